What follows belongs to an exercise in optimizing a design on an open flow for small area and a short achievable clock period; a production flow would make more cautious choices. RTL that was checked went through simulation tests only; none was proved equivalent to the original. Runs are listed by start time; runs that overlapped did not see each other's results, and the first one shown may already differ from the original design. Some runs may be left out. An edit can pass the tests and still lose a function that they never use. Function not checked in runs 1 to 6, 9 to 19 and 33 to 37: the RTL went through the layout flow alone. Power figures rest on the tool's default switching activity, not on a simulated workload.

==> flow/config.mk <==
export PLATFORM = sky130hd
export DESIGN_NAME = bist
export DESIGN_NICKNAME = bist
export VERILOG_FILES = /design/flow/design.v
export SDC_FILE = /design/flow/constraint.sdc
export NUM_CORES = 4
export LEC_CHECK = 0
export CAP_MARGIN = 20
export CORE_MARGIN = 2
export CORE_UTILIZATION = 40
export SETUP_SLACK_MARGIN = 1.5
export SLEW_MARGIN = 20
==> flow/constraint.sdc <==
create_clock -name core_clock -period 4.5 [get_ports {clk}]
set_input_delay 0.9000 -clock core_clock [delete_from_list [all_inputs] [get_ports {clk}]]
set_output_delay 0.9000 -clock core_clock [all_outputs]
set_load 0.01 [all_outputs]
==> flow/design.v <==
module controller (
    input  logic clk,
    input  logic rst,
    input  logic start,
    input  logic cout,
    output logic NbarT,
    output logic ld
);
  typedef enum logic { 
    S_RESET, 
    S_TEST 
  } state_t;
  state_t state, next_state;
  always_comb begin
    next_state = state;
    NbarT      = 1'b0;
    ld         = 1'b0;
    case (state)
      S_RESET: begin
        ld = 1'b1;                  
        if (start)
          next_state = S_TEST;
      end
      S_TEST: begin
        NbarT = 1'b1;               
        if (cout)
          next_state = S_RESET;
      end
    endcase
  end
  always_ff @(posedge clk) begin
    if (rst)
      state <= S_RESET;
    else
      state <= next_state;
  end
endmodule
module counter #(
    parameter int length = 10  
) (
    input  logic [length-1:0] d_in,   
    input  logic              clk,    
    input  logic              ld,     
    input  logic              u_d,    
    input  logic              cen,    
    output logic [length-1:0] q,      
    output logic              cout    
);
    always_ff @(posedge clk) begin
        if (cen) begin
            if (ld) begin
                q <= d_in;
                cout <= 0;
            end else if (u_d) begin   
                if (q == {length{1'b1}}) begin
                    q <= '0;         
                    cout <= 1;       
                end else begin
                    q <= q + 1;
                    cout <= 0;
                end
            end else begin   
                if (q == 0) begin
                    q <= {length{1'b1}};   
                    cout <= 1;            
                end else begin
                    q <= q - 1;
                    cout <= 0;
                end
            end
        end
    end
endmodule
module decoder (
    input  logic [2:0] q,      
    output logic [7:0] data_t  
);
    always_comb begin
        case (q)
            3'b000: data_t = 8'b1010_1010;   
            3'b001: data_t = 8'b0101_0101;   
            3'b010: data_t = 8'b1111_0000;   
            3'b011: data_t = 8'b0000_1111;   
            3'b100: data_t = 8'b0000_0000;   
            3'b101: data_t = 8'b1111_1111;   
            3'b110: data_t = 8'b0011_0011;   
            default: data_t = 8'b1100_1100;  
        endcase
    end
endmodule
module multiplexer #(
    parameter int WIDTH = 6 
) (
    input  logic [WIDTH-1:0] normal_in,  
    input  logic [WIDTH-1:0] bist_in,    
    input  logic             NbarT,      
    output logic [WIDTH-1:0] out         
);
    assign out = (NbarT) ? bist_in : normal_in;
endmodule
module sram (
    input  logic [5:0]  ramaddr,  
    input  logic [7:0]  ramin,    
    input  logic        rwbar,    
    input  logic        clk,      
    input  logic        cs,       
    output logic [7:0]  ramout    
);
    logic [7:0] ram [63:0];
    logic [5:0] addr_reg;
    always_ff @(posedge clk) begin
        addr_reg <= ramaddr;
        if (cs) begin
            if (!rwbar) begin
                ram[ramaddr] <= ramin;
            end
        end
    end
    assign ramout = (cs && rwbar) ? ram[addr_reg] : 8'd0;
endmodule
module comparator (
    input  logic [7:0] data_t,   
    input  logic [7:0] ramout,   
    output logic       gt,       
    output logic       eq,       
    output logic       lt        
);
    assign gt = (data_t > ramout);
    assign eq = (data_t == ramout);
    assign lt = (data_t < ramout);
endmodule
module bist #(
  parameter int size   = 6,  
  parameter int length = 8   
) (
  input  logic             start,    
  input  logic             rst,      
  input  logic             clk,      
  input  logic             csin,    
  input  logic             rwbarin,  
  input  logic             opr,      
  input  logic [size-1:0]  address,  
  input  logic [length-1:0] datain,  
  output logic [length-1:0] dataout, 
  output logic             fail      
);
  logic [9:0]               q;           
  logic                     cout;        
  logic [length-1:0]        data_t;      
  logic [size-1:0]          address_sel; 
  logic [length-1:0]        din_sel;     
  logic                     NbarT, ld;   
  logic                     rwbar;       
  logic                     cs;          
  logic [length-1:0]        ramout;      
  logic                     eq, gt, lt;  
  controller u_ctrl (
    .clk   (clk),
    .rst   (rst),
    .start (start),
    .cout  (cout),
    .NbarT (NbarT),
    .ld    (ld)
  );
  counter #(.length(10)) u_ctr (
    .d_in  (10'b0),   
    .clk   (clk),
    .ld    (ld),
    .u_d   (1'b1),    
    .cen   (1'b1),    
    .q     (q),
    .cout  (cout)
  );
  decoder u_dec (
    .q      (q[9:7]),
    .data_t (data_t)
  );
  multiplexer #(.WIDTH(size)) u_muxA (
    .normal_in(address),
    .bist_in  (q[size-1:0]),
    .NbarT    (NbarT),
    .out      (address_sel)
  );
  multiplexer #(.WIDTH(length)) u_muxD (
    .normal_in(datain),
    .bist_in  (data_t),
    .NbarT    (NbarT),
    .out      (din_sel)
  );
  sram u_sram (
    .ramaddr(address_sel),
    .ramin  (din_sel),
    .rwbar  (rwbar),
    .clk    (clk),
    .cs     (cs),
    .ramout (ramout)
  );
  comparator u_cmp (
    .data_t(data_t),
    .ramout(ramout),
    .gt    (gt),
    .eq    (eq),
    .lt    (lt)
  );
  assign rwbar = NbarT ? q[6]      : rwbarin;
  assign cs    = NbarT ? 1'b1      : csin;
  assign dataout = ramout;
  logic read_cycle;
  assign read_cycle = (NbarT && rwbarin) || (NbarT && q[6]);
  always_ff @(posedge clk) begin
    if (rst) begin
      fail <= 1'b0;
    end else begin
      if (opr && read_cycle && ~eq) begin
        fail <= 1'b1;
      end
    end
  end
endmodule
==> flow/run.sh <==
#!/bin/bash
# synth_recipe.tcl (not shown) runs the flow's synth.tcl, then flattens the netlist and writes it again
# the make line also repeats each setting of config.mk as NAME=value (left out here)
make -C /OpenROAD-flow-scripts/flow DESIGN_CONFIG=/design/flow/config.mk WORK_HOME=/design/flow/orfs CLKGATE_MAP_FILE= SYNTH_SCRIPT=/design/flow/synth_recipe.tcl finish
==> results of run 1 <==
[area by class of cell]
| cell class | instances | area [um^2] |
|---|---|---|
| Fill cell | 4249 | 27040 |
| Sequential cell | 531 | 15770 |
| Multi-Input combinational cell | 484 | 5527 |
| Timing Repair Buffer | 152 | 1524 |
| Clock buffer | 68 | 1443 |
| Tap cell | 688 | 860.8 |
| Clock inverter | 24 | 212.7 |
| Inverter | 19 | 71.32 |
[flip-flops by register name (all words and copies together) (netlist names), named ones only]
name and count:
u_ctr.q 10, u_ctrl.state 1, fail 1, u_ctr.cout 1, u_sram.ram 512
[kinds of logic after synthesis]
| logic type | share of synthesized area [%] |
|---|---|
| compound gates | 2.871 |
| fa+ha+maj | 0.1181 |
| buf+inv | 1.890 |
| simple gates | 4.223 |
| mux | 15.69 |
| flops | 74.38 |
| xor+xnor | 0.8270 |
[timing repair]
item,in CTS,in global routing
pin swaps,17,15
gates resized for setup,109,46
cloned,6,0
setup buffers,27,6
hold buffers,0,0
setup endpoints to repair,117,125
[metal layers]
metal  vias up  track usage (%)  part of all wire, %
li1       4721                -                    -
met1      5873            27.54                   43
met2       389            30.40                   48
met3        89            2.833                  6.2
met4         0            5.676                  2.8
met5         -                0                    0
[stage by stage]
stage	instance area, um^2	setup WS, ps	power, mW	hold WS [ps]
global placement	22770	431.3	6.483	469.5
global route	25410	641.9	11.13	530.1
floorplan	21200	1057	6.163	437.9
CTS	25170	708.6	10.85	489.4
finish	25410	719.1	10.81	488.7
detailed placement	22810	385.6	6.502	475.4
[power groups by stage]
stage	combinational [mW]	sequential, mW	clock (mW)
after floorplan	0.547	5.62	0
after global placement	0.845	5.64	0
after detailed placement	0.862	5.64	0
after CTS	1.01	5.52	4.31
after global routing	1.09	5.53	4.51
final	1.04	5.53	4.25
[cell usage in the layout, fill, tap and decap left out, types with 12 or more instances in the layout]
| master | n |
|---|---|
| nor2_1 | 88 |
| edfxtp_1 | 512 |
| buf_4 | 98 |
| clkdlybuf4s50_1 | 20 |
| dfxtp_1 | 14 |
| nand2_1 | 30 |
| mux4_2 | 127 |
| nand3_1 | 13 |
| clkbuf_16 | 53 |
| inv_1 | 17 |
| xnor2_1 | 15 |
| nor2_2 | 12 |
| mux2i_1 | 29 |
[path summary, 6_finish.rpt]
path | start | to | slack, ps | depth (start not counted)
max | register | dataout[5] | 720 | 7
max reg2reg | register | fail | 1250 | 13
min | u_ctr.q[0] | u_ctr.q[0] | 490 | 1
min reg2reg | u_ctr.q[0] | u_ctr.q[0] | 490 | 1
==> flow_summary.toml, run 1 <==
[outcome]
outcome = "no timing/DRC/antenna violations"

[yosys]
synth_area_leaders = "edfxtp_1 (73%), mux4_2 (14%), mux2i_1 (2.1%), nor2_1 (1.8%), dfxtp_1 (1.8%)"
synth_seq_area_share_pct = 74.38
synthesis.area_um2 = 21180
yosys_warnings = 5
ys_ff_latch = 531
ys.flop_type = "edfxtp_1"
netlist_instances = 1084
synth_area_leader_cell = "edfxtp_1"
synth.distinct_cells = 55
netlist.area_leader.share_pct = 72.59
synth_edf_count = 512
synthArstFlopShare_pct = 0
ys_top_cells_by_count = "edfxtp_1 (512), mux4_2 (127), nor2_1 (104)"
avgSynthCellArea_um2 = 19.54
synth_most_common_cell = "edfxtp_1"

[critical_path]
endpoint_kind = "primary output"
cp.required_ps = 3600
crit_fanout = 8
crit_chain = "buf_12 > buf_16 > mux4_2 > mux4_2 > a22oi_2 > nand2_2 > buf_6"
critical_path_arrival_ps = 2880
critPathKind = "register to primary output"
critPathSlowestCell = "mux4_2"
cp_slowest_stage_delay_ps = 570
crit_family = "multiplexers"
cpMostUsedCell = "mux4_2"
worstSetupStartpointType = "register"
critical_path_buf_inv_count = 3

[global_route]
overflow = 0
grt_max_degree = 65
grt_pass1_wl_mm = 75.47
antenna_found_initial = 0
grt_usage_pct = 19.14
grt_pass1_vias = 11020

[clock_network]
clock_latency_ps = 570
clk_pin_slew_ps = 60
clock_path_buffers = 3
cts_root_buffer = "clkbuf_16"
tritoncts = "done"
cts.sinks = 531
cts_inserted_buffers = 52
htree_levels = 2

[power]
vdd_drop_max_uv = 261.6
swShare_pct = 22.21
p_leak_nw = 8.119
power.share.combinational_pct = 9.6
powerDensity_nw_per_um2 = 425.5
p_int_mw = 8.411
power.switching_mw = 2.401
p_seq_share_pct = 51.1
pwr-share-clk_pct = 39.3

[drt]
ant_nets = 0
vias_per_cell = 5.632
wire_per_inst_um = 26.20
num_vias = 11070
dr.first_iter.drc_count = 1181
totalWireLength_mm = 51.50
drt_first_pass_iters = 5
drc_errors = 0

[floorplan]
ios = 29
fp.dieH_um = 234.1
die_area_um2 = 54810
start_util_pct = 40.39
core_area_um2 = 52450
die_w_um = 234.1
rows = 84

[placed_design]
place_congestion = 0.8777
io_buffers = 28
dp_cells = 1835
dp_hpwl_mm = 32.01

[job]
maxCapViolCount = 0

[hold_path]
hold_class = "register to register"

[sta]
fmax_ghz = 0.2645
worst_pin_slew_ps = 774.3
rsz0062_at_grt = "true"
period_minus_slack_ps = 3781
finalClockSkew_ps = 9.443
tns_ps = 0
slew_headroom_pct = 46.90
setup_viol_count_final = 0
final_max_slew_viol_count = 0
hold_viol_final = 0
post-route-period-util_pct = 84.02

[finish]
fin_util_pct = 48.44
nets = 1262
area_delta_synth_final_pct = 19.95
instances_no_fill = 1966
n_antenna_cell = 0
layout-drive-gt1-share_pct = 33.18
==> run 2, diff against run 1 <==
==> flow/design.v (replaced) <==
module bist #(
  parameter int size   = 6,
  parameter int length = 8
) (
  input  logic              start,
  input  logic              rst,
  input  logic              clk,
  input  logic              csin,
  input  logic              rwbarin,
  input  logic              opr,
  input  logic [size-1:0]   address,
  input  logic [length-1:0] datain,
  output logic [length-1:0] dataout,
  output logic              fail
);
  localparam int HB = 2;                
  localparam int NG = 1 << HB;          
  localparam int LB = size - HB;        
  logic             NbarT;              
  logic [9:0]       q;
  logic             cout;
  logic [7:0]       ram [0:63];
  logic [7:0] data_t;
  always_comb begin
    case (q[9:7])
      3'd0: data_t = 8'hAA;
      3'd1: data_t = 8'h55;
      3'd2: data_t = 8'hF0;
      3'd3: data_t = 8'h0F;
      3'd4: data_t = 8'h00;
      3'd5: data_t = 8'hFF;
      3'd6: data_t = 8'h33;
      default: data_t = 8'hCC;
    endcase
  end
  logic [5:0] a;
  logic [7:0] d;
  logic       we;
  assign a  = NbarT ? q[5:0] : address;
  assign d  = NbarT ? data_t : datain;
  assign we = NbarT ? ~q[6] : (csin & ~rwbarin);
  always_ff @(posedge clk)
    if (we) ram[a] <= d;
  logic [7:0]    grp [0:NG-1];
  logic [HB-1:0] a_hi;
  always_ff @(posedge clk) begin
    a_hi <= a[5:LB];
    for (int k = 0; k < NG; k++)
      grp[k] <= we ? d : ram[{k[HB-1:0], a[LB-1:0]}];
  end
  logic [7:0] word;
  logic       rd_en;
  assign word    = grp[a_hi];
  assign rd_en   = NbarT ? q[6] : (csin & rwbarin);
  assign dataout = rd_en ? word : 8'd0;
  always_ff @(posedge clk) begin
    if (rst) NbarT <= 1'b0;
    else if (!NbarT) NbarT <= start;
    else if (cout) NbarT <= 1'b0;
  end
  always_ff @(posedge clk) begin
    if (!NbarT) begin
      q    <= '0;
      cout <= 1'b0;
    end else begin
      q    <= q + 10'd1;
      cout <= (q == 10'h3FF);
    end
  end
  always_ff @(posedge clk) begin
    if (rst) fail <= 1'b0;
    else if (opr && NbarT && (rwbarin || q[6]) && (dataout != data_t)) fail <= 1'b1;
  end
endmodule
--- a/flow/config.mk
+++ b/flow/config.mk
@@ -9,4 +9,4 @@
 export CORE_MARGIN = 2
 export CORE_UTILIZATION = 40
-export SETUP_SLACK_MARGIN = 1.5
+export SETUP_SLACK_MARGIN = 2.2
 export SLEW_MARGIN = 20
==> run 2 against run 1 <==
Compared with the run above:
- largest power group unchanged
- hold slack better by 19 ps
- worst setup slack better by 760 ps
- global-route usage up 7.7 points
- register-to-register slack better by 230 ps
- power up 17%
==> flow_summary.toml, run 2 <==
[yosys]
ys_ff_latch = 559
synth.distinct_cells = 73
synthesis.area_um2 = 22280
ys_top_cells_by_count = "edfxtp_1 (512), nand2_1 (128), nor2_1 (106)"
synth_area_leader_cell = "edfxtp_1"
synthArstFlopShare_pct = 0
avgSynthCellArea_um2 = 15.42
ys.flop_type = "edfxtp_1"
synth_most_common_cell = "edfxtp_1"
netlist.area_leader.share_pct = 69.02
netlist_instances = 1445
synth_seq_area_share_pct = 73.24
synth_edf_count = 512
yosys_warnings = 2
synth_area_leaders = "edfxtp_1 (69%), dfxtp_1 (4.2%), mux2_2 (3.7%), a221oi_1 (2.9%), nand2_1 (2.2%)"

[sta]
worst_pin_slew_ps = 920.1
post-route-period-util_pct = 67.20
tns_ps = 0
rsz0062_at_grt = "true"
final_max_slew_viol_count = 0
slew_headroom_pct = 38.66
finalClockSkew_ps = 27.12
period_minus_slack_ps = 3024
setup_viol_count_final = 0
fmax_ghz = 0.3307
hold_viol_final = 0

[finish]
top_register = "ram"
layout_common_cells = "edfxtp_1 (512), buf_4 (179), buf_12 (109), nand2_1 (107), buf_6 (68)"
n_antenna_cell = 0
layout_commonest_cell = "edfxtp_1"
reg_top3 = "ram (512), grp (32), q (10)"
nets = 1848
area_delta_synth_final_pct = 43.38
layout-drive-gt1-share_pct = 46.42
largest_reg_flops = 512

[critical_path]
crit_family = "compound AO/OA/AOI/OAI gates"
cp.required_ps = 4990
critPathSlowestCell = "a2111oi_1"
crit_fanout = 12
cp_slowest_stage_delay_ps = 590
endpoint_kind = "register"
worstSetupStartpointType = "register"
crit_chain = "buf_6 > buf_12 > buf_4 > buf_12 > and3b_2 > buf_4 > o21a_2 > buf_8 > a22oi_1 > o21ai_0 > a2111oi_1 > o31ai_1"
critical_path_buf_inv_count = 6
critical_path_arrival_ps = 3510
r2r_setup_slack_ps = 1480
critPathKind = "register to register"

[drt]
num_vias = 16660
drc_errors = 0
ant_nets = 0
dr.first_iter.drc_count = 2453
vias_per_cell = 6.360
drt_first_pass_iters = 6
totalWireLength_mm = 86.15
wire_per_inst_um = 32.88

[power]
power_mw = 12.65
p_leak_nw = 10.79
vdd_drop_max_uv = 320.0
powerDensity_nw_per_um2 = 396.0

[clock_network]
cts.sinks = 559
clock_path_buffers = 3
cts_root_buffer = "clkbuf_16"
clock_latency_ps = 640
cts_inserted_buffers = 57
htree_levels = 2
postCtsHoldBufs = 0
clk_pin_slew_ps = 70
tritoncts = "done"

[job]
maxCapViolCount = 0

[global_route]
grt_usage_pct = 26.83
grt_pass1_vias = 15240
antenna_found_initial = 1
grt_pass1_wl_mm = 109.4
grt_max_degree = 64
overflow = 0

[floorplan]
core_area_um2 = 55090
start_util_pct = 40.43
ios = 29
die_area_um2 = 57600
fp.dieH_um = 240.0
rows = 86
die_w_um = 240.0

[placed_design]
io_buffers = 28
place_congestion = 0.8902
dp_hpwl_mm = 43.44

[outcome]
outcome = "no timing/DRC/antenna violations"

[hold_path]
hold_class = "register to register"
[run 2: final timing paths]
| path | end | depth (start not counted) | startpoint |
|---|---|---|---|
| worst max-delay path | grp[3][2] | 12 | NbarT |
| worst min-delay path | NbarT | 3 | cout |
| worst max register to register | grp[3][2] | 12 | NbarT |
| worst min register to register | NbarT | 3 | cout |
[run 2: cell type report]
type                       count  area (um^2)
timing repair buffer         401         4928
multi-input combinational    794         7799
inverter                      10        41.29
tap                          748        935.9
fill                        3939        23150
sequential                   559        16330
clock buffer                  72         1545
clock inverter                36        356.6
[run 2: kinds of logic after synthesis]
logic type / Yosys count / share of synthesized area [%]
and+or+nand+nor: 326 / 6.504
adders and majority gates: 5 / 0.2808
xor gates and xnor gates: 11 / 0.4325
DFF: 559 / 73.24
buffers and inverters: 101 / 2.393
AOI/OAI and AO/OA: 329 / 10.80
muxes: 114 / 6.352
[run 2: power breakdown]
| group | switching [mW] | total [mW] | internal, mW |
|---|---|---|---|
| combinational | 1.15 | 1.97 | 0.818 |
| clock | 2.06 | 4.84 | 2.78 |
| sequential | 0.0573 | 5.83 | 5.78 |
[run 2: per-layer routing]
layer	vias to the layer above	share of wire, %	track usage, %
met5	-	0.010	0
met4	2	7.1	13.59
met3	370	13	6.372
met2	1364	44	41.19
met1	8392	36	35.73
li1	6534	-	-
[run 2: tightest hold or removal path: stages, from the launching register on]
cell and delay [ps]:
dfxtp_1 300, inv_1 50, mux2i_1 60, nor2_1 70
[run 2: metrics by stage]
step	hold slack, ps	cell area, um^2	cells	setup WS [ps]	util, %
floorplan	466.2	23040	1445	1921	-
global placement	481.6	24370	2211	60.81	44.23
detailed placement	488.9	24370	2211	309.7	44.23
CTS	501.0	29360	2480	1638	53.30
global route	564.4	31940	2620	1534	57.97
finish	508.1	31940	2620	1476	57.97
[run 2: timing repair]
action                                  in CTS  in global routing
gates cloned                                 8                  9
buffers inserted                           153                131
pin swaps                                  102                140
endpoints found under the setup margin    1039                732
gates resized for setup                    301                262
==> run 3, diff against run 2 <==
--- a/flow/design.v
+++ b/flow/design.v
@@ -14,7 +14,4 @@
   output logic              fail
 );
-  localparam int HB = 2;                
-  localparam int NG = 1 << HB;          
-  localparam int LB = size - HB;        
   logic             NbarT;              
   logic [9:0]       q;
@@ -42,16 +39,10 @@
   always_ff @(posedge clk)
     if (we) ram[a] <= d;
-  logic [7:0]    grp [0:NG-1];
-  logic [HB-1:0] a_hi;
-  always_ff @(posedge clk) begin
-    a_hi <= a[5:LB];
-    for (int k = 0; k < NG; k++)
-      grp[k] <= we ? d : ram[{k[HB-1:0], a[LB-1:0]}];
-  end
-  logic [7:0] word;
-  logic       rd_en;
-  assign word    = grp[a_hi];
+  logic [7:0] rdata;
+  always_ff @(posedge clk)
+    rdata <= we ? d : ram[a];
+  logic rd_en;
   assign rd_en   = NbarT ? q[6] : (csin & rwbarin);
-  assign dataout = rd_en ? word : 8'd0;
+  assign dataout = rd_en ? rdata : 8'd0;
   always_ff @(posedge clk) begin
     if (rst) NbarT <= 1'b0;
--- a/flow/config.mk
+++ b/flow/config.mk
@@ -9,4 +9,4 @@
 export CORE_MARGIN = 2
 export CORE_UTILIZATION = 40
-export SETUP_SLACK_MARGIN = 2.2
+export SETUP_SLACK_MARGIN = 2.3
 export SLEW_MARGIN = 20
==> run 3 against run 2 <==
Compared with the run above:
- global-route usage is 6.6 points lower
- non-clock buffer count shrank 163
- final cell count is 23% lower
- hold slack worse by 43 ps
- synthesized cell count fell by 28%
- clock power fell by 17%
- core utilization shrank 4.1 points
- die area fell by 5.7%
- via count decreased by 31%
- critical endpoint is now dataout[0]
==> flow_summary.toml, run 3 <==
[finish]
layout_commonest_cell = "edfxtp_1"
multi_input_area_um2 = 6371
layout_common_cells = "edfxtp_1 (512), mux4_2 (128), buf_4 (96), buf_12 (85), nor2_4 (75)"
top_register = "ram"
fin_area_um2 = 27820
nets = 1321
instances_no_fill = 2017
fillCellCount = 3891
reg_top3 = "ram (512), q (10)"
area_delta_synth_final_pct = 32.51
layout-drive-gt1-share_pct = 46.07
register_area_um2 = 15780
largest_reg_flops = 512
n_antenna_cell = 0

[sta]
rsz0062_at_grt = "true"
finalClockSkew_ps = 19.40
post-route-period-util_pct = 83.39
fmax_ghz = 0.2665
period_minus_slack_ps = 3752
setup_viol_count_final = 0
worst_pin_slew_ps = 712.8
final_max_slew_viol_count = 0
tns_ps = 0
setup_ws_ps = 747.5
hold_viol_final = 0
slew_headroom_pct = 52.38

[floorplan]
rows = 83
fp.dieH_um = 233.1
die_area_um2 = 54340
start_util_pct = 40.68
die_w_um = 233.1
core_area_um2 = 51610
ios = 29

[clock_network]
tritoncts = "done"
clk_pin_slew_ps = 60
clock_path_buffers = 3
cts_inserted_buffers = 53
cts_root_buffer = "clkbuf_16"
htree_levels = 2
cts.sinks = 531
clock_latency_ps = 610
postCtsHoldBufs = 0

[yosys]
synth_area_leader_cell = "edfxtp_1"
ys_top_cells_by_count = "edfxtp_1 (512), mux4_2 (128), nor2_1 (91)"
synth.distinct_cells = 53
avgSynthCellArea_um2 = 20.09
netlist_instances = 1045
yosys_warnings = 1
ys.flop_type = "edfxtp_1"
synthArstFlopShare_pct = 0
synthesis.area_um2 = 21000
ys_ff_latch = 531
synth_edf_count = 512
synth_most_common_cell = "edfxtp_1"
synth_area_leaders = "edfxtp_1 (73%), mux4_2 (14%), dfxtp_1 (1.8%), nor2_1 (1.6%), mux2i_1 (1.4%)"
synth_seq_area_share_pct = 75.04
netlist.area_leader.share_pct = 73.23

[global_route]
grt_pass1_wl_mm = 78.14
overflow = 0
grt_pass1_vias = 11430
grt_max_degree = 65
grt_usage_pct = 20.24
antenna_found_initial = 0

[critical_path]
critPathSlowestCell = "mux4_2"
r2r_setup_slack_ps = 1520
cp.required_ps = 3600
endpoint_kind = "primary output"
critical_path_arrival_ps = 2850
worstSetupStartpointType = "register"
critical_path_buf_inv_count = 4
crit_fanout = 5
cp_slowest_stage_delay_ps = 500
crit_chain = "buf_12 > buf_16 > buf_4 > mux4_2 > o22a_1 > o221a_2 > a22o_1 > buf_2"
critPathKind = "register to primary output"
crit_family = "compound AO/OA/AOI/OAI gates"
reg2reg_depth = 12
timing.rr.end = "fail"

[placed_design]
dp_slack_ps = 530.4
io_buffers = 28
post_dp_cell_area_um2 = 23080
place_congestion = 0.8397
dp_hpwl_mm = 30.82
dp_cells = 1745

[drt]
wire_per_inst_um = 26.89
drc_errors = 0
totalWireLength_mm = 54.24
drt_first_pass_iters = 6
num_vias = 11420
vias_per_cell = 5.659
ant_nets = 0
dr.first_iter.drc_count = 997

[power]
vdd_drop_max_uv = 274.4
power_mw = 10.78
p_leak_nw = 8.819
powerDensity_nw_per_um2 = 387.3

[hold_path]
hold_path.startpoint = "fail"
hold_depth = 2
holdPathEnd = "fail"
hold_class = "register to register"

[outcome]
outcome = "no timing/DRC/antenna violations"

[job]
maxCapViolCount = 0
==> run 3: worst max-delay path by stage <==
| stage | depth (start not counted) | to | start | slack, ps |
|---|---|---|---|---|
| after global routing | 8 | dataout[0] | register | 690 |
| after detailed placement | 7 | dataout[5] | rwbarin | 530 |
| after CTS | 8 | dataout[3] | register | 710 |
| after floorplan | 7 | dataout[1] | register | 1780 |
| after global placement | 7 | dataout[2] | register | 530 |
| final | 8 | dataout[0] | register | 750 |
==> run 3: timing repair <==
| action | in CTS | in global routing |
|---|---|---|
| cloned | 9 | 1 |
| gates resized for setup | 141 | 65 |
| endpoints found under the setup margin | 888 | 882 |
| buffers inserted | 139 | 27 |
| pin swaps | 81 | 66 |
| endpoints found under the hold margin | 0 | 0 |
==> run 3: cell families (layout without fill, tap and decap cells) <==
kind of cell | after synthesis | in the layout | share of synthesized area [%]
xor gates and xnor gates | 15 | 15 | 0.6258
buffers and inverters | 58 | 346 | 1.508
DFF | 531 | 531 | 75.04
adders and majority gates | 5 | 5 | 0.2980
and+or+nand+nor | 181 | 181 | 3.999
AOI/OAI and AO/OA | 94 | 97 | 3.200
muxes | 161 | 162 | 15.33
==> run 3: worst min-delay path, cell delays in order, from the launching register on <==
cell	delay, ps
dfxtp_1	320
nand2b_1	50
o31ai_1	50
==> run 3: area by class of cell <==
type	count	area share, %
sequential	531	56.72
multi-input combinational	460	22.90
timing repair buffer	238	11.57
clock buffer	65	4.929
tap	680	3.058
clock inverter	31	0.6431
inverter	12	0.1799
==> run 3: layer usage <==
layer	routed length (um)	track usage (%)	vias up	share of wire (%)
met5	0	0	-	0
met4	1525	6.190	0	2.8
met3	3906	5.042	89	7.2
met2	26670	32.84	412	49
met1	22140	27.04	6080	41
li1	-	-	4834	-
==> run 3: stage by stage <==
stage | utilization (%) | hold slack, ps
2_1_floorplan | - | 464.7
3_3_place_gp | 44.71 | 446.8
3_5_place_dp | 44.71 | 455.7
4_1_cts | 52.57 | 467.7
5_1_grt | 53.90 | 495.9
6_report | 53.90 | 464.7
==> run 3: where the power goes <==
part           total, mW  internal [mW]  switching (mW)
Clock               4.02           2.21            1.81
Combinational       1.23          0.571           0.661
Sequential          5.52           5.49          0.0305
Total               10.8           8.27            2.50
==> run 4, diff against run 3 <==
--- a/flow/design.v
+++ b/flow/design.v
@@ -17,5 +17,5 @@
   logic [9:0]       q;
   logic             cout;
-  logic [7:0]       ram [0:63];
+  logic [63:0][7:0] ram;               
   logic [7:0] data_t;
   always_comb begin
@@ -38,8 +38,23 @@
   assign we = NbarT ? ~q[6] : (csin & ~rwbarin);
   always_ff @(posedge clk)
-    if (we) ram[a] <= d;
+    for (int w = 0; w < 64; w++)
+      if (we && a == w[5:0]) ram[w] <= d;
+  logic [7:0] l1 [0:31];
+  logic [7:0] l2 [0:15];
+  logic [7:0] l3 [0:7];
+  logic [7:0] l4 [0:3];
+  logic [7:0] l5 [0:1];
+  logic [7:0] rd;
+  always_comb begin
+    for (int i = 0; i < 32; i++) l1[i] = a[0] ? ram[2*i+1] : ram[2*i];
+    for (int i = 0; i < 16; i++) l2[i] = a[1] ? l1[2*i+1]  : l1[2*i];
+    for (int i = 0; i < 8;  i++) l3[i] = a[2] ? l2[2*i+1]  : l2[2*i];
+    for (int i = 0; i < 4;  i++) l4[i] = a[3] ? l3[2*i+1]  : l3[2*i];
+    for (int i = 0; i < 2;  i++) l5[i] = a[4] ? l4[2*i+1]  : l4[2*i];
+    rd = a[5] ? l5[1] : l5[0];
+  end
   logic [7:0] rdata;
   always_ff @(posedge clk)
-    rdata <= we ? d : ram[a];
+    rdata <= we ? d : rd;
   logic rd_en;
   assign rd_en   = NbarT ? q[6] : (csin & rwbarin);
==> run 4 against run 3 <==
Compared with the run above:
- clock skew rose by 2.6 ps
- flip-flop and latch count rose by 2
- wire length up 75%
- global-route usage increased by 7.9 points
- cell area rose by 22%
- clock power is 11% higher
- sequential power up 0.7%
- sequential share of layout area down 10 points
- highest routed layer is now met5
- hold slack gained 60 ps
- combinational power rose by 59%
- non-clock buffer count rose by 153
- critical path type is now register to register
- maximum frequency rose by 26%
==> flow_summary.toml, run 4 <==
[yosys]
synth_most_common_cell = "edfxtp_1"
ys_ff_latch = 533
ys_top_cells_by_count = "edfxtp_1 (512), nand2_1 (223), a22oi_1 (129)"
avgSynthCellArea_um2 = 12.33
netlist.area_leader.share_pct = 63.09
synth.distinct_cells = 58
synthArstFlopShare_pct = 0
synth_area_leaders = "edfxtp_1 (63%), a22oi_1 (4.0%), nand2_1 (3.4%), o41ai_1 (2.9%), a32o_1 (2.8%)"
synthesis.area_um2 = 24370
yosys_warnings = 6
netlist_instances = 1976
synth_area_leader_cell = "edfxtp_1"
ys.flop_type = "edfxtp_1"
synth_seq_area_share_pct = 64.82
synth_edf_count = 512

[power]
powerDensity_nw_per_um2 = 351.6
power.share.combinational_pct = 16.4
p_seq_share_pct = 46.4
power.switching_mw = 3.178
pwr-share-clk_pct = 37.2
swShare_pct = 26.54
p_leak_nw = 11.32
p_int_mw = 8.795
vdd_drop_max_uv = 281.2

[critical_path]
r2r_setup_slack_ps = 1520
critPathSlowestCell = "o41ai_1"
crit_fanout = 8
cpMostUsedCell = "buf_12"
critPathKind = "register to register"
cp.required_ps = 4980
critical_path_arrival_ps = 3460
crit_family = "buffers and inverters"
critical_path_buf_inv_count = 8
cp_slowest_stage_delay_ps = 410
crit_chain = "buf_6 > buf_12 > buf_12 > buf_12 > nor2_4 > buf_6 > clkbuf_16 > clkbuf_4 > buf_4 > a32o_1 > o41ai_1 > nand4_1 > a22oi_2 > a41oi_2"
endpoint_kind = "register"
worstSetupStartpointType = "register"

[floorplan]
fp.dieH_um = 250.8
rows = 90
core_area_um2 = 60250
ios = 29
die_area_um2 = 62910
die_w_um = 250.8
start_util_pct = 40.45

[sta]
hold_viol_final = 0
slew_headroom_pct = 50.65
final_max_slew_viol_count = 0
setup_viol_count_final = 0
rsz0062_at_grt = "true"
fmax_ghz = 0.3357
setup_ws_ps = 1521
worst_pin_slew_ps = 740.3
period_minus_slack_ps = 2979
tns_ps = 0
finalClockSkew_ps = 22.02
post-route-period-util_pct = 66.21

[placed_design]
dp_cells = 2734
place_congestion = 0.8672
io_buffers = 28
dp_slack_ps = 314.8
dp_hpwl_mm = 46.39

[drt]
wire_per_inst_um = 30.91
ant_nets = 0
drt_first_pass_iters = 7
totalWireLength_mm = 94.94
drc_errors = 0
dr.first_iter.drc_count = 3416
num_vias = 20320
vias_per_cell = 6.617

[global_route]
antenna_found_initial = 1
grt_usage_pct = 28.14
overflow = 0
grt_pass1_vias = 19160
grt_max_degree = 66
grt_pass1_wl_mm = 130.3

[finish]
top_register = "ram"
layout-drive-gt1-share_pct = 33.64
reg_top3 = "ram (512), q (10), rdata (8)"
layout_commonest_cell = "edfxtp_1"
nets = 2266
area_delta_synth_final_pct = 39.76
largest_reg_flops = 512
register_area_um2 = 15810
instances_no_fill = 3071
n_antenna_cell = 0
multi_input_area_um2 = 9819
fin_util_pct = 56.53
layout_common_cells = "edfxtp_1 (512), nand2_1 (200), buf_4 (132), a22oi_1 (91), buf_6 (80)"
fillCellCount = 4470

[clock_network]
clk_pin_slew_ps = 70
clock_path_buffers = 3
tritoncts = "done"
cts_inserted_buffers = 53
htree_levels = 2
cts.sinks = 533
cts_root_buffer = "clkbuf_16"
clock_latency_ps = 640

[job]
maxCapViolCount = 0

[outcome]
outcome = "no timing/DRC/antenna violations"

[hold_path]
hold_class = "register to register"
==> run 4: cell types whose count changed in the layout (fill, tap and decap cells not counted), sizes merged, moves of 61 or more <==
cell / change
a32o: +66
mux4: -128
nand2b: +62
inv: +64
a21oi: +63
o41ai: +79
buf: +139
a22oi: +129
nand4: +75
o21ai: +61
o32ai: +65
nand2: +194
==> run 4: kinds of logic after synthesis <==
family | share of synthesized area [%]
mux | 0.2619
xor+xnor | 0.4313
fa+ha+maj | 0.05134
buf+inv | 4.801
simple gates | 11.25
flops | 64.82
compound gates | 18.39
==> run 4: worst min-delay path, cell delays in order (launching register included) <==
cell	delay [ps]
dfxtp_1	290
inv_1	50
mux2i_1	70
nor2_1	80
==> run 4: repair_timing <==
item / CTS / global route
hold buffers: 0 / 0
pin swaps: 118 / 103
resized for setup: 474 / 182
endpoints found under the setup margin: 991 / 782
cloned: 34 / 6
setup buffers: 154 / 44
==> run 4: final timing paths <==
check | startpoint | end | cells past startpoint
setup / recovery | NbarT | rdata[1] | 14
hold / removal | cout | NbarT | 3
setup reg to reg | NbarT | rdata[1] | 14
hold reg to reg | cout | NbarT | 3
==> run 4: final cells by class <==
type / instances / share of cell area (%)
clock buffers: 67 / 4.199
repair buffers: 391 / 15.89
flip-flops and latches: 533 / 46.43
inverters: 75 / 0.8891
clock inverters: 32 / 0.8303
well taps: 782 / 2.873
multi-input cells: 1189 / 28.83
repair inverters: 2 / 0.05878
==> run 4: per-layer routing <==
metal  vias up  track usage (%)  wire (um)
met3       387            5.684      12480
met5         -                0         13
met2      1630            44.07      42190
li1       8321                -          -
met1      9980            37.87      34530
met4         2            12.81       5724
==> run 4: per-stage QoR <==
| step | area, um^2 | hold WS, ps | power, mW |
|---|---|---|---|
| after global routing | 34060 | 603.6 | 12.20 |
| after floorplan | 24800 | 466.2 | 6.307 |
| final | 34060 | 524.9 | 11.97 |
| after detailed placement | 26240 | 515.1 | 6.754 |
| after CTS | 32680 | 532.9 | 11.71 |
| after global placement | 26240 | 495.4 | 6.738 |
==> run 4: power groups by stage <==
stage	combinational (mW)	clock, mW	sequential (mW)
6_report	1.96	4.45	5.56
5_1_grt	1.99	4.65	5.56
4_1_cts	1.70	4.46	5.55
3_5_place_dp	1.07	0	5.68
3_3_place_gp	1.06	0	5.68
2_1_floorplan	0.668	0	5.64
==> run 5, diff against run 4 <==
--- a/flow/design.v
+++ b/flow/design.v
@@ -15,7 +15,9 @@
 );
   logic             NbarT;              
+  logic             nrm_a;              
+  logic             nrm_d;              
   logic [9:0]       q;
   logic             cout;
-  logic [63:0][7:0] ram;               
+  logic [63:0][7:0] ram;                
   logic [7:0] data_t;
   always_comb begin
@@ -34,23 +36,23 @@
   logic [7:0] d;
   logic       we;
-  assign a  = NbarT ? q[5:0] : address;
-  assign d  = NbarT ? data_t : datain;
+  assign a  = nrm_a ? address : q[5:0];
+  assign d  = nrm_d ? datain  : data_t;
   assign we = NbarT ? ~q[6] : (csin & ~rwbarin);
+  logic [7:0]  lo, hi;
+  logic [63:0] sel;
+  always_comb begin
+    for (int j = 0; j < 8; j++) begin
+      lo[j] = (a[2:0] == j[2:0]);
+      hi[j] = (a[5:3] == j[2:0]);
+    end
+    for (int w = 0; w < 64; w++) sel[w] = hi[w/8] & lo[w%8];
+  end
   always_ff @(posedge clk)
     for (int w = 0; w < 64; w++)
-      if (we && a == w[5:0]) ram[w] <= d;
-  logic [7:0] l1 [0:31];
-  logic [7:0] l2 [0:15];
-  logic [7:0] l3 [0:7];
-  logic [7:0] l4 [0:3];
-  logic [7:0] l5 [0:1];
+      if (we && sel[w]) ram[w] <= d;
   logic [7:0] rd;
   always_comb begin
-    for (int i = 0; i < 32; i++) l1[i] = a[0] ? ram[2*i+1] : ram[2*i];
-    for (int i = 0; i < 16; i++) l2[i] = a[1] ? l1[2*i+1]  : l1[2*i];
-    for (int i = 0; i < 8;  i++) l3[i] = a[2] ? l2[2*i+1]  : l2[2*i];
-    for (int i = 0; i < 4;  i++) l4[i] = a[3] ? l3[2*i+1]  : l3[2*i];
-    for (int i = 0; i < 2;  i++) l5[i] = a[4] ? l4[2*i+1]  : l4[2*i];
-    rd = a[5] ? l5[1] : l5[0];
+    rd = '0;
+    for (int w = 0; w < 64; w++) rd = rd | (ram[w] & {8{sel[w]}});
   end
   logic [7:0] rdata;
@@ -60,8 +62,15 @@
   assign rd_en   = NbarT ? q[6] : (csin & rwbarin);
   assign dataout = rd_en ? rdata : 8'd0;
+  logic mode_next;
+  always_comb begin
+    if (rst) mode_next = 1'b0;
+    else if (!NbarT) mode_next = start;
+    else if (cout) mode_next = 1'b0;
+    else mode_next = 1'b1;
+  end
   always_ff @(posedge clk) begin
-    if (rst) NbarT <= 1'b0;
-    else if (!NbarT) NbarT <= start;
-    else if (cout) NbarT <= 1'b0;
+    NbarT <= mode_next;
+    nrm_a <= ~mode_next;
+    nrm_d <= ~mode_next;
   end
   always_ff @(posedge clk) begin
--- a/flow/config.mk
+++ b/flow/config.mk
@@ -9,4 +9,4 @@
 export CORE_MARGIN = 2
 export CORE_UTILIZATION = 40
-export SETUP_SLACK_MARGIN = 2.3
+export SETUP_SLACK_MARGIN = 2.0
 export SLEW_MARGIN = 20
==> run 5 against run 4 <==
Compared with the run above:
- still clean on timing, DRC and antenna
- first-iteration DRC count is 13% lower
- register-to-register slack got worse by 70 ps
- sequential share of layout area increased by 11 points
- core utilization down 3.1 points
- cell area shrank 19%
- hold slack worse by 39 ps
==> flow_summary.toml, run 5 <==
[clock_network]
cts_root_buffer = "clkbuf_16"
htree_levels = 2
tritoncts = "done"
clock_path_buffers = 3
cts.sinks = 534
clock_latency_ps = 650
postCtsHoldBufs = 0
cts_inserted_buffers = 53
clk_pin_slew_ps = 60

[yosys]
synthArstFlopShare_pct = 0
synth-compound-area-share_pct = 12.30
synth_area_leaders = "edfxtp_1 (73%), a22oi_1 (3.2%), a22o_1 (2.1%), dfxtp_1 (2.1%), a221oi_1 (1.9%)"
synth_simple_gate_area_share_pct = 8.996
synth_edf_count = 512
ys_ff_latch = 534
yosys_warnings = 1
synth-xor-area-share_pct = 0.5422
synthesis.area_um2 = 21000
avgSynthCellArea_um2 = 15.89
synth_area_leader_cell = "edfxtp_1"
synth_top_family_by_area = "compound AO/OA/AOI/OAI gates"
synthMuxAreaShare_pct = 0.6196
netlist.area_leader.share_pct = 73.21
synth_most_common_cell = "edfxtp_1"
netlist_instances = 1322
synth_seq_area_share_pct = 75.31
ys_top_cells_by_count = "edfxtp_1 (512), a22oi_1 (89), nand2_1 (75)"
synth_fa_ha_area_share_pct = 0.2979
synth.distinct_cells = 62
ys.flop_type = "edfxtp_1"

[sta]
holdWs_ps = 485.8
tns_ps = 0
hold_viol_final = 0
period_minus_slack_ps = 3053
final_max_slew_viol_count = 0
worst_pin_slew_ps = 923.8
fmax_ghz = 0.3276
setup_viol_count_final = 0
slew_headroom_pct = 38.41
rsz0062_at_grt = "true"
post-route-period-util_pct = 67.84
finalClockSkew_ps = 23.83

[drt]
num_vias = 15920
drt_first_pass_iters = 6
ant_nets = 0
dr.first_iter.drc_count = 2963
wire_per_inst_um = 39.91
vias_per_cell = 6.822
totalWireLength_mm = 93.15
drc_errors = 0

[placed_design]
place_congestion = 1.033
dp_hpwl_mm = 62.02
io_buffers = 28

[floorplan]
fp.dieH_um = 233.1
rows = 83
die_area_um2 = 54350
ios = 29
die_w_um = 233.1
core_area_um2 = 51610
start_util_pct = 40.69

[power]
powerDensity_nw_per_um2 = 393.6
power_mw = 10.86
p_leak_nw = 9.321
vdd_drop_max_uv = 273.4

[outcome]
outcome = "no timing/DRC/antenna violations"

[global_route]
grt_max_degree = 66
grt_pass1_wl_mm = 124.0
antenna_found_initial = 3
overflow = 0
grt_usage_pct = 34.19
grt_pass1_vias = 14790

[critical_path]
crit_fanout = 8
cp.required_ps = 5010
worstSetupStartpointType = "register"
endpoint_kind = "register"
critical_path_arrival_ps = 3560
critPathKind = "register to register"

[finish]
layout_commonest_cell = "edfxtp_1"
area_delta_synth_final_pct = 31.40
largest_reg_flops = 512
nets = 1635
top_register = "ram"
layout_common_cells = "edfxtp_1 (512), buf_4 (218), a22oi_1 (70), clkbuf_16 (57), nand2_1 (53)"
layout-drive-gt1-share_pct = 37.27
fillCellCount = 4126
reg_top3 = "ram (512), q (10), rdata (8)"

[hold_path]
hold_class = "register to register"

[job]
maxCapViolCount = 0
run 5: cell types whose count changed after synthesis, sizes merged, moves of 40 or more:
cell,previous run,this run
o22ai,67,7
a221oi,0,45
a32o,67,25
a22oi,129,89
o32ai,65,0
a21oi,80,15
nor2b,67,1
inv,74,7
buf,113,19
a22o,1,51
o41ai,80,1
nand2b,69,3
o21ai,73,10
nand2,223,80
run 5: layout make-up:
cell class	instances	area, um^2	share of cell area, %
Antenna cell	1	2.502	0.009068
Clock buffer	75	1451	5.260
Clock inverter	23	232.7	0.8433
Inverter	7	26.28	0.09522
Multi-Input combinational cell	696	6148	22.28
Sequential cell	534	15830	57.37
Tap cell	680	850.8	3.083
Timing Repair Buffer	318	3053	11.06
run 5: where the power goes:
part	switching (mW)	leakage [nW]	internal [mW]	total (mW)
Clock	1.89	0.814	2.52	4.41
Combinational	0.591	3.71	0.304	0.895
Sequential	0.0365	4.80	5.51	5.55
Total	2.52	9.32	8.34	10.9
run 5: kinds of logic after synthesis:
logic type                 after synthesis
AOI/OAI and AO/OA                      316
adders and majority gates                5
muxes                                   12
DFF                                    534
xor gates and xnor gates                13
buffers and inverters                   93
and+or+nand+nor                        349
run 5: through the flow:
| step | setup WS [ps] | instances | area (um^2) | util (%) |
|---|---|---|---|---|
| 6_report | 1447 | 2334 | 27600 | 53.47 |
| 5_1_grt | 1529 | 2333 | 27590 | 53.46 |
| 4_1_cts | 1573 | 2298 | 26890 | 52.10 |
| 3_5_place_dp | -116.4 | 2093 | 23270 | 45.09 |
| 3_3_place_gp | -121.4 | 2093 | 23270 | 45.08 |
| 2_1_floorplan | 1629 | 1322 | 21400 | - |
run 5: worst max-delay path, stage by stage (launching register included):
cell and delay [ps]:
dfxtp_4 430, buf_6 150, nand3b_1 250, a22oi_2 230
buf_4 210, a32oi_4 380, nand4b_1 350, or4_1 570
o32a_1 360
run 5: final timing paths:
path	start	endpoint	slack, ps	cells past startpoint
max	nrm_a	rdata[4]	1450	8
min	cout	nrm_a	490	2
max reg2reg	nrm_a	rdata[4]	1450	8
min reg2reg	cout	nrm_a	490	2
run 5: metal layers:
layer	wire length (um)	track usage (%)	vias up	part of all wire, %
met5	63	0	-	0.068
met4	7645	22.23	8	8.2
met3	13060	11.43	360	14
met2	39010	48.98	1513	42
met1	33370	44.34	7983	36
li1	-	-	6058	-
run 5: what timing repair did:
action / 4_1_cts / 5_1_grt
setup buffers: 105 / 33
setup endpoints to repair: 610 / 456
gates resized for setup: 268 / 78
cloned: 2 / 2
pin swaps: 74 / 39
==> run 6, diff against run 5 <==
--- a/flow/config.mk
+++ b/flow/config.mk
@@ -9,4 +9,4 @@
 export CORE_MARGIN = 2
 export CORE_UTILIZATION = 40
-export SETUP_SLACK_MARGIN = 2.0
+export SETUP_SLACK_MARGIN = 2.3
 export SLEW_MARGIN = 20
==> run 6 against run 5 <==
Compared with the run above:
- still clean
- global-route usage fell by 0.50 points
- cell area rose by 5.5%
- die area did not move
- worst setup slack improved by 72 ps
- via count rose by 3.9%
- combinational power rose by about 10%
- flip-flop and latch count did not move
- power rose by 2.2%
- critical path type unchanged
- largest power group unchanged
==> flow_summary.toml, run 6 <==
[critical_path]
endpoint_kind = "register"
critical_path_arrival_ps = 3490
worstSetupStartpointType = "register"
critPathKind = "register to register"
crit_fanout = 13
cp.required_ps = 5010

[clock_network]
cts_root_buffer = "clkbuf_16"
cts_inserted_buffers = 54
cts.sinks = 534
clock_path_buffers = 3
htree_levels = 2
postCtsHoldBufs = 0
clk_pin_slew_ps = 60
clock_latency_ps = 630
tritoncts = "done"

[floorplan]
start_util_pct = 40.69
ios = 29
core_area_um2 = 51610
die_w_um = 233.1
fp.dieH_um = 233.1
die_area_um2 = 54350
rows = 83

[sta]
final_max_slew_viol_count = 0
slew_headroom_pct = 48.54
rsz0062_at_grt = "true"
period_minus_slack_ps = 2981
worst_pin_slew_ps = 771.9
post-route-period-util_pct = 66.24
holdWs_ps = 501.1
setup_viol_count_final = 0
tns_ps = 0
fmax_ghz = 0.3355
finalClockSkew_ps = 20.16
setup_ws_ps = 1519
hold_viol_final = 0

[yosys]
synth-compound-area-share_pct = 12.30
netlist_instances = 1322
synthMuxAreaShare_pct = 0.6196
netlist.area_leader.share_pct = 73.21
synth.distinct_cells = 62
synth_simple_gate_area_share_pct = 8.996
synth_fa_ha_area_share_pct = 0.2979
synthesis.area_um2 = 21000
ys_top_cells_by_count = "edfxtp_1 (512), a22oi_1 (89), nand2_1 (75)"
synth_area_leader_cell = "edfxtp_1"
synth-xor-area-share_pct = 0.5422
synthArstFlopShare_pct = 0
synth_most_common_cell = "edfxtp_1"
synth_top_family_by_area = "compound AO/OA/AOI/OAI gates"
ys.flop_type = "edfxtp_1"
synth_edf_count = 512
ys_ff_latch = 534
yosys_warnings = 1
avgSynthCellArea_um2 = 15.89
synth_area_leaders = "edfxtp_1 (73%), a22oi_1 (3.2%), a22o_1 (2.1%), dfxtp_1 (2.1%), a221oi_1 (1.9%)"
synth_seq_area_share_pct = 75.31

[drt]
ant_nets = 0
drt_first_pass_iters = 10
num_vias = 16540
totalWireLength_mm = 93.18
vias_per_cell = 6.980
wire_per_inst_um = 39.32
drc_errors = 0
dr.first_iter.drc_count = 3294

[placed_design]
dp_hpwl_mm = 57.70
dp_slack_ps = 259.3
io_buffers = 28
post_dp_cell_area_um2 = 23320
place_congestion = 1.063

[finish]
register_area_um2 = 15840
reg_top3 = "ram (512), q (10), rdata (8)"
nets = 1666
area_delta_synth_final_pct = 38.59
layout_commonest_cell = "edfxtp_1"
layout_common_cells = "edfxtp_1 (512), buf_4 (182), a22oi_1 (72), buf_12 (69), buf_6 (58)"
multi_input_area_um2 = 6730
largest_reg_flops = 512
top_register = "ram"
layout-drive-gt1-share_pct = 41.97
fin_area_um2 = 29110
fillCellCount = 3797

[power]
vdd_drop_max_uv = 348.7
power_mw = 11.10
p_leak_nw = 9.808
powerDensity_nw_per_um2 = 381.3

[global_route]
grt_usage_pct = 33.69
grt_max_degree = 66
overflow = 0
grt_pass1_vias = 15120
antenna_found_initial = 6
grt_pass1_wl_mm = 123.9

[hold_path]
hold_class = "register to register"

[job]
maxCapViolCount = 0

[outcome]
outcome = "no timing/DRC/antenna violations"
[run 6: cell counts after synthesis]
No cell type changed its count.
[run 6: cell families (layout without fill, tap and decap cells)]
family | count (synthesis) | count (layout)
AOI/OAI and AO/OA | 316 | 316
xor gates and xnor gates | 13 | 13
adders and majority gates | 5 | 5
buffers and inverters | 93 | 454
DFF | 534 | 534
muxes | 12 | 13
other | 0 | 3
and+or+nand+nor | 349 | 352
[run 6: final timing paths]
path / start / endpoint / slack (ps) / cells after the start
worst min-delay path: cout / nrm_a / 500 / 2
worst min register to register: cout / nrm_a / 500 / 2
worst max-delay path: nrm_a / rdata[4] / 1520 / 10
worst max register to register: nrm_a / rdata[4] / 1520 / 10
[run 6: layout make-up]
cell class	count	share of cell area, %
Sequential cell	534	54.41
Multi-Input combinational cell	699	23.12
Timing Repair Buffer	345	13.32
Clock buffer	80	5.288
Tap cell	680	2.923
Clock inverter	22	0.8254
Inverter	7	0.09028
Antenna cell	3	0.02579
[run 6: what timing repair did]
action | 4_1_cts | 5_1_grt
pin swaps | 101 | 80
setup buffers | 162 | 60
resized for setup | 276 | 152
gates cloned | 6 | 2
setup endpoints to repair | 864 | 754
[run 6: metal layers]
layer,global-route usage [%],up-vias,share of wire (%)
li1,-,6143,-
met1,42.42,8197,34
met2,47.90,1745,41
met3,13.24,449,16
met4,22.55,8,9.0
met5,0,-,0.14
[run 6: metrics by stage]
step                util (%)  std cells
global placement       45.18       2035
CTS                    54.04       2305
detailed placement     45.19       2035
finish                 56.39       2370
floorplan                  -       1322
global route           56.38       2368
[run 6: power by group]
part,internal [mW],total [mW],switching [mW]
combinational,0.352,0.988,0.636
clock,2.61,4.55,1.95
sequential,5.51,5.56,0.0445
[run 6: critical path: stages, from the launching register on]
cell and delay (ps):
dfxtp_4 400, buf_16 150, nand3b_1 270, buf_4 190
a22oi_2 100, buf_6 210, a32o_2 350, a221oi_2 240
buf_4 190, nand4_1 340, o32a_1 410
==> run 7, diff against run 6 <==
==> flow/design.v (replaced) <==
module bist #(
  parameter int size   = 6,
  parameter int length = 8
) (
  input  logic              start,
  input  logic              rst,
  input  logic              clk,
  input  logic              csin,
  input  logic              rwbarin,
  input  logic              opr,
  input  logic [size-1:0]   address,
  input  logic [length-1:0] datain,
  output logic [length-1:0] dataout,
  output logic              fail
);
  logic             NbarT;              
  logic             nrm;                
  logic [9:0]       q;
  logic             cout;
  logic [7:0]       tlo, thi;           
  logic [63:0][7:0] ram;                
  logic [7:0] data_t;
  always_comb begin
    case (q[9:7])
      3'd0: data_t = 8'hAA;
      3'd1: data_t = 8'h55;
      3'd2: data_t = 8'hF0;
      3'd3: data_t = 8'h0F;
      3'd4: data_t = 8'h00;
      3'd5: data_t = 8'hFF;
      3'd6: data_t = 8'h33;
      default: data_t = 8'hCC;
    endcase
  end
  logic [7:0] d;
  logic       we;
  assign d  = nrm ? datain : data_t;
  assign we = NbarT ? ~q[6] : (csin & ~rwbarin);
  logic [7:0]  lo, hi;
  logic [63:0] sel;
  always_comb begin
    for (int j = 0; j < 8; j++) begin
      lo[j] = (nrm && address[2:0] == j[2:0]) || tlo[j];
      hi[j] = (nrm && address[5:3] == j[2:0]) || thi[j];
    end
    for (int w = 0; w < 64; w++) sel[w] = hi[w/8] & lo[w%8];
  end
  always_ff @(posedge clk)
    for (int w = 0; w < 64; w++)
      if (we && sel[w]) ram[w] <= d;
  logic [7:0] grp [0:7];
  logic [7:0] rd, rnext;
  always_comb begin
    for (int i = 0; i < 8; i++) begin
      grp[i] = '0;
      for (int j = 0; j < 8; j++) grp[i] = grp[i] | (ram[8*i+j] & {8{lo[j]}});
    end
    rd = '0;
    for (int i = 0; i < 8; i++) rd = rd | (grp[i] & {8{hi[i]}});
    rnext = we ? d : rd;
  end
  logic       mode_next;
  logic [9:0] q_next;
  always_comb begin
    if (rst) mode_next = 1'b0;
    else if (!NbarT) mode_next = start;
    else if (cout) mode_next = 1'b0;
    else mode_next = 1'b1;
    q_next = NbarT ? q + 10'd1 : 10'd0;
  end
  always_ff @(posedge clk) begin
    NbarT <= mode_next;
    nrm   <= ~mode_next;
    q     <= q_next;
    cout  <= NbarT && (q == 10'h3FF);
    for (int j = 0; j < 8; j++) begin
      tlo[j] <= mode_next && (q_next[2:0] == j[2:0]);
      thi[j] <= mode_next && (q_next[5:3] == j[2:0]);
    end
  end
  logic [7:0] rd_n;                     
  logic [7:0] rd_t;                     
  always_ff @(posedge clk) begin
    rd_n <= rnext & {8{~mode_next}};
    rd_t <= rnext & {8{mode_next & q_next[6]}};
  end
  assign dataout = ({8{csin & rwbarin}} & rd_n) | rd_t;
  always_ff @(posedge clk) begin
    if (rst) fail <= 1'b0;
    else if (opr && NbarT && (rwbarin || q[6]) && (rd_t != data_t)) fail <= 1'b1;
  end
endmodule
--- a/flow/config.mk
+++ b/flow/config.mk
@@ -9,4 +9,4 @@
 export CORE_MARGIN = 2
 export CORE_UTILIZATION = 40
-export SETUP_SLACK_MARGIN = 2.3
+export SETUP_SLACK_MARGIN = 2.2
 export SLEW_MARGIN = 20
==> run 7 against run 6 <==
Compared with the run above:
- via count decreased by 14%
- cell area decreased by 7.3%
- count of clock-buffer cells in the layout decreased by 9
- critical path depth decreased by 1
- wire length decreased by 26%
- sequential share of layout area increased by 6.0 points
- clock skew increased by 4.6 ps
- clock power increased by 4.6%
- power increased by 2.8%
- still clean on timing, DRC and antenna
- critical path type is now primary input to register
- core utilization decreased by 5.0 points
==> flow_summary.toml, run 7 <==
[finish]
reg_top3 = "ram (512), q (10)"
layout_common_cells = "edfxtp_1 (512), o21ai_0 (147), a22oi_1 (101), buf_4 (94), nand2_1 (67)"
top_register = "ram"
layout-drive-gt1-share_pct = 29.00
nets = 1575
largest_reg_flops = 512
instances_no_fill = 2288
fin_area_um2 = 26980
n_antenna_cell = 0
layout_commonest_cell = "edfxtp_1"
area_delta_synth_final_pct = 26.85
fillCellCount = 4212

[power]
p_leak_nw = 8.241
p_seq_share_pct = 50.5
power.switching_mw = 2.598
vdd_drop_max_uv = 309.1
p_int_mw = 8.812
power.share.combinational_pct = 7.7
swShare_pct = 22.77
power_mw = 11.41
powerDensity_nw_per_um2 = 422.9
pwr-share-clk_pct = 41.7

[floorplan]
rows = 84
core_area_um2 = 52550
start_util_pct = 40.48
die_w_um = 234.6
ios = 29
die_area_um2 = 55040
fp.dieH_um = 234.6

[yosys]
avgSynthCellArea_um2 = 15.16
ys.flop_type = "edfxtp_1"
netlist_instances = 1403
synth-xor-area-share_pct = 0.4529
synth_area_leaders = "edfxtp_1 (72%), a22oi_1 (5.1%), dfxtp_1 (4.3%), o21ai_0 (3.6%), and4_1 (1.8%)"
synth_top_family_by_area = "compound AO/OA/AOI/OAI gates"
synth_most_common_cell = "edfxtp_1"
synth.distinct_cells = 57
synth_area_leader_cell = "edfxtp_1"
synthesis.area_um2 = 21270
synthArstFlopShare_pct = 0
synth_fa_ha_area_share_pct = 0.1176
netlist.area_leader.share_pct = 72.28
synthMuxAreaShare_pct = 0.2000
yosys_warnings = 2
synth-compound-area-share_pct = 12.71
ys_ff_latch = 558
synth_simple_gate_area_share_pct = 7.976
synth_edf_count = 512
ys_top_cells_by_count = "edfxtp_1 (512), o21ai_0 (155), a22oi_1 (145)"
synth_seq_area_share_pct = 76.61

[clock_network]
cts_root_buffer = "clkbuf_16"
cts_inserted_buffers = 57
tritoncts = "done"
cts.sinks = 558
clock_latency_ps = 620
clk_pin_slew_ps = 60
clock_path_buffers = 3
htree_levels = 2

[sta]
fmax_ghz = 0.3738
finalClockSkew_ps = 24.77
tns_ps = 0
setup_viol_count_final = 0
slew_headroom_pct = 28.75
post-route-period-util_pct = 59.45
worst_pin_slew_ps = 1069
hold_viol_final = 0
period_minus_slack_ps = 2675
final_max_slew_viol_count = 0
rsz0062_at_grt = "true"

[drt]
dr.first_iter.drc_count = 1623
wire_per_inst_um = 30.09
ant_nets = 0
totalWireLength_mm = 68.85
drt_first_pass_iters = 5
vias_per_cell = 6.233
drc_errors = 0
num_vias = 14260

[critical_path]
worstSetupStartpointType = "primary input"
critical_path_arrival_ps = 3150
cp_slowest_stage_delay_ps = 530
critPathSlowestCell = "nor4_1"
crit_fanout = 6
cp.required_ps = 4970
critPathKind = "primary input to register"
crit_chain = "clkdlybuf4s15_1 > nor2b_4 > buf_4 > a31oi_4 > buf_12 > a31oi_1 > nor4_1 > and3_4 > nor3_1"
endpoint_kind = "register"

[placed_design]
post_dp_cell_area_um2 = 23300
place_congestion = 0.8380
dp_cells = 2095
dp_hpwl_mm = 38.15
io_buffers = 28

[global_route]
grt_max_degree = 66
grt_usage_pct = 24.46
overflow = 0
antenna_found_initial = 2
gr-usage-met1_pct = 33.71
grt_pass1_wl_mm = 97.77
use_met3_pct = 5.146
grt-busiest-layer = "met2"
grt_pass1_vias = 13490
met2_usage_pct = 38.01

[job]
maxCapViolCount = 0

[hold_path]
hold_class = "register to register"

[outcome]
outcome = "no timing/DRC/antenna violations"
## run 7: changes by cell type after synthesis, sizes merged, moves of 14 or more
cell,previous run,this run
and2,33,3
a32o,25,0
dfxtp,22,46
a32oi,21,0
a41oi,0,14
and4,3,44
a22oi,89,146
nor2,60,89
a22o,51,11
a221oi,45,4
nand4,51,6
o21ai,10,155
a31oi,4,52
and3,37,4
## run 7: cells by family (layout without fill, tap and decap cells)
family	Yosys count	count (layout)
AOI/OAI and AO/OA	417	421
xor gates and xnor gates	11	11
adders and majority gates	2	2
buffers and inverters	96	284
DFF	558	558
muxes	4	4
and+or+nand+nor	315	320
## run 7: final cells by class
cell class / count / area (um^2) / share of cell area, %
Clock buffer: 71 / 1509 / 5.592
Clock inverter: 35 / 365.4 / 1.354
Inverter: 8 / 35.03 / 0.1298
Multi-Input combinational cell: 758 / 6038 / 22.38
Sequential cell: 558 / 16310 / 60.45
Tap cell: 688 / 860.8 / 3.190
Timing Repair Buffer: 170 / 1863 / 6.904
## run 7: timing repair
action,4_1_cts,5_1_grt
gates cloned,15,0
setup endpoints to repair,955,370
hold buffers,0,0
endpoints found under the hold margin,0,0
buffers inserted,46,26
resized for setup,203,48
pin swaps,58,26
## run 7: critical path, delay by kind of cell
family | cells | cell delay, ps
compound gates | 2 | 390
simple gates | 4 | 1030
buf+inv | 3 | 820
## run 7: final timing paths
check                           startpoint  endpoint  slack (ps)  cells after the start
worst min-delay path                  fail      fail         480                      1
worst max register to register         nrm   rd_t[3]        1840                     10
worst max-delay path            address[3]   rd_t[3]        1820                      9
worst min register to register        fail      fail         480                      1
## run 7: power groups by stage
stage               logic, mW  clock network (mW)  registers [mW]
finish                  0.882                4.76            5.77
global route            0.912                4.98            5.76
CTS                     0.825                4.80            5.76
detailed placement      0.676                   0            5.87
global placement        0.669                   0            5.87
floorplan               0.386                   0            5.86
## run 7: metrics by stage
step | hold slack [ps] | utilization [%] | setup WS [ps]
6_report | 481.4 | 51.35 | 1825
5_1_grt | 523.6 | 51.35 | 1813
4_1_cts | 486.7 | 50.25 | 1910
3_5_place_dp | 476.6 | 44.33 | 492.4
3_3_place_gp | 473.6 | 44.33 | 527.4
2_1_floorplan | 486.6 | - | 1736
## run 7: metal layers
metal,vias to the layer above,wire length (um)
met3,172,7121
li1,5954,-
met1,7252,27150
met4,4,2962
met2,880,31590
met5,-,28
==> run 8, diff against run 7 <==
--- a/flow/config.mk
+++ b/flow/config.mk
@@ -9,4 +9,4 @@
 export CORE_MARGIN = 2
 export CORE_UTILIZATION = 40
-export SETUP_SLACK_MARGIN = 2.2
+export SETUP_SLACK_MARGIN = 1.8
 export SLEW_MARGIN = 20
==> run 8 against run 7 <==
Compared with the run above:
- first-iteration DRC count up 4.9%
- synthesized cell count is the same
- combinational power shrank 18%
- global-route usage down 1.3 points
- hold slack got worse by 4.0 ps
- register-to-register slack hardly changed
- count of clock-buffer cells in the layout is 2 higher
- non-clock buffer count down 46
- area after synthesis unchanged
==> flow_summary.toml, run 8 <==
[placed_design]
io_buffers = 28
dp_hpwl_mm = 38.54
place_congestion = 0.8806

[drt]
ant_nets = 0
num_vias = 13670
drt_first_pass_iters = 6
wire_per_inst_um = 28.90
vias_per_cell = 6.118
drc_errors = 0
dr.first_iter.drc_count = 1702
totalWireLength_mm = 64.55

[critical_path]
reg2reg_depth = 5
timing.rr.end = "ram[252]"
path_depth = 8
r2r_setup_slack_ps = 1830
critPathKind = "primary input to register"
endpoint_kind = "register"
cp.required_ps = 4960
crit_chain = "clkdlybuf4s50_1 > nor2_1 > a21oi_4 > buf_4 > a31oi_1 > nor4_2 > and3_4 > nor3_1"
critical_path_buf_inv_count = 2
worstSetupStartpointType = "primary input"
critPathSlowestCell = "clkdlybuf4s50_1"
r2r-start = "NbarT"
crit_fanout = 7
critical_path_arrival_ps = 3150
crit_family = "simple AND/OR/NAND/NOR gates"
cp_slowest_stage_delay_ps = 600

[yosys]
synthArstFlopShare_pct = 0
synth_seq_area_share_pct = 76.61
synth.distinct_cells = 57
yosys_warnings = 2
netlist_instances = 1403
synth_edf_count = 512
ys.flop_type = "edfxtp_1"
synthesis.area_um2 = 21270
synth_most_common_cell = "edfxtp_1"
netlist.area_leader.share_pct = 72.28
synth_area_leader_cell = "edfxtp_1"
ys_ff_latch = 558
synth_area_leaders = "edfxtp_1 (72%), a22oi_1 (5.1%), dfxtp_1 (4.3%), o21ai_0 (3.6%), and4_1 (1.8%)"
ys_top_cells_by_count = "edfxtp_1 (512), o21ai_0 (155), a22oi_1 (145)"
avgSynthCellArea_um2 = 15.16

[global_route]
grt_pass1_wl_mm = 93.40
antenna_found_initial = 2
grt_max_degree = 66
overflow = 0
grt_usage_pct = 23.12
grt_pass1_vias = 13230

[sta]
finalClockSkew_ps = 21.87
setup_viol_count_final = 0
hold_viol_final = 0
final_max_slew_viol_count = 0
tns_ps = 0
slew_headroom_pct = 37.35
worst_pin_slew_ps = 936.2
fmax_ghz = 0.3716
rsz0062_at_grt = "true"
post-route-period-util_pct = 59.79
period_minus_slack_ps = 2691

[hold_path]
hold_depth = 1
holdPathEnd = "fail"
hold_path.startpoint = "fail"
hold_class = "register to register"

[floorplan]
ios = 29
die_area_um2 = 55040
rows = 84
die_w_um = 234.6
start_util_pct = 40.48
core_area_um2 = 52550
fp.dieH_um = 234.6

[finish]
nets = 1521
largest_reg_flops = 512
layout_common_cells = "edfxtp_1 (512), o21ai_0 (150), a22oi_1 (134), nand2_1 (76), buf_4 (72)"
layout-drive-gt1-share_pct = 19.43
layout_commonest_cell = "edfxtp_1"
area_delta_synth_final_pct = 18.35
top_register = "ram"
fillCellCount = 4485
reg_top3 = "ram (512), q (10)"

[power]
vdd_drop_max_uv = 254.4
power_mw = 10.83
powerDensity_nw_per_um2 = 430.4
p_leak_nw = 7.657

[clock_network]
cts.sinks = 558
tritoncts = "done"
cts_root_buffer = "clkbuf_16"
postCtsHoldBufs = 0
clock_path_buffers = 3
clk_pin_slew_ps = 60
clock_latency_ps = 620
htree_levels = 2
cts_inserted_buffers = 55

[outcome]
outcome = "no timing/DRC/antenna violations"

[job]
maxCapViolCount = 0
## run 8: timing repair
action,in CTS,in global routing
resized for setup,116,38
pin swaps,12,7
setup buffers,10,14
cloned,3,0
setup endpoints to repair,586,198
## run 8: metrics by stage
step	setup slack (ps)	hold WS (ps)	std cells	area [um^2]	util, %
after CTS	1708	481.0	2218	24890	47.37
after detailed placement	305.7	467.7	2103	22840	43.47
after global routing	1778	511.1	2232	25170	47.90
after global placement	302.7	467.9	2103	22840	43.47
after floorplan	1626	486.6	1403	21390	-
final	1809	477.4	2234	25170	47.90
## run 8: cell families (layout without fill, tap and decap cells)
| group | count (synthesis) | after routing | share of synthesized area (%) |
|---|---|---|---|
| adders and majority gates | 2 | 2 | 0.1176 |
| other | 0 | 2 | 0 |
| buffers and inverters | 96 | 234 | 1.941 |
| muxes | 4 | 4 | 0.2000 |
| AOI/OAI and AO/OA | 417 | 418 | 12.71 |
| xor gates and xnor gates | 11 | 11 | 0.4529 |
| DFF | 558 | 558 | 76.61 |
| and+or+nand+nor | 315 | 317 | 7.976 |
## run 8: final cells by class
| class | count | area, um^2 | area share, % |
|---|---|---|---|
| flip-flops and latches | 558 | 16300 | 64.76 |
| diodes | 2 | 5.005 | 0.01988 |
| clock inverters | 29 | 225.2 | 0.8946 |
| multi-input cells | 752 | 5161 | 20.50 |
| clock buffers | 73 | 1454 | 5.775 |
| repair buffers | 124 | 1134 | 4.503 |
| well taps | 688 | 860.8 | 3.419 |
| inverters | 8 | 31.28 | 0.1243 |
## run 8: how the worst max path moves through the flow
| stage | end | startpoint |
|---|---|---|
| floorplan | ram[0] | address[0] |
| global placement | rd_n[0] | address[1] |
| detailed placement | rd_n[0] | address[1] |
| CTS | ram[271] | nrm |
| global route | fail | q[7] |
| finish | rd_n[5] | address[4] |
## run 8: layer usage
layer  routed length (um)  global-route usage [%]
met5                   13                       0
met3                 6661                   4.864
met1                26020                   32.37
met2                29700                   35.74
met4                 2158                   8.362
## run 8: power breakdown
part           total, mW  switching, mW  internal, mW
Sequential          5.76         0.0188          5.74
Clock               4.36           1.92          2.44
Combinational      0.720          0.505         0.215
Total               10.8           2.44          8.39
==> run 9, diff against run 8 <==
--- a/flow/design.v
+++ b/flow/design.v
@@ -20,4 +20,6 @@
   logic [7:0]       tlo, thi;           
   logic [63:0][7:0] ram;                
+  logic [7:0]       rd_n;               
+  logic [7:0]       rd_t;               
   logic [7:0] data_t;
   always_comb begin
@@ -37,27 +39,4 @@
   assign d  = nrm ? datain : data_t;
   assign we = NbarT ? ~q[6] : (csin & ~rwbarin);
-  logic [7:0]  lo, hi;
-  logic [63:0] sel;
-  always_comb begin
-    for (int j = 0; j < 8; j++) begin
-      lo[j] = (nrm && address[2:0] == j[2:0]) || tlo[j];
-      hi[j] = (nrm && address[5:3] == j[2:0]) || thi[j];
-    end
-    for (int w = 0; w < 64; w++) sel[w] = hi[w/8] & lo[w%8];
-  end
-  always_ff @(posedge clk)
-    for (int w = 0; w < 64; w++)
-      if (we && sel[w]) ram[w] <= d;
-  logic [7:0] grp [0:7];
-  logic [7:0] rd, rnext;
-  always_comb begin
-    for (int i = 0; i < 8; i++) begin
-      grp[i] = '0;
-      for (int j = 0; j < 8; j++) grp[i] = grp[i] | (ram[8*i+j] & {8{lo[j]}});
-    end
-    rd = '0;
-    for (int i = 0; i < 8; i++) rd = rd | (grp[i] & {8{hi[i]}});
-    rnext = we ? d : rd;
-  end
   logic       mode_next;
   logic [9:0] q_next;
@@ -68,4 +47,47 @@
     else mode_next = 1'b1;
     q_next = NbarT ? q + 10'd1 : 10'd0;
+  end
+  logic [7:0] lo, hi;
+  predec u_lo (.en(nrm), .a(address[2:0]), .t(tlo), .y(lo));
+  predec u_hi (.en(nrm), .a(address[5:3]), .t(thi), .y(hi));
+  logic [7:0]  hiw;
+  logic [63:0] de;
+  always_comb begin
+    hiw = hi & {8{we}};
+    for (int w = 0; w < 64; w++) de[w] = hiw[w/8] & lo[w%8];
+  end
+  always_ff @(posedge clk)
+    for (int w = 0; w < 64; w++)
+      if (de[w]) ram[w] <= d;
+  logic [7:0] grp [0:7];
+  for (genvar i = 0; i < 8; i++) begin : g_grp
+    for (genvar b = 0; b < 8; b++) begin : g_bit
+      ao8 u_ao (.s(lo),
+                .m({ram[8*i+7][b], ram[8*i+6][b], ram[8*i+5][b], ram[8*i+4][b],
+                    ram[8*i+3][b], ram[8*i+2][b], ram[8*i+1][b], ram[8*i][b]}),
+                .y(grp[i][b]));
+    end
+  end
+  logic       to_n, to_t;               
+  logic [7:0] hin, hit;
+  logic       byn, byt;
+  always_comb begin
+    to_n = ~mode_next;
+    to_t = mode_next & q_next[6];
+    hin  = hi & {8{~we & to_n}};
+    hit  = hi & {8{~we & to_t}};
+    byn  = we & to_n;
+    byt  = we & to_t;
+  end
+  logic [7:0] rn_next, rt_next;
+  for (genvar b = 0; b < 8; b++) begin : g_rd
+    ao9 u_n (.s({byn, hin}),
+             .m({d[b], grp[7][b], grp[6][b], grp[5][b], grp[4][b],
+                 grp[3][b], grp[2][b], grp[1][b], grp[0][b]}),
+             .y(rn_next[b]));
+    ao9 u_t (.s({byt, hit}),
+             .m({d[b], grp[7][b], grp[6][b], grp[5][b], grp[4][b],
+                 grp[3][b], grp[2][b], grp[1][b], grp[0][b]}),
+             .y(rt_next[b]));
   end
   always_ff @(posedge clk) begin
@@ -78,12 +100,10 @@
       thi[j] <= mode_next && (q_next[5:3] == j[2:0]);
     end
+    rd_n <= rn_next;
+    rd_t <= rt_next;
   end
-  logic [7:0] rd_n;                     
-  logic [7:0] rd_t;                     
-  always_ff @(posedge clk) begin
-    rd_n <= rnext & {8{~mode_next}};
-    rd_t <= rnext & {8{mode_next & q_next[6]}};
+  for (genvar b = 0; b < 8; b++) begin : g_out
+    outgate u_o (.a(csin), .b(rwbarin), .c(rd_n[b]), .d(rd_t[b]), .y(dataout[b]));
   end
-  assign dataout = ({8{csin & rwbarin}} & rd_n) | rd_t;
   always_ff @(posedge clk) begin
     if (rst) fail <= 1'b0;
@@ -91,2 +111,34 @@
   end
 endmodule
+module predec (
+  input  logic       en,
+  input  logic [2:0] a,
+  input  logic [7:0] t,
+  output logic [7:0] y
+);
+  always_comb
+    for (int j = 0; j < 8; j++) y[j] = (en && a == j[2:0]) || t[j];
+endmodule
+module ao8 (
+  input  logic [7:0] s,
+  input  logic [7:0] m,
+  output logic       y
+);
+  assign y = |(s & m);
+endmodule
+module ao9 (
+  input  logic [8:0] s,
+  input  logic [8:0] m,
+  output logic       y
+);
+  assign y = |(s & m);
+endmodule
+module outgate (
+  input  logic a,
+  input  logic b,
+  input  logic c,
+  input  logic d,
+  output logic y
+);
+  assign y = (a & b & c) | d;
+endmodule
--- a/flow/config.mk
+++ b/flow/config.mk
@@ -9,4 +9,6 @@
 export CORE_MARGIN = 2
 export CORE_UTILIZATION = 40
-export SETUP_SLACK_MARGIN = 1.8
+export SETUP_SLACK_MARGIN = 2.2
 export SLEW_MARGIN = 20
+export SYNTH_HIERARCHICAL = 1
+export SYNTH_MINIMUM_KEEP_SIZE = 0
==> run 9 against run 8 <==
Compared with the run above:
- maximum frequency rose by 1.5%
- wire length increased by 6.2%
- area after synthesis fell by 1.3%
- flip-flop and latch count unchanged
- cell area rose by 5.4%
- hold slack better by 110 ps
- combinational power grew 44%
- via count is 3.5% higher
- sequential share of layout area down 3.3 points
- synthesized cell count fell by 13%
- still clean on timing, DRC and antenna
- non-clock buffer count is 30 higher
- core utilization up 3.5 points
==> flow_summary.toml, run 9 <==
[outcome]
outcome = "no timing/DRC/antenna violations"

[floorplan]
core_area_um2 = 51610
die_w_um = 233.1
rows = 83
die_area_um2 = 54350
start_util_pct = 40.69
ios = 29
fp.dieH_um = 233.1

[sta]
worst_pin_slew_ps = 1039
setup_viol_count_final = 0
final_max_slew_viol_count = 0
period_minus_slack_ps = 2652
tns_ps = 0
setup_ws_ps = 1848
rsz0062_at_grt = "true"
fmax_ghz = 0.3770
hold_viol_final = 0
post-route-period-util_pct = 58.94
finalClockSkew_ps = 12.38
slew_headroom_pct = 30.48

[global_route]
use_met3_pct = 7.178
met2_usage_pct = 36.56
antenna_found_initial = 1
grt_usage_pct = 24.95
grt_max_degree = 67
overflow = 0
grt_pass1_vias = 13350
grt-busiest-layer = "met2"
gr-usage-met1_pct = 35.10
grt_pass1_wl_mm = 96.39

[finish]
layout_common_cells = "edfxtp_1 (512), a22oi_1 (193), a22oi_2 (79), buf_4 (79), nand4_1 (64)"
nets = 1468
area_delta_synth_final_pct = 26.32
reg_top3 = "ram (512), q (10)"
largest_reg_flops = 512
n_antenna_cell = 0
layout-drive-gt1-share_pct = 31.65
layout_commonest_cell = "edfxtp_1"
top_register = "ram"

[power]
p_leak_nw = 8.676
pwr-share-clk_pct = 40.4
p_int_mw = 8.827
powerDensity_nw_per_um2 = 430.5
vdd_drop_max_uv = 273.5
power.share.combinational_pct = 9.1
swShare_pct = 22.71
power.switching_mw = 2.594
p_seq_share_pct = 50.5

[yosys]
synth_edf_count = 512
ys.flop_type = "edfxtp_1"
yosys_warnings = 9
ys_ff_latch = 558
ys_top_cells_by_count = "edfxtp_1 (512), a22oi_1 (272), and3_1 (67)"
synth.distinct_cells = 53
netlist_instances = 1220
synth_most_common_cell = "edfxtp_1"
synthArstFlopShare_pct = 0
avgSynthCellArea_um2 = 17.21
synth_seq_area_share_pct = 77.60
netlist.area_leader.share_pct = 73.21
synthesis.area_um2 = 21000
synth_area_leader_cell = "edfxtp_1"
synth_area_leaders = "edfxtp_1 (73%), a22oi_1 (9.7%), dfxtp_1 (4.4%), and3_1 (2.0%), nand4_1 (1.9%)"

[critical_path]
crit_family = "compound AO/OA/AOI/OAI gates"
endpoint_kind = "register"
critPathSlowestCell = "a222oi_1"
crit_fanout = 7
cp.required_ps = 4940
cp_slowest_stage_delay_ps = 860
critical_path_buf_inv_count = 2
critical_path_arrival_ps = 3100
crit_chain = "nor2b_4 > buf_6 > buf_8 > a31o_4 > a22oi_2 > nand4_1 > a222oi_1 > nand3_1"
worstSetupStartpointType = "register"
critPathKind = "register to register"

[placed_design]
dp_hpwl_mm = 33.49
dp_slack_ps = 676.3
place_congestion = 0.8562
io_buffers = 28

[clock_network]
clock_path_buffers = 3
tritoncts = "done"
cts_inserted_buffers = 56
clock_latency_ps = 600
postCtsHoldBufs = 0
cts.sinks = 558
clk_pin_slew_ps = 60
htree_levels = 2
cts_root_buffer = "clkbuf_16"

[drt]
totalWireLength_mm = 68.54
num_vias = 14150
drc_errors = 0
wire_per_inst_um = 31.61
ant_nets = 0
vias_per_cell = 6.525
dr.first_iter.drc_count = 2294
drt_first_pass_iters = 10

[hold_path]
hold_class = "register to register"

[job]
maxCapViolCount = 0
==> run 9: cell count changes after synthesis, sizes merged, moves of 21 or more <==
cell    before  now
buf         32    5
a31oi       52    2
nand4        6   64
a22oi      146  272
nor3        25    4
o21ai      155   18
nor2        89   28
clkbuf      56    8
nand2       77   17
and4        44    1
and3         4   67
==> run 9: path summary, 6_finish.rpt <==
path         startpoint      end  slack (ps)  cells past startpoint
max                 nrm  rd_t[6]        1850                      8
min                q[0]   tlo[2]         590                      2
max reg2reg         nrm  rd_t[6]        1850                      8
min reg2reg        q[0]   tlo[2]         590                      2
==> run 9: per-module statistics from Yosys, one instance, submodules excluded <==
module / cells inside / flops+latches
ao8: 5 / 0
ao9: 5 / 0
predec: 12 / 0
outgate: 1 / 0
bist: 788 / 558
==> run 9: worst reg2reg max path, cell delays in order (launching register included) <==
cell and delay, ps:
dfxtp_4 360, nor2b_4 180, buf_6 150, buf_8 140, a31o_4 270, a22oi_2 190
nand4_1 190, a222oi_1 860, nand3_1 160
==> run 9: per-stage QoR <==
| stage | util, % | instance area, um^2 | power [mW] | hold WS, ps | cells |
|---|---|---|---|---|---|
| global route | 51.40 | 26530 | 11.68 | 614.7 | 2168 |
| CTS | 50.20 | 25910 | 11.38 | 576.2 | 2136 |
| global placement | 43.50 | 22450 | 6.550 | 506.6 | 1942 |
| finish | 51.40 | 26530 | 11.42 | 587.8 | 2168 |
| floorplan | - | 21050 | 6.219 | 476.7 | 1220 |
| detailed placement | 43.50 | 22450 | 6.566 | 509.7 | 1942 |
==> run 9: cell type report <==
class                   instances  area [um^2]
flip-flops and latches        558        16310
clock buffers                  71         1499
repair buffers                154         1709
multi-input cells             664         5786
clock inverters                29        316.6
fillers                      4044        25090
well taps                     680        850.8
inverters                      12        53.80
==> run 9: power groups by stage <==
stage | Sequential (mW) | Clock (mW) | Combinational [mW]
3_3_place_gp | 5.87 | 0 | 0.683
2_1_floorplan | 5.87 | 0 | 0.348
6_report | 5.77 | 4.62 | 1.04
4_1_cts | 5.77 | 4.67 | 0.942
5_1_grt | 5.77 | 4.86 | 1.06
3_5_place_dp | 5.87 | 0 | 0.698
==> run 9: cell families after synthesis <==
family	Yosys count	synth area share [%]
XOR/XNOR	16	0.6673
adder cells (fa/ha/maj)	2	0.1191
AO/OA/AOI/OAI	383	14.57
AND/OR/NAND/NOR	233	6.375
multiplexers	3	0.1490
flip-flops	558	77.60
buffers and inverters	25	0.5242
==> run 9: timing repair <==
item	CTS	global route
pin swaps	83	73
setup endpoints to repair	932	471
buffers inserted	63	30
hold endpoints to repair	0	0
cloned	31	2
resized for setup	249	99
==> run 9: metal layers <==
| metal | vias up | wire, um |
|---|---|---|
| li1 | 5812 | - |
| met1 | 7177 | 27500 |
| met2 | 952 | 29700 |
| met3 | 204 | 8505 |
| met4 | 2 | 2819 |
| met5 | - | 13 |
==> run 10, diff against run 9 <==
--- a/flow/config.mk
+++ b/flow/config.mk
@@ -9,5 +9,5 @@
 export CORE_MARGIN = 2
 export CORE_UTILIZATION = 40
-export SETUP_SLACK_MARGIN = 2.2
+export SETUP_SLACK_MARGIN = 2.0
 export SLEW_MARGIN = 20
 export SYNTH_HIERARCHICAL = 1
==> run 10 against run 9 <==
Compared with the run above:
- count of clock-buffer cells in the layout increased by 4
- core utilization shrank 3.1 points
- synthesized cell count unchanged
- wire length fell by 9.6%
- worst setup slack improved by 150 ps
- critical path depth grew 1
- die area is the same
- area after synthesis is the same
- maximum frequency increased by 5.9%
- sequential share of layout area is 3.9 points higher
- sequential power barely moved
- flip-flop and latch count unchanged
- critical path type is now primary input to register
- critical endpoint is now rd_t[7]
==> flow_summary.toml, run 10 <==
[sta]
finalClockSkew_ps = 23.03
tns_ps = 0
rsz0062_at_grt = "true"
final_max_slew_viol_count = 0
period_minus_slack_ps = 2505
worst_pin_slew_ps = 868.6
setup_ws_ps = 1995
post-route-period-util_pct = 55.66
hold_viol_final = 0
slew_headroom_pct = 42.08
fmax_ghz = 0.3992
setup_viol_count_final = 0

[placed_design]
dp_hpwl_mm = 33.54
place_congestion = 0.8443
io_buffers = 28
dp_slack_ps = 655.3
dp_cells = 1945

[critical_path]
crit_fanout = 8
critPathKind = "primary input to register"
critical_path_arrival_ps = 3040
cp.required_ps = 5030
worstSetupStartpointType = "primary input"
endpoint_kind = "register"

[floorplan]
start_util_pct = 40.69
die_area_um2 = 54350
rows = 83
die_w_um = 233.1
core_area_um2 = 51610
ios = 29
fp.dieH_um = 233.1

[power]
p_leak_nw = 8.078
power_mw = 10.99
powerDensity_nw_per_um2 = 440.9
vdd_drop_max_uv = 348.0

[finish]
instances_no_fill = 2092
largest_reg_flops = 512
layout_commonest_cell = "edfxtp_1"
area_delta_synth_final_pct = 18.73
multi_input_area_um2 = 5144
reg_top3 = "ram (512), q (10)"
fin_util_pct = 48.31
nets = 1392
layout-drive-gt1-share_pct = 17.22
layout_common_cells = "edfxtp_1 (512), a22oi_1 (258), and3_1 (66), nand4_1 (64), clkbuf_16 (57)"
top_register = "ram"
register_area_um2 = 16310
fillCellCount = 4284

[yosys]
ys.flop_type = "edfxtp_1"
synth_area_leaders = "edfxtp_1 (73%), a22oi_1 (9.7%), dfxtp_1 (4.4%), and3_1 (2.0%), nand4_1 (1.9%)"
ys_ff_latch = 558
netlist_instances = 1220
ys_top_cells_by_count = "edfxtp_1 (512), a22oi_1 (272), and3_1 (67)"
yosys_warnings = 9
netlist.area_leader.share_pct = 73.21
synth_most_common_cell = "edfxtp_1"
synthArstFlopShare_pct = 0
synth.distinct_cells = 53
avgSynthCellArea_um2 = 17.21
synth_seq_area_share_pct = 77.60
synth_edf_count = 512
synth_area_leader_cell = "edfxtp_1"
synthesis.area_um2 = 21000

[drt]
wl_met2_mm = 27.20
dr.first_iter.drc_count = 2496
highest_layer = "met4"
drc_errors = 0
ant_nets = 0
drt-met1-wl_mm = 26.28
vias_per_cell = 6.427
wl_met3_mm = 6.793
totalWireLength_mm = 61.96
wire_per_inst_um = 29.62
num_vias = 13450
drt_first_pass_iters = 7

[clock_network]
htree_levels = 2
cts_root_buffer = "clkbuf_16"
clock_latency_ps = 610
clock_path_buffers = 3
tritoncts = "done"
cts_inserted_buffers = 55
clk_pin_slew_ps = 60
cts.sinks = 558

[global_route]
grt_pass1_wl_mm = 88.37
antenna_found_initial = 2
grt_max_degree = 67
grt_usage_pct = 22.63
overflow = 0
grt_pass1_vias = 12490

[outcome]
outcome = "no timing/DRC/antenna violations"

[hold_path]
hold_class = "register to register"

[job]
maxCapViolCount = 0
==> run 10: changes by cell type in the layout (fill, tap and decap cells not counted), sizes merged, moves of 2 or more <==
cell	delta
a41o	+2
a21o	-2
dlygate4sd2	+7
buf	-71
clkdlybuf4s50	+3
clkinv	-3
a31o	-10
bufinv	-4
==> run 10: worst max-delay path: stages <==
cell,delay (ps)
clkdlybuf4s50_1,500
nor2_2,60
a211oi_4,340
buf_4,200
and4_4,310
and2_1,320
a22o_1,230
a221oi_2,70
nand3_1,110
==> run 10: modules after synthesis, one instance, submodules excluded <==
module   cells  copies in the design
ao9          5                    16
ao8          5                    64
bist       788                     1
outgate      1                     8
predec      12                     2
==> run 10: final cells by class <==
cell class | instances | share of cell area (%)
antenna | 1 | 0.01004
clock buffer | 75 | 6.072
clock inverter | 23 | 0.7578
inverter | 12 | 0.2158
multi-input combinational | 655 | 20.63
sequential | 558 | 65.40
tap | 680 | 3.412
timing repair buffer | 88 | 3.498
==> run 10: power by group <==
part | internal, mW | switching, mW | total (mW)
Clock | 2.51 | 1.88 | 4.39
Sequential | 5.74 | 0.0220 | 5.76
Combinational | 0.237 | 0.604 | 0.841
Total | 8.49 | 2.50 | 11.0
==> run 10: per-stage QoR <==
stage               cell area (um^2)  hold WS, ps
floorplan                      21040        476.7
global placement               22420        517.3
detailed placement             22420        527.4
CTS                            24590        558.2
global route                   24930        592.0
finish                         24930        562.9
==> run 10: cell families (layout without fill, tap and decap cells) <==
| kind of cell | after synthesis | count (layout) | share of synthesized area [%] |
|---|---|---|---|
| flops | 558 | 558 | 77.60 |
| compound gates | 383 | 401 | 14.57 |
| simple gates | 233 | 233 | 6.375 |
| buf+inv | 25 | 198 | 0.5242 |
| xor+xnor | 16 | 16 | 0.6673 |
| mux | 3 | 3 | 0.1490 |
| fa+ha+maj | 2 | 2 | 0.1191 |
| other cells | 0 | 1 | 0 |
==> run 10: path summary, 6_finish.rpt <==
kind,from,cells past startpoint,slack [ps],endpoint
worst max-delay path,start,9,2000,rd_t[7]
worst min-delay path,q[0],2,560,tlo[2]
worst max register to register,NbarT,6,2030,ram[16]
worst min register to register,q[0],2,560,tlo[2]
==> run 10: routing by layer <==
metal | up-vias | GRT usage (%)
met5 | - | 0
met4 | 0 | 6.210
met3 | 109 | 4.968
met2 | 827 | 33.33
met1 | 6891 | 33.79
li1 | 5619 | -
==> run 10: what timing repair did <==
action / CTS / global route
endpoints found under the setup margin: 787 / 369
gates resized for setup: 80 / 34
hold buffers: 0 / 0
pin swaps: 22 / 24
cloned: 16 / 2
setup buffers: 13 / 17
==> run 11, diff against run 10 <==
--- a/flow/design.v
+++ b/flow/design.v
@@ -132,5 +132,19 @@
   output logic       y
 );
-  assign y = |(s & m);
+  logic [3:0] x;
+  aoi22  u_x0 (.a(s[0]), .b(m[0]), .c(s[1]), .d(m[1]), .y(x[0]));
+  aoi22  u_x1 (.a(s[2]), .b(m[2]), .c(s[3]), .d(m[3]), .y(x[1]));
+  aoi22  u_x2 (.a(s[4]), .b(m[4]), .c(s[5]), .d(m[5]), .y(x[2]));
+  aoi222 u_x3 (.a(s[6]), .b(m[6]), .c(s[7]), .d(m[7]), .e(s[8]), .f(m[8]), .y(x[3]));
+  nand4  u_y  (.a(x[0]), .b(x[1]), .c(x[2]), .d(x[3]), .y(y));
+endmodule
+module aoi22 (input logic a, b, c, d, output logic y);
+  assign y = ~((a & b) | (c & d));
+endmodule
+module aoi222 (input logic a, b, c, d, e, f, output logic y);
+  assign y = ~((a & b) | (c & d) | (e & f));
+endmodule
+module nand4 (input logic a, b, c, d, output logic y);
+  assign y = ~(a & b & c & d);
 endmodule
 module outgate (
==> run 11 against run 10 <==
Compared with the run above:
- critical endpoint is now ram[300]
- highest routed layer unchanged
- final cell count is 0.19% higher
- flip-flop and latch count stayed put
- power is 1.4% higher
- maximum frequency is 0.96% lower
==> flow_summary.toml, run 11 <==
[outcome]
outcome = "no timing/DRC/antenna violations"

[finish]
layout_common_cells = "edfxtp_1 (512), a22oi_1 (252), nand4_1 (80), clkbuf_16 (57), and3_1 (56)"
layout_commonest_cell = "edfxtp_1"
top_register = "ram"
n_antenna_cell = 0
largest_reg_flops = 512
nets = 1385
fin_area_um2 = 25070
reg_top3 = "ram (512), q (10)"
fin_util_pct = 47.90
layout-drive-gt1-share_pct = 19.03
instances_no_fill = 2096
area_delta_synth_final_pct = 18.71

[clock_network]
htree_levels = 2
clock_path_buffers = 3
clock_latency_ps = 620
cts.sinks = 558
cts_inserted_buffers = 56
cts_root_buffer = "clkbuf_16"
clk_pin_slew_ps = 60
tritoncts = "done"

[drt]
ant_nets = 0
totalWireLength_mm = 63.49
num_vias = 13210
dr.first_iter.drc_count = 2103
drt_first_pass_iters = 7
vias_per_cell = 6.300
wire_per_inst_um = 30.29
drc_errors = 0

[power]
p_int_mw = 8.596
swShare_pct = 22.89
power.share.combinational_pct = 7.5
powerDensity_nw_per_um2 = 444.6
p_leak_nw = 8.012
power.switching_mw = 2.552
p_seq_share_pct = 51.7
pwr-share-clk_pct = 40.8
vdd_drop_max_uv = 291.9
power_mw = 11.15

[sta]
period_minus_slack_ps = 2529
post-route-period-util_pct = 56.20
finalClockSkew_ps = 21.96
setup_ws_ps = 1971
fmax_ghz = 0.3954
rsz0062_at_grt = "true"
holdWs_ps = 565.8
final_max_slew_viol_count = 0
worst_pin_slew_ps = 1035
slew_headroom_pct = 31.01
hold_viol_final = 0
setup_viol_count_final = 0
tns_ps = 0

[global_route]
grt_usage_pct = 22.48
antenna_found_initial = 4
overflow = 0
grt_pass1_wl_mm = 87.88
grt_max_degree = 67
use_met3_pct = 5.533
gr-usage-met1_pct = 31.82
grt_pass1_vias = 12480
grt-busiest-layer = "met2"
met2_usage_pct = 34.66

[placed_design]
dp_hpwl_mm = 33.89
io_buffers = 28
post_dp_cell_area_um2 = 22570
dp_slack_ps = 647.8
dp_cells = 1951
place_congestion = 0.8655

[yosys]
synth_most_common_cell = "edfxtp_1"
yosys_warnings = 9
netlist.area_leader.share_pct = 72.80
ys_ff_latch = 558
ys_top_cells_by_count = "edfxtp_1 (512), a22oi_1 (256), nand4_1 (80)"
netlist_instances = 1220
synth.distinct_cells = 52
synthArstFlopShare_pct = 0
synth_area_leader_cell = "edfxtp_1"
ys.flop_type = "edfxtp_1"
synth_seq_area_share_pct = 77.16
avgSynthCellArea_um2 = 17.31
synthesis.area_um2 = 21120
synth_area_leaders = "edfxtp_1 (73%), a22oi_1 (9.1%), dfxtp_1 (4.4%), a22oi_2 (2.8%), nand4_1 (2.4%)"
synth_edf_count = 512

[critical_path]
cp.required_ps = 4740
worstSetupStartpointType = "primary input"
endpoint_kind = "register"
critical_path_arrival_ps = 2770
crit_fanout = 10
critPathKind = "primary input to register"

[floorplan]
fp.dieH_um = 233.8
die_w_um = 233.8
start_util_pct = 40.35
rows = 84
core_area_um2 = 52340
die_area_um2 = 54660
ios = 29

[hold_path]
hold_class = "register to register"

[job]
maxCapViolCount = 0
==> run 11: cell types whose count changed in the layout (fill, tap and decap cells not counted), moves of 5 or more <==
cell             before  now
a31o_4               12   18
dlygate4sd2_1         9    2
a22oi_2              14   52
and3_2                1   11
a22o_1               16    0
and3_1               66   56
a22oi_1             258  252
clkdlybuf4s15_1       1    6
a221oi_2             14    0
nand3_1              24    8
nand4_1              64   80
==> run 11: final timing paths <==
path,from,end,slack (ps),cells past startpoint
setup / recovery,address[4],ram[300],1970,4
setup reg to reg,nrm,rd_t[6],2000,7
hold / removal,q[0],tlo[2],570,2
hold reg to reg,q[0],tlo[2],570,2
==> run 11: cell families after synthesis <==
| family | count (synthesis) | synth area share [%] |
|---|---|---|
| muxes | 3 | 0.1481 |
| AOI/OAI and AO/OA | 383 | 14.96 |
| buffers and inverters | 25 | 0.5213 |
| xor gates and xnor gates | 16 | 0.6635 |
| adders and majority gates | 2 | 0.1185 |
| and+or+nand+nor | 233 | 6.434 |
| DFF | 558 | 77.16 |
==> run 11: timing repair <==
item / in CTS / in global routing
setup buffers: 12 / 12
hold buffers: 0 / 0
resized for setup: 77 / 40
pin swaps: 14 / 11
cloned: 12 / 5
setup endpoints to repair: 840 / 247
==> run 11: layer usage <==
metal | part of all wire [%] | vias to the layer above
li1 | - | 5612
met1 | 41 | 6708
met2 | 45 | 771
met3 | 11 | 114
met4 | 3.1 | 0
met5 | 0 | -
==> run 11: per-module statistics from Yosys (local to each module, per instance), a selection <==
module  area, um^2  flip-flops and latches  cells  copies in the design
aoi22        12.51                       0      1                    48
nand4        6.256                       0      1                    16
predec       102.6                       0     12                     2
ao8          36.28                       0      5                    64
aoi222       10.01                       0      1                    16
bist         17660                     558    788                     1
==> run 11: layout make-up <==
type | instances | area [um^2]
Multi-Input combinational cell | 654 | 5245
Clock inverter | 27 | 229.0
Fill cell | 4435 | 27270
Sequential cell | 558 | 16310
Timing Repair Buffer | 81 | 822.0
Clock buffer | 76 | 1548
Inverter | 12 | 55.05
Tap cell | 688 | 860.8
==> run 11: power by group through the flow <==
stage / Clock, mW / Sequential, mW / Combinational (mW)
5_1_grt: 4.82 / 5.77 / 0.870
3_3_place_gp: 0 / 5.87 / 0.700
2_1_floorplan: 0 / 5.87 / 0.366
6_report: 4.55 / 5.77 / 0.831
4_1_cts: 4.61 / 5.76 / 0.781
3_5_place_dp: 0 / 5.87 / 0.712
==> run 11: critical path, stage by stage <==
cell,delay (ps)
clkdlybuf4s50_1,610
nor2_1,240
a31o_1,450
and3_1,560
==> run 12, diff against run 11 <==
--- a/flow/config.mk
+++ b/flow/config.mk
@@ -9,5 +9,5 @@
 export CORE_MARGIN = 2
 export CORE_UTILIZATION = 40
-export SETUP_SLACK_MARGIN = 2.0
+export SETUP_SLACK_MARGIN = 1.7
 export SLEW_MARGIN = 20
 export SYNTH_HIERARCHICAL = 1
==> run 12 against run 11 <==
Compared with the run above:
- hold slack lost 67 ps
- clock skew grew 3.2 ps
- synthesized cell count is the same
- die area is the same
- power shrank 2.0%
- sequential share of layout area grew 1.3 points
- sequential power is essentially flat
- worst setup slack lost 250 ps
- count of clock-buffer cells in the layout shrank 5
- flip-flop and latch count is the same
- maximum frequency shrank 8.9%
- via count shrank 3.5%
==> flow_summary.toml, run 12 <==
[drt]
drt_first_pass_iters = 6
num_vias = 12750
dr.first_iter.drc_count = 1806
wire_per_inst_um = 28.49
ant_nets = 0
totalWireLength_mm = 58.85
vias_per_cell = 6.169
drc_errors = 0

[floorplan]
start_util_pct = 40.35
die_w_um = 233.8
die_area_um2 = 54660
ios = 29
fp.dieH_um = 233.8
rows = 84
core_area_um2 = 52340

[sta]
period_minus_slack_ps = 2776
final_max_slew_viol_count = 0
tns_ps = 0
setup_viol_count_final = 0
post-route-period-util_pct = 61.70
rsz0062_at_grt = "true"
finalClockSkew_ps = 25.17
slew_headroom_pct = 42.01
hold_viol_final = 0
fmax_ghz = 0.3602
worst_pin_slew_ps = 866.6

[clock_network]
cts_inserted_buffers = 56
clock_latency_ps = 610
cts.sinks = 558
clock_path_buffers = 3
cts_root_buffer = "clkbuf_16"
postCtsHoldBufs = 0
clk_pin_slew_ps = 60
htree_levels = 2
tritoncts = "done"

[finish]
reg_top3 = "ram (512), q (10)"
layout-drive-gt1-share_pct = 15.89
fin_util_pct = 46.92
n_antenna_cell = 0
layout_common_cells = "edfxtp_1 (512), a22oi_1 (254), nand4_1 (80), and3_1 (67), clkbuf_16 (58)"
nets = 1354
layout_commonest_cell = "edfxtp_1"
area_delta_synth_final_pct = 16.27
top_register = "ram"
largest_reg_flops = 512

[global_route]
grt_usage_pct = 21.62
grt_max_degree = 73
overflow = 0
grt_pass1_vias = 12500
antenna_found_initial = 0
grt_pass1_wl_mm = 85.57

[power]
power.switching_mw = 2.504
pwr-share-clk_pct = 40.0
power.share.combinational_pct = 7.1
swShare_pct = 22.92
p_int_mw = 8.421
p_leak_nw = 7.745
p_seq_share_pct = 52.8
powerDensity_nw_per_um2 = 444.9
vdd_drop_max_uv = 245.2

[yosys]
synth_area_leader_cell = "edfxtp_1"
ys_ff_latch = 558
netlist_instances = 1220
netlist.area_leader.share_pct = 72.80
avgSynthCellArea_um2 = 17.31
synth_edf_count = 512
synthArstFlopShare_pct = 0
ys_top_cells_by_count = "edfxtp_1 (512), a22oi_1 (256), nand4_1 (80)"
synthesis.area_um2 = 21120
yosys_warnings = 9
ys.flop_type = "edfxtp_1"
synth_most_common_cell = "edfxtp_1"
synth_seq_area_share_pct = 77.16
synth.distinct_cells = 52
synth_area_leaders = "edfxtp_1 (73%), a22oi_1 (9.1%), dfxtp_1 (4.4%), a22oi_2 (2.8%), nand4_1 (2.4%)"

[critical_path]
worstSetupStartpointType = "primary input"
cp.required_ps = 3600
reg2reg_depth = 7
critical_path_arrival_ps = 1880
cp-endpoint = "dataout[7]"
r2r_setup_slack_ps = 1750
r2r-start = "nrm"
critPathKind = "primary input to primary output"
startpoint = "csin"
timing.rr.end = "rd_t[0]"
endpoint_kind = "primary output"
crit_fanout = 9

[hold_path]
hold_class = "register to register"

[placed_design]
place_congestion = 0.8810
io_buffers = 28
dp_hpwl_mm = 35.16

[job]
maxCapViolCount = 0

[outcome]
outcome = "no timing/DRC/antenna violations"
-- run 12: cell counts after synthesis --
No cell type changed its count.
-- run 12: repair_timing --
action	CTS	global route
buffers inserted	4	1
cloned	4	1
resized for setup	40	13
endpoints found under the setup margin	357	11
pin swaps	6	8
-- run 12: how the worst min path moves through the flow --
stage,start,endpoint,slack [ps],depth (start not counted)
finish,cout,NbarT,500,1
global route,cout,NbarT,510,1
CTS,cout,NbarT,550,1
detailed placement,cout,NbarT,540,1
global placement,cout,NbarT,550,1
floorplan,cout,NbarT,480,1
-- run 12: final cells by class --
type	count	area, um^2
clock buffer	71	1500
fill	4491	27780
inverter	12	46.29
multi-input combinational	642	4960
clock inverter	33	216.5
timing repair buffer	62	669.4
tap	688	860.8
sequential	558	16300
-- run 12: modules after synthesis (local to each module, per instance), a selection --
module   copies in the design  flip-flops and latches
ao8                        64                       0
aoi22                      48                       0
aoi222                     16                       0
bist                        1                     558
nand4                      16                       0
outgate                     8                       0
predec                      2                       0
-- run 12: worst max-delay path, stage by stage --
cell and delay (ps):
buf_4 190, a31o_4 230, clkdlybuf4s50_1 550
-- run 12: cells by family after synthesis --
group / count (synthesis) / share of synthesized area (%)
AOI/OAI and AO/OA: 383 / 14.96
adders and majority gates: 2 / 0.1185
DFF: 558 / 77.16
and+or+nand+nor: 233 / 6.434
muxes: 3 / 0.1481
buffers and inverters: 25 / 0.5213
xor gates and xnor gates: 16 / 0.6635
-- run 12: power groups by stage --
| stage | registers (mW) | clock network, mW | logic, mW |
|---|---|---|---|
| after global routing | 5.77 | 4.65 | 0.819 |
| after CTS | 5.77 | 4.45 | 0.772 |
| after global placement | 5.88 | 0 | 0.715 |
| final | 5.77 | 4.37 | 0.779 |
| after floorplan | 5.87 | 0 | 0.365 |
| after detailed placement | 5.87 | 0 | 0.740 |
-- run 12: metrics by stage --
stage / hold slack [ps] / std cells / setup WS, ps / total power [mW] / cell area (um^2)
floorplan: 476.7 / 1220 / 1573 / 6.235 / 21140
global placement: 545.9 / 1949 / 640.0 / 6.591 / 22570
detailed placement: 537.2 / 1952 / 630.3 / 6.614 / 22660
CTS: 545.3 / 2064 / 1674 / 10.99 / 24520
global route: 509.0 / 2066 / 1695 / 11.24 / 24560
finish: 499.3 / 2066 / 1724 / 10.93 / 24560
-- run 12: routing by layer --
layer  track usage, %  up-vias  share of wire (%)
met5                0        -                  0
met3            4.645       93                8.5
met2            33.52      590                 46
met4            5.775        0                2.5
li1                 -     5500                  -
met1            30.99     6563                 43
==> run 13, diff against run 12 <==
--- a/flow/design.v
+++ b/flow/design.v
@@ -19,4 +19,7 @@
   logic             cout;
   logic [7:0]       tlo, thi;           
+  logic             wt;                 
+  logic             endt;               
+  logic             kt;                 
   logic [63:0][7:0] ram;                
   logic [7:0]       rd_n;               
@@ -38,7 +41,7 @@
   logic       we;
   assign d  = nrm ? datain : data_t;
-  assign we = NbarT ? ~q[6] : (csin & ~rwbarin);
-  logic       mode_next;
-  logic [9:0] q_next;
+  assign we = wt | (nrm & csin & ~rwbarin);
+  logic       mode_next, cout_next;
+  logic [9:0] q_next, q_next1;
   always_comb begin
     if (rst) mode_next = 1'b0;
@@ -46,14 +49,25 @@
     else if (cout) mode_next = 1'b0;
     else mode_next = 1'b1;
-    q_next = NbarT ? q + 10'd1 : 10'd0;
+    q_next    = NbarT ? q + 10'd1 : 10'd0;
+    q_next1   = q_next + 10'd1;
+    cout_next = NbarT && (q == 10'h3FF);
   end
-  logic [7:0] lo, hi;
-  predec u_lo (.en(nrm), .a(address[2:0]), .t(tlo), .y(lo));
-  predec u_hi (.en(nrm), .a(address[5:3]), .t(thi), .y(hi));
-  logic [7:0]  hiw;
+  logic to_n, to_t;
+  assign to_n = rst | endt | (nrm & ~start);
+  assign to_t = ~rst & kt;
+  logic gn, gt, byn, byt;
+  assign gn  = ~we & to_n;
+  assign gt  = ~we & to_t;
+  assign byn = we & to_n;
+  assign byt = we & to_t;
+  logic [7:0] lo_r, lo_w, hin, hit, hiw;
+  predec u_lo_r (.g(1'b1), .en(nrm), .a(address[2:0]), .t(tlo), .y(lo_r));
+  predec u_lo_w (.g(1'b1), .en(nrm), .a(address[2:0]), .t(tlo), .y(lo_w));
+  predec u_hin  (.g(gn),   .en(nrm), .a(address[5:3]), .t(thi), .y(hin));
+  predec u_hit  (.g(gt),   .en(nrm), .a(address[5:3]), .t(thi), .y(hit));
+  predec u_hiw  (.g(we),   .en(nrm), .a(address[5:3]), .t(thi), .y(hiw));
   logic [63:0] de;
-  always_comb begin
-    hiw = hi & {8{we}};
-    for (int w = 0; w < 64; w++) de[w] = hiw[w/8] & lo[w%8];
+  for (genvar w = 0; w < 64; w++) begin : g_de
+    and2 u_de (.a(hiw[w/8]), .b(lo_w[w%8]), .y(de[w]));
   end
   always_ff @(posedge clk)
@@ -63,20 +77,9 @@
   for (genvar i = 0; i < 8; i++) begin : g_grp
     for (genvar b = 0; b < 8; b++) begin : g_bit
-      ao8 u_ao (.s(lo),
+      ao8 u_ao (.s(lo_r),
                 .m({ram[8*i+7][b], ram[8*i+6][b], ram[8*i+5][b], ram[8*i+4][b],
                     ram[8*i+3][b], ram[8*i+2][b], ram[8*i+1][b], ram[8*i][b]}),
                 .y(grp[i][b]));
     end
-  end
-  logic       to_n, to_t;               
-  logic [7:0] hin, hit;
-  logic       byn, byt;
-  always_comb begin
-    to_n = ~mode_next;
-    to_t = mode_next & q_next[6];
-    hin  = hi & {8{~we & to_n}};
-    hit  = hi & {8{~we & to_t}};
-    byn  = we & to_n;
-    byt  = we & to_t;
   end
   logic [7:0] rn_next, rt_next;
@@ -95,5 +98,8 @@
     nrm   <= ~mode_next;
     q     <= q_next;
-    cout  <= NbarT && (q == 10'h3FF);
+    cout  <= cout_next;
+    wt    <= mode_next & ~q_next[6];
+    endt  <= mode_next & cout_next;
+    kt    <= mode_next & ~cout_next & q_next1[6];
     for (int j = 0; j < 8; j++) begin
       tlo[j] <= mode_next && (q_next[2:0] == j[2:0]);
@@ -112,4 +118,5 @@
 endmodule
 module predec (
+  input  logic       g,
   input  logic       en,
   input  logic [2:0] a,
@@ -118,5 +125,5 @@
 );
   always_comb
-    for (int j = 0; j < 8; j++) y[j] = (en && a == j[2:0]) || t[j];
+    for (int j = 0; j < 8; j++) y[j] = g && ((en && a == j[2:0]) || t[j]);
 endmodule
 module ao8 (
@@ -148,4 +155,7 @@
   assign y = ~(a & b & c & d);
 endmodule
+module and2 (input logic a, b, output logic y);
+  assign y = a & b;
+endmodule
 module outgate (
   input  logic a,
--- a/flow/config.mk
+++ b/flow/config.mk
@@ -9,5 +9,5 @@
 export CORE_MARGIN = 2
 export CORE_UTILIZATION = 40
-export SETUP_SLACK_MARGIN = 1.7
+export SETUP_SLACK_MARGIN = 2.0
 export SLEW_MARGIN = 20
 export SYNTH_HIERARCHICAL = 1
==> run 13 against run 12 <==
Compared with the run above:
- still clean on timing, DRC and antenna
- cell area rose by 4.4%
- clock power rose by 6.4%
- register-to-register slack improved by 270 ps
- global-route usage grew 1.8 points
- combinational power fell by 12%
- area after synthesis increased by 2.8%
- count of clock-buffer cells in the layout is 7 lower
- power is 1.7% higher
- hold slack gained 25 ps
==> flow_summary.toml, run 13 <==
[critical_path]
timing.rr.end = "ram[424]"
endpoint_kind = "primary output"
cp_slowest_stage_delay_ps = 260
worstSetupStartpointType = "primary input"
critical_path_arrival_ps = 1610
reg2reg_depth = 4
critPathKind = "primary input to primary output"
crit_chain = "buf_2 > buf_6 > a31o_4 > clkbuf_2"
critPathSlowestCell = "a31o_4"
r2r-start = "nrm"
startpoint = "rwbarin"
cp.required_ps = 3600
r2r_setup_slack_ps = 2020
crit_fanout = 5

[yosys]
synth_most_common_cell = "edfxtp_1"
synthesis.area_um2 = 21720
synth_seq_area_share_pct = 75.30
ys_ff_latch = 561
synth.distinct_cells = 53
synth_edf_count = 512
synth_area_leader_cell = "edfxtp_1"
synthArstFlopShare_pct = 0
netlist.area_leader.share_pct = 70.78
ys_top_cells_by_count = "edfxtp_1 (512), a22oi_1 (256), nand4_1 (82)"
ys.flop_type = "edfxtp_1"
synth_area_leaders = "edfxtp_1 (71%), a22oi_1 (8.8%), dfxtp_1 (4.5%), a22oi_2 (2.8%), nand4_1 (2.4%)"
netlist_instances = 1283
yosys_warnings = 9
avgSynthCellArea_um2 = 16.93

[global_route]
grt_pass1_vias = 13080
overflow = 0
grt_pass1_wl_mm = 94.30
grt_usage_pct = 23.45
antenna_found_initial = 5
grt_max_degree = 65

[sta]
rsz0062_at_grt = "true"
finalClockSkew_ps = 25.89
slew_headroom_pct = 30.08
setup_ws_ps = 1987
hold_viol_final = 0
fmax_ghz = 0.3979
tns_ps = 0
holdWs_ps = 524.3
worst_pin_slew_ps = 1049
setup_viol_count_final = 0
post-route-period-util_pct = 55.85
final_max_slew_viol_count = 0
period_minus_slack_ps = 2513

[clock_network]
clock_latency_ps = 620
htree_levels = 2
clk_pin_slew_ps = 60
cts_root_buffer = "clkbuf_16"
clock_path_buffers = 3
postCtsHoldBufs = 0
tritoncts = "done"
cts_inserted_buffers = 56
cts.sinks = 561

[drt]
totalWireLength_mm = 68.03
wire_per_inst_um = 31.50
vias_per_cell = 6.340
num_vias = 13690
drc_errors = 0
ant_nets = 0
drt_first_pass_iters = 8
dr.first_iter.drc_count = 1824

[finish]
fin_area_um2 = 25630
fin_util_pct = 47.73
layout-drive-gt1-share_pct = 22.83
layout_common_cells = "edfxtp_1 (512), a22oi_1 (244), nand4_1 (82), a22oi_2 (60), clkbuf_16 (60)"
area_delta_synth_final_pct = 18.01
fillCellCount = 4477
top_register = "ram"
layout_commonest_cell = "edfxtp_1"
instances_no_fill = 2160
largest_reg_flops = 512
nets = 1437
reg_top3 = "ram (512), q (10)"

[placed_design]
place_congestion = 0.8759
io_buffers = 28
dp_cells = 2027
dp_slack_ps = 613.5
dp_hpwl_mm = 38.24
post_dp_cell_area_um2 = 23250

[power]
vdd_drop_max_uv = 293.8
power_mw = 11.11
powerDensity_nw_per_um2 = 433.5
p_leak_nw = 7.921

[floorplan]
rows = 85
start_util_pct = 40.44
core_area_um2 = 53710
ios = 29
die_area_um2 = 56180
fp.dieH_um = 237.0
die_w_um = 237.0

[job]
maxCapViolCount = 0

[hold_path]
holdPathEnd = "tlo[6]"
hold_class = "register to register"
hold_path.startpoint = "q[0]"
hold_depth = 2

[outcome]
outcome = "no timing/DRC/antenna violations"
[run 13: kinds of logic after synthesis]
kind of cell / synth area share, %
other: 0.01726
adders and majority gates: 0.1613
muxes: 0.4435
AOI/OAI and AO/OA: 15.09
and+or+nand+nor: 8.151
xor gates and xnor gates: 0.4033
buffers and inverters: 0.4320
DFF: 75.30
[run 13: worst max path at each step]
stage                       endpoint  slack (ps)
after floorplan             ram[103]        1250
after global placement       rd_n[2]         670
after detailed placement     rd_n[2]         610
after CTS                 dataout[0]        1850
after global routing         rd_t[0]        1960
final                     dataout[0]        1990
[run 13: critical path: cells and delay by family]
| kind | cells | cell delay (ps) |
|---|---|---|
| buffers and inverters | 3 | 450 |
| AO/OA/AOI/OAI | 1 | 260 |
[run 13: area by class of cell]
| type | instances | area (um^2) | area share (%) |
|---|---|---|---|
| Inverter | 11 | 41.29 | 0.1611 |
| Clock buffer | 64 | 1474 | 5.750 |
| Multi-Input combinational cell | 711 | 5813 | 22.68 |
| Clock inverter | 42 | 364.1 | 1.420 |
| Tap cell | 696 | 870.8 | 3.397 |
| Sequential cell | 561 | 16370 | 63.86 |
| Timing Repair Buffer | 74 | 698.2 | 2.724 |
| Antenna cell | 1 | 2.502 | 0.009763 |
[run 13: per-layer routing]
metal  track usage (%)  vias up  wire [um]
met5                 0        -         40
met4             9.494        6       3132
met3             5.188      143       7102
met2             36.56      769      30880
met1             31.99     7005      26880
li1                  -     5771          -
[run 13: power breakdown]
group          leakage, nW  internal (mW)  switching, mW  total, mW
clock                0.894           2.69           1.96       4.65
combinational         2.01          0.187          0.496      0.683
sequential            5.02           5.75         0.0227       5.78
total                 7.92           8.63           2.48       11.1
[run 13: repair_timing]
item | in CTS | in global routing
resized for setup | 129 | 37
endpoints found under the hold margin | 0 | 0
setup buffers | 8 | 3
gates cloned | 11 | 4
pin swaps | 13 | 8
setup endpoints to repair | 687 | 399
[run 13: per-module statistics from Yosys (local to each module, per instance), a selection]
module	cells inside	copies in the design	cell area (um^2)
outgate	1	8	8.758
nand4	1	16	6.256
aoi22	1	48	12.51
and2	1	64	6.256
predec	17	5	150.1
bist	726	1	17320
ao8	5	64	36.28
aoi222	1	16	10.01
==> run 14, diff against run 13 <==
==> flow/flow/run.sh (new file) <==
#!/bin/bash
# Layout flow: the standard flow (standard.sh), with two changes after
# the standard synthesis:
#  - the port buffers are plain buffers (buf_4) instead of the delay cells
#    buffer_ports picks by default;
#  - the delay cells are not used by repair, so no path gets a delay cell
#    as a buffer.
# Each step's output goes to a log of its own in this folder (ORFS also
# keeps its per-step logs under orfs/logs).
set -euo pipefail

bash standard.sh synth > synth.log 2>&1

export BUFFER_PORTS_ARGS="-buffer_cell sky130_fd_sc_hd__buf_4"
export DONT_USE_CELLS="sky130_fd_sc_hd__dlygate4sd1_1 sky130_fd_sc_hd__dlygate4sd2_1 sky130_fd_sc_hd__dlygate4sd3_1 sky130_fd_sc_hd__clkdlybuf4s15_1 sky130_fd_sc_hd__clkdlybuf4s15_2 sky130_fd_sc_hd__clkdlybuf4s18_1 sky130_fd_sc_hd__clkdlybuf4s18_2 sky130_fd_sc_hd__clkdlybuf4s25_1 sky130_fd_sc_hd__clkdlybuf4s25_2 sky130_fd_sc_hd__clkdlybuf4s50_1 sky130_fd_sc_hd__clkdlybuf4s50_2 sky130_fd_sc_hd__dlymetal6s2s_1 sky130_fd_sc_hd__dlymetal6s4s_1 sky130_fd_sc_hd__dlymetal6s6s_1"

bash standard.sh floorplan > floorplan.log 2>&1
bash standard.sh place > place.log 2>&1
bash standard.sh cts > cts.log 2>&1
bash standard.sh route > route.log 2>&1
bash standard.sh finish > finish.log 2>&1
==> flow/standard.sh (new file) <==
#!/bin/bash
# synth_recipe.tcl (not shown) runs the flow's synth.tcl, then flattens the netlist and writes it again
# the make line also repeats each setting of config.mk as NAME=value (left out here)
make -C /OpenROAD-flow-scripts/flow DESIGN_CONFIG=/design/flow/config.mk WORK_HOME=/design/flow/orfs CLKGATE_MAP_FILE= SYNTH_SCRIPT=/design/flow/synth_recipe.tcl "${@:-finish}"
removed: flow/run.sh
==> run 14 against run 13 <==
Compared with the run above:
- still clean on timing, DRC and antenna
- non-clock buffer count is 6 higher
- count of clock-buffer cells in the layout is 5 higher
- first-iteration DRC count is 18% higher
- critical endpoint is now rd_n[1]
- largest power group unchanged
==> flow_summary.toml, run 14 <==
[outcome]
outcome = "no timing/DRC/antenna violations"

[placed_design]
io_buffers = 28
place_congestion = 0.8929
post_dp_cell_area_um2 = 23080
dp_hpwl_mm = 36.56

[finish]
largest_reg_flops = 512
layout_commonest_cell = "edfxtp_1"
register_area_um2 = 16370
multi_input_area_um2 = 5727
layout-drive-gt1-share_pct = 20.01
area_delta_synth_final_pct = 17.91
layout_common_cells = "edfxtp_1 (512), a22oi_1 (255), nand4_1 (82), buf_4 (66), and2_1 (65)"
fillCellCount = 4441
reg_top3 = "ram (512), q (10)"
nets = 1449
top_register = "ram"
fin_area_um2 = 25610

[yosys]
synth_seq_area_share_pct = 75.30
synth.distinct_cells = 53
synthArstFlopShare_pct = 0
synth_area_leaders = "edfxtp_1 (71%), a22oi_1 (8.8%), dfxtp_1 (4.5%), a22oi_2 (2.8%), nand4_1 (2.4%)"
synth_most_common_cell = "edfxtp_1"
netlist_instances = 1283
ys_ff_latch = 561
synthesis.area_um2 = 21720
ys_top_cells_by_count = "edfxtp_1 (512), a22oi_1 (256), nand4_1 (82)"
ys.flop_type = "edfxtp_1"
yosys_warnings = 9
avgSynthCellArea_um2 = 16.93
synth_edf_count = 512
netlist.area_leader.share_pct = 70.78
synth_area_leader_cell = "edfxtp_1"

[floorplan]
die_w_um = 237.0
fp.dieH_um = 237.0
core_area_um2 = 53710
die_area_um2 = 56180
rows = 85
start_util_pct = 40.44
ios = 29

[sta]
slew_headroom_pct = 35.60
rsz0062_at_grt = "false"
hold_viol_final = 0
fmax_ghz = 0.3956
final_max_slew_viol_count = 0
post-route-period-util_pct = 56.17
worst_pin_slew_ps = 947.3
tns_ps = 0
setup_viol_count_final = 0
period_minus_slack_ps = 2528
finalClockSkew_ps = 33.99

[global_route]
antenna_found_initial = 3
grt_max_degree = 43
grt_usage_pct = 23.60
grt_pass1_wl_mm = 95.28
grt_pass1_vias = 13120
overflow = 0

[critical_path]
reg2reg_depth = 6
critPathKind = "primary input to register"
timing.rr.end = "rd_n[1]"
critical_path_arrival_ps = 2980
cp.required_ps = 4950
endpoint_kind = "register"
r2r_setup_slack_ps = 2000
worstSetupStartpointType = "primary input"
r2r-start = "nrm"
crit_fanout = 16

[drt]
totalWireLength_mm = 67.59
drt_first_pass_iters = 9
num_vias = 13870
ant_nets = 0
drc_errors = 0
dr.first_iter.drc_count = 2148
vias_per_cell = 6.386
wire_per_inst_um = 31.13

[clock_network]
htree_levels = 2
cts.sinks = 561
clk_pin_slew_ps = 60
cts_inserted_buffers = 56
clock_path_buffers = 3
tritoncts = "done"
cts_root_buffer = "clkbuf_16"
postCtsHoldBufs = 0
clock_latency_ps = 630

[power]
p_seq_share_pct = 51.8
power_mw = 11.16
powerDensity_nw_per_um2 = 435.7
p_int_mw = 8.674
p_leak_nw = 7.943
power.share.combinational_pct = 6.1
power.switching_mw = 2.484
swShare_pct = 22.26
vdd_drop_max_uv = 332.9
pwr-share-clk_pct = 42.1

[hold_path]
hold_path.startpoint = "q[0]"
hold_depth = 2
hold_class = "register to register"
holdPathEnd = "tlo[2]"

[job]
maxCapViolCount = 0
-- run 14: changes by cell type in the layout (fill, tap and decap cells not counted), moves of 11 or more --
cell,previous run,this run
clkdlybuf4s50_1,13,0
and2_1,30,65
a22oi_1,244,255
buf_4,35,66
and2_2,40,5
o21a_1,19,30
a22oi_2,60,49
-- run 14: how the worst max path moves through the flow --
| stage | from | endpoint | slack, ps |
|---|---|---|---|
| floorplan | q[9] | ram[103] | 1250 |
| global placement | address[0] | rd_n[1] | 1010 |
| detailed placement | address[0] | rd_n[1] | 1050 |
| CTS | rd_t[0] | dataout[0] | 2010 |
| global route | address[0] | rd_n[1] | 2000 |
| finish | address[0] | rd_n[1] | 1970 |
-- run 14: cell families after synthesis --
logic type | synth area share, %
other cells | 0.01726
fa+ha+maj | 0.1613
flops | 75.30
buf+inv | 0.4320
compound gates | 15.09
mux | 0.4435
xor+xnor | 0.4033
simple gates | 8.151
-- run 14: layout make-up --
cell class | count | area share (%)
Clock inverter | 36 | 1.466
Clock buffer | 69 | 5.745
Inverter | 11 | 0.1612
Timing Repair Buffer | 80 | 2.956
Multi-Input combinational cell | 717 | 22.36
Antenna cell | 1 | 0.009771
Sequential cell | 561 | 63.90
Tap cell | 696 | 3.400
-- run 14: modules after synthesis (local to each module, per instance), excerpt --
module   flops+latches  cells  cell area [um^2]  times used
aoi222               0      1             10.01          16
nand4                0      1             6.256          16
outgate              0      1             8.758           8
aoi22                0      1             12.51          48
ao8                  0      5             36.28          64
bist               561    726             17320           1
predec               0     17             150.1           5
and2                 0      1             6.256          64
-- run 14: what timing repair did --
| item | in CTS | in global routing |
|---|---|---|
| cloned | 17 | 3 |
| endpoints found under the setup margin | 803 | 63 |
| pin swaps | 8 | 12 |
| buffers inserted | 6 | 21 |
| resized for setup | 30 | 24 |
-- run 14: per-layer routing --
layer	vias up	routed length [um]	track usage (%)
met5	-	31	0
met1	7086	27590	33.17
li1	5819	-	-
met3	151	7158	5.852
met4	4	2556	8.650
met2	805	30260	35.62
-- run 14: power by group through the flow --
| stage | clock [mW] | sequential, mW | combinational [mW] |
|---|---|---|---|
| floorplan | 0 | 5.89 | 0.293 |
| global placement | 0 | 5.88 | 0.581 |
| detailed placement | 0 | 5.88 | 0.592 |
| CTS | 4.78 | 5.77 | 0.641 |
| global route | 4.98 | 5.77 | 0.709 |
| finish | 4.70 | 5.77 | 0.683 |
-- run 14: stage by stage --
step	setup WS, ps	cells	utilization, %	hold slack [ps]
global placement	1015	2018	42.98	510.8
floorplan	1247	1284	-	466.3
global route	1997	2170	47.68	559.7
CTS	2006	2146	47.11	525.8
detailed placement	1050	2018	42.98	516.7
finish	1972	2171	47.69	520.4
-- run 14: critical path, stage by stage --
cell and delay, ps:
buf_6 150, and4bb_2 330, o21a_4 320, a22oi_1 220, nand4_1 300, a222oi_1 570
nand4_1 170
==> run 15, diff against run 14 <==
--- a/flow/design.v
+++ b/flow/design.v
@@ -24,5 +24,5 @@
   logic [63:0][7:0] ram;                
   logic [7:0]       rd_n;               
-  logic [7:0]       rd_t;               
+  logic [7:0]       rd_t_n;             
   logic [7:0] data_t;
   always_comb begin
@@ -83,14 +83,18 @@
     end
   end
-  logic [7:0] rn_next, rt_next;
+  logic [7:0] rn_next, rt_next, bn, bt;
+  always_comb begin
+    bn = d & {8{byn}};
+    bt = d & {8{byt}};
+  end
   for (genvar b = 0; b < 8; b++) begin : g_rd
-    ao9 u_n (.s({byn, hin}),
-             .m({d[b], grp[7][b], grp[6][b], grp[5][b], grp[4][b],
-                 grp[3][b], grp[2][b], grp[1][b], grp[0][b]}),
-             .y(rn_next[b]));
-    ao9 u_t (.s({byt, hit}),
-             .m({d[b], grp[7][b], grp[6][b], grp[5][b], grp[4][b],
-                 grp[3][b], grp[2][b], grp[1][b], grp[0][b]}),
-             .y(rt_next[b]));
+    ao8b u_n (.s(hin),
+              .m({grp[7][b], grp[6][b], grp[5][b], grp[4][b],
+                  grp[3][b], grp[2][b], grp[1][b], grp[0][b]}),
+              .b(bn[b]), .y(rn_next[b]));
+    ao8b u_t (.s(hit),
+              .m({grp[7][b], grp[6][b], grp[5][b], grp[4][b],
+                  grp[3][b], grp[2][b], grp[1][b], grp[0][b]}),
+              .b(bt[b]), .y(rt_next[b]));
   end
   always_ff @(posedge clk) begin
@@ -107,12 +111,14 @@
     end
     rd_n <= rn_next;
-    rd_t <= rt_next;
+    rd_t_n <= ~rt_next;
   end
+  logic [7:0] on;
   for (genvar b = 0; b < 8; b++) begin : g_out
-    outgate u_o (.a(csin), .b(rwbarin), .c(rd_n[b]), .d(rd_t[b]), .y(dataout[b]));
+    nand3 u_a (.a(csin), .b(rwbarin), .c(rd_n[b]), .y(on[b]));
+    nand2 u_o (.a(on[b]), .b(rd_t_n[b]), .y(dataout[b]));
   end
   always_ff @(posedge clk) begin
     if (rst) fail <= 1'b0;
-    else if (opr && NbarT && (rwbarin || q[6]) && (rd_t != data_t)) fail <= 1'b1;
+    else if (opr && NbarT && (rwbarin || q[6]) && (~rd_t_n != data_t)) fail <= 1'b1;
   end
 endmodule
@@ -134,7 +140,8 @@
   assign y = |(s & m);
 endmodule
-module ao9 (
-  input  logic [8:0] s,
-  input  logic [8:0] m,
+module ao8b (
+  input  logic [7:0] s,
+  input  logic [7:0] m,
+  input  logic       b,
   output logic       y
 );
@@ -143,5 +150,5 @@
   aoi22  u_x1 (.a(s[2]), .b(m[2]), .c(s[3]), .d(m[3]), .y(x[1]));
   aoi22  u_x2 (.a(s[4]), .b(m[4]), .c(s[5]), .d(m[5]), .y(x[2]));
-  aoi222 u_x3 (.a(s[6]), .b(m[6]), .c(s[7]), .d(m[7]), .e(s[8]), .f(m[8]), .y(x[3]));
+  aoi221 u_x3 (.a(s[6]), .b(m[6]), .c(s[7]), .d(m[7]), .e(b), .y(x[3]));
   nand4  u_y  (.a(x[0]), .b(x[1]), .c(x[2]), .d(x[3]), .y(y));
 endmodule
@@ -149,6 +156,6 @@
   assign y = ~((a & b) | (c & d));
 endmodule
-module aoi222 (input logic a, b, c, d, e, f, output logic y);
-  assign y = ~((a & b) | (c & d) | (e & f));
+module aoi221 (input logic a, b, c, d, e, output logic y);
+  assign y = ~((a & b) | (c & d) | e);
 endmodule
 module nand4 (input logic a, b, c, d, output logic y);
@@ -158,11 +165,8 @@
   assign y = a & b;
 endmodule
-module outgate (
-  input  logic a,
-  input  logic b,
-  input  logic c,
-  input  logic d,
-  output logic y
-);
-  assign y = (a & b & c) | d;
+module nand3 (input logic a, b, c, output logic y);
+  assign y = ~(a & b & c);
 endmodule
+module nand2 (input logic a, b, output logic y);
+  assign y = ~(a & b);
+endmodule
--- a/flow/config.mk
+++ b/flow/config.mk
@@ -9,5 +9,5 @@
 export CORE_MARGIN = 2
 export CORE_UTILIZATION = 40
-export SETUP_SLACK_MARGIN = 2.0
+export SETUP_SLACK_MARGIN = 2.2
 export SLEW_MARGIN = 20
 export SYNTH_HIERARCHICAL = 1
==> run 15 against run 14 <==
Compared with the run above:
- combinational power increased by 4.5%
- global-route usage increased by 1.7 points
- core utilization increased by 0.32 points
- first-iteration DRC count decreased by 4.0%
- clock power decreased by 5.3%
- clock skew decreased by 12 ps
- maximum frequency increased by 7.2%
- power decreased by 2.0%
- via count increased by 3.6%
- critical path type unchanged
- critical endpoint unchanged
- largest cell class unchanged
==> flow_summary.toml, run 15 <==
[outcome]
outcome = "no timing/DRC/antenna violations"

[floorplan]
die_w_um = 237.7
core_area_um2 = 53920
start_util_pct = 40.52
fp.dieH_um = 237.7
rows = 85
die_area_um2 = 56500
ios = 29

[clock_network]
clock_latency_ps = 630
cts_inserted_buffers = 56
cts_root_buffer = "clkbuf_16"
clock_path_buffers = 3
cts.sinks = 561
tritoncts = "done"
htree_levels = 2
clk_pin_slew_ps = 60

[global_route]
grt_pass1_wl_mm = 100.9
grt_usage_pct = 25.30
grt_max_degree = 65
overflow = 0
grt_pass1_vias = 13500
antenna_found_initial = 6

[yosys]
synthesis.area_um2 = 21850
synth_most_common_cell = "edfxtp_1"
ys_ff_latch = 561
synth.distinct_cells = 53
synthArstFlopShare_pct = 0
synth_area_leader_cell = "edfxtp_1"
ys.flop_type = "edfxtp_1"
ys_top_cells_by_count = "edfxtp_1 (512), a22oi_1 (256), nand4_1 (85)"
avgSynthCellArea_um2 = 16.74
synth_area_leaders = "edfxtp_1 (70%), a22oi_1 (8.8%), dfxtp_1 (4.5%), a22oi_2 (2.7%), nand4_1 (2.4%)"
netlist.area_leader.share_pct = 70.38
synth_edf_count = 512
yosys_warnings = 9
netlist_instances = 1305
synth_seq_area_share_pct = 74.87

[finish]
layout_commonest_cell = "edfxtp_1"
top_register = "ram"
layout-drive-gt1-share_pct = 24.47
area_delta_synth_final_pct = 18.48
layout_common_cells = "edfxtp_1 (512), a22oi_1 (235), nand4_1 (85), a22oi_2 (69), buf_4 (59)"
reg_top3 = "ram (512), q (10)"
nets = 1478
largest_reg_flops = 512
fin_area_um2 = 25880

[drt]
totalWireLength_mm = 72.54
drc_errors = 0
drt_first_pass_iters = 5
vias_per_cell = 6.535
ant_nets = 0
num_vias = 14370
wire_per_inst_um = 33.00
dr.first_iter.drc_count = 2063

[sta]
setup_viol_count_final = 0
rsz0062_at_grt = "true"
fmax_ghz = 0.4242
period_minus_slack_ps = 2357
holdWs_ps = 515.4
hold_viol_final = 0
slew_headroom_pct = 38.93
final_max_slew_viol_count = 0
worst_pin_slew_ps = 914.7
post-route-period-util_pct = 52.39
tns_ps = 0
finalClockSkew_ps = 22.36

[critical_path]
endpoint_kind = "register"
cpMostUsedCell = "nand4_1"
critPathSlowestCell = "o21a_4"
cp.required_ps = 4950
cp_slowest_stage_delay_ps = 350
critical_path_buf_inv_count = 1
critical_path_arrival_ps = 2810
critPathKind = "primary input to register"
crit_chain = "buf_6 > and4b_4 > o21a_4 > a22oi_1 > nand4_1 > a22oi_2 > nand4_1"
crit_family = "compound AO/OA/AOI/OAI gates"
crit_fanout = 16
worstSetupStartpointType = "primary input"

[job]
maxCapViolCount = 0

[power]
powerDensity_nw_per_um2 = 422.4
p_leak_nw = 8.019
vdd_drop_max_uv = 274.6
power_mw = 10.93

[placed_design]
dp_hpwl_mm = 36.82
place_congestion = 0.8910
post_dp_cell_area_um2 = 23070
io_buffers = 28

[hold_path]
hold_class = "primary input to register"
run 15: kinds of logic (layout without fill, tap and decap cells):
kind of cell / Yosys count / in the layout / share of synthesized area (%)
xor+xnor: 17 / 17 / 0.6815
flops: 561 / 561 / 74.87
simple gates: 295 / 295 / 8.471
buf+inv: 36 / 202 / 0.6643
compound gates: 387 / 411 / 14.91
fa+ha+maj: 2 / 2 / 0.1145
mux: 6 / 6 / 0.2749
other cells: 1 / 8 / 0.01717
run 15: worst paths after layout:
path / start / endpoint / slack (ps) / cells past startpoint
max: address[1] / rd_n[1] / 2140 / 7
min: rst / fail / 520 / 2
max reg2reg: nrm / rd_n[1] / 2150 / 8
min reg2reg: cout / nrm / 530 / 1
run 15: routing by layer:
layer,routed length [um],track usage (%),vias to the layer above
met5,13,0,-
met4,3154,10.94,2
met3,8267,5.214,155
li1,-,-,5873
met1,29070,35.91,7393
met2,32030,37.80,942
run 15: stage by stage:
step	setup slack (ps)	std cells	utilization, %
floorplan	2097	1306	-
global placement	1226	2032	42.79
detailed placement	1264	2032	42.79
CTS	2174	2183	47.60
global route	2151	2193	47.98
finish	2143	2198	48.00
run 15: power breakdown:
part           total [mW]  internal, mW  switching, mW  leakage, nW
clock network        4.45          2.53           1.92        0.827
logic               0.714         0.199          0.515         2.18
registers            5.77          5.75         0.0235         5.01
total                10.9          8.48           2.46         8.02
run 15: area by class of cell:
type / instances / area [um^2]
timing repair buffer: 79 / 742.0
fill: 4462 / 28040
tap: 696 / 870.8
clock buffer: 73 / 1486
multi-input combinational: 733 / 6058
antenna: 6 / 15.01
clock inverter: 25 / 219.0
sequential: 561 / 16370
inverter: 25 / 120.1
run 15: Yosys stat by module (local to each module, per instance), excerpt:
module | flip-flops and latches | cell area (um^2) | cells inside
bist | 561 | 17360 | 740
predec | 0 | 150.1 | 17
ao8 | 0 | 36.28 | 5
aoi221 | 0 | 15.01 | 1
aoi22 | 0 | 12.51 | 1
and2 | 0 | 6.256 | 1
nand4 | 0 | 6.256 | 1
nand3 | 0 | 5.005 | 1
nand2 | 0 | 3.754 | 1
run 15: timing repair:
| item | 4_1_cts | 5_1_grt |
|---|---|---|
| hold buffers | 0 | 0 |
| cloned | 22 | 2 |
| resized for setup | 87 | 38 |
| pin swaps | 32 | 19 |
| setup buffers | 31 | 7 |
| setup endpoints to repair | 1047 | 445 |
==> run 16, diff against run 15 <==
==> flow/run.sh (new file) <==
#!/bin/bash
# synth_recipe.tcl (not shown) runs the flow's synth.tcl, then flattens the netlist and writes it again
# the make line also repeats each setting of config.mk as NAME=value (left out here)
make -C /OpenROAD-flow-scripts/flow DESIGN_CONFIG=/design/flow/config.mk WORK_HOME=/design/flow/orfs CLKGATE_MAP_FILE= SYNTH_SCRIPT=/design/flow/synth_recipe.tcl finish
removed: flow/flow/run.sh
removed: flow/standard.sh
==> run 16 against run 15 <==
Compared with the run above:
- still clean
- flip-flop and latch count did not move
- wire length is 2.9% higher
- die area unchanged
- cell area is 4.3% higher
- first-iteration DRC count increased by 11%
- area after synthesis stayed put
- clock skew grew 11 ps
- worst setup slack worse by 13 ps
- maximum frequency shrank 0.54%
- combinational power up 11%
- sequential power about the same
- critical path type unchanged
- largest cell class unchanged
==> flow_summary.toml, run 16 <==
[outcome]
outcome = "no timing/DRC/antenna violations"

[yosys]
netlist_instances = 1305
synth_seq_area_share_pct = 74.87
synth_most_common_cell = "edfxtp_1"
netlist.area_leader.share_pct = 70.38
yosys_warnings = 9
synth_area_leader_cell = "edfxtp_1"
synth_area_leaders = "edfxtp_1 (70%), a22oi_1 (8.8%), dfxtp_1 (4.5%), a22oi_2 (2.7%), nand4_1 (2.4%)"
ys.flop_type = "edfxtp_1"
ys_ff_latch = 561
synth_edf_count = 512
ys_top_cells_by_count = "edfxtp_1 (512), a22oi_1 (256), nand4_1 (85)"
synthesis.area_um2 = 21850
avgSynthCellArea_um2 = 16.74
synthArstFlopShare_pct = 0
synth.distinct_cells = 53

[global_route]
antenna_found_initial = 9
grt_usage_pct = 26.10
overflow = 0
grt_max_degree = 38
grt_pass1_wl_mm = 104.3
grt_pass1_vias = 14050

[clock_network]
htree_levels = 2
tritoncts = "done"
postCtsHoldBufs = 0
cts.sinks = 561
clk_pin_slew_ps = 60
clock_latency_ps = 640
cts_root_buffer = "clkbuf_16"
cts_inserted_buffers = 56
clock_path_buffers = 3

[critical_path]
r2r_setup_slack_ps = 2150
crit_fanout = 8
cp.required_ps = 5060
critPathKind = "primary input to register"
worstSetupStartpointType = "primary input"
critical_path_arrival_ps = 2930
endpoint_kind = "register"

[sta]
finalClockSkew_ps = 32.90
fmax_ghz = 0.4219
setup_viol_count_final = 0
hold_viol_final = 0
post-route-period-util_pct = 52.67
period_minus_slack_ps = 2370
worst_pin_slew_ps = 837.5
slew_headroom_pct = 44.05
tns_ps = 0
final_max_slew_viol_count = 0
rsz0062_at_grt = "true"

[floorplan]
die_area_um2 = 56500
core_area_um2 = 53920
fp.dieH_um = 237.7
start_util_pct = 40.52
die_w_um = 237.7
rows = 85
ios = 29

[placed_design]
dp_hpwl_mm = 39.19
place_congestion = 0.9321
io_buffers = 28
dp_cells = 2045

[finish]
area_delta_synth_final_pct = 23.55
nets = 1528
n_antenna_cell = 0
layout_commonest_cell = "edfxtp_1"
largest_reg_flops = 512
top_register = "ram"
layout-drive-gt1-share_pct = 30.69
layout_common_cells = "edfxtp_1 (512), a22oi_1 (211), a22oi_2 (93), nand4_1 (85), buf_4 (62)"
instances_no_fill = 2250
reg_top3 = "ram (512), q (10)"

[drt]
drt_first_pass_iters = 5
dr.first_iter.drc_count = 2294
num_vias = 14680
totalWireLength_mm = 74.64
drc_errors = 0
vias_per_cell = 6.526
ant_nets = 0
wire_per_inst_um = 33.17

[power]
p_leak_nw = 8.470
powerDensity_nw_per_um2 = 421.0
vdd_drop_max_uv = 265.6

[job]
maxCapViolCount = 0

[hold_path]
hold_class = "register to register"
run 16: cell counts after synthesis:
No cell type changed its count.
run 16: layout make-up:
| class | instances | area (um^2) |
|---|---|---|
| repair buffers | 122 | 1275 |
| clock inverters | 36 | 402.9 |
| flip-flops and latches | 561 | 16380 |
| well taps | 696 | 870.8 |
| inverters | 25 | 107.6 |
| multi-input cells | 740 | 6476 |
| clock buffers | 70 | 1475 |
| fillers | 4337 | 26930 |
run 16: per-layer routing:
layer	vias to the layer above	global-route usage, %	share of wire, %
li1	5988	-	-
met1	7419	35.09	39
met2	1056	39.74	45
met3	211	7.328	12
met4	10	11.23	4.7
met5	-	0	0.074
run 16: metrics by stage:
stage / power (mW) / area (um^2) / hold slack [ps] / setup WS [ps] / utilization, %
3_3_place_gp: 6.452 / 23280 / 525.8 / 679.2 / 43.17
5_1_grt: 11.62 / 26990 / 557.5 / 2099 / 50.05
3_5_place_dp: 6.463 / 23280 / 527.2 / 662.5 / 43.17
4_1_cts: 11.34 / 26480 / 541.7 / 2068 / 49.11
2_1_floorplan: 6.168 / 21940 / 476.7 / 2097 / -
6_report: 11.36 / 26990 / 553.8 / 2130 / 50.05
run 16: cells by family after synthesis:
kind of cell,Yosys count,share of synthesized area [%]
xor+xnor,17,0.6815
mux,6,0.2749
other cells,1,0.01717
flops,561,74.87
compound gates,387,14.91
simple gates,295,8.471
fa+ha+maj,2,0.1145
buf+inv,36,0.6643
run 16: where the power goes:
part	internal (mW)	total, mW	switching (mW)
combinational	0.257	0.794	0.537
clock	2.79	4.80	2.01
sequential	5.74	5.77	0.0236
total	8.79	11.4	2.57
run 16: per-module statistics from Yosys (local to each module, per instance), a selection:
module	area [um^2]	flops+latches	copies in the design	cells inside
nand2	3.754	0	8	1
nand4	6.256	0	16	1
predec	150.1	0	5	17
nand3	5.005	0	8	1
ao8	36.28	0	64	5
aoi221	15.01	0	16	1
run 16: critical path: stages:
cell and delay, ps:
buf_4 130, buf_2 160, and4bb_4 300, o21a_4 310, a22oi_2 220, nand4_1 130, buf_6 160, a221oi_4 370
nand4_1 130, inv_1 100
run 16: path summary, 6_finish.rpt:
check,start,endpoint,cells after the start
setup / recovery,address[2],rd_t_n[1],10
hold / removal,cout,nrm,1
setup reg to reg,nrm,rd_t_n[6],10
hold reg to reg,cout,nrm,1
run 16: timing repair:
item,in CTS,in global routing
endpoints found under the setup margin,960,444
pin swaps,60,52
endpoints found under the hold margin,0,0
gates cloned,34,2
gates resized for setup,194,107
setup buffers,50,13
==> run 17, diff against run 16 <==
--- a/flow/design.v
+++ b/flow/design.v
@@ -67,11 +67,16 @@
   predec u_hit  (.g(gt),   .en(nrm), .a(address[5:3]), .t(thi), .y(hit));
   predec u_hiw  (.g(we),   .en(nrm), .a(address[5:3]), .t(thi), .y(hiw));
-  logic [63:0] de;
+  logic [63:0] de, den;
   for (genvar w = 0; w < 64; w++) begin : g_de
-    and2 u_de (.a(hiw[w/8]), .b(lo_w[w%8]), .y(de[w]));
+    and2  u_de  (.a(hiw[w/8]), .b(lo_w[w%8]), .y(de[w]));
+    nand2 u_den (.a(hiw[w/8]), .b(lo_w[w%8]), .y(den[w]));
   end
-  always_ff @(posedge clk)
-    for (int w = 0; w < 64; w++)
-      if (de[w]) ram[w] <= d;
+  logic [63:0][7:0] ram_d;
+  for (genvar w = 0; w < 64; w++) begin : g_hold
+    for (genvar b = 0; b < 8; b++) begin : g_bit
+      hold u_h (.s(de[w]), .sn(den[w]), .d(d[b]), .q(ram[w][b]), .y(ram_d[w][b]));
+    end
+  end
+  always_ff @(posedge clk) ram <= ram_d;
   logic [7:0] grp [0:7];
   for (genvar i = 0; i < 8; i++) begin : g_grp
@@ -168,4 +173,7 @@
   assign y = ~(a & b & c);
 endmodule
+module hold (input logic s, sn, d, q, output logic y);
+  assign y = (s & d) | (sn & q);
+endmodule
 module nand2 (input logic a, b, output logic y);
   assign y = ~(a & b);
==> run 17 against run 16 <==
Compared with the run above:
- still clean
- die area is 2.0% lower
- hold slack lost 84 ps
- wire length up 15%
- highest routed layer is now met4
==> flow_summary.toml, run 17 <==
[outcome]
outcome = "no timing/DRC/antenna violations"

[global_route]
antenna_found_initial = 3
grt_pass1_wl_mm = 121.7
gr-usage-met1_pct = 41.47
use_met3_pct = 5.546
met2_usage_pct = 42.08
grt_usage_pct = 29.13
grt_pass1_vias = 17590
grt_max_degree = 53
overflow = 0
grt-busiest-layer = "met2"

[critical_path]
cp.required_ps = 3600
endpoint_kind = "primary output"
critical_path_arrival_ps = 1490
critPathKind = "primary input to primary output"
reg2reg_depth = 7
crit_fanout = 6
timing.rr.end = "ram[279]"
r2r-start = "q[7]"
r2r_setup_slack_ps = 2210
worstSetupStartpointType = "primary input"

[clock_network]
clk_pin_slew_ps = 60
htree_levels = 2
clock_latency_ps = 650
clock_path_buffers = 3
cts_inserted_buffers = 58
tritoncts = "done"
cts_root_buffer = "clkbuf_16"
cts.sinks = 561

[yosys]
synth_most_common_cell = "dfxtp_1"
ys_ff_latch = 561
synthesis.area_um2 = 21400
synth.distinct_cells = 50
synth_seq_area_share_pct = 52.49
synth_area_leader_cell = "dfxtp_1"
synth_edf_count = 0
netlist.area_leader.share_pct = 52.49
ys.flop_type = "dfxtp_1"
avgSynthCellArea_um2 = 11.40
ys_top_cells_by_count = "dfxtp_1 (561), a22o_1 (512), a22oi_1 (256)"
synthArstFlopShare_pct = 0
netlist_instances = 1877
yosys_warnings = 9
synth_area_leaders = "dfxtp_1 (52%), a22o_1 (21%), a22oi_1 (9.0%), a22oi_2 (2.8%), nand4_1 (2.4%)"

[sta]
post-route-period-util_pct = 53.14
worst_pin_slew_ps = 683.2
period_minus_slack_ps = 2391
finalClockSkew_ps = 41.94
slew_headroom_pct = 54.39
fmax_ghz = 0.4182
tns_ps = 0
hold_viol_final = 0
setup_viol_count_final = 0
final_max_slew_viol_count = 0
rsz0062_at_grt = "true"

[power]
swShare_pct = 25.31
power.share.combinational_pct = 8.8
powerDensity_nw_per_um2 = 443.2
power_mw = 11.43
p_seq_share_pct = 48.9
power.switching_mw = 2.892
pwr-share-clk_pct = 42.3
p_leak_nw = 9.470
vdd_drop_max_uv = 314.8
p_int_mw = 8.536

[drt]
num_vias = 19060
totalWireLength_mm = 86.09
drc_errors = 0
vias_per_cell = 6.893
drt_first_pass_iters = 6
ant_nets = 0
dr.first_iter.drc_count = 2532
wire_per_inst_um = 31.14

[hold_path]
hold_depth = 1
hold_class = "register to register"
hold_path.startpoint = "ram[20]"
holdPathEnd = "ram[20]"

[finish]
top_register = "ram"
fillCellCount = 4710
layout-drive-gt1-share_pct = 17.37
register_area_um2 = 11250
area_delta_synth_final_pct = 20.51
layout_common_cells = "dfxtp_1 (551), a22o_1 (512), a22oi_1 (240), nand4_1 (81), nand2_1 (80)"
multi_input_area_um2 = 10760
reg_top3 = "ram (512), q (10)"
nets = 2054
layout_commonest_cell = "dfxtp_1"
fin_area_um2 = 25780
largest_reg_flops = 512

[floorplan]
start_util_pct = 40.55
die_w_um = 235.3
core_area_um2 = 52760
fp.dieH_um = 235.3
ios = 29
die_area_um2 = 55360
rows = 84

[placed_design]
io_buffers = 28
place_congestion = 0.9106
dp_hpwl_mm = 46.70
post_dp_cell_area_um2 = 22830

[job]
maxCapViolCount = 0
[run 17: critical path, stage by stage]
cell and delay [ps]:
buf_12 110, buf_8 130, nand3_4 80, nand2_4 100, buf_6 150
[run 17: cell type report]
cell class                      count  share of cell area (%)
Tap cell                          688                   3.339
Clock buffer                       86                   6.585
Multi-Input combinational cell   1301                   41.74
Timing Repair Buffer               82                   3.372
Sequential cell                   561                   43.62
Inverter                           28                  0.6114
Antenna cell                        4                 0.03882
Clock inverter                     15                  0.6891
[run 17: worst max path at each step]
stage | startpoint | to | slack, ps | cells after the start
after floorplan | address[2] | rd_t_n[0] | 2100 | 7
after CTS | csin | dataout[0] | 2050 | 5
after global routing | csin | dataout[2] | 2110 | 5
after global placement | address[2] | rd_n[7] | 630 | 7
after detailed placement | address[2] | rd_n[7] | 530 | 7
final | csin | dataout[1] | 2110 | 5
[run 17: kinds of logic (layout without fill, tap and decap cells)]
logic type                 Yosys count  count (layout)  synth area share (%)
and+or+nand+nor                    356             356                 9.701
other                                1               6               0.01753
DFF                                561             561                 52.49
adders and majority gates            2               2                0.1169
buffers and inverters               40             211                0.7192
xor gates and xnor gates            15              15                0.6140
AOI/OAI and AO/OA                  897             921                 36.05
muxes                                5               5                0.2924
[run 17: repair_timing]
action                     4_1_cts  5_1_grt
hold endpoints to repair         0        0
pin swaps                       21       22
setup endpoints to repair      537      479
setup buffers                   16       12
gates resized for setup        153       56
hold buffers                     0        0
cloned                          18        6
[run 17: Yosys stat by module (local to each module, per instance), excerpt]
module | cells inside | cell area (um^2) | flip-flops and latches | copies in the design
ao8 | 5 | 36.28 | 0 | 64
predec | 17 | 150.1 | 0 | 5
nand4 | 1 | 6.256 | 0 | 16
aoi221 | 1 | 15.01 | 0 | 16
nand2 | 1 | 3.754 | 0 | 72
and2 | 1 | 6.256 | 0 | 64
aoi22 | 1 | 12.51 | 0 | 48
bist | 736 | 12190 | 561 | 1
hold | 1 | 8.758 | 0 | 512
nand3 | 1 | 5.005 | 0 | 8
[run 17: through the flow]
step | utilization, % | worst slack (ps) | instances | hold WS, ps
3_3_place_gp | 43.28 | 633.4 | 2608 | 452.2
4_1_cts | 48.07 | 2054 | 2743 | 472.5
2_1_floorplan | - | 2104 | 1878 | 439.8
5_1_grt | 48.87 | 2114 | 2764 | 479.5
3_5_place_dp | 43.28 | 534.4 | 2608 | 452.8
6_report | 48.87 | 2109 | 2765 | 469.6
[run 17: power by group through the flow]
| stage | registers [mW] | clock network [mW] | logic, mW |
|---|---|---|---|
| after detailed placement | 5.68 | 0 | 0.843 |
| after CTS | 5.57 | 4.86 | 0.933 |
| after floorplan | 5.61 | 0 | 0.550 |
| after global placement | 5.67 | 0 | 0.822 |
| final | 5.59 | 4.84 | 1.00 |
| after global routing | 5.62 | 5.06 | 1.04 |
[run 17: per-layer routing]
layer  up-vias  routed length, um
li1       8125                  -
met1      9473              36610
met2      1226              35990
met3       234               9058
met4         0               4434
met5         -                  0
==> run 18, diff against run 17 <==
==> flow/flow/run.sh (new file) <==
#!/bin/bash
# Layout flow: the standard flow (standard.sh), with two changes after
# the standard synthesis:
#  - the port buffers are plain buffers (buf_4) instead of the delay cells
#    buffer_ports picks by default;
#  - the delay cells are not used by repair, so no path gets a delay cell
#    as a buffer.
# Each step's output goes to a log of its own in this folder (ORFS also
# keeps its per-step logs under orfs/logs).
set -euo pipefail

bash standard.sh synth > synth.log 2>&1

export BUFFER_PORTS_ARGS="-buffer_cell sky130_fd_sc_hd__buf_4"
export DONT_USE_CELLS="sky130_fd_sc_hd__dlygate4sd1_1 sky130_fd_sc_hd__dlygate4sd2_1 sky130_fd_sc_hd__dlygate4sd3_1 sky130_fd_sc_hd__clkdlybuf4s15_1 sky130_fd_sc_hd__clkdlybuf4s15_2 sky130_fd_sc_hd__clkdlybuf4s18_1 sky130_fd_sc_hd__clkdlybuf4s18_2 sky130_fd_sc_hd__clkdlybuf4s25_1 sky130_fd_sc_hd__clkdlybuf4s25_2 sky130_fd_sc_hd__clkdlybuf4s50_1 sky130_fd_sc_hd__clkdlybuf4s50_2 sky130_fd_sc_hd__dlymetal6s2s_1 sky130_fd_sc_hd__dlymetal6s4s_1 sky130_fd_sc_hd__dlymetal6s6s_1"

bash standard.sh floorplan > floorplan.log 2>&1
bash standard.sh place > place.log 2>&1
bash standard.sh cts > cts.log 2>&1
bash standard.sh route > route.log 2>&1
bash standard.sh finish > finish.log 2>&1
==> flow/standard.sh (new file) <==
#!/bin/bash
# synth_recipe.tcl (not shown) runs the flow's synth.tcl, then flattens the netlist and writes it again
# the make line also repeats each setting of config.mk as NAME=value (left out here)
make -C /OpenROAD-flow-scripts/flow DESIGN_CONFIG=/design/flow/config.mk WORK_HOME=/design/flow/orfs CLKGATE_MAP_FILE= SYNTH_SCRIPT=/design/flow/synth_recipe.tcl "${@:-finish}"
removed: flow/run.sh
==> run 18 against run 17 <==
Compared with the run above:
- critical path depth grew 2
- die area stayed put
- count of clock-buffer cells in the layout shrank 1
- cell area rose by 0.74%
- maximum frequency is 1.4% lower
- sequential share of layout area decreased by 0.34 points
- power rose by 0.21%
- combinational power is essentially flat
- sequential power hardly changed
- clock skew is 19 ps lower
- worst setup slack got worse by 34 ps
- register-to-register slack lost 140 ps
- largest cell class unchanged
- highest routed layer unchanged
==> flow_summary.toml, run 18 <==
[floorplan]
ios = 29
rows = 84
die_area_um2 = 55360
fp.dieH_um = 235.3
start_util_pct = 40.55
die_w_um = 235.3
core_area_um2 = 52760

[drt]
dr.first_iter.drc_count = 2314
wire_per_inst_um = 31.00
ant_nets = 0
vias_per_cell = 6.898
drc_errors = 0
totalWireLength_mm = 86.61
drt_first_pass_iters = 6
num_vias = 19270

[critical_path]
cp.required_ps = 4980
endpoint_kind = "register"
critical_path_arrival_ps = 2900
crit_fanout = 16
critPathKind = "register to register"
worstSetupStartpointType = "register"

[power]
power_mw = 11.45
powerDensity_nw_per_um2 = 440.8
vdd_drop_max_uv = 304.3
p_leak_nw = 9.625

[placed_design]
place_congestion = 0.9057
io_buffers = 28
dp_hpwl_mm = 45.16

[sta]
final_max_slew_viol_count = 0
setup_viol_count_final = 0
finalClockSkew_ps = 23.09
post-route-period-util_pct = 53.90
worst_pin_slew_ps = 1092
hold_viol_final = 0
rsz0062_at_grt = "true"
slew_headroom_pct = 26.57
period_minus_slack_ps = 2425
tns_ps = 0
fmax_ghz = 0.4123

[yosys]
synth_area_leaders = "dfxtp_1 (52%), a22o_1 (21%), a22oi_1 (9.0%), a22oi_2 (2.8%), nand4_1 (2.4%)"
netlist.area_leader.share_pct = 52.49
avgSynthCellArea_um2 = 11.40
synth_edf_count = 0
ys.flop_type = "dfxtp_1"
synthArstFlopShare_pct = 0
netlist_instances = 1877
synthesis.area_um2 = 21400
synth_most_common_cell = "dfxtp_1"
synth_seq_area_share_pct = 52.49
synth.distinct_cells = 50
ys_ff_latch = 561
synth_area_leader_cell = "dfxtp_1"
yosys_warnings = 9
ys_top_cells_by_count = "dfxtp_1 (561), a22o_1 (512), a22oi_1 (256)"

[clock_network]
postCtsHoldBufs = 0
cts_root_buffer = "clkbuf_16"
clock_path_buffers = 3
cts.sinks = 561
clock_latency_ps = 630
clk_pin_slew_ps = 70
cts_inserted_buffers = 57
tritoncts = "done"
htree_levels = 2

[global_route]
grt_pass1_wl_mm = 122.8
grt_max_degree = 63
overflow = 0
grt_usage_pct = 29.29
grt_pass1_vias = 17870
antenna_found_initial = 3

[finish]
layout_commonest_cell = "dfxtp_1"
layout_common_cells = "dfxtp_1 (554), a22o_1 (512), a22oi_1 (229), nand4_1 (81), nand2_1 (76)"
top_register = "ram"
reg_top3 = "ram (512), q (10)"
layout-drive-gt1-share_pct = 19.81
largest_reg_flops = 512
area_delta_synth_final_pct = 21.40
nets = 2079
fillCellCount = 4673

[hold_path]
hold_class = "register to register"

[outcome]
outcome = "no timing/DRC/antenna violations"

[job]
maxCapViolCount = 0
## run 18: report_power, final
part           total (mW)  leakage, nW  switching [mW]  internal [mW]
Clock                4.86        0.954            2.04           2.82
Sequential           5.58         4.56           0.229           5.35
Combinational        1.01         4.11           0.600          0.413
Total                11.5         9.63            2.87           8.58
## run 18: cell type report
| cell class | instances | area (um^2) | area share (%) |
|---|---|---|---|
| Antenna cell | 1 | 2.502 | 0.009633 |
| Multi-Input combinational cell | 1308 | 10870 | 41.83 |
| Sequential cell | 561 | 11240 | 43.29 |
| Clock inverter | 22 | 200.2 | 0.7707 |
| Inverter | 28 | 126.4 | 0.4865 |
| Tap cell | 688 | 860.8 | 3.314 |
| Clock buffer | 85 | 1724 | 6.637 |
| Timing Repair Buffer | 101 | 950.9 | 3.661 |
## run 18: timing repair
item	CTS	global route
pin swaps	32	21
resized for setup	75	59
setup buffers	34	21
cloned	24	7
setup endpoints to repair	464	367
## run 18: metrics by stage
step / cell area (um^2) / std cells / hold WS [ps] / util (%) / worst slack, ps
floorplan: 21520 / 1878 / 439.8 / - / 2104
global placement: 22670 / 2599 / 452.1 / 42.97 / 1178
detailed placement: 22690 / 2600 / 452.8 / 43.01 / 1174
CTS: 25450 / 2765 / 472.7 / 48.24 / 2001
global route: 25980 / 2794 / 481.2 / 49.23 / 2130
finish: 25980 / 2794 / 469.9 / 49.23 / 2075
## run 18: path summary, 6_finish.rpt
kind,end,slack [ps],cells after the start,from
worst max-delay path,rd_n[2],2070,7,nrm
worst min-delay path,ram[143],470,1,ram[143]
worst max register to register,rd_n[2],2070,7,nrm
worst min register to register,ram[143],470,1,ram[143]
## run 18: critical path: stages, from the launching register on
cell     delay [ps]
dfxtp_4         420
nor4b_4         150
buf_4           180
o21a_4          350
a22oi_1         370
nand4_1         370
a22oi_2         310
nand4_1         130
## run 18: logic make-up (layout without fill, tap and decap cells)
| family | after synthesis | count (layout) | synth area share (%) |
|---|---|---|---|
| other | 1 | 3 | 0.01753 |
| AND/OR/NAND/NOR | 356 | 356 | 9.701 |
| XOR/XNOR | 15 | 15 | 0.6140 |
| buffers and inverters | 40 | 236 | 0.7192 |
| flip-flops | 561 | 561 | 52.49 |
| multiplexers | 5 | 5 | 0.2924 |
| AO/OA/AOI/OAI | 897 | 928 | 36.05 |
| adder cells (fa/ha/maj) | 2 | 2 | 0.1169 |
## run 18: metal layers
metal | GRT usage (%) | up-vias | routed length [um]
li1 | - | 8197 | -
met1 | 40.69 | 9629 | 36480
met2 | 42.68 | 1180 | 36210
met3 | 6.719 | 267 | 9315
met4 | 14.46 | 0 | 4601
met5 | 0 | - | 0
## run 18: Yosys stat by module (local to each module, per instance), a selection
module  area [um^2]  copies in the design
nand3         5.005                     8
ao8           36.28                    64
and2          6.256                    64
bist          12190                     1
hold          8.758                   512
predec        150.1                     5
aoi22         12.51                    48
nand2         3.754                    72
nand4         6.256                    16
aoi221        15.01                    16
==> run 19, diff against run 18 <==
==> flow/run.sh (new file) <==
#!/bin/bash
# synth_recipe.tcl (not shown) runs the flow's synth.tcl, then flattens the netlist and writes it again
# the make line also repeats each setting of config.mk as NAME=value (left out here)
make -C /OpenROAD-flow-scripts/flow DESIGN_CONFIG=/design/flow/config.mk WORK_HOME=/design/flow/orfs CLKGATE_MAP_FILE= SYNTH_SCRIPT=/design/flow/synth_recipe.tcl finish
--- a/flow/config.mk
+++ b/flow/config.mk
@@ -9,4 +9,5 @@
 export CORE_MARGIN = 2
 export CORE_UTILIZATION = 40
+export CTS_BUF_LIST = sky130_fd_sc_hd__clkbuf_8
 export SETUP_SLACK_MARGIN = 2.2
 export SLEW_MARGIN = 20
removed: flow/flow/run.sh
removed: flow/standard.sh
==> run 19 against run 18 <==
Compared with the run above:
- non-clock buffer count fell by 18
- die area did not move
- worst setup slack improved by 28 ps
- highest routed layer unchanged
==> flow_summary.toml, run 19 <==
[power]
p_leak_nw = 9.640
vdd_drop_max_uv = 205.2
pwr-share-clk_pct = 40.4
p_seq_share_pct = 50.5
power.switching_mw = 2.893
power_mw = 11.07
swShare_pct = 26.14
p_int_mw = 8.174
power.share.combinational_pct = 9.0
powerDensity_nw_per_um2 = 429.7

[sta]
tns_ps = 0
hold_viol_final = 0
final_max_slew_viol_count = 0
post-route-period-util_pct = 53.28
fmax_ghz = 0.4171
worst_pin_slew_ps = 698.2
rsz0062_at_grt = "true"
finalClockSkew_ps = 49.78
setup_viol_count_final = 0
holdWs_ps = 471.0
slew_headroom_pct = 53.46
setup_ws_ps = 2102
period_minus_slack_ps = 2398

[global_route]
grt_usage_pct = 29.12
grt_pass1_vias = 17760
overflow = 0
grt_max_degree = 53
grt_pass1_wl_mm = 121.7
antenna_found_initial = 4

[finish]
largest_reg_flops = 512
reg_top3 = "ram (512), q (10)"
fin_area_um2 = 25750
layout-drive-gt1-share_pct = 20.13
nets = 2092
top_register = "ram"
area_delta_synth_final_pct = 20.37
instances_no_fill = 2828
layout_commonest_cell = "dfxtp_1"
fin_util_pct = 48.81
layout_common_cells = "dfxtp_1 (544), a22o_1 (512), a22oi_1 (238), clkbuf_8 (122), nand4_1 (81)"

[floorplan]
start_util_pct = 40.55
ios = 29
rows = 84
core_area_um2 = 52760
die_w_um = 235.3
die_area_um2 = 55360
fp.dieH_um = 235.3

[placed_design]
dp_hpwl_mm = 46.70
place_congestion = 0.9106
io_buffers = 28
dp_slack_ps = 534.4
dp_cells = 2608
post_dp_cell_area_um2 = 22830

[yosys]
ys_top_cells_by_count = "dfxtp_1 (561), a22o_1 (512), a22oi_1 (256)"
avgSynthCellArea_um2 = 11.40
yosys_warnings = 9
ys_ff_latch = 561
synth_area_leaders = "dfxtp_1 (52%), a22o_1 (21%), a22oi_1 (9.0%), a22oi_2 (2.8%), nand4_1 (2.4%)"
netlist.area_leader.share_pct = 52.49
ys.flop_type = "dfxtp_1"
synth_most_common_cell = "dfxtp_1"
synth_edf_count = 0
synth_area_leader_cell = "dfxtp_1"
synthArstFlopShare_pct = 0
synthesis.area_um2 = 21400
netlist_instances = 1877
synth.distinct_cells = 50
synth_seq_area_share_pct = 52.49

[clock_network]
tritoncts = "done"
clock_latency_ps = 700
clk_pin_slew_ps = 50
clock_path_buffers = 3
cts_root_buffer = "clkbuf_8"
cts.sinks = 561
cts_inserted_buffers = 95
htree_levels = 3

[critical_path]
crit_family = "buffers and inverters"
cp.required_ps = 3600
r2r_setup_slack_ps = 2170
worstSetupStartpointType = "primary input"
r2r-start = "nrm"
endpoint_kind = "primary output"
cp_slowest_stage_delay_ps = 150
critPathSlowestCell = "buf_6"
reg2reg_depth = 7
critPathKind = "primary input to primary output"
crit_fanout = 6
critical_path_arrival_ps = 1500
critical_path_buf_inv_count = 3
crit_chain = "buf_12 > buf_8 > nand3_4 > nand2_4 > buf_6"
timing.rr.end = "rd_n[0]"

[outcome]
outcome = "no timing/DRC/antenna violations"

[drt]
drc_errors = 0
wire_per_inst_um = 30.43
highest_layer = "met4"
wl_met2_mm = 36.10
drt_first_pass_iters = 8
ant_nets = 0
totalWireLength_mm = 86.06
wl_met3_mm = 9.673
drt-met1-wl_mm = 36.06
dr.first_iter.drc_count = 2428
vias_per_cell = 6.807
num_vias = 19250

[job]
maxCapViolCount = 0

[hold_path]
holdPathEnd = "ram[93]"
hold_path.startpoint = "ram[93]"
hold_depth = 1
hold_class = "register to register"
## run 19: cell types whose count changed in the layout (fill, tap and decap cells not counted), moves of 10 or more
cell	delta
buf_4	-30
clkbuf_1	-11
clkbuf_16	-59
clkbuf_8	+107
clkdlybuf4s50_1	+10
dfxtp_1	-10
inv_1	+32
## run 19: modules after synthesis, one instance, submodules excluded, excerpt
module  flip-flops and latches  cells inside
bist                       561           736
predec                       0            17
ao8                          0             5
aoi221                       0             1
aoi22                        0             1
hold                         0             1
and2                         0             1
nand4                        0             1
nand3                        0             1
nand2                        0             1
## run 19: power by group through the flow
stage               Combinational [mW]  Sequential (mW)  Clock (mW)
finish                           0.997             5.59        4.48
global route                      1.03             5.62        4.75
CTS                              0.927             5.58        4.52
detailed placement               0.843             5.68           0
floorplan                        0.550             5.61           0
global placement                 0.822             5.67           0
## run 19: metal layers
metal,global-route usage [%],vias up
met3,6.543,233
met4,14.07,0
met2,42.18,1243
met5,0,-
met1,40.85,9556
li1,-,8218
## run 19: cells by family after synthesis
logic type / after synthesis / share of synthesized area, %
AND/OR/NAND/NOR: 356 / 9.701
multiplexers: 5 / 0.2924
buffers and inverters: 40 / 0.7192
XOR/XNOR: 15 / 0.6140
other: 1 / 0.01753
adder cells (fa/ha/maj): 2 / 0.1169
flip-flops: 561 / 52.49
AO/OA/AOI/OAI: 897 / 36.05
## run 19: cell type report
| type | instances | area [um^2] |
|---|---|---|
| fill | 4756 | 27010 |
| sequential | 561 | 11260 |
| multi-input combinational | 1301 | 10820 |
| clock buffer | 122 | 1679 |
| tap | 688 | 860.8 |
| timing repair buffer | 83 | 798.3 |
| clock inverter | 41 | 173.9 |
| inverter | 28 | 155.1 |
| antenna | 4 | 10.01 |
## run 19: worst max-delay path by stage
stage               startpoint  depth (start not counted)          to  slack, ps
global route              csin                          5  dataout[1]       2110
floorplan           address[2]                          7   rd_t_n[0]       2100
finish                    csin                          5  dataout[3]       2100
detailed placement  address[2]                          7     rd_n[7]        530
global placement    address[2]                          7     rd_n[7]        630
CTS                       csin                          5  dataout[3]       2050
## run 19: timing repair
action / CTS / global route
hold buffers: 0 / 0
setup endpoints to repair: 537 / 399
pin swaps: 18 / 21
resized for setup: 162 / 65
buffers inserted: 13 / 16
cloned: 18 / 6
==> run 20, diff against run 19 <==
--- a/flow/design.v
+++ b/flow/design.v
@@ -18,5 +18,5 @@
   logic [9:0]       q;
   logic             cout;
-  logic [7:0]       tlo, thi;           
+  logic [7:0]       tlo_n, thi_n;       
   logic             wt;                 
   logic             endt;               
@@ -25,4 +25,5 @@
   logic [7:0]       rd_n;               
   logic [7:0]       rd_t_n;             
+  logic [7:0]       rd_t;               
   logic [7:0] data_t;
   always_comb begin
@@ -61,14 +62,33 @@
   assign byn = we & to_n;
   assign byt = we & to_t;
-  logic [7:0] lo_r, lo_w, hin, hit, hiw;
-  predec u_lo_r (.g(1'b1), .en(nrm), .a(address[2:0]), .t(tlo), .y(lo_r));
-  predec u_lo_w (.g(1'b1), .en(nrm), .a(address[2:0]), .t(tlo), .y(lo_w));
-  predec u_hin  (.g(gn),   .en(nrm), .a(address[5:3]), .t(thi), .y(hin));
-  predec u_hit  (.g(gt),   .en(nrm), .a(address[5:3]), .t(thi), .y(hit));
-  predec u_hiw  (.g(we),   .en(nrm), .a(address[5:3]), .t(thi), .y(hiw));
+  logic [5:0] l1, l0;                   
+  for (genvar k = 0; k < 6; k++) begin : g_lit
+    and2  u_l1 (.a(address[k]), .b(nrm), .y(l1[k]));
+    nor2b u_l0 (.a(address[k]), .bn(nrm), .y(l0[k]));
+  end
+  logic [7:0] mlo_n, mhi_n;             
+  for (genvar j = 0; j < 8; j++) begin : g_match
+    nand3 u_ml (.a(j[0] ? l1[0] : l0[0]), .b(j[1] ? l1[1] : l0[1]), .c(j[2] ? l1[2] : l0[2]), .y(mlo_n[j]));
+    nand3 u_mh (.a(j[0] ? l1[3] : l0[3]), .b(j[1] ? l1[4] : l0[4]), .c(j[2] ? l1[5] : l0[5]), .y(mhi_n[j]));
+  end
+  logic [15:0] lo_r, lo_w;              
+  logic       gn_n, gt_n, we_n;
+  assign gn_n = ~gn;
+  assign gt_n = ~gt;
+  assign we_n = ~we;
+  logic [7:0] hin, hit, hiw;
+  for (genvar j = 0; j < 8; j++) begin : g_sel
+    nand2 u_r0 (.a(mlo_n[j]), .b(tlo_n[j]), .y(lo_r[j]));
+    nand2 u_r1 (.a(mlo_n[j]), .b(tlo_n[j]), .y(lo_r[8+j]));
+    nand2 u_w0 (.a(mlo_n[j]), .b(tlo_n[j]), .y(lo_w[j]));
+    nand2 u_w1 (.a(mlo_n[j]), .b(tlo_n[j]), .y(lo_w[8+j]));
+    aoi21 u_hn (.a(mhi_n[j]), .b(thi_n[j]), .c(gn_n), .y(hin[j]));
+    aoi21 u_ht (.a(mhi_n[j]), .b(thi_n[j]), .c(gt_n), .y(hit[j]));
+    aoi21 u_hw (.a(mhi_n[j]), .b(thi_n[j]), .c(we_n), .y(hiw[j]));
+  end
   logic [63:0] de, den;
   for (genvar w = 0; w < 64; w++) begin : g_de
-    and2  u_de  (.a(hiw[w/8]), .b(lo_w[w%8]), .y(de[w]));
-    nand2 u_den (.a(hiw[w/8]), .b(lo_w[w%8]), .y(den[w]));
+    and2  u_de  (.a(hiw[w/8]), .b(lo_w[(w/32)*8 + w%8]), .y(de[w]));
+    nand2 u_den (.a(hiw[w/8]), .b(lo_w[(w/32)*8 + w%8]), .y(den[w]));
   end
   logic [63:0][7:0] ram_d;
@@ -82,5 +102,5 @@
   for (genvar i = 0; i < 8; i++) begin : g_grp
     for (genvar b = 0; b < 8; b++) begin : g_bit
-      ao8 u_ao (.s(lo_r),
+      ao8 u_ao (.s(lo_r[(i/4)*8 +: 8]),
                 .m({ram[8*i+7][b], ram[8*i+6][b], ram[8*i+5][b], ram[8*i+4][b],
                     ram[8*i+3][b], ram[8*i+2][b], ram[8*i+1][b], ram[8*i][b]}),
@@ -112,9 +132,10 @@
     kt    <= mode_next & ~cout_next & q_next1[6];
     for (int j = 0; j < 8; j++) begin
-      tlo[j] <= mode_next && (q_next[2:0] == j[2:0]);
-      thi[j] <= mode_next && (q_next[5:3] == j[2:0]);
+      tlo_n[j] <= !(mode_next && (q_next[2:0] == j[2:0]));
+      thi_n[j] <= !(mode_next && (q_next[5:3] == j[2:0]));
     end
     rd_n <= rn_next;
     rd_t_n <= ~rt_next;
+    rd_t   <= rt_next;
   end
   logic [7:0] on;
@@ -125,16 +146,12 @@
   always_ff @(posedge clk) begin
     if (rst) fail <= 1'b0;
-    else if (opr && NbarT && (rwbarin || q[6]) && (~rd_t_n != data_t)) fail <= 1'b1;
+    else if (opr && NbarT && (rwbarin || q[6]) && (rd_t != data_t)) fail <= 1'b1;
   end
 endmodule
-module predec (
-  input  logic       g,
-  input  logic       en,
-  input  logic [2:0] a,
-  input  logic [7:0] t,
-  output logic [7:0] y
-);
-  always_comb
-    for (int j = 0; j < 8; j++) y[j] = g && ((en && a == j[2:0]) || t[j]);
+module nor2b (input logic a, bn, output logic y);
+  assign y = ~a & bn;
+endmodule
+module aoi21 (input logic a, b, c, output logic y);
+  assign y = ~((a & b) | c);
 endmodule
 module ao8 (
==> flow/flow/run.sh (new file) <==
#!/bin/bash
# Layout flow: the standard flow (standard.sh), with two changes after
# the standard synthesis:
#  - the port buffers are plain buffers (buf_4) instead of the delay cells
#    buffer_ports picks by default;
#  - the delay cells are not used by repair, so no path gets a delay cell
#    as a buffer.
# Each step's output goes to a log of its own in this folder (ORFS also
# keeps its per-step logs under orfs/logs).
set -euo pipefail

bash standard.sh synth > synth.log 2>&1

export BUFFER_PORTS_ARGS="-buffer_cell sky130_fd_sc_hd__buf_4"
export DONT_USE_CELLS="sky130_fd_sc_hd__dlygate4sd1_1 sky130_fd_sc_hd__dlygate4sd2_1 sky130_fd_sc_hd__dlygate4sd3_1 sky130_fd_sc_hd__clkdlybuf4s15_1 sky130_fd_sc_hd__clkdlybuf4s15_2 sky130_fd_sc_hd__clkdlybuf4s18_1 sky130_fd_sc_hd__clkdlybuf4s18_2 sky130_fd_sc_hd__clkdlybuf4s25_1 sky130_fd_sc_hd__clkdlybuf4s25_2 sky130_fd_sc_hd__clkdlybuf4s50_1 sky130_fd_sc_hd__clkdlybuf4s50_2 sky130_fd_sc_hd__dlymetal6s2s_1 sky130_fd_sc_hd__dlymetal6s4s_1 sky130_fd_sc_hd__dlymetal6s6s_1"

bash standard.sh floorplan > floorplan.log 2>&1
bash standard.sh place > place.log 2>&1
bash standard.sh cts > cts.log 2>&1
bash standard.sh route > route.log 2>&1
bash standard.sh finish > finish.log 2>&1
==> flow/standard.sh (new file) <==
#!/bin/bash
# synth_recipe.tcl (not shown) runs the flow's synth.tcl, then flattens the netlist and writes it again
# the make line also repeats each setting of config.mk as NAME=value (left out here)
make -C /OpenROAD-flow-scripts/flow DESIGN_CONFIG=/design/flow/config.mk WORK_HOME=/design/flow/orfs CLKGATE_MAP_FILE= SYNTH_SCRIPT=/design/flow/synth_recipe.tcl "${@:-finish}"
--- a/flow/config.mk
+++ b/flow/config.mk
@@ -9,5 +9,4 @@
 export CORE_MARGIN = 2
 export CORE_UTILIZATION = 40
-export CTS_BUF_LIST = sky130_fd_sc_hd__clkbuf_8
 export SETUP_SLACK_MARGIN = 2.2
 export SLEW_MARGIN = 20
removed: flow/run.sh
==> run 20 against run 19 <==
Compared with the run above:
- critical path depth increased by 3
- clock skew shrank 27 ps
- via count down 4.2%
- largest power group unchanged
==> flow_summary.toml, run 20 <==
[yosys]
synth_seq_area_share_pct = 53.06
ys_top_cells_by_count = "dfxtp_1 (569), a22o_1 (512), a22oi_1 (256)"
synth_most_common_cell = "dfxtp_1"
yosys_warnings = 8
ys.flop_type = "dfxtp_1"
synth_edf_count = 0
synthesis.area_um2 = 21470
avgSynthCellArea_um2 = 11.28
synth_area_leader_cell = "dfxtp_1"
synth.distinct_cells = 56
netlist_instances = 1903
ys_ff_latch = 569
synthArstFlopShare_pct = 0
netlist.area_leader.share_pct = 53.06
synth_area_leaders = "dfxtp_1 (53%), a22o_1 (21%), a22oi_1 (9.0%), a22oi_2 (2.8%), nand4_1 (2.3%)"

[clock_network]
clock_path_buffers = 3
clk_pin_slew_ps = 60
clock_latency_ps = 620
htree_levels = 2
cts_root_buffer = "clkbuf_16"
tritoncts = "done"
postCtsHoldBufs = 0
cts_inserted_buffers = 58
cts.sinks = 569

[global_route]
antenna_found_initial = 0
use_met3_pct = 4.597
grt-busiest-layer = "met2"
grt_usage_pct = 26.03
grt_pass1_vias = 17480
overflow = 0
grt_max_degree = 59
met2_usage_pct = 39.00
grt_pass1_wl_mm = 112.2
gr-usage-met1_pct = 37.74

[finish]
layout_commonest_cell = "dfxtp_1"
fin_area_um2 = 26270
largest_reg_flops = 512
area_delta_synth_final_pct = 22.36
top_register = "ram"
nets = 2094
layout-drive-gt1-share_pct = 20.54
layout_common_cells = "dfxtp_1 (559), a22o_1 (512), a22oi_1 (201), a22oi_2 (103), buf_4 (96)"
reg_top3 = "ram (512), q (10)"
instances_no_fill = 2802

[sta]
post-route-period-util_pct = 51.03
setup_viol_count_final = 0
hold_viol_final = 0
tns_ps = 0
period_minus_slack_ps = 2297
slew_headroom_pct = 37.04
rsz0062_at_grt = "true"
holdWs_ps = 469.9
finalClockSkew_ps = 22.60
final_max_slew_viol_count = 0
worst_pin_slew_ps = 943.0
fmax_ghz = 0.4354

[floorplan]
ios = 29
start_util_pct = 40.69
rows = 84
die_w_um = 235.7
fp.dieH_um = 235.7
die_area_um2 = 55540
core_area_um2 = 52760

[drt]
drt_first_pass_iters = 6
totalWireLength_mm = 78.35
ant_nets = 0
drc_errors = 0
wire_per_inst_um = 27.96
vias_per_cell = 6.583
num_vias = 18450
dr.first_iter.drc_count = 2068

[critical_path]
endpoint_kind = "register"
cp.required_ps = 4960
crit_fanout = 32
r2r-start = "nrm"
critPathKind = "register to register"
worstSetupStartpointType = "register"
r2r_setup_slack_ps = 2200
critical_path_arrival_ps = 2760
timing.rr.end = "rd_n[0]"
reg2reg_depth = 8

[hold_path]
hold_class = "register to register"
hold_depth = 1
holdPathEnd = "ram[69]"
hold_path.startpoint = "ram[69]"

[placed_design]
place_congestion = 0.9645
dp_hpwl_mm = 48.51
io_buffers = 28
post_dp_cell_area_um2 = 22840
dp_cells = 2619

[job]
maxCapViolCount = 0

[outcome]
outcome = "no timing/DRC/antenna violations"

[power]
p_leak_nw = 9.654
powerDensity_nw_per_um2 = 431.4
power_mw = 11.33
vdd_drop_max_uv = 286.1
## run 20: changes by cell type after synthesis, moves of 5 or more
| cell | before | now |
|---|---|---|
| and4b_1 | 5 | 0 |
| a21oi_2 | 0 | 25 |
| nor4b_1 | 5 | 0 |
| and2_1 | 67 | 73 |
| nand2_1 | 87 | 123 |
| o21a_1 | 36 | 1 |
| nand3_1 | 13 | 37 |
| and4bb_2 | 15 | 0 |
| and4b_2 | 10 | 0 |
| nor2b_4 | 0 | 6 |
| nor3_1 | 8 | 3 |
| dfxtp_1 | 561 | 569 |
## run 20: power breakdown
group          switching (mW)  internal (mW)
combinational           0.596          0.375
sequential              0.204           5.36
clock                    2.01           2.79
total                    2.81           8.52
## run 20: per-stage QoR
stage                     utilization (%)  worst slack [ps]
after floorplan                         -              1795
after global placement              43.29              1272
after CTS                           48.53              2158
after detailed placement            43.29              1243
after global routing                49.78              2158
final                               49.79              2203
## run 20: worst max-delay path by stage
stage | start | endpoint | slack [ps] | cells past startpoint
floorplan | csin | rd_t_n[0] | 1790 | 6
global placement | address[0] | rd_n[1] | 1270 | 8
detailed placement | rwbarin | rd_t_n[7] | 1240 | 8
CTS | nrm | rd_n[1] | 2160 | 8
global route | nrm | rd_t_n[5] | 2160 | 10
finish | nrm | rd_n[0] | 2200 | 8
## run 20: per-layer routing
layer | up-vias | wire length, um
met5 | - | 0
met4 | 0 | 2811
met3 | 181 | 6727
met2 | 944 | 33740
met1 | 9184 | 35070
li1 | 8137 | -
## run 20: cell type report
class	count	area, um^2
Antenna cell	1	2.502
Clock buffer	89	1689
Clock inverter	12	168.9
Fill cell	4713	26490
Inverter	29	141.4
Multi-Input combinational cell	1303	11020
Sequential cell	569	11410
Tap cell	688	860.8
Timing Repair Buffer	110	973.4
Timing Repair inverter	1	7.507
## run 20: what timing repair did
action,4_1_cts,5_1_grt
endpoints found under the setup margin,544,418
gates cloned,2,9
gates resized for setup,98,64
buffers inserted,45,25
pin swaps,48,35
## run 20: critical path: stages (launching register included)
cell	delay (ps)
dfxtp_4	410
and2_4	200
nand3_4	180
nand2_8	200
a22oi_2	350
nand4_1	110
buf_4	170
a22oi_2	270
nand4_1	200
## run 20: cells by family (layout without fill, tap and decap cells)
family,after synthesis,after routing,synth area share (%)
AND/OR/NAND/NOR,383,393,9.331
multiplexers,7,7,0.4429
adder cells (fa/ha/maj),2,2,0.1165
AO/OA/AOI/OAI,888,888,35.76
flip-flops,569,569,53.06
XOR/XNOR,13,13,0.5304
other,0,1,0
buffers and inverters,41,241,0.7577
## run 20: modules after synthesis, one instance, submodules excluded, excerpt
module  cells  cell area [um^2]  flip-flops and latches  copies in the design
bist      763             12480                     569                     1
aoi21       1             8.758                       0                    24
nand3       1             5.005                       0                    24
aoi22       1             12.51                       0                    48
hold        1             8.758                       0                   512
and2        1             6.256                       0                    70
nand2       1             3.754                       0                   104
ao8         5             36.28                       0                    64
nor2b       1             13.76                       0                     6
aoi221      1             15.01                       0                    16
==> run 21, diff against run 20 <==
--- a/flow/config.mk
+++ b/flow/config.mk
@@ -9,5 +9,5 @@
 export CORE_MARGIN = 2
 export CORE_UTILIZATION = 40
-export SETUP_SLACK_MARGIN = 2.2
+export SETUP_SLACK_MARGIN = 2.35
 export SLEW_MARGIN = 20
 export SYNTH_HIERARCHICAL = 1
==> run 21 against run 20 <==
Compared with the run above:
- still clean
- global-route usage increased by 2.0 points
- clock power increased by 4%
- cell area increased by 5.9%
- final cell count increased by 2.2%
- flip-flop and latch count unchanged
- die area unchanged
- area after synthesis unchanged
- highest routed layer unchanged
==> flow_summary.toml, run 21 <==
[power]
power.switching_mw = 2.937
powerDensity_nw_per_um2 = 420.0
power.share.combinational_pct = 9.6
p_leak_nw = 10.20
p_int_mw = 8.742
p_seq_share_pct = 47.7
vdd_drop_max_uv = 328.3
pwr-share-clk_pct = 42.7
swShare_pct = 25.15

[placed_design]
place_congestion = 0.9384
dp_slack_ps = 1285
dp_cells = 2618
dp_hpwl_mm = 47.07
io_buffers = 28

[floorplan]
start_util_pct = 40.69
core_area_um2 = 52760
rows = 84
ios = 29
die_w_um = 235.7
die_area_um2 = 55540
fp.dieH_um = 235.7

[sta]
worst_pin_slew_ps = 756.5
period_minus_slack_ps = 2386
post-route-period-util_pct = 53.02
finalClockSkew_ps = 19.12
rsz0062_at_grt = "true"
slew_headroom_pct = 49.57
fmax_ghz = 0.4191
hold_viol_final = 0
setup_ws_ps = 2114
setup_viol_count_final = 0
final_max_slew_viol_count = 0
tns_ps = 0

[global_route]
grt_pass1_vias = 18140
grt_max_degree = 65
overflow = 0
grt_pass1_wl_mm = 119.1
grt_usage_pct = 28.01
antenna_found_initial = 0

[clock_network]
clock_latency_ps = 630
clk_pin_slew_ps = 60
clock_path_buffers = 3
tritoncts = "done"
postCtsHoldBufs = 0
htree_levels = 2
cts.sinks = 569
cts_inserted_buffers = 58
cts_root_buffer = "clkbuf_16"

[yosys]
synthesis.area_um2 = 21470
ys.flop_type = "dfxtp_1"
netlist.area_leader.share_pct = 53.06
yosys_warnings = 8
synth_most_common_cell = "dfxtp_1"
netlist_instances = 1903
synth.distinct_cells = 56
synth_area_leaders = "dfxtp_1 (53%), a22o_1 (21%), a22oi_1 (9.0%), a22oi_2 (2.8%), nand4_1 (2.3%)"
synth_seq_area_share_pct = 53.06
synth_edf_count = 0
synthArstFlopShare_pct = 0
ys_ff_latch = 569
synth_area_leader_cell = "dfxtp_1"
avgSynthCellArea_um2 = 11.28
ys_top_cells_by_count = "dfxtp_1 (569), a22o_1 (512), a22oi_1 (256)"

[finish]
area_delta_synth_final_pct = 29.54
reg_top3 = "ram (512), q (10)"
nets = 2151
layout_commonest_cell = "dfxtp_1"
instances_no_fill = 2864
largest_reg_flops = 512
multi_input_area_um2 = 11700
register_area_um2 = 11430
fillCellCount = 4559
layout_common_cells = "dfxtp_1 (551), a22o_1 (512), a22oi_1 (183), a22oi_2 (121), buf_4 (97)"
top_register = "ram"
layout-drive-gt1-share_pct = 26.57

[critical_path]
r2r_setup_slack_ps = 2140
worstSetupStartpointType = "primary input"
cp_slowest_stage_delay_ps = 390
crit_fanout = 7
critPathKind = "primary input to register"
crit_family = "simple AND/OR/NAND/NOR gates"
crit_chain = "buf_6 > and2_4 > nand3_4 > buf_12 > nand2_8 > a22oi_2 > nand4_1 > buf_4 > a221oi_4 > nand4_1"
critical_path_arrival_ps = 2820
cp.required_ps = 4940
endpoint_kind = "register"
cpMostUsedCell = "nand4_1"
critPathSlowestCell = "a221oi_4"
critical_path_buf_inv_count = 3

[drt]
totalWireLength_mm = 84.85
drc_errors = 0
dr.first_iter.drc_count = 2349
num_vias = 19450
wire_per_inst_um = 29.63
drt_first_pass_iters = 6
ant_nets = 0
vias_per_cell = 6.790

[outcome]
outcome = "no timing/DRC/antenna violations"

[job]
maxCapViolCount = 0

[hold_path]
hold_class = "register to register"
run 21: power by group through the flow:
| stage | clock network (mW) | logic [mW] | registers, mW |
|---|---|---|---|
| final | 4.99 | 1.12 | 5.57 |
| after global routing | 5.23 | 1.15 | 5.60 |
| after detailed placement | 0 | 0.841 | 5.65 |
| after global placement | 0 | 0.823 | 5.64 |
| after CTS | 5.02 | 1.01 | 5.55 |
| after floorplan | 0 | 0.542 | 5.58 |
run 21: cells by family after synthesis:
group | after synthesis | share of synthesized area [%]
adders and majority gates | 2 | 0.1165
DFF | 569 | 53.06
muxes | 7 | 0.4429
and+or+nand+nor | 383 | 9.331
buffers and inverters | 41 | 0.7577
xor gates and xnor gates | 13 | 0.5304
AOI/OAI and AO/OA | 888 | 35.76
run 21: per-stage QoR:
stage	utilization, %	cell area (um^2)	hold slack [ps]	power [mW]
after floorplan	-	21860	439.8	6.126
after global placement	43.53	22970	452.0	6.467
after detailed placement	43.53	22970	452.8	6.486
after CTS	50.97	26890	472.7	11.59
after global routing	52.70	27810	481.0	11.98
final	52.71	27810	467.8	11.68
run 21: final timing paths:
kind	from	endpoint	cells past startpoint
max	address[1]	rd_n[2]	10
min	ram[122]	ram[122]	1
max reg2reg	nrm	rd_n[2]	9
min reg2reg	ram[122]	ram[122]	1
run 21: modules after synthesis, one instance, submodules excluded, a selection:
module  flops+latches  cell area, um^2
aoi221              0            15.01
hold                0            8.758
nand4               0            6.256
aoi21               0            8.758
nand2               0            3.754
nor2b               0            13.76
and2                0            6.256
bist              569            12480
nand3               0            5.005
ao8                 0            36.28
aoi22               0            12.51
run 21: cell type report:
cell class,instances,share of cell area [%]
Multi-Input combinational cell,1316,42.06
Sequential cell,569,41.11
Clock buffer,92,6.447
Timing Repair Buffer,151,6.024
Tap cell,688,3.095
Clock inverter,14,0.6209
Inverter,29,0.5174
Timing Repair inverter,4,0.1080
Antenna cell,1,0.008998
run 21: layer usage:
metal / GRT usage (%) / vias up / wire (um)
li1: - / 8274 / -
met1: 40.19 / 9609 / 35630
met2: 39.39 / 1276 / 34790
met3: 6.895 / 287 / 10100
met4: 12.64 / 0 / 4327
met5: 0 / - / 0
run 21: what timing repair did:
action,4_1_cts,5_1_grt
gates cloned,19,10
gates resized for setup,185,103
buffers inserted,80,30
endpoints found under the setup margin,544,459
pin swaps,85,43
==> run 22, diff against run 21 <==
--- a/flow/config.mk
+++ b/flow/config.mk
@@ -9,5 +9,7 @@
 export CORE_MARGIN = 2
 export CORE_UTILIZATION = 40
-export SETUP_SLACK_MARGIN = 2.35
+export CTS_CLUSTER_DIAMETER = 100
+export CTS_CLUSTER_SIZE = 30
+export SETUP_SLACK_MARGIN = 2.2
 export SLEW_MARGIN = 20
 export SYNTH_HIERARCHICAL = 1
==> run 22 against run 21 <==
Compared with the run above:
- count of clock-buffer cells in the layout down 68
- cell area decreased by 10%
- clock skew down 2.2 ps
- non-clock buffer count shrank 45
- global-route usage decreased by 1.8 points
- area after synthesis is the same
- via count is 7.4% lower
- die area did not move
- sequential share of layout area is 4.6 points higher
- first-iteration DRC count shrank 16%
- critical path type unchanged
- critical endpoint unchanged
- largest power group unchanged
==> flow_summary.toml, run 22 <==
[critical_path]
cp.required_ps = 4960
timing.rr.end = "rd_n[2]"
path_depth = 10
reg2reg_depth = 9
worstSetupStartpointType = "primary input"
r2r_setup_slack_ps = 2210
critPathKind = "primary input to register"
crit_fanout = 8
crit_chain = "buf_4 > and2_4 > nand3_4 > buf_12 > nand2_4 > a22oi_2 > nand4_1 > buf_4 > a221oi_2 > nand4_1"
r2r-start = "nrm"
endpoint_kind = "register"
critPathSlowestCell = "a22oi_2"
startpoint = "address[0]"
crit_family = "simple AND/OR/NAND/NOR gates"
cp_slowest_stage_delay_ps = 330
cp-endpoint = "rd_n[2]"
critical_path_buf_inv_count = 3
critical_path_arrival_ps = 2780

[finish]
n_antenna_cell = 0
area_delta_synth_final_pct = 16.21
top_register = "ram"
layout_commonest_cell = "dfxtp_1"
nets = 2051
layout_common_cells = "dfxtp_1 (562), a22o_1 (512), a22oi_1 (218), nand2_1 (95)"
layout-drive-gt1-share_pct = 17.18
fillCellCount = 4804
largest_reg_flops = 512
fin_util_pct = 47.29
reg_top3 = "ram (512), q (10)"

[yosys]
yosys_warnings = 8
avgSynthCellArea_um2 = 11.28
synthesis.area_um2 = 21470
ys_ff_latch = 569
ys_top_cells_by_count = "dfxtp_1 (569), a22o_1 (512), a22oi_1 (256)"
synth_area_leader_cell = "dfxtp_1"
ys.flop_type = "dfxtp_1"
synth_seq_area_share_pct = 53.06
synth.distinct_cells = 56
netlist_instances = 1903
synth_most_common_cell = "dfxtp_1"
synth_area_leaders = "dfxtp_1 (53%), a22o_1 (21%), a22oi_1 (9.0%), a22oi_2 (2.8%), nand4_1 (2.3%)"
netlist.area_leader.share_pct = 53.06
synthArstFlopShare_pct = 0
synth_edf_count = 0

[floorplan]
rows = 84
ios = 29
start_util_pct = 40.69
die_w_um = 235.7
die_area_um2 = 55540
core_area_um2 = 52760
fp.dieH_um = 235.7

[clock_network]
clock_path_buffers = 3
cts.sinks = 569
clock_latency_ps = 600
postCtsHoldBufs = 0
cts_root_buffer = "clkbuf_16"
clk_pin_slew_ps = 110
htree_levels = 1
tritoncts = "done"
cts_inserted_buffers = 23

[power]
vdd_drop_max_uv = 253.9
powerDensity_nw_per_um2 = 363.7
p_leak_nw = 9.044

[sta]
period_minus_slack_ps = 2317
fmax_ghz = 0.4317
final_max_slew_viol_count = 0
hold_viol_final = 0
rsz0062_at_grt = "true"
finalClockSkew_ps = 16.96
setup_viol_count_final = 0
slew_headroom_pct = 62.28
worst_pin_slew_ps = 565.9
post-route-period-util_pct = 51.48
tns_ps = 0

[drt]
drt_first_pass_iters = 5
vias_per_cell = 6.620
num_vias = 18000
dr.first_iter.drc_count = 1974
ant_nets = 0
drc_errors = 0
totalWireLength_mm = 75.48
wire_per_inst_um = 27.76

[global_route]
overflow = 0
antenna_found_initial = 0
grt_pass1_wl_mm = 112.9
grt_usage_pct = 26.25
grt_pass1_vias = 17110
grt_max_degree = 59

[outcome]
outcome = "no timing/DRC/antenna violations"

[placed_design]
dp_hpwl_mm = 48.51
io_buffers = 28
place_congestion = 0.9645

[hold_path]
hold_path.startpoint = "ram[380]"
hold_class = "register to register"

[job]
maxCapViolCount = 0
## run 22: changes by cell type in the layout (fill, tap and decap cells not counted), moves of 16 or more
cell / before / now
clkbuf_16: 61 / 23
a22oi_1: 183 / 218
a22oi_2: 121 / 86
nand2_1: 75 / 95
buf_12: 33 / 15
and2_1: 53 / 70
and2_2: 17 / 0
clkbuf_1: 16 / 0
## run 22: report_power, final
group,total [mW],internal (mW),leakage [nW],switching (mW)
Combinational,0.966,0.378,4.12,0.587
Sequential,5.55,5.35,4.62,0.200
Clock,2.56,0.965,0.310,1.59
## run 22: layout make-up
class                   count  area, um^2  area share [%]
clock buffers              24       589.3           2.362
repair inverters            1       7.507         0.03009
clock inverters             3       38.79          0.1555
well taps                 688       860.8           3.450
multi-input cells        1299       10870           43.57
flip-flops and latches    569       11410           45.72
repair buffers            106        1010           4.047
inverters                  29       165.2          0.6620
## run 22: modules after synthesis (local to each module, per instance), excerpt
module / cells / flip-flops and latches
and2: 1 / 0
ao8: 5 / 0
aoi21: 1 / 0
aoi22: 1 / 0
aoi221: 1 / 0
bist: 763 / 569
nand3: 1 / 0
nor2b: 1 / 0
## run 22: worst reg2reg max path, cell delays in order, from the launching register on
cell,delay [ps]
dfxtp_4,410
and2_4,190
nand3_4,120
buf_12,160
nand2_4,180
a22oi_2,340
nand4_1,120
buf_4,180
a221oi_2,280
nand4_1,180
## run 22: layer usage
layer | global-route usage [%] | share of wire [%] | wire, um
met1 | 38.53 | 46 | 34530
met3 | 4.491 | 8.0 | 6011
met4 | 8.203 | 3.3 | 2488
met5 | 0 | 0 | 0
met2 | 39.09 | 43 | 32450
## run 22: what timing repair did
item	CTS	global route
setup endpoints to repair	544	467
resized for setup	94	52
buffers inserted	49	17
cloned	6	1
pin swaps	48	28
## run 22: worst min-delay path by stage
stage	cells past startpoint	slack, ps	to
2_1_floorplan	1	440	ram[0]
3_3_place_gp	1	450	ram[173]
3_5_place_dp	1	450	ram[379]
4_1_cts	1	480	ram[221]
5_1_grt	1	490	ram[317]
6_report	1	480	ram[380]
## run 22: stage by stage
stage / area (um^2) / worst slack, ps / hold WS [ps] / total power [mW] / instances
5_1_grt: 24950 / 2147 / 493.7 / 9.378 / 2719
2_1_floorplan: 21730 / 1795 / 439.8 / 6.114 / 1903
3_3_place_gp: 22840 / 1272 / 452.0 / 6.450 / 2619
3_5_place_dp: 22840 / 1243 / 453.7 / 6.466 / 2619
4_1_cts: 24500 / 2202 / 483.8 / 9.056 / 2701
6_report: 24950 / 2183 / 480.1 / 9.074 / 2719
## run 22: cells by family after synthesis
logic type	count (synthesis)	share of synthesized area (%)
flops	569	53.06
buf+inv	41	0.7577
mux	7	0.4429
compound gates	888	35.76
fa+ha+maj	2	0.1165
simple gates	383	9.331
xor+xnor	13	0.5304
==> run 23, diff against run 22 <==
--- a/flow/design.v
+++ b/flow/design.v
@@ -62,13 +62,14 @@
   assign byn = we & to_n;
   assign byt = we & to_t;
-  logic [5:0] l1, l0;                   
+  logic [5:0] an;                       
   for (genvar k = 0; k < 6; k++) begin : g_lit
-    and2  u_l1 (.a(address[k]), .b(nrm), .y(l1[k]));
-    nor2b u_l0 (.a(address[k]), .bn(nrm), .y(l0[k]));
+    inv u_an (.a(address[k]), .y(an[k]));
   end
   logic [7:0] mlo_n, mhi_n;             
   for (genvar j = 0; j < 8; j++) begin : g_match
-    nand3 u_ml (.a(j[0] ? l1[0] : l0[0]), .b(j[1] ? l1[1] : l0[1]), .c(j[2] ? l1[2] : l0[2]), .y(mlo_n[j]));
-    nand3 u_mh (.a(j[0] ? l1[3] : l0[3]), .b(j[1] ? l1[4] : l0[4]), .c(j[2] ? l1[5] : l0[5]), .y(mhi_n[j]));
+    nand4 u_ml (.a(nrm), .b(j[0] ? address[0] : an[0]), .c(j[1] ? address[1] : an[1]),
+                .d(j[2] ? address[2] : an[2]), .y(mlo_n[j]));
+    nand4 u_mh (.a(nrm), .b(j[0] ? address[3] : an[3]), .c(j[1] ? address[4] : an[4]),
+                .d(j[2] ? address[5] : an[5]), .y(mhi_n[j]));
   end
   logic [15:0] lo_r, lo_w;              
@@ -149,6 +150,6 @@
   end
 endmodule
-module nor2b (input logic a, bn, output logic y);
-  assign y = ~a & bn;
+module inv (input logic a, output logic y);
+  assign y = ~a;
 endmodule
 module aoi21 (input logic a, b, c, output logic y);
==> run 23 against run 22 <==
Compared with the run above:
- combinational power increased by 46%
- critical path type unchanged
- sequential share of layout area increased by 1.2 points
- global-route usage decreased by 0.69 points
- cell area decreased by 2.6%
- highest routed layer is now met5
- largest power group unchanged
- still clean
- critical path depth decreased by 1
==> flow_summary.toml, run 23 <==
[yosys]
netlist_instances = 1897
ys_top_cells_by_count = "dfxtp_1 (569), a22o_1 (512), a22oi_1 (256)"
synth_area_leaders = "dfxtp_1 (53%), a22o_1 (21%), a22oi_1 (9.0%), a22oi_2 (2.8%), nand4_1 (2.8%)"
synth.distinct_cells = 55
synthArstFlopShare_pct = 0
netlist.area_leader.share_pct = 53.25
synth_seq_area_share_pct = 53.25
synth_most_common_cell = "dfxtp_1"
synthesis.area_um2 = 21390
ys.flop_type = "dfxtp_1"
ys_ff_latch = 569
avgSynthCellArea_um2 = 11.28
synth_area_leader_cell = "dfxtp_1"
synth_edf_count = 0
yosys_warnings = 8

[hold_path]
hold_class = "register to register"

[global_route]
grt_usage_pct = 25.56
grt_pass1_wl_mm = 110.3
grt_max_degree = 44
antenna_found_initial = 1
grt_pass1_vias = 16950
overflow = 0

[sta]
final_max_slew_viol_count = 0
tns_ps = 0
finalClockSkew_ps = 21.90
period_minus_slack_ps = 2323
rsz0062_at_grt = "true"
worst_pin_slew_ps = 589.2
setup_viol_count_final = 0
post-route-period-util_pct = 51.63
slew_headroom_pct = 60.63
setup_ws_ps = 2177
hold_viol_final = 0
fmax_ghz = 0.4304

[clock_network]
cts.sinks = 569
htree_levels = 1
clk_pin_slew_ps = 120
clock_path_buffers = 3
tritoncts = "done"
cts_root_buffer = "clkbuf_16"
clock_latency_ps = 610
cts_inserted_buffers = 23

[floorplan]
rows = 84
ios = 29
fp.dieH_um = 235.3
die_w_um = 235.3
core_area_um2 = 52760
start_util_pct = 40.54
die_area_um2 = 55340

[critical_path]
crit_chain = "buf_4 > inv_1 > nand4_1 > buf_6 > nand2_8 > a22oi_1 > nand4_1 > a221oi_2 > nand4_1"
cpMostUsedCell = "nand4_1"
cp_slowest_stage_delay_ps = 410
worstSetupStartpointType = "primary input"
endpoint_kind = "register"
critical_path_arrival_ps = 2790
critPathKind = "primary input to register"
cp.required_ps = 4960
crit_fanout = 32
critPathSlowestCell = "a221oi_2"

[finish]
top_register = "ram"
layout-drive-gt1-share_pct = 14.59
area_delta_synth_final_pct = 13.62
nets = 2014
layout_common_cells = "dfxtp_1 (564), a22o_1 (512), a22oi_1 (231), nand4_1 (96), nand2_1 (92)"
register_area_um2 = 11410
layout_commonest_cell = "dfxtp_1"
multi_input_area_um2 = 10500
n_antenna_cell = 0
largest_reg_flops = 512
reg_top3 = "ram (512), q (10)"
fin_util_pct = 46.07
fillCellCount = 4823

[drt]
dr.first_iter.drc_count = 2308
wire_per_inst_um = 27.74
drc_errors = 0
drt_first_pass_iters = 6
vias_per_cell = 6.705
num_vias = 17990
ant_nets = 0
totalWireLength_mm = 74.43

[placed_design]
io_buffers = 28
dp_slack_ps = 1198
dp_hpwl_mm = 49.55
place_congestion = 0.9187

[job]
maxCapViolCount = 0

[power]
power_mw = 10.02
powerDensity_nw_per_um2 = 412.3
vdd_drop_max_uv = 284.1
p_leak_nw = 8.958

[outcome]
outcome = "no timing/DRC/antenna violations"
==> run 23: cell types whose count changed after synthesis <==
cell / delta
and2_1: -6
inv_1: +6
nand3_1: -16
nand4_1: +16
nor2b_4: -6
==> run 23: stage by stage <==
stage / cells / hold WS (ps) / area (um^2)
after CTS: 2669 / 484.4 / 23980
after floorplan: 1897 / 439.8 / 21540
after global routing: 2683 / 491.8 / 24300
after global placement: 2617 / 452.1 / 22680
after detailed placement: 2617 / 453.1 / 22690
final: 2683 / 483.3 / 24300
==> run 23: final timing paths <==
path / startpoint / end / slack [ps] / cells past startpoint
hold reg to reg: ram[203] / ram[203] / 480 / 1
setup reg to reg: q[9] / ram[21] / 2240 / 8
hold / removal: ram[203] / ram[203] / 480 / 1
setup / recovery: address[2] / rd_t[0] / 2180 / 9
==> run 23: routing by layer <==
layer	vias up	global-route usage (%)	wire (um)
met1	9014	36.54	32530
met2	901	40.04	33010
met5	-	0	11
li1	7929	-	-
met3	143	3.940	6572
met4	2	7.045	2296
==> run 23: final cells by class <==
class / count / area share (%)
flip-flops and latches: 569 / 46.93
multi-input cells: 1282 / 43.20
well taps: 688 / 3.542
repair buffers: 80 / 3.058
clock buffers: 23 / 2.368
inverters: 35 / 0.6641
clock inverters: 5 / 0.2059
repair inverters: 1 / 0.03089
==> run 23: worst max-delay path, delay by kind of cell <==
kind,cells,cell delay [ps]
AOI/OAI and AO/OA,2,720
buffers and inverters,3,400
and+or+nand+nor,4,730
==> run 23: power by group <==
part / switching, mW / internal (mW)
clock network: 1.61 / 0.949
registers: 0.393 / 5.66
logic: 0.802 / 0.608
==> run 23: timing repair <==
item                                    4_1_cts  5_1_grt
hold buffers                                  0        0
setup buffers                                23       13
endpoints found under the setup margin      545      503
pin swaps                                    22       26
gates cloned                                  1        1
gates resized for setup                      91       34
hold endpoints to repair                      0        0
==> run 23: kinds of logic after synthesis <==
family,after synthesis,share of synthesized area [%]
and+or+nand+nor,371,8.897
DFF,569,53.25
AOI/OAI and AO/OA,888,35.89
adders and majority gates,2,0.1170
buffers and inverters,47,0.8657
xor gates and xnor gates,13,0.5323
muxes,7,0.4445
==> run 23: per-module statistics from Yosys (local to each module, per instance), excerpt <==
module | cell area [um^2] | flip-flops and latches | times used | cells inside
nand4 | 6.256 | 0 | 32 | 1
nand3 | 5.005 | 0 | 8 | 1
hold | 8.758 | 0 | 512 | 1
aoi22 | 12.51 | 0 | 48 | 1
ao8 | 36.28 | 0 | 64 | 5
and2 | 6.256 | 0 | 64 | 1
bist | 12480 | 569 | 1 | 763
nand2 | 3.754 | 0 | 104 | 1
aoi221 | 15.01 | 0 | 16 | 1
aoi21 | 8.758 | 0 | 24 | 1
==> run 24, diff against run 23 <==
--- a/flow/config.mk
+++ b/flow/config.mk
@@ -9,6 +9,6 @@
 export CORE_MARGIN = 2
 export CORE_UTILIZATION = 40
-export CTS_CLUSTER_DIAMETER = 100
-export CTS_CLUSTER_SIZE = 30
+export CTS_CLUSTER_DIAMETER = 80
+export CTS_CLUSTER_SIZE = 24
 export SETUP_SLACK_MARGIN = 2.2
 export SLEW_MARGIN = 20
==> run 24 against run 23 <==
Compared with the run above:
- flip-flop and latch count unchanged
- via count up 0.23%
- sequential power about the same
- synthesized cell count unchanged
- maximum frequency up 0.99%
- critical path type is now primary input to primary output
- largest power group unchanged
==> flow_summary.toml, run 24 <==
[clock_network]
htree_levels = 1
clock_latency_ps = 620
cts_root_buffer = "clkbuf_16"
postCtsHoldBufs = 0
cts_inserted_buffers = 30
clock_path_buffers = 3
tritoncts = "done"
clk_pin_slew_ps = 90
cts.sinks = 569

[yosys]
synthArstFlopShare_pct = 0
netlist.area_leader.share_pct = 53.25
synth_most_common_cell = "dfxtp_1"
synthesis.area_um2 = 21390
synth.distinct_cells = 55
netlist_instances = 1897
ys_top_cells_by_count = "dfxtp_1 (569), a22o_1 (512), a22oi_1 (256)"
synth_area_leader_cell = "dfxtp_1"
ys_ff_latch = 569
synth_area_leaders = "dfxtp_1 (53%), a22o_1 (21%), a22oi_1 (9.0%), a22oi_2 (2.8%), nand4_1 (2.8%)"
synth_edf_count = 0
yosys_warnings = 8
synth_seq_area_share_pct = 53.25
ys.flop_type = "dfxtp_1"
avgSynthCellArea_um2 = 11.28

[finish]
layout-drive-gt1-share_pct = 15.48
area_delta_synth_final_pct = 15.32
top_register = "ram"
nets = 2027
layout_common_cells = "dfxtp_1 (565), a22o_1 (512), a22oi_1 (228), nand4_1 (96), nand2_1 (93)"
largest_reg_flops = 512
reg_top3 = "ram (512), q (10)"
n_antenna_cell = 0
fin_util_pct = 46.75
layout_commonest_cell = "dfxtp_1"

[sta]
slew_headroom_pct = 55.33
post-route-period-util_pct = 51.12
rsz0062_at_grt = "true"
finalClockSkew_ps = 18.28
period_minus_slack_ps = 2300
final_max_slew_viol_count = 0
setup_viol_count_final = 0
fmax_ghz = 0.4347
worst_pin_slew_ps = 668.4
hold_viol_final = 0
tns_ps = 0

[critical_path]
cp.required_ps = 3600
crit_fanout = 9
endpoint_kind = "primary output"
critPathKind = "primary input to primary output"
critical_path_arrival_ps = 1400
worstSetupStartpointType = "primary input"

[floorplan]
core_area_um2 = 52760
rows = 84
die_area_um2 = 55340
ios = 29
fp.dieH_um = 235.3
start_util_pct = 40.54
die_w_um = 235.3

[power]
p_seq_share_pct = 57.3
pwr-share-clk_pct = 29.3
p_int_mw = 7.642
powerDensity_nw_per_um2 = 428.1
power.share.combinational_pct = 13.4
swShare_pct = 27.64
p_leak_nw = 9.139
vdd_drop_max_uv = 320.9
power.switching_mw = 2.919

[drt]
vias_per_cell = 6.668
dr.first_iter.drc_count = 2122
drt_first_pass_iters = 6
num_vias = 18030
wire_per_inst_um = 27.40
drc_errors = 0
ant_nets = 0
totalWireLength_mm = 74.09

[placed_design]
dp_hpwl_mm = 49.55
place_congestion = 0.9187
io_buffers = 28

[global_route]
grt_pass1_vias = 17000
antenna_found_initial = 1
grt_pass1_wl_mm = 110.5
grt_usage_pct = 25.63
grt_max_degree = 44
overflow = 0

[job]
maxCapViolCount = 0

[outcome]
outcome = "no timing/DRC/antenna violations"

[hold_path]
hold_class = "register to register"
run 24: cell counts after synthesis:
No cell type changed its count.
run 24: power groups by stage:
| stage | Combinational [mW] | Clock [mW] | Sequential (mW) |
|---|---|---|---|
| floorplan | 0.876 | 0 | 6.01 |
| global route | 1.49 | 3.33 | 6.12 |
| CTS | 1.35 | 3.14 | 6.03 |
| detailed placement | 1.29 | 0 | 6.13 |
| finish | 1.41 | 3.10 | 6.05 |
| global placement | 1.25 | 0 | 6.14 |
run 24: what timing repair did:
action	in CTS	in global routing
pin swaps	21	27
endpoints found under the setup margin	545	519
resized for setup	87	37
hold endpoints to repair	0	0
gates cloned	1	0
setup buffers	25	18
run 24: layout make-up:
cell class / count / area (um^2)
well taps: 688 / 860.8
clock buffers: 34 / 807.0
multi-input cells: 1281 / 10500
repair buffers: 87 / 817.0
repair inverters: 1 / 7.507
inverters: 35 / 161.4
clock inverters: 9 / 112.6
fillers: 4797 / 28090
flip-flops and latches: 569 / 11410
run 24: per-stage QoR:
stage / hold slack (ps) / worst slack, ps / area, um^2 / instances / total power, mW
2_1_floorplan: 439.8 / 1795 / 21540 / 1897 / 6.884
3_3_place_gp: 452.1 / 1056 / 22680 / 2617 / 7.389
3_5_place_dp: 453.1 / 1198 / 22690 / 2617 / 7.417
4_1_cts: 479.6 / 2205 / 24270 / 2686 / 10.53
5_1_grt: 487.6 / 2159 / 24670 / 2704 / 10.95
6_report: 479.7 / 2200 / 24670 / 2704 / 10.56
run 24: final timing paths:
check             slack, ps  startpoint    endpoint  cells past startpoint
setup / recovery       2200        csin  dataout[4]                      4
hold / removal          480    ram[477]    ram[477]                      1
setup reg to reg       2240         nrm     rd_t[2]                      7
hold reg to reg         480    ram[477]    ram[477]                      1
run 24: cell families (layout without fill, tap and decap cells):
kind of cell,count (synthesis),in the layout,share of synthesized area (%)
simple gates,371,371,8.897
flops,569,569,53.25
mux,7,7,0.4445
xor+xnor,13,13,0.5323
buf+inv,47,166,0.8657
fa+ha+maj,2,2,0.1170
compound gates,888,888,35.89
run 24: per-module statistics from Yosys (local to each module, per instance), a selection:
module  flip-flops and latches  cell area (um^2)
bist                       569             12480
ao8                          0             36.28
aoi221                       0             15.01
aoi21                        0             8.758
hold                         0             8.758
nand4                        0             6.256
and2                         0             6.256
nand3                        0             5.005
inv                          0             3.754
run 24: routing by layer:
layer / global-route usage [%] / share of wire, %
met1: 36.97 / 44
met2: 39.33 / 44
met3: 3.705 / 8.1
met4: 8.435 / 3.4
met5: 0 / 0.015
run 24: worst max-delay path, stage by stage:
cell and delay, ps:
buf_12 120, nand3_2 90, nand2_2 120, buf_4 150
==> run 25, diff against run 24 <==
--- a/flow/design.v
+++ b/flow/design.v
@@ -24,6 +24,6 @@
   logic [63:0][7:0] ram;                
   logic [7:0]       rd_n;               
-  logic [7:0]       rd_t_n;             
   logic [7:0]       rd_t;               
+  logic             s63;                
   logic [7:0] data_t;
   always_comb begin
@@ -109,8 +109,7 @@
     end
   end
-  logic [7:0] rn_next, rt_next, bn, bt;
+  logic [7:0] rn_next, rt_next, bn;
   always_comb begin
     bn = d & {8{byn}};
-    bt = d & {8{byt}};
   end
   for (genvar b = 0; b < 8; b++) begin : g_rd
@@ -119,8 +118,8 @@
                   grp[3][b], grp[2][b], grp[1][b], grp[0][b]}),
               .b(bn[b]), .y(rn_next[b]));
-    ao8b u_t (.s(hit),
+    ao8  u_t (.s(hit),
               .m({grp[7][b], grp[6][b], grp[5][b], grp[4][b],
                   grp[3][b], grp[2][b], grp[1][b], grp[0][b]}),
-              .b(bt[b]), .y(rt_next[b]));
+              .y(rt_next[b]));
   end
   always_ff @(posedge clk) begin
@@ -137,15 +136,19 @@
     end
     rd_n <= rn_next;
-    rd_t_n <= ~rt_next;
     rd_t   <= rt_next;
-  end
-  logic [7:0] on;
+    s63    <= byt;
+  end
+  logic [7:0] on, rd_t_n, w63_n;
   for (genvar b = 0; b < 8; b++) begin : g_out
+    inv   u_i (.a(rd_t[b]), .y(rd_t_n[b]));
+    nand2 u_w (.a(s63), .b(ram[63][b]), .y(w63_n[b]));
     nand3 u_a (.a(csin), .b(rwbarin), .c(rd_n[b]), .y(on[b]));
-    nand2 u_o (.a(on[b]), .b(rd_t_n[b]), .y(dataout[b]));
-  end
+    nand3 u_o (.a(on[b]), .b(rd_t_n[b]), .c(w63_n[b]), .y(dataout[b]));
+  end
+  logic [7:0] test_out;                 
+  assign test_out = rd_t | (ram[63] & {8{s63}});
   always_ff @(posedge clk) begin
     if (rst) fail <= 1'b0;
-    else if (opr && NbarT && (rwbarin || q[6]) && (rd_t != data_t)) fail <= 1'b1;
+    else if (opr && NbarT && (rwbarin || q[6]) && (test_out != data_t)) fail <= 1'b1;
   end
 endmodule
==> run 25 against run 24 <==
Compared with the run above:
- synthesized cell count shrank 1.3%
- count of clock-buffer cells in the layout grew 3
- highest routed layer unchanged
- power grew 2.4%
- cell area is 0.86% lower
- clock skew is 0.81 ps higher
- maximum frequency is 1.2% lower
- critical path type is now register to register
- still clean
==> flow_summary.toml, run 25 <==
[yosys]
synth_edf_count = 0
synth_fa_ha_area_share_pct = 0.1191
synth.distinct_cells = 47
ys_top_cells_by_count = "dfxtp_1 (562), a22o_1 (512), a22oi_1 (288)"
synthArstFlopShare_pct = 0
synthesis.area_um2 = 21010
ys_ff_latch = 562
netlist_instances = 1873
ys.flop_type = "dfxtp_1"
synthMuxAreaShare_pct = 0.1548
synth-xor-area-share_pct = 0.7086
synth_seq_area_share_pct = 53.54
synth_area_leader_cell = "dfxtp_1"
synth_most_common_cell = "dfxtp_1"
yosys_warnings = 8
synth_simple_gate_area_share_pct = 9.224
synth-compound-area-share_pct = 35.53
netlist.area_leader.share_pct = 53.54
synth_area_leaders = "dfxtp_1 (54%), a22o_1 (21%), a22oi_1 (10%), nand4_1 (2.9%), nand2_1 (2.3%)"
avgSynthCellArea_um2 = 11.22
synth_top_family_by_area = "compound AO/OA/AOI/OAI gates"

[sta]
slew_headroom_pct = 42.92
fmax_ghz = 0.4293
period_minus_slack_ps = 2329
post-route-period-util_pct = 51.76
finalClockSkew_ps = 19.09
rsz0062_at_grt = "true"
hold_viol_final = 0
final_max_slew_viol_count = 0
setup_viol_count_final = 0
worst_pin_slew_ps = 856.1
tns_ps = 0

[floorplan]
fp.dieH_um = 233.2
die_w_um = 233.2
rows = 83
ios = 29
die_area_um2 = 54380
start_util_pct = 40.71
core_area_um2 = 51610

[global_route]
grt_usage_pct = 26.93
grt_pass1_vias = 16810
overflow = 0
grt_pass1_wl_mm = 111.6
grt_max_degree = 66
antenna_found_initial = 1

[critical_path]
worstSetupStartpointType = "register"
cp.required_ps = 5000
crit_fanout = 32
endpoint_kind = "register"
critPathKind = "register to register"
critical_path_arrival_ps = 2830

[clock_network]
cts_inserted_buffers = 31
postCtsHoldBufs = 0
cts.sinks = 562
tritoncts = "done"
htree_levels = 1
clock_latency_ps = 630
cts_root_buffer = "clkbuf_16"
clk_pin_slew_ps = 90
clock_path_buffers = 3

[finish]
nets = 2013
layout_commonest_cell = "dfxtp_1"
largest_reg_flops = 512
layout_common_cells = "dfxtp_1 (553), a22o_1 (512), a22oi_1 (279), nand2_1 (103), nand4_1 (98)"
layout-drive-gt1-share_pct = 13.59
top_register = "ram"
reg_top3 = "ram (512), q (10)"
fin_util_pct = 47.38
area_delta_synth_final_pct = 16.39

[drt]
num_vias = 18050
dr.first_iter.drc_count = 2146
ant_nets = 0
totalWireLength_mm = 75.70
drt_first_pass_iters = 6
drc_errors = 0
vias_per_cell = 6.709
wire_per_inst_um = 28.13

[placed_design]
dp_hpwl_mm = 48.85
io_buffers = 28
place_congestion = 0.8931

[hold_path]
hold_class = "register to register"

[power]
vdd_drop_max_uv = 301.0
power_mw = 10.81
powerDensity_nw_per_um2 = 442.1
p_leak_nw = 9.229

[job]
maxCapViolCount = 0

[outcome]
outcome = "no timing/DRC/antenna violations"
-- run 25: changes by cell type in the layout (fill, tap and decap cells not counted), moves of 6 or more --
cell      before  now
a22oi_1      228  279
a22oi_2       76   33
nor2_1        39   20
dfxtp_1      565  553
nand2_1       93  103
nand3_2        5   15
a221oi_2      16    8
dfxtp_2        0    8
nand2_2       15    8
nor2b_1        3    9
-- run 25: layer usage --
metal / part of all wire [%] / GRT usage [%] / vias to the layer above / routed length [um]
met5: 0.017 / 0 / - / 13
met4: 3.7 / 9.295 / 2 / 2817
met3: 10 / 5.151 / 145 / 7577
met2: 42 / 38.92 / 987 / 31560
met1: 45 / 39.75 / 8994 / 33730
li1: - / - / 7925 / -
-- run 25: final cells by class --
cell class                 count  area (um^2)
antenna                        2        5.005
clock buffer                  37        808.3
clock inverter                14        236.5
fill                        4707        27160
inverter                      24        90.09
multi-input combinational   1281        10320
sequential                   562        11260
tap                          680        850.8
timing repair buffer          91        875.8
-- run 25: modules after synthesis, one instance, submodules excluded, a selection --
module  cell area (um^2)  cells inside  times used
nand2              3.754             1         104
aoi21              8.758             1          24
bist               12210           723           1
and2               6.256             1          64
ao8                36.28             5          72
aoi221             15.01             1           8
nand4              6.256             1          24
aoi22              12.51             1          24
-- run 25: critical path, cell delays in order, from the launching register on --
cell,delay [ps]
dfxtp_1,330
buf_12,180
nand4_1,120
buf_4,180
nand2_8,170
a22oi_1,390
nand4_1,320
a221oi_2,350
nand4_1,120
-- run 25: path summary, 6_finish.rpt --
path,startpoint,to,slack [ps],cells past startpoint
setup / recovery,nrm,rd_n[4],2170,8
setup reg to reg,nrm,rd_n[4],2170,8
hold reg to reg,ram[122],ram[122],480,1
hold / removal,ram[122],ram[122],480,1
-- run 25: power breakdown --
group	switching (mW)	internal, mW	leakage, nW	total [mW]
combinational	0.812	0.639	4.13	1.45
sequential	0.421	5.61	4.60	6.03
clock	1.77	1.56	0.501	3.33
total	3.00	7.81	9.23	10.8
-- run 25: cell families (layout without fill, tap and decap cells) --
group,Yosys count,count (layout)
AO/OA/AOI/OAI,884,885
flip-flops,562,562
AND/OR/NAND/NOR,372,374
buffers and inverters,33,166
XOR/XNOR,17,17
multiplexers,3,3
adder cells (fa/ha/maj),2,2
other,0,2
-- run 25: stage by stage --
step	worst slack, ps	cell area, um^2	hold WS, ps	cells
finish	2171	24460	478.7	2691
floorplan	2183	21180	439.8	1873
global placement	1297	22340	452.1	2590
CTS	2093	24120	468.7	2678
detailed placement	1297	22370	452.8	2591
global route	2149	24450	491.1	2689
-- run 25: what timing repair did --
action                                  4_1_cts  5_1_grt
endpoints found under the setup margin      536      417
gates cloned                                  2        1
endpoints found under the hold margin         0        0
resized for setup                            77       39
setup buffers                                34       10
pin swaps                                    29       24
==> run 26, diff against run 25 <==
--- a/flow/design.v
+++ b/flow/design.v
@@ -16,4 +16,5 @@
   logic             NbarT;              
   logic             nrm;                
+  logic             nrm_l, nrm_h;       
   logic [9:0]       q;
   logic             cout;
@@ -26,17 +27,17 @@
   logic [7:0]       rd_t;               
   logic             s63;                
+  function automatic logic [7:0] pattern(input logic [2:0] p);
+    case (p)
+      3'd0: pattern = 8'hAA;
+      3'd1: pattern = 8'h55;
+      3'd2: pattern = 8'hF0;
+      3'd3: pattern = 8'h0F;
+      3'd4: pattern = 8'h00;
+      3'd5: pattern = 8'hFF;
+      3'd6: pattern = 8'h33;
+      default: pattern = 8'hCC;
+    endcase
+  endfunction
   logic [7:0] data_t;
-  always_comb begin
-    case (q[9:7])
-      3'd0: data_t = 8'hAA;
-      3'd1: data_t = 8'h55;
-      3'd2: data_t = 8'hF0;
-      3'd3: data_t = 8'h0F;
-      3'd4: data_t = 8'h00;
-      3'd5: data_t = 8'hFF;
-      3'd6: data_t = 8'h33;
-      default: data_t = 8'hCC;
-    endcase
-  end
   logic [7:0] d;
   logic       we;
@@ -66,9 +67,12 @@
     inv u_an (.a(address[k]), .y(an[k]));
   end
+  logic nrm_l_d, nrm_h_d;
+  inv u_nl (.a(mode_next), .y(nrm_l_d));
+  inv u_nh (.a(mode_next), .y(nrm_h_d));
   logic [7:0] mlo_n, mhi_n;             
   for (genvar j = 0; j < 8; j++) begin : g_match
-    nand4 u_ml (.a(nrm), .b(j[0] ? address[0] : an[0]), .c(j[1] ? address[1] : an[1]),
+    nand4 u_ml (.a(nrm_l), .b(j[0] ? address[0] : an[0]), .c(j[1] ? address[1] : an[1]),
                 .d(j[2] ? address[2] : an[2]), .y(mlo_n[j]));
-    nand4 u_mh (.a(nrm), .b(j[0] ? address[3] : an[3]), .c(j[1] ? address[4] : an[4]),
+    nand4 u_mh (.a(nrm_h), .b(j[0] ? address[3] : an[3]), .c(j[1] ? address[4] : an[4]),
                 .d(j[2] ? address[5] : an[5]), .y(mhi_n[j]));
   end
@@ -137,4 +141,7 @@
     rd_n <= rn_next;
     rd_t   <= rt_next;
+    data_t <= pattern(q_next[9:7]);
+    nrm_l  <= nrm_l_d;
+    nrm_h  <= nrm_h_d;
     s63    <= byt;
   end
--- a/flow/config.mk
+++ b/flow/config.mk
@@ -11,5 +11,5 @@
 export CTS_CLUSTER_DIAMETER = 80
 export CTS_CLUSTER_SIZE = 24
-export SETUP_SLACK_MARGIN = 2.2
+export SETUP_SLACK_MARGIN = 2.27
 export SLEW_MARGIN = 20
 export SYNTH_HIERARCHICAL = 1
==> run 26 against run 25 <==
Compared with the run above:
- still clean
- clock power is 6.6% lower
- power is 1.0% lower
- count of clock-buffer cells in the layout stayed put
- synthesized cell count is 0.32% lower
- critical path type is now register to primary output
- largest power group unchanged
==> flow_summary.toml, run 26 <==
[drt]
wire_per_inst_um = 27.69
drc_errors = 0
num_vias = 17720
drt_first_pass_iters = 6
vias_per_cell = 6.593
dr.first_iter.drc_count = 1891
ant_nets = 0
totalWireLength_mm = 74.43

[sta]
finalClockSkew_ps = 33.59
rsz0062_at_grt = "true"
setup_viol_count_final = 0
tns_ps = 0
hold_viol_final = 0
fmax_ghz = 0.4253
final_max_slew_viol_count = 0
period_minus_slack_ps = 2351
slew_headroom_pct = 27.07
setup_ws_ps = 2149
worst_pin_slew_ps = 1094
post-route-period-util_pct = 52.25

[floorplan]
fp.dieH_um = 234.0
die_w_um = 234.0
die_area_um2 = 54750
ios = 29
start_util_pct = 40.34
core_area_um2 = 52450
rows = 84

[yosys]
netlist.area_leader.share_pct = 54.13
avgSynthCellArea_um2 = 11.33
synth-xor-area-share_pct = 0.6624
synthMuxAreaShare_pct = 0.6210
ys_top_cells_by_count = "dfxtp_1 (572), a22o_1 (512), a22oi_1 (288)"
netlist_instances = 1867
synth_area_leaders = "dfxtp_1 (54%), a22o_1 (21%), a22oi_1 (10%), nand4_1 (3.0%), nand2_1 (2.1%)"
synthesis.area_um2 = 21160
synth_top_family_by_area = "compound AO/OA/AOI/OAI gates"
ys.flop_type = "dfxtp_1"
synthArstFlopShare_pct = 0
synth-compound-area-share_pct = 35.08
synth_simple_gate_area_share_pct = 8.741
synth_fa_ha_area_share_pct = 0.1183
synth_edf_count = 0
yosys_warnings = 8
synth_seq_area_share_pct = 54.13
ys_ff_latch = 572
synth_area_leader_cell = "dfxtp_1"
synth_most_common_cell = "dfxtp_1"
synth.distinct_cells = 43

[power]
power_mw = 10.70
p_leak_nw = 9.302
powerDensity_nw_per_um2 = 435.9
vdd_drop_max_uv = 266.4

[global_route]
antenna_found_initial = 2
grt_pass1_wl_mm = 110.0
grt_max_degree = 66
overflow = 0
grt_usage_pct = 26.42
grt_pass1_vias = 16660

[finish]
largest_reg_flops = 512
reg_top3 = "ram (512), q (10)"
fillCellCount = 4792
fin_util_pct = 46.81
layout_commonest_cell = "dfxtp_1"
instances_no_fill = 2688
layout_common_cells = "dfxtp_1 (567), a22o_1 (512), a22oi_1 (266), nand4_1 (101), nand2_1 (95)"
layout-drive-gt1-share_pct = 13.50
n_antenna_cell = 0
top_register = "ram"
nets = 2007
area_delta_synth_final_pct = 16.04

[hold_path]
hold_depth = 2
hold_class = "register to register"

[critical_path]
critical_path_arrival_ps = 1450
critPathKind = "register to primary output"
crit_fanout = 5
r2r-start = "nrm_l"
cp.required_ps = 3600
endpoint_kind = "primary output"
startpoint = "s63"
timing.rr.end = "ram[435]"
reg2reg_depth = 5
worstSetupStartpointType = "register"
r2r_setup_slack_ps = 2290
cp-endpoint = "dataout[2]"

[placed_design]
dp_cells = 2588
dp_hpwl_mm = 48.37
io_buffers = 28
dp_slack_ps = 1226
place_congestion = 0.8922

[clock_network]
clk_pin_slew_ps = 90
htree_levels = 1
cts.sinks = 572
cts_root_buffer = "clkbuf_16"
cts_inserted_buffers = 31
clock_path_buffers = 3
clock_latency_ps = 640
tritoncts = "done"

[job]
maxCapViolCount = 0

[outcome]
outcome = "no timing/DRC/antenna violations"
-- run 26: cell types whose count changed in the layout (fill, tap and decap cells not counted), moves of 5 or more --
| cell | previous run | this run |
|---|---|---|
| a22oi_2 | 33 | 46 |
| nand2_4 | 3 | 10 |
| dfxtp_1 | 553 | 567 |
| nand3_1 | 16 | 10 |
| o21ai_4 | 5 | 0 |
| nand2_2 | 8 | 2 |
| nand3_4 | 3 | 10 |
| mux2_2 | 0 | 8 |
| nand3_2 | 15 | 4 |
| nand2_1 | 103 | 95 |
| nor2_1 | 20 | 14 |
| a22oi_1 | 279 | 266 |
| inv_1 | 22 | 27 |
-- run 26: worst max-delay path, stage by stage, from the launching register on --
cell	delay, ps
dfxtp_4	380
buf_6	140
nand2_4	70
nand3_4	100
buf_6	140
-- run 26: per-module statistics from Yosys (local to each module, per instance), a selection --
module	flip-flops and latches	cell area, um^2
nand4	0	6.256
nand2	0	3.754
inv	0	3.754
and2	0	6.256
aoi21	0	8.758
hold	0	8.758
aoi22	0	12.51
nand3	0	5.005
bist	572	12350
aoi221	0	15.01
ao8	0	36.28
-- run 26: layout make-up --
class | count | area [um^2] | share of cell area (%)
clock buffers | 37 | 808.3 | 3.292
clock inverters | 11 | 123.9 | 0.5045
inverters | 29 | 113.9 | 0.4638
multi-input cells | 1262 | 10310 | 41.99
flip-flops and latches | 572 | 11460 | 46.68
well taps | 688 | 860.8 | 3.506
repair buffers | 89 | 875.8 | 3.567
-- run 26: repair_timing --
item | 4_1_cts | 5_1_grt
endpoints found under the setup margin | 536 | 536
gates cloned | 1 | 0
pin swaps | 22 | 38
hold buffers | 0 | 0
buffers inserted | 22 | 29
gates resized for setup | 93 | 39
-- run 26: how the worst min path moves through the flow --
stage	from	endpoint
after floorplan	q[0]	tlo_n[2]
after global placement	ram[443]	ram[443]
after detailed placement	ram[23]	ram[23]
after CTS	rst	s63
after global routing	rst	s63
final	fail	fail
-- run 26: report_power, final --
part	internal, mW	switching [mW]
sequential	5.72	0.411
clock	1.32	1.79
combinational	0.655	0.803
-- run 26: routing by layer --
layer,global-route usage [%],wire length (um)
met1,39.10,34340
met2,39.96,32620
met5,0,0
met4,7.318,2049
met3,3.745,5431
-- run 26: metrics by stage --
step | instance area, um^2 | hold slack, ps
floorplan | 21270 | 435.1
global placement | 22450 | 452.3
detailed placement | 22450 | 452.8
CTS | 24090 | 463.6
global route | 24550 | 485.1
finish | 24550 | 475.5
-- run 26: cell families after synthesis --
group,Yosys count
compound gates,878
fa+ha+maj,2
mux,12
buf+inv,33
simple gates,354
xor+xnor,16
flops,572
==> run 27, diff against run 26 <==
--- a/flow/design.v
+++ b/flow/design.v
@@ -16,5 +16,4 @@
   logic             NbarT;              
   logic             nrm;                
-  logic             nrm_l, nrm_h;       
   logic [9:0]       q;
   logic             cout;
@@ -27,17 +26,17 @@
   logic [7:0]       rd_t;               
   logic             s63;                
-  function automatic logic [7:0] pattern(input logic [2:0] p);
-    case (p)
-      3'd0: pattern = 8'hAA;
-      3'd1: pattern = 8'h55;
-      3'd2: pattern = 8'hF0;
-      3'd3: pattern = 8'h0F;
-      3'd4: pattern = 8'h00;
-      3'd5: pattern = 8'hFF;
-      3'd6: pattern = 8'h33;
-      default: pattern = 8'hCC;
+  logic [7:0] data_t;
+  always_comb begin
+    case (q[9:7])
+      3'd0: data_t = 8'hAA;
+      3'd1: data_t = 8'h55;
+      3'd2: data_t = 8'hF0;
+      3'd3: data_t = 8'h0F;
+      3'd4: data_t = 8'h00;
+      3'd5: data_t = 8'hFF;
+      3'd6: data_t = 8'h33;
+      default: data_t = 8'hCC;
     endcase
-  endfunction
-  logic [7:0] data_t;
+  end
   logic [7:0] d;
   logic       we;
@@ -67,12 +66,9 @@
     inv u_an (.a(address[k]), .y(an[k]));
   end
-  logic nrm_l_d, nrm_h_d;
-  inv u_nl (.a(mode_next), .y(nrm_l_d));
-  inv u_nh (.a(mode_next), .y(nrm_h_d));
   logic [7:0] mlo_n, mhi_n;             
   for (genvar j = 0; j < 8; j++) begin : g_match
-    nand4 u_ml (.a(nrm_l), .b(j[0] ? address[0] : an[0]), .c(j[1] ? address[1] : an[1]),
+    nand4 u_ml (.a(nrm), .b(j[0] ? address[0] : an[0]), .c(j[1] ? address[1] : an[1]),
                 .d(j[2] ? address[2] : an[2]), .y(mlo_n[j]));
-    nand4 u_mh (.a(nrm_h), .b(j[0] ? address[3] : an[3]), .c(j[1] ? address[4] : an[4]),
+    nand4 u_mh (.a(nrm), .b(j[0] ? address[3] : an[3]), .c(j[1] ? address[4] : an[4]),
                 .d(j[2] ? address[5] : an[5]), .y(mhi_n[j]));
   end
@@ -141,7 +137,4 @@
     rd_n <= rn_next;
     rd_t   <= rt_next;
-    data_t <= pattern(q_next[9:7]);
-    nrm_l  <= nrm_l_d;
-    nrm_h  <= nrm_h_d;
     s63    <= byt;
   end
==> run 27 against run 26 <==
Compared with the run above:
- die area is 0.67% lower
- critical path depth did not move
- clock skew is 9.8 ps lower
- non-clock buffer count up 23
- combinational power is essentially flat
- maximum frequency rose by 0.75%
- clock power decreased by 3%
- final cell count grew 0.52%
- flip-flop and latch count fell by 10
- core utilization increased by 0.54 points
- power fell by 1.5%
- count of clock-buffer cells in the layout decreased by 4
- critical endpoint is now dataout[4]
==> flow_summary.toml, run 27 <==
[outcome]
outcome = "no timing/DRC/antenna violations"

[power]
swShare_pct = 28.06
power.switching_mw = 2.956
vdd_drop_max_uv = 315.2
p_int_mw = 7.581
powerDensity_nw_per_um2 = 431.1
p_leak_nw = 9.268
pwr-share-clk_pct = 28.7
power.share.combinational_pct = 14.0
p_seq_share_pct = 57.3

[drt]
drt_first_pass_iters = 6
dr.first_iter.drc_count = 2217
ant_nets = 0
vias_per_cell = 6.563
totalWireLength_mm = 73.76
drc_errors = 0
num_vias = 17730
wire_per_inst_um = 27.30

[floorplan]
die_w_um = 233.2
die_area_um2 = 54380
fp.dieH_um = 233.2
start_util_pct = 40.71
rows = 83
ios = 29
core_area_um2 = 51610

[finish]
n_antenna_cell = 0
layout_commonest_cell = "dfxtp_1"
fillCellCount = 4671
register_area_um2 = 11270
reg_top3 = "ram (512), q (10)"
nets = 2032
layout-drive-gt1-share_pct = 15.08
multi_input_area_um2 = 10350
area_delta_synth_final_pct = 16.32
largest_reg_flops = 512
layout_common_cells = "dfxtp_1 (553), a22o_1 (512), a22oi_1 (263), nand2_1 (105), nand4_1 (98)"
top_register = "ram"

[critical_path]
critical_path_arrival_ps = 1430
crit_fanout = 8
cp_slowest_stage_delay_ps = 400
reg2reg_depth = 8
timing.rr.end = "rd_n[6]"
critPathSlowestCell = "dfxtp_4"
crit_chain = "buf_6 > nand2_4 > nand3_4 > buf_6"
critical_path_buf_inv_count = 2
r2r_setup_slack_ps = 2280
cp.required_ps = 3600
r2r-start = "nrm"
critPathKind = "register to primary output"
cpMostUsedCell = "buf_6"
crit_family = "flip-flops"
worstSetupStartpointType = "register"
endpoint_kind = "primary output"

[sta]
setup_viol_count_final = 0
period_minus_slack_ps = 2334
final_max_slew_viol_count = 0
holdWs_ps = 476.2
post-route-period-util_pct = 51.87
hold_viol_final = 0
worst_pin_slew_ps = 807.2
fmax_ghz = 0.4285
slew_headroom_pct = 46.18
rsz0062_at_grt = "true"
finalClockSkew_ps = 23.79
tns_ps = 0

[yosys]
netlist_instances = 1873
ys_top_cells_by_count = "dfxtp_1 (562), a22o_1 (512), a22oi_1 (288)"
yosys_warnings = 8
synth_area_leaders = "dfxtp_1 (54%), a22o_1 (21%), a22oi_1 (10%), nand4_1 (2.9%), nand2_1 (2.3%)"
avgSynthCellArea_um2 = 11.22
synth_area_leader_cell = "dfxtp_1"
synthArstFlopShare_pct = 0
netlist.area_leader.share_pct = 53.54
synth_edf_count = 0
synth_most_common_cell = "dfxtp_1"
synth.distinct_cells = 47
synth_seq_area_share_pct = 53.54
synthesis.area_um2 = 21010
ys_ff_latch = 562
ys.flop_type = "dfxtp_1"

[clock_network]
tritoncts = "done"
clock_path_buffers = 3
cts_inserted_buffers = 30
clock_latency_ps = 620
postCtsHoldBufs = 0
htree_levels = 1
cts_root_buffer = "clkbuf_16"
cts.sinks = 562
clk_pin_slew_ps = 90

[global_route]
antenna_found_initial = 1
grt_usage_pct = 26.55
overflow = 0
grt_pass1_wl_mm = 109.9
grt_pass1_vias = 16660
grt_max_degree = 35

[hold_path]
holdPathEnd = "ram[51]"
hold_path.startpoint = "ram[51]"
hold_class = "register to register"
hold_depth = 1

[placed_design]
io_buffers = 28
place_congestion = 0.8793
dp_hpwl_mm = 48.55

[job]
maxCapViolCount = 0
-- run 27: cell count changes after synthesis, moves of 5 or more --
cell | before | now
buf_4 | 0 | 5
dfxtp_1 | 572 | 562
inv_1 | 27 | 22
mux2_2 | 9 | 2
nand2_1 | 120 | 126
nand3_1 | 24 | 32
nor2_1 | 14 | 20
o21ai_0 | 2 | 8
-- run 27: per-stage QoR --
step / setup WS, ps / instance area, um^2 / power, mW / util [%] / cells
finish: 2166 / 24440 / 10.54 / 47.35 / 2702
global route: 2124 / 24440 / 10.90 / 47.35 / 2702
CTS: 2129 / 24010 / 10.46 / 46.52 / 2675
detailed placement: 1233 / 22370 / 7.411 / 43.35 / 2591
global placement: 1235 / 22350 / 7.385 / 43.30 / 2590
floorplan: 2183 / 21200 / 6.839 / - / 1873
-- run 27: per-module statistics from Yosys, one instance, submodules excluded, a selection --
module,times used,flip-flops and latches
aoi221,8,0
nand4,24,0
hold,512,0
ao8,72,0
nand3,16,0
aoi22,24,0
aoi21,24,0
inv,14,0
and2,64,0
bist,1,562
nand2,104,0
-- run 27: worst reg2reg max path, delay by kind of cell, from the launching register on --
family	cells	cell delay [ps]
AOI/OAI and AO/OA	2	610
buffers and inverters	2	400
DFF	1	430
and+or+nand+nor	4	650
-- run 27: what timing repair did --
action | CTS | global route
endpoints found under the setup margin | 536 | 288
cloned | 2 | 0
gates resized for setup | 85 | 38
hold endpoints to repair | 0 | 0
pin swaps | 32 | 39
setup buffers | 38 | 27
-- run 27: kinds of logic (layout without fill, tap and decap cells) --
family          count (synthesis)  after routing  share of synthesized area (%)
compound gates                884            885                          35.53
flops                         562            562                          53.54
simple gates                  372            373                          9.224
buf+inv                        33            180                         0.7205
xor+xnor                       17             17                         0.7086
mux                             3              3                         0.1548
fa+ha+maj                       2              2                         0.1191
-- run 27: worst max path at each step --
stage	startpoint	end	slack, ps	depth (start not counted)
finish	s63	dataout[4]	2170	4
detailed placement	address[1]	rd_n[6]	1230	8
floorplan	rwbarin	rd_t[0]	2180	6
global placement	address[2]	rd_n[6]	1230	8
global route	s63	dataout[4]	2120	4
CTS	s63	dataout[4]	2130	4
-- run 27: cell type report --
class | count | area share (%)
sequential | 562 | 46.10
multi-input combinational | 1280 | 42.34
clock buffer | 33 | 3.246
clock inverter | 11 | 0.4198
tap | 680 | 3.481
inverter | 24 | 0.3686
timing repair buffer | 112 | 4.044
-- run 27: power by group through the flow --
stage / Clock (mW) / Sequential [mW] / Combinational (mW)
final: 3.02 / 6.04 / 1.48
after global routing: 3.24 / 6.10 / 1.56
after CTS: 3.07 / 6.01 / 1.38
after detailed placement: 0 / 6.11 / 1.31
after global placement: 0 / 6.12 / 1.27
after floorplan: 0 / 5.97 / 0.873
-- run 27: routing by layer --
metal	vias to the layer above	part of all wire, %	GRT usage (%)
li1	7955	-	-
met1	8703	45	39.08
met2	965	42	38.58
met3	109	10	5.713
met4	0	3.1	8.002
met5	-	0	0
==> run 28, diff against run 27 <==
--- a/flow/design.v
+++ b/flow/design.v
@@ -16,4 +16,5 @@
   logic             NbarT;              
   logic             nrm;                
+  logic             nrm_l, nrm_h;       
   logic [9:0]       q;
   logic             cout;
@@ -26,17 +27,17 @@
   logic [7:0]       rd_t;               
   logic             s63;                
+  function automatic logic [7:0] pattern(input logic [2:0] p);
+    case (p)
+      3'd0: pattern = 8'hAA;
+      3'd1: pattern = 8'h55;
+      3'd2: pattern = 8'hF0;
+      3'd3: pattern = 8'h0F;
+      3'd4: pattern = 8'h00;
+      3'd5: pattern = 8'hFF;
+      3'd6: pattern = 8'h33;
+      default: pattern = 8'hCC;
+    endcase
+  endfunction
   logic [7:0] data_t;
-  always_comb begin
-    case (q[9:7])
-      3'd0: data_t = 8'hAA;
-      3'd1: data_t = 8'h55;
-      3'd2: data_t = 8'hF0;
-      3'd3: data_t = 8'h0F;
-      3'd4: data_t = 8'h00;
-      3'd5: data_t = 8'hFF;
-      3'd6: data_t = 8'h33;
-      default: data_t = 8'hCC;
-    endcase
-  end
   logic [7:0] d;
   logic       we;
@@ -66,9 +67,12 @@
     inv u_an (.a(address[k]), .y(an[k]));
   end
+  logic nrm_l_d, nrm_h_d;
+  inv u_nl (.a(mode_next), .y(nrm_l_d));
+  inv u_nh (.a(mode_next), .y(nrm_h_d));
   logic [7:0] mlo_n, mhi_n;             
   for (genvar j = 0; j < 8; j++) begin : g_match
-    nand4 u_ml (.a(nrm), .b(j[0] ? address[0] : an[0]), .c(j[1] ? address[1] : an[1]),
+    nand4 u_ml (.a(nrm_l), .b(j[0] ? address[0] : an[0]), .c(j[1] ? address[1] : an[1]),
                 .d(j[2] ? address[2] : an[2]), .y(mlo_n[j]));
-    nand4 u_mh (.a(nrm), .b(j[0] ? address[3] : an[3]), .c(j[1] ? address[4] : an[4]),
+    nand4 u_mh (.a(nrm_h), .b(j[0] ? address[3] : an[3]), .c(j[1] ? address[4] : an[4]),
                 .d(j[2] ? address[5] : an[5]), .y(mhi_n[j]));
   end
@@ -137,4 +141,7 @@
     rd_n <= rn_next;
     rd_t   <= rt_next;
+    data_t <= pattern(q_next[9:7]);
+    nrm_l  <= nrm_l_d;
+    nrm_h  <= nrm_h_d;
     s63    <= byt;
   end
--- a/flow/config.mk
+++ b/flow/config.mk
@@ -9,7 +9,7 @@
 export CORE_MARGIN = 2
 export CORE_UTILIZATION = 40
-export CTS_CLUSTER_DIAMETER = 80
-export CTS_CLUSTER_SIZE = 24
-export SETUP_SLACK_MARGIN = 2.27
+export CTS_CLUSTER_DIAMETER = 90
+export CTS_CLUSTER_SIZE = 28
+export SETUP_SLACK_MARGIN = 2.3
 export SLEW_MARGIN = 20
 export SYNTH_HIERARCHICAL = 1
==> run 28 against run 27 <==
Compared with the run above:
- synthesized cell count shrank 0.32%
- maximum frequency grew 1.3%
- core utilization shrank 0.90 points
- final cell count shrank 0.96%
- clock power shrank 6%
- global-route usage grew 0.10 points
- non-clock buffer count shrank 28
- register-to-register slack gained 30 ps
- wire length grew 4.5%
- sequential power grew 2%
- area after synthesis grew 0.68%
- largest power group unchanged
==> flow_summary.toml, run 28 <==
[power]
p_int_mw = 7.524
power.switching_mw = 2.942
power.share.combinational_pct = 13.9
p_seq_share_pct = 58.9
swShare_pct = 28.11
p_leak_nw = 9.128
vdd_drop_max_uv = 267.1
pwr-share-clk_pct = 27.2
powerDensity_nw_per_um2 = 429.6

[global_route]
grt_pass1_wl_mm = 110.9
antenna_found_initial = 2
grt_pass1_vias = 16790
overflow = 0
grt_usage_pct = 26.65
grt_max_degree = 66

[clock_network]
clock_path_buffers = 3
cts_inserted_buffers = 26
cts_root_buffer = "clkbuf_16"
tritoncts = "done"
clock_latency_ps = 610
clk_pin_slew_ps = 100
postCtsHoldBufs = 0
htree_levels = 1
cts.sinks = 572

[drt]
wire_per_inst_um = 28.80
num_vias = 17840
drt_first_pass_iters = 6
ant_nets = 0
dr.first_iter.drc_count = 2196
totalWireLength_mm = 77.06
vias_per_cell = 6.665
drc_errors = 0

[finish]
top_register = "ram"
area_delta_synth_final_pct = 15.15
largest_reg_flops = 512
fin_area_um2 = 24360
instances_no_fill = 2676
reg_top3 = "ram (512), q (10)"
layout_common_cells = "dfxtp_1 (564), a22o_1 (512), a22oi_1 (259), nand2_1 (102), nand4_1 (101)"
layout-drive-gt1-share_pct = 13.58
n_antenna_cell = 0
layout_commonest_cell = "dfxtp_1"
nets = 2001
fin_util_pct = 46.45

[yosys]
avgSynthCellArea_um2 = 11.33
synth_area_leader_cell = "dfxtp_1"
netlist_instances = 1867
yosys_warnings = 8
synthesis.area_um2 = 21160
netlist.area_leader.share_pct = 54.13
synth_area_leaders = "dfxtp_1 (54%), a22o_1 (21%), a22oi_1 (10%), nand4_1 (3.0%), nand2_1 (2.1%)"
synth_edf_count = 0
synthArstFlopShare_pct = 0
synth.distinct_cells = 43
ys_top_cells_by_count = "dfxtp_1 (572), a22o_1 (512), a22oi_1 (288)"
ys_ff_latch = 572
synth_seq_area_share_pct = 54.13
ys.flop_type = "dfxtp_1"
synth_most_common_cell = "dfxtp_1"

[critical_path]
critPathKind = "register to primary output"
cp.required_ps = 3600
worstSetupStartpointType = "register"
crit_fanout = 9
timing.rr.end = "rd_t[1]"
critical_path_arrival_ps = 1400
reg2reg_depth = 8
startpoint = "s63"
endpoint_kind = "primary output"
r2r-start = "nrm_l"
r2r_setup_slack_ps = 2310
cp-endpoint = "dataout[0]"

[floorplan]
die_area_um2 = 54750
rows = 84
ios = 29
start_util_pct = 40.34
core_area_um2 = 52450
die_w_um = 234.0
fp.dieH_um = 234.0

[sta]
period_minus_slack_ps = 2305
final_max_slew_viol_count = 0
finalClockSkew_ps = 33.81
fmax_ghz = 0.4339
rsz0062_at_grt = "true"
slew_headroom_pct = 25.15
hold_viol_final = 0
post-route-period-util_pct = 51.22
setup_viol_count_final = 0
tns_ps = 0
worst_pin_slew_ps = 1123

[placed_design]
post_dp_cell_area_um2 = 22420
dp_hpwl_mm = 49.09
place_congestion = 0.9043
dp_cells = 2587
io_buffers = 28

[hold_path]
hold_class = "register to register"

[outcome]
outcome = "no timing/DRC/antenna violations"

[job]
maxCapViolCount = 0
==> run 28: changes by cell type after synthesis, sizes merged, moves of 5 or more <==
cell,change
nand2,-6
buf,-5
dfxtp,+10
nand3,-10
o21ai,-5
mux2,+7
nor2,-5
==> run 28: logic make-up after synthesis <==
group,Yosys count,synth area share [%]
fa+ha+maj,2,0.1183
flops,572,54.13
mux,12,0.6210
simple gates,354,8.741
compound gates,878,35.08
buf+inv,33,0.6505
xor+xnor,16,0.6623
==> run 28: final cells by class <==
| cell class | instances | area (um^2) |
|---|---|---|
| Fill cell | 4766 | 28080 |
| Timing Repair Buffer | 84 | 799.5 |
| Clock buffer | 29 | 703.2 |
| Inverter | 29 | 118.9 |
| Tap cell | 688 | 860.8 |
| Multi-Input combinational cell | 1266 | 10330 |
| Clock inverter | 8 | 86.33 |
| Sequential cell | 572 | 11460 |
==> run 28: worst max-delay path: stages (launching register included) <==
cell	delay, ps
dfxtp_4	400
nand2_1	110
nand3_2	120
buf_4	170
==> run 28: Yosys stat by module, one instance, submodules excluded, excerpt <==
module	cell area, um^2	flops+latches	times used
inv	3.754	0	16
bist	12350	572	1
hold	8.758	0	512
nand4	6.256	0	24
aoi221	15.01	0	8
aoi21	8.758	0	24
nand3	5.005	0	16
ao8	36.28	0	72
aoi22	12.51	0	24
and2	6.256	0	64
nand2	3.754	0	104
==> run 28: what timing repair did <==
| item | CTS | global route |
|---|---|---|
| setup buffers | 22 | 26 |
| resized for setup | 76 | 49 |
| setup endpoints to repair | 536 | 272 |
| gates cloned | 0 | 4 |
| pin swaps | 16 | 40 |
==> run 28: how the worst min path moves through the flow <==
| stage | start | end | slack (ps) | cells after the start |
|---|---|---|---|---|
| 2_1_floorplan | q[0] | tlo_n[2] | 440 | 1 |
| 4_1_cts | rst | s63 | 480 | 2 |
| 5_1_grt | rst | s63 | 490 | 2 |
| 6_report | q[0] | tlo_n[6] | 460 | 1 |
| 3_5_place_dp | ram[204] | ram[204] | 450 | 1 |
| 3_3_place_gp | ram[464] | ram[464] | 450 | 1 |
==> run 28: per-stage QoR <==
step	setup WS (ps)	hold slack (ps)	total power [mW]
finish	2195	457.7	10.47
global route	2170	488.2	10.80
CTS	2166	476.0	10.37
detailed placement	1275	453.2	7.542
global placement	1265	452.2	7.523
floorplan	2183	435.1	6.959
==> run 28: per-layer routing <==
layer,global-route usage (%),part of all wire [%],wire (um)
met4,9.909,4.0,3089
met5,0,0,0
met2,41.25,44,33920
met3,4.061,7.8,6002
met1,37.52,44,34040
==> run 28: power by group through the flow <==
stage                     Clock, mW  Combinational (mW)  Sequential, mW
after global routing           3.05                1.53            6.22
after global placement            0                1.28            6.25
after detailed placement          0                1.31            6.23
after CTS                      2.88                1.36            6.14
final                          2.85                1.45            6.16
after floorplan                   0               0.877            6.08
==> run 29, diff against run 28 <==
--- a/flow/config.mk
+++ b/flow/config.mk
@@ -9,7 +9,7 @@
 export CORE_MARGIN = 2
 export CORE_UTILIZATION = 40
-export CTS_CLUSTER_DIAMETER = 90
-export CTS_CLUSTER_SIZE = 28
-export SETUP_SLACK_MARGIN = 2.3
+export CTS_CLUSTER_DIAMETER = 80
+export CTS_CLUSTER_SIZE = 24
+export SETUP_SLACK_MARGIN = 2.33
 export SLEW_MARGIN = 20
 export SYNTH_HIERARCHICAL = 1
==> run 29 against run 28 <==
Compared with the run above:
- via count rose by 2.2%
- critical endpoint is now dataout[6]
- count of clock-buffer cells in the layout rose by 8
- wire length rose by 2.6%
- non-clock buffer count rose by 11
- cell area rose by 1.7%
- synthesized cell count did not move
- clock power rose by 12%
- first-iteration DRC count fell by 7.9%
- critical path type unchanged
- sequential share of layout area fell by 0.76 points
- highest routed layer unchanged
- combinational power rose by 5%
- global-route usage barely moved
- flip-flop and latch count did not move
==> flow_summary.toml, run 29 <==
[finish]
area_delta_synth_final_pct = 17.10
reg_top3 = "ram (512), q (10)"
layout_common_cells = "dfxtp_1 (560), a22o_1 (512), a22oi_1 (252), nand2_1 (101), nand4_1 (101)"
n_antenna_cell = 0
nets = 2022
largest_reg_flops = 512
top_register = "ram"
layout-drive-gt1-share_pct = 15.19
layout_commonest_cell = "dfxtp_1"
fin_area_um2 = 24770

[drt]
dr.first_iter.drc_count = 2022
totalWireLength_mm = 79.03
wire_per_inst_um = 29.24
vias_per_cell = 6.745
ant_nets = 0
drc_errors = 0
drt_first_pass_iters = 5
num_vias = 18230

[yosys]
ys_top_cells_by_count = "dfxtp_1 (572), a22o_1 (512), a22oi_1 (288)"
synth_most_common_cell = "dfxtp_1"
synth.distinct_cells = 43
synth_edf_count = 0
synth_area_leader_cell = "dfxtp_1"
ys.flop_type = "dfxtp_1"
avgSynthCellArea_um2 = 11.33
yosys_warnings = 8
ys_ff_latch = 572
synthArstFlopShare_pct = 0
netlist_instances = 1867
synthesis.area_um2 = 21160
synth_seq_area_share_pct = 54.13
netlist.area_leader.share_pct = 54.13
synth_area_leaders = "dfxtp_1 (54%), a22o_1 (21%), a22oi_1 (10%), nand4_1 (3.0%), nand2_1 (2.1%)"

[critical_path]
critical_path_buf_inv_count = 1
endpoint_kind = "primary output"
worstSetupStartpointType = "register"
critPathKind = "register to primary output"
crit_family = "flip-flops"
crit_fanout = 9
crit_chain = "nand2_1 > nand3_2 > buf_4"
cp.required_ps = 3600
path_depth = 3
critPathSlowestCell = "dfxtp_4"
critical_path_arrival_ps = 1430
cp_slowest_stage_delay_ps = 390
reg2reg_depth = 7

[power]
powerDensity_nw_per_um2 = 438.5
vdd_drop_max_uv = 294.6
p_seq_share_pct = 56.7
p_int_mw = 7.808
power.switching_mw = 3.055
power_mw = 10.86
power.share.combinational_pct = 14.0
swShare_pct = 28.12
p_leak_nw = 9.357
pwr-share-clk_pct = 29.3

[placed_design]
io_buffers = 28
dp_slack_ps = 1280
dp_hpwl_mm = 49.60
place_congestion = 0.8894
post_dp_cell_area_um2 = 22450

[sta]
post-route-period-util_pct = 51.81
hold_viol_final = 0
period_minus_slack_ps = 2331
tns_ps = 0
finalClockSkew_ps = 58.92
worst_pin_slew_ps = 769.0
fmax_ghz = 0.4289
slew_headroom_pct = 48.61
holdWs_ps = 455.1
rsz0062_at_grt = "true"
setup_viol_count_final = 0
setup_ws_ps = 2169
final_max_slew_viol_count = 0

[global_route]
grt_pass1_vias = 16760
grt_usage_pct = 26.65
antenna_found_initial = 2
grt_max_degree = 37
grt_pass1_wl_mm = 110.4
overflow = 0

[clock_network]
cts.sinks = 572
clock_latency_ps = 650
htree_levels = 1
tritoncts = "done"
clock_path_buffers = 3
cts_root_buffer = "clkbuf_16"
cts_inserted_buffers = 31
clk_pin_slew_ps = 90

[floorplan]
fp.dieH_um = 234.0
start_util_pct = 40.34
rows = 84
core_area_um2 = 52450
ios = 29
die_w_um = 234.0
die_area_um2 = 54750

[hold_path]
hold_class = "register to register"
hold_depth = 1

[job]
maxCapViolCount = 0

[outcome]
outcome = "no timing/DRC/antenna violations"
-- run 29: cell counts after synthesis --
No cell type changed its count.
-- run 29: per-stage QoR --
step / cells / util, %
after floorplan: 1867 / -
after global placement: 2590 / 42.81
after detailed placement: 2590 / 42.81
after CTS: 2664 / 45.98
after global routing: 2703 / 47.24
final: 2703 / 47.24
-- run 29: final timing paths --
kind / startpoint / slack (ps) / endpoint
min reg2reg: q[0] / 460 / tlo_n[6]
min: q[0] / 460 / tlo_n[6]
max reg2reg: nrm_l / 2320 / rd_n[6]
max: s63 / 2170 / dataout[6]
-- run 29: power groups by stage --
| stage | logic [mW] | clock network [mW] | registers (mW) |
|---|---|---|---|
| after CTS | 1.38 | 3.22 | 6.12 |
| final | 1.52 | 3.19 | 6.16 |
| after global routing | 1.59 | 3.39 | 6.22 |
| after detailed placement | 1.32 | 0 | 6.22 |
| after global placement | 1.29 | 0 | 6.23 |
| after floorplan | 0.877 | 0 | 6.08 |
-- run 29: final cells by class --
| class | count | area (um^2) |
|---|---|---|
| fill | 4781 | 27670 |
| sequential | 572 | 11470 |
| multi-input combinational | 1271 | 10440 |
| timing repair buffer | 95 | 923.4 |
| tap | 688 | 860.8 |
| clock buffer | 37 | 828.3 |
| clock inverter | 11 | 143.9 |
| inverter | 29 | 113.9 |
-- run 29: what timing repair did --
| action | 4_1_cts | 5_1_grt |
|---|---|---|
| resized for setup | 78 | 58 |
| pin swaps | 26 | 55 |
| buffers inserted | 26 | 30 |
| setup endpoints to repair | 536 | 344 |
| cloned | 0 | 9 |
| hold buffers | 0 | 0 |
-- run 29: cell families after synthesis --
kind of cell               Yosys count  synth area share [%]
xor gates and xnor gates            16                0.6623
DFF                                572                 54.13
buffers and inverters               33                0.6505
AOI/OAI and AO/OA                  878                 35.08
and+or+nand+nor                    354                 8.741
adders and majority gates            2                0.1183
muxes                               12                0.6210
-- run 29: per-module statistics from Yosys, one instance, submodules excluded, excerpt --
module	cells inside	flops+latches	cell area, um^2	copies in the design
and2	1	0	6.256	64
inv	1	0	3.754	16
hold	1	0	8.758	512
aoi22	1	0	12.51	24
ao8	5	0	36.28	72
aoi21	1	0	8.758	24
-- run 29: routing by layer --
| metal | vias up | wire length (um) | share of wire (%) | GRT usage [%] |
|---|---|---|---|---|
| met5 | - | 0 | 0 | 0 |
| met4 | 0 | 3199 | 4.0 | 9.494 |
| met3 | 167 | 7558 | 9.6 | 4.536 |
| met2 | 981 | 34210 | 43 | 40.49 |
| met1 | 9136 | 34060 | 43 | 37.99 |
| li1 | 7949 | - | - | - |
==> run 30, diff against run 29 <==
--- a/flow/config.mk
+++ b/flow/config.mk
@@ -8,8 +8,8 @@
 export CAP_MARGIN = 20
 export CORE_MARGIN = 2
-export CORE_UTILIZATION = 40
+export CORE_UTILIZATION = 60
 export CTS_CLUSTER_DIAMETER = 80
 export CTS_CLUSTER_SIZE = 24
-export SETUP_SLACK_MARGIN = 2.33
+export SETUP_SLACK_MARGIN = 2.3
 export SLEW_MARGIN = 20
 export SYNTH_HIERARCHICAL = 1
==> run 30 against run 29 <==
Compared with the run above:
- clock power shrank 3%
- cell area is 2.4% lower
- first-iteration DRC count up 31%
- flip-flop and latch count unchanged
- power down 1.6%
- clock skew decreased by 42 ps
- largest cell class unchanged
==> flow_summary.toml, run 30 <==
[yosys]
netlist.area_leader.share_pct = 54.13
synth_area_leader_cell = "dfxtp_1"
netlist_instances = 1867
synth_most_common_cell = "dfxtp_1"
synthesis.area_um2 = 21160
synth.distinct_cells = 43
ys.flop_type = "dfxtp_1"
ys_top_cells_by_count = "dfxtp_1 (572), a22o_1 (512), a22oi_1 (288)"
synth_area_leaders = "dfxtp_1 (54%), a22o_1 (21%), a22oi_1 (10%), nand4_1 (3.0%), nand2_1 (2.1%)"
synthArstFlopShare_pct = 0
avgSynthCellArea_um2 = 11.33
yosys_warnings = 8
synth_edf_count = 0
synth_seq_area_share_pct = 54.13
ys_ff_latch = 572

[outcome]
outcome = "no timing/DRC/antenna violations"

[drt]
dr.first_iter.drc_count = 2643
vias_per_cell = 7.483
drt_first_pass_iters = 6
drc_errors = 0
num_vias = 18310
wire_per_inst_um = 29.57
ant_nets = 0
totalWireLength_mm = 72.36

[power]
powerDensity_nw_per_um2 = 442.2
vdd_drop_max_uv = 457.6
p_leak_nw = 9.294

[critical_path]
cp_slowest_stage_delay_ps = 370
critPathKind = "register to primary output"
crit_chain = "buf_12 > nand2_2 > nand3_4 > buf_6"
cp.required_ps = 3600
crit_fanout = 7
critPathSlowestCell = "dfxtp_4"
critical_path_arrival_ps = 1430
endpoint_kind = "primary output"
worstSetupStartpointType = "register"

[sta]
fmax_ghz = 0.4293
tns_ps = 0
worst_pin_slew_ps = 1037
final_max_slew_viol_count = 0
setup_ws_ps = 2171
hold_viol_final = 0
setup_viol_count_final = 0
post-route-period-util_pct = 51.76
period_minus_slack_ps = 2329
holdWs_ps = 476.1
slew_headroom_pct = 30.85
rsz0062_at_grt = "true"
finalClockSkew_ps = 16.44

[clock_network]
cts_inserted_buffers = 30
htree_levels = 1
cts_root_buffer = "clkbuf_16"
tritoncts = "done"
cts.sinks = 572
clock_path_buffers = 3
postCtsHoldBufs = 0
clock_latency_ps = 610
clk_pin_slew_ps = 90

[placed_design]
io_buffers = 28
dp_hpwl_mm = 45.49
dp_cells = 2354
dp_slack_ps = 1295
post_dp_cell_area_um2 = 22090
place_congestion = 0.9783

[finish]
n_antenna_cell = 0
largest_reg_flops = 512
layout_common_cells = "dfxtp_1 (566), a22o_1 (512), a22oi_1 (270), nand4_1 (101), nand2_1 (94)"
area_delta_synth_final_pct = 14.31
layout_commonest_cell = "dfxtp_1"
reg_top3 = "ram (512), q (10)"
fin_area_um2 = 24180
fillCellCount = 2578
top_register = "ram"
nets = 2003
layout-drive-gt1-share_pct = 13.45
instances_no_fill = 2447

[floorplan]
die_area_um2 = 36780
rows = 68
fp.dieH_um = 191.8
die_w_um = 191.8
core_area_um2 = 34630
start_util_pct = 61.10
ios = 29

[hold_path]
hold_class = "register to register"

[global_route]
grt_pass1_vias = 16720
grt_usage_pct = 37.42
antenna_found_initial = 0
overflow = 0
grt_max_degree = 65
grt_pass1_wl_mm = 105.2

[job]
maxCapViolCount = 0
[run 30: kinds of logic (layout without fill, tap and decap cells)]
group           after synthesis  in the layout  share of synthesized area, %
buf+inv                      33            153                        0.6505
xor+xnor                     16             16                        0.6623
flops                       572            572                         54.13
simple gates                354            359                         8.741
mux                          12             12                        0.6210
fa+ha+maj                     2              2                        0.1183
compound gates              878            878                         35.08
[run 30: worst paths after layout]
path / start / to / slack [ps] / depth (start not counted)
max: s63 / dataout[0] / 2170 / 4
min: kt / s63 / 480 / 1
max reg2reg: nrm_l / rd_t[6] / 2290 / 7
min reg2reg: kt / s63 / 480 / 1
[run 30: worst max-delay path: cells and delay by family, from the launching register on]
family | cells | cell delay (ps)
buffers and inverters | 2 | 280
DFF | 1 | 370
and+or+nand+nor | 2 | 170
[run 30: repair_timing]
action                                  in CTS  in global routing
endpoints found under the setup margin     536                161
pin swaps                                   18                 41
buffers inserted                            16                 29
cloned                                       0                  5
gates resized for setup                     70                 64
[run 30: layer usage]
metal / track usage, % / part of all wire, %
met1: 55.34 / 42
met2: 53.68 / 41
met3: 8.113 / 13
met5: 0 / 0
met4: 12.90 / 4.3
[run 30: per-module statistics from Yosys (local to each module, per instance), a selection]
module | area (um^2) | copies in the design | flops+latches | cells inside
bist | 12350 | 1 | 572 | 715
ao8 | 36.28 | 72 | 0 | 5
aoi221 | 15.01 | 8 | 0 | 1
aoi22 | 12.51 | 24 | 0 | 1
aoi21 | 8.758 | 24 | 0 | 1
hold | 8.758 | 512 | 0 | 1
and2 | 6.256 | 64 | 0 | 1
nand4 | 6.256 | 24 | 0 | 1
nand3 | 5.005 | 16 | 0 | 1
inv | 3.754 | 16 | 0 | 1
nand2 | 3.754 | 104 | 0 | 1
[run 30: where the power goes]
group          leakage, nW  switching (mW)  internal (mW)  total [mW]
Sequential            4.68           0.444           5.72        6.16
Combinational         4.15           0.801          0.645        1.45
Clock                0.461            1.68           1.40        3.08
Total                 9.29            2.93           7.77        10.7
[run 30: per-stage QoR]
| step | power, mW | utilization [%] |
|---|---|---|
| 6_report | 10.69 | 69.84 |
| 3_5_place_dp | 7.498 | 63.79 |
| 4_1_cts | 10.55 | 68.05 |
| 3_3_place_gp | 7.468 | 63.79 |
| 5_1_grt | 11.00 | 69.84 |
| 2_1_floorplan | 6.959 | - |
[run 30: final cells by class]
| class | count | area, um^2 | area share, % |
|---|---|---|---|
| Clock buffer | 32 | 789.5 | 3.265 |
| Clock inverter | 11 | 142.6 | 0.5898 |
| Inverter | 29 | 113.9 | 0.4708 |
| Multi-Input combinational cell | 1267 | 10360 | 42.83 |
| Sequential cell | 572 | 11460 | 47.39 |
| Tap cell | 455 | 569.3 | 2.354 |
| Timing Repair Buffer | 81 | 750.7 | 3.104 |
==> run 31, diff against run 30 <==
--- a/flow/config.mk
+++ b/flow/config.mk
@@ -8,7 +8,8 @@
 export CAP_MARGIN = 20
 export CORE_MARGIN = 2
-export CORE_UTILIZATION = 60
+export CORE_UTILIZATION = 40
 export CTS_CLUSTER_DIAMETER = 80
 export CTS_CLUSTER_SIZE = 24
+export PLACE_DENSITY = 0.75
 export SETUP_SLACK_MARGIN = 2.3
 export SLEW_MARGIN = 20
==> run 31 against run 30 <==
Compared with the run above:
- combinational power hardly changed
- global-route usage shrank 13 points
- power is 1.7% lower
- non-clock buffer count up 7
- synthesized cell count did not move
- clock power decreased by 6%
- sequential power about the same
- core utilization decreased by 23 points
- flip-flop and latch count did not move
- maximum frequency up 0.16%
- clock skew up 7.3 ps
- critical path type is now primary input to primary output
- largest cell class unchanged
==> flow_summary.toml, run 31 <==
[finish]
fillCellCount = 4614
layout_common_cells = "dfxtp_1 (564), a22o_1 (512), a22oi_1 (261), nand2_1 (102), nand4_1 (101)"
layout-drive-gt1-share_pct = 13.61
reg_top3 = "ram (512), q (10)"
n_antenna_cell = 0
nets = 2011
top_register = "ram"
instances_no_fill = 2686
layout_commonest_cell = "dfxtp_1"
largest_reg_flops = 512
area_delta_synth_final_pct = 15.94

[global_route]
antenna_found_initial = 1
grt_usage_pct = 24.60
grt_max_degree = 41
grt_pass1_wl_mm = 104.8
grt_pass1_vias = 17020
overflow = 0

[sta]
period_minus_slack_ps = 2325
fmax_ghz = 0.4300
final_max_slew_viol_count = 0
setup_ws_ps = 2175
setup_viol_count_final = 0
slew_headroom_pct = 37.59
post-route-period-util_pct = 51.68
tns_ps = 0
worst_pin_slew_ps = 936.1
finalClockSkew_ps = 23.79
hold_viol_final = 0
rsz0062_at_grt = "true"

[drt]
wire_per_inst_um = 27.20
drc_errors = 0
drt_first_pass_iters = 8
dr.first_iter.drc_count = 2182
totalWireLength_mm = 73.07
num_vias = 18270
ant_nets = 0
vias_per_cell = 6.803

[hold_path]
hold_path.startpoint = "q[0]"
hold_class = "register to register"
holdPathEnd = "tlo_n[6]"
hold_depth = 1

[yosys]
synth_edf_count = 0
ys_ff_latch = 572
synth_most_common_cell = "dfxtp_1"
synth_seq_area_share_pct = 54.13
synth.distinct_cells = 43
synthArstFlopShare_pct = 0
ys_top_cells_by_count = "dfxtp_1 (572), a22o_1 (512), a22oi_1 (288)"
yosys_warnings = 8
synth_area_leaders = "dfxtp_1 (54%), a22o_1 (21%), a22oi_1 (10%), nand4_1 (3.0%), nand2_1 (2.1%)"
ys.flop_type = "dfxtp_1"
avgSynthCellArea_um2 = 11.33
netlist.area_leader.share_pct = 54.13
synthesis.area_um2 = 21160
netlist_instances = 1867
synth_area_leader_cell = "dfxtp_1"

[floorplan]
fp.dieH_um = 234.0
core_area_um2 = 52450
die_area_um2 = 54750
die_w_um = 234.0
rows = 84
start_util_pct = 40.34
ios = 29

[placed_design]
dp_hpwl_mm = 45.91
dp_slack_ps = 1202
place_congestion = 0.9142
io_buffers = 28
dp_cells = 2591

[clock_network]
htree_levels = 1
clk_pin_slew_ps = 80
cts.sinks = 572
cts_inserted_buffers = 29
tritoncts = "done"
clock_latency_ps = 600
clock_path_buffers = 3
cts_root_buffer = "clkbuf_16"

[critical_path]
critPathKind = "primary input to primary output"
timing.rr.end = "ram[448]"
r2r_setup_slack_ps = 2230
endpoint_kind = "primary output"
crit_fanout = 9
critical_path_arrival_ps = 1430
worstSetupStartpointType = "primary input"
reg2reg_depth = 4
cp.required_ps = 3600
r2r-start = "nrm_h"

[power]
power_mw = 10.52
p_leak_nw = 9.205
powerDensity_nw_per_um2 = 428.8
vdd_drop_max_uv = 328.2

[outcome]
outcome = "no timing/DRC/antenna violations"

[job]
maxCapViolCount = 0
-- run 31: cell counts after synthesis --
Identical to the previous run, type by type.
-- run 31: timing repair --
action | CTS | global route
pin swaps | 24 | 27
endpoints found under the setup margin | 485 | 403
gates cloned | 0 | 8
hold buffers | 0 | 0
buffers inserted | 24 | 23
gates resized for setup | 70 | 54
-- run 31: layer usage --
| metal | vias up | track usage (%) | routed length (um) |
|---|---|---|---|
| met5 | - | 0 | 13 |
| met4 | 2 | 10.66 | 3993 |
| met3 | 219 | 3.855 | 7196 |
| met2 | 1128 | 39.11 | 32690 |
| met1 | 9025 | 33.10 | 29180 |
| li1 | 7900 | - | - |
-- run 31: worst max path at each step --
stage / depth (start not counted) / slack [ps] / to / startpoint
after global routing: 9 / 2100 / rd_t[7] / csin
after floorplan: 6 / 2180 / rd_t[0] / rwbarin
after global placement: 8 / 1120 / rd_n[1] / address[2]
final: 4 / 2170 / dataout[6] / csin
after CTS: 4 / 2180 / dataout[6] / csin
after detailed placement: 8 / 1200 / rd_n[1] / address[2]
-- run 31: cells by family (layout without fill, tap and decap cells) --
group | after synthesis | count (layout) | share of synthesized area [%]
AOI/OAI and AO/OA | 878 | 878 | 35.08
DFF | 572 | 572 | 54.13
and+or+nand+nor | 354 | 361 | 8.741
buffers and inverters | 33 | 157 | 0.6505
xor gates and xnor gates | 16 | 16 | 0.6623
muxes | 12 | 12 | 0.6210
adders and majority gates | 2 | 2 | 0.1183
-- run 31: Yosys stat by module (local to each module, per instance), excerpt --
module,cells,copies in the design
aoi21,1,24
inv,1,16
nand4,1,24
nand2,1,104
aoi221,1,8
aoi22,1,24
ao8,5,72
-- run 31: final cells by class --
cell class / count / area, um^2 / area share (%)
clock inverters: 7 / 86.33 / 0.3520
well taps: 688 / 860.8 / 3.509
multi-input cells: 1269 / 10330 / 42.10
flip-flops and latches: 572 / 11470 / 46.75
inverters: 29 / 113.9 / 0.4642
repair buffers: 88 / 924.6 / 3.770
clock buffers: 33 / 750.7 / 3.061
-- run 31: metrics by stage --
step	hold slack, ps	area [um^2]	utilization, %
floorplan	435.1	21270	-
global placement	451.8	22450	42.80
detailed placement	452.8	22450	42.80
CTS	480.4	23860	45.49
global route	480.3	24530	46.77
finish	451.7	24530	46.77
-- run 31: power breakdown --
group | internal [mW] | total [mW] | switching, mW
sequential | 5.72 | 6.15 | 0.433
combinational | 0.653 | 1.46 | 0.803
clock | 1.26 | 2.91 | 1.65
-- run 31: worst max-delay path: stages --
cell and delay [ps]:
buf_12 120, nand3_1 90, nand3_2 140, buf_6 160
==> run 32, diff against run 31 <==
--- a/flow/config.mk
+++ b/flow/config.mk
@@ -11,5 +11,4 @@
 export CTS_CLUSTER_DIAMETER = 80
 export CTS_CLUSTER_SIZE = 24
-export PLACE_DENSITY = 0.75
 export SETUP_SLACK_MARGIN = 2.3
 export SLEW_MARGIN = 20
==> run 32 against run 31 <==
Compared with the run above:
- flip-flop and latch count unchanged
- combinational power up 3%
- critical endpoint is now dataout[2]
- via count is 0.75% lower
- worst setup slack improved by 24 ps
- maximum frequency is 1.1% higher
==> flow_summary.toml, run 32 <==
[floorplan]
ios = 29
fp.dieH_um = 234.0
die_area_um2 = 54750
core_area_um2 = 52450
start_util_pct = 40.34
die_w_um = 234.0
rows = 84

[sta]
slew_headroom_pct = 23.18
period_minus_slack_ps = 2301
fmax_ghz = 0.4346
rsz0062_at_grt = "true"
hold_viol_final = 0
final_max_slew_viol_count = 0
setup_ws_ps = 2199
tns_ps = 0
finalClockSkew_ps = 24.53
holdWs_ps = 464.3
worst_pin_slew_ps = 1152
setup_viol_count_final = 0
post-route-period-util_pct = 51.13

[critical_path]
endpoint_kind = "primary output"
cp.required_ps = 3600
reg2reg_depth = 3
crit_fanout = 9
critPathKind = "primary input to primary output"
worstSetupStartpointType = "primary input"
critical_path_arrival_ps = 1400

[drt]
drt_first_pass_iters = 8
num_vias = 18140
vias_per_cell = 6.740
wire_per_inst_um = 29.46
totalWireLength_mm = 79.27
ant_nets = 0
dr.first_iter.drc_count = 2210
drc_errors = 0

[placed_design]
place_congestion = 0.9043
dp_hpwl_mm = 49.09
io_buffers = 28
dp_slack_ps = 1275

[hold_path]
hold_depth = 1
hold_class = "register to register"

[finish]
reg_top3 = "ram (512), q (10)"
register_area_um2 = 11460
top_register = "ram"
layout-drive-gt1-share_pct = 15.23
area_delta_synth_final_pct = 16.86
layout_common_cells = "dfxtp_1 (563), a22o_1 (512), a22oi_1 (237), nand2_1 (102), nand4_1 (101)"
largest_reg_flops = 512
layout_commonest_cell = "dfxtp_1"
nets = 2016
n_antenna_cell = 0
multi_input_area_um2 = 10530
fillCellCount = 4721

[outcome]
outcome = "no timing/DRC/antenna violations"

[yosys]
netlist_instances = 1867
ys_top_cells_by_count = "dfxtp_1 (572), a22o_1 (512), a22oi_1 (288)"
synth_most_common_cell = "dfxtp_1"
avgSynthCellArea_um2 = 11.33
synth_area_leader_cell = "dfxtp_1"
ys_ff_latch = 572
synth_area_leaders = "dfxtp_1 (54%), a22o_1 (21%), a22oi_1 (10%), nand4_1 (3.0%), nand2_1 (2.1%)"
synth_seq_area_share_pct = 54.13
synth_edf_count = 0
synthesis.area_um2 = 21160
synthArstFlopShare_pct = 0
ys.flop_type = "dfxtp_1"
netlist.area_leader.share_pct = 54.13
yosys_warnings = 8
synth.distinct_cells = 43

[global_route]
antenna_found_initial = 2
grt_max_degree = 66
overflow = 0
grt_usage_pct = 26.77
grt_pass1_vias = 16890
grt_pass1_wl_mm = 111.4

[power]
vdd_drop_max_uv = 271.4
p_leak_nw = 9.276
powerDensity_nw_per_um2 = 434.5

[job]
maxCapViolCount = 0

[clock_network]
htree_levels = 1
cts.sinks = 572
cts_inserted_buffers = 30
clock_latency_ps = 620
clk_pin_slew_ps = 90
tritoncts = "done"
clock_path_buffers = 3
cts_root_buffer = "clkbuf_16"
run 32: changes by cell type in the layout (fill, tap and decap cells not counted), sizes merged:
| cell | change |
|---|---|
| nand2 | +3 |
| buf | +2 |
| clkbuf | +2 |
| clkinvlp | -2 |
| inv | +2 |
| bufinv | -1 |
| clkinv | -1 |
run 32: per-module statistics from Yosys, one instance, submodules excluded, a selection:
module,cell area [um^2],cells inside,copies in the design
aoi221,15.01,1,8
nand3,5.005,1,16
inv,3.754,1,16
nand4,6.256,1,24
nand2,3.754,1,104
ao8,36.28,5,72
bist,12350,715,1
aoi22,12.51,1,24
and2,6.256,1,64
aoi21,8.758,1,24
hold,8.758,1,512
run 32: worst paths after layout:
kind / startpoint / end / slack (ps)
worst max-delay path: csin / dataout[2] / 2200
worst min register to register: q[0] / tlo_n[6] / 460
worst max register to register: tlo_n[0] / ram[387] / 2200
worst min-delay path: q[0] / tlo_n[6] / 460
run 32: cell type report:
| type | count | area share [%] |
|---|---|---|
| inverters | 29 | 0.4605 |
| clock inverters | 5 | 0.3239 |
| clock buffers | 36 | 3.335 |
| well taps | 688 | 3.482 |
| multi-input cells | 1272 | 42.57 |
| repair buffers | 89 | 3.452 |
| flip-flops and latches | 572 | 46.37 |
run 32: power breakdown:
part           internal (mW)  switching (mW)
clock network           1.33            1.73
registers               5.72           0.458
logic                  0.668           0.831
run 32: repair_timing:
item	CTS	global route
pin swaps	23	55
gates resized for setup	75	69
setup endpoints to repair	536	288
cloned	0	10
setup buffers	31	22
hold buffers	0	0
run 32: kinds of logic after synthesis:
family	after synthesis	share of synthesized area, %
AND/OR/NAND/NOR	354	8.741
AO/OA/AOI/OAI	878	35.08
adder cells (fa/ha/maj)	2	0.1183
buffers and inverters	33	0.6505
XOR/XNOR	16	0.6623
multiplexers	12	0.6210
flip-flops	572	54.13
run 32: critical path, stage by stage:
cell and delay [ps]:
buf_12 130, nand3_2 80, nand3_2 110, buf_4 170
run 32: per-stage QoR:
step / util [%] / std cells / instance area (um^2) / power (mW)
CTS: 45.84 / 2659 / 24040 / 10.62
finish: 47.14 / 2691 / 24720 / 10.74
floorplan: - / 1867 / 21270 / 6.959
global placement: 42.75 / 2587 / 22420 / 7.523
detailed placement: 42.75 / 2587 / 22420 / 7.542
global route: 47.14 / 2691 / 24720 / 11.09
run 32: layer usage:
metal,vias to the layer above,GRT usage [%],wire length (um)
met5,-,0,0
met4,0,9.652,3270
met3,168,3.587,7333
met2,981,41.61,34720
met1,9090,37.95,33950
li1,7898,-,-
==> run 33, diff against run 32 <==
--- a/flow/design.v
+++ b/flow/design.v
@@ -19,5 +19,4 @@
   logic [9:0]       q;
   logic             cout;
-  logic [7:0]       tlo_n, thi_n;       
   logic             wt;                 
   logic             endt;               
@@ -70,4 +69,15 @@
   inv u_nl (.a(mode_next), .y(nrm_l_d));
   inv u_nh (.a(mode_next), .y(nrm_h_d));
+  logic [5:0] qn;
+  logic [7:0] tlo_n, thi_n;
+  for (genvar k = 0; k < 6; k++) begin : g_qlit
+    inv u_qn (.a(q[k]), .y(qn[k]));
+  end
+  for (genvar j = 0; j < 8; j++) begin : g_tdec
+    nand4 u_tl (.a(NbarT), .b(j[0] ? q[0] : qn[0]), .c(j[1] ? q[1] : qn[1]),
+                .d(j[2] ? q[2] : qn[2]), .y(tlo_n[j]));
+    nand4 u_th (.a(NbarT), .b(j[0] ? q[3] : qn[3]), .c(j[1] ? q[4] : qn[4]),
+                .d(j[2] ? q[5] : qn[5]), .y(thi_n[j]));
+  end
   logic [7:0] mlo_n, mhi_n;             
   for (genvar j = 0; j < 8; j++) begin : g_match
@@ -94,6 +104,6 @@
   logic [63:0] de, den;
   for (genvar w = 0; w < 64; w++) begin : g_de
-    and2  u_de  (.a(hiw[w/8]), .b(lo_w[(w/32)*8 + w%8]), .y(de[w]));
     nand2 u_den (.a(hiw[w/8]), .b(lo_w[(w/32)*8 + w%8]), .y(den[w]));
+    inv   u_de  (.a(den[w]), .y(de[w]));
   end
   logic [63:0][7:0] ram_d;
@@ -135,9 +145,5 @@
     endt  <= mode_next & cout_next;
     kt    <= mode_next & ~cout_next & q_next1[6];
-    for (int j = 0; j < 8; j++) begin
-      tlo_n[j] <= !(mode_next && (q_next[2:0] == j[2:0]));
-      thi_n[j] <= !(mode_next && (q_next[5:3] == j[2:0]));
-    end
-    rd_n <= rn_next;
+    rd_n   <= rn_next;
     rd_t   <= rt_next;
     data_t <= pattern(q_next[9:7]);
==> run 33 against run 32 <==
Compared with the run above:
- sequential share of layout area decreased by 0.83 points
- count of clock-buffer cells in the layout decreased by 3
- core utilization increased by 0.61 points
- final cell count increased by 0.11%
- worst setup slack improved by 4.5 ps
- wire length decreased by 5.2%
- area after synthesis decreased by 2.0%
- largest cell class unchanged
==> flow_summary.toml, run 33 <==
[outcome]
outcome = "no timing/DRC/antenna violations"

[placed_design]
place_congestion = 0.9294
io_buffers = 28
dp_hpwl_mm = 48.34
dp_slack_ps = 1207

[finish]
n_antenna_cell = 0
layout_commonest_cell = "dfxtp_1"
largest_reg_flops = 512
layout-drive-gt1-share_pct = 18.42
area_delta_synth_final_pct = 18.20
layout_common_cells = "dfxtp_1 (545), a22o_1 (512), a22oi_1 (236), nand4_1 (116), buf_4 (93)"
reg_top3 = "ram (512), q (10)"
top_register = "ram"
fin_util_pct = 47.75
nets = 2025

[floorplan]
die_w_um = 231.6
ios = 29
fp.dieH_um = 231.6
core_area_um2 = 51300
start_util_pct = 40.40
die_area_um2 = 53650
rows = 83

[drt]
wire_per_inst_um = 27.90
highest_layer = "met5"
ant_nets = 0
vias_per_cell = 6.640
num_vias = 17890
drt_first_pass_iters = 6
wl_met3_mm = 7.291
totalWireLength_mm = 75.18
wl_met2_mm = 32.47
drt-met1-wl_mm = 31.95
drc_errors = 0
dr.first_iter.drc_count = 1945

[yosys]
yosys_warnings = 8
netlist_instances = 1847
netlist.area_leader.share_pct = 53.71
synth_most_common_cell = "dfxtp_1"
synthArstFlopShare_pct = 0
ys_ff_latch = 556
synth.distinct_cells = 44
synth_seq_area_share_pct = 53.71
ys.flop_type = "dfxtp_1"
ys_top_cells_by_count = "dfxtp_1 (556), a22o_1 (512), a22oi_1 (288)"
avgSynthCellArea_um2 = 11.22
synth_edf_count = 0
synthesis.area_um2 = 20720
synth_area_leaders = "dfxtp_1 (54%), a22o_1 (22%), a22oi_1 (10%), nand4_1 (3.5%), nand2_1 (2.0%)"
synth_area_leader_cell = "dfxtp_1"

[global_route]
grt_pass1_vias = 16750
overflow = 0
antenna_found_initial = 1
grt_max_degree = 41
grt_pass1_wl_mm = 108.2
grt_usage_pct = 26.16

[critical_path]
worstSetupStartpointType = "primary input"
path_depth = 4
critPathKind = "primary input to primary output"
crit_fanout = 9
timing.rr.end = "rd_n[1]"
crit_chain = "buf_8 > nand3_2 > nand3_2 > buf_6"
r2r-start = "NbarT"
critical_path_buf_inv_count = 2
critical_path_arrival_ps = 1400
critPathSlowestCell = "buf_6"
r2r_setup_slack_ps = 2310
cp.required_ps = 3600
endpoint_kind = "primary output"
cpMostUsedCell = "nand3_2"
startpoint = "csin"
crit_family = "buffers and inverters"
reg2reg_depth = 7
cp_slowest_stage_delay_ps = 150

[power]
p_leak_nw = 9.756
powerDensity_nw_per_um2 = 429.4
vdd_drop_max_uv = 328.8

[hold_path]
hold_depth = 1
holdPathEnd = "ram[349]"
hold_path.startpoint = "ram[349]"
hold_class = "register to register"

[clock_network]
postCtsHoldBufs = 0
htree_levels = 1
clock_path_buffers = 3
cts_inserted_buffers = 29
cts.sinks = 556
cts_root_buffer = "clkbuf_16"
tritoncts = "done"
clk_pin_slew_ps = 100
clock_latency_ps = 610

[sta]
fmax_ghz = 0.4355
tns_ps = 0
setup_ws_ps = 2204
post-route-period-util_pct = 51.03
setup_viol_count_final = 0
final_max_slew_viol_count = 0
finalClockSkew_ps = 18.45
period_minus_slack_ps = 2296
holdWs_ps = 479.2
worst_pin_slew_ps = 680.0
hold_viol_final = 0
rsz0062_at_grt = "true"
slew_headroom_pct = 54.67

[job]
maxCapViolCount = 0
-- run 33: cell types whose count changed after synthesis, moves of 5 or more --
cell / delta
nand2_1: -12
nand4_1: +15
inv_1: +68
nor2_1: -5
dfxtp_1: -16
and2_1: -64
-- run 33: cells by family after synthesis --
group / Yosys count / synth area share (%)
AOI/OAI and AO/OA: 877 / 35.80
xor gates and xnor gates: 16 / 0.7124
adders and majority gates: 2 / 0.1207
buffers and inverters: 101 / 1.854
DFF: 556 / 53.71
muxes: 11 / 0.6641
and+or+nand+nor: 284 / 7.136
-- run 33: metrics by stage --
stage	instances	instance area (um^2)	power [mW]
global route	2694	24500	10.85
floorplan	1847	20840	6.809
CTS	2658	23940	10.41
detailed placement	2564	22010	7.370
global placement	2564	22010	7.338
finish	2694	24500	10.52
-- run 33: cell type report --
type	count	area (um^2)
clock buffer	33	770.7
fill	4640	26810
clock inverter	9	110.1
multi-input combinational	1196	10080
timing repair buffer	123	1160
tap	680	850.8
sequential	556	11160
inverter	97	366.6
-- run 33: how the worst max path moves through the flow --
stage | end | slack (ps)
2_1_floorplan | rd_t[0] | 2180
3_3_place_gp | rd_n[2] | 1210
3_5_place_dp | rd_n[2] | 1210
4_1_cts | dataout[2] | 2190
5_1_grt | dataout[6] | 2170
6_report | dataout[1] | 2200
-- run 33: worst register-to-register path, delay by kind of cell (launching register included) --
family / cells / cell delay [ps]
DFF: 1 / 450
and+or+nand+nor: 4 / 740
AOI/OAI and AO/OA: 2 / 670
buffers and inverters: 1 / 190
-- run 33: power by group --
part	internal [mW]	leakage, nW	switching, mW
registers	5.58	4.56	0.442
logic	0.693	4.77	0.822
clock network	1.31	0.427	1.68
-- run 33: layer usage --
layer  track usage [%]  up-vias
met2             39.75     1008
met5                 0        -
met1             37.13     8840
met3             4.183      198
li1                  -     7841
met4             10.14        2
-- run 33: modules after synthesis, one instance, submodules excluded, excerpt --
module / area [um^2] / flip-flops and latches / times used / cells
inv: 3.754 / 0 / 86 / 1
bist: 11950 / 556 / 1 / 673
nand2: 3.754 / 0 / 104 / 1
nand3: 5.005 / 0 / 16 / 1
aoi221: 15.01 / 0 / 8 / 1
hold: 8.758 / 0 / 512 / 1
nand4: 6.256 / 0 / 40 / 1
aoi21: 8.758 / 0 / 24 / 1
ao8: 36.28 / 0 / 72 / 5
aoi22: 12.51 / 0 / 24 / 1
-- run 33: timing repair --
item	in CTS	in global routing
resized for setup	113	62
endpoints found under the setup margin	536	522
buffers inserted	52	30
gates cloned	0	6
endpoints found under the hold margin	0	0
pin swaps	47	49
==> run 34, diff against run 33 <==
--- a/flow/config.mk
+++ b/flow/config.mk
@@ -15,2 +15,3 @@
 export SYNTH_HIERARCHICAL = 1
 export SYNTH_MINIMUM_KEEP_SIZE = 0
+export TNS_END_PERCENT = 0
==> run 34 against run 33 <==
Compared with the run above:
- synthesized cell count unchanged
- worst setup slack got worse by 56 ps
- hold slack about the same
- maximum frequency decreased by 2.4%
- count of clock-buffer cells in the layout decreased by 1
- area after synthesis unchanged
- core utilization decreased by 0.35 points
- sequential share of layout area increased by 0.30 points
- via count about the same
- still clean on timing, DRC and antenna
- critical path depth increased by 6
==> flow_summary.toml, run 34 <==
[critical_path]
crit_fanout = 8
critical_path_arrival_ps = 2830
critPathKind = "primary input to register"
reg2reg_depth = 9
worstSetupStartpointType = "primary input"
cp.required_ps = 4980
endpoint_kind = "register"

[clock_network]
tritoncts = "done"
cts_root_buffer = "clkbuf_16"
cts_inserted_buffers = 29
cts.sinks = 556
clock_latency_ps = 610
clock_path_buffers = 3
clk_pin_slew_ps = 90
htree_levels = 1

[sta]
period_minus_slack_ps = 2352
fmax_ghz = 0.4251
worst_pin_slew_ps = 840.1
setup_viol_count_final = 0
rsz0062_at_grt = "true"
finalClockSkew_ps = 15.94
tns_ps = 0
hold_viol_final = 0
slew_headroom_pct = 44.00
final_max_slew_viol_count = 0
post-route-period-util_pct = 52.27

[floorplan]
die_area_um2 = 53650
core_area_um2 = 51300
fp.dieH_um = 231.6
rows = 83
ios = 29
start_util_pct = 40.40
die_w_um = 231.6

[global_route]
overflow = 0
grt_max_degree = 39
grt_pass1_wl_mm = 108.1
grt_usage_pct = 26.00
grt_pass1_vias = 16790
antenna_found_initial = 0

[power]
powerDensity_nw_per_um2 = 425.4
p_leak_nw = 9.760
vdd_drop_max_uv = 322.5

[yosys]
synth_seq_area_share_pct = 53.71
netlist.area_leader.share_pct = 53.71
synth_edf_count = 0
synthesis.area_um2 = 20720
synth_area_leader_cell = "dfxtp_1"
ys_top_cells_by_count = "dfxtp_1 (556), a22o_1 (512), a22oi_1 (288)"
avgSynthCellArea_um2 = 11.22
synth.distinct_cells = 44
yosys_warnings = 8
netlist_instances = 1847
ys_ff_latch = 556
ys.flop_type = "dfxtp_1"
synth_area_leaders = "dfxtp_1 (54%), a22o_1 (22%), a22oi_1 (10%), nand4_1 (3.5%), nand2_1 (2.0%)"
synth_most_common_cell = "dfxtp_1"
synthArstFlopShare_pct = 0

[drt]
drt_first_pass_iters = 6
totalWireLength_mm = 72.87
dr.first_iter.drc_count = 2041
num_vias = 17900
ant_nets = 0
drc_errors = 0
vias_per_cell = 6.671
wire_per_inst_um = 27.16

[placed_design]
io_buffers = 28
dp_cells = 2563
place_congestion = 0.9448
post_dp_cell_area_um2 = 21960
dp_hpwl_mm = 47.53

[hold_path]
hold_depth = 1
hold_class = "register to register"

[outcome]
outcome = "no timing/DRC/antenna violations"

[finish]
nets = 2015
top_register = "ram"
n_antenna_cell = 0
layout_commonest_cell = "dfxtp_1"
area_delta_synth_final_pct = 17.33
fin_area_um2 = 24320
largest_reg_flops = 512
instances_no_fill = 2683
layout_common_cells = "dfxtp_1 (550), a22o_1 (512), a22oi_1 (261), nand4_1 (116), buf_4 (94)"
reg_top3 = "ram (512), q (10)"
layout-drive-gt1-share_pct = 16.63

[job]
maxCapViolCount = 0
run 34: per-layer routing:
metal	wire, um	GRT usage (%)	vias up
li1	-	-	7826
met1	30880	36.30	8991
met2	33550	41.59	910
met3	5626	3.113	171
met4	2810	8.894	0
met5	0	0	-
run 34: through the flow:
stage                     hold slack, ps  total power, mW  setup WS (ps)  util [%]
after floorplan                    439.8            6.807           2183         -
final                              478.9            10.34           2148     47.40
after CTS                          471.6            10.26           2194     46.08
after global routing               489.9            10.70           2116     47.40
after global placement             451.9            7.330           1104     42.81
after detailed placement           452.8            7.354           1217     42.82
run 34: area by class of cell:
class | instances | area (um^2)
fillers | 4660 | 26990
flip-flops and latches | 556 | 11150
multi-input cells | 1192 | 10050
repair buffers | 117 | 1060
well taps | 680 | 850.8
clock buffers | 32 | 757.0
inverters | 97 | 366.6
clock inverters | 9 | 83.83
run 34: cells by family (layout without fill, tap and decap cells):
logic type      after synthesis  in the layout  synth area share [%]
compound gates              877            877                 35.80
flops                       556            556                 53.71
simple gates                284            286                 7.136
buf+inv                     101            255                 1.854
xor+xnor                     16             16                0.7124
mux                          11             11                0.6641
fa+ha+maj                     2              2                0.1207
run 34: Yosys stat by module (local to each module, per instance), excerpt:
module / cells inside / flip-flops and latches / copies in the design
bist: 673 / 556 / 1
ao8: 5 / 0 / 72
aoi221: 1 / 0 / 8
aoi22: 1 / 0 / 24
aoi21: 1 / 0 / 24
hold: 1 / 0 / 512
nand4: 1 / 0 / 40
nand3: 1 / 0 / 16
inv: 1 / 0 / 86
nand2: 1 / 0 / 104
run 34: report_power, final:
part	switching, mW	internal (mW)	total, mW
clock network	1.67	1.23	2.90
logic	0.796	0.657	1.45
registers	0.413	5.58	5.99
run 34: critical path, stage by stage:
cell and delay (ps):
buf_4 110, inv_1 90, nand4_1 380, buf_6 210, buf_8 150, nand2_8 110
a22oi_2 210, nand4_1 290, a22oi_1 260, nand4_1 110
run 34: what timing repair did:
| item | CTS | global route |
|---|---|---|
| pin swaps | 25 | 48 |
| hold buffers | 0 | 0 |
| setup endpoints to repair | 512 | 536 |
| gates resized for setup | 87 | 82 |
| cloned | 0 | 2 |
| setup buffers | 37 | 40 |
run 34: worst paths after layout:
| path | to | slack (ps) | from |
|---|---|---|---|
| setup / recovery | rd_t[6] | 2150 | address[1] |
| hold / removal | ram[196] | 480 | ram[196] |
| setup reg to reg | rd_n[0] | 2170 | NbarT |
| hold reg to reg | ram[196] | 480 | ram[196] |
==> run 35, diff against run 34 <==
--- a/flow/config.mk
+++ b/flow/config.mk
@@ -15,3 +15,3 @@
 export SYNTH_HIERARCHICAL = 1
 export SYNTH_MINIMUM_KEEP_SIZE = 0
-export TNS_END_PERCENT = 0
+export TNS_END_PERCENT = 10
==> run 35 against run 34 <==
Compared with the run above:
- sequential share of layout area rose by 0.080 points
- register-to-register slack better by 120 ps
- non-clock buffer count unchanged
- die area is the same
- via count is 0.70% lower
- flip-flop and latch count unchanged
- synthesized cell count did not move
- sequential power about the same
- worst setup slack improved by 22 ps
- largest cell class unchanged
- wire length rose by 0.69%
- critical path type is now primary input to primary output
- final cell count about the same
- power up 1.3%
==> flow_summary.toml, run 35 <==
[yosys]
synth.distinct_cells = 44
avgSynthCellArea_um2 = 11.22
ys_ff_latch = 556
netlist.area_leader.share_pct = 53.71
ys.flop_type = "dfxtp_1"
synth_area_leader_cell = "dfxtp_1"
synth_edf_count = 0
ys_top_cells_by_count = "dfxtp_1 (556), a22o_1 (512), a22oi_1 (288)"
synthesis.area_um2 = 20720
synth_most_common_cell = "dfxtp_1"
synth_seq_area_share_pct = 53.71
netlist_instances = 1847
yosys_warnings = 8
synth_area_leaders = "dfxtp_1 (54%), a22o_1 (22%), a22oi_1 (10%), nand4_1 (3.5%), nand2_1 (2.0%)"
synthArstFlopShare_pct = 0

[finish]
largest_reg_flops = 512
instances_no_fill = 2684
nets = 2015
layout-drive-gt1-share_pct = 17.07
top_register = "ram"
fillCellCount = 4661
reg_top3 = "ram (512), q (10)"
fin_area_um2 = 24290
area_delta_synth_final_pct = 17.19
register_area_um2 = 11150
layout_commonest_cell = "dfxtp_1"
multi_input_area_um2 = 9950
layout_common_cells = "dfxtp_1 (547), a22o_1 (512), a22oi_1 (245), nand4_1 (116), buf_4 (93)"
n_antenna_cell = 0
fin_util_pct = 47.34

[global_route]
grt_pass1_wl_mm = 108.1
grt_usage_pct = 26.14
overflow = 0
grt_max_degree = 41
grt_pass1_vias = 16750
antenna_found_initial = 1

[power]
p_leak_nw = 9.689
powerDensity_nw_per_um2 = 431.2
power_mw = 10.47
vdd_drop_max_uv = 326.2

[hold_path]
hold_depth = 1
holdPathEnd = "s63"
hold_path.startpoint = "kt"
hold_class = "register to register"

[critical_path]
crit_fanout = 9
worstSetupStartpointType = "primary input"
endpoint_kind = "primary output"
cp.required_ps = 3600
timing.rr.end = "rd_n[6]"
critical_path_arrival_ps = 1430
critPathKind = "primary input to primary output"
r2r-start = "NbarT"
r2r_setup_slack_ps = 2290
reg2reg_depth = 7

[placed_design]
io_buffers = 28
post_dp_cell_area_um2 = 22010
place_congestion = 0.9294
dp_slack_ps = 1207
dp_hpwl_mm = 48.34
dp_cells = 2564

[drt]
totalWireLength_mm = 73.37
num_vias = 17770
drc_errors = 0
vias_per_cell = 6.622
drt_first_pass_iters = 6
ant_nets = 0
wire_per_inst_um = 27.34
dr.first_iter.drc_count = 1807

[sta]
post-route-period-util_pct = 51.78
tns_ps = 0
final_max_slew_viol_count = 0
worst_pin_slew_ps = 839.1
hold_viol_final = 0
slew_headroom_pct = 44.06
period_minus_slack_ps = 2330
finalClockSkew_ps = 20.25
holdWs_ps = 478.5
setup_ws_ps = 2170
setup_viol_count_final = 0
fmax_ghz = 0.4291
rsz0062_at_grt = "true"

[clock_network]
clk_pin_slew_ps = 100
tritoncts = "done"
cts_inserted_buffers = 29
cts.sinks = 556
htree_levels = 1
postCtsHoldBufs = 0
clock_latency_ps = 620
cts_root_buffer = "clkbuf_16"
clock_path_buffers = 3

[floorplan]
rows = 83
core_area_um2 = 51300
start_util_pct = 40.40
ios = 29
die_area_um2 = 53650
die_w_um = 231.6
fp.dieH_um = 231.6

[job]
maxCapViolCount = 0

[outcome]
outcome = "no timing/DRC/antenna violations"
run 35: cell families after synthesis:
logic type | after synthesis | synth area share, %
compound gates | 877 | 35.80
flops | 556 | 53.71
simple gates | 284 | 7.136
buf+inv | 101 | 1.854
xor+xnor | 16 | 0.7124
mux | 11 | 0.6641
fa+ha+maj | 2 | 0.1207
run 35: worst max-delay path, stage by stage:
cell and delay, ps:
buf_6 150, nand3_2 110, nand3_2 120, buf_4 130
run 35: modules after synthesis (local to each module, per instance), a selection:
module / cells / area (um^2)
hold: 1 / 8.758
nand4: 1 / 6.256
inv: 1 / 3.754
nand2: 1 / 3.754
aoi22: 1 / 12.51
aoi221: 1 / 15.01
bist: 673 / 11950
ao8: 5 / 36.28
nand3: 1 / 5.005
aoi21: 1 / 8.758
run 35: how the worst max path moves through the flow:
stage,startpoint,endpoint,slack [ps]
floorplan,rwbarin,rd_t[0],2180
global placement,address[1],rd_n[2],1210
detailed placement,address[1],rd_n[2],1210
CTS,s63,dataout[2],2190
global route,csin,dataout[0],2170
finish,csin,dataout[0],2170
run 35: routing by layer:
metal / wire length [um] / part of all wire, % / global-route usage (%) / vias up
li1: - / - / - / 7821
met2: 32070 / 44 / 39.87 / 909
met5: 14 / 0.019 / 0 / -
met3: 6080 / 8.3 / 4.109 / 188
met4: 3067 / 4.2 / 9.936 / 2
met1: 32140 / 44 / 37.11 / 8853
run 35: report_power, final:
| part | total [mW] | switching, mW | internal, mW |
|---|---|---|---|
| sequential | 6.01 | 0.436 | 5.58 |
| combinational | 1.48 | 0.802 | 0.675 |
| clock | 2.98 | 1.68 | 1.31 |
run 35: final cells by class:
cell class / instances / area share, %
tap: 680 / 3.503
inverter: 97 / 1.509
sequential: 556 / 45.93
clock inverter: 9 / 0.4534
clock buffer: 33 / 3.173
multi-input combinational: 1192 / 40.97
timing repair buffer: 117 / 4.467
run 35: repair_timing:
item / in CTS / in global routing
setup buffers: 46 / 30
gates resized for setup: 97 / 46
cloned: 0 / 2
setup endpoints to repair: 536 / 528
pin swaps: 36 / 35
==> run 36, diff against run 35 <==
--- a/flow/config.mk
+++ b/flow/config.mk
@@ -11,7 +11,6 @@
 export CTS_CLUSTER_DIAMETER = 80
 export CTS_CLUSTER_SIZE = 24
-export SETUP_SLACK_MARGIN = 2.3
+export SETUP_SLACK_MARGIN = 2.25
 export SLEW_MARGIN = 20
 export SYNTH_HIERARCHICAL = 1
 export SYNTH_MINIMUM_KEEP_SIZE = 0
-export TNS_END_PERCENT = 10
==> run 36 against run 35 <==
Compared with the run above:
- clock power is 4% higher
- worst setup slack better by 38 ps
- cell area is 0.39% lower
- die area stayed put
- largest cell class unchanged
- still clean on timing, DRC and antenna
- critical path type is now register to primary output
- via count is 0.55% lower
- count of clock-buffer cells in the layout is 1 higher
- critical path depth is 1 lower
- non-clock buffer count is 12 lower
- combinational power hardly changed
- hold slack hardly changed
- maximum frequency is 1.7% higher
==> flow_summary.toml, run 36 <==
[outcome]
outcome = "no timing/DRC/antenna violations"

[hold_path]
hold_depth = 1
hold_class = "register to register"

[finish]
layout-drive-gt1-share_pct = 15.38
fin_util_pct = 47.16
top_register = "ram"
reg_top3 = "ram (512), q (10)"
nets = 2004
largest_reg_flops = 512
layout_common_cells = "dfxtp_1 (545), a22o_1 (512), a22oi_1 (269), nand4_1 (116), inv_1 (93)"
layout_commonest_cell = "dfxtp_1"
area_delta_synth_final_pct = 16.74
fin_area_um2 = 24190

[sta]
tns_ps = 0
finalClockSkew_ps = 20.42
post-route-period-util_pct = 50.94
fmax_ghz = 0.4362
hold_viol_final = 0
final_max_slew_viol_count = 0
rsz0062_at_grt = "true"
slew_headroom_pct = 30.29
worst_pin_slew_ps = 1046
period_minus_slack_ps = 2292
setup_viol_count_final = 0
holdWs_ps = 478.3

[yosys]
ys_ff_latch = 556
avgSynthCellArea_um2 = 11.22
synth_area_leader_cell = "dfxtp_1"
netlist.area_leader.share_pct = 53.71
yosys_warnings = 8
synth_most_common_cell = "dfxtp_1"
synth.distinct_cells = 44
synth_area_leaders = "dfxtp_1 (54%), a22o_1 (22%), a22oi_1 (10%), nand4_1 (3.5%), nand2_1 (2.0%)"
netlist_instances = 1847
synthesis.area_um2 = 20720
ys.flop_type = "dfxtp_1"
synth_edf_count = 0
ys_top_cells_by_count = "dfxtp_1 (556), a22o_1 (512), a22oi_1 (288)"
synthArstFlopShare_pct = 0
synth_seq_area_share_pct = 53.71

[critical_path]
crit_fanout = 13
r2r-start = "nrm_l"
worstSetupStartpointType = "register"
crit_chain = "nand2_1 > nand3_2 > buf_4"
critPathKind = "register to primary output"
timing.rr.end = "rd_n[5]"
r2r_setup_slack_ps = 2260
startpoint = "s63"
critPathSlowestCell = "dfxtp_4"
reg2reg_depth = 7
cp_slowest_stage_delay_ps = 400
critical_path_arrival_ps = 1390
cp.required_ps = 3600
cp-endpoint = "dataout[4]"
endpoint_kind = "primary output"

[job]
maxCapViolCount = 0

[floorplan]
die_area_um2 = 53650
rows = 83
fp.dieH_um = 231.6
ios = 29
start_util_pct = 40.40
die_w_um = 231.6
core_area_um2 = 51300

[drt]
drt_first_pass_iters = 5
totalWireLength_mm = 74.05
drc_errors = 0
num_vias = 17680
wire_per_inst_um = 27.66
dr.first_iter.drc_count = 2207
vias_per_cell = 6.603
ant_nets = 0

[clock_network]
cts_root_buffer = "clkbuf_16"
cts.sinks = 556
tritoncts = "done"
htree_levels = 1
clock_latency_ps = 630
cts_inserted_buffers = 30
clock_path_buffers = 3
clk_pin_slew_ps = 90

[placed_design]
post_dp_cell_area_um2 = 22000
dp_hpwl_mm = 47.87
io_buffers = 28
place_congestion = 0.8576

[global_route]
overflow = 0
grt_pass1_wl_mm = 108.9
grt_pass1_vias = 16990
grt_max_degree = 36
grt_usage_pct = 26.40
antenna_found_initial = 1

[power]
vdd_drop_max_uv = 315.0
powerDensity_nw_per_um2 = 436.0
p_leak_nw = 9.668
## run 36: cell counts after synthesis
No cell type changed its count.
## run 36: timing repair
action	CTS	global route
setup buffers	29	34
endpoints found under the setup margin	536	469
hold buffers	0	0
resized for setup	84	36
pin swaps	28	41
cloned	0	2
## run 36: layout make-up
type / instances / area (um^2)
fillers: 4726 / 27110
multi-input cells: 1192 / 9889
well taps: 680 / 850.8
flip-flops and latches: 556 / 11160
diodes: 1 / 2.502
repair buffers: 105 / 982.2
inverters: 97 / 366.6
clock inverters: 12 / 136.4
clock buffers: 34 / 807.0
## run 36: critical path: cells and delay by family, from the launching register on
family	cells	cell delay [ps]
DFF	1	400
buffers and inverters	1	170
and+or+nand+nor	2	210
## run 36: Yosys stat by module, one instance, submodules excluded, a selection
module  cells inside  flops+latches
bist             673            556
ao8                5              0
aoi221             1              0
aoi22              1              0
aoi21              1              0
hold               1              0
nand4              1              0
nand3              1              0
inv                1              0
nand2              1              0
## run 36: per-layer routing
metal	vias to the layer above	GRT usage (%)	wire length [um]
met5	-	0	0
met4	0	9.996	3038
met3	146	3.716	5992
met2	822	40.97	32980
met1	8909	37.19	32040
li1	7798	-	-
## run 36: worst min-delay path by stage
| stage | start | slack [ps] | endpoint |
|---|---|---|---|
| final | ram[102] | 480 | ram[102] |
| after global routing | ram[235] | 490 | ram[235] |
| after CTS | kt | 480 | s63 |
| after detailed placement | ram[40] | 450 | ram[40] |
| after global placement | ram[1] | 450 | ram[1] |
| after floorplan | ram[0] | 440 | ram[0] |
## run 36: metrics by stage
stage | cells | power (mW) | worst slack [ps]
after global placement | 2565 | 7.345 | 1249
after detailed placement | 2565 | 7.374 | 1293
after global routing | 2676 | 10.91 | 2169
after floorplan | 1847 | 6.809 | 2183
final | 2677 | 10.55 | 2208
after CTS | 2640 | 10.48 | 2197
## run 36: report_power, final
| part | switching (mW) | leakage, nW | internal [mW] |
|---|---|---|---|
| combinational | 0.797 | 4.64 | 0.652 |
| sequential | 0.426 | 4.56 | 5.58 |
| clock | 1.72 | 0.465 | 1.38 |
| total | 2.94 | 9.67 | 7.60 |
## run 36: kinds of logic (layout without fill, tap and decap cells)
group	count (synthesis)	count (layout)	synth area share, %
flip-flops	556	556	53.71
buffers and inverters	101	248	1.854
adder cells (fa/ha/maj)	2	2	0.1207
other	0	1	0
AND/OR/NAND/NOR	284	286	7.136
XOR/XNOR	16	16	0.7124
multiplexers	11	11	0.6641
AO/OA/AOI/OAI	877	877	35.80
==> run 37, diff against run 36 <==
--- a/flow/config.mk
+++ b/flow/config.mk
@@ -11,5 +11,5 @@
 export CTS_CLUSTER_DIAMETER = 80
 export CTS_CLUSTER_SIZE = 24
-export SETUP_SLACK_MARGIN = 2.25
+export SETUP_SLACK_MARGIN = 2.2
 export SLEW_MARGIN = 20
 export SYNTH_HIERARCHICAL = 1
==> run 37 against run 36 <==
Compared with the run above:
- final cell count down 0.15%
- combinational power about the same
- hold slack got worse by 2.7 ps
- synthesized cell count did not move
- non-clock buffer count increased by 5
- flip-flop and latch count unchanged
- maximum frequency is 0.26% lower
- die area unchanged
- still clean on timing, DRC and antenna
- clock skew rose by 1.0 ps
- count of clock-buffer cells in the layout is 4 lower
==> flow_summary.toml, run 37 <==
[sta]
setup_viol_count_final = 0
fmax_ghz = 0.4351
worst_pin_slew_ps = 942.3
rsz0062_at_grt = "true"
period_minus_slack_ps = 2298
hold_viol_final = 0
post-route-period-util_pct = 51.08
setup_ws_ps = 2202
finalClockSkew_ps = 21.42
final_max_slew_viol_count = 0
slew_headroom_pct = 37.18
tns_ps = 0

[yosys]
synth_most_common_cell = "dfxtp_1"
ys_top_cells_by_count = "dfxtp_1 (556), a22o_1 (512), a22oi_1 (288)"
avgSynthCellArea_um2 = 11.22
synth_area_leader_cell = "dfxtp_1"
yosys_warnings = 8
synth_edf_count = 0
synthesis.area_um2 = 20720
synth_area_leaders = "dfxtp_1 (54%), a22o_1 (22%), a22oi_1 (10%), nand4_1 (3.5%), nand2_1 (2.0%)"
synth_seq_area_share_pct = 53.71
synth.distinct_cells = 44
synthArstFlopShare_pct = 0
netlist_instances = 1847
ys.flop_type = "dfxtp_1"
ys_ff_latch = 556
netlist.area_leader.share_pct = 53.71

[drt]
totalWireLength_mm = 72.46
drt_first_pass_iters = 5
dr.first_iter.drc_count = 1991
wire_per_inst_um = 27.11
vias_per_cell = 6.622
drc_errors = 0
ant_nets = 0
num_vias = 17700

[clock_network]
cts_inserted_buffers = 29
cts_root_buffer = "clkbuf_16"
clk_pin_slew_ps = 100
clock_path_buffers = 3
tritoncts = "done"
cts.sinks = 556
clock_latency_ps = 610
htree_levels = 1

[power]
power_mw = 10.50
powerDensity_nw_per_um2 = 436.2
p_leak_nw = 9.589
vdd_drop_max_uv = 277.0

[finish]
layout-drive-gt1-share_pct = 15.61
instances_no_fill = 2673
fin_area_um2 = 24060
layout_commonest_cell = "dfxtp_1"
largest_reg_flops = 512
layout_common_cells = "dfxtp_1 (545), a22o_1 (512), a22oi_1 (270), nand4_1 (116), buf_4 (99)"
reg_top3 = "ram (512), q (10)"
top_register = "ram"
area_delta_synth_final_pct = 16.12
nets = 2006

[floorplan]
start_util_pct = 40.40
rows = 83
ios = 29
core_area_um2 = 51300
fp.dieH_um = 231.6
die_w_um = 231.6
die_area_um2 = 53650

[placed_design]
dp_cells = 2565
io_buffers = 28
place_congestion = 0.9297
dp_slack_ps = 1240
post_dp_cell_area_um2 = 21970
dp_hpwl_mm = 47.93

[critical_path]
crit_fanout = 32
critPathKind = "register to register"
reg2reg_depth = 8
r2r_setup_slack_ps = 2200
worstSetupStartpointType = "register"
cp.required_ps = 4990
endpoint_kind = "register"
critical_path_arrival_ps = 2790

[global_route]
grt_usage_pct = 26.12
overflow = 0
grt_max_degree = 40
antenna_found_initial = 0
grt_pass1_vias = 16690
grt_pass1_wl_mm = 108.0

[outcome]
outcome = "no timing/DRC/antenna violations"

[job]
maxCapViolCount = 0

[hold_path]
hold_class = "register to register"
hold_depth = 1
run 37: changes by cell type in the layout (fill, tap and decap cells not counted), moves of 2 or more:
cell,change
clkinv_2,-2
inv_1,-13
buf_4,+12
clkbuf_16,-2
nand2_1,+5
inv_2,+13
nand2_2,-6
inv_8,-2
bufinv_16,+2
buf_12,-7
run 37: cells by family (layout without fill, tap and decap cells):
group	count (synthesis)	count (layout)	share of synthesized area, %
compound gates	877	877	35.80
xor+xnor	16	16	0.7124
fa+ha+maj	2	2	0.1207
buf+inv	101	246	1.854
flops	556	556	53.71
mux	11	11	0.6641
other cells	0	1	0
simple gates	284	284	7.136
run 37: final timing paths:
check / start / to
max: NbarT / rd_n[1]
min: ram[86] / ram[86]
max reg2reg: NbarT / rd_n[1]
min reg2reg: ram[86] / ram[86]
run 37: power breakdown:
group / internal (mW) / switching [mW] / leakage, nW
Sequential: 5.58 / 0.414 / 4.56
Combinational: 0.658 / 0.789 / 4.59
Clock: 1.38 / 1.68 / 0.440
Total: 7.61 / 2.89 / 9.59
run 37: modules after synthesis (local to each module, per instance), excerpt:
module  area [um^2]  copies in the design  cells
bist          11950                     1    673
ao8           36.28                    72      5
aoi221        15.01                     8      1
aoi22         12.51                    24      1
hold          8.758                   512      1
nand3         5.005                    16      1
nand2         3.754                   104      1
inv           3.754                    86      1
run 37: final cells by class:
class | instances | area, um^2
tap | 680 | 850.8
inverter | 97 | 366.6
clock buffer | 30 | 739.5
sequential | 556 | 11150
multi-input combinational | 1190 | 9858
clock inverter | 9 | 156.4
fill | 4747 | 27240
antenna | 1 | 2.502
timing repair buffer | 110 | 935.9
run 37: worst max-delay path, cell delays in order (launching register included):
cell	delay [ps]
dfxtp_2	430
buf_4	220
nand4_1	150
buf_12	150
nand2_8	160
a22oi_1	330
nand4_1	310
a22oi_2	260
nand4_1	120
run 37: metal layers:
metal	routed length (um)	track usage, %	part of all wire (%)	vias up
met5	0	0	0	-
met4	3280	10.94	4.5	0
met1	30720	36.33	42	8942
met3	5496	3.211	7.6	167
met2	32970	40.97	45	790
li1	-	-	-	7801
run 37: what timing repair did:
item,in CTS,in global routing
endpoints found under the setup margin,496,533
setup buffers,27,41
pin swaps,20,39
hold buffers,0,0
resized for setup,84,47
run 37: stage by stage:
step                utilization (%)  hold slack [ps]
finish                        46.91            475.6
global route                  46.90            487.8
CTS                           45.99            478.2
detailed placement            42.82            452.8
global placement              42.82            452.1
floorplan                         -            439.8

## afterwards: timing with drivers on the ports
In the flow no input, the clock included, has a driving cell. The finished layouts below were timed again as built, in two steps.
Step 1, drivers: a clkbuf_16 drives clk and a buf_2 each remaining input, both assumed.
Step 2 moves the port delays by t, midway between the first and last clock arrival at a register: inputs arrive t later, outputs are due t later. That takes back most of the time a late clock gives input paths.
a / b / c = ideal ports / drivers / drivers and shift; a / b = the first two.
| run | t, ns | setup WS [ns] | worst setup path at the end | clock arrival spread, ns | worst data-port slew with drivers (ns) |
|---|---|---|---|---|---|
| run 1 | 0.621 | 0.719 / 0.664 / 0.757 | input to output | 0.012 / 0.012 | 0.04 |
| run 2 | 0.686 | 1.476 / 1.476 / 0.964 | input to register | 0.032 / 0.033 | 0.07 |
| run 3 | 0.655 | 0.748 / 0.687 / 1.125 | input to output | 0.023 / 0.023 | 0.04 |
| run 4 | 0.692 | 1.521 / 1.521 / 1.017 | input to register | 0.023 / 0.022 | 0.05 |
| run 5 | 0.691 | 1.447 / 1.447 / 0.806 | input to register | 0.029 / 0.029 | 0.05 |
| run 6 | 0.675 | 1.519 / 1.519 / 0.885 | input to register | 0.022 / 0.022 | 0.05 |
| run 7 | 0.669 | 1.825 / 1.835 / 1.178 | input to register | 0.024 / 0.025 | 0.04 |
| run 8 | 0.668 | 1.809 / 1.825 / 1.174 | input to register | 0.021 / 0.022 | 0.04 |
| run 9 | 0.653 | 1.848 / 1.846 / 1.193 | input to register | 0.014 / 0.013 | 0.18 |
| run 10 | 0.657 | 1.995 / 1.973 / 1.372 | input to register | 0.023 / 0.023 | 0.07 |
| run 11 | 0.661 | 1.971 / 1.970 / 1.333 | input to register | 0.022 / 0.022 | 0.05 |
| run 12 | 0.659 | 1.724 / 1.695 / 1.164 | input to register | 0.028 / 0.028 | 0.07 |
| run 13 | 0.674 | 1.987 / 1.961 / 1.336 | input to register | 0.026 / 0.026 | 0.11 |
| run 14 | 0.673 | 1.972 / 1.987 / 1.317 | input to register | 0.034 / 0.034 | 0.13 |
| run 15 | 0.681 | 2.143 / 2.126 / 1.484 | input to register | 0.025 / 0.025 | 0.12 |
| run 16 | 0.678 | 2.130 / 2.138 / 1.483 | input to register | 0.033 / 0.033 | 0.11 |
| run 17 | 0.693 | 2.109 / 2.052 / 1.534 | input to register | 0.043 / 0.043 | 0.10 |
| run 18 | 0.673 | 2.075 / 2.075 / 1.431 | input to register | 0.027 / 0.027 | 0.09 |
| run 19 | 0.727 | 2.102 / 2.044 / 1.464 | input to register | 0.051 / 0.050 | 0.10 |
| run 20 | 0.673 | 2.203 / 2.123 / 1.562 | input to register | 0.025 / 0.025 | 0.08 |
| run 21 | 0.671 | 2.114 / 2.045 / 1.462 | input to register | 0.019 / 0.019 | 0.21 |
| run 22 | 0.653 | 2.183 / 2.120 / 1.567 | input to register | 0.018 / 0.019 | 0.07 |
| run 23 | 0.655 | 2.177 / 2.125 / 1.521 | input to register | 0.022 / 0.022 | 0.07 |
| run 24 | 0.675 | 2.200 / 2.127 / 1.551 | input to register | 0.019 / 0.019 | 0.07 |
| run 25 | 0.671 | 2.171 / 2.136 / 1.582 | input to register | 0.029 / 0.029 | 0.09 |
| run 26 | 0.681 | 2.149 / 2.022 / 1.593 | input to register | 0.040 / 0.041 | 0.19 |
| run 27 | 0.660 | 2.166 / 2.116 / 1.607 | input to register | 0.028 / 0.028 | 0.06 |
| run 28 | 0.651 | 2.195 / 2.123 / 1.594 | input to register | 0.035 / 0.035 | 0.10 |
| run 29 | 0.677 | 2.169 / 2.111 / 1.642 | input to register | 0.059 / 0.059 | 0.07 |
| run 30 | 0.660 | 2.171 / 2.113 / 1.615 | input to register | 0.020 / 0.020 | 0.08 |
| run 31 | 0.644 | 2.175 / 2.036 / 1.429 | input to register | 0.024 / 0.024 | 0.19 |
| run 32 | 0.664 | 2.199 / 2.133 / 1.608 | input to register | 0.026 / 0.026 | 0.10 |
| run 33 | 0.658 | 2.204 / 2.160 / 1.668 | input to register | 0.019 / 0.020 | 0.06 |
| run 34 | 0.649 | 2.148 / 2.139 / 1.514 | input to register | 0.016 / 0.016 | 0.08 |
| run 35 | 0.663 | 2.170 / 2.132 / 1.666 | input to register | 0.021 / 0.021 | 0.06 |
| run 36 | 0.669 | 2.208 / 2.151 / 1.593 | input to register | 0.028 / 0.027 | 0.07 |
| run 37 | 0.654 | 2.202 / 2.164 / 1.669 | input to register | 0.022 / 0.022 | 0.07 |
After both steps setup and hold are still met in every run listed. The setup slack of run 31, which loses most, moves by -0.139 ns with the drivers and by -0.746 ns with both steps.
